Source: an optimization exercise on an open RTL-to-GDS flow (aim: small area, a short achievable clock period and few clock cycles). Production flows keep margins and buffers that such runs may drop.
Where RTL was checked, it was by simulation tests only, not by an equivalence proof against the original.
Runs are listed by start time; runs that overlapped did not see each other's results, and the first one shown may already differ from the original design.
Not every run is shown, and edits may drop behaviour that the tests do not exercise.
Only the layout flow was run in runs 1, 3 to 10, 12, 19, 20, 24 and 30; the RTL was not checked for function there.
Power is estimated from default activity; no workload was simulated.

### flow/design.v
module apb_ram (
  input presetn,
  input pclk,
  input psel,
  input penable,
  input pwrite,
  input [31:0] paddr, pwdata,
  output reg [31:0] prdata,
  output reg pready, pslverr
);
  reg [31:0] mem [32];
  typedef enum {idle = 0, setup = 1, access = 2, transfer = 3} state_type;
  state_type state;
  always@(posedge pclk)
    begin
      if(presetn == 1'b0)  
        begin
        state <= idle;
        prdata <= 32'h00000000;
        pready <= 1'b0;
        pslverr <= 1'b0;
        for(int i = 0; i < 32; i++) 
        begin
          mem[i] <= 0;
        end
       end 
      else 
        begin
      case(state)
      idle : 
      begin
        prdata <= 32'h00000000;
        pready <= 1'b0;
        pslverr <= 1'b0;
        state   <= setup;
      end
      setup:  
      begin
           if(psel == 1'b1)
             state <= access;
           else
             state <= setup;
      end
      access: 
      begin 
        if(pwrite && penable) 
          begin
            if(paddr < 32) 
            begin
            mem[paddr] <= pwdata;
            state <= transfer;
            pslverr <= 1'b0;
            pready  <= 1'b1;
            end
            else 
            begin
            state <= transfer;
            pready <= 1'b1;
            pslverr <= 1'b1;
            end
          end
        else if (!pwrite && penable)
            begin
            if(paddr < 32) 
            begin
            prdata <= mem[paddr];
            state <= transfer;
            pready <= 1'b1;
            pslverr <= 1'b0;
            end
            else 
            begin
            state <= transfer;
            pready <= 1'b1;
            pslverr <= 1'b1;
            prdata <= 32'h00000000;
            end
          end
        else
           state <= setup;
       end  
        transfer: begin
          state <= setup;
          pready <= 1'b0;
          pslverr <= 1'b0;
        end
      default : state <= idle;
      endcase      
    end
  end
endmodule
### flow/run.sh
#!/bin/bash
# synth_recipe.tcl (not shown) runs the flow's synth.tcl, then flattens the netlist and writes it again
# the make line also repeats each setting of config.mk as NAME=value (left out here)
make -C /OpenROAD-flow-scripts/flow DESIGN_CONFIG=/design/flow/config.mk WORK_HOME=/design/flow/orfs CLKGATE_MAP_FILE= SYNTH_SCRIPT=/design/flow/synth_recipe.tcl finish
### flow/config.mk
export PLATFORM = sky130hd
export DESIGN_NAME = apb_ram
export DESIGN_NICKNAME = apb_ram
export VERILOG_FILES = /design/flow/design.v
export SDC_FILE = /design/flow/constraint.sdc
export NUM_CORES = 4
export LEC_CHECK = 0
export CAP_MARGIN = 20
export CORE_MARGIN = 2
export CORE_UTILIZATION = 40
export SLEW_MARGIN = 20
### flow/constraint.sdc
create_clock -name core_clock -period 2.6 [get_ports {pclk}]
set_input_delay 0.5200 -clock core_clock [delete_from_list [all_inputs] [get_ports {pclk}]]
set_output_delay 0.5200 -clock core_clock [all_outputs]
set_load 0.01 [all_outputs]
==> results of run 1 <==
[cell families after synthesis]
family	after synthesis
and+or+nand+nor	1240
DFF	1060
AOI/OAI and AO/OA	228
adders and majority gates	3
buffers and inverters	316
muxes	385
[worst max-delay path, delay by kind of cell, from the launching register on]
family / cells / cell delay (ns)
buf+inv: 3 / 0.49
fa+ha+maj: 1 / 0.25
flops: 1 / 0.31
simple gates: 4 / 1.06
[power by group through the flow]
| stage | sequential, mW | clock, mW | combinational (mW) |
|---|---|---|---|
| after floorplan | 19.5 | 0 | 1.28 |
| after global placement | 19.5 | 0 | 2.67 |
| after detailed placement | 19.5 | 0 | 2.68 |
| after CTS | 19.2 | 16.0 | 2.69 |
| after global routing | 19.2 | 16.7 | 2.82 |
| final | 19.2 | 15.8 | 2.68 |
[worst paths after layout]
check        slack [ns]            startpoint                  endpoint  cells past startpoint
min reg2reg        0.47  pslverr$_SDFFE_PN0P_      pslverr$_SDFFE_PN0P_                      2
max reg2reg        0.19   state[0]$_SDFF_PN0_  mem[30][5]$_SDFFCE_PN0P_                      8
min                0.15               presetn      pslverr$_SDFFE_PN0P_                      2
max                0.19   state[0]$_SDFF_PN0_  mem[30][5]$_SDFFCE_PN0P_                      8
[placed cells by master (no fill, tap or decap), drive strengths merged, types with 47 or more instances in the layout]
master,synthesis,layout
buf,83,331
edfxtp,1024,1024
mux2i,257,257
clkbuf,229,141
o22ai,63,63
mux4,128,128
clkinv,0,47
clkdlybuf4s50,0,99
a22oi,128,128
and2,1025,1025
[layout make-up]
cell class	count	area share [%]
antenna	3	0.0131
clock buffer	141	5.04
clock inverter	63	1.19
inverter	4	0.0261
multi-input combinational	1856	27.2
sequential	1060	54.7
tap	1612	3.51
timing repair buffer	430	8.35
[metrics by stage]
| stage | area (um2) | TNS (ns) | instances | setup slack [ns] | power, mW |
|---|---|---|---|---|---|
| final | 57500 | 0 | 5169 | 0.187 | 37.7 |
| after global routing | 57500 | 0 | 5166 | 0.0698 | 38.7 |
| after CTS | 57500 | 0 | 5166 | 0.190 | 37.9 |
| after detailed placement | 53900 | -708.47 | 4962 | -0.447 | 22.2 |
| after global placement | 53900 | -698.09 | 4962 | -0.442 | 22.2 |
| after floorplan | 48400 | 0 | 3232 | 0.00261 | 20.8 |
[state kept, by name, summed over array words and instances, names as in the netlist]
signal   cells
prdata      32
state        2
pslverr      1
pready       1
mem       1024
[per-layer routing]
| layer | wire length [um] | share of wire, % | vias to the layer above |
|---|---|---|---|
| li1 | - | - | 12400 |
| met1 | 58800 | 43 | 14500 |
| met2 | 64800 | 47 | 1047 |
| met3 | 11500 | 8.4 | 181 |
| met4 | 2950 | 2.1 | 2 |
| met5 | 8 | 0.0058 | - |
==> qor.yml, run 1 <==
clock_network:
  clk_pin_slew_worst_paths_ns: 0.07
  numCtsBuffers: 110
  clock_path_buffers: 3
  ctsResizeCount: 0
  clock_sinks: 1060
  cts_tree: "yes"
  cts_setup_buffers: 0
  clock_latency_ns: 0.73
  ctsHoldBuffers: 0
  cts_root_buf: "clkbuf_16"
  htree_num_levels: 3
synth:
  async_flop_share_pct: 0
  synth-warning-count: 1
  ys_seq_elements: 1060
  synth-edff-count: 1024
  synth_fa_ha_area_share_pct: 0.0777
  ys.flop_type: "edfxtp_1"
  synth_fp_nets: 3304
  synthesis.area_um2: 48300
  synth_top_area_share_pct: 63.7
  synth_compound_area_share_pct: 3.69
  synth_common_cells: "1025 x and2_1, 1024 x edfxtp_1, 257 x mux2i_1"
  synthTopCellsByArea: "edfxtp_1 64%, and2_1 13%, mux4_2 6.0%"
  syn_inst: 3232
  synth_top_family_by_area: "simple AND/OR/NAND/NOR gates"
  synth_xor_area_share_pct: 0
  yosysMostFrequentCell: "and2_1"
  ys_seq_area_share_pct: 65.1
  avgSynthCellArea_um2: 14.9
  synthDistinctLibCells: 46
  muxShareOfSynthArea_pct: 11.3
  synth_top_cell_by_area: "edfxtp_1"
  synth-simple-area-share_pct: 17.0
pwr:
  power_frac_seq_pct: 50.9
  p_per_area_nw_per_um2: 655
  vdd_drop_max_mv: 0.539
  p_leak_nw: 22.2
  p_sw_mw: 8.55
  pwr-share-comb_pct: 7.1
  switching_share_pct: 22.7
  p_clk_share_pct: 41.9
  p_int_mw: 29.1
timing:
  min_period_ns: 2.41
  grt_setup_unrepaired: "false"
  timing.slew.headroom_pct: 27.3
  post-route-period-util_pct: 92.8
  fmax_ghz: 0.414
  finalHoldViolations: 0
  worstMarginPinSlew_ns: 1.09
  setup_viol_count_final: 0
  whs_ns: 0.146
  drv_slew: 0
  fin_skew_ns: 0.0388
layout:
  fillers: 10100
  multi_input_area_um2: 15600
  syn_to_final_growth_pct: 19.1
  nNetsFinal: 3534
  regArea_um2: 31500
  post-route-util_pct: 48.0
  drive_gt1_share_pct: 21.4
routing:
  drt_pre_antenna_iters: 5
  wl_per_cell_um: 26.7
  ant_nets: 0
  routed_wl_mm: 138
  drt-vias-per-instance: 5.44
  routed-via-count: 28100
  drc: 0
  drtIter0Drc: 2622
global_routing:
  grt_pass1_wl_mm: 199
  met3_usage_pct: 4.46
  grt_pass1_vias: 27800
  grt_use_total_pct: 22.5
  use_met1_pct: 31.8
  grt_overflow_total: 0
  busiest_layer: "met2"
  grt_use_met2_pct: 35.6
  grt_max_degree: 47
  antenna_found_initial: 7
min_path:
  min_path_type: "primary input to flip-flop"
critical_path:
  crit_top_cell: "buf_12"
  slowest_stage: "and4_1"
  end_kind: "flip-flop"
  slowest_delay_ns: 0.41
  worstPathArrival_ns: 2.82
  critPathLaunchType: "flip-flop"
  critPathKind: "flip-flop to flip-flop"
  cp.required_ns: 3.01
  path_max_fanout: 20
  crit_chain: "inv_1 -> ha_1 -> and4_1 -> nand2_1 -> buf_12 -> nor4_4 -> nand2b_2 -> buf_12"
die:
  rows: 127
  dieHeight_um: 352
  die_x_um: 352
  ioPinCount: 103
  die_area_um2: 124000
  initial_utilization_pct: 40.3
  core_um2: 120000
job:
  cap_violations: 0
outcome:
  status: "no timing/DRC/antenna violations"
place:
  gp_congestion: 0.820
  dp_hpwl_mm: 90.0
  io_buffers: 102
==> run 2: changes to the inputs <==
==> flow/design.v (replaced) <==
module apb_ram (
  input presetn,
  input pclk,
  input psel,
  input penable,
  input pwrite,
  input [31:0] paddr, pwdata,
  output reg [31:0] prdata,
  output pready,
  output reg pslverr
);
  wire [31:0] mem [0:31];
  wire [4:0]  a   = paddr[4:0];
  wire        wr  = psel & penable & pwrite & ~pslverr;
  wire [31:0] wd  = pwdata & {32{presetn}};
  assign pready = penable;
  always @(posedge pclk) begin
    prdata  <= mem[a];
    pslverr <= |paddr[31:5];
  end
  genvar i;
  generate
    for (i = 0; i < 32; i = i + 1) begin : g_word
      reg [31:0] q;
      always @(posedge pclk)
        if (!presetn || (wr && a == i))
          q <= wd;
      assign mem[i] = q;
    end
  endgenerate
endmodule
--- a/flow/config.mk
+++ b/flow/config.mk
@@ -5,6 +5,7 @@
 export SDC_FILE = /design/flow/constraint.sdc
 export NUM_CORES = 4
 export LEC_CHECK = 0
+export ABC_AREA = 1
 export CAP_MARGIN = 20
 export CORE_MARGIN = 2
 export CORE_UTILIZATION = 40
==> qor.yml, run 2 <==
critical_path:
  end_kind: "output port"  # was flip-flop
  regToRegEndpoint: "g_word[1].q[24]$_DFFE_PP_"  # was mem[30][5]$_SDFFCE_PN0P_
  path_max_fanout: 1  # was 20
  slowest_delay_ns: 0.62  # was 0.41 ns
  reg2regPathDepth: 5  # was 8
  cp_top_family: "buffers and inverters"  # was simple AND/OR/NAND/NOR gates
  r2r_start: "pslverr$_DFF_P_"  # was state[0]$_SDFF_PN0_
  crit_chain: "clkdlybuf4s50_1"  # was inv_1 -> ha_1 -> and4_1 -> nand2_1 -> buf_12 -> nor4_4 -> nand2b_2 -> buf_12
  critPathKind: "flip-flop to output port"  # was flip-flop to flip-flop
  slowest_stage: "clkdlybuf4s50_1"  # was and4_1
  r2r_setup_slack_ns: 0.86  # was 0.19 ns
  cp_num_buf_inv: 1  # was 3
  worstPathArrival_ns: 1.82  # was 2.82 ns
  cp.required_ns: 2.08  # was 3.01 ns
  critPathLaunchType: "flip-flop"  # unchanged
routing:
  drt_pre_antenna_iters: 5  # unchanged
  ant_nets: 0  # unchanged
  wl_per_cell_um: 24.3  # was 26.7 um
  drtIter0Drc: 3245  # was 2622
  drc: 0  # unchanged
  routed_wl_mm: 128  # was 138 mm
  drt-vias-per-instance: 5.59  # was 5.44
  routed-via-count: 29500  # was 28100
synth:
  synth_top_cell_by_area: "edfxtp_1"  # unchanged
  synthesis.area_um2: 42600  # was 48300 um2
  synth_common_cells: "1024 x edfxtp_1, 666 x nand2_1, 589 x nand3_1"  # was 1025 x and2_1, 1024 x edfxtp_1, 257 x mux2i_1
  ys.flop_type: "edfxtp_1"  # unchanged
  yosysMostFrequentCell: "edfxtp_1"  # was and2_1
  synth_top_area_share_pct: 72.1  # was 63.7%
  avgSynthCellArea_um2: 12.1  # was 14.9 um2
  async_flop_share_pct: 0  # unchanged
  syn_inst: 3513  # was 3232
  ys_seq_elements: 1057  # was 1060
  synthDistinctLibCells: 18  # was 46
  ys_seq_area_share_pct: 73.7  # was 65.1%
  synth-edff-count: 1024  # unchanged
  synth_fp_nets: 3582  # was 3304
  synth-warning-count: 1  # unchanged
  synthTopCellsByArea: "edfxtp_1 72%, nand3_1 6.9%, nand2_1 5.9%"  # was edfxtp_1 64%, and2_1 13%, mux4_2 6.0%
clock_network:
  clock_sinks: 1057  # was 1060
  clock_latency_ns: 0.69  # was 0.73 ns
  cts_tree: "yes"  # unchanged
  ctsResizeCount: 0  # unchanged
  cts_setup_buffers: 0  # unchanged
  ctsHoldBuffers: 0  # unchanged
  clock_path_buffers: 3  # unchanged
  numCtsBuffers: 109  # was 110
  htree_num_levels: 3  # unchanged
  cts_root_buf: "clkbuf_16"  # unchanged
  clk_pin_slew_worst_paths_ns: 0.05  # was 0.07 ns
layout:
  final_common_cell: "edfxtp_1"  # was and2_1
  layout_common_cells: "1024 x edfxtp_1, 665 x nand2_1, 589 x nand3_1"  # was 1025 x and2_1, 1024 x edfxtp_1, 257 x mux2i_1
  drive_gt1_share_pct: 14.2  # was 21.4%
  syn_to_final_growth_pct: 22.3  # was 19.1%
  nNetsFinal: 3863  # was 3534
  reg_top3: "g_word.q (1024), prdata (32), pslverr (1)"  # was mem (1024), prdata (32), state (2)
  layout.cells.non_filler: 5278  # was 5169
  regMostFlops: "g_word.q"  # was mem
  fillers: 9119  # was 10100
  post-route-util_pct: 49.5  # was 48.0%
  largest_reg_flops: 1024  # unchanged
  fin_area_um2: 52100  # was 57500 um2
pwr:
  vdd_drop_max_mv: 0.653  # was 0.539 mV
  p_per_area_nw_per_um2: 754  # was 655 nW/um2
  p_leak_nw: 20.4  # was 22.2 nW
  switching_share_pct: 22.7  # about the same
  p_clk_share_pct: 39.7  # was 41.9%
  p_int_mw: 30.4  # was 29.1 mW
  p_sw_mw: 8.91  # was 8.55 mW
  pwr-share-comb_pct: 7.8  # was 7.1%
  power_frac_seq_pct: 52.5  # was 50.9%
global_routing:
  grt_max_degree: 103  # was 47
  grt_overflow_total: 0  # unchanged
  grt_pass1_wl_mm: 189  # was 199 mm
  grt_pass1_vias: 28300  # was 27800
  grt_use_total_pct: 23.6  # was 22.5%
  antenna_found_initial: 1  # was 7
min_path:
  hold_depth: 3  # was 2
  min_path_type: "primary input to flip-flop"  # unchanged
  hp-start: "paddr[27]"  # was presetn
  worstHoldEndpoint: "pslverr$_DFF_P_"  # was pslverr$_SDFFE_PN0P_
place:
  gp_congestion: 0.820  # about the same
  pre_cts_ws_ns: -0.180  # was -0.447 ns
  dp_hpwl_mm: 81.1  # was 90.0 mm
  dpl.cell_count: 5074  # was 4962
  io_buffers: 102  # unchanged
  post_dp_cell_area_um2: 48600  # was 53900 um2
die:
  initial_utilization_pct: 40.4  # was 40.3%
  die_area_um2: 109000  # was 124000 um2
  dieHeight_um: 330  # was 352 um
  core_um2: 105000  # was 120000 um2
  rows: 119  # was 127
  ioPinCount: 103  # unchanged
  die_x_um: 330  # was 352 um
timing:
  drv_slew: 0  # unchanged
  setup_viol_count_final: 0  # unchanged
  post-route-period-util_pct: 89.9  # was 92.8%
  worstMarginPinSlew_ns: 0.916  # was 1.09 ns
  grt_setup_unrepaired: "false"  # unchanged
  setup_ws_ns: 0.263  # was 0.187 ns
  timing.slew.headroom_pct: 39.0  # was 27.3%
  min_period_ns: 2.34  # was 2.41 ns
  whs_ns: 0.436  # was 0.146 ns
  fin_skew_ns: 0.0199  # was 0.0388 ns
  fmax_ghz: 0.428  # was 0.414 GHz
  finalHoldViolations: 0  # unchanged
outcome:
  status: "no timing/DRC/antenna violations"  # unchanged
job:
  cap_violations: 0  # unchanged
[run 2: changes by cell type after synthesis, moves of 128 or more]
cell | previous run | this run
mux4_2 | 128 | 0
and2_1 | 1025 | 0
clkbuf_1 | 226 | 88
nand3_1 | 3 | 589
mux2i_1 | 257 | 0
a22oi_1 | 128 | 0
nand2_1 | 36 | 666
nor2_1 | 3 | 366
nand4_1 | 34 | 386
[run 2: stage by stage]
stage	TNS [ns]	total power, mW
3_3_place_gp	-36.03	24.0
2_1_floorplan	-72.19	22.1
5_1_grt	0	40.5
4_1_cts	0	39.5
6_report	0	39.3
3_5_place_dp	-46.57	24.1
[run 2: area by class of cell]
class | instances | area, um2 | area share (%)
clock buffers | 161 | 3130 | 5.99
multi-input cells | 2081 | 10100 | 19.4
well taps | 1391 | 1740 | 3.34
diodes | 1 | 2.50 | 0.00480
flip-flops and latches | 1057 | 31400 | 60.2
repair buffers | 440 | 4910 | 9.42
inverters | 105 | 402 | 0.770
clock inverters | 42 | 462 | 0.885
[run 2: cells by family after synthesis]
logic type | Yosys count | share of synthesized area, %
AND/OR/NAND/NOR | 2017 | 21.8
flip-flops | 1057 | 73.7
AO/OA/AOI/OAI | 64 | 0.751
buffers and inverters | 375 | 3.73
[run 2: power by group through the flow]
stage | Clock [mW] | Combinational [mW] | Sequential (mW)
finish | 15.6 | 3.06 | 20.7
detailed placement | 0 | 3.04 | 21.0
CTS | 15.8 | 3.05 | 20.7
global route | 16.5 | 3.25 | 20.8
global placement | 0 | 3.02 | 21.0
floorplan | 0 | 1.23 | 20.9
[run 2: worst max-delay path by stage]
stage / cells past startpoint / start / end / slack (ns)
floorplan: 6 / paddr[4] / g_word[28].q[0]$_DFFE_PP_ / -0.55
global placement: 10 / paddr[1] / g_word[9].q[19]$_DFFE_PP_ / -0.18
detailed placement: 10 / paddr[1] / g_word[9].q[19]$_DFFE_PP_ / -0.18
CTS: 1 / prdata[9]$_DFF_P_ / prdata[9] / 0.19
global route: 1 / prdata[11]$_DFF_P_ / prdata[11] / 0.23
finish: 1 / prdata[2]$_DFF_P_ / prdata[2] / 0.26
[run 2: layer usage]
layer / track usage, % / part of all wire (%)
met5: 0 / 0
met4: 7.31 / 2.9
met2: 38.2 / 47
met3: 3.54 / 7.9
met1: 33.0 / 42
==> run 3: changes to the inputs <==
--- a/flow/design.v
+++ b/flow/design.v
@@ -15,10 +15,23 @@
   wire [31:0] wd  = pwdata & {32{presetn}};
   assign pready = penable;
   always @(posedge pclk) begin
-    prdata  <= mem[a];
+    prdata  <= rd;
     pslverr <= |paddr[31:5];
   end
+  wire [31:0] l1 [0:7];
+  wire [31:0] l2 [0:1];
+  wire [31:0] rd = a[4] ? l2[1] : l2[0];
   genvar i;
+  generate
+    for (i = 0; i < 8; i = i + 1) begin : g_l1
+      assign l1[i] = a[1] ? (a[0] ? mem[4*i+3] : mem[4*i+2])
+                          : (a[0] ? mem[4*i+1] : mem[4*i]);
+    end
+    for (i = 0; i < 2; i = i + 1) begin : g_l2
+      assign l2[i] = a[3] ? (a[2] ? l1[4*i+3] : l1[4*i+2])
+                          : (a[2] ? l1[4*i+1] : l1[4*i]);
+    end
+  endgenerate
   generate
     for (i = 0; i < 32; i = i + 1) begin : g_word
       reg [31:0] q;
--- a/flow/config.mk
+++ b/flow/config.mk
@@ -5,7 +5,6 @@
 export SDC_FILE = /design/flow/constraint.sdc
 export NUM_CORES = 4
 export LEC_CHECK = 0
-export ABC_AREA = 1
 export CAP_MARGIN = 20
 export CORE_MARGIN = 2
 export CORE_UTILIZATION = 40
==> qor.yml, run 3 <==
outcome:
  status: "no timing/DRC/antenna violations"  # unchanged
pwr:
  finalPower_mw: 37.6  # was 39.3 mW
  pwr-share-comb_pct: 8.1  # was 7.8%
  p_per_area_nw_per_um2: 776  # was 754 nW/um2
  power_frac_seq_pct: 53.3  # was 52.5%
  p_sw_mw: 8.22  # was 8.91 mW
  p_leak_nw: 17.3  # was 20.4 nW
  p_clk_share_pct: 38.6  # was 39.7%
  p_int_mw: 29.4  # was 30.4 mW
  switching_share_pct: 21.9  # was 22.7%
  vdd_drop_max_mv: 0.463  # was 0.653 mV
timing:
  fin_skew_ns: 0.0264  # was 0.0199 ns
  worstMarginPinSlew_ns: 0.820  # was 0.916 ns
  whs_ns: 0.459  # was 0.436 ns
  grt_setup_unrepaired: "false"  # unchanged
  min_period_ns: 2.18  # was 2.34 ns
  drv_slew: 0  # unchanged
  setup_tns_ns: 0  # unchanged
  setup_viol_count_final: 0  # unchanged
  fmax_ghz: 0.460  # was 0.428 GHz
  post-route-period-util_pct: 83.7  # was 89.9%
  finalHoldViolations: 0  # unchanged
  timing.slew.headroom_pct: 45.3  # was 39.0%
layout:
  fin_area_um2: 48400  # was 52100 um2
  largest_reg_flops: 1024  # unchanged
  regMostFlops: "g_word.q"  # unchanged
  layout.cells.non_filler: 3653  # was 5278
  reg_top3: "g_word.q (1024), prdata (32), pslverr (1)"  # unchanged
  layout_common_cells: "1024 x edfxtp_1, 248 x mux2i_1, 132 x mux4_2"  # was 1024 x edfxtp_1, 665 x nand2_1, 589 x nand3_1
  regArea_um2: 31400  # unchanged
  syn_to_final_growth_pct: 20.7  # was 22.3%
  antennaDiodeCount: 0  # was 1
  multi_input_area_um2: 8460  # was 10100 um2
  fillers: 7950  # was 9119
  final_common_cell: "edfxtp_1"  # unchanged
  drive_gt1_share_pct: 23.1  # was 14.2%
  nNetsFinal: 2339  # was 3863
clock_network:
  cts_root_buf: "clkbuf_16"  # unchanged
  clock_sinks: 1057  # unchanged
  ctsHoldBuffers: 0  # unchanged
  cts_tree: "yes"  # unchanged
  numCtsBuffers: 100  # was 109
  clk_pin_slew_worst_paths_ns: 0.07  # was 0.05 ns
  clock_latency_ns: 0.67  # was 0.69 ns
  clock_path_buffers: 3  # unchanged
  cts_setup_buffers: 0  # unchanged
  ctsResizeCount: 0  # unchanged
  htree_num_levels: 3  # unchanged
critical_path:
  r2r_setup_slack_ns: 0.56  # was 0.86 ns
  path_max_fanout: 1  # unchanged
  slowest_stage: "clkdlybuf4s50_1"  # unchanged
  cp_num_buf_inv: 1  # unchanged
  end_kind: "output port"  # unchanged
  cp.required_ns: 2.08  # about the same
  critPathLaunchType: "flip-flop"  # unchanged
  critPathKind: "flip-flop to output port"  # unchanged
  crit_chain: "clkdlybuf4s50_1"  # unchanged
  worstPathArrival_ns: 1.66  # was 1.82 ns
  slowest_delay_ns: 0.58  # was 0.62 ns
  cp_top_family: "buffers and inverters"  # unchanged
routing:
  wl_per_cell_um: 26.5  # was 24.3 um
  routed.top_layer: "met5"  # was met4
  met3_length_mm: 7.37  # was 10.1 mm
  drt-vias-per-instance: 5.53  # was 5.59
  ant_nets: 0  # unchanged
  drc: 0  # unchanged
  drtIter0Drc: 2304  # was 3245
  met1_length_mm: 42.8  # was 54.0 mm
  wl_met2_mm: 44.7  # was 60.2 mm
  drt_pre_antenna_iters: 6  # was 5
  routed-via-count: 20200  # was 29500
  routed_wl_mm: 96.7  # was 128 mm
global_routing:
  grt_max_degree: 52  # was 103
  grt_pass1_vias: 20700  # was 28300
  grt_pass1_wl_mm: 141  # was 189 mm
  grt_overflow_total: 0  # unchanged
  antenna_found_initial: 2  # was 1
  grt_use_total_pct: 18.9  # was 23.6%
synth:
  ys_seq_elements: 1057  # unchanged
  ys_seq_area_share_pct: 78.3  # was 73.7%
  synth_common_cells: "1024 x edfxtp_1, 248 x mux2i_1, 132 x mux4_2"  # was 1024 x edfxtp_1, 666 x nand2_1, 589 x nand3_1
  avgSynthCellArea_um2: 20.3  # was 12.1 um2
  synthesis.area_um2: 40100  # was 42600 um2
  syn_inst: 1977  # was 3513
  ys.flop_type: "edfxtp_1"  # unchanged
  synth-edff-count: 1024  # unchanged
  yosysMostFrequentCell: "edfxtp_1"  # unchanged
  async_flop_share_pct: 0  # unchanged
  synth_top_area_share_pct: 76.6  # was 72.1%
  synth_fp_nets: 2046  # was 3582
  synth_top_cell_by_area: "edfxtp_1"  # unchanged
  synthDistinctLibCells: 37  # was 18
  synthTopCellsByArea: "edfxtp_1 77%, mux4_2 7.4%, mux2i_1 6.2%"  # was edfxtp_1 72%, nand3_1 6.9%, nand2_1 5.9%
  synth-warning-count: 1  # unchanged
place:
  dpl.cell_count: 3466  # was 5074
  gp_congestion: 0.829  # was 0.820
  post_dp_cell_area_um2: 45100  # was 48600 um2
  dp_hpwl_mm: 62.3  # was 81.1 mm
  io_buffers: 102  # unchanged
die:
  dieHeight_um: 321  # was 330 um
  ioPinCount: 103  # unchanged
  die_x_um: 321  # was 330 um
  initial_utilization_pct: 40.2  # was 40.4%
  rows: 116  # was 119
  die_area_um2: 103000  # was 109000 um2
  core_um2: 99700  # was 105000 um2
min_path:
  min_path_type: "primary input to flip-flop"  # unchanged
job:
  cap_violations: 0  # unchanged
## run 3: cell count changes after synthesis, moves of 62 or more
cell	before	now
nand2_1	666	37
nand3_1	589	31
nand4_1	386	1
nor2_1	366	19
mux2i_1	0	248
mux4_2	0	132
buf_2	141	38
inv_1	103	1
o22ai_1	0	62
## run 3: final timing paths
check / start / endpoint / depth (start not counted)
min reg2reg: g_word[21].q[10]$_DFFE_PP_ / prdata[10]$_DFF_P_ / 4
max: prdata[19]$_DFF_P_ / prdata[19] / 1
min: paddr[19] / pslverr$_DFF_P_ / 3
max reg2reg: pslverr$_DFF_P_ / g_word[11].q[18]$_DFFE_PP_ / 8
## run 3: worst register-to-register path, stage by stage (launching register included)
cell and delay (ns):
dfxtp_1 0.31, nand4b_1 0.17, buf_4 0.19, nor2_1 0.21, buf_4 0.15, nand2_1 0.10, buf_4 0.18, o21ai_4 0.15
buf_12 0.23
## run 3: cell families (layout without fill, tap and decap cells)
family                 after synthesis  count (layout)  synth area share [%]
AOI/OAI and AO/OA                  256             256                  4.47
buffers and inverters              124             502                  1.62
DFF                               1057            1057                  78.3
and+or+nand+nor                    160             160                  2.03
muxes                              380             380                  13.6
## run 3: layout make-up
type	count	area share [%]
sequential	1057	64.9
multi-input combinational	796	17.5
timing repair buffer	313	7.54
clock buffer	123	5.50
tap	1298	3.35
clock inverter	64	1.26
inverter	2	0.0155
## run 3: power by group through the flow
stage | clock network (mW) | registers [mW] | logic [mW]
final | 14.5 | 20.0 | 3.06
after global routing | 15.4 | 20.1 | 3.25
after CTS | 14.8 | 20.0 | 3.09
after detailed placement | 0 | 20.4 | 3.08
after global placement | 0 | 20.3 | 3.04
after floorplan | 0 | 20.3 | 1.53
## run 3: per-layer routing
| metal | global-route usage [%] | vias up |
|---|---|---|
| li1 | - | 8801 |
| met1 | 27.4 | 10600 |
| met2 | 28.9 | 731 |
| met3 | 4.00 | 106 |
| met4 | 5.20 | 2 |
| met5 | 0 | - |
## run 3: per-stage QoR
stage          setup WS [ns]  utilization [%]
6_report               0.425             48.6
5_1_grt                0.377             48.6
4_1_cts                0.364             48.6
3_5_place_dp         -0.0382             45.3
3_3_place_gp         -0.0643             45.3
2_1_floorplan         -0.255                -
==> run 4: changes to the inputs <==
--- a/flow/config.mk
+++ b/flow/config.mk
@@ -8,4 +8,5 @@
 export CAP_MARGIN = 20
 export CORE_MARGIN = 2
 export CORE_UTILIZATION = 40
+export SETUP_SLACK_MARGIN = 0.5
 export SLEW_MARGIN = 20
==> qor.yml, run 4 <==
global_routing:
  grt_max_degree: 49  # was 52
  antenna_found_initial: 3  # was 2
  grt_overflow_total: 0  # unchanged
  grt_use_total_pct: 19.3  # was 18.9%
  grt_pass1_vias: 20500  # was 20700
  grt_pass1_wl_mm: 144  # was 141 mm
clock_network:
  clock_path_buffers: 3  # unchanged
  cts_root_buf: "clkbuf_16"  # unchanged
  numCtsBuffers: 99  # was 100
  htree_num_levels: 3  # unchanged
  ctsHoldBuffers: 0  # unchanged
  clk_pin_slew_worst_paths_ns: 0.06  # was 0.07 ns
  clock_sinks: 1057  # unchanged
  clock_latency_ns: 0.67  # about the same
  cts_tree: "yes"  # unchanged
routing:
  ant_nets: 0  # unchanged
  routed-via-count: 20900  # was 20200
  wl_per_cell_um: 27.8  # was 26.5 um
  drt_pre_antenna_iters: 6  # unchanged
  drt-vias-per-instance: 5.62  # was 5.53
  routed_wl_mm: 104  # was 96.7 mm
  drtIter0Drc: 2544  # was 2304
  drc: 0  # unchanged
outcome:
  status: "no timing/DRC/antenna violations"  # unchanged
critical_path:
  cp.required_ns: 2.99  # was 2.08 ns
  critPathLaunchType: "flip-flop"  # unchanged
  critPathKind: "flip-flop to flip-flop"  # was flip-flop to output port
  cp_num_buf_inv: 4  # was 1
  slowest_delay_ns: 0.40  # was 0.58 ns
  path_max_fanout: 7  # was 1
  cp_top_family: "simple AND/OR/NAND/NOR gates"  # was buffers and inverters
  end_kind: "flip-flop"  # was output port
  crit_chain: "nand4b_1 -> buf_4 -> buf_6 -> or3_4 -> o21ai_4 -> buf_12 -> clkbuf_16"  # was clkdlybuf4s50_1
  slowest_stage: "or3_4"  # was clkdlybuf4s50_1
  worstPathArrival_ns: 2.61  # was 1.66 ns
layout:
  largest_reg_flops: 1024  # unchanged
  reg_top3: "g_word.q (1024), prdata (32), pslverr (1)"  # unchanged
  layout_common_cells: "1024 x edfxtp_1, 248 x mux2i_1, 139 x clkbuf_16"  # was 1024 x edfxtp_1, 248 x mux2i_1, 132 x mux4_2
  syn_to_final_growth_pct: 25.5  # was 20.7%
  post-route-util_pct: 50.5  # was 48.6%
  fillers: 7696  # was 7950
  regMostFlops: "g_word.q"  # unchanged
  nNetsFinal: 2413  # was 2339
  multi_input_area_um2: 8540  # was 8460 um2
  drive_gt1_share_pct: 26.3  # was 23.1%
  regArea_um2: 31400  # about the same
  final_common_cell: "edfxtp_1"  # unchanged
timing:
  finalHoldViolations: 0  # unchanged
  worstMarginPinSlew_ns: 0.556  # was 0.820 ns
  post-route-period-util_pct: 85.4  # was 83.7%
  min_period_ns: 2.22  # was 2.18 ns
  drv_slew: 0  # unchanged
  timing.slew.headroom_pct: 62.6  # was 45.3%
  grt_setup_unrepaired: "true"  # was false
  setup_viol_count_final: 0  # unchanged
  fin_skew_ns: 0.0260  # was 0.0264 ns
  fmax_ghz: 0.451  # was 0.460 GHz
place:
  dp_hpwl_mm: 61.7  # was 62.3 mm
  gp_congestion: 0.809  # was 0.829
  io_buffers: 102  # unchanged
pwr:
  vdd_drop_max_mv: 0.434  # was 0.463 mV
  power_frac_seq_pct: 53.0  # was 53.3%
  p_clk_share_pct: 37.9  # was 38.6%
  switching_share_pct: 22.0  # was 21.9%
  p_int_mw: 29.5  # was 29.4 mW
  p_sw_mw: 8.33  # was 8.22 mW
  finalPower_mw: 37.8  # was 37.6 mW
  pwr-share-comb_pct: 9.1  # was 8.1%
  p_per_area_nw_per_um2: 751  # was 776 nW/um2
  p_leak_nw: 18.3  # was 17.3 nW
die:
  die_area_um2: 103000  # unchanged
  initial_utilization_pct: 40.2  # unchanged
  rows: 116  # unchanged
  dieHeight_um: 321  # unchanged
  ioPinCount: 103  # unchanged
  core_um2: 99700  # unchanged
  die_x_um: 321  # unchanged
synth:
  ys_seq_area_share_pct: 78.3  # unchanged
  ys_seq_elements: 1057  # unchanged
  syn_inst: 1977  # unchanged
  ys.flop_type: "edfxtp_1"  # unchanged
  yosysMostFrequentCell: "edfxtp_1"  # unchanged
  async_flop_share_pct: 0  # unchanged
  synth_top_cell_by_area: "edfxtp_1"  # unchanged
  synth_fp_nets: 2046  # unchanged
  synthTopCellsByArea: "edfxtp_1 77%, mux4_2 7.4%, mux2i_1 6.2%"  # unchanged
  avgSynthCellArea_um2: 20.3  # unchanged
  synthDistinctLibCells: 37  # unchanged
  synth-warning-count: 1  # unchanged
  synthesis.area_um2: 40100  # unchanged
  synth_common_cells: "1024 x edfxtp_1, 248 x mux2i_1, 132 x mux4_2"  # unchanged
  synth_top_area_share_pct: 76.6  # unchanged
  synth-edff-count: 1024  # unchanged
job:
  cap_violations: 0  # unchanged
min_path:
  min_path_type: "primary input to flip-flop"  # unchanged
[run 4: what timing repair did]
action,4_1_cts,5_1_grt
setup buffers,20,17
pin swaps,7,10
cloned,8,40
gates resized for setup,35,22
endpoints found under the setup margin,646,730
[run 4: metrics by stage]
stage / setup slack [ns] / instances / instance area (um2) / hold slack, ns / setup TNS [ns]
after CTS: 0.413 / 3671 / 49000 / 0.382 / 0
after global placement: -0.240 / 3456 / 45300 / 0.740 / -148.92
after global routing: 0.303 / 3728 / 50300 / 0.432 / 0
after floorplan: 0.0144 / 1977 / 40600 / 0.637 / 0
final: 0.380 / 3729 / 50300 / 0.445 / 0
after detailed placement: -0.228 / 3456 / 45300 / 0.763 / -156.08
[run 4: kinds of logic (layout without fill, tap and decap cells)]
family,after synthesis,in the layout,share of synthesized area (%)
AO/OA/AOI/OAI,256,256,4.47
buffers and inverters,124,577,1.62
flip-flops,1057,1057,78.3
multiplexers,380,380,13.6
other,0,1,0
AND/OR/NAND/NOR,160,160,2.03
[run 4: final cells by class]
cell class / count / share of cell area, %
Antenna cell: 1 / 0.00497
Clock buffer: 133 / 5.46
Clock inverter: 54 / 0.999
Inverter: 2 / 0.0174
Multi-Input combinational cell: 796 / 17.0
Sequential cell: 1057 / 62.4
Tap cell: 1298 / 3.23
Timing Repair Buffer: 388 / 10.9
[run 4: worst paths after layout]
check	start	cells past startpoint	end	slack, ns
setup / recovery	pslverr$_DFF_P_	7	g_word[16].q[0]$_DFFE_PP_	0.38
hold / removal	paddr[22]	3	pslverr$_DFF_P_	0.45
setup reg to reg	pslverr$_DFF_P_	7	g_word[16].q[0]$_DFFE_PP_	0.38
hold reg to reg	g_word[21].q[10]$_DFFE_PP_	4	prdata[10]$_DFF_P_	0.75
[run 4: power by group through the flow]
| stage | Sequential, mW | Clock [mW] | Combinational (mW) |
|---|---|---|---|
| detailed placement | 20.4 | 0 | 3.12 |
| finish | 20.0 | 14.3 | 3.44 |
| CTS | 20.0 | 14.6 | 3.21 |
| global placement | 20.4 | 0 | 3.08 |
| floorplan | 20.3 | 0 | 1.56 |
| global route | 20.1 | 15.2 | 3.61 |
[run 4: tightest hold or removal path: cells and delay by family]
kind,cells,cell delay (ns)
simple gates,2,0.11
buf+inv,1,0.45
[run 4: metal layers]
| metal | GRT usage (%) | routed length (um) |
|---|---|---|
| met1 | 28.6 | 44100 |
| met2 | 29.6 | 49100 |
| met3 | 3.86 | 8770 |
| met4 | 4.47 | 1780 |
| met5 | 0 | 0 |
==> run 5: changes to the inputs <==
--- a/flow/config.mk
+++ b/flow/config.mk
@@ -8,5 +8,6 @@
 export CAP_MARGIN = 20
 export CORE_MARGIN = 2
 export CORE_UTILIZATION = 40
-export SETUP_SLACK_MARGIN = 0.5
+export CTS_BUF_LIST = sky130_fd_sc_hd__clkbuf_8
+export CTS_CLUSTER_SIZE = 30
 export SLEW_MARGIN = 20
==> qor.yml, run 5 <==
outcome:
  status: "no timing/DRC/antenna violations"  # unchanged
pwr:
  p_leak_nw: 17.4  # was 18.3 nW
  vdd_drop_max_mv: 0.408  # was 0.434 mV
  p_per_area_nw_per_um2: 745  # was 751 nW/um2
synth:
  synth-warning-count: 1  # unchanged
  syn_inst: 1977  # unchanged
  ys_seq_elements: 1057  # unchanged
  yosysMostFrequentCell: "edfxtp_1"  # unchanged
  synth_top_area_share_pct: 76.6  # unchanged
  ys.flop_type: "edfxtp_1"  # unchanged
  async_flop_share_pct: 0  # unchanged
  synth-edff-count: 1024  # unchanged
  synthDistinctLibCells: 37  # unchanged
  synthesis.area_um2: 40100  # unchanged
  avgSynthCellArea_um2: 20.3  # unchanged
  ys_seq_area_share_pct: 78.3  # unchanged
  synthTopCellsByArea: "edfxtp_1 77%, mux4_2 7.4%, mux2i_1 6.2%"  # unchanged
  synth_common_cells: "1024 x edfxtp_1, 248 x mux2i_1, 132 x mux4_2"  # unchanged
  synth_top_cell_by_area: "edfxtp_1"  # unchanged
  synth_fp_nets: 2046  # unchanged
critical_path:
  cp_num_buf_inv: 1  # was 4
  r2r_start: "pslverr$_DFF_P_"  # unchanged
  crit_start: "prdata[19]$_DFF_P_"  # was pslverr$_DFF_P_
  worstPathArrival_ns: 1.80  # was 2.61 ns
  cp.required_ns: 2.08  # was 2.99 ns
  end_kind: "output port"  # was flip-flop
  critPathKind: "flip-flop to output port"  # was flip-flop to flip-flop
  cp_top_family: "buffers and inverters"  # was simple AND/OR/NAND/NOR gates
  critPathLaunchType: "flip-flop"  # unchanged
  slowest_stage: "clkdlybuf4s50_1"  # was or3_4
  crit_chain: "clkdlybuf4s50_1"  # was nand4b_1 -> buf_4 -> buf_6 -> or3_4 -> o21ai_4 -> buf_12 -> clkbuf_16
  path_max_fanout: 1  # was 7
  slowest_delay_ns: 0.58  # was 0.40 ns
layout:
  reg_top3: "g_word.q (1024), prdata (32), pslverr (1)"  # unchanged
  layout_common_cells: "1024 x edfxtp_1, 248 x mux2i_1, 175 x clkbuf_8"  # was 1024 x edfxtp_1, 248 x mux2i_1, 139 x clkbuf_16
  final_common_cell: "edfxtp_1"  # unchanged
  largest_reg_flops: 1024  # unchanged
  syn_to_final_growth_pct: 20.0  # was 25.5%
  post-route-util_pct: 48.3  # was 50.5%
  regMostFlops: "g_word.q"  # unchanged
  drive_gt1_share_pct: 24.6  # was 26.3%
  nNetsFinal: 2400  # was 2413
job:
  cap_violations: 0  # unchanged
clock_network:
  ctsResizeCount: 0  # was 35
  clock_latency_ns: 0.80  # was 0.67 ns
  numCtsBuffers: 161  # was 99
  clock_path_buffers: 3  # unchanged
  clock_sinks: 1057  # unchanged
  cts_root_buf: "clkbuf_8"  # was clkbuf_16
  ctsHoldBuffers: 0  # unchanged
  clk_pin_slew_worst_paths_ns: 0.06  # about the same
  cts_setup_buffers: 0  # was 20
  cts_tree: "yes"  # unchanged
  htree_num_levels: 4  # was 3
global_routing:
  grt_overflow_total: 0  # unchanged
  use_met1_pct: 27.7  # was 28.6%
  grt_max_degree: 52  # was 49
  grt_use_total_pct: 19.1  # was 19.3%
  met3_usage_pct: 4.02  # was 3.86%
  busiest_layer: "met2"  # unchanged
  grt_pass1_wl_mm: 142  # was 144 mm
  antenna_found_initial: 4  # was 3
  grt_pass1_vias: 21100  # was 20500
  grt_use_met2_pct: 29.2  # was 29.6%
die:
  die_x_um: 321  # unchanged
  core_um2: 99700  # unchanged
  ioPinCount: 103  # unchanged
  dieHeight_um: 321  # unchanged
  initial_utilization_pct: 40.2  # unchanged
  rows: 116  # unchanged
  die_area_um2: 103000  # unchanged
timing:
  drv_slew: 0  # unchanged
  setup_viol_count_final: 0  # unchanged
  finalHoldViolations: 0  # unchanged
  min_period_ns: 2.32  # was 2.22 ns
  timing.slew.headroom_pct: 52.1  # was 62.6%
  worstMarginPinSlew_ns: 0.718  # was 0.556 ns
  fmax_ghz: 0.431  # was 0.451 GHz
  fin_skew_ns: 0.0228  # was 0.0260 ns
  setup_tns_ns: 0  # unchanged
  post-route-period-util_pct: 89.3  # was 85.4%
  grt_setup_unrepaired: "false"  # was true
routing:
  ant_nets: 0  # unchanged
  drtIter0Drc: 2094  # was 2544
  routed-via-count: 20600  # was 20900
  wl_per_cell_um: 25.9  # was 27.8 um
  drt_pre_antenna_iters: 6  # unchanged
  routed_wl_mm: 97.3  # was 104 mm
  drc: 0  # unchanged
  drt-vias-per-instance: 5.49  # was 5.62
min_path:
  hp-start: "paddr[19]"  # was paddr[22]
  min_path_type: "primary input to flip-flop"  # unchanged
place:
  dp_hpwl_mm: 62.3  # was 61.7 mm
  io_buffers: 102  # unchanged
  gp_congestion: 0.829  # was 0.809
-- run 5: path summary, 6_finish.rpt --
check                                            endpoint  slack (ns)  cells after the start
worst min register to register         prdata[10]$_DFF_P_        0.77                      4
worst max register to register  g_word[11].q[7]$_DFFE_PP_        0.55                      8
worst max-delay path                           prdata[19]        0.28                      1
worst min-delay path                      pslverr$_DFF_P_        0.31                      3
-- run 5: power by group --
group	switching (mW)	internal, mW	total, mW
clock	6.20	6.60	12.8
combinational	1.77	1.29	3.06
sequential	0.253	19.8	20.0
total	8.23	27.7	35.9
-- run 5: kinds of logic (layout without fill, tap and decap cells) --
kind of cell           Yosys count  count (layout)  synth area share, %
buffers and inverters          124             600                 1.62
flip-flops                    1057            1057                 78.3
other                            0               1                    0
AO/OA/AOI/OAI                  256             256                 4.47
multiplexers                   380             380                 13.6
AND/OR/NAND/NOR                160             160                 2.03
-- run 5: cell type report --
cell class	count	area (um2)
multi-input combinational	796	8460
clock buffer	175	2410
sequential	1057	31400
antenna	1	2.50
fill	8020	51500
tap	1298	1620
clock inverter	110	601
timing repair buffer	313	3650
inverter	2	7.51
-- run 5: stage by stage --
step,std cells,hold WS (ns),area (um2),setup slack (ns),total power [mW]
final,3752,0.314,48200,0.278,35.9
after global routing,3752,0.278,48200,0.215,37.2
after CTS,3751,0.240,48200,0.206,36.3
after detailed placement,3466,0.747,45100,-0.0382,23.5
after global placement,3466,0.749,45100,-0.0643,23.4
after floorplan,1977,0.637,40400,-0.255,21.9
-- run 5: metal layers --
| metal | wire, um | part of all wire, % | vias to the layer above |
|---|---|---|---|
| met5 | 0 | 0 | - |
| met4 | 1660 | 1.7 | 0 |
| met3 | 7260 | 7.5 | 114 |
| met2 | 45100 | 46 | 829 |
| met1 | 43400 | 45 | 10700 |
| li1 | - | - | 8938 |
==> run 6: changes to the inputs <==
==> flow/flow/run.sh (new file) <==
#!/bin/bash
# Standard ORFS layout (standard synthesis unchanged); only the port buffers
# differ: buf_2 instead of the default pick (a slow delay buffer).
set -euo pipefail
bash standard.sh "BUFFER_PORTS_ARGS=-buffer_cell sky130_fd_sc_hd__buf_2" finish > orfs_make.log 2>&1
==> flow/standard.sh (new file) <==
#!/bin/bash
# synth_recipe.tcl (not shown) runs the flow's synth.tcl, then flattens the netlist and writes it again
# the make line also repeats each setting of config.mk as NAME=value (left out here)
make -C /OpenROAD-flow-scripts/flow DESIGN_CONFIG=/design/flow/config.mk WORK_HOME=/design/flow/orfs CLKGATE_MAP_FILE= SYNTH_SCRIPT=/design/flow/synth_recipe.tcl "${@:-finish}"
--- a/flow/config.mk
+++ b/flow/config.mk
@@ -8,6 +8,4 @@
 export CAP_MARGIN = 20
 export CORE_MARGIN = 2
 export CORE_UTILIZATION = 40
-export CTS_BUF_LIST = sky130_fd_sc_hd__clkbuf_8
-export CTS_CLUSTER_SIZE = 30
 export SLEW_MARGIN = 20
removed: flow/run.sh
==> qor.yml, run 6 <==
pwr:
  p_per_area_nw_per_um2: 787  # was 745 nW/um2
  finalPower_mw: 37.1  # was 35.9 mW
  vdd_drop_max_mv: 0.620  # was 0.408 mV
  p_leak_nw: 16.9  # was 17.4 nW
critical_path:
  reg2regPathDepth: 6  # was 8
  critPathKind: "flip-flop to flip-flop"  # was flip-flop to output port
  critPathLaunchType: "flip-flop"  # unchanged
  worstPathArrival_ns: 2.53  # was 1.80 ns
  end_kind: "flip-flop"  # was output port
  path_max_fanout: 25  # was 1
  cp.required_ns: 2.95  # was 2.08 ns
synth:
  muxShareOfSynthArea_pct: 13.6  # unchanged
  synth_top_family_by_area: "multiplexers"  # unchanged
  synthesis.area_um2: 40100  # unchanged
  syn_inst: 1977  # unchanged
  ys_seq_elements: 1057  # unchanged
  synth_compound_area_share_pct: 4.47  # unchanged
  synth-edff-count: 1024  # unchanged
  synth_top_area_share_pct: 76.6  # unchanged
  synth-warning-count: 1  # unchanged
  avgSynthCellArea_um2: 20.3  # unchanged
  ys.flop_type: "edfxtp_1"  # unchanged
  yosysMostFrequentCell: "edfxtp_1"  # unchanged
  synth_fa_ha_area_share_pct: 0  # unchanged
  ys_seq_area_share_pct: 78.3  # unchanged
  synthTopCellsByArea: "edfxtp_1 77%, mux4_2 7.4%, mux2i_1 6.2%"  # unchanged
  synth_fp_nets: 2046  # unchanged
  synth-simple-area-share_pct: 2.03  # unchanged
  synth_top_cell_by_area: "edfxtp_1"  # unchanged
  async_flop_share_pct: 0  # unchanged
  synthDistinctLibCells: 37  # unchanged
  synth_xor_area_share_pct: 0  # unchanged
  synth_common_cells: "1024 x edfxtp_1, 248 x mux2i_1, 132 x mux4_2"  # unchanged
layout:
  layout_common_cells: "1024 x edfxtp_1, 248 x mux2i_1, 132 x mux4_2"  # was 1024 x edfxtp_1, 248 x mux2i_1, 175 x clkbuf_8
  layout.cells.non_filler: 3592  # was 3752
  regMostFlops: "g_word.q"  # unchanged
  syn_to_final_growth_pct: 17.6  # was 20.0%
  nNetsFinal: 2281  # was 2400
  drive_gt1_share_pct: 25.3  # was 24.6%
  reg_top3: "g_word.q (1024), prdata (32), pslverr (1)"  # unchanged
  final_common_cell: "edfxtp_1"  # unchanged
  largest_reg_flops: 1024  # unchanged
global_routing:
  grt_use_total_pct: 19.3  # was 19.1%
  grt_overflow_total: 0  # unchanged
  grt_pass1_wl_mm: 143  # was 142 mm
  antenna_found_initial: 0  # was 4
  grt_pass1_vias: 20700  # was 21100
  grt_max_degree: 59  # was 52
clock_network:
  cts_setup_buffers: 0  # unchanged
  clk_pin_slew_worst_paths_ns: 0.06  # about the same
  htree_num_levels: 3  # was 4
  clock_path_buffers: 3  # unchanged
  clock_sinks: 1057  # unchanged
  cts_tree: "yes"  # unchanged
  cts_root_buf: "clkbuf_16"  # was clkbuf_8
  ctsHoldBuffers: 0  # unchanged
  clock_latency_ns: 0.67  # was 0.80 ns
  numCtsBuffers: 98  # was 161
  ctsResizeCount: 0  # unchanged
die:
  rows: 116  # unchanged
  die_area_um2: 103000  # unchanged
  dieHeight_um: 321  # unchanged
  die_x_um: 321  # unchanged
  initial_utilization_pct: 40.2  # unchanged
  ioPinCount: 103  # unchanged
  core_um2: 99700  # unchanged
timing:
  min_period_ns: 2.18  # was 2.32 ns
  setup_viol_count_final: 0  # unchanged
  timing.slew.headroom_pct: 61.8  # was 52.1%
  fin_skew_ns: 0.0267  # was 0.0228 ns
  fmax_ghz: 0.460  # was 0.431 GHz
  drv_slew: 0  # unchanged
  finalHoldViolations: 0  # unchanged
  post-route-period-util_pct: 83.7  # was 89.3%
  worstMarginPinSlew_ns: 0.569  # was 0.718 ns
  setup_tns_ns: 0  # unchanged
  grt_setup_unrepaired: "false"  # unchanged
  setup_ws_ns: 0.424  # was 0.278 ns
min_path:
  min_path_type: "primary input to flip-flop"  # unchanged
  hold_depth: 3  # unchanged
place:
  gp_congestion: 0.804  # was 0.829
  pre_cts_ws_ns: 0.142  # was -0.0382 ns
  dp_hpwl_mm: 60.3  # was 62.3 mm
  dpl.cell_count: 3410  # was 3466
  io_buffers: 102  # unchanged
routing:
  routed-via-count: 20200  # was 20600
  ant_nets: 0  # unchanged
  wl_per_cell_um: 27.5  # was 25.9 um
  routed_wl_mm: 98.7  # was 97.3 mm
  drt-vias-per-instance: 5.61  # was 5.49
  drc: 0  # unchanged
  drt_pre_antenna_iters: 7  # was 6
  drtIter0Drc: 1987  # was 2094
outcome:
  status: "no timing/DRC/antenna violations"  # unchanged
job:
  cap_violations: 0  # unchanged
-- run 6: cell types whose count changed in the layout (fill, tap and decap cells not counted), sizes merged --
cell / previous run / this run
buf: 217 / 257
bufinv: 4 / 9
clkbuf: 175 / 134
clkdlybuf4s50: 96 / 0
clkinv: 52 / 33
clkinvlp: 6 / 4
inv: 50 / 3
-- run 6: cell type report --
class / count / area (um2)
Clock buffer: 134 / 2690
Antenna cell: 1 / 2.50
Tap cell: 1298 / 1620
Clock inverter: 47 / 529
Fill cell: 8097 / 52500
Sequential cell: 1057 / 31400
Inverter: 2 / 7.51
Multi-Input combinational cell: 796 / 8460
Timing Repair Buffer: 257 / 2470
-- run 6: worst max-delay path, cell delays in order (launching register included) --
cell and delay [ns]:
dfxtp_1 0.31, nand4b_1 0.18, buf_4 0.20, nor2_1 0.18, nand3_1 0.36, o21ai_4 0.35, buf_12 0.25
-- run 6: worst paths after layout --
check,from,endpoint,slack [ns]
setup / recovery,pslverr$_DFF_P_,g_word[6].q[31]$_DFFE_PP_,0.42
hold reg to reg,g_word[5].q[0]$_DFFE_PP_,prdata[0]$_DFF_P_,0.75
setup reg to reg,pslverr$_DFF_P_,g_word[6].q[31]$_DFFE_PP_,0.42
hold / removal,paddr[22],pslverr$_DFF_P_,0.06
-- run 6: cell families (layout without fill, tap and decap cells) --
logic type	after synthesis	count (layout)
buf+inv	124	440
flops	1057	1057
other cells	0	1
simple gates	160	160
compound gates	256	256
mux	380	380
-- run 6: per-stage QoR --
step	hold WS [ns]	utilization [%]	cell area [um2]
6_report	0.0575	47.3	47200
5_1_grt	0.0590	47.3	47200
4_1_cts	0.0260	47.3	47200
3_5_place_dp	0.708	44.1	44000
3_3_place_gp	0.678	44.1	44000
2_1_floorplan	0.637	-	40400
-- run 6: where the power goes --
| group | total (mW) | internal [mW] | leakage [nW] | switching (mW) |
|---|---|---|---|---|
| Clock | 14.3 | 8.17 | 1.57 | 6.10 |
| Sequential | 20.0 | 19.8 | 10.8 | 0.268 |
| Combinational | 2.81 | 1.07 | 4.53 | 1.74 |
| Total | 37.1 | 29.0 | 16.9 | 8.11 |
-- run 6: per-layer routing --
metal	GRT usage (%)	vias to the layer above	part of all wire [%]
li1	-	8683	-
met1	27.3	10600	43
met2	31.3	739	49
met3	3.35	110	6.8
met4	4.43	0	1.7
met5	0	-	0
==> run 7: changes to the inputs <==
==> flow/run.sh (new file) <==
#!/bin/bash
# synth_recipe.tcl (not shown) runs the flow's synth.tcl, then flattens the netlist and writes it again
# the make line also repeats each setting of config.mk as NAME=value (left out here)
make -C /OpenROAD-flow-scripts/flow DESIGN_CONFIG=/design/flow/config.mk WORK_HOME=/design/flow/orfs CLKGATE_MAP_FILE= SYNTH_SCRIPT=/design/flow/synth_recipe.tcl finish
--- a/flow/config.mk
+++ b/flow/config.mk
@@ -8,4 +8,6 @@
 export CAP_MARGIN = 20
 export CORE_MARGIN = 2
 export CORE_UTILIZATION = 40
+export CTS_CLUSTER_DIAMETER = 100
+export CTS_CLUSTER_SIZE = 32
 export SLEW_MARGIN = 20
removed: flow/flow/run.sh
removed: flow/standard.sh
==> qor.yml, run 7 <==
layout:
  layout.cells.non_filler: 3536  # was 3592
  fillers: 8123  # was 8097
  syn_to_final_growth_pct: 15.5  # was 17.6%
  fin_area_um2: 46300  # was 47200 um2
  antennaDiodeCount: 0  # was 1
  reg_top3: "g_word.q (1024), prdata (32), pslverr (1)"  # unchanged
  post-route-util_pct: 46.5  # was 47.3%
  nNetsFinal: 2278  # was 2281
  largest_reg_flops: 1024  # unchanged
  drive_gt1_share_pct: 19.5  # was 25.3%
  final_common_cell: "edfxtp_1"  # unchanged
  regMostFlops: "g_word.q"  # unchanged
  layout_common_cells: "1024 x edfxtp_1, 248 x mux2i_1, 132 x mux4_2"  # unchanged
routing:
  drtIter0Drc: 2545  # was 1987
  drc: 0  # unchanged
  drt-vias-per-instance: 5.63  # was 5.61
  ant_nets: 0  # unchanged
  wl_per_cell_um: 27.0  # was 27.5 um
  routed_wl_mm: 95.5  # was 98.7 mm
  drt_pre_antenna_iters: 5  # was 7
  routed-via-count: 19900  # was 20200
die:
  initial_utilization_pct: 40.2  # unchanged
  die_area_um2: 103000  # unchanged
  ioPinCount: 103  # unchanged
  core_um2: 99700  # unchanged
  dieHeight_um: 321  # unchanged
  die_x_um: 321  # unchanged
  rows: 116  # unchanged
timing:
  finalHoldViolations: 0  # unchanged
  drv_slew: 0  # unchanged
  post-route-period-util_pct: 82.9  # was 83.7%
  setup_tns_ns: 0  # unchanged
  grt_setup_unrepaired: "false"  # unchanged
  fin_skew_ns: 0.0203  # was 0.0267 ns
  fmax_ghz: 0.464  # was 0.460 GHz
  worstMarginPinSlew_ns: 0.677  # was 0.569 ns
  timing.slew.headroom_pct: 54.9  # was 61.8%
  min_period_ns: 2.16  # was 2.18 ns
  setup_viol_count_final: 0  # unchanged
  whs_ns: 0.511  # was 0.0575 ns
  setup_ws_ns: 0.444  # was 0.424 ns
clock_network:
  ctsResizeCount: 0  # unchanged
  cts_tree: "yes"  # unchanged
  cts_setup_buffers: 0  # unchanged
  clock_sinks: 1057  # unchanged
  clock_path_buffers: 3  # unchanged
  ctsHoldBuffers: 0  # unchanged
  numCtsBuffers: 39  # was 98
  htree_num_levels: 2  # was 3
  cts_root_buf: "clkbuf_16"  # unchanged
  clk_pin_slew_worst_paths_ns: 0.12  # was 0.06 ns
  clock_latency_ns: 0.60  # was 0.67 ns
critical_path:
  cp_top_family: "buffers and inverters"  # was simple AND/OR/NAND/NOR gates
  end_kind: "output port"  # was flip-flop
  path_max_fanout: 1  # was 25
  cp_num_buf_inv: 1  # was 2
  cp.required_ns: 2.08  # was 2.95 ns
  critPathLaunchType: "flip-flop"  # unchanged
  critPathKind: "flip-flop to output port"  # was flip-flop to flip-flop
  crit_start: "prdata[19]$_DFF_P_"  # was pslverr$_DFF_P_
  slowest_stage: "clkdlybuf4s50_1"  # was nand3_1
  worstPathArrival_ns: 1.64  # was 2.53 ns
  slowest_delay_ns: 0.59  # was 0.36 ns
  r2r_start: "pslverr$_DFF_P_"  # unchanged
  crit_chain: "clkdlybuf4s50_1"  # was nand4b_1 -> buf_4 -> nor2_1 -> nand3_1 -> o21ai_4 -> buf_12
synth:
  synth-warning-count: 1  # unchanged
  synthDistinctLibCells: 37  # unchanged
  avgSynthCellArea_um2: 20.3  # unchanged
  synth_common_cells: "1024 x edfxtp_1, 248 x mux2i_1, 132 x mux4_2"  # unchanged
  syn_inst: 1977  # unchanged
  ys.flop_type: "edfxtp_1"  # unchanged
  synth-edff-count: 1024  # unchanged
  synthTopCellsByArea: "edfxtp_1 77%, mux4_2 7.4%, mux2i_1 6.2%"  # unchanged
  synth_top_area_share_pct: 76.6  # unchanged
  synthesis.area_um2: 40100  # unchanged
  ys_seq_elements: 1057  # unchanged
  synth_top_cell_by_area: "edfxtp_1"  # unchanged
  async_flop_share_pct: 0  # unchanged
  synth_fp_nets: 2046  # unchanged
  yosysMostFrequentCell: "edfxtp_1"  # unchanged
  ys_seq_area_share_pct: 78.3  # unchanged
place:
  dp_hpwl_mm: 62.3  # was 60.3 mm
  gp_congestion: 0.829  # was 0.804
  post_dp_cell_area_um2: 45100  # was 44000 um2
  pre_cts_ws_ns: -0.0382  # was 0.142 ns
  io_buffers: 102  # unchanged
  dpl.cell_count: 3466  # was 3410
job:
  cap_violations: 0  # unchanged
pwr:
  finalPower_mw: 31.0  # was 37.1 mW
  p_per_area_nw_per_um2: 670  # was 787 nW/um2
  vdd_drop_max_mv: 0.433  # was 0.620 mV
  p_leak_nw: 16.3  # was 16.9 nW
outcome:
  status: "no timing/DRC/antenna violations"  # unchanged
global_routing:
  grt_pass1_wl_mm: 139  # was 143 mm
  grt_pass1_vias: 20000  # was 20700
  grt_overflow_total: 0  # unchanged
  antenna_found_initial: 1  # was 0
  grt_use_total_pct: 18.5  # was 19.3%
  grt_max_degree: 52  # was 59
min_path:
  min_path_type: "primary input to flip-flop"  # unchanged
  hp-start: "paddr[19]"  # was paddr[22]
-- run 7: worst paths after layout --
check	slack (ns)	cells past startpoint	endpoint
setup / recovery	0.44	1	prdata[19]
hold / removal	0.51	3	pslverr$_DFF_P_
setup reg to reg	0.56	8	g_word[11].q[20]$_DFFE_PP_
hold reg to reg	0.78	4	prdata[10]$_DFF_P_
-- run 7: power by group --
group	switching, mW	total (mW)	internal (mW)
combinational	1.77	3.06	1.29
sequential	0.254	20.0	19.7
clock	4.83	7.98	3.15
total	6.85	31.0	24.2
-- run 7: cell families after synthesis --
kind of cell,after synthesis,share of synthesized area (%)
AOI/OAI and AO/OA,256,4.47
buffers and inverters,124,1.62
DFF,1057,78.3
muxes,380,13.6
and+or+nand+nor,160,2.03
-- run 7: area by class of cell --
type | instances | area, um2 | share of cell area (%)
flip-flops and latches | 1057 | 31400 | 67.8
clock buffers | 67 | 1120 | 2.43
multi-input cells | 796 | 8460 | 18.3
well taps | 1298 | 1620 | 3.51
inverters | 2 | 7.51 | 0.0162
repair buffers | 313 | 3650 | 7.88
clock inverters | 3 | 58.8 | 0.127
-- run 7: per-layer routing --
metal / up-vias / part of all wire, % / track usage (%)
met1: 10500 / 45 / 28.2
met4: 0 / 1.4 / 3.08
met3: 70 / 6.6 / 2.25
met2: 734 / 47 / 28.9
li1: 8598 / - / -
met5: - / 0 / 0
==> run 8: changes to the inputs <==
==> flow/design.v (replaced) <==
module apb_ram (
  input presetn,
  input pclk,
  input psel,
  input penable,
  input pwrite,
  input [31:0] paddr, pwdata,
  output reg [31:0] prdata,
  output pready,
  output reg pslverr
);
  wire [31:0] mem [0:31];
  wire [4:0]  a   = paddr[4:0];
  wire        bad = |paddr[31:5];
  wire [31:0] wd  = pwdata & {32{presetn}};
  reg         wr_q;
  assign pready = penable;
  wire [31:0] oh;
  wire [31:0] rd;
  always @(posedge pclk) begin
    prdata  <= rd;
    pslverr <= bad;
    wr_q    <= psel & ~penable & pwrite & ~bad;
  end
  genvar i, j;
  generate
    for (i = 0; i < 32; i = i + 1) begin : g_word
      reg [31:0] q;
      assign oh[i] = (a == i);
      always @(posedge pclk)
        if (!presetn || (wr_q && oh[i]))
          q <= wd;
      assign mem[i] = q;
    end
    for (j = 0; j < 32; j = j + 1) begin : g_rd
      wire [31:0] col;
      wire [10:0] g;
      for (i = 0; i < 32; i = i + 1) begin : g_col
        assign col[i] = mem[i][j];
      end
      for (i = 0; i < 11; i = i + 1) begin : g_grp
        if (i < 10) begin : g3
          apb_ram_aoi3 u_aoi (.s(oh[3*i+2:3*i]), .d(col[3*i+2:3*i]), .y_n(g[i]));
        end else begin : g2
          apb_ram_aoi2 u_aoi (.s(oh[31:30]), .d(col[31:30]), .y_n(g[i]));
        end
      end
      apb_ram_nand11 u_or (.g_n(g), .y(rd[j]));
    end
  endgenerate
endmodule
module apb_ram_aoi3 (
  input  [2:0] s,
  input  [2:0] d,
  output       y_n
);
  assign y_n = ~|(s & d);
endmodule
module apb_ram_aoi2 (
  input  [1:0] s,
  input  [1:0] d,
  output       y_n
);
  assign y_n = ~|(s & d);
endmodule
module apb_ram_nand11 (
  input  [10:0] g_n,
  output        y
);
  assign y = ~&g_n;
endmodule
==> flow/flow/run.sh (new file) <==
#!/bin/bash
# Standard ORFS layout (standard synthesis unchanged); only the port buffers
# differ: buf_2 instead of the default pick (a slow delay buffer).
set -euo pipefail
bash standard.sh "BUFFER_PORTS_ARGS=-buffer_cell sky130_fd_sc_hd__buf_2" finish > orfs_make.log 2>&1
==> flow/standard.sh (new file) <==
#!/bin/bash
# synth_recipe.tcl (not shown) runs the flow's synth.tcl, then flattens the netlist and writes it again
# the make line also repeats each setting of config.mk as NAME=value (left out here)
make -C /OpenROAD-flow-scripts/flow DESIGN_CONFIG=/design/flow/config.mk WORK_HOME=/design/flow/orfs CLKGATE_MAP_FILE= SYNTH_SCRIPT=/design/flow/synth_recipe.tcl "${@:-finish}"
--- a/flow/config.mk
+++ b/flow/config.mk
@@ -9,5 +9,7 @@
 export CORE_MARGIN = 2
 export CORE_UTILIZATION = 40
 export CTS_CLUSTER_DIAMETER = 100
-export CTS_CLUSTER_SIZE = 32
+export CTS_CLUSTER_SIZE = 24
 export SLEW_MARGIN = 20
+export SYNTH_HIERARCHICAL = 1
+export SYNTH_MINIMUM_KEEP_SIZE = 0
removed: flow/run.sh
==> qor.yml, run 8 <==
synth:
  yosysMostFrequentCell: "edfxtp_1"  # unchanged
  ys_seq_area_share_pct: 85.8  # was 78.3%
  synth_top_cell_by_area: "edfxtp_1"  # unchanged
  avgSynthCellArea_um2: 21.7  # was 20.3 um2
  synthTopCellsByArea: "edfxtp_1 84%, a222oi_1 8.7%, dfxtp_1 1.9%"  # was edfxtp_1 77%, mux4_2 7.4%, mux2i_1 6.2%
  synth_top_area_share_pct: 84.0  # was 76.6%
  synth_fp_nets: 1760  # was 2046
  synthesis.area_um2: 36600  # was 40100 um2
  synth_common_cells: "1024 x edfxtp_1, 320 x a222oi_1, 66 x nand4_1"  # was 1024 x edfxtp_1, 248 x mux2i_1, 132 x mux4_2
  synthDistinctLibCells: 27  # was 37
  async_flop_share_pct: 0  # unchanged
  ys.flop_type: "edfxtp_1"  # unchanged
  synth-edff-count: 1024  # unchanged
  syn_inst: 1691  # was 1977
  synth-warning-count: 7  # was 1
  ys_seq_elements: 1058  # was 1057
pwr:
  pwr-share-comb_pct: 6.3  # was 9.9%
  power_frac_seq_pct: 65.7  # was 64.4%
  vdd_drop_max_mv: 0.566  # was 0.433 mV
  p_sw_mw: 6.89  # was 6.85 mW
  switching_share_pct: 21.9  # was 22.1%
  p_int_mw: 24.6  # was 24.2 mW
  p_leak_nw: 14.0  # was 16.3 nW
  p_per_area_nw_per_um2: 733  # was 670 nW/um2
  p_clk_share_pct: 28.0  # was 25.7%
die:
  die_area_um2: 94000  # was 103000 um2
  dieHeight_um: 307  # was 321 um
  die_x_um: 307  # was 321 um
  ioPinCount: 103  # unchanged
  core_um2: 90400  # was 99700 um2
  rows: 110  # was 116
  initial_utilization_pct: 40.5  # was 40.2%
timing:
  min_period_ns: 2.29  # was 2.16 ns
  post-route-period-util_pct: 88.2  # was 82.9%
  setup_ws_ns: 0.308  # was 0.444 ns
  finalHoldViolations: 0  # unchanged
  worstMarginPinSlew_ns: 1.24  # was 0.677 ns
  fmax_ghz: 0.436  # was 0.464 GHz
  timing.slew.headroom_pct: 16.9  # was 54.9%
  setup_tns_ns: 0  # unchanged
  fin_skew_ns: 0.0336  # was 0.0203 ns
  grt_setup_unrepaired: "false"  # unchanged
  drv_slew: 0  # unchanged
  setup_viol_count_final: 0  # unchanged
place:
  post_dp_cell_area_um2: 41500  # was 45100 um2
  pre_cts_ws_ns: -0.256  # was -0.0382 ns
  dp_hpwl_mm: 67.2  # was 62.3 mm
  io_buffers: 102  # unchanged
  gp_congestion: 0.857  # was 0.829
global_routing:
  grt_pass1_vias: 20300  # was 20000
  antenna_found_initial: 11  # was 1
  grt_pass1_wl_mm: 152  # was 139 mm
  grt_use_total_pct: 22.8  # was 18.5%
  grt_overflow_total: 0  # unchanged
  grt_max_degree: 42  # was 52
critical_path:
  end_kind: "flip-flop"  # was output port
  path_max_fanout: 19  # was 1
  cp.required_ns: 3.11  # was 2.08 ns
  critPathKind: "primary input to flip-flop"  # was flip-flop to output port
  worstPathArrival_ns: 2.80  # was 1.64 ns
  critPathLaunchType: "primary input"  # was flip-flop
layout:
  antennaDiodeCount: 0  # unchanged
  largest_reg_flops: 1024  # unchanged
  regMostFlops: "g_word.q"  # unchanged
  drive_gt1_share_pct: 22.0  # was 19.5%
  reg_top3: "g_word.q (1024), prdata (32)"  # was g_word.q (1024), prdata (32), pslverr (1)
  layout_common_cells: "1024 x edfxtp_1, 320 x a222oi_1, 144 x buf_4"  # was 1024 x edfxtp_1, 248 x mux2i_1, 132 x mux4_2
  syn_to_final_growth_pct: 17.4  # was 15.5%
  nNetsFinal: 2107  # was 2278
  final_common_cell: "edfxtp_1"  # unchanged
  fin_area_um2: 43000  # was 46300 um2
clock_network:
  cts_setup_buffers: 0  # unchanged
  clk_pin_slew_worst_paths_ns: 0.09  # was 0.12 ns
  cts_root_buf: "clkbuf_16"  # unchanged
  htree_num_levels: 2  # unchanged
  numCtsBuffers: 50  # was 39
  cts_tree: "yes"  # unchanged
  ctsResizeCount: 0  # unchanged
  clock_latency_ns: 0.65  # was 0.60 ns
  clock_path_buffers: 3  # unchanged
  ctsHoldBuffers: 0  # unchanged
  clock_sinks: 1058  # was 1057
job:
  cap_violations: 0  # unchanged
routing:
  wl_per_cell_um: 33.4  # was 27.0 um
  routed-via-count: 20700  # was 19900
  drc: 0  # unchanged
  routed_wl_mm: 109  # was 95.5 mm
  drt_pre_antenna_iters: 7  # was 5
  drt-vias-per-instance: 6.37  # was 5.63
  drtIter0Drc: 3922  # was 2545
  ant_nets: 0  # unchanged
outcome:
  status: "no timing/DRC/antenna violations"  # unchanged
min_path:
  min_path_type: "primary input to flip-flop"  # unchanged
## run 8: cell count changes after synthesis, moves of 32 or more
cell	previous run	this run
a22oi_2	0	32
a22oi_1	46	0
a222oi_1	0	320
mux4_2	132	0
a21oi_1	33	0
nand4_1	1	66
o221ai_1	32	0
clkbuf_1	52	9
buf_2	38	2
o22ai_1	62	0
mux2i_1	248	0
## run 8: path summary, 6_finish.rpt
| path | startpoint | to | slack, ns | cells after the start |
|---|---|---|---|---|
| setup / recovery | paddr[1] | prdata[19]$_DFF_P_ | 0.31 | 9 |
| hold / removal | psel | wr_q$_DFF_P_ | 0.13 | 3 |
| setup reg to reg | wr_q$_DFF_P_ | g_word[1].q[23]$_DFFE_PP_ | 0.56 | 5 |
| hold reg to reg | g_word[31].q[9]$_DFFE_PP_ | prdata[9]$_DFF_P_ | 0.56 | 3 |
## run 8: routing by layer
layer  up-vias  global-route usage (%)  routed length [um]
met5         -                       0                  51
met4        10                    6.62                3280
met3       178                    3.88               10300
met2      1227                    37.6               52700
met1     10800                    31.4               42400
li1       8476                       -                   -
## run 8: cell families (layout without fill, tap and decap cells)
group | Yosys count | count (layout) | synth area share (%)
AOI/OAI and AO/OA | 384 | 384 | 10.3
buffers and inverters | 15 | 402 | 0.191
DFF | 1058 | 1058 | 85.8
and+or+nand+nor | 234 | 234 | 3.68
## run 8: area by class of cell
type,count,area [um2]
clock buffer,89,1420
clock inverter,3,62.6
fill,7330,47400
inverter,1,3.75
multi-input combinational,618,5720
sequential,1058,31400
tap,1176,1470
timing repair buffer,309,2870
## run 8: per-stage QoR
stage               power [mW]  utilization, %  hold slack (ns)  std cells
floorplan                 21.7               -            0.516       1691
global placement          23.0            45.9            0.541       3162
detailed placement        23.1            45.9            0.546       3162
CTS                       31.6            47.5            0.107       3254
global route              32.4            47.5            0.125       3254
finish                    31.5            47.5            0.133       3254
## run 8: modules after synthesis, one instance, submodules excluded
module          times used  area (um2)  flops+latches
apb_ram                  1       32300           1058
apb_ram_aoi2            32        12.5              0
apb_ram_aoi3           320        10.0              0
apb_ram_nand11          32        23.8              0
## run 8: worst max-delay path: stages
cell	delay, ns
buf_2	0.18
and2b_1	0.23
nand2_1	0.18
buf_4	0.18
nor2_4	0.04
buf_4	0.26
a222oi_1	0.37
nand4_1	0.35
or3_1	0.47
## run 8: power by group through the flow
stage	registers (mW)	logic, mW	clock network [mW]
after floorplan	20.9	0.764	0
after global placement	21.0	1.97	0
after detailed placement	21.1	2.01	0
after CTS	20.7	2.01	8.94
after global routing	20.8	2.10	9.55
final	20.7	2.00	8.82
==> run 9: changes to the inputs <==
==> flow/run.sh (new file) <==
#!/bin/bash
# synth_recipe.tcl (not shown) runs the flow's synth.tcl, then flattens the netlist and writes it again
# the make line also repeats each setting of config.mk as NAME=value (left out here)
make -C /OpenROAD-flow-scripts/flow DESIGN_CONFIG=/design/flow/config.mk WORK_HOME=/design/flow/orfs CLKGATE_MAP_FILE= SYNTH_SCRIPT=/design/flow/synth_recipe.tcl finish
removed: flow/flow/run.sh
removed: flow/standard.sh
==> qor.yml, run 9 <==
outcome:
  status: "finished with violations"  # was no timing/DRC/antenna violations
  so.violations: "setup timing"
synth:
  yosysMostFrequentCell: "edfxtp_1"  # unchanged
  synth-warning-count: 7  # unchanged
  synthTopCellsByArea: "edfxtp_1 84%, a222oi_1 8.7%, dfxtp_1 1.9%"  # unchanged
  synthesis.area_um2: 36600  # unchanged
  avgSynthCellArea_um2: 21.7  # unchanged
  synth_fp_nets: 1760  # unchanged
  synthDistinctLibCells: 27  # unchanged
  synth-edff-count: 1024  # unchanged
  ys.flop_type: "edfxtp_1"  # unchanged
  synth_top_cell_by_area: "edfxtp_1"  # unchanged
  syn_inst: 1691  # unchanged
  synth_top_area_share_pct: 84.0  # unchanged
  synth_common_cells: "1024 x edfxtp_1, 320 x a222oi_1, 66 x nand4_1"  # unchanged
  async_flop_share_pct: 0  # unchanged
  ys_seq_elements: 1058  # unchanged
  ys_seq_area_share_pct: 85.8  # unchanged
routing:
  drtIter0Drc: 3667  # was 3922
  routed_wl_mm: 103  # was 109 mm
  routed-via-count: 20600  # was 20700
  drt_pre_antenna_iters: 9  # was 7
  drc: 0  # unchanged
  drt-vias-per-instance: 6.16  # was 6.37
  ant_nets: 0  # unchanged
  wl_per_cell_um: 30.9  # was 33.4 um
timing:
  setup_viol_count_final: 11  # was 0
  drv_slew: 0  # unchanged
  worstMarginPinSlew_ns: 1.22  # was 1.24 ns
  fin_skew_ns: 0.0437  # was 0.0336 ns
  grt_setup_unrepaired: "true"  # was false
  finalHoldViolations: 0  # unchanged
  fmax_ghz: 0.379  # was 0.436 GHz
  post-route-period-util_pct: 102  # was 88.2%
  timing.slew.headroom_pct: 18.3  # was 16.9%
  setup_ws_ns: -0.0412  # was 0.308 ns
  min_period_ns: 2.64  # was 2.29 ns
  whs_ns: 0.471  # was 0.133 ns
clock_network:
  cts_root_buf: "clkbuf_16"  # unchanged
  numCtsBuffers: 50  # unchanged
  clock_sinks: 1058  # unchanged
  clock_path_buffers: 3  # unchanged
  clk_pin_slew_worst_paths_ns: 0.09  # about the same
  clock_latency_ns: 0.65  # about the same
  ctsHoldBuffers: 0  # unchanged
  htree_num_levels: 2  # unchanged
  cts_tree: "yes"  # unchanged
  cts_setup_buffers: 0  # unchanged
layout:
  final_common_cell: "edfxtp_1"  # unchanged
  reg_top3: "g_word.q (1024), prdata (32)"  # unchanged
  largest_reg_flops: 1024  # unchanged
  post-route-util_pct: 49.3  # was 47.5%
  layout.cells.non_filler: 3334  # was 3254
  nNetsFinal: 2188  # was 2107
  drive_gt1_share_pct: 20.4  # was 22.0%
  fin_area_um2: 44600  # was 43000 um2
  layout_common_cells: "1024 x edfxtp_1, 320 x a222oi_1, 188 x buf_4"  # was 1024 x edfxtp_1, 320 x a222oi_1, 144 x buf_4
  regMostFlops: "g_word.q"  # unchanged
  syn_to_final_growth_pct: 21.7  # was 17.4%
job:
  cap_violations: 0  # unchanged
pwr:
  p_leak_nw: 14.6  # was 14.0 nW
  p_sw_mw: 6.90  # was 6.89 mW
  p_clk_share_pct: 27.8  # was 28.0%
  p_int_mw: 24.9  # was 24.6 mW
  vdd_drop_max_mv: 0.534  # was 0.566 mV
  p_per_area_nw_per_um2: 714  # was 733 nW/um2
  power_frac_seq_pct: 65.1  # was 65.7%
  pwr-share-comb_pct: 7.1  # was 6.3%
  switching_share_pct: 21.7  # was 21.9%
die:
  dieHeight_um: 307  # unchanged
  initial_utilization_pct: 40.5  # unchanged
  ioPinCount: 103  # unchanged
  die_x_um: 307  # unchanged
  rows: 110  # unchanged
  core_um2: 90400  # unchanged
  die_area_um2: 94000  # unchanged
critical_path:
  critPathKind: "primary input to flip-flop"  # unchanged
  path_max_fanout: 15  # was 19
  crit_start: "paddr[1]"  # unchanged
  cp.required_ns: 3.19  # was 3.11 ns
  end_kind: "flip-flop"  # unchanged
  r2r_start: "wr_q$_DFF_P_"  # unchanged
  worstPathArrival_ns: 3.23  # was 2.80 ns
  critPathLaunchType: "primary input"  # unchanged
place:
  io_buffers: 102  # unchanged
  gp_congestion: 0.814  # was 0.857
  pre_cts_ws_ns: -0.639  # was -0.256 ns
  post_dp_cell_area_um2: 43000  # was 41500 um2
  dp_hpwl_mm: 64.2  # was 67.2 mm
  dpl.cell_count: 3238  # was 3162
global_routing:
  grt_use_total_pct: 21.4  # was 22.8%
  grt_pass1_wl_mm: 145  # was 152 mm
  grt_pass1_vias: 20500  # was 20300
  grt_max_degree: 44  # was 42
  antenna_found_initial: 5  # was 11
  grt_overflow_total: 0  # unchanged
min_path:
  min_path_type: "primary input to flip-flop"  # unchanged
  hp-start: "psel"  # unchanged
## run 9: power groups by stage
stage | clock [mW] | sequential (mW) | combinational [mW]
after floorplan | 0 | 20.9 | 0.764
after global placement | 0 | 21.0 | 2.23
after detailed placement | 0 | 21.1 | 2.27
after CTS | 8.97 | 20.7 | 2.28
after global routing | 9.53 | 20.8 | 2.38
final | 8.84 | 20.7 | 2.27
## run 9: cells by family (layout without fill, tap and decap cells)
family,count (synthesis),in the layout,share of synthesized area (%)
flops,1058,1058,85.8
simple gates,234,236,3.68
compound gates,384,384,10.3
other cells,0,1,0
buf+inv,15,479,0.191
## run 9: what timing repair did
action	CTS	global route
hold endpoints to repair	0	0
setup endpoints to repair	0	22
gates resized for setup	0	2
## run 9: final cells by class
cell class | count | area (um2)
Tap cell | 1176 | 1470
Clock buffer | 87 | 1430
Clock inverter | 3 | 55.1
Fill cell | 7194 | 45900
Timing Repair Buffer | 388 | 4430
Antenna cell | 1 | 2.50
Inverter | 1 | 3.75
Multi-Input combinational cell | 620 | 5740
Sequential cell | 1058 | 31400
## run 9: path summary, 6_finish.rpt
kind | depth (start not counted) | slack, ns | end
worst max-delay path | 8 | -0.04 | prdata[26]$_DFF_P_
worst min-delay path | 3 | 0.47 | wr_q$_DFF_P_
worst max register to register | 5 | 0.69 | g_word[9].q[11]$_DFFE_PP_
worst min register to register | 3 | 0.57 | prdata[29]$_DFF_P_
## run 9: stage by stage
stage	total power, mW	setup TNS [ns]
final	31.8	-0.193
after global routing	32.7	-0.0699
after detailed placement	23.4	-21.01
after global placement	23.3	-20.22
after CTS	32.0	0
after floorplan	21.7	-35.94
## run 9: critical path, stage by stage
cell	delay (ns)
clkdlybuf4s50_1	0.57
buf_4	0.16
nand3_2	0.19
nor2_2	0.98
a222oi_1	0.32
nand4_1	0.22
buf_4	0.15
or3_1	0.09
## run 9: per-layer routing
metal  vias to the layer above  wire length [um]  global-route usage [%]
met4                         4              3910                    8.01
met3                       137              9440                    3.44
met5                         -                24                       0
met1                     10700             39900                    28.7
li1                       8643                 -                       -
met2                      1037             49700                    35.3
## run 9: per-module statistics from Yosys (local to each module, per instance)
module	cell area [um2]	cells inside	copies in the design
apb_ram	32300	1211	1
apb_ram_aoi2	12.5	1	32
apb_ram_aoi3	10.0	1	320
apb_ram_nand11	23.8	4	32
==> run 10: changes to the inputs <==
==> flow/design.v (replaced) <==
module apb_ram (
  input presetn,
  input pclk,
  input psel,
  input penable,
  input pwrite,
  input [31:0] paddr, pwdata,
  output reg [31:0] prdata,
  output pready,
  output reg pslverr
);
  wire [31:0] mem [0:31];
  wire [4:0]  a   = paddr[4:0];
  wire        bad = |paddr[31:5];
  wire [31:0] wd  = pwdata & {32{presetn}};
  reg         wr_q;
  assign pready = penable;
  wire [31:0] oh;
  wire [31:0] l1 [0:7];
  wire [31:0] l2 [0:1];
  wire [31:0] rd = a[4] ? l2[1] : l2[0];
  always @(posedge pclk) begin
    prdata  <= rd;
    pslverr <= bad;
    wr_q    <= psel & ~penable & pwrite & ~bad;
  end
  genvar i;
  generate
    for (i = 0; i < 32; i = i + 1) begin : g_word
      reg [31:0] q;
      assign oh[i] = (a == i);
      always @(posedge pclk)
        if (!presetn || (wr_q && oh[i]))
          q <= wd;
      assign mem[i] = q;
    end
    for (i = 0; i < 8; i = i + 1) begin : g_l1
      assign l1[i] = a[1] ? (a[0] ? mem[4*i+3] : mem[4*i+2])
                          : (a[0] ? mem[4*i+1] : mem[4*i]);
    end
    for (i = 0; i < 2; i = i + 1) begin : g_l2
      assign l2[i] = a[3] ? (a[2] ? l1[4*i+3] : l1[4*i+2])
                          : (a[2] ? l1[4*i+1] : l1[4*i]);
    end
  endgenerate
endmodule
==> flow/flow/run.sh (new file) <==
#!/bin/bash
# Standard ORFS layout (standard synthesis unchanged); only the port buffers
# differ: buf_2 instead of the default pick (a slow delay buffer).
set -euo pipefail
bash standard.sh "BUFFER_PORTS_ARGS=-buffer_cell sky130_fd_sc_hd__buf_2" finish > orfs_make.log 2>&1
==> flow/standard.sh (new file) <==
#!/bin/bash
# synth_recipe.tcl (not shown) runs the flow's synth.tcl, then flattens the netlist and writes it again
# the make line also repeats each setting of config.mk as NAME=value (left out here)
make -C /OpenROAD-flow-scripts/flow DESIGN_CONFIG=/design/flow/config.mk WORK_HOME=/design/flow/orfs CLKGATE_MAP_FILE= SYNTH_SCRIPT=/design/flow/synth_recipe.tcl "${@:-finish}"
--- a/flow/config.mk
+++ b/flow/config.mk
@@ -11,5 +11,3 @@
 export CTS_CLUSTER_DIAMETER = 100
 export CTS_CLUSTER_SIZE = 24
 export SLEW_MARGIN = 20
-export SYNTH_HIERARCHICAL = 1
-export SYNTH_MINIMUM_KEEP_SIZE = 0
removed: flow/run.sh
==> qor.yml, run 10 <==
critical_path:
  cp.required_ns: 3.11  # was 3.19 ns
  critPathKind: "flip-flop to flip-flop"  # was primary input to flip-flop
  slowest_delay_ns: 0.79  # was 0.98 ns
  cp_top_family: "compound AO/OA/AOI/OAI gates"  # was simple AND/OR/NAND/NOR gates
  slowest_stage: "a2111oi_0"  # was nor2_2
  cp_num_buf_inv: 1  # was 3
  path_max_fanout: 1  # was 15
  crit_chain: "mux4_2 -> mux2_2 -> a2111oi_0 -> buf_4 -> a21oi_1"  # was clkdlybuf4s50_1 -> buf_4 -> nand3_2 -> nor2_2 -> a222oi_1 -> nand4_1 -> buf_4 -> or3_1
  end_kind: "flip-flop"  # unchanged
  critPathLaunchType: "flip-flop"  # was primary input
  worstPathArrival_ns: 2.84  # was 3.23 ns
layout:
  syn_to_final_growth_pct: 14.3  # was 21.7%
  reg_top3: "g_word.q (1024), prdata (32)"  # unchanged
  regMostFlops: "g_word.q"  # unchanged
  nNetsFinal: 2262  # was 2188
  largest_reg_flops: 1024  # unchanged
  drive_gt1_share_pct: 26.1  # was 20.4%
  final_common_cell: "edfxtp_1"  # unchanged
  fin_area_um2: 46100  # was 44600 um2
  layout.cells.non_filler: 3534  # was 3334
  layout_common_cells: "1024 x edfxtp_1, 194 x mux2i_1, 132 x buf_4"  # was 1024 x edfxtp_1, 320 x a222oi_1, 188 x buf_4
routing:
  drt_pre_antenna_iters: 5  # was 9
  routed_wl_mm: 100  # was 103 mm
  drtIter0Drc: 2277  # was 3667
  routed-via-count: 20200  # was 20600
  drt-vias-per-instance: 5.71  # was 6.16
  ant_nets: 0  # unchanged
  drc: 0  # unchanged
  wl_per_cell_um: 28.3  # was 30.9 um
pwr:
  p_per_area_nw_per_um2: 709  # was 714 nW/um2
  p_int_mw: 25.4  # was 24.9 mW
  p_sw_mw: 7.33  # was 6.90 mW
  power_frac_seq_pct: 62.8  # was 65.1%
  vdd_drop_max_mv: 0.491  # was 0.534 mV
  switching_share_pct: 22.4  # was 21.7%
  pwr-share-comb_pct: 9.5  # was 7.1%
  p_clk_share_pct: 27.6  # was 27.8%
  p_leak_nw: 15.6  # was 14.6 nW
die:
  ioPinCount: 103  # unchanged
  initial_utilization_pct: 40.3  # was 40.5%
  core_um2: 100000  # was 90400 um2
  die_area_um2: 103000  # was 94000 um2
  rows: 116  # was 110
  dieHeight_um: 322  # was 307 um
  die_x_um: 322  # was 307 um
synth:
  synthTopCellsByArea: "edfxtp_1 76%, mux4_2 7.3%, mux2i_1 4.8%"  # was edfxtp_1 84%, a222oi_1 8.7%, dfxtp_1 1.9%
  async_flop_share_pct: 0  # unchanged
  synth_top_area_share_pct: 76.2  # was 84.0%
  synth_fp_nets: 2032  # was 1760
  synthDistinctLibCells: 42  # was 27
  syn_inst: 1963  # was 1691
  ys.flop_type: "edfxtp_1"  # unchanged
  ys_seq_area_share_pct: 77.9  # was 85.8%
  synth_common_cells: "1024 x edfxtp_1, 194 x mux2i_1, 130 x mux4_2"  # was 1024 x edfxtp_1, 320 x a222oi_1, 66 x nand4_1
  ys_seq_elements: 1058  # unchanged
  synth-warning-count: 1  # was 7
  synth-edff-count: 1024  # unchanged
  avgSynthCellArea_um2: 20.5  # was 21.7 um2
  synthesis.area_um2: 40300  # was 36600 um2
  synth_top_cell_by_area: "edfxtp_1"  # unchanged
  yosysMostFrequentCell: "edfxtp_1"  # unchanged
global_routing:
  grt_max_degree: 41  # was 44
  antenna_found_initial: 0  # was 5
  grt_pass1_wl_mm: 144  # was 145 mm
  grt_overflow_total: 0  # unchanged
  grt_use_total_pct: 19.3  # was 21.4%
  grt_pass1_vias: 20400  # was 20500
clock_network:
  clock_sinks: 1058  # unchanged
  cts_tree: "yes"  # unchanged
  ctsHoldBuffers: 0  # unchanged
  ctsResizeCount: 0  # unchanged
  clk_pin_slew_worst_paths_ns: 0.09  # about the same
  numCtsBuffers: 51  # was 50
  clock_latency_ns: 0.64  # was 0.65 ns
  cts_setup_buffers: 0  # unchanged
  htree_num_levels: 2  # unchanged
  clock_path_buffers: 3  # unchanged
  cts_root_buf: "clkbuf_16"  # unchanged
timing:
  timing.slew.headroom_pct: 24.0  # was 18.3%
  fmax_ghz: 0.430  # was 0.379 GHz
  post-route-period-util_pct: 89.4  # was 102%
  drv_slew: 0  # unchanged
  min_period_ns: 2.32  # was 2.64 ns
  fin_skew_ns: 0.0229  # was 0.0437 ns
  setup_viol_count_final: 0  # was 11
  whs_ns: 0.0843  # was 0.471 ns
  grt_setup_unrepaired: "false"  # was true
  worstMarginPinSlew_ns: 1.14  # was 1.22 ns
  finalHoldViolations: 0  # unchanged
job:
  cap_violations: 0  # unchanged
place:
  io_buffers: 102  # unchanged
  dpl.cell_count: 3438  # was 3238
  dp_hpwl_mm: 60.3  # was 64.2 mm
  post_dp_cell_area_um2: 44600  # was 43000 um2
  gp_congestion: 0.771  # was 0.814
outcome:
  status: "no timing/DRC/antenna violations"  # was finished with violations
min_path:
  min_path_type: "primary input to flip-flop"  # unchanged
==> run 10: per-stage QoR <==
stage               TNS, ns  total power [mW]  util [%]  worst slack (ns)
floorplan            -73.21              22.6         -            -0.307
global placement     -0.568              24.0      44.6            -0.290
detailed placement   -0.592              24.1      44.6            -0.276
CTS                       0              33.0      46.1             0.313
global route              0              33.8      46.1             0.249
finish                    0              32.7      46.1             0.275
==> run 10: cell type report <==
| class | instances | area [um2] |
|---|---|---|
| clock inverters | 5 | 76.3 |
| fillers | 8241 | 53900 |
| repair buffers | 298 | 2870 |
| diodes | 1 | 2.50 |
| well taps | 1298 | 1620 |
| clock buffers | 90 | 1450 |
| multi-input cells | 783 | 8650 |
| flip-flops and latches | 1058 | 31400 |
| inverters | 1 | 3.75 |
==> run 10: worst paths after layout <==
path,cells past startpoint,endpoint,slack [ns],startpoint
max,5,prdata[28]$_DFF_P_,0.28,g_word[14].q[28]$_DFFE_PP_
min,2,wr_q$_DFF_P_,0.08,penable
max reg2reg,5,prdata[28]$_DFF_P_,0.28,g_word[14].q[28]$_DFFE_PP_
min reg2reg,4,prdata[4]$_DFF_P_,0.67,g_word[17].q[4]$_DFFE_PP_
==> run 10: cell families after synthesis <==
group	after synthesis	share of synthesized area [%]
compound gates	240	4.25
buf+inv	122	1.60
flops	1058	77.9
mux	384	14.3
simple gates	159	1.95
==> run 10: layer usage <==
layer | GRT usage [%] | vias to the layer above | wire length (um) | share of wire [%]
met4 | 4.28 | 0 | 2140 | 2.1
met3 | 2.90 | 110 | 6410 | 6.4
met1 | 27.4 | 10800 | 43100 | 43
met2 | 31.7 | 663 | 48500 | 48
li1 | - | 8580 | - | -
met5 | 0 | - | 0 | 0
==> run 10: worst reg2reg max path, delay by kind of cell, from the launching register on <==
kind,cells,cell delay (ns)
compound gates,2,0.83
mux,2,0.77
flops,1,0.37
buf+inv,1,0.23
==> run 10: power by group through the flow <==
| stage | Sequential, mW | Clock, mW | Combinational, mW |
|---|---|---|---|
| finish | 20.5 | 9.04 | 3.12 |
| global route | 20.7 | 9.82 | 3.32 |
| CTS | 20.6 | 9.24 | 3.15 |
| detailed placement | 21.0 | 0 | 3.14 |
| global placement | 20.9 | 0 | 3.10 |
| floorplan | 20.8 | 0 | 1.74 |
==> run 11: changes to the inputs <==
==> flow/design.v (replaced) <==
module apb_ram (
  input presetn,
  input pclk,
  input psel,
  input penable,
  input pwrite,
  input [31:0] paddr, pwdata,
  output reg [31:0] prdata,
  output pready,
  output reg pslverr
);
  wire [31:0] mem [0:31];
  wire [4:0]  a   = paddr[4:0];
  wire        bad = |paddr[31:5];
  wire [31:0] wd  = pwdata & {32{presetn}};
  reg         wr_q;
  assign pready = penable;
  wire [31:0] oh;
  wire [7:0]  oh8;
  wire [31:0] rd;
  always @(posedge pclk) begin
    prdata  <= rd;
    pslverr <= bad;
    wr_q    <= psel & ~penable & pwrite & ~bad;
  end
  genvar i, j;
  generate
    for (i = 0; i < 32; i = i + 1) begin : g_word
      reg [31:0] q;
      assign oh[i] = (a == i);
      always @(posedge pclk)
        if (!presetn || (wr_q && oh[i]))
          q <= wd;
      assign mem[i] = q;
    end
    for (i = 0; i < 8; i = i + 1) begin : g_oh8
      assign oh8[i] = (a[4:2] == i);
    end
    for (j = 0; j < 32; j = j + 1) begin : g_rd
      wire [7:0] m;
      wire [2:0] g;
      for (i = 0; i < 8; i = i + 1) begin : g_l1
        apb_ram_mux4 u_mux (.s(a[1:0]),
                            .d({mem[4*i+3][j], mem[4*i+2][j], mem[4*i+1][j], mem[4*i][j]}),
                            .y(m[i]));
      end
      apb_ram_aoi3 u_aoi0 (.s(oh8[2:0]), .d(m[2:0]), .y_n(g[0]));
      apb_ram_aoi3 u_aoi1 (.s(oh8[5:3]), .d(m[5:3]), .y_n(g[1]));
      apb_ram_aoi2 u_aoi2 (.s(oh8[7:6]), .d(m[7:6]), .y_n(g[2]));
      assign rd[j] = ~&g;
    end
  endgenerate
endmodule
module apb_ram_mux4 (
  input  [1:0] s,
  input  [3:0] d,
  output       y
);
  assign y = d[s];
endmodule
module apb_ram_aoi3 (
  input  [2:0] s,
  input  [2:0] d,
  output       y_n
);
  assign y_n = ~|(s & d);
endmodule
module apb_ram_aoi2 (
  input  [1:0] s,
  input  [1:0] d,
  output       y_n
);
  assign y_n = ~|(s & d);
endmodule
--- a/flow/config.mk
+++ b/flow/config.mk
@@ -11,3 +11,5 @@
 export CTS_CLUSTER_DIAMETER = 100
 export CTS_CLUSTER_SIZE = 24
 export SLEW_MARGIN = 20
+export SYNTH_HIERARCHICAL = 1
+export SYNTH_MINIMUM_KEEP_SIZE = 0
==> qor.yml, run 11 <==
synth:
  synth-warning-count: 7  # was 1
  synth-edff-count: 1024  # unchanged
  syn_inst: 1553  # was 1963
  avgSynthCellArea_um2: 25.1  # was 20.5 um2
  synth_top_family_by_area: "multiplexers"  # unchanged
  synthDistinctLibCells: 24  # was 42
  synth_common_cells: "1024 x edfxtp_1, 256 x mux4_2, 64 x a222oi_1"  # was 1024 x edfxtp_1, 194 x mux2i_1, 130 x mux4_2
  synthesis.area_um2: 39000  # was 40300 um2
  synth-simple-area-share_pct: 1.47  # was 1.95%
  synth_fa_ha_area_share_pct: 0  # unchanged
  ys.flop_type: "edfxtp_1"  # unchanged
  ys_seq_elements: 1058  # unchanged
  async_flop_share_pct: 0  # unchanged
  synth_top_cell_by_area: "edfxtp_1"  # unchanged
  ys_seq_area_share_pct: 80.6  # was 77.9%
  yosysMostFrequentCell: "edfxtp_1"  # unchanged
  synthTopCellsByArea: "edfxtp_1 79%, mux4_2 15%, dfxtp_1 1.7%"  # was edfxtp_1 76%, mux4_2 7.3%, mux2i_1 4.8%
  synth_fp_nets: 1622  # was 2032
  muxShareOfSynthArea_pct: 14.8  # was 14.3%
  synth_top_area_share_pct: 78.8  # was 76.2%
  synth_xor_area_share_pct: 0  # unchanged
  synth_compound_area_share_pct: 3.08  # was 4.25%
global_routing:
  antenna_found_initial: 3  # was 0
  grt_use_total_pct: 20.0  # was 19.3%
  grt_pass1_wl_mm: 141  # was 144 mm
  grt_overflow_total: 0  # unchanged
  grt_max_degree: 44  # was 41
  grt_pass1_vias: 19100  # was 20400
place:
  dpl.cell_count: 3087  # was 3438
  dp_hpwl_mm: 58.0  # was 60.3 mm
  gp_congestion: 0.777  # was 0.771
  pre_cts_ws_ns: -0.0162  # was -0.276 ns
  post_dp_cell_area_um2: 43500  # was 44600 um2
  io_buffers: 102  # unchanged
routing:
  ant_nets: 0  # unchanged
  routed_wl_mm: 99.3  # was 100 mm
  drt-vias-per-instance: 5.86  # was 5.71
  routed-via-count: 18600  # was 20200
  drt_pre_antenna_iters: 5  # unchanged
  drc: 0  # unchanged
  wl_per_cell_um: 31.3  # was 28.3 um
  drtIter0Drc: 2651  # was 2277
layout:
  nNetsFinal: 1932  # was 2262
  largest_reg_flops: 1024  # unchanged
  layout_common_cells: "1024 x edfxtp_1, 256 x mux4_2, 103 x buf_4"  # was 1024 x edfxtp_1, 194 x mux2i_1, 132 x buf_4
  layout.cells.non_filler: 3179  # was 3534
  antennaDiodeCount: 0  # was 1
  reg_top3: "g_word.q (1024), prdata (32)"  # unchanged
  drive_gt1_share_pct: 34.4  # was 26.1%
  regMostFlops: "g_word.q"  # unchanged
  final_common_cell: "edfxtp_1"  # unchanged
  fin_area_um2: 45000  # was 46100 um2
  post-route-util_pct: 46.5  # was 46.1%
  syn_to_final_growth_pct: 15.4  # was 14.3%
min_path:
  hold_depth: 3  # was 2
  min_path_type: "primary input to flip-flop"  # unchanged
  worstHoldEndpoint: "wr_q$_DFF_P_"  # unchanged
  hp-start: "psel"  # was penable
die:
  core_um2: 96700  # was 100000 um2
  rows: 114  # was 116
  die_area_um2: 100000  # was 103000 um2
  ioPinCount: 103  # unchanged
  dieHeight_um: 316  # was 322 um
  die_x_um: 316  # was 322 um
  initial_utilization_pct: 40.3  # about the same
clock_network:
  cts_root_buf: "clkbuf_16"  # unchanged
  clock_path_buffers: 3  # unchanged
  cts_setup_buffers: 0  # unchanged
  clock_latency_ns: 0.65  # was 0.64 ns
  clk_pin_slew_worst_paths_ns: 0.09  # about the same
  numCtsBuffers: 50  # was 51
  cts_tree: "yes"  # unchanged
  ctsResizeCount: 0  # unchanged
  htree_num_levels: 2  # unchanged
  clock_sinks: 1058  # unchanged
  ctsHoldBuffers: 0  # unchanged
timing:
  setup_ws_ns: 0.509  # was 0.275 ns
  min_period_ns: 2.09  # was 2.32 ns
  whs_ns: 0.161  # was 0.0843 ns
  finalHoldViolations: 0  # unchanged
  timing.slew.headroom_pct: 41.8  # was 24.0%
  fin_skew_ns: 0.0420  # was 0.0229 ns
  drv_slew: 0  # unchanged
  worstMarginPinSlew_ns: 0.874  # was 1.14 ns
  post-route-period-util_pct: 80.4  # was 89.4%
  fmax_ghz: 0.478  # was 0.430 GHz
  setup_viol_count_final: 0  # unchanged
  setup_tns_ns: 0  # unchanged
  grt_setup_unrepaired: "false"  # unchanged
critical_path:
  path_max_fanout: 24  # was 1
  critPathLaunchType: "flip-flop"  # unchanged
  cp.required_ns: 2.91  # was 3.11 ns
  end_kind: "flip-flop"  # unchanged
  r2r_setup_slack_ns: 0.51  # was 0.28 ns
  worstPathArrival_ns: 2.40  # was 2.84 ns
  critPathKind: "flip-flop to flip-flop"  # unchanged
  reg2regPathDepth: 4  # was 5
  regToRegEndpoint: "g_word[24].q[0]$_DFFE_PP_"  # was prdata[28]$_DFF_P_
  r2r_start: "wr_q$_DFF_P_"  # was g_word[14].q[28]$_DFFE_PP_
job:
  cap_violations: 0  # unchanged
pwr:
  p_per_area_nw_per_um2: 721  # was 709 nW/um2
  vdd_drop_max_mv: 0.528  # was 0.491 mV
  p_leak_nw: 14.5  # was 15.6 nW
  finalPower_mw: 32.5  # was 32.7 mW
outcome:
  status: "no timing/DRC/antenna violations"  # unchanged
-- run 11: changes by cell type after synthesis, sizes merged, moves of 47 or more --
| cell | change |
|---|---|
| a222oi | +64 |
| buf | -69 |
| mux2i | -194 |
| mux4 | +112 |
| nand2 | -47 |
| o22ai | -50 |
-- run 11: worst max path at each step --
stage / cells past startpoint / slack [ns] / end / from
global placement: 6 / 0.05 / prdata[5]$_DFF_P_ / paddr[0]
global route: 4 / 0.46 / g_word[24].q[0]$_DFFE_PP_ / wr_q$_DFF_P_
finish: 4 / 0.51 / g_word[24].q[0]$_DFFE_PP_ / wr_q$_DFF_P_
floorplan: 3 / -0.32 / g_word[0].q[0]$_DFFE_PP_ / paddr[0]
CTS: 4 / 0.56 / g_word[24].q[0]$_DFFE_PP_ / wr_q$_DFF_P_
detailed placement: 6 / -0.02 / prdata[16]$_DFF_P_ / paddr[0]
-- run 11: cell families (layout without fill, tap and decap cells) --
kind of cell,after synthesis,count (layout)
DFF,1058,1058
muxes,256,256
AOI/OAI and AO/OA,128,128
and+or+nand+nor,101,101
buffers and inverters,10,360
-- run 11: power by group --
| group | switching (mW) | internal (mW) | total (mW) |
|---|---|---|---|
| sequential | 0.394 | 20.2 | 20.6 |
| clock | 5.10 | 3.76 | 8.87 |
| combinational | 1.68 | 1.32 | 3.00 |
| total | 7.18 | 25.3 | 32.5 |
-- run 11: cell type report --
class | instances | area [um2]
well taps | 1276 | 1600
multi-input cells | 485 | 7940
fillers | 7907 | 51700
flip-flops and latches | 1058 | 31400
clock inverters | 5 | 56.3
repair buffers | 268 | 2580
clock buffers | 87 | 1410
-- run 11: per-layer routing --
layer,share of wire (%),routed length (um),track usage [%],vias up
li1,-,-,-,7562
met1,41,40600,28.4,10200
met2,50,49300,32.9,748
met3,7.1,7010,3.01,125
met4,2.5,2440,4.93,4
met5,0.030,30,0,-
-- run 11: modules after synthesis (local to each module, per instance) --
module,cells inside,flip-flops and latches,area (um2)
apb_ram_aoi2,1,0,12.5
apb_ram,1201,1058,32200
apb_ram_mux4,1,0,22.5
apb_ram_aoi3,1,0,10.0
-- run 11: critical path: stages, from the launching register on --
cell,delay (ns)
dfxtp_1,0.48
nor2b_1,0.32
nand3_1,0.38
o21ai_4,0.32
buf_12,0.27
Testbench counts for the RTL of run 11, summed over its fixed seeds: cycles 32,000.
==> run 12: changes to the inputs <==
==> flow/design.v (replaced) <==
module apb_ram (
  input presetn,
  input pclk,
  input psel,
  input penable,
  input pwrite,
  input [31:0] paddr, pwdata,
  output reg [31:0] prdata,
  output pready,
  output reg pslverr
);
  wire [31:0] mem [0:31];
  wire [4:0]  a   = paddr[4:0];
  wire        bad = |paddr[31:5];
  wire [31:0] wd  = pwdata & {32{presetn}};
  reg         wr_q;
  assign pready = penable;
  wire [31:0] oh;
  wire [31:0] rd;
  always @(posedge pclk) begin
    prdata  <= rd;
    pslverr <= bad;
    wr_q    <= psel & ~penable & pwrite & ~bad;
  end
  genvar i, j;
  generate
    for (i = 0; i < 32; i = i + 1) begin : g_word
      reg [31:0] q;
      assign oh[i] = (a == i);
      always @(posedge pclk)
        if (!presetn || (wr_q && oh[i]))
          q <= wd;
      assign mem[i] = q;
    end
    for (j = 0; j < 32; j = j + 1) begin : g_rd
      wire [31:0] col;
      wire [10:0] g;
      for (i = 0; i < 32; i = i + 1) begin : g_col
        assign col[i] = mem[i][j];
      end
      for (i = 0; i < 11; i = i + 1) begin : g_grp
        if (i < 10) begin : g3
          apb_ram_aoi3 u_aoi (.s(oh[3*i+2:3*i]), .d(col[3*i+2:3*i]), .y_n(g[i]));
        end else begin : g2
          apb_ram_aoi2 u_aoi (.s(oh[31:30]), .d(col[31:30]), .y_n(g[i]));
        end
      end
      apb_ram_nand11 u_or (.g_n(g), .y(rd[j]));
    end
  endgenerate
endmodule
module apb_ram_aoi3 (
  input  [2:0] s,
  input  [2:0] d,
  output       y_n
);
  assign y_n = ~|(s & d);
endmodule
module apb_ram_aoi2 (
  input  [1:0] s,
  input  [1:0] d,
  output       y_n
);
  assign y_n = ~|(s & d);
endmodule
module apb_ram_nand11 (
  input  [10:0] g_n,
  output        y
);
  assign y = ~&g_n;
endmodule
--- a/flow/config.mk
+++ b/flow/config.mk
@@ -10,6 +10,7 @@
 export CORE_UTILIZATION = 40
 export CTS_CLUSTER_DIAMETER = 100
 export CTS_CLUSTER_SIZE = 24
+export SETUP_SLACK_MARGIN = 1.0
 export SLEW_MARGIN = 20
 export SYNTH_HIERARCHICAL = 1
 export SYNTH_MINIMUM_KEEP_SIZE = 0
==> qor.yml, run 12 <==
synth:
  ys.flop_type: "edfxtp_1"  # unchanged
  yosysMostFrequentCell: "edfxtp_1"  # unchanged
  syn_inst: 1691  # was 1553
  synth_top_cell_by_area: "edfxtp_1"  # unchanged
  synthDistinctLibCells: 27  # was 24
  synth-warning-count: 7  # unchanged
  synthesis.area_um2: 36600  # was 39000 um2
  ys_seq_area_share_pct: 85.8  # was 80.6%
  avgSynthCellArea_um2: 21.7  # was 25.1 um2
  synthTopCellsByArea: "edfxtp_1 84%, a222oi_1 8.7%, dfxtp_1 1.9%"  # was edfxtp_1 79%, mux4_2 15%, dfxtp_1 1.7%
  synth_top_area_share_pct: 84.0  # was 78.8%
  synth-edff-count: 1024  # unchanged
  async_flop_share_pct: 0  # unchanged
  synth_fp_nets: 1760  # was 1622
  ys_seq_elements: 1058  # unchanged
  synth_common_cells: "1024 x edfxtp_1, 320 x a222oi_1, 66 x nand4_1"  # was 1024 x edfxtp_1, 256 x mux4_2, 64 x a222oi_1
timing:
  finalHoldViolations: 0  # unchanged
  fin_skew_ns: 0.0193  # was 0.0420 ns
  worstMarginPinSlew_ns: 1.01  # was 0.874 ns
  setup_viol_count_final: 0  # unchanged
  drv_slew: 0  # unchanged
  timing.slew.headroom_pct: 32.1  # was 41.8%
  min_period_ns: 2.09  # about the same
  grt_setup_unrepaired: "true"  # was false
  post-route-period-util_pct: 80.3  # was 80.4%
  fmax_ghz: 0.479  # was 0.478 GHz
clock_network:
  cts_tree: "yes"  # unchanged
  cts_root_buf: "clkbuf_16"  # unchanged
  clk_pin_slew_worst_paths_ns: 0.10  # was 0.09 ns
  clock_sinks: 1058  # unchanged
  clock_latency_ns: 0.63  # was 0.65 ns
  htree_num_levels: 2  # unchanged
  clock_path_buffers: 3  # unchanged
  numCtsBuffers: 50  # unchanged
global_routing:
  grt_pass1_wl_mm: 163  # was 141 mm
  antenna_found_initial: 0  # was 3
  grt_max_degree: 41  # was 44
  grt_overflow_total: 0  # unchanged
  grt_use_total_pct: 24.7  # was 20.0%
  grt_pass1_vias: 21200  # was 19100
critical_path:
  r2r_setup_slack_ns: 0.61  # was 0.51 ns
  worstPathArrival_ns: 2.67  # was 2.40 ns
  cp.required_ns: 3.18  # was 2.91 ns
  path_max_fanout: 8  # was 24
  end_kind: "flip-flop"  # unchanged
  critPathKind: "primary input to flip-flop"  # was flip-flop to flip-flop
  critPathLaunchType: "primary input"  # was flip-flop
die:
  initial_utilization_pct: 40.5  # was 40.3%
  rows: 110  # was 114
  dieHeight_um: 307  # was 316 um
  die_area_um2: 94000  # was 100000 um2
  core_um2: 90400  # was 96700 um2
  die_x_um: 307  # was 316 um
  ioPinCount: 103  # unchanged
routing:
  wl_per_cell_um: 37.2  # was 31.3 um
  routed-via-count: 23300  # was 18600
  ant_nets: 0  # unchanged
  drt-vias-per-instance: 6.63  # was 5.86
  routed_wl_mm: 130  # was 99.3 mm
  drt_pre_antenna_iters: 9  # was 5
  drtIter0Drc: 5337  # was 2651
  drc: 0  # unchanged
place:
  post_dp_cell_area_um2: 41400  # was 43500 um2
  io_buffers: 102  # unchanged
  dp_hpwl_mm: 56.6  # was 58.0 mm
  gp_congestion: 0.795  # was 0.777
pwr:
  switching_share_pct: 22.7  # was 22.1%
  vdd_drop_max_mv: 0.523  # was 0.528 mV
  p_per_area_nw_per_um2: 679  # was 721 nW/um2
  p_leak_nw: 16.4  # was 14.5 nW
  pwr-share-comb_pct: 9.3  # was 9.2%
  finalPower_mw: 32.7  # was 32.5 mW
  p_sw_mw: 7.42  # was 7.18 mW
  power_frac_seq_pct: 63.5  # was 63.4%
  p_int_mw: 25.3  # about the same
  p_clk_share_pct: 27.2  # was 27.3%
outcome:
  status: "no timing/DRC/antenna violations"  # unchanged
layout:
  drive_gt1_share_pct: 33.4  # was 34.4%
  layout_common_cells: "1024 x edfxtp_1, 320 x a222oi_1, 159 x buf_4"  # was 1024 x edfxtp_1, 256 x mux4_2, 103 x buf_4
  regArea_um2: 31500  # was 31400 um2
  fin_area_um2: 48200  # was 45000 um2
  fillers: 6645  # was 7907
  multi_input_area_um2: 6230  # was 7940 um2
  final_common_cell: "edfxtp_1"  # unchanged
  syn_to_final_growth_pct: 31.5  # was 15.4%
  regMostFlops: "g_word.q"  # unchanged
  largest_reg_flops: 1024  # unchanged
  reg_top3: "g_word.q (1024), prdata (32)"  # unchanged
  nNetsFinal: 2364  # was 1932
min_path:
  min_path_type: "primary input to flip-flop"  # unchanged
job:
  cap_violations: 0  # unchanged
run 12: cell families after synthesis:
family                 share of synthesized area (%)
buffers and inverters                          0.191
flip-flops                                      85.8
AO/OA/AOI/OAI                                   10.3
AND/OR/NAND/NOR                                 3.68
run 12: stage by stage:
step                instances  worst slack [ns]  hold WS (ns)  util [%]  TNS (ns)
floorplan                1691            0.0284         0.520         -         0
global placement         3135            -0.333         0.540      45.8     -7.06
detailed placement       3137            -0.295         0.550      45.8     -7.38
CTS                      3403             0.655         0.102      50.9         0
global route             3510             0.576         0.129      53.3         0
finish                   3511             0.514         0.116      53.3         0
run 12: layout make-up:
class / instances / share of cell area, %
clock buffers: 88 / 2.94
clock inverters: 3 / 0.0701
flip-flops and latches: 1058 / 65.4
well taps: 1176 / 3.05
diodes: 1 / 0.00519
repair buffers: 542 / 15.6
multi-input cells: 642 / 12.9
inverters: 1 / 0.00779
run 12: critical path: stages:
cell       delay (ns)
buf_12           0.10
buf_8            0.12
nand2_8          0.08
nor4b_4          0.90
bufbuf_16        0.43
a222oi_1         0.12
nand4_1          0.24
or3_1            0.14
run 12: final timing paths:
kind | from | end | cells past startpoint
worst max register to register | wr_q$_DFF_P_ | g_word[13].q[19]$_DFFE_PP_ | 10
worst min-delay path | pwrite | wr_q$_DFF_P_ | 3
worst min register to register | g_word[16].q[8]$_DFFE_PP_ | prdata[8]$_DFF_P_ | 3
worst max-delay path | paddr[3] | prdata[24]$_DFF_P_ | 8
run 12: power groups by stage:
| stage | combinational, mW | sequential [mW] | clock [mW] |
|---|---|---|---|
| 2_1_floorplan | 0.809 | 20.9 | 0 |
| 3_3_place_gp | 1.92 | 21.0 | 0 |
| 3_5_place_dp | 1.96 | 21.1 | 0 |
| 4_1_cts | 2.56 | 20.8 | 8.90 |
| 5_1_grt | 3.10 | 20.9 | 9.48 |
| 6_report | 3.04 | 20.8 | 8.88 |
run 12: what timing repair did:
item,4_1_cts,5_1_grt
gates resized for setup,220,80
setup buffers,117,48
gates cloned,58,59
pin swaps,122,104
hold buffers,0,0
endpoints found under the setup margin,444,893
run 12: per-layer routing:
layer / vias up / GRT usage [%] / share of wire [%]
met5: - / 0 / 0
met4: 0 / 8.89 / 4.2
met3: 272 / 5.78 / 15
met2: 2060 / 38.7 / 45
met1: 11900 / 33.9 / 35
li1: 9082 / - / -
run 12: modules after synthesis (local to each module, per instance):
module          area (um2)  flip-flops and latches  cells  times used
apb_ram_aoi3          10.0                       0      1         320
apb_ram_nand11        23.8                       0      4          32
apb_ram_aoi2          12.5                       0      1          32
apb_ram              32300                    1058   1211           1
==> run 13: changes to the inputs <==
--- a/flow/design.v
+++ b/flow/design.v
@@ -16,6 +16,7 @@
   reg         wr_q;
   assign pready = penable;
   wire [31:0] oh;
+  wire [7:0]  oh8;
   wire [31:0] rd;
   always @(posedge pclk) begin
     prdata  <= rd;
@@ -32,22 +33,30 @@
           q <= wd;
       assign mem[i] = q;
     end
+    for (i = 0; i < 8; i = i + 1) begin : g_oh8
+      assign oh8[i] = (a[4:2] == i);
+    end
     for (j = 0; j < 32; j = j + 1) begin : g_rd
-      wire [31:0] col;
-      wire [10:0] g;
-      for (i = 0; i < 32; i = i + 1) begin : g_col
-        assign col[i] = mem[i][j];
+      wire [7:0] m;
+      wire [2:0] g;
+      for (i = 0; i < 8; i = i + 1) begin : g_l1
+        apb_ram_mux4 u_mux (.s(a[1:0]),
+                            .d({mem[4*i+3][j], mem[4*i+2][j], mem[4*i+1][j], mem[4*i][j]}),
+                            .y(m[i]));
       end
-      for (i = 0; i < 11; i = i + 1) begin : g_grp
-        if (i < 10) begin : g3
-          apb_ram_aoi3 u_aoi (.s(oh[3*i+2:3*i]), .d(col[3*i+2:3*i]), .y_n(g[i]));
-        end else begin : g2
-          apb_ram_aoi2 u_aoi (.s(oh[31:30]), .d(col[31:30]), .y_n(g[i]));
-        end
-      end
-      apb_ram_nand11 u_or (.g_n(g), .y(rd[j]));
+      apb_ram_aoi3 u_aoi0 (.s(oh8[2:0]), .d(m[2:0]), .y_n(g[0]));
+      apb_ram_aoi3 u_aoi1 (.s(oh8[5:3]), .d(m[5:3]), .y_n(g[1]));
+      apb_ram_aoi2 u_aoi2 (.s(oh8[7:6]), .d(m[7:6]), .y_n(g[2]));
+      assign rd[j] = ~&g;
     end
   endgenerate
+endmodule
+module apb_ram_mux4 (
+  input  [1:0] s,
+  input  [3:0] d,
+  output       y
+);
+  assign y = d[s];
 endmodule
 module apb_ram_aoi3 (
   input  [2:0] s,
@@ -63,9 +72,3 @@
 );
   assign y_n = ~|(s & d);
 endmodule
-module apb_ram_nand11 (
-  input  [10:0] g_n,
-  output        y
-);
-  assign y = ~&g_n;
-endmodule
--- a/flow/config.mk
+++ b/flow/config.mk
@@ -10,7 +10,7 @@
 export CORE_UTILIZATION = 40
 export CTS_CLUSTER_DIAMETER = 100
 export CTS_CLUSTER_SIZE = 24
-export SETUP_SLACK_MARGIN = 1.0
+export SETUP_SLACK_MARGIN = 0.7
 export SLEW_MARGIN = 20
 export SYNTH_HIERARCHICAL = 1
 export SYNTH_MINIMUM_KEEP_SIZE = 0
==> qor.yml, run 13 <==
layout:
  nNetsFinal: 1945  # was 2364
  fillers: 7968  # was 6645
  layout_common_cells: "1024 x edfxtp_1, 256 x mux4_2, 111 x buf_4"  # was 1024 x edfxtp_1, 320 x a222oi_1, 159 x buf_4
  fin_area_um2: 45300  # was 48200 um2
  drive_gt1_share_pct: 35.8  # was 33.4%
  regMostFlops: "g_word.q"  # unchanged
  post-route-util_pct: 46.8  # was 53.3%
  syn_to_final_growth_pct: 16.1  # was 31.5%
  final_common_cell: "edfxtp_1"  # unchanged
  multi_input_area_um2: 8040  # was 6230 um2
  largest_reg_flops: 1024  # unchanged
  layout.cells.non_filler: 3186  # was 3511
  reg_top3: "g_word.q (1024), prdata (32)"  # unchanged
  regArea_um2: 31400  # was 31500 um2
timing:
  post-route-period-util_pct: 71.8  # was 80.3%
  grt_setup_unrepaired: "false"  # was true
  min_period_ns: 1.87  # was 2.09 ns
  timing.slew.headroom_pct: 20.7  # was 32.1%
  setup_viol_count_final: 0  # unchanged
  worstMarginPinSlew_ns: 1.19  # was 1.01 ns
  fin_skew_ns: 0.0206  # was 0.0193 ns
  whs_ns: 0.149  # was 0.116 ns
  fmax_ghz: 0.535  # was 0.479 GHz
  setup_tns_ns: 0  # unchanged
  finalHoldViolations: 0  # unchanged
  drv_slew: 0  # unchanged
synth:
  async_flop_share_pct: 0  # unchanged
  synth-edff-count: 1024  # unchanged
  yosysMostFrequentCell: "edfxtp_1"  # unchanged
  ys_seq_area_share_pct: 80.6  # was 85.8%
  syn_inst: 1553  # was 1691
  synth_fp_nets: 1622  # was 1760
  synth_common_cells: "1024 x edfxtp_1, 256 x mux4_2, 64 x a222oi_1"  # was 1024 x edfxtp_1, 320 x a222oi_1, 66 x nand4_1
  synth_top_cell_by_area: "edfxtp_1"  # unchanged
  synth_top_area_share_pct: 78.8  # was 84.0%
  avgSynthCellArea_um2: 25.1  # was 21.7 um2
  synthesis.area_um2: 39000  # was 36600 um2
  synthDistinctLibCells: 24  # was 27
  ys_seq_elements: 1058  # unchanged
  ys.flop_type: "edfxtp_1"  # unchanged
  synthTopCellsByArea: "edfxtp_1 79%, mux4_2 15%, dfxtp_1 1.7%"  # was edfxtp_1 84%, a222oi_1 8.7%, dfxtp_1 1.9%
  synth-warning-count: 7  # unchanged
critical_path:
  slowest_stage: "nor2b_4"  # was nor4b_4
  critPathKind: "primary input to flip-flop"  # unchanged
  cp.required_ns: 3.17  # was 3.18 ns
  path_max_fanout: 21  # was 8
  critPathLaunchType: "primary input"  # unchanged
  cp_num_buf_inv: 2  # was 3
  crit_chain: "buf_2 -> and2b_2 -> nor2b_4 -> buf_4 -> a222oi_1 -> nand3_1"  # was buf_12 -> buf_8 -> nand2_8 -> nor4b_4 -> bufbuf_16 -> a222oi_1 -> nand4_1 -> or3_1
  end_kind: "flip-flop"  # unchanged
  cp_top_family: "simple AND/OR/NAND/NOR gates"  # unchanged
  worstPathArrival_ns: 2.44  # was 2.67 ns
  slowest_delay_ns: 0.94  # was 0.90 ns
place:
  dpl.cell_count: 3095  # was 3137
  io_buffers: 102  # unchanged
  post_dp_cell_area_um2: 43700  # was 41400 um2
  gp_congestion: 0.771  # was 0.795
  dp_hpwl_mm: 56.2  # was 56.6 mm
clock_network:
  clock_latency_ns: 0.64  # was 0.63 ns
  clk_pin_slew_worst_paths_ns: 0.09  # was 0.10 ns
  numCtsBuffers: 51  # was 50
  ctsHoldBuffers: 0  # unchanged
  clock_sinks: 1058  # unchanged
  clock_path_buffers: 3  # unchanged
  cts_tree: "yes"  # unchanged
  htree_num_levels: 2  # unchanged
  cts_root_buf: "clkbuf_16"  # unchanged
global_routing:
  grt_overflow_total: 0  # unchanged
  grt_use_total_pct: 20.3  # was 24.7%
  grt_max_degree: 41  # unchanged
  grt_pass1_wl_mm: 142  # was 163 mm
  antenna_found_initial: 4  # was 0
  grt_pass1_vias: 19200  # was 21200
outcome:
  status: "no timing/DRC/antenna violations"  # unchanged
routing:
  routed_wl_mm: 102  # was 130 mm
  drtIter0Drc: 2771  # was 5337
  wl_per_cell_um: 31.9  # was 37.2 um
  drc: 0  # unchanged
  routed-via-count: 18700  # was 23300
  ant_nets: 0  # unchanged
  drt_pre_antenna_iters: 5  # was 9
  drt-vias-per-instance: 5.86  # was 6.63
min_path:
  min_path_type: "primary input to flip-flop"  # unchanged
pwr:
  vdd_drop_max_mv: 0.447  # was 0.523 mV
  p_leak_nw: 14.7  # was 16.4 nW
  p_per_area_nw_per_um2: 720  # was 679 nW/um2
die:
  dieHeight_um: 316  # was 307 um
  core_um2: 96700  # was 90400 um2
  die_x_um: 316  # was 307 um
  ioPinCount: 103  # unchanged
  die_area_um2: 100000  # was 94000 um2
  initial_utilization_pct: 40.3  # was 40.5%
  rows: 114  # was 110
job:
  cap_violations: 0  # unchanged
==> run 13: routing by layer <==
metal / global-route usage, % / wire length (um)
met2: 35.2 / 52000
met4: 3.83 / 1940
met3: 2.62 / 7230
met1: 27.7 / 40400
met5: 0 / 0
==> run 13: final timing paths <==
kind	slack, ns	startpoint	to	cells past startpoint
worst max-delay path	0.73	paddr[4]	prdata[12]$_DFF_P_	6
worst min-delay path	0.15	psel	wr_q$_DFF_P_	3
worst max register to register	0.75	wr_q$_DFF_P_	g_word[10].q[28]$_DFFE_PP_	5
worst min register to register	0.69	g_word[7].q[24]$_DFFE_PP_	prdata[24]$_DFF_P_	3
==> run 13: final cells by class <==
cell class / instances / share of cell area, %
multi-input cells: 485 / 17.8
flip-flops and latches: 1058 / 69.4
diodes: 1 / 0.00553
clock buffers: 79 / 3.10
well taps: 1276 / 3.53
repair buffers: 280 / 6.02
clock inverters: 7 / 0.182
==> run 13: cells by family after synthesis <==
group	count (synthesis)	share of synthesized area [%]
and+or+nand+nor	101	1.47
AOI/OAI and AO/OA	128	3.08
muxes	256	14.8
buffers and inverters	10	0.109
DFF	1058	80.6
==> run 13: stage by stage <==
step / setup slack (ns) / total power [mW]
global route: 0.700 / 33.6
finish: 0.732 / 32.6
CTS: 0.695 / 32.8
detailed placement: -0.112 / 24.0
global placement: -0.141 / 23.9
floorplan: 0.612 / 22.4
==> run 13: per-module statistics from Yosys (local to each module, per instance) <==
module | copies in the design | cell area, um2 | cells inside
apb_ram | 1 | 32200 | 1201
apb_ram_aoi2 | 32 | 12.5 | 1
apb_ram_aoi3 | 64 | 10.0 | 1
apb_ram_mux4 | 256 | 22.5 | 1
==> run 13: report_power, final <==
group,leakage [nW],switching (mW),internal (mW),total [mW]
combinational,3.83,1.70,1.34,3.04
clock,0.707,5.20,3.80,9.00
sequential,10.2,0.367,20.2,20.6
total,14.7,7.27,25.3,32.6
==> run 13: worst reg2reg max path: cells and delay by family, from the launching register on <==
| family | cells | cell delay, ns |
|---|---|---|
| flip-flops | 1 | 0.45 |
| buffers and inverters | 2 | 0.45 |
| AND/OR/NAND/NOR | 2 | 0.36 |
| AO/OA/AOI/OAI | 1 | 0.29 |
==> run 13: what timing repair did <==
| item | 4_1_cts | 5_1_grt |
|---|---|---|
| gates resized for setup | 1 | 4 |
| cloned | 0 | 2 |
| pin swaps | 0 | 1 |
| buffers inserted | 2 | 0 |
| endpoints found under the setup margin | 97 | 103 |
Testbench counts for the RTL of run 13, summed over its fixed seeds: cycles 32,000.
==> run 14: changes to the inputs <==
--- a/flow/config.mk
+++ b/flow/config.mk
@@ -7,7 +7,7 @@
 export LEC_CHECK = 0
 export CAP_MARGIN = 20
 export CORE_MARGIN = 2
-export CORE_UTILIZATION = 40
+export CORE_UTILIZATION = 60
 export CTS_CLUSTER_DIAMETER = 100
 export CTS_CLUSTER_SIZE = 24
 export SETUP_SLACK_MARGIN = 0.7
==> qor.yml, run 14 <==
layout:
  antennaDiodeCount: 0  # was 1
  regMostFlops: "g_word.q"  # unchanged
  fillers: 3911  # was 7968
  final_common_cell: "edfxtp_1"  # unchanged
  reg_top3: "g_word.q (1024), prdata (32)"  # unchanged
  nNetsFinal: 1931  # was 1945
  drive_gt1_share_pct: 35.2  # was 35.8%
  layout_common_cells: "1024 x edfxtp_1, 256 x mux4_2, 99 x buf_2"  # was 1024 x edfxtp_1, 256 x mux4_2, 111 x buf_4
  syn_to_final_growth_pct: 14.6  # was 16.1%
  largest_reg_flops: 1024  # unchanged
timing:
  worstMarginPinSlew_ns: 0.955  # was 1.19 ns
  fmax_ghz: 0.539  # was 0.535 GHz
  grt_setup_unrepaired: "false"  # unchanged
  setup_viol_count_final: 0  # unchanged
  timing.slew.headroom_pct: 36.2  # was 20.7%
  fin_skew_ns: 0.0291  # was 0.0206 ns
  drv_slew: 0  # unchanged
  setup_tns_ns: 0  # unchanged
  finalHoldViolations: 0  # unchanged
  min_period_ns: 1.86  # was 1.87 ns
  post-route-period-util_pct: 71.3  # was 71.8%
global_routing:
  grt_pass1_vias: 18800  # was 19200
  grt_max_degree: 60  # was 41
  grt_overflow_total: 0  # unchanged
  grt_pass1_wl_mm: 135  # was 142 mm
  antenna_found_initial: 0  # was 4
  grt_use_total_pct: 29.1  # was 20.3%
routing:
  routed.top_layer: "met4"  # unchanged
  routed-via-count: 18500  # was 18700
  drt_pre_antenna_iters: 9  # was 5
  drtIter0Drc: 2366  # was 2771
  routed_wl_mm: 95.2  # was 102 mm
  met3_length_mm: 8.03  # was 7.23 mm
  wl_per_cell_um: 34.7  # was 31.9 um
  drt-vias-per-instance: 6.73  # was 5.86
  drc: 0  # unchanged
  ant_nets: 0  # unchanged
  wl_met2_mm: 48.0  # was 52.0 mm
  met1_length_mm: 36.8  # was 40.4 mm
outcome:
  status: "no timing/DRC/antenna violations"  # unchanged
critical_path:
  critPathLaunchType: "flip-flop"  # was primary input
  crit_start: "wr_q$_DFF_P_"  # was paddr[4]
  cp.required_ns: 2.93  # was 3.17 ns
  end_kind: "flip-flop"  # unchanged
  critPathKind: "flip-flop to flip-flop"  # was primary input to flip-flop
  r2r_setup_slack_ns: 0.74  # was 0.75 ns
  reg2regPathDepth: 4  # was 5
  r2r_start: "wr_q$_DFF_P_"  # unchanged
  regToRegEndpoint: "g_word[17].q[3]$_DFFE_PP_"  # was g_word[10].q[28]$_DFFE_PP_
  path_max_fanout: 16  # was 21
  worstPathArrival_ns: 2.18  # was 2.44 ns
die:
  ioPinCount: 103  # unchanged
  core_um2: 64300  # was 96700 um2
  die_x_um: 259  # was 316 um
  dieHeight_um: 259  # was 316 um
  initial_utilization_pct: 60.6  # was 40.3%
  rows: 93  # was 114
  die_area_um2: 67100  # was 100000 um2
job:
  cap_violations: 0  # unchanged
clock_network:
  cts_root_buf: "clkbuf_16"  # unchanged
  ctsHoldBuffers: 0  # unchanged
  htree_num_levels: 2  # unchanged
  cts_tree: "yes"  # unchanged
  clk_pin_slew_worst_paths_ns: 0.10  # was 0.09 ns
  numCtsBuffers: 50  # was 51
  clock_path_buffers: 3  # unchanged
  clock_latency_ns: 0.65  # was 0.64 ns
  clock_sinks: 1058  # unchanged
synth:
  async_flop_share_pct: 0  # unchanged
  synthDistinctLibCells: 24  # unchanged
  ys.flop_type: "edfxtp_1"  # unchanged
  synth-warning-count: 7  # unchanged
  yosysMostFrequentCell: "edfxtp_1"  # unchanged
  synth_common_cells: "1024 x edfxtp_1, 256 x mux4_2, 64 x a222oi_1"  # unchanged
  synthTopCellsByArea: "edfxtp_1 79%, mux4_2 15%, dfxtp_1 1.7%"  # unchanged
  ys_seq_elements: 1058  # unchanged
  synth-edff-count: 1024  # unchanged
  synth_fp_nets: 1622  # unchanged
  synth_top_area_share_pct: 78.8  # unchanged
  avgSynthCellArea_um2: 25.1  # unchanged
  syn_inst: 1553  # unchanged
  ys_seq_area_share_pct: 80.6  # unchanged
  synthesis.area_um2: 39000  # unchanged
  synth_top_cell_by_area: "edfxtp_1"  # unchanged
pwr:
  p_leak_nw: 14.6  # was 14.7 nW
  p_clk_share_pct: 26.9  # was 27.6%
  p_per_area_nw_per_um2: 721  # was 720 nW/um2
  p_sw_mw: 7.00  # was 7.27 mW
  power_frac_seq_pct: 63.8  # was 63.1%
  finalPower_mw: 32.2  # was 32.6 mW
  p_int_mw: 25.2  # was 25.3 mW
  switching_share_pct: 21.7  # was 22.3%
  vdd_drop_max_mv: 0.790  # was 0.447 mV
  pwr-share-comb_pct: 9.3  # about the same
min_path:
  min_path_type: "primary input to flip-flop"  # unchanged
  hp-start: "pwrite"  # was psel
  hold_depth: 3  # unchanged
  worstHoldEndpoint: "wr_q$_DFF_P_"  # unchanged
place:
  gp_congestion: 0.766  # was 0.771
  io_buffers: 102  # unchanged
  dp_hpwl_mm: 51.0  # was 56.2 mm
-- run 14: area by class of cell --
| type | instances | area [um2] | share of cell area (%) |
|---|---|---|---|
| well taps | 855 | 1070 | 2.39 |
| clock buffers | 79 | 1380 | 3.09 |
| repair buffers | 267 | 2770 | 6.18 |
| clock inverters | 3 | 33.8 | 0.0755 |
| multi-input cells | 485 | 8040 | 18.0 |
| flip-flops and latches | 1058 | 31400 | 70.3 |
-- run 14: kinds of logic (layout without fill, tap and decap cells) --
family	Yosys count	in the layout	synth area share, %
flip-flops	1058	1058	80.6
multiplexers	256	256	14.8
AO/OA/AOI/OAI	128	128	3.08
AND/OR/NAND/NOR	101	101	1.47
buffers and inverters	10	349	0.109
-- run 14: worst max path at each step --
stage                                      to  depth (start not counted)
floorplan           g_word[28].q[0]$_DFFE_PP_                          2
global placement           prdata[16]$_DFF_P_                          5
detailed placement         prdata[16]$_DFF_P_                          5
CTS                 g_word[18].q[3]$_DFFE_PP_                          4
global route                prdata[1]$_DFF_P_                          6
finish              g_word[17].q[3]$_DFFE_PP_                          4
-- run 14: timing repair --
action / 4_1_cts / 5_1_grt
endpoints found under the setup margin: 0 / 30
resized for setup: 0 / 2
setup buffers: 0 / 3
-- run 14: metal layers --
layer  global-route usage [%]  up-vias
met1                     41.3     9937
met3                     5.06      135
met5                        0        -
met4                     7.47        0
li1                         -     7540
met2                     48.0      873
-- run 14: Yosys stat by module, one instance, submodules excluded --
| module | flops+latches | area, um2 | copies in the design |
|---|---|---|---|
| apb_ram | 1058 | 32200 | 1 |
| apb_ram_mux4 | 0 | 22.5 | 256 |
| apb_ram_aoi2 | 0 | 12.5 | 32 |
| apb_ram_aoi3 | 0 | 10.0 | 64 |
-- run 14: stage by stage --
step	hold WS (ns)	utilization, %	instance area (um2)	worst slack (ns)	std cells
global route	0.179	69.5	44700	0.710	2747
CTS	0.145	69.4	44600	0.715	2743
detailed placement	0.671	67.2	43200	0.0752	2661
floorplan	0.647	-	39500	0.612	1553
finish	0.179	69.5	44700	0.745	2747
global placement	0.669	67.2	43200	0.0516	2661
-- run 14: critical path, stage by stage (launching register included) --
cell and delay (ns):
dfxtp_2 0.44, nor2b_4 0.33, nand2_4 0.15, o21ai_4 0.37, buf_12 0.24
-- run 14: power by group through the flow --
stage	registers, mW	logic (mW)	clock network [mW]
after global routing	20.7	3.16	9.36
after detailed placement	21.0	3.01	0
after floorplan	20.8	1.52	0
final	20.6	3.00	8.68
after global placement	20.9	2.98	0
after CTS	20.6	3.01	8.81
==> run 15: changes to the inputs <==
--- a/flow/config.mk
+++ b/flow/config.mk
@@ -7,10 +7,10 @@
 export LEC_CHECK = 0
 export CAP_MARGIN = 20
 export CORE_MARGIN = 2
-export CORE_UTILIZATION = 60
+export CORE_UTILIZATION = 40
 export CTS_CLUSTER_DIAMETER = 100
 export CTS_CLUSTER_SIZE = 24
-export SETUP_SLACK_MARGIN = 0.7
+export SETUP_SLACK_MARGIN = 0.8
 export SLEW_MARGIN = 20
 export SYNTH_HIERARCHICAL = 1
 export SYNTH_MINIMUM_KEEP_SIZE = 0
==> qor.yml, run 15 <==
outcome:
  status: "no timing/DRC/antenna violations"  # unchanged
layout:
  regMostFlops: "g_word.q"  # unchanged
  final_common_cell: "edfxtp_1"  # unchanged
  reg_top3: "g_word.q (1024), prdata (32)"  # unchanged
  fin_area_um2: 45600  # was 44700 um2
  antennaDiodeCount: 0  # unchanged
  syn_to_final_growth_pct: 16.8  # was 14.6%
  layout_common_cells: "1024 x edfxtp_1, 256 x mux4_2, 103 x buf_4"  # was 1024 x edfxtp_1, 256 x mux4_2, 99 x buf_2
  drive_gt1_share_pct: 35.8  # was 35.2%
  largest_reg_flops: 1024  # unchanged
  post-route-util_pct: 47.1  # was 69.5%
  nNetsFinal: 1947  # was 1931
timing:
  min_period_ns: 1.87  # was 1.86 ns
  grt_setup_unrepaired: "true"  # was false
  finalHoldViolations: 0  # unchanged
  drv_slew: 0  # unchanged
  timing.slew.headroom_pct: 49.5  # was 36.2%
  fin_skew_ns: 0.0240  # was 0.0291 ns
  worstMarginPinSlew_ns: 0.756  # was 0.955 ns
  setup_viol_count_final: 0  # unchanged
  post-route-period-util_pct: 71.9  # was 71.3%
  setup_tns_ns: 0  # unchanged
  fmax_ghz: 0.535  # was 0.539 GHz
die:
  dieHeight_um: 316  # was 259 um
  initial_utilization_pct: 40.3  # was 60.6%
  ioPinCount: 103  # unchanged
  core_um2: 96700  # was 64300 um2
  die_area_um2: 100000  # was 67100 um2
  die_x_um: 316  # was 259 um
  rows: 114  # was 93
synth:
  async_flop_share_pct: 0  # unchanged
  synth_fp_nets: 1622  # unchanged
  synth_common_cells: "1024 x edfxtp_1, 256 x mux4_2, 64 x a222oi_1"  # unchanged
  avgSynthCellArea_um2: 25.1  # unchanged
  synth-edff-count: 1024  # unchanged
  ys.flop_type: "edfxtp_1"  # unchanged
  synth-warning-count: 7  # unchanged
  synthesis.area_um2: 39000  # unchanged
  synth_compound_area_share_pct: 3.08  # unchanged
  synth_fa_ha_area_share_pct: 0  # unchanged
  synthTopCellsByArea: "edfxtp_1 79%, mux4_2 15%, dfxtp_1 1.7%"  # unchanged
  synth_top_cell_by_area: "edfxtp_1"  # unchanged
  synth_top_area_share_pct: 78.8  # unchanged
  muxShareOfSynthArea_pct: 14.8  # unchanged
  synth_top_family_by_area: "multiplexers"  # unchanged
  syn_inst: 1553  # unchanged
  synth-simple-area-share_pct: 1.47  # unchanged
  ys_seq_area_share_pct: 80.6  # unchanged
  yosysMostFrequentCell: "edfxtp_1"  # unchanged
  ys_seq_elements: 1058  # unchanged
  synth_xor_area_share_pct: 0  # unchanged
  synthDistinctLibCells: 24  # unchanged
min_path:
  worstHoldEndpoint: "wr_q$_DFF_P_"  # unchanged
  hold_depth: 3  # unchanged
  hp-start: "pwrite"  # unchanged
  min_path_type: "primary input to flip-flop"  # unchanged
critical_path:
  regToRegEndpoint: "prdata[15]$_DFF_P_"  # was g_word[17].q[3]$_DFFE_PP_
  cp_top_family: "compound AO/OA/AOI/OAI gates"  # was simple AND/OR/NAND/NOR gates
  crit_chain: "buf_2 -> buf_4 -> nor2b_2 -> and2_4 -> buf_4 -> a222oi_1 -> nand3_1"  # was nor2b_4 -> nand2_4 -> o21ai_4 -> buf_12
  end_kind: "flip-flop"  # unchanged
  critPathKind: "primary input to flip-flop"  # was flip-flop to flip-flop
  crit_top_cell: "buf_4"
  critPathLaunchType: "primary input"  # was flip-flop
  slowest_stage: "a222oi_1"  # was dfxtp_2
  cp_num_buf_inv: 3  # was 1
  r2r_start: "g_word[15].q[15]$_DFFE_PP_"  # was wr_q$_DFF_P_
  r2r_setup_slack_ns: 0.77  # was 0.74 ns
  reg2regPathDepth: 3  # was 4
  slowest_delay_ns: 0.69  # was 0.44 ns
  path_depth: 7  # was 4
  path_max_fanout: 14  # was 16
  worstPathArrival_ns: 2.35  # was 2.18 ns
  cp.required_ns: 3.08  # was 2.93 ns
routing:
  wl_per_cell_um: 30.5  # was 34.7 um
  drtIter0Drc: 2420  # was 2366
  drc: 0  # unchanged
  ant_nets: 0  # unchanged
  routed-via-count: 18600  # was 18500
  drt-vias-per-instance: 5.84  # was 6.73
  drt_pre_antenna_iters: 6  # was 9
  routed_wl_mm: 97.4  # was 95.2 mm
place:
  dp_hpwl_mm: 54.5  # was 51.0 mm
  post_dp_cell_area_um2: 43700  # was 43200 um2
  gp_congestion: 0.729  # was 0.766
  io_buffers: 102  # unchanged
clock_network:
  clock_sinks: 1058  # unchanged
  clock_path_buffers: 3  # unchanged
  htree_num_levels: 2  # unchanged
  numCtsBuffers: 51  # was 50
  clk_pin_slew_worst_paths_ns: 0.09  # was 0.10 ns
  clock_latency_ns: 0.64  # was 0.65 ns
  cts_root_buf: "clkbuf_16"  # unchanged
  cts_tree: "yes"  # unchanged
job:
  cap_violations: 0  # unchanged
global_routing:
  grt_pass1_wl_mm: 137  # was 135 mm
  grt_overflow_total: 0  # unchanged
  grt_pass1_vias: 19200  # was 18800
  grt_max_degree: 40  # was 60
  antenna_found_initial: 0  # unchanged
  grt_use_total_pct: 19.4  # was 29.1%
pwr:
  vdd_drop_max_mv: 0.640  # was 0.790 mV
  p_per_area_nw_per_um2: 718  # was 721 nW/um2
  p_leak_nw: 14.8  # was 14.6 nW
run 15: cell count changes in the layout (fill, tap and decap cells not counted), moves of 2 or more:
cell / previous run / this run
clkbuf_16: 52 / 57
clkbuf_1: 28 / 33
buf_12: 77 / 70
buf_4: 88 / 103
buf_16: 1 / 5
inv_6: 2 / 0
clkinv_8: 0 / 2
run 15: cells by family (layout without fill, tap and decap cells):
logic type / after synthesis / in the layout
compound gates: 128 / 128
buf+inv: 10 / 374
flops: 1058 / 1058
mux: 256 / 256
simple gates: 101 / 101
run 15: layer usage:
metal / global-route usage, % / up-vias / wire (um)
met4: 4.00 / 0 / 1920
met3: 3.09 / 107 / 7230
li1: - / 7608 / -
met5: 0 / - / 0
met2: 31.6 / 753 / 47200
met1: 28.0 / 10200 / 41000
run 15: power breakdown:
group	internal, mW	leakage (nW)	switching (mW)	total [mW]
combinational	1.37	3.91	1.68	3.05
sequential	20.2	10.2	0.370	20.6
clock	3.90	0.731	5.19	9.08
run 15: what timing repair did:
| item | 4_1_cts | 5_1_grt |
|---|---|---|
| buffers inserted | 3 | 7 |
| endpoints found under the hold margin | 0 | 0 |
| pin swaps | 4 | 7 |
| hold buffers | 0 | 0 |
| setup endpoints to repair | 134 | 285 |
| gates resized for setup | 8 | 4 |
| gates cloned | 2 | 4 |
run 15: worst max path at each step:
stage                                          start                        end  slack (ns)
after floorplan                             paddr[2]  g_word[28].q[0]$_DFFE_PP_        0.60
after global placement                      paddr[0]         prdata[15]$_DFF_P_       -0.16
after detailed placement                    paddr[0]         prdata[15]$_DFF_P_       -0.08
after CTS                 g_word[15].q[15]$_DFFE_PP_         prdata[15]$_DFF_P_        0.73
after global routing      g_word[15].q[15]$_DFFE_PP_         prdata[15]$_DFF_P_        0.76
final                                       paddr[3]         prdata[15]$_DFF_P_        0.73
run 15: through the flow:
stage	setup WS [ns]	total power, mW	std cells	hold slack (ns)
final	0.732	32.7	3193	0.144
after floorplan	0.602	22.4	1553	0.647
after global placement	-0.163	23.9	3085	0.675
after global routing	0.758	33.7	3193	0.152
after CTS	0.734	32.9	3182	0.118
after detailed placement	-0.0770	24.0	3085	0.679
run 15: worst register-to-register path: cells and delay by family, from the launching register on:
family           cells  cell delay, ns
AO/OA/AOI/OAI        1            0.68
multiplexers         1            0.48
flip-flops           1            0.36
AND/OR/NAND/NOR      1            0.17
run 15: modules after synthesis, one instance, submodules excluded:
module	flops+latches	area [um2]	cells inside	copies in the design
apb_ram_aoi2	0	12.5	1	32
apb_ram_mux4	0	22.5	1	256
apb_ram	1058	32200	1201	1
apb_ram_aoi3	0	10.0	1	64
run 15: layout make-up:
class	count	area, um2
Clock buffer	86	1450
Clock inverter	6	82.6
Fill cell	7865	51200
Multi-Input combinational cell	485	8040
Sequential cell	1058	31400
Tap cell	1276	1600
Timing Repair Buffer	282	2950
==> run 16: changes to the inputs <==
--- a/flow/config.mk
+++ b/flow/config.mk
@@ -7,10 +7,10 @@
 export LEC_CHECK = 0
 export CAP_MARGIN = 20
 export CORE_MARGIN = 2
-export CORE_UTILIZATION = 40
+export CORE_UTILIZATION = 75
 export CTS_CLUSTER_DIAMETER = 100
 export CTS_CLUSTER_SIZE = 24
-export SETUP_SLACK_MARGIN = 0.8
+export SETUP_SLACK_MARGIN = 0.7
 export SLEW_MARGIN = 20
 export SYNTH_HIERARCHICAL = 1
 export SYNTH_MINIMUM_KEEP_SIZE = 0
==> qor.yml, run 16 <==
synth:
  synth-edff-count: 1024  # unchanged
  yosysMostFrequentCell: "edfxtp_1"  # unchanged
  ys_seq_area_share_pct: 80.6  # unchanged
  synth-warning-count: 7  # unchanged
  synthTopCellsByArea: "edfxtp_1 79%, mux4_2 15%, dfxtp_1 1.7%"  # unchanged
  ys_seq_elements: 1058  # unchanged
  async_flop_share_pct: 0  # unchanged
  synthDistinctLibCells: 24  # unchanged
  ys.flop_type: "edfxtp_1"  # unchanged
  synth_common_cells: "1024 x edfxtp_1, 256 x mux4_2, 64 x a222oi_1"  # unchanged
  synthesis.area_um2: 39000  # unchanged
  avgSynthCellArea_um2: 25.1  # unchanged
  synth_fp_nets: 1622  # unchanged
  synth_top_area_share_pct: 78.8  # unchanged
  syn_inst: 1553  # unchanged
  synth_top_cell_by_area: "edfxtp_1"  # unchanged
die:
  rows: 83  # was 114
  initial_utilization_pct: 75.9  # was 40.3%
  die_x_um: 232  # was 316 um
  dieHeight_um: 232  # was 316 um
  ioPinCount: 103  # unchanged
clock_network:
  htree_num_levels: 2  # unchanged
  clock_sinks: 1058  # unchanged
  clock_path_buffers: 3  # unchanged
  cts_setup_buffers: 2  # was 3
  ctsResizeCount: 3  # was 8
  numCtsBuffers: 50  # was 51
  cts_root_buf: "clkbuf_16"  # unchanged
  ctsHoldBuffers: 0  # unchanged
outcome:
  status: "stopped before the end"  # was no timing/DRC/antenna violations
  stop_error: "[ERROR DPL-0033] detailed placement checks failed during check placement."
  flow.stopped_at: "clock tree synthesis (4_1_cts)"
place:
  gp_congestion: 0.772  # was 0.729
  io_buffers: 102  # unchanged
  dp_hpwl_mm: 54.8  # was 54.5 mm
run 16: cell counts after synthesis:
No cell type changed its count.
run 16: cell families after synthesis:
group | Yosys count | share of synthesized area (%)
AO/OA/AOI/OAI | 128 | 3.08
buffers and inverters | 10 | 0.109
flip-flops | 1058 | 80.6
multiplexers | 256 | 14.8
AND/OR/NAND/NOR | 101 | 1.47
run 16: modules after synthesis, one instance, submodules excluded:
module | area (um2) | cells inside | flops+latches
apb_ram_aoi3 | 10.0 | 1 | 0
apb_ram_aoi2 | 12.5 | 1 | 0
apb_ram | 32200 | 1201 | 1058
apb_ram_mux4 | 22.5 | 1 | 0
run 16: power groups by stage:
stage / sequential, mW / combinational (mW) / clock, mW
after floorplan: 20.8 / 1.52 / 0
after global placement: 20.9 / 2.84 / 0
after detailed placement: 21.0 / 2.95 / 0
run 16: stage by stage:
step	total power, mW	setup WS [ns]	util [%]	std cells	instance area (um2)
after floorplan	22.4	0.612	-	1553	39500
after global placement	23.7	0.0490	83.3	2480	42800
after detailed placement	24.0	0.00675	83.4	2481	42900
run 16: worst min path at each step:
stage | from | endpoint | cells after the start
floorplan | g_word[18].q[0]$_DFFE_PP_ | prdata[0]$_DFF_P_ | 3
global placement | g_word[18].q[2]$_DFFE_PP_ | prdata[2]$_DFF_P_ | 3
detailed placement | g_word[19].q[2]$_DFFE_PP_ | prdata[2]$_DFF_P_ | 3
==> run 17: changes to the inputs <==
--- a/flow/config.mk
+++ b/flow/config.mk
@@ -7,10 +7,10 @@
 export LEC_CHECK = 0
 export CAP_MARGIN = 20
 export CORE_MARGIN = 2
-export CORE_UTILIZATION = 75
+export CORE_UTILIZATION = 60
 export CTS_CLUSTER_DIAMETER = 100
 export CTS_CLUSTER_SIZE = 24
-export SETUP_SLACK_MARGIN = 0.7
+export SETUP_SLACK_MARGIN = 0.6
 export SLEW_MARGIN = 20
 export SYNTH_HIERARCHICAL = 1
 export SYNTH_MINIMUM_KEEP_SIZE = 0
==> qor.yml, run 17 <==
outcome:
  status: "no timing/DRC/antenna violations"  # was stopped before the end
die:
  die_area_um2: 67100
  core_um2: 64300
  ioPinCount: 103  # unchanged
  rows: 93  # was 83
  die_x_um: 259  # was 232 um
  dieHeight_um: 259  # was 232 um
  initial_utilization_pct: 60.6  # was 75.9%
clock_network:
  clock_latency_ns: 0.63
  cts_root_buf: "clkbuf_16"  # unchanged
  clock_path_buffers: 3  # unchanged
  htree_num_levels: 2  # unchanged
  clk_pin_slew_worst_paths_ns: 0.09
  ctsHoldBuffers: 0  # unchanged
  cts_tree: "yes"
  clock_sinks: 1058  # unchanged
  numCtsBuffers: 50  # unchanged
routing:
  drc: 0
  routed-via-count: 18700
  routed_wl_mm: 94.8
  drt-vias-per-instance: 6.75
  wl_per_cell_um: 34.2
  drtIter0Drc: 2678
  drt_pre_antenna_iters: 6
  ant_nets: 0
timing:
  finalHoldViolations: 0
  fin_skew_ns: 0.0342
  setup_viol_count_final: 0
  worstMarginPinSlew_ns: 0.999
  fmax_ghz: 0.503
  post-route-period-util_pct: 76.4
  timing.slew.headroom_pct: 33.2
  min_period_ns: 1.99
  drv_slew: 0
  setup_tns_ns: 0
  grt_setup_unrepaired: "true"
synth:
  synthesis.area_um2: 39000  # unchanged
  synthTopCellsByArea: "edfxtp_1 79%, mux4_2 15%, dfxtp_1 1.7%"  # unchanged
  ys.flop_type: "edfxtp_1"  # unchanged
  ys_seq_area_share_pct: 80.6  # unchanged
  synth_fp_nets: 1622  # unchanged
  yosysMostFrequentCell: "edfxtp_1"  # unchanged
  synthDistinctLibCells: 24  # unchanged
  avgSynthCellArea_um2: 25.1  # unchanged
  synth_top_cell_by_area: "edfxtp_1"  # unchanged
  synth_top_area_share_pct: 78.8  # unchanged
  synth-edff-count: 1024  # unchanged
  async_flop_share_pct: 0  # unchanged
  synth-warning-count: 7  # unchanged
  ys_seq_elements: 1058  # unchanged
  synth_common_cells: "1024 x edfxtp_1, 256 x mux4_2, 64 x a222oi_1"  # unchanged
  syn_inst: 1553  # unchanged
layout:
  reg_top3: "g_word.q (1024), prdata (32)"
  layout_common_cells: "1024 x edfxtp_1, 256 x mux4_2, 112 x buf_4"
  antennaDiodeCount: 0
  largest_reg_flops: 1024
  final_common_cell: "edfxtp_1"
  syn_to_final_growth_pct: 14.5
  nNetsFinal: 1946
  fin_area_um2: 44700
  fillers: 3907
  regMostFlops: "g_word.q"
  drive_gt1_share_pct: 35.0
pwr:
  p_per_area_nw_per_um2: 726
  vdd_drop_max_mv: 0.684
  finalPower_mw: 32.4
  p_leak_nw: 14.6
place:
  post_dp_cell_area_um2: 43200  # was 42900 um2
  dp_hpwl_mm: 54.1  # was 54.8 mm
  io_buffers: 102  # unchanged
  gp_congestion: 0.776  # was 0.772
min_path:
  hp-start: "psel"
  min_path_type: "primary input to flip-flop"
  worstHoldEndpoint: "wr_q$_DFF_P_"
  hold_depth: 3
global_routing:
  grt_pass1_wl_mm: 136
  grt_overflow_total: 0
  grt_pass1_vias: 19000
  grt_use_total_pct: 29.1
  grt_max_degree: 42
  antenna_found_initial: 0
critical_path:
  critPathKind: "flip-flop to flip-flop"
  critPathLaunchType: "flip-flop"
  r2r_start: "wr_q$_DFF_P_"
  regToRegEndpoint: "g_word[17].q[0]$_DFFE_PP_"
  cp.required_ns: 2.91
  worstPathArrival_ns: 2.30
  path_max_fanout: 13
  reg2regPathDepth: 4
  end_kind: "flip-flop"
  r2r_setup_slack_ns: 0.61
job:
  cap_violations: 0
run 17: cell counts after synthesis:
Identical to the previous run, type by type.
run 17: worst max-delay path, stage by stage (launching register included):
cell and delay [ns]:
dfxtp_1 0.47, nor2b_2 0.31, nand2_1 0.30, o21ai_4 0.30, buf_6 0.27
run 17: layout make-up:
type / instances / area [um2] / share of cell area [%]
Clock buffer: 91 / 1470 / 3.29
Clock inverter: 2 / 25.0 / 0.0560
Multi-Input combinational cell: 485 / 7960 / 17.8
Sequential cell: 1058 / 31400 / 70.4
Tap cell: 855 / 1070 / 2.39
Timing Repair Buffer: 282 / 2720 / 6.09
run 17: per-module statistics from Yosys, one instance, submodules excluded:
| module | copies in the design | flops+latches |
|---|---|---|
| apb_ram | 1 | 1058 |
| apb_ram_aoi2 | 32 | 0 |
| apb_ram_aoi3 | 64 | 0 |
| apb_ram_mux4 | 256 | 0 |
run 17: what timing repair did:
| action | in CTS | in global routing |
|---|---|---|
| endpoints found under the setup margin | 25 | 57 |
| buffers inserted | 0 | 0 |
| resized for setup | 2 | 3 |
| gates cloned | 0 | 0 |
run 17: how the worst max path moves through the flow:
stage	cells past startpoint	to	startpoint	slack, ns
after floorplan	3	g_word[21].q[0]$_DFFE_PP_	paddr[4]	0.33
after global placement	5	prdata[12]$_DFF_P_	paddr[0]	0.07
after detailed placement	6	prdata[26]$_DFF_P_	paddr[4]	0.07
after CTS	4	g_word[17].q[14]$_DFFE_PP_	wr_q$_DFF_P_	0.58
after global routing	4	g_word[17].q[0]$_DFFE_PP_	wr_q$_DFF_P_	0.57
final	4	g_word[17].q[0]$_DFFE_PP_	wr_q$_DFF_P_	0.61
run 17: kinds of logic (layout without fill, tap and decap cells):
group / count (synthesis) / after routing / synth area share, %
simple gates: 101 / 101 / 1.47
flops: 1058 / 1058 / 80.6
buf+inv: 10 / 375 / 0.109
mux: 256 / 256 / 14.8
compound gates: 128 / 128 / 3.08
run 17: routing by layer:
metal  GRT usage (%)  up-vias  part of all wire [%]
met4            7.84        0                   2.7
met2            48.1      899                    51
met3            3.42      139                   7.6
li1                -     7600                     -
met5               0        -                     0
met1            42.2    10100                    39
run 17: metrics by stage:
| step | setup WS, ns | util (%) | std cells | hold slack (ns) |
|---|---|---|---|---|
| after floorplan | 0.330 | - | 1553 | 0.647 |
| after global placement | 0.0749 | 67.1 | 2680 | 0.669 |
| after global routing | 0.570 | 69.4 | 2773 | 0.151 |
| after detailed placement | 0.0682 | 67.1 | 2680 | 0.676 |
| after CTS | 0.584 | 69.4 | 2773 | 0.123 |
| final | 0.613 | 69.4 | 2773 | 0.144 |
run 17: where the power goes:
part           leakage, nW  switching [mW]  internal [mW]  total (mW)
clock                0.712            5.01           3.88        8.89
combinational         3.77            1.65           1.33        2.98
sequential            10.2           0.364           20.2        20.6
total                 14.6            7.03           25.4        32.4
==> run 18: changes to the inputs <==
--- a/flow/config.mk
+++ b/flow/config.mk
@@ -7,10 +7,10 @@
 export LEC_CHECK = 0
 export CAP_MARGIN = 20
 export CORE_MARGIN = 2
-export CORE_UTILIZATION = 60
+export CORE_UTILIZATION = 65
 export CTS_CLUSTER_DIAMETER = 100
 export CTS_CLUSTER_SIZE = 24
-export SETUP_SLACK_MARGIN = 0.6
+export SETUP_SLACK_MARGIN = 0.7
 export SLEW_MARGIN = 20
 export SYNTH_HIERARCHICAL = 1
 export SYNTH_MINIMUM_KEEP_SIZE = 0
==> qor.yml, run 18 <==
synth:
  synth_top_area_share_pct: 78.8  # unchanged
  ys.flop_type: "edfxtp_1"  # unchanged
  synthesis.area_um2: 39000  # unchanged
  syn_inst: 1553  # unchanged
  ys_seq_elements: 1058  # unchanged
  ys_seq_area_share_pct: 80.6  # unchanged
  synth-warning-count: 7  # unchanged
  async_flop_share_pct: 0  # unchanged
  synth-edff-count: 1024  # unchanged
  synthDistinctLibCells: 24  # unchanged
  avgSynthCellArea_um2: 25.1  # unchanged
  synthTopCellsByArea: "edfxtp_1 79%, mux4_2 15%, dfxtp_1 1.7%"  # unchanged
  synth_top_cell_by_area: "edfxtp_1"  # unchanged
  synth_fp_nets: 1622  # unchanged
  yosysMostFrequentCell: "edfxtp_1"  # unchanged
  synth_common_cells: "1024 x edfxtp_1, 256 x mux4_2, 64 x a222oi_1"  # unchanged
routing:
  wl_per_cell_um: 34.6  # was 34.2 um
  drt_pre_antenna_iters: 8  # was 6
  ant_nets: 0  # unchanged
  drtIter0Drc: 2700  # was 2678
  drt-vias-per-instance: 6.96  # was 6.75
  routed_wl_mm: 92.0  # was 94.8 mm
  routed-via-count: 18500  # was 18700
  drc: 0  # unchanged
timing:
  min_period_ns: 1.92  # was 1.99 ns
  setup_ws_ns: 0.679  # was 0.613 ns
  post-route-period-util_pct: 73.9  # was 76.4%
  timing.slew.headroom_pct: 20.0  # was 33.2%
  setup_tns_ns: 0  # unchanged
  fin_skew_ns: 0.0281  # was 0.0342 ns
  worstMarginPinSlew_ns: 1.20  # was 0.999 ns
  setup_viol_count_final: 0  # unchanged
  drv_slew: 0  # unchanged
  grt_setup_unrepaired: "false"  # was true
  fmax_ghz: 0.521  # was 0.503 GHz
  finalHoldViolations: 0  # unchanged
layout:
  largest_reg_flops: 1024  # unchanged
  antennaDiodeCount: 0  # unchanged
  nNetsFinal: 1916  # was 1946
  regMostFlops: "g_word.q"  # unchanged
  drive_gt1_share_pct: 34.5  # was 35.0%
  fillers: 3186  # was 3907
  final_common_cell: "edfxtp_1"  # unchanged
  reg_top3: "g_word.q (1024), prdata (32)"  # unchanged
  syn_to_final_growth_pct: 13.6  # was 14.5%
  post-route-util_pct: 75.0  # was 69.4%
  layout.cells.non_filler: 2659  # was 2773
  layout_common_cells: "1024 x edfxtp_1, 256 x mux4_2, 99 x buf_2"  # was 1024 x edfxtp_1, 256 x mux4_2, 112 x buf_4
  fin_area_um2: 44300  # was 44700 um2
clock_network:
  clock_latency_ns: 0.64  # was 0.63 ns
  clock_sinks: 1058  # unchanged
  cts_root_buf: "clkbuf_16"  # unchanged
  htree_num_levels: 2  # unchanged
  cts_tree: "yes"  # unchanged
  clk_pin_slew_worst_paths_ns: 0.10  # was 0.09 ns
  clock_path_buffers: 3  # unchanged
  numCtsBuffers: 50  # unchanged
pwr:
  vdd_drop_max_mv: 0.857  # was 0.684 mV
  p_leak_nw: 14.5  # was 14.6 nW
  p_per_area_nw_per_um2: 728  # was 726 nW/um2
outcome:
  status: "no timing/DRC/antenna violations"  # unchanged
global_routing:
  grt_pass1_vias: 18800  # was 19000
  grt_pass1_wl_mm: 132  # was 136 mm
  grt_max_degree: 47  # was 42
  antenna_found_initial: 1  # was 0
  grt_use_total_pct: 30.4  # was 29.1%
  grt_overflow_total: 0  # unchanged
die:
  core_um2: 59100  # was 64300 um2
  rows: 89  # was 93
  die_x_um: 249  # was 259 um
  initial_utilization_pct: 66.0  # was 60.6%
  ioPinCount: 103  # unchanged
  die_area_um2: 62000  # was 67100 um2
  dieHeight_um: 249  # was 259 um
critical_path:
  path_max_fanout: 25  # was 13
  regToRegEndpoint: "g_word[10].q[17]$_DFFE_PP_"  # was g_word[17].q[0]$_DFFE_PP_
  r2r_setup_slack_ns: 0.77  # was 0.61 ns
  reg2regPathDepth: 4  # unchanged
  crit_start: "paddr[4]"  # was wr_q$_DFF_P_
  endpoint: "prdata[19]$_DFF_P_"  # was g_word[17].q[0]$_DFFE_PP_
  critPathKind: "primary input to flip-flop"  # was flip-flop to flip-flop
  end_kind: "flip-flop"  # unchanged
  r2r_start: "wr_q$_DFF_P_"  # unchanged
  cp.required_ns: 3.17  # was 2.91 ns
  critPathLaunchType: "primary input"  # was flip-flop
  worstPathArrival_ns: 2.49  # was 2.30 ns
place:
  io_buffers: 102  # unchanged
  gp_congestion: 0.764  # was 0.776
  dp_hpwl_mm: 50.4  # was 54.1 mm
  pre_cts_ws_ns: 0.0830  # was 0.0682 ns
  dpl.cell_count: 2567  # was 2680
  post_dp_cell_area_um2: 42800  # was 43200 um2
job:
  cap_violations: 0  # unchanged
min_path:
  min_path_type: "primary input to flip-flop"  # unchanged
## run 18: cell count changes in the layout (fill, tap and decap cells not counted), moves of 2 or more
cell and change:
buf_4 -24, buf_12 -7, nand2_4 +3, nand3_4 +3, nand2_1 -2, nand2b_1 -2
nand2b_4 +2, nand3_1 -2, nor2b_4 +2
## run 18: metrics by stage
step | power (mW) | hold slack (ns)
3_5_place_dp | 23.9 | 0.676
5_1_grt | 33.2 | 0.155
2_1_floorplan | 22.4 | 0.647
3_3_place_gp | 23.7 | 0.667
6_report | 32.3 | 0.121
4_1_cts | 32.4 | 0.0967
## run 18: kinds of logic (layout without fill, tap and decap cells)
logic type	count (synthesis)	count (layout)	share of synthesized area (%)
muxes	256	256	14.8
DFF	1058	1058	80.6
buffers and inverters	10	343	0.109
AOI/OAI and AO/OA	128	128	3.08
and+or+nand+nor	101	101	1.47
## run 18: power by group
| part | switching, mW | leakage [nW] | internal, mW |
|---|---|---|---|
| Sequential | 0.373 | 10.2 | 20.2 |
| Clock | 5.02 | 0.688 | 3.75 |
| Combinational | 1.63 | 3.66 | 1.30 |
| Total | 7.02 | 14.5 | 25.2 |
## run 18: per-module statistics from Yosys, one instance, submodules excluded
module	cell area (um2)	cells inside	flops+latches	times used
apb_ram_mux4	22.5	1	0	256
apb_ram_aoi3	10.0	1	0	64
apb_ram_aoi2	12.5	1	0	32
apb_ram	32200	1201	1058	1
## run 18: layer usage
metal / global-route usage [%] / share of wire (%)
met1: 45.2 / 38
met2: 48.5 / 49
met3: 5.26 / 10
met4: 7.91 / 2.4
met5: 0 / 0.014
## run 18: worst min-delay path by stage
stage	from	slack, ns	cells after the start	to
detailed placement	g_word[16].q[18]$_DFFE_PP_	0.68	3	prdata[18]$_DFF_P_
finish	psel	0.12	3	wr_q$_DFF_P_
floorplan	g_word[18].q[0]$_DFFE_PP_	0.65	3	prdata[0]$_DFF_P_
CTS	psel	0.1	3	wr_q$_DFF_P_
global route	psel	0.15	3	wr_q$_DFF_P_
global placement	g_word[19].q[20]$_DFFE_PP_	0.67	3	prdata[20]$_DFF_P_
## run 18: worst max-delay path, cell delays in order
cell,delay (ns)
buf_2,0.10
and2b_2,0.21
nor2b_4,0.95
buf_4,0.41
a222oi_1,0.15
nand3_1,0.13
## run 18: layout make-up
class	count	area, um2	share of cell area (%)
flip-flops and latches	1058	31400	70.9
clock buffers	88	1420	3.19
well taps	773	967	2.18
clock inverters	3	32.5	0.0734
multi-input cells	485	8040	18.1
repair buffers	252	2440	5.51
## run 18: repair_timing
action	CTS	global route
gates resized for setup	1	2
buffers inserted	0	0
gates cloned	0	1
hold buffers	0	0
pin swaps	0	2
endpoints found under the hold margin	0	0
setup endpoints to repair	6	17
==> run 19: changes to the inputs <==
--- a/flow/design.v
+++ b/flow/design.v
@@ -17,6 +17,7 @@
   assign pready = penable;
   wire [31:0] oh;
   wire [7:0]  oh8;
+  wire [3:0]  oh4;
   wire [31:0] rd;
   always @(posedge pclk) begin
     prdata  <= rd;
@@ -36,11 +37,14 @@
     for (i = 0; i < 8; i = i + 1) begin : g_oh8
       assign oh8[i] = (a[4:2] == i);
     end
+    for (i = 0; i < 4; i = i + 1) begin : g_oh4
+      assign oh4[i] = (a[1:0] == i);
+    end
     for (j = 0; j < 32; j = j + 1) begin : g_rd
       wire [7:0] m;
       wire [2:0] g;
       for (i = 0; i < 8; i = i + 1) begin : g_l1
-        apb_ram_mux4 u_mux (.s(a[1:0]),
+        apb_ram_aor4 u_mux (.s(oh4),
                             .d({mem[4*i+3][j], mem[4*i+2][j], mem[4*i+1][j], mem[4*i][j]}),
                             .y(m[i]));
       end
@@ -51,12 +55,12 @@
     end
   endgenerate
 endmodule
-module apb_ram_mux4 (
-  input  [1:0] s,
+module apb_ram_aor4 (
+  input  [3:0] s,
   input  [3:0] d,
   output       y
 );
-  assign y = d[s];
+  assign y = |(s & d);
 endmodule
 module apb_ram_aoi3 (
   input  [2:0] s,
--- a/flow/config.mk
+++ b/flow/config.mk
@@ -7,7 +7,7 @@
 export LEC_CHECK = 0
 export CAP_MARGIN = 20
 export CORE_MARGIN = 2
-export CORE_UTILIZATION = 65
+export CORE_UTILIZATION = 60
 export CTS_CLUSTER_DIAMETER = 100
 export CTS_CLUSTER_SIZE = 24
 export SETUP_SLACK_MARGIN = 0.7
==> qor.yml, run 19 <==
global_routing:
  antenna_found_initial: 0  # was 1
  grt_pass1_vias: 21400  # was 18800
  grt_overflow_total: 0  # unchanged
  grt_use_total_pct: 31.0  # was 30.4%
  grt_max_degree: 76  # was 47
  grt_pass1_wl_mm: 147  # was 132 mm
layout:
  post-route-util_pct: 70.2  # was 75.0%
  fillers: 4125  # was 3186
  syn_to_final_growth_pct: 15.9  # was 13.6%
  fin_area_um2: 44100  # was 44300 um2
  final_common_cell: "edfxtp_1"  # unchanged
  layout_common_cells: "1024 x edfxtp_1, 500 x a22oi_1, 262 x nand2_1"  # was 1024 x edfxtp_1, 256 x mux4_2, 99 x buf_2
  nNetsFinal: 2483  # was 1916
  reg_top3: "g_word.q (1024), prdata (32)"  # unchanged
  largest_reg_flops: 1024  # unchanged
  layout.cells.non_filler: 3298  # was 2659
  multi_input_area_um2: 7050  # was 8040 um2
  antennaDiodeCount: 0  # unchanged
  regMostFlops: "g_word.q"  # unchanged
  regArea_um2: 31400  # about the same
  drive_gt1_share_pct: 18.4  # was 34.5%
synth:
  synth-edff-count: 1024  # unchanged
  synth_top_area_share_pct: 80.8  # was 78.8%
  synth_top_family_by_area: "compound AO/OA/AOI/OAI gates"  # was multiplexers
  synthDistinctLibCells: 25  # was 24
  syn_inst: 2069  # was 1553
  avgSynthCellArea_um2: 18.4  # was 25.1 um2
  synthesis.area_um2: 38100  # was 39000 um2
  synth-simple-area-share_pct: 4.03  # was 1.47%
  yosysMostFrequentCell: "edfxtp_1"  # unchanged
  synth_xor_area_share_pct: 0  # unchanged
  ys_seq_elements: 1058  # unchanged
  synth-warning-count: 7  # unchanged
  synth_fp_nets: 2138  # was 1622
  synthTopCellsByArea: "edfxtp_1 81%, a22oi_1 10%, nand2_1 2.6%"  # was edfxtp_1 79%, mux4_2 15%, dfxtp_1 1.7%
  synth_common_cells: "1024 x edfxtp_1, 512 x a22oi_1, 262 x nand2_1"  # was 1024 x edfxtp_1, 256 x mux4_2, 64 x a222oi_1
  ys_seq_area_share_pct: 82.6  # was 80.6%
  synth_fa_ha_area_share_pct: 0  # unchanged
  synth_top_cell_by_area: "edfxtp_1"  # unchanged
  muxShareOfSynthArea_pct: 0  # was 14.8%
  synth_compound_area_share_pct: 13.3  # was 3.08%
  async_flop_share_pct: 0  # unchanged
  ys.flop_type: "edfxtp_1"  # unchanged
critical_path:
  cp.required_ns: 3.10  # was 3.17 ns
  reg2regPathDepth: 4  # unchanged
  endpoint: "prdata[27]$_DFF_P_"  # was prdata[19]$_DFF_P_
  critPathLaunchType: "primary input"  # unchanged
  worstPathArrival_ns: 2.40  # was 2.49 ns
  r2r_setup_slack_ns: 0.71  # was 0.77 ns
  critPathKind: "primary input to flip-flop"  # unchanged
  r2r_start: "wr_q$_DFF_P_"  # unchanged
  path_max_fanout: 13  # was 25
  end_kind: "flip-flop"  # unchanged
  crit_start: "paddr[1]"  # was paddr[4]
  regToRegEndpoint: "g_word[1].q[16]$_DFFE_PP_"  # was g_word[10].q[17]$_DFFE_PP_
clock_network:
  numCtsBuffers: 50  # unchanged
  clock_latency_ns: 0.63  # was 0.64 ns
  cts_root_buf: "clkbuf_16"  # unchanged
  clock_path_buffers: 3  # unchanged
  clock_sinks: 1058  # unchanged
  clk_pin_slew_worst_paths_ns: 0.10  # about the same
  htree_num_levels: 2  # unchanged
  cts_tree: "yes"  # unchanged
timing:
  fin_skew_ns: 0.0266  # was 0.0281 ns
  timing.slew.headroom_pct: 52.5  # was 20.0%
  grt_setup_unrepaired: "true"  # was false
  drv_slew: 0  # unchanged
  finalHoldViolations: 0  # unchanged
  setup_tns_ns: 0  # unchanged
  setup_ws_ns: 0.703  # was 0.679 ns
  min_period_ns: 1.90  # was 1.92 ns
  setup_viol_count_final: 0  # unchanged
  post-route-period-util_pct: 73.0  # was 73.9%
  fmax_ghz: 0.527  # was 0.521 GHz
  worstMarginPinSlew_ns: 0.709  # was 1.20 ns
  whs_ns: 0.146  # was 0.121 ns
outcome:
  status: "no timing/DRC/antenna violations"  # unchanged
routing:
  drt_pre_antenna_iters: 8  # unchanged
  drt-vias-per-instance: 6.76  # was 6.96
  routed_wl_mm: 107  # was 92.0 mm
  wl_per_cell_um: 32.4  # was 34.6 um
  ant_nets: 0  # unchanged
  drtIter0Drc: 3437  # was 2700
  routed-via-count: 22300  # was 18500
  drc: 0  # unchanged
pwr:
  finalPower_mw: 32.2  # was 32.3 mW
  p_per_area_nw_per_um2: 731  # was 728 nW/um2
  vdd_drop_max_mv: 0.610  # was 0.857 mV
  p_leak_nw: 15.2  # was 14.5 nW
place:
  post_dp_cell_area_um2: 42000  # was 42800 um2
  io_buffers: 102  # unchanged
  dp_hpwl_mm: 55.1  # was 50.4 mm
  pre_cts_ws_ns: -0.0994  # was 0.0830 ns
  gp_congestion: 0.811  # was 0.764
  dpl.cell_count: 3170  # was 2567
min_path:
  min_path_type: "primary input to flip-flop"  # unchanged
die:
  initial_utilization_pct: 60.6  # was 66.0%
  die_area_um2: 65500  # was 62000 um2
  rows: 92  # was 89
  core_um2: 62900  # was 59100 um2
  dieHeight_um: 256  # was 249 um
  ioPinCount: 103  # unchanged
  die_x_um: 256  # was 249 um
job:
  cap_violations: 0  # unchanged
-- run 19: cell count changes after synthesis --
cell     delta
a22oi_1   +512
nand2_1   +256
mux4_2    -256
inv_1       +4
-- run 19: timing repair --
action	4_1_cts	5_1_grt
pin swaps	3	12
resized for setup	3	30
setup buffers	4	19
hold buffers	0	0
gates cloned	1	14
endpoints found under the setup margin	178	147
-- run 19: cells by family (layout without fill, tap and decap cells) --
group,count (synthesis),after routing
buffers and inverters,14,397
and+or+nand+nor,357,357
DFF,1058,1058
AOI/OAI and AO/OA,640,640
-- run 19: per-layer routing --
layer | GRT usage (%) | share of wire (%)
met2 | 51.3 | 50
met5 | 0 | 0
met1 | 44.8 | 39
met3 | 3.39 | 9.0
met4 | 8.15 | 2.5
-- run 19: cell type report --
| cell class | instances | share of cell area (%) |
|---|---|---|
| Inverter | 4 | 0.0681 |
| Clock inverter | 3 | 0.0936 |
| Timing Repair Buffer | 303 | 7.05 |
| Clock buffer | 87 | 3.15 |
| Sequential cell | 1058 | 71.2 |
| Tap cell | 846 | 2.40 |
| Multi-Input combinational cell | 997 | 16.0 |
-- run 19: worst min path at each step --
stage | from | end | slack (ns) | cells after the start
finish | pwrite | wr_q$_DFF_P_ | 0.15 | 3
global placement | g_word[19].q[23]$_DFFE_PP_ | prdata[23]$_DFF_P_ | 0.56 | 4
CTS | pwrite | wr_q$_DFF_P_ | 0.12 | 3
detailed placement | g_word[19].q[23]$_DFFE_PP_ | prdata[23]$_DFF_P_ | 0.56 | 4
global route | pwrite | wr_q$_DFF_P_ | 0.13 | 3
floorplan | g_word[19].q[0]$_DFFE_PP_ | prdata[0]$_DFF_P_ | 0.54 | 4
-- run 19: modules after synthesis (local to each module, per instance) --
module | cell area [um2] | cells inside | flip-flops and latches
apb_ram | 32200 | 1205 | 1058
apb_ram_aor4 | 18.8 | 3 | 0
apb_ram_aoi3 | 10.0 | 1 | 0
apb_ram_aoi2 | 12.5 | 1 | 0
-- run 19: critical path, stage by stage --
cell and delay [ns]:
buf_4 0.11, or2_4 0.13, clkinvlp_4 0.15, buf_6 0.17, buf_16 0.15, a22oi_2 0.19
nand2_1 0.06, a222oi_1 0.58, buf_4 0.23, nand3_2 0.08
-- run 19: report_power, final --
| group | switching, mW | internal, mW |
|---|---|---|
| combinational | 1.96 | 1.01 |
| sequential | 0.410 | 20.2 |
| clock | 4.97 | 3.69 |
==> run 20: changes to the inputs <==
--- a/flow/config.mk
+++ b/flow/config.mk
@@ -10,7 +10,7 @@
 export CORE_UTILIZATION = 60
 export CTS_CLUSTER_DIAMETER = 100
 export CTS_CLUSTER_SIZE = 24
-export SETUP_SLACK_MARGIN = 0.7
+export SETUP_SLACK_MARGIN = 0.8
 export SLEW_MARGIN = 20
 export SYNTH_HIERARCHICAL = 1
 export SYNTH_MINIMUM_KEEP_SIZE = 0
==> qor.yml, run 20 <==
layout:
  layout_common_cells: "1024 x edfxtp_1, 495 x a22oi_1, 258 x nand2_1"  # was 1024 x edfxtp_1, 500 x a22oi_1, 262 x nand2_1
  final_common_cell: "edfxtp_1"  # unchanged
  antennaDiodeCount: 0  # unchanged
  multi_input_area_um2: 7090  # was 7050 um2
  reg_top3: "g_word.q (1024), prdata (32)"  # unchanged
  fillers: 4084  # was 4125
  regArea_um2: 31400  # about the same
  syn_to_final_growth_pct: 15.8  # was 15.9%
  drive_gt1_share_pct: 18.3  # was 18.4%
  largest_reg_flops: 1024  # unchanged
  fin_area_um2: 44100  # about the same
  nNetsFinal: 2469  # was 2483
  regMostFlops: "g_word.q"  # unchanged
clock_network:
  clk_pin_slew_worst_paths_ns: 0.10  # about the same
  clock_latency_ns: 0.64  # was 0.63 ns
  cts_tree: "yes"  # unchanged
  htree_num_levels: 2  # unchanged
  numCtsBuffers: 50  # unchanged
  clock_sinks: 1058  # unchanged
  cts_root_buf: "clkbuf_16"  # unchanged
  clock_path_buffers: 3  # unchanged
routing:
  drc: 0  # unchanged
  routed_wl_mm: 109  # was 107 mm
  drtIter0Drc: 3115  # was 3437
  drt_pre_antenna_iters: 8  # unchanged
  routed-via-count: 22500  # was 22300
  ant_nets: 0  # unchanged
  drt-vias-per-instance: 6.84  # was 6.76
  wl_per_cell_um: 33.1  # was 32.4 um
timing:
  whs_ns: 0.155  # was 0.146 ns
  drv_slew: 0  # unchanged
  finalHoldViolations: 0  # unchanged
  post-route-period-util_pct: 70.3  # was 73.0%
  setup_viol_count_final: 0  # unchanged
  timing.slew.headroom_pct: 28.4  # was 52.5%
  fin_skew_ns: 0.0213  # was 0.0266 ns
  grt_setup_unrepaired: "true"  # unchanged
  fmax_ghz: 0.547  # was 0.527 GHz
  worstMarginPinSlew_ns: 1.07  # was 0.709 ns
  min_period_ns: 1.83  # was 1.90 ns
critical_path:
  cp_top_family: "compound AO/OA/AOI/OAI gates"  # was buffers and inverters
  cp.required_ns: 3.09  # was 3.10 ns
  critPathLaunchType: "primary input"  # unchanged
  path_max_fanout: 11  # was 13
  cp_num_buf_inv: 4  # was 5
  slowest_stage: "a222oi_1"  # unchanged
  r2r_start: "wr_q$_DFF_P_"  # unchanged
  worstPathArrival_ns: 2.31  # was 2.40 ns
  crit_top_cell: "buf_4"  # unchanged
  endpoint: "prdata[16]$_DFF_P_"  # was prdata[27]$_DFF_P_
  crit_chain: "buf_4 -> nand2b_4 -> clkinvlp_4 -> buf_16 -> buf_4 -> a22oi_1 -> nand2_1 -> a222oi_1 -> nand3_1"  # was buf_4 -> or2_4 -> clkinvlp_4 -> buf_6 -> buf_16 -> a22oi_2 -> nand2_1 -> a222oi_1 -> buf_4 -> nand3_2
  end_kind: "flip-flop"  # unchanged
  slowest_delay_ns: 0.53  # was 0.58 ns
  r2r_setup_slack_ns: 0.87  # was 0.71 ns
  path_depth: 9  # was 10
  reg2regPathDepth: 5  # was 4
  critPathKind: "primary input to flip-flop"  # unchanged
  crit_start: "paddr[0]"  # was paddr[1]
  regToRegEndpoint: "g_word[6].q[6]$_DFFE_PP_"  # was g_word[1].q[16]$_DFFE_PP_
place:
  gp_congestion: 0.795  # was 0.811
  io_buffers: 102  # unchanged
  post_dp_cell_area_um2: 41800  # was 42000 um2
  dp_hpwl_mm: 54.2  # was 55.1 mm
synth:
  yosysMostFrequentCell: "edfxtp_1"  # unchanged
  synth-edff-count: 1024  # unchanged
  avgSynthCellArea_um2: 18.4  # unchanged
  synth_common_cells: "1024 x edfxtp_1, 512 x a22oi_1, 262 x nand2_1"  # unchanged
  synthDistinctLibCells: 25  # unchanged
  synth-warning-count: 7  # unchanged
  synth_top_cell_by_area: "edfxtp_1"  # unchanged
  ys_seq_elements: 1058  # unchanged
  synthTopCellsByArea: "edfxtp_1 81%, a22oi_1 10%, nand2_1 2.6%"  # unchanged
  synthesis.area_um2: 38100  # unchanged
  ys_seq_area_share_pct: 82.6  # unchanged
  syn_inst: 2069  # unchanged
  async_flop_share_pct: 0  # unchanged
  ys.flop_type: "edfxtp_1"  # unchanged
  synth_fp_nets: 2138  # unchanged
  synth_top_area_share_pct: 80.8  # unchanged
min_path:
  min_path_type: "primary input to flip-flop"  # unchanged
  hold_depth: 3  # unchanged
global_routing:
  grt_pass1_wl_mm: 152  # was 147 mm
  grt_max_degree: 94  # was 76
  grt_use_total_pct: 32.4  # was 31.0%
  grt_overflow_total: 0  # unchanged
  antenna_found_initial: 0  # unchanged
  grt_pass1_vias: 21700  # was 21400
die:
  dieHeight_um: 256  # unchanged
  die_x_um: 256  # unchanged
  die_area_um2: 65500  # unchanged
  initial_utilization_pct: 60.6  # unchanged
  rows: 92  # unchanged
  core_um2: 62900  # unchanged
  ioPinCount: 103  # unchanged
outcome:
  status: "no timing/DRC/antenna violations"  # unchanged
pwr:
  finalPower_mw: 32.4  # was 32.2 mW
  p_leak_nw: 15.2  # about the same
  p_per_area_nw_per_um2: 735  # was 731 nW/um2
  vdd_drop_max_mv: 0.710  # was 0.610 mV
job:
  cap_violations: 0  # unchanged
==> run 20: cell counts after synthesis <==
No cell type changed its count.
==> run 20: cell type report <==
cell class              count  share of cell area, %
flip-flops and latches   1058                   71.3
multi-input cells         997                   16.1
repair buffers            289                   6.77
clock buffers              89                   3.22
well taps                 846                   2.40
clock inverters             3                  0.133
inverters                   4                 0.0681
==> run 20: worst reg2reg max path: cells and delay by family (launching register included) <==
kind	cells	cell delay, ns
compound gates	1	0.26
flops	1	0.39
buf+inv	2	0.37
simple gates	2	0.40
==> run 20: metrics by stage <==
stage / setup slack [ns] / utilization (%) / std cells / TNS [ns]
2_1_floorplan: -1.52 / - / 2069 / -1092.55
5_1_grt: 0.762 / 70.1 / 3286 / 0
4_1_cts: 0.769 / 69.4 / 3266 / 0
3_5_place_dp: -0.0478 / 66.6 / 3160 / -0.0478
6_report: 0.773 / 70.1 / 3286 / 0
3_3_place_gp: -0.0384 / 66.6 / 3160 / -0.0384
==> run 20: per-layer routing <==
layer / track usage (%) / wire [um] / vias up
met4: 9.73 / 3320 / 0
met1: 47.7 / 43100 / 11600
met2: 51.3 / 52000 / 1276
met3: 5.01 / 10500 / 175
met5: 0 / 0 / -
li1: - / - / 9420
==> run 20: how the worst min path moves through the flow <==
stage	slack, ns	end	startpoint
3_5_place_dp	0.57	prdata[18]$_DFF_P_	g_word[19].q[18]$_DFFE_PP_
5_1_grt	0.15	wr_q$_DFF_P_	paddr[27]
3_3_place_gp	0.56	prdata[26]$_DFF_P_	g_word[19].q[26]$_DFFE_PP_
2_1_floorplan	0.54	prdata[0]$_DFF_P_	g_word[19].q[0]$_DFFE_PP_
4_1_cts	0.14	wr_q$_DFF_P_	paddr[27]
6_report	0.16	wr_q$_DFF_P_	psel
==> run 20: kinds of logic (layout without fill, tap and decap cells) <==
logic type | after synthesis | count (layout) | synth area share [%]
DFF | 1058 | 1058 | 82.6
and+or+nand+nor | 357 | 357 | 4.03
AOI/OAI and AO/OA | 640 | 640 | 13.3
buffers and inverters | 14 | 385 | 0.151
==> run 20: power breakdown <==
group,internal [mW],switching (mW)
logic,0.997,2.00
registers,20.2,0.396
clock network,3.77,5.04
==> run 20: per-module statistics from Yosys, one instance, submodules excluded <==
module,flip-flops and latches,area (um2)
apb_ram,1058,32200
apb_ram_aor4,0,18.8
apb_ram_aoi2,0,12.5
apb_ram_aoi3,0,10.0
==> run 20: repair_timing <==
item,in CTS,in global routing
endpoints found under the setup margin,487,66
cloned,6,6
pin swaps,5,20
buffers inserted,8,14
hold buffers,0,0
resized for setup,14,44
==> run 21: changes to the inputs <==
--- a/flow/design.v
+++ b/flow/design.v
@@ -42,16 +42,12 @@
     end
     for (j = 0; j < 32; j = j + 1) begin : g_rd
       wire [7:0] m;
-      wire [2:0] g;
       for (i = 0; i < 8; i = i + 1) begin : g_l1
         apb_ram_aor4 u_mux (.s(oh4),
                             .d({mem[4*i+3][j], mem[4*i+2][j], mem[4*i+1][j], mem[4*i][j]}),
                             .y(m[i]));
       end
-      apb_ram_aoi3 u_aoi0 (.s(oh8[2:0]), .d(m[2:0]), .y_n(g[0]));
-      apb_ram_aoi3 u_aoi1 (.s(oh8[5:3]), .d(m[5:3]), .y_n(g[1]));
-      apb_ram_aoi2 u_aoi2 (.s(oh8[7:6]), .d(m[7:6]), .y_n(g[2]));
-      assign rd[j] = ~&g;
+      apb_ram_aor8 u_aor (.s(oh8), .d(m), .y(rd[j]));
     end
   endgenerate
 endmodule
@@ -62,17 +58,10 @@
 );
   assign y = |(s & d);
 endmodule
-module apb_ram_aoi3 (
-  input  [2:0] s,
-  input  [2:0] d,
-  output       y_n
+module apb_ram_aor8 (
+  input  [7:0] s,
+  input  [7:0] d,
+  output       y
 );
-  assign y_n = ~|(s & d);
+  assign y = |(s & d);
 endmodule
-module apb_ram_aoi2 (
-  input  [1:0] s,
-  input  [1:0] d,
-  output       y_n
-);
-  assign y_n = ~|(s & d);
-endmodule
==> qor.yml, run 21 <==
layout:
  reg_top3: "g_word.q (1024), prdata (32)"  # unchanged
  fillers: 4140  # was 4084
  syn_to_final_growth_pct: 14.6  # was 15.8%
  layout_common_cells: "1024 x edfxtp_1, 638 x a22oi_1, 259 x nand2_1"  # was 1024 x edfxtp_1, 495 x a22oi_1, 258 x nand2_1
  largest_reg_flops: 1024  # unchanged
  final_common_cell: "edfxtp_1"  # unchanged
  post-route-util_pct: 69.3  # was 70.1%
  multi_input_area_um2: 6970  # was 7090 um2
  nNetsFinal: 2476  # was 2469
  antennaDiodeCount: 0  # unchanged
  regArea_um2: 31400  # about the same
  regMostFlops: "g_word.q"  # unchanged
  drive_gt1_share_pct: 15.3  # was 18.3%
clock_network:
  cts_root_buf: "clkbuf_16"  # unchanged
  clock_path_buffers: 3  # unchanged
  clock_latency_ns: 0.62  # was 0.64 ns
  clk_pin_slew_worst_paths_ns: 0.09  # was 0.10 ns
  htree_num_levels: 2  # unchanged
  numCtsBuffers: 50  # unchanged
  cts_tree: "yes"  # unchanged
  ctsHoldBuffers: 0  # unchanged
  clock_sinks: 1058  # unchanged
routing:
  drtIter0Drc: 2638  # was 3115
  routed.top_layer: "met4"  # unchanged
  met1_length_mm: 40.8  # was 43.1 mm
  drt-vias-per-instance: 6.67  # was 6.84
  met3_length_mm: 7.65  # was 10.5 mm
  drc: 0  # unchanged
  routed-via-count: 22000  # was 22500
  wl_met2_mm: 49.1  # was 52.0 mm
  routed_wl_mm: 99.9  # was 109 mm
  drt_pre_antenna_iters: 5  # was 8
  ant_nets: 0  # unchanged
  wl_per_cell_um: 30.4  # was 33.1 um
global_routing:
  grt_use_total_pct: 29.9  # was 32.4%
  grt_max_degree: 137  # was 94
  antenna_found_initial: 0  # unchanged
  grt_pass1_wl_mm: 143  # was 152 mm
  grt_pass1_vias: 21400  # was 21700
  grt_overflow_total: 0  # unchanged
die:
  rows: 92  # unchanged
  dieHeight_um: 256  # about the same
  ioPinCount: 103  # unchanged
  initial_utilization_pct: 60.5  # was 60.6%
  die_x_um: 256  # about the same
  die_area_um2: 65400  # was 65500 um2
  core_um2: 62900  # unchanged
synth:
  synth_top_family_by_area: "compound AO/OA/AOI/OAI gates"  # unchanged
  ys_seq_elements: 1058  # unchanged
  synthDistinctLibCells: 23  # was 25
  synth_top_area_share_pct: 80.9  # was 80.8%
  synth_fp_nets: 2170  # was 2138
  synth_compound_area_share_pct: 13.1  # was 13.3%
  ys_seq_area_share_pct: 82.7  # was 82.6%
  synthesis.area_um2: 38000  # was 38100 um2
  synth-warning-count: 7  # unchanged
  synth-simple-area-share_pct: 4.14  # was 4.03%
  synth_xor_area_share_pct: 0  # unchanged
  synth_common_cells: "1024 x edfxtp_1, 640 x a22oi_1, 262 x nand2_1"  # was 1024 x edfxtp_1, 512 x a22oi_1, 262 x nand2_1
  async_flop_share_pct: 0  # unchanged
  synth_top_cell_by_area: "edfxtp_1"  # unchanged
  synth-edff-count: 1024  # unchanged
  ys.flop_type: "edfxtp_1"  # unchanged
  syn_inst: 2101  # was 2069
  synth_fa_ha_area_share_pct: 0  # unchanged
  avgSynthCellArea_um2: 18.1  # was 18.4 um2
  synthTopCellsByArea: "edfxtp_1 81%, a22oi_1 13%, nand2_1 2.6%"  # was edfxtp_1 81%, a22oi_1 10%, nand2_1 2.6%
  yosysMostFrequentCell: "edfxtp_1"  # unchanged
  muxShareOfSynthArea_pct: 0  # unchanged
critical_path:
  critPathKind: "flip-flop to flip-flop"  # was primary input to flip-flop
  worstPathArrival_ns: 2.18  # was 2.31 ns
  path_max_fanout: 16  # was 11
  cp_num_buf_inv: 1  # was 4
  slowest_delay_ns: 0.43  # was 0.53 ns
  slowest_stage: "dfxtp_2"  # was a222oi_1
  path_depth: 4  # was 9
  cp.required_ns: 2.93  # was 3.09 ns
  crit_chain: "nor2b_4 -> nand2_2 -> o21ai_4 -> bufbuf_16"  # was buf_4 -> nand2b_4 -> clkinvlp_4 -> buf_16 -> buf_4 -> a22oi_1 -> nand2_1 -> a222oi_1 -> nand3_1
  end_kind: "flip-flop"  # unchanged
  cp_top_family: "simple AND/OR/NAND/NOR gates"  # was compound AO/OA/AOI/OAI gates
  critPathLaunchType: "flip-flop"  # was primary input
  reg2regPathDepth: 4  # was 5
pwr:
  vdd_drop_max_mv: 0.632  # was 0.710 mV
  p_per_area_nw_per_um2: 736  # was 735 nW/um2
  p_leak_nw: 14.9  # was 15.2 nW
  finalPower_mw: 32.1  # was 32.4 mW
timing:
  fmax_ghz: 0.539  # was 0.547 GHz
  min_period_ns: 1.86  # was 1.83 ns
  setup_ws_ns: 0.745  # was 0.773 ns
  finalHoldViolations: 0  # unchanged
  timing.slew.headroom_pct: 39.9  # was 28.4%
  worstMarginPinSlew_ns: 0.902  # was 1.07 ns
  setup_viol_count_final: 0  # unchanged
  post-route-period-util_pct: 71.4  # was 70.3%
  drv_slew: 0  # unchanged
  grt_setup_unrepaired: "true"  # unchanged
  fin_skew_ns: 0.0209  # was 0.0213 ns
outcome:
  status: "no timing/DRC/antenna violations"  # unchanged
place:
  pre_cts_ws_ns: 0.197  # was -0.0478 ns
  gp_congestion: 0.755  # was 0.795
  io_buffers: 102  # unchanged
  dp_hpwl_mm: 52.3  # was 54.2 mm
min_path:
  hold_depth: 3  # unchanged
  min_path_type: "primary input to flip-flop"  # unchanged
job:
  cap_violations: 0  # unchanged
==> run 21: per-stage QoR <==
step	setup TNS, ns	instances	cell area [um2]	hold WS, ns
finish	0	3290	43600	0.156
global route	0	3290	43600	0.159
CTS	0	3282	43400	0.132
detailed placement	0	3187	41900	0.569
global placement	0	3187	41900	0.566
floorplan	-1091.43	2101	38100	0.541
==> run 21: power breakdown <==
| part | switching, mW | internal, mW | total [mW] |
|---|---|---|---|
| Combinational | 1.84 | 0.921 | 2.76 |
| Clock | 4.97 | 3.74 | 8.71 |
| Sequential | 0.388 | 20.2 | 20.6 |
==> run 21: worst reg2reg max path: cells and delay by family, from the launching register on <==
| kind | cells | cell delay, ns |
|---|---|---|
| buffers and inverters | 1 | 0.39 |
| AO/OA/AOI/OAI | 1 | 0.26 |
| AND/OR/NAND/NOR | 2 | 0.47 |
| flip-flops | 1 | 0.43 |
==> run 21: area by class of cell <==
class                           count  area share [%]
Clock buffer                       86            3.23
Clock inverter                      3          0.0775
Inverter                            4          0.0689
Multi-Input combinational cell   1029            16.0
Sequential cell                  1058            72.1
Tap cell                          846            2.43
Timing Repair Buffer              264            6.09
==> run 21: logic make-up after synthesis <==
kind of cell	after synthesis
simple gates	357
buf+inv	14
flops	1058
compound gates	672
==> run 21: path summary, 6_finish.rpt <==
check             slack, ns                  startpoint                    endpoint
hold / removal         0.16                   paddr[27]                wr_q$_DFF_P_
hold reg to reg        0.60  g_word[27].q[23]$_DFFE_PP_          prdata[23]$_DFF_P_
setup reg to reg       0.74                wr_q$_DFF_P_  g_word[17].q[11]$_DFFE_PP_
setup / recovery       0.74                wr_q$_DFF_P_  g_word[17].q[11]$_DFFE_PP_
==> run 21: per-layer routing <==
| layer | up-vias | track usage, % |
|---|---|---|
| li1 | 9423 | - |
| met4 | 0 | 7.55 |
| met3 | 138 | 3.48 |
| met1 | 11400 | 44.1 |
| met2 | 1031 | 48.7 |
| met5 | - | 0 |
==> run 21: Yosys stat by module, one instance, submodules excluded <==
module	copies in the design	area, um2	cells
apb_ram	1	32100	1173
apb_ram_aor8	32	36.3	5
apb_ram_aor4	256	18.8	3
==> run 21: timing repair <==
| action | CTS | global route |
|---|---|---|
| pin swaps | 5 | 2 |
| setup endpoints to repair | 512 | 130 |
| resized for setup | 9 | 8 |
| buffers inserted | 5 | 4 |
| gates cloned | 1 | 4 |
| hold endpoints to repair | 0 | 0 |
Testbench counts for the RTL of run 21, summed over its fixed seeds: cycles 32,000.
==> run 22: changes to the inputs <==
--- a/flow/config.mk
+++ b/flow/config.mk
@@ -8,8 +8,9 @@
 export CAP_MARGIN = 20
 export CORE_MARGIN = 2
 export CORE_UTILIZATION = 60
+export CTS_BUF_LIST = sky130_fd_sc_hd__clkbuf_8
 export CTS_CLUSTER_DIAMETER = 100
-export CTS_CLUSTER_SIZE = 24
+export CTS_CLUSTER_SIZE = 16
 export SETUP_SLACK_MARGIN = 0.8
 export SLEW_MARGIN = 20
 export SYNTH_HIERARCHICAL = 1
==> qor.yml, run 22 <==
clock_network:
  ctsHoldBuffers: 0  # unchanged
  clk_pin_slew_worst_paths_ns: 0.10  # was 0.09 ns
  cts_root_buf: "clkbuf_8"  # was clkbuf_16
  clock_latency_ns: 0.69  # was 0.62 ns
  clock_path_buffers: 3  # unchanged
  htree_num_levels: 3  # was 2
  cts_tree: "yes"  # unchanged
  numCtsBuffers: 76  # was 50
  clock_sinks: 1058  # unchanged
synth:
  avgSynthCellArea_um2: 18.1  # unchanged
  synth-warning-count: 7  # unchanged
  synthesis.area_um2: 38000  # unchanged
  synth_top_area_share_pct: 80.9  # unchanged
  ys_seq_area_share_pct: 82.7  # unchanged
  ys_seq_elements: 1058  # unchanged
  async_flop_share_pct: 0  # unchanged
  yosysMostFrequentCell: "edfxtp_1"  # unchanged
  synth_fp_nets: 2170  # unchanged
  synth-edff-count: 1024  # unchanged
  syn_inst: 2101  # unchanged
  synthDistinctLibCells: 23  # unchanged
  synth_common_cells: "1024 x edfxtp_1, 640 x a22oi_1, 262 x nand2_1"  # unchanged
  synthTopCellsByArea: "edfxtp_1 81%, a22oi_1 13%, nand2_1 2.6%"  # unchanged
  synth_top_cell_by_area: "edfxtp_1"  # unchanged
  ys.flop_type: "edfxtp_1"  # unchanged
critical_path:
  cp_top_family: "simple AND/OR/NAND/NOR gates"  # unchanged
  crit_start: "wr_q$_DFF_P_"  # unchanged
  worstPathArrival_ns: 2.17  # was 2.18 ns
  slowest_stage: "dfxtp_4"  # was dfxtp_2
  r2r_setup_slack_ns: 0.82  # was 0.74 ns
  cp.required_ns: 3.00  # was 2.93 ns
  regToRegEndpoint: "g_word[26].q[17]$_DFFE_PP_"  # was g_word[17].q[11]$_DFFE_PP_
  endpoint: "g_word[26].q[17]$_DFFE_PP_"  # was g_word[17].q[11]$_DFFE_PP_
  critPathKind: "flip-flop to flip-flop"  # unchanged
  slowest_delay_ns: 0.40  # was 0.43 ns
  cp_num_buf_inv: 2  # was 1
  path_max_fanout: 14  # was 16
  reg2regPathDepth: 5  # was 4
  crit_chain: "nor2b_4 -> nand3_2 -> o21ai_4 -> buf_12 -> clkbuf_16"  # was nor2b_4 -> nand2_2 -> o21ai_4 -> bufbuf_16
  path_depth: 5  # was 4
  critPathLaunchType: "flip-flop"  # unchanged
  r2r_start: "wr_q$_DFF_P_"  # unchanged
  end_kind: "flip-flop"  # unchanged
die:
  initial_utilization_pct: 60.5  # unchanged
  die_x_um: 256  # unchanged
  die_area_um2: 65400  # unchanged
  ioPinCount: 103  # unchanged
  rows: 92  # unchanged
  dieHeight_um: 256  # unchanged
  core_um2: 62900  # unchanged
layout:
  fin_area_um2: 43300  # was 43600 um2
  drive_gt1_share_pct: 15.9  # was 15.3%
  regMostFlops: "g_word.q"  # unchanged
  nNetsFinal: 2496  # was 2476
  post-route-util_pct: 68.9  # was 69.3%
  layout_common_cells: "1024 x edfxtp_1, 639 x a22oi_1, 259 x nand2_1"  # was 1024 x edfxtp_1, 638 x a22oi_1, 259 x nand2_1
  syn_to_final_growth_pct: 13.9  # was 14.6%
  reg_top3: "g_word.q (1024), prdata (32)"  # unchanged
  final_common_cell: "edfxtp_1"  # unchanged
  largest_reg_flops: 1024  # unchanged
timing:
  min_period_ns: 1.78  # was 1.86 ns
  post-route-period-util_pct: 68.4  # was 71.4%
  drv_slew: 0  # unchanged
  fmax_ghz: 0.562  # was 0.539 GHz
  fin_skew_ns: 0.0234  # was 0.0209 ns
  grt_setup_unrepaired: "true"  # unchanged
  setup_viol_count_final: 0  # unchanged
  finalHoldViolations: 0  # unchanged
  worstMarginPinSlew_ns: 0.840  # was 0.902 ns
  timing.slew.headroom_pct: 44.0  # was 39.9%
routing:
  drtIter0Drc: 2431  # was 2638
  drt_pre_antenna_iters: 8  # was 5
  drt-vias-per-instance: 6.56  # was 6.67
  ant_nets: 0  # unchanged
  drc: 0  # unchanged
  routed_wl_mm: 99.4  # was 99.9 mm
  routed-via-count: 21800  # was 22000
  wl_per_cell_um: 29.8  # was 30.4 um
place:
  gp_congestion: 0.755  # unchanged
  post_dp_cell_area_um2: 41900  # unchanged
  dp_hpwl_mm: 52.3  # unchanged
  io_buffers: 102  # unchanged
global_routing:
  use_met1_pct: 43.8  # was 44.1%
  grt_use_total_pct: 30.3  # was 29.9%
  grt_pass1_wl_mm: 143  # about the same
  grt_use_met2_pct: 47.7  # was 48.7%
  busiest_layer: "met2"  # unchanged
  grt_max_degree: 137  # unchanged
  met3_usage_pct: 4.91  # was 3.48%
  antenna_found_initial: 1  # was 0
  grt_overflow_total: 0  # unchanged
  grt_pass1_vias: 21500  # was 21400
pwr:
  p_per_area_nw_per_um2: 720  # was 736 nW/um2
  finalPower_mw: 31.2  # was 32.1 mW
  p_leak_nw: 15.0  # was 14.9 nW
  vdd_drop_max_mv: 0.607  # was 0.632 mV
job:
  cap_violations: 0  # unchanged
outcome:
  status: "no timing/DRC/antenna violations"  # unchanged
min_path:
  min_path_type: "primary input to flip-flop"  # unchanged
## run 22: layer usage
metal / share of wire (%) / vias up
met3: 8.2 / 193
li1: - / 9459
met1: 41 / 11100
met5: 0 / -
met4: 3.2 / 0
met2: 48 / 1044
## run 22: area by class of cell
class                   count  area [um2]
diodes                      1        2.50
clock buffers              78        1070
clock inverters            56         228
fillers                  4148       19500
inverters                   4        30.0
multi-input cells        1029        6970
flip-flops and latches   1058       31400
well taps                 846        1060
repair buffers            258        2530
## run 22: stage by stage
stage          setup TNS (ns)  setup WS [ns]  instances  hold WS (ns)
6_report                    0          0.821       3330         0.105
5_1_grt                     0          0.785       3330         0.102
4_1_cts                     0          0.774       3327        0.0627
3_5_place_dp                0          0.197       3187         0.569
3_3_place_gp                0          0.252       3187         0.566
2_1_floorplan        -1091.43          -1.43       2101         0.541
## run 22: timing repair
action / in CTS / in global routing
cloned: 1 / 1
hold endpoints to repair: 0 / 0
endpoints found under the setup margin: 516 / 95
pin swaps: 5 / 2
buffers inserted: 5 / 1
gates resized for setup: 13 / 6
## run 22: worst register-to-register path, delay by kind of cell, from the launching register on
family,cells,cell delay (ns)
flops,1,0.40
simple gates,2,0.52
compound gates,1,0.22
buf+inv,2,0.36
## run 22: worst min-delay path by stage
stage                     depth (start not counted)                       start  slack [ns]            endpoint
after global placement                            4  g_word[27].q[23]$_DFFE_PP_        0.57  prdata[23]$_DFF_P_
after CTS                                         3                   paddr[27]        0.06        wr_q$_DFF_P_
after detailed placement                          4  g_word[27].q[23]$_DFFE_PP_        0.57  prdata[23]$_DFF_P_
final                                             3                   paddr[27]        0.11        wr_q$_DFF_P_
after floorplan                                   4   g_word[27].q[0]$_DFFE_PP_        0.54   prdata[0]$_DFF_P_
after global routing                              3                   paddr[27]        0.10        wr_q$_DFF_P_
## run 22: logic make-up after synthesis
family	share of synthesized area (%)
compound gates	13.1
buf+inv	0.151
flops	82.7
simple gates	4.14
## run 22: Yosys stat by module (local to each module, per instance)
module	times used	flip-flops and latches	cell area (um2)
apb_ram_aor4	256	0	18.8
apb_ram_aor8	32	0	36.3
apb_ram	1	1058	32100
## run 22: power breakdown
| group | switching, mW | internal, mW | leakage [nW] |
|---|---|---|---|
| registers | 0.389 | 20.2 | 10.2 |
| logic | 1.82 | 0.902 | 4.03 |
| clock network | 5.07 | 2.83 | 0.860 |
| total | 7.29 | 23.9 | 15.0 |
==> run 23: changes to the inputs <==
--- a/flow/config.mk
+++ b/flow/config.mk
@@ -10,7 +10,7 @@
 export CORE_UTILIZATION = 60
 export CTS_BUF_LIST = sky130_fd_sc_hd__clkbuf_8
 export CTS_CLUSTER_DIAMETER = 100
-export CTS_CLUSTER_SIZE = 16
+export CTS_CLUSTER_SIZE = 12
 export SETUP_SLACK_MARGIN = 0.8
 export SLEW_MARGIN = 20
 export SYNTH_HIERARCHICAL = 1
==> qor.yml, run 23 <==
clock_network:
  clock_path_buffers: 3  # unchanged
  clock_sinks: 1058  # unchanged
  cts_root_buf: "clkbuf_8"  # unchanged
  cts_tree: "yes"  # unchanged
  clk_pin_slew_worst_paths_ns: 0.08  # was 0.10 ns
  numCtsBuffers: 98  # was 76
  ctsHoldBuffers: 0  # unchanged
  htree_num_levels: 3  # unchanged
  clock_latency_ns: 0.71  # was 0.69 ns
synth:
  synth_common_cells: "1024 x edfxtp_1, 640 x a22oi_1, 262 x nand2_1"  # unchanged
  synthTopCellsByArea: "edfxtp_1 81%, a22oi_1 13%, nand2_1 2.6%"  # unchanged
  synthDistinctLibCells: 23  # unchanged
  synth-edff-count: 1024  # unchanged
  synth_xor_area_share_pct: 0  # unchanged
  yosysMostFrequentCell: "edfxtp_1"  # unchanged
  synth-simple-area-share_pct: 4.14  # unchanged
  ys_seq_area_share_pct: 82.7  # unchanged
  syn_inst: 2101  # unchanged
  muxShareOfSynthArea_pct: 0  # unchanged
  async_flop_share_pct: 0  # unchanged
  synthesis.area_um2: 38000  # unchanged
  synth_fp_nets: 2170  # unchanged
  synth_top_cell_by_area: "edfxtp_1"  # unchanged
  synth_top_area_share_pct: 80.9  # unchanged
  synth-warning-count: 7  # unchanged
  synth_compound_area_share_pct: 13.1  # unchanged
  synth_fa_ha_area_share_pct: 0  # unchanged
  ys_seq_elements: 1058  # unchanged
  avgSynthCellArea_um2: 18.1  # unchanged
  ys.flop_type: "edfxtp_1"  # unchanged
  synth_top_family_by_area: "compound AO/OA/AOI/OAI gates"  # unchanged
timing:
  setup_viol_count_final: 0  # unchanged
  grt_setup_unrepaired: "true"  # unchanged
  fmax_ghz: 0.553  # was 0.562 GHz
  setup_tns_ns: 0  # unchanged
  whs_ns: 0.0879  # was 0.105 ns
  finalHoldViolations: 0  # unchanged
  drv_slew: 0  # unchanged
  fin_skew_ns: 0.0211  # was 0.0234 ns
  worstMarginPinSlew_ns: 0.820  # was 0.840 ns
  min_period_ns: 1.81  # was 1.78 ns
  setup_ws_ns: 0.791  # was 0.821 ns
  post-route-period-util_pct: 69.6  # was 68.4%
  timing.slew.headroom_pct: 45.3  # was 44.0%
die:
  initial_utilization_pct: 60.5  # unchanged
  die_x_um: 256  # unchanged
  core_um2: 62900  # unchanged
  die_area_um2: 65400  # unchanged
  rows: 92  # unchanged
  ioPinCount: 103  # unchanged
  dieHeight_um: 256  # unchanged
critical_path:
  worstPathArrival_ns: 2.21  # was 2.17 ns
  regToRegEndpoint: "g_word[17].q[12]$_DFFE_PP_"  # was g_word[26].q[17]$_DFFE_PP_
  end_kind: "flip-flop"  # unchanged
  cp.required_ns: 3.01  # was 3.00 ns
  critPathLaunchType: "flip-flop"  # unchanged
  r2r_start: "wr_q$_DFF_P_"  # unchanged
  path_max_fanout: 16  # was 14
  critPathKind: "flip-flop to flip-flop"  # unchanged
  r2r_setup_slack_ns: 0.79  # was 0.82 ns
  reg2regPathDepth: 4  # was 5
global_routing:
  antenna_found_initial: 1  # unchanged
  busiest_layer: "met2"  # unchanged
  grt_max_degree: 137  # unchanged
  grt_use_total_pct: 30.4  # was 30.3%
  grt_pass1_vias: 21800  # was 21500
  use_met1_pct: 43.4  # was 43.8%
  grt_overflow_total: 0  # unchanged
  grt_pass1_wl_mm: 144  # was 143 mm
  grt_use_met2_pct: 47.9  # was 47.7%
  met3_usage_pct: 5.50  # was 4.91%
pwr:
  p_per_area_nw_per_um2: 737  # was 720 nW/um2
  p_leak_nw: 15.2  # was 15.0 nW
  finalPower_mw: 32.2  # was 31.2 mW
  vdd_drop_max_mv: 0.528  # was 0.607 mV
layout:
  drive_gt1_share_pct: 16.6  # was 15.9%
  reg_top3: "g_word.q (1024), prdata (32)"  # unchanged
  regMostFlops: "g_word.q"  # unchanged
  syn_to_final_growth_pct: 14.7  # was 13.9%
  layout.cells.non_filler: 3361  # was 3330
  final_common_cell: "edfxtp_1"  # unchanged
  largest_reg_flops: 1024  # unchanged
  fillers: 4169  # was 4148
  layout_common_cells: "1024 x edfxtp_1, 639 x a22oi_1, 259 x nand2_1"  # unchanged
  nNetsFinal: 2516  # was 2496
routing:
  drc: 0  # unchanged
  routed_wl_mm: 99.7  # was 99.4 mm
  routed-via-count: 22000  # was 21800
  drt-vias-per-instance: 6.56  # about the same
  drtIter0Drc: 2428  # was 2431
  ant_nets: 0  # unchanged
  wl_per_cell_um: 29.7  # was 29.8 um
  drt_pre_antenna_iters: 5  # was 8
min_path:
  worstHoldEndpoint: "wr_q$_DFF_P_"  # unchanged
  min_path_type: "primary input to flip-flop"  # unchanged
  hp-start: "paddr[27]"  # unchanged
  hold_depth: 3  # unchanged
place:
  pre_cts_ws_ns: 0.197  # unchanged
  gp_congestion: 0.755  # unchanged
  io_buffers: 102  # unchanged
  dpl.cell_count: 3187  # unchanged
  dp_hpwl_mm: 52.3  # unchanged
outcome:
  status: "no timing/DRC/antenna violations"  # unchanged
job:
  cap_violations: 0  # unchanged
[run 23: cell counts after synthesis]
No cell type changed its count.
[run 23: power by group]
part           total, mW  internal [mW]  switching [mW]
Clock               8.86           3.56            5.30
Sequential          20.6           20.2           0.389
Combinational       2.72          0.895            1.82
Total               32.2           24.7            7.51
[run 23: per-stage QoR]
step                      utilization [%]  area [um2]
final                                69.4       43600
after global routing                 69.4       43600
after CTS                            69.4       43600
after detailed placement             66.6       41900
after global placement               66.6       41900
after floorplan                         -       38100
[run 23: timing repair]
action / CTS / global route
pin swaps: 4 / 1
cloned: 1 / 0
endpoints found under the hold margin: 0 / 0
gates resized for setup: 14 / 3
buffers inserted: 4 / 1
endpoints found under the setup margin: 517 / 45
[run 23: layout make-up]
type / instances / area (um2) / area share [%]
Sequential cell: 1058 / 31400 / 72.1
Multi-Input combinational cell: 1029 / 6960 / 16.0
Timing Repair Buffer: 256 / 2480 / 5.69
Clock buffer: 100 / 1380 / 3.16
Tap cell: 846 / 1060 / 2.43
Clock inverter: 67 / 272 / 0.622
Inverter: 4 / 30.0 / 0.0688
Antenna cell: 1 / 2.50 / 0.00574
[run 23: how the worst max path moves through the flow]
stage | slack (ns) | depth (start not counted) | from | endpoint
global route | 0.78 | 4 | wr_q$_DFF_P_ | g_word[26].q[21]$_DFFE_PP_
finish | 0.79 | 4 | wr_q$_DFF_P_ | g_word[17].q[12]$_DFFE_PP_
floorplan | -1.43 | 7 | paddr[1] | prdata[0]$_DFF_P_
CTS | 0.80 | 1 | prdata[13]$_DFF_P_ | prdata[13]
global placement | 0.25 | 9 | paddr[1] | prdata[11]$_DFF_P_
detailed placement | 0.20 | 9 | paddr[1] | prdata[11]$_DFF_P_
[run 23: modules after synthesis (local to each module, per instance)]
module / flip-flops and latches / cells / times used / cell area, um2
apb_ram_aor8: 0 / 5 / 32 / 36.3
apb_ram_aor4: 0 / 3 / 256 / 18.8
apb_ram: 1058 / 1173 / 1 / 32100
[run 23: logic make-up after synthesis]
| family | count (synthesis) |
|---|---|
| flip-flops | 1058 |
| AO/OA/AOI/OAI | 672 |
| buffers and inverters | 14 |
| AND/OR/NAND/NOR | 357 |
[run 23: critical path, stage by stage (launching register included)]
cell,delay [ns]
dfxtp_2,0.41
nor2b_4,0.27
nand2_2,0.19
o21ai_4,0.26
bufbuf_16,0.38
[run 23: layer usage]
metal | vias up | part of all wire, %
met5 | - | 0
met4 | 0 | 3.2
met3 | 204 | 9.0
met2 | 1120 | 48
met1 | 11200 | 40
li1 | 9519 | -
==> run 24: changes to the inputs <==
==> flow/design.v (replaced) <==
module apb_ram (
  input presetn,
  input pclk,
  input psel,
  input penable,
  input pwrite,
  input [31:0] paddr, pwdata,
  output reg [31:0] prdata,
  output pready,
  output reg pslverr
);
  wire [31:0] mem [0:31];
  wire [4:0]  a   = paddr[4:0];
  wire        bad = |paddr[31:5];
  wire [31:0] wd  = pwdata & {32{presetn}};
  reg         wr_q;
  assign pready = penable;
  wire [31:0] oh;
  wire [31:0] rd;
  always @(posedge pclk) begin
    prdata  <= rd;
    pslverr <= bad;
    wr_q    <= psel & ~penable & pwrite & ~bad;
  end
  genvar i, j;
  generate
    for (i = 0; i < 32; i = i + 1) begin : g_word
      reg [31:0] q;
      assign oh[i] = (a == i);
      always @(posedge pclk)
        if (!presetn || (wr_q && oh[i]))
          q <= wd;
      assign mem[i] = q;
    end
    for (j = 0; j < 32; j = j + 1) begin : g_rd
      wire [31:0] col;
      for (i = 0; i < 32; i = i + 1) begin : g_col
        assign col[i] = mem[i][j];
      end
      apb_ram_aor32 u_aor (.s(oh), .d(col), .y(rd[j]));
    end
  endgenerate
endmodule
module apb_ram_aor32 (
  input  [31:0] s,
  input  [31:0] d,
  output        y
);
  assign y = |(s & d);
endmodule
--- a/flow/config.mk
+++ b/flow/config.mk
@@ -8,9 +8,8 @@
 export CAP_MARGIN = 20
 export CORE_MARGIN = 2
 export CORE_UTILIZATION = 60
-export CTS_BUF_LIST = sky130_fd_sc_hd__clkbuf_8
 export CTS_CLUSTER_DIAMETER = 100
-export CTS_CLUSTER_SIZE = 12
+export CTS_CLUSTER_SIZE = 24
 export SETUP_SLACK_MARGIN = 0.8
 export SLEW_MARGIN = 20
 export SYNTH_HIERARCHICAL = 1
==> qor.yml, run 24 <==
routing:
  ant_nets: 0  # unchanged
  drt-vias-per-instance: 6.90  # was 6.56
  drc: 0  # unchanged
  drt_pre_antenna_iters: 5  # unchanged
  routed-via-count: 21800  # was 22000
  wl_per_cell_um: 35.2  # was 29.7 um
  drtIter0Drc: 2601  # was 2428
  routed_wl_mm: 112  # was 99.7 mm
layout:
  layout_common_cells: "1024 x edfxtp_1, 419 x a22oi_1, 147 x buf_4"  # was 1024 x edfxtp_1, 639 x a22oi_1, 259 x nand2_1
  drive_gt1_share_pct: 26.1  # was 16.6%
  nNetsFinal: 2356  # was 2516
  final_common_cell: "edfxtp_1"  # unchanged
  regMostFlops: "g_word.q"  # unchanged
  fin_area_um2: 44700  # was 43600 um2
  largest_reg_flops: 1024  # unchanged
  fillers: 3681  # was 4169
  syn_to_final_growth_pct: 19.8  # was 14.7%
  reg_top3: "g_word.q (1024), prdata (32)"  # unchanged
place:
  post_dp_cell_area_um2: 41800  # was 41900 um2
  dp_hpwl_mm: 60.8  # was 52.3 mm
  io_buffers: 102  # unchanged
  gp_congestion: 0.846  # was 0.755
timing:
  min_period_ns: 1.95  # was 1.81 ns
  whs_ns: 0.151  # was 0.0879 ns
  timing.slew.headroom_pct: 42.9  # was 45.3%
  fin_skew_ns: 0.0233  # was 0.0211 ns
  grt_setup_unrepaired: "true"  # unchanged
  finalHoldViolations: 0  # unchanged
  post-route-period-util_pct: 75.0  # was 69.6%
  drv_slew: 0  # unchanged
  fmax_ghz: 0.513  # was 0.553 GHz
  worstMarginPinSlew_ns: 0.854  # was 0.820 ns
  setup_viol_count_final: 0  # unchanged
synth:
  syn_inst: 1883  # was 2101
  synth_top_cell_by_area: "edfxtp_1"  # unchanged
  ys_seq_elements: 1058  # unchanged
  synthDistinctLibCells: 28  # was 23
  ys.flop_type: "edfxtp_1"  # unchanged
  synth_common_cells: "1024 x edfxtp_1, 480 x a22oi_1, 130 x nand4_1"  # was 1024 x edfxtp_1, 640 x a22oi_1, 262 x nand2_1
  synthTopCellsByArea: "edfxtp_1 82%, a22oi_1 9.7%, nand4_1 2.2%"  # was edfxtp_1 81%, a22oi_1 13%, nand2_1 2.6%
  synth_top_area_share_pct: 82.4  # was 80.9%
  synthesis.area_um2: 37300  # was 38000 um2
  yosysMostFrequentCell: "edfxtp_1"  # unchanged
  async_flop_share_pct: 0  # unchanged
  synth-edff-count: 1024  # unchanged
  avgSynthCellArea_um2: 19.8  # was 18.1 um2
  synth-warning-count: 7  # unchanged
  ys_seq_area_share_pct: 84.3  # was 82.7%
  synth_fp_nets: 1952  # was 2170
clock_network:
  clock_sinks: 1058  # unchanged
  numCtsBuffers: 50  # was 98
  htree_num_levels: 2  # was 3
  cts_root_buf: "clkbuf_16"  # was clkbuf_8
  clock_path_buffers: 3  # unchanged
  clock_latency_ns: 0.65  # was 0.71 ns
  clk_pin_slew_worst_paths_ns: 0.09  # was 0.08 ns
  cts_tree: "yes"  # unchanged
global_routing:
  grt_use_total_pct: 34.7  # was 30.4%
  grt_pass1_wl_mm: 153  # was 144 mm
  grt_max_degree: 43  # was 137
  antenna_found_initial: 3  # was 1
  grt_overflow_total: 0  # unchanged
  grt_pass1_vias: 20900  # was 21800
critical_path:
  end_kind: "flip-flop"  # unchanged
  reg2regPathDepth: 4  # unchanged
  worstPathArrival_ns: 2.45  # was 2.21 ns
  critPathKind: "primary input to flip-flop"  # was flip-flop to flip-flop
  slowest_stage: "or4_1"  # was dfxtp_2
  slowest_delay_ns: 0.55  # was 0.41 ns
  path_depth: 11  # was 4
  crit_chain: "buf_6 -> buf_12 -> and2b_2 -> buf_6 -> buf_4 -> nand2_4 -> nor2_4 -> buf_12 -> a22oi_1 -> nand4_1 -> or4_1"  # was nor2b_4 -> nand2_2 -> o21ai_4 -> bufbuf_16
  path_max_fanout: 8  # was 16
  cp_top_family: "simple AND/OR/NAND/NOR gates"  # unchanged
  r2r_setup_slack_ns: 0.85  # was 0.79 ns
  cp.required_ns: 3.10  # was 3.01 ns
  cp_num_buf_inv: 5  # was 1
  critPathLaunchType: "primary input"  # was flip-flop
pwr:
  finalPower_mw: 31.6  # was 32.2 mW
  p_leak_nw: 14.6  # was 15.2 nW
  vdd_drop_max_mv: 0.708  # was 0.528 mV
  p_per_area_nw_per_um2: 708  # was 737 nW/um2
outcome:
  status: "no timing/DRC/antenna violations"  # unchanged
die:
  rows: 91  # was 92
  die_x_um: 253  # was 256 um
  core_um2: 61600  # was 62900 um2
  die_area_um2: 64200  # was 65400 um2
  ioPinCount: 103  # unchanged
  initial_utilization_pct: 60.6  # was 60.5%
  dieHeight_um: 253  # was 256 um
min_path:
  hold_depth: 3  # unchanged
  min_path_type: "primary input to flip-flop"  # unchanged
job:
  cap_violations: 0  # unchanged
[run 24: metrics by stage]
step	util, %	setup TNS, ns	cells	setup slack [ns]
after global routing	72.6	0	3165	0.636
after detailed placement	67.9	-2.65	2993	-0.191
after CTS	71.8	0	3141	0.699
after global placement	67.7	-3.89	2988	-0.164
after floorplan	-	0	1883	0.0440
final	72.6	0	3166	0.649
[run 24: path summary, 6_finish.rpt]
check,endpoint,startpoint
worst max-delay path,prdata[18]$_DFF_P_,paddr[1]
worst min-delay path,wr_q$_DFF_P_,psel
worst max register to register,g_word[12].q[13]$_DFFE_PP_,wr_q$_DFF_P_
worst min register to register,prdata[29]$_DFF_P_,g_word[25].q[29]$_DFFE_PP_
[run 24: worst register-to-register path, cell delays in order (launching register included)]
cell and delay [ns]:
dfxtp_2 0.45, nor2b_4 0.25, nand3_4 0.16, o31ai_4 0.34, buf_8 0.24
[run 24: cell families (layout without fill, tap and decap cells)]
| logic type | count (synthesis) | count (layout) | share of synthesized area, % |
|---|---|---|---|
| AO/OA/AOI/OAI | 544 | 544 | 11.2 |
| AND/OR/NAND/NOR | 266 | 270 | 4.36 |
| buffers and inverters | 15 | 456 | 0.188 |
| other | 0 | 1 | 0 |
| flip-flops | 1058 | 1058 | 84.3 |
[run 24: per-layer routing]
layer  global-route usage [%]  wire length (um)
met1                     49.7             41800
met3                     6.76             13300
met4                     9.23              3180
met5                    0.849               110
met2                     55.3             53200
[run 24: timing repair]
item,CTS,global route
pin swaps,71,48
gates cloned,7,6
setup buffers,48,18
hold endpoints to repair,0,0
gates resized for setup,70,43
endpoints found under the setup margin,203,105
hold buffers,0,0
[run 24: modules after synthesis (local to each module, per instance)]
module | area (um2) | copies in the design | flops+latches
apb_ram_aor32 | 158 | 32 | 0
apb_ram | 32300 | 1 | 1058
[run 24: layout make-up]
type,instances,area (um2),area share [%]
sequential,1058,31400,70.3
antenna,1,2.50,0.00560
timing repair buffer,362,3820,8.56
clock inverter,2,38.8,0.0868
tap,837,1050,2.34
inverter,1,3.75,0.00840
multi-input combinational,814,6910,15.5
clock buffer,91,1430,3.19
[run 24: power breakdown]
group / switching (mW) / internal (mW)
clock network: 5.03 / 3.77
logic: 1.42 / 0.682
registers: 0.509 / 20.2
==> run 25: changes to the inputs <==
--- a/flow/design.v
+++ b/flow/design.v
@@ -16,6 +16,8 @@
   reg         wr_q;
   assign pready = penable;
   wire [31:0] oh;
+  wire [7:0]  oh8;
+  wire [3:0]  oh4;
   wire [31:0] rd;
   always @(posedge pclk) begin
     prdata  <= rd;
@@ -32,19 +34,35 @@
           q <= wd;
       assign mem[i] = q;
     end
+    for (i = 0; i < 8; i = i + 1) begin : g_oh8
+      assign oh8[i] = (a[2:0] == i);
+    end
+    for (i = 0; i < 4; i = i + 1) begin : g_oh4
+      assign oh4[i] = (a[4:3] == i);
+    end
     for (j = 0; j < 32; j = j + 1) begin : g_rd
-      wire [31:0] col;
-      for (i = 0; i < 32; i = i + 1) begin : g_col
-        assign col[i] = mem[i][j];
+      wire [3:0] m;
+      for (i = 0; i < 4; i = i + 1) begin : g_l1
+        apb_ram_aor8 u_aor (.s(oh8),
+                            .d({mem[8*i+7][j], mem[8*i+6][j], mem[8*i+5][j], mem[8*i+4][j],
+                                mem[8*i+3][j], mem[8*i+2][j], mem[8*i+1][j], mem[8*i][j]}),
+                            .y(m[i]));
       end
-      apb_ram_aor32 u_aor (.s(oh), .d(col), .y(rd[j]));
+      apb_ram_aor4 u_aor (.s(oh4), .d(m), .y(rd[j]));
     end
   endgenerate
 endmodule
-module apb_ram_aor32 (
-  input  [31:0] s,
-  input  [31:0] d,
-  output        y
+module apb_ram_aor4 (
+  input  [3:0] s,
+  input  [3:0] d,
+  output       y
 );
   assign y = |(s & d);
 endmodule
+module apb_ram_aor8 (
+  input  [7:0] s,
+  input  [7:0] d,
+  output       y
+);
+  assign y = |(s & d);
+endmodule
--- a/flow/config.mk
+++ b/flow/config.mk
@@ -8,9 +8,10 @@
 export CAP_MARGIN = 20
 export CORE_MARGIN = 2
 export CORE_UTILIZATION = 60
+export CTS_BUF_LIST = sky130_fd_sc_hd__clkbuf_8
 export CTS_CLUSTER_DIAMETER = 100
-export CTS_CLUSTER_SIZE = 24
-export SETUP_SLACK_MARGIN = 0.8
+export CTS_CLUSTER_SIZE = 12
+export SETUP_SLACK_MARGIN = 0.7
 export SLEW_MARGIN = 20
 export SYNTH_HIERARCHICAL = 1
 export SYNTH_MINIMUM_KEEP_SIZE = 0
==> qor.yml, run 25 <==
timing:
  fin_skew_ns: 0.0405  # was 0.0233 ns
  timing.slew.headroom_pct: 53.5  # was 42.9%
  setup_viol_count_final: 0  # unchanged
  post-route-period-util_pct: 70.8  # was 75.0%
  drv_slew: 0  # unchanged
  grt_setup_unrepaired: "false"  # was true
  worstMarginPinSlew_ns: 0.697  # was 0.854 ns
  whs_ns: 0.0676  # was 0.151 ns
  fmax_ghz: 0.543  # was 0.513 GHz
  finalHoldViolations: 0  # unchanged
  setup_ws_ns: 0.759  # was 0.649 ns
  min_period_ns: 1.84  # was 1.95 ns
global_routing:
  grt_overflow_total: 0  # unchanged
  grt_use_total_pct: 32.6  # was 34.7%
  grt_max_degree: 93  # was 43
  grt_pass1_vias: 21300  # was 20900
  grt_pass1_wl_mm: 146  # was 153 mm
  antenna_found_initial: 1  # was 3
layout:
  layout.cells.non_filler: 3182  # was 3166
  reg_top3: "g_word.q (1024), prdata (32)"  # unchanged
  fillers: 4025  # was 3681
  largest_reg_flops: 1024  # unchanged
  final_common_cell: "edfxtp_1"  # unchanged
  multi_input_area_um2: 6200  # was 6910 um2
  regArea_um2: 31400  # about the same
  layout_common_cells: "1024 x edfxtp_1, 576 x a22oi_1, 129 x nand4_1"  # was 1024 x edfxtp_1, 419 x a22oi_1, 147 x buf_4
  drive_gt1_share_pct: 18.3  # was 26.1%
  nNetsFinal: 2336  # was 2356
  regMostFlops: "g_word.q"  # unchanged
  post-route-util_pct: 69.9  # was 72.6%
  syn_to_final_growth_pct: 15.5  # was 19.8%
synth:
  async_flop_share_pct: 0  # unchanged
  synth_fp_nets: 1973  # was 1952
  ys_seq_area_share_pct: 84.3  # about the same
  synthTopCellsByArea: "edfxtp_1 82%, a22oi_1 12%, nand4_1 2.2%"  # was edfxtp_1 82%, a22oi_1 9.7%, nand4_1 2.2%
  synthDistinctLibCells: 20  # was 28
  synth-edff-count: 1024  # unchanged
  synthesis.area_um2: 37300  # about the same
  synth_common_cells: "1024 x edfxtp_1, 576 x a22oi_1, 129 x nand4_1"  # was 1024 x edfxtp_1, 480 x a22oi_1, 130 x nand4_1
  yosysMostFrequentCell: "edfxtp_1"  # unchanged
  synth_top_cell_by_area: "edfxtp_1"  # unchanged
  synth-warning-count: 7  # unchanged
  synth_top_area_share_pct: 82.5  # was 82.4%
  ys.flop_type: "edfxtp_1"  # unchanged
  avgSynthCellArea_um2: 19.6  # was 19.8 um2
  syn_inst: 1904  # was 1883
  ys_seq_elements: 1058  # unchanged
critical_path:
  cp.required_ns: 3.00  # was 3.10 ns
  r2r_setup_slack_ns: 0.76  # was 0.85 ns
  path_max_fanout: 23  # was 8
  end_kind: "flip-flop"  # unchanged
  regToRegEndpoint: "g_word[2].q[12]$_DFFE_PP_"  # was g_word[12].q[13]$_DFFE_PP_
  worstPathArrival_ns: 2.24  # was 2.45 ns
  reg2regPathDepth: 4  # unchanged
  critPathKind: "flip-flop to flip-flop"  # was primary input to flip-flop
  r2r_start: "wr_q$_DFF_P_"  # unchanged
  critPathLaunchType: "flip-flop"  # was primary input
place:
  pre_cts_ws_ns: 0.244  # was -0.191 ns
  dp_hpwl_mm: 53.2  # was 60.8 mm
  dpl.cell_count: 2989  # was 2993
  io_buffers: 102  # unchanged
  gp_congestion: 0.768  # was 0.846
pwr:
  p_clk_share_pct: 28.0  # was 27.8%
  p_per_area_nw_per_um2: 744  # was 708 nW/um2
  power_frac_seq_pct: 64.3  # was 65.6%
  p_int_mw: 24.6  # was 24.7 mW
  p_sw_mw: 7.43  # was 6.95 mW
  vdd_drop_max_mv: 0.615  # was 0.708 mV
  p_leak_nw: 14.3  # was 14.6 nW
  switching_share_pct: 23.2  # was 22.0%
  pwr-share-comb_pct: 7.7  # was 6.6%
clock_network:
  numCtsBuffers: 98  # was 50
  clk_pin_slew_worst_paths_ns: 0.09  # about the same
  clock_latency_ns: 0.73  # was 0.65 ns
  cts_tree: "yes"  # unchanged
  ctsHoldBuffers: 0  # unchanged
  clock_sinks: 1058  # unchanged
  htree_num_levels: 3  # was 2
  cts_root_buf: "clkbuf_8"  # was clkbuf_16
  clock_path_buffers: 3  # unchanged
outcome:
  status: "no timing/DRC/antenna violations"  # unchanged
job:
  cap_violations: 0  # unchanged
die:
  ioPinCount: 103  # unchanged
  core_um2: 61600  # unchanged
  initial_utilization_pct: 60.5  # was 60.6%
  dieHeight_um: 253  # about the same
  rows: 91  # unchanged
  die_x_um: 253  # about the same
  die_area_um2: 64200  # about the same
routing:
  routed_wl_mm: 104  # was 112 mm
  drt_pre_antenna_iters: 5  # unchanged
  wl_per_cell_um: 32.7  # was 35.2 um
  ant_nets: 0  # unchanged
  drt-vias-per-instance: 6.77  # was 6.90
  routed-via-count: 21500  # was 21800
  drc: 0  # unchanged
  drtIter0Drc: 2529  # was 2601
min_path:
  min_path_type: "primary input to flip-flop"  # unchanged
  hold_depth: 3  # unchanged
  hp-start: "psel"  # unchanged
  worstHoldEndpoint: "wr_q$_DFF_P_"  # unchanged
==> run 25: cell count changes after synthesis, moves of 7 or more <==
cell,delta
inv_1,+7
or4_1,-32
a22oi_2,-32
nand2_1,+22
o21ai_1,+14
a22oi_1,+96
nor2_1,-22
o21ai_0,-11
==> run 25: per-layer routing <==
layer	share of wire [%]	wire length (um)	track usage, %
met5	0	0	0
met4	3.4	3530	12.0
met3	9.5	9840	6.05
met2	48	50300	52.4
met1	39	40300	45.1
==> run 25: power by group through the flow <==
stage	Combinational, mW	Clock [mW]	Sequential, mW
floorplan	1.09	0	20.9
global placement	2.38	0	20.9
detailed placement	2.42	0	21.0
CTS	2.44	9.13	20.6
global route	2.61	9.73	20.7
finish	2.48	8.97	20.6
==> run 25: timing repair <==
item,in CTS,in global routing
gates cloned,1,3
endpoints found under the setup margin,28,93
pin swaps,2,2
resized for setup,0,3
buffers inserted,5,6
==> run 25: critical path, stage by stage (launching register included) <==
cell and delay (ns):
dfxtp_2 0.38, or3b_1 0.35, buf_4 0.21, o21ai_4 0.27, buf_12 0.29
==> run 25: layout make-up <==
cell class	instances	share of cell area (%)
Timing Repair Buffer	272	6.06
Multi-Input combinational cell	829	14.4
Antenna cell	1	0.00581
Clock inverter	76	0.732
Inverter	8	0.139
Tap cell	837	2.43
Sequential cell	1058	73.0
Clock buffer	101	3.23
==> run 25: how the worst max path moves through the flow <==
stage,to,cells after the start,slack [ns],startpoint
after global routing,g_word[0].q[1]$_DFFE_PP_,5,0.72,wr_q$_DFF_P_
after CTS,g_word[5].q[13]$_DFFE_PP_,4,0.71,wr_q$_DFF_P_
after floorplan,g_word[19].q[0]$_DFFE_PP_,2,-0.29,paddr[3]
after detailed placement,prdata[7]$_DFF_P_,8,0.24,paddr[1]
final,g_word[2].q[12]$_DFFE_PP_,4,0.76,wr_q$_DFF_P_
after global placement,prdata[7]$_DFF_P_,8,0.25,paddr[1]
==> run 25: per-stage QoR <==
stage	TNS (ns)	area, um2	total power, mW
finish	0	43100	32.0
floorplan	-64.22	37500	22.0
global placement	0	41100	23.3
CTS	0	42900	32.2
global route	0	43100	33.1
detailed placement	0	41100	23.4
==> run 25: cell families (layout without fill, tap and decap cells) <==
logic type,after synthesis,count (layout),share of synthesized area [%]
AOI/OAI and AO/OA,608,608,12.0
and+or+nand+nor,221,221,3.52
DFF,1058,1058,84.3
other,0,1,0
buffers and inverters,17,457,0.185
==> run 25: modules after synthesis (local to each module, per instance) <==
module	area, um2	copies in the design	cells
apb_ram	32000	1	1168
apb_ram_aor4	18.8	32	3
apb_ram_aor8	36.3	128	5
Testbench counts for the RTL of run 25, summed over its fixed seeds: cycles 32,000.
==> run 26: changes to the inputs <==
--- a/flow/config.mk
+++ b/flow/config.mk
@@ -11,7 +11,7 @@
 export CTS_BUF_LIST = sky130_fd_sc_hd__clkbuf_8
 export CTS_CLUSTER_DIAMETER = 100
 export CTS_CLUSTER_SIZE = 12
-export SETUP_SLACK_MARGIN = 0.7
+export SETUP_SLACK_MARGIN = 0.8
 export SLEW_MARGIN = 20
 export SYNTH_HIERARCHICAL = 1
 export SYNTH_MINIMUM_KEEP_SIZE = 0
==> qor.yml, run 26 <==
place:
  dp_hpwl_mm: 52.5  # was 53.2 mm
  pre_cts_ws_ns: 0.0427  # was 0.244 ns
  io_buffers: 102  # unchanged
  gp_congestion: 0.773  # was 0.768
synth:
  ys_seq_area_share_pct: 84.3  # unchanged
  syn_inst: 1904  # unchanged
  synthTopCellsByArea: "edfxtp_1 82%, a22oi_1 12%, nand4_1 2.2%"  # unchanged
  synthesis.area_um2: 37300  # unchanged
  synth-warning-count: 7  # unchanged
  synth_top_area_share_pct: 82.5  # unchanged
  synth_fp_nets: 1973  # unchanged
  avgSynthCellArea_um2: 19.6  # unchanged
  synth-edff-count: 1024  # unchanged
  yosysMostFrequentCell: "edfxtp_1"  # unchanged
  synth_common_cells: "1024 x edfxtp_1, 576 x a22oi_1, 129 x nand4_1"  # unchanged
  synthDistinctLibCells: 20  # unchanged
  synth_top_cell_by_area: "edfxtp_1"  # unchanged
  ys.flop_type: "edfxtp_1"  # unchanged
  ys_seq_elements: 1058  # unchanged
  async_flop_share_pct: 0  # unchanged
pwr:
  vdd_drop_max_mv: 0.595  # was 0.615 mV
  p_leak_nw: 14.2  # was 14.3 nW
  p_sw_mw: 7.48  # was 7.43 mW
  p_int_mw: 24.6  # about the same
  p_per_area_nw_per_um2: 747  # was 744 nW/um2
  switching_share_pct: 23.3  # was 23.2%
  p_clk_share_pct: 28.0  # about the same
  power_frac_seq_pct: 64.3  # about the same
  pwr-share-comb_pct: 7.7  # about the same
  finalPower_mw: 32.1  # was 32.0 mW
routing:
  wl_per_cell_um: 32.5  # was 32.7 um
  routed-via-count: 21300  # was 21500
  drtIter0Drc: 2442  # was 2529
  drt-vias-per-instance: 6.71  # was 6.77
  drc: 0  # unchanged
  met1_length_mm: 39.3  # was 40.3 mm
  routed.top_layer: "met5"  # was met4
  routed_wl_mm: 103  # was 104 mm
  met3_length_mm: 8.48  # was 9.84 mm
  ant_nets: 0  # unchanged
  drt_pre_antenna_iters: 5  # unchanged
  wl_met2_mm: 51.8  # was 50.3 mm
outcome:
  status: "no timing/DRC/antenna violations"  # unchanged
layout:
  multi_input_area_um2: 6220  # was 6200 um2
  regArea_um2: 31500  # was 31400 um2
  fillers: 3990  # was 4025
  largest_reg_flops: 1024  # unchanged
  final_common_cell: "edfxtp_1"  # unchanged
  syn_to_final_growth_pct: 15.0  # was 15.5%
  nNetsFinal: 2324  # was 2336
  drive_gt1_share_pct: 18.5  # was 18.3%
  regMostFlops: "g_word.q"  # unchanged
  reg_top3: "g_word.q (1024), prdata (32)"  # unchanged
  layout_common_cells: "1024 x edfxtp_1, 573 x a22oi_1, 129 x nand4_1"  # was 1024 x edfxtp_1, 576 x a22oi_1, 129 x nand4_1
timing:
  min_period_ns: 1.75  # was 1.84 ns
  setup_viol_count_final: 0  # unchanged
  whs_ns: 0.0488  # was 0.0676 ns
  fmax_ghz: 0.571  # was 0.543 GHz
  fin_skew_ns: 0.0464  # was 0.0405 ns
  setup_ws_ns: 0.847  # was 0.759 ns
  post-route-period-util_pct: 67.4  # was 70.8%
  timing.slew.headroom_pct: 48.3  # was 53.5%
  drv_slew: 0  # unchanged
  grt_setup_unrepaired: "false"  # unchanged
  worstMarginPinSlew_ns: 0.776  # was 0.697 ns
  finalHoldViolations: 0  # unchanged
clock_network:
  clk_pin_slew_worst_paths_ns: 0.08  # was 0.09 ns
  clock_path_buffers: 3  # unchanged
  numCtsBuffers: 98  # unchanged
  cts_tree: "yes"  # unchanged
  cts_root_buf: "clkbuf_8"  # unchanged
  ctsHoldBuffers: 0  # unchanged
  htree_num_levels: 3  # unchanged
  clock_sinks: 1058  # unchanged
  clock_latency_ns: 0.75  # was 0.73 ns
critical_path:
  end_kind: "output port"  # was flip-flop
  crit_chain: "buf_2"  # was or3b_1 -> buf_4 -> o21ai_4 -> buf_12
  slowest_delay_ns: 0.39  # was 0.38 ns
  cp_top_family: "flip-flops"  # was buffers and inverters
  worstPathArrival_ns: 1.23  # was 2.24 ns
  cp.required_ns: 2.08  # was 3.00 ns
  path_max_fanout: 2  # was 23
  slowest_stage: "dfxtp_4"  # was dfxtp_2
  critPathLaunchType: "flip-flop"  # unchanged
  critPathKind: "flip-flop to output port"  # was flip-flop to flip-flop
  cp_num_buf_inv: 1  # was 2
die:
  ioPinCount: 103  # unchanged
  die_area_um2: 64200  # unchanged
  die_x_um: 253  # unchanged
  initial_utilization_pct: 60.5  # unchanged
  dieHeight_um: 253  # unchanged
  rows: 91  # unchanged
  core_um2: 61600  # unchanged
global_routing:
  grt_overflow_total: 0  # unchanged
  grt_pass1_vias: 21300  # about the same
  grt_max_degree: 79  # was 93
  antenna_found_initial: 2  # was 1
  grt_pass1_wl_mm: 146  # about the same
  grt_use_total_pct: 32.5  # was 32.6%
job:
  cap_violations: 0  # unchanged
min_path:
  min_path_type: "primary input to flip-flop"  # unchanged
run 26: cell counts after synthesis:
No cell type changed its count.
run 26: metal layers:
layer,vias up,global-route usage [%]
li1,9005,-
met1,11000,43.3
met2,1122,54.9
met3,196,5.34
met4,2,11.5
met5,-,0
run 26: layout make-up:
| type | count | share of cell area (%) |
|---|---|---|
| flip-flops and latches | 1058 | 73.3 |
| inverters | 8 | 0.140 |
| diodes | 2 | 0.0117 |
| repair buffers | 260 | 5.59 |
| multi-input cells | 829 | 14.5 |
| clock inverters | 79 | 0.773 |
| clock buffers | 100 | 3.21 |
| well taps | 837 | 2.44 |
run 26: kinds of logic (layout without fill, tap and decap cells):
group / count (synthesis) / in the layout / share of synthesized area [%]
AOI/OAI and AO/OA: 608 / 608 / 12.0
buffers and inverters: 17 / 447 / 0.185
DFF: 1058 / 1058 / 84.3
other: 0 / 2 / 0
and+or+nand+nor: 221 / 221 / 3.52
run 26: what timing repair did:
| item | 4_1_cts | 5_1_grt |
|---|---|---|
| setup buffers | 5 | 0 |
| pin swaps | 2 | 0 |
| endpoints found under the setup margin | 101 | 316 |
| gates cloned | 0 | 1 |
| gates resized for setup | 26 | 6 |
run 26: modules after synthesis, one instance, submodules excluded:
module	flip-flops and latches	copies in the design	area, um2
apb_ram_aor4	0	32	18.8
apb_ram	1058	1	32000
apb_ram_aor8	0	128	36.3
run 26: worst register-to-register path, cell delays in order (launching register included):
cell	delay (ns)
dfxtp_2	0.39
or3b_1	0.35
buf_4	0.22
o21ai_4	0.24
buf_12	0.24
run 26: final timing paths:
| kind | end | slack (ns) | from | cells past startpoint |
|---|---|---|---|---|
| hold reg to reg | prdata[0]$_DFF_P_ | 0.60 | g_word[30].q[0]$_DFFE_PP_ | 4 |
| setup / recovery | prdata[6] | 0.85 | prdata[6]$_DFF_P_ | 1 |
| hold / removal | wr_q$_DFF_P_ | 0.05 | psel | 3 |
| setup reg to reg | g_word[2].q[11]$_DFFE_PP_ | 0.85 | wr_q$_DFF_P_ | 4 |
run 26: stage by stage:
stage	setup TNS [ns]	utilization, %	instances	area (um2)
detailed placement	0	66.6	2986	41000
floorplan	-64.22	-	1904	37500
finish	0	69.6	3173	42900
CTS	0	69.6	3170	42800
global route	0	69.6	3172	42900
global placement	0	66.6	2986	41000
run 26: power by group through the flow:
stage	Combinational (mW)	Clock, mW	Sequential (mW)
3_3_place_gp	2.38	0	20.9
4_1_cts	2.45	9.09	20.6
3_5_place_dp	2.41	0	21.0
5_1_grt	2.60	9.68	20.7
2_1_floorplan	1.09	0	20.9
6_report	2.46	8.98	20.6
==> run 27: changes to the inputs <==
--- a/flow/config.mk
+++ b/flow/config.mk
@@ -11,7 +11,7 @@
 export CTS_BUF_LIST = sky130_fd_sc_hd__clkbuf_8
 export CTS_CLUSTER_DIAMETER = 100
 export CTS_CLUSTER_SIZE = 12
-export SETUP_SLACK_MARGIN = 0.8
+export SETUP_SLACK_MARGIN = 0.9
 export SLEW_MARGIN = 20
 export SYNTH_HIERARCHICAL = 1
 export SYNTH_MINIMUM_KEEP_SIZE = 0
==> qor.yml, run 27 <==
place:
  io_buffers: 102  # unchanged
  dpl.cell_count: 2988  # was 2986
  post_dp_cell_area_um2: 41100  # was 41000 um2
  gp_congestion: 0.797  # was 0.773
  dp_hpwl_mm: 54.4  # was 52.5 mm
  pre_cts_ws_ns: 0.134  # was 0.0427 ns
synth:
  ys_seq_elements: 1058  # unchanged
  synth_top_cell_by_area: "edfxtp_1"  # unchanged
  ys_seq_area_share_pct: 84.3  # unchanged
  synthDistinctLibCells: 20  # unchanged
  synthTopCellsByArea: "edfxtp_1 82%, a22oi_1 12%, nand4_1 2.2%"  # unchanged
  async_flop_share_pct: 0  # unchanged
  syn_inst: 1904  # unchanged
  synth_top_area_share_pct: 82.5  # unchanged
  synth_common_cells: "1024 x edfxtp_1, 576 x a22oi_1, 129 x nand4_1"  # unchanged
  ys.flop_type: "edfxtp_1"  # unchanged
  synthesis.area_um2: 37300  # unchanged
  synth-edff-count: 1024  # unchanged
  avgSynthCellArea_um2: 19.6  # unchanged
  yosysMostFrequentCell: "edfxtp_1"  # unchanged
  synth_fp_nets: 1973  # unchanged
  synth-warning-count: 7  # unchanged
timing:
  worstMarginPinSlew_ns: 0.875  # was 0.776 ns
  drv_slew: 0  # unchanged
  timing.slew.headroom_pct: 41.7  # was 48.3%
  fmax_ghz: 0.558  # was 0.571 GHz
  post-route-period-util_pct: 69.0  # was 67.4%
  setup_viol_count_final: 0  # unchanged
  finalHoldViolations: 0  # unchanged
  setup_ws_ns: 0.806  # was 0.847 ns
  fin_skew_ns: 0.0371  # was 0.0464 ns
  min_period_ns: 1.79  # was 1.75 ns
  setup_tns_ns: 0  # unchanged
  grt_setup_unrepaired: "true"  # was false
critical_path:
  path_max_fanout: 8  # was 2
  r2r_setup_slack_ns: 0.81  # was 0.85 ns
  crit_start: "wr_q$_DFF_P_"  # was prdata[6]$_DFF_P_
  critPathKind: "flip-flop to flip-flop"  # was flip-flop to output port
  reg2regPathDepth: 5  # was 4
  r2r_start: "wr_q$_DFF_P_"  # unchanged
  cp.required_ns: 3.03  # was 2.08 ns
  end_kind: "flip-flop"  # was output port
  critPathLaunchType: "flip-flop"  # unchanged
  regToRegEndpoint: "g_word[2].q[21]$_DFFE_PP_"  # was g_word[2].q[11]$_DFFE_PP_
  worstPathArrival_ns: 2.23  # was 1.23 ns
routing:
  drt-vias-per-instance: 6.79  # was 6.71
  ant_nets: 0  # unchanged
  routed-via-count: 21700  # was 21300
  drc: 0  # unchanged
  drt_pre_antenna_iters: 6  # was 5
  wl_per_cell_um: 33.5  # was 32.5 um
  routed_wl_mm: 107  # was 103 mm
  drtIter0Drc: 2995  # was 2442
die:
  initial_utilization_pct: 60.5  # unchanged
  die_x_um: 253  # unchanged
  core_um2: 61600  # unchanged
  dieHeight_um: 253  # unchanged
  ioPinCount: 103  # unchanged
  die_area_um2: 64200  # unchanged
  rows: 91  # unchanged
layout:
  final_common_cell: "edfxtp_1"  # unchanged
  reg_top3: "g_word.q (1024), prdata (32)"  # unchanged
  regMostFlops: "g_word.q"  # unchanged
  syn_to_final_growth_pct: 17.6  # was 15.0%
  largest_reg_flops: 1024  # unchanged
  regArea_um2: 31500  # about the same
  multi_input_area_um2: 6240  # was 6220 um2
  nNetsFinal: 2356  # was 2324
  fillers: 3916  # was 3990
  layout.cells.non_filler: 3201  # was 3173
  layout_common_cells: "1024 x edfxtp_1, 572 x a22oi_1, 129 x nand4_1"  # was 1024 x edfxtp_1, 573 x a22oi_1, 129 x nand4_1
  drive_gt1_share_pct: 20.3  # was 18.5%
  fin_area_um2: 43900  # was 42900 um2
clock_network:
  clock_sinks: 1058  # unchanged
  cts_root_buf: "clkbuf_8"  # unchanged
  cts_tree: "yes"  # unchanged
  clk_pin_slew_worst_paths_ns: 0.08  # about the same
  clock_path_buffers: 3  # unchanged
  htree_num_levels: 3  # unchanged
  numCtsBuffers: 98  # unchanged
  clock_latency_ns: 0.72  # was 0.75 ns
job:
  cap_violations: 0  # unchanged
global_routing:
  grt_pass1_wl_mm: 144  # was 146 mm
  grt_pass1_vias: 21300  # about the same
  grt_overflow_total: 0  # unchanged
  grt_use_total_pct: 32.2  # was 32.5%
  antenna_found_initial: 1  # was 2
  grt_max_degree: 77  # was 79
pwr:
  p_per_area_nw_per_um2: 737  # was 747 nW/um2
  finalPower_mw: 32.3  # was 32.1 mW
  vdd_drop_max_mv: 0.484  # was 0.595 mV
  p_leak_nw: 14.6  # was 14.2 nW
min_path:
  min_path_type: "primary input to flip-flop"  # unchanged
  hp-start: "psel"  # unchanged
  hold_depth: 3  # unchanged
  worstHoldEndpoint: "wr_q$_DFF_P_"  # unchanged
outcome:
  status: "no timing/DRC/antenna violations"  # unchanged
-- run 27: cell counts after synthesis --
No cell type changed its count.
-- run 27: per-layer routing --
metal  vias to the layer above  global-route usage (%)  wire length [um]
li1                       9071                       -                 -
met1                     11300                    43.4             41100
met2                      1163                    54.2             53100
met3                       188                    4.53              9290
met4                         0                    11.8              3590
met5                         -                       0                 0
-- run 27: timing repair --
item,4_1_cts,5_1_grt
gates cloned,1,19
pin swaps,1,1
endpoints found under the setup margin,555,259
hold buffers,0,0
gates resized for setup,71,46
buffers inserted,2,14
-- run 27: cell type report --
| cell class | instances | share of cell area, % |
|---|---|---|
| Tap cell | 837 | 2.39 |
| Clock buffer | 101 | 3.17 |
| Sequential cell | 1058 | 71.8 |
| Clock inverter | 75 | 0.716 |
| Inverter | 8 | 0.137 |
| Multi-Input combinational cell | 829 | 14.2 |
| Timing Repair Buffer | 292 | 7.58 |
| Antenna cell | 1 | 0.00571 |
-- run 27: logic make-up after synthesis --
kind of cell / count (synthesis) / share of synthesized area (%)
AOI/OAI and AO/OA: 608 / 12.0
and+or+nand+nor: 221 / 3.52
buffers and inverters: 17 / 0.185
DFF: 1058 / 84.3
-- run 27: where the power goes --
group	switching, mW	leakage, nW	internal, mW
combinational	1.76	3.36	0.935
sequential	0.408	10.2	20.2
clock	5.38	1.12	3.62
total	7.55	14.6	24.8
-- run 27: how the worst max path moves through the flow --
stage	end	slack, ns	cells past startpoint
finish	g_word[2].q[21]$_DFFE_PP_	0.81	5
global route	g_word[1].q[3]$_DFFE_PP_	0.80	5
CTS	prdata[16]	0.80	1
detailed placement	prdata[30]$_DFF_P_	0.13	9
global placement	prdata[30]$_DFF_P_	0.15	9
floorplan	g_word[19].q[0]$_DFFE_PP_	-0.29	2
-- run 27: modules after synthesis, one instance, submodules excluded --
module	flops+latches	cells inside	times used	area (um2)
apb_ram	1058	1168	1	32000
apb_ram_aor4	0	3	32	18.8
apb_ram_aor8	0	5	128	36.3
-- run 27: stage by stage --
step	util [%]	hold slack (ns)
after floorplan	-	0.544
after global placement	66.7	0.580
after detailed placement	66.7	0.575
after CTS	70.0	0.000195
after global routing	71.2	0.0478
final	71.2	0.0649
-- run 27: critical path: stages, from the launching register on --
cell and delay [ns]:
dfxtp_4 0.38, or3b_4 0.39, buf_12 0.17, o21ai_4 0.16, buf_6 0.19, clkbuf_16 0.20
==> run 28: changes to the inputs <==
--- a/flow/config.mk
+++ b/flow/config.mk
@@ -10,8 +10,8 @@
 export CORE_UTILIZATION = 60
 export CTS_BUF_LIST = sky130_fd_sc_hd__clkbuf_8
 export CTS_CLUSTER_DIAMETER = 100
-export CTS_CLUSTER_SIZE = 12
-export SETUP_SLACK_MARGIN = 0.9
+export CTS_CLUSTER_SIZE = 14
+export SETUP_SLACK_MARGIN = 0.8
 export SLEW_MARGIN = 20
 export SYNTH_HIERARCHICAL = 1
 export SYNTH_MINIMUM_KEEP_SIZE = 0
==> qor.yml, run 28 <==
pwr:
  p_leak_nw: 14.0  # was 14.6 nW
  p_per_area_nw_per_um2: 734  # was 737 nW/um2
  vdd_drop_max_mv: 0.633  # was 0.484 mV
routing:
  wl_per_cell_um: 32.7  # was 33.5 um
  drt-vias-per-instance: 6.77  # was 6.79
  ant_nets: 0  # unchanged
  drt_pre_antenna_iters: 5  # was 6
  drtIter0Drc: 2457  # was 2995
  routed_wl_mm: 103  # was 107 mm
  routed-via-count: 21300  # was 21700
  drc: 0  # unchanged
layout:
  multi_input_area_um2: 6220  # was 6240 um2
  fillers: 4013  # was 3916
  regMostFlops: "g_word.q"  # unchanged
  regArea_um2: 31500  # about the same
  post-route-util_pct: 69.2  # was 71.2%
  syn_to_final_growth_pct: 14.3  # was 17.6%
  reg_top3: "g_word.q (1024), prdata (32)"  # unchanged
  drive_gt1_share_pct: 17.9  # was 20.3%
  layout_common_cells: "1024 x edfxtp_1, 573 x a22oi_1, 129 x nand4_1"  # was 1024 x edfxtp_1, 572 x a22oi_1, 129 x nand4_1
  fin_area_um2: 42600  # was 43900 um2
  largest_reg_flops: 1024  # unchanged
  final_common_cell: "edfxtp_1"  # unchanged
  nNetsFinal: 2312  # was 2356
timing:
  min_period_ns: 1.78  # was 1.79 ns
  timing.slew.headroom_pct: 46.1  # was 41.7%
  drv_slew: 0  # unchanged
  finalHoldViolations: 0  # unchanged
  fin_skew_ns: 0.0322  # was 0.0371 ns
  setup_viol_count_final: 0  # unchanged
  fmax_ghz: 0.561  # was 0.558 GHz
  grt_setup_unrepaired: "true"  # unchanged
  setup_ws_ns: 0.818  # was 0.806 ns
  worstMarginPinSlew_ns: 0.808  # was 0.875 ns
  post-route-period-util_pct: 68.5  # was 69.0%
clock_network:
  ctsHoldBuffers: 0  # unchanged
  htree_num_levels: 3  # unchanged
  clk_pin_slew_worst_paths_ns: 0.09  # was 0.08 ns
  cts_root_buf: "clkbuf_8"  # unchanged
  clock_sinks: 1058  # unchanged
  clock_latency_ns: 0.70  # was 0.72 ns
  cts_tree: "yes"  # unchanged
  numCtsBuffers: 85  # was 98
  clock_path_buffers: 3  # unchanged
synth:
  synth_top_cell_by_area: "edfxtp_1"  # unchanged
  synth_fp_nets: 1973  # unchanged
  synth_top_area_share_pct: 82.5  # unchanged
  synthesis.area_um2: 37300  # unchanged
  ys_seq_elements: 1058  # unchanged
  synthTopCellsByArea: "edfxtp_1 82%, a22oi_1 12%, nand4_1 2.2%"  # unchanged
  ys.flop_type: "edfxtp_1"  # unchanged
  synth_common_cells: "1024 x edfxtp_1, 576 x a22oi_1, 129 x nand4_1"  # unchanged
  async_flop_share_pct: 0  # unchanged
  syn_inst: 1904  # unchanged
  avgSynthCellArea_um2: 19.6  # unchanged
  yosysMostFrequentCell: "edfxtp_1"  # unchanged
  synth-warning-count: 7  # unchanged
  synthDistinctLibCells: 20  # unchanged
  ys_seq_area_share_pct: 84.3  # unchanged
  synth-edff-count: 1024  # unchanged
place:
  io_buffers: 102  # unchanged
  pre_cts_ws_ns: 0.0427  # was 0.134 ns
  gp_congestion: 0.773  # was 0.797
  dp_hpwl_mm: 52.5  # was 54.4 mm
  post_dp_cell_area_um2: 41000  # was 41100 um2
die:
  dieHeight_um: 253  # unchanged
  die_x_um: 253  # unchanged
  core_um2: 61600  # unchanged
  initial_utilization_pct: 60.5  # unchanged
  ioPinCount: 103  # unchanged
  rows: 91  # unchanged
  die_area_um2: 64200  # unchanged
global_routing:
  grt_pass1_vias: 21200  # was 21300
  grt_pass1_wl_mm: 146  # was 144 mm
  antenna_found_initial: 2  # was 1
  grt_overflow_total: 0  # unchanged
  grt_use_total_pct: 32.4  # was 32.2%
  grt_max_degree: 79  # was 77
critical_path:
  r2r_setup_slack_ns: 0.84  # was 0.81 ns
  critPathKind: "primary input to flip-flop"  # was flip-flop to flip-flop
  critPathLaunchType: "primary input"  # was flip-flop
  cp.required_ns: 3.16  # was 3.03 ns
  worstPathArrival_ns: 2.34  # was 2.23 ns
  end_kind: "flip-flop"  # unchanged
  path_max_fanout: 58  # was 8
outcome:
  status: "no timing/DRC/antenna violations"  # unchanged
job:
  cap_violations: 0  # unchanged
min_path:
  min_path_type: "primary input to flip-flop"  # unchanged
==> run 28: cell counts after synthesis <==
Identical to the previous run, type by type.
==> run 28: layer usage <==
layer  track usage, %  part of all wire (%)  up-vias  wire (um)
li1                 -                     -     8962          -
met1             43.8                    38    10900      39400
met2             54.2                    50     1146      51100
met3             4.74                   8.4      207       8670
met4             12.3                   3.7        2       3760
met5                0                0.0068        -          7
==> run 28: power by group <==
part           switching [mW]  internal, mW
Sequential              0.402          20.2
Clock                    5.13          3.12
Combinational            1.69         0.764
Total                    7.22          24.1
==> run 28: area by class of cell <==
class	instances	area share, %
sequential	1058	73.8
multi-input combinational	829	14.6
timing repair buffer	261	5.65
clock buffer	87	2.81
tap	837	2.46
clock inverter	61	0.558
inverter	8	0.141
antenna	1	0.00587
==> run 28: timing repair <==
| item | in CTS | in global routing |
|---|---|---|
| pin swaps | 2 | 1 |
| setup endpoints to repair | 153 | 16 |
| resized for setup | 17 | 4 |
| buffers inserted | 4 | 1 |
| cloned | 1 | 1 |
==> run 28: modules after synthesis, one instance, submodules excluded <==
module | cells | copies in the design | cell area [um2]
apb_ram_aor4 | 3 | 32 | 18.8
apb_ram | 1168 | 1 | 32000
apb_ram_aor8 | 5 | 128 | 36.3
==> run 28: worst paths after layout <==
| check | from | end | cells past startpoint |
|---|---|---|---|
| worst max-delay path | paddr[1] | prdata[28]$_DFF_P_ | 9 |
| worst min-delay path | psel | wr_q$_DFF_P_ | 3 |
| worst max register to register | wr_q$_DFF_P_ | g_word[2].q[15]$_DFFE_PP_ | 5 |
| worst min register to register | g_word[28].q[29]$_DFFE_PP_ | prdata[29]$_DFF_P_ | 4 |
==> run 28: logic make-up after synthesis <==
group | share of synthesized area [%]
AO/OA/AOI/OAI | 12.0
buffers and inverters | 0.185
flip-flops | 84.3
AND/OR/NAND/NOR | 3.52
==> run 28: worst max-delay path, stage by stage <==
cell and delay, ns:
buf_2 0.15, nand3b_1 0.19, clkinvlp_4 0.16, buf_12 0.22, buf_4 0.26, a22oi_1 0.23
nand4_1 0.14, a22oi_2 0.30, nand2_1 0.09
==> run 28: per-stage QoR <==
step,setup TNS [ns],cells,total power [mW],hold WS [ns]
after global placement,0,2986,23.3,0.571
after detailed placement,0,2986,23.4,0.578
after floorplan,-64.22,1904,22.0,0.544
after global routing,0,3142,32.3,0.0704
final,0,3142,31.3,0.0799
after CTS,0,3139,31.4,0.0217
==> run 29: changes to the inputs <==
--- a/flow/config.mk
+++ b/flow/config.mk
@@ -8,9 +8,9 @@
 export CAP_MARGIN = 20
 export CORE_MARGIN = 2
 export CORE_UTILIZATION = 60
-export CTS_BUF_LIST = sky130_fd_sc_hd__clkbuf_8
+export CTS_BUF_LIST = sky130_fd_sc_hd__clkbuf_4 sky130_fd_sc_hd__clkbuf_8
 export CTS_CLUSTER_DIAMETER = 100
-export CTS_CLUSTER_SIZE = 14
+export CTS_CLUSTER_SIZE = 8
 export SETUP_SLACK_MARGIN = 0.8
 export SLEW_MARGIN = 20
 export SYNTH_HIERARCHICAL = 1
==> qor.yml, run 29 <==
synth:
  yosysMostFrequentCell: "edfxtp_1"  # unchanged
  synth_top_area_share_pct: 82.5  # unchanged
  ys_seq_area_share_pct: 84.3  # unchanged
  synthDistinctLibCells: 20  # unchanged
  ys_seq_elements: 1058  # unchanged
  synth-warning-count: 7  # unchanged
  synthesis.area_um2: 37300  # unchanged
  synth-edff-count: 1024  # unchanged
  avgSynthCellArea_um2: 19.6  # unchanged
  synthTopCellsByArea: "edfxtp_1 82%, a22oi_1 12%, nand4_1 2.2%"  # unchanged
  ys.flop_type: "edfxtp_1"  # unchanged
  syn_inst: 1904  # unchanged
  async_flop_share_pct: 0  # unchanged
  synth_common_cells: "1024 x edfxtp_1, 576 x a22oi_1, 129 x nand4_1"  # unchanged
  synth_top_cell_by_area: "edfxtp_1"  # unchanged
  synth_fp_nets: 1973  # unchanged
die:
  initial_utilization_pct: 60.5  # unchanged
  core_um2: 61600  # unchanged
  dieHeight_um: 253  # unchanged
  die_x_um: 253  # unchanged
  ioPinCount: 103  # unchanged
  die_area_um2: 64200  # unchanged
  rows: 91  # unchanged
layout:
  largest_reg_flops: 1024  # unchanged
  drive_gt1_share_pct: 24.7  # was 17.9%
  fillers: 3820  # was 4013
  nNetsFinal: 2389  # was 2312
  reg_top3: "g_word.q (1024), prdata (32)"  # unchanged
  final_common_cell: "edfxtp_1"  # unchanged
  regMostFlops: "g_word.q"  # unchanged
  fin_area_um2: 44400  # was 42600 um2
  layout_common_cells: "1024 x edfxtp_1, 575 x a22oi_1, 150 x clkbuf_8"  # was 1024 x edfxtp_1, 573 x a22oi_1, 129 x nand4_1
  syn_to_final_growth_pct: 19.1  # was 14.3%
global_routing:
  grt_max_degree: 79  # unchanged
  antenna_found_initial: 1  # was 2
  grt_pass1_vias: 22000  # was 21200
  grt_use_total_pct: 33.3  # was 32.4%
  grt_pass1_wl_mm: 150  # was 146 mm
  grt_overflow_total: 0  # unchanged
timing:
  fin_skew_ns: 0.0275  # was 0.0322 ns
  setup_viol_count_final: 0  # unchanged
  setup_ws_ns: 0.723  # was 0.818 ns
  post-route-period-util_pct: 72.2  # was 68.5%
  fmax_ghz: 0.533  # was 0.561 GHz
  worstMarginPinSlew_ns: 0.811  # was 0.808 ns
  min_period_ns: 1.88  # was 1.78 ns
  grt_setup_unrepaired: "true"  # unchanged
  drv_slew: 0  # unchanged
  timing.slew.headroom_pct: 45.9  # was 46.1%
  finalHoldViolations: 0  # unchanged
  setup_tns_ns: 0  # unchanged
routing:
  ant_nets: 0  # unchanged
  wl_per_cell_um: 32.1  # was 32.7 um
  drt_pre_antenna_iters: 6  # was 5
  routed_wl_mm: 105  # was 103 mm
  routed-via-count: 21800  # was 21300
  drc: 0  # unchanged
  drtIter0Drc: 2509  # was 2457
  drt-vias-per-instance: 6.67  # was 6.77
place:
  dp_hpwl_mm: 52.5  # unchanged
  io_buffers: 102  # unchanged
  pre_cts_ws_ns: 0.0427  # unchanged
  post_dp_cell_area_um2: 41000  # unchanged
  gp_congestion: 0.773  # unchanged
critical_path:
  critPathLaunchType: "primary input"  # unchanged
  path_max_fanout: 1  # was 58
  worstPathArrival_ns: 2.63  # was 2.34 ns
  critPathKind: "primary input to flip-flop"  # unchanged
  cp.required_ns: 3.35  # was 3.16 ns
  end_kind: "flip-flop"  # unchanged
clock_network:
  cts_root_buf: "clkbuf_8"  # unchanged
  clk_pin_slew_worst_paths_ns: 0.07  # was 0.09 ns
  clock_path_buffers: 3  # unchanged
  htree_num_levels: 4  # was 3
  numCtsBuffers: 150  # was 85
  cts_tree: "yes"  # unchanged
  clock_latency_ns: 0.82  # was 0.70 ns
  clock_sinks: 1058  # unchanged
pwr:
  pwr-share-comb_pct: 7.0  # was 7.8%
  p_leak_nw: 14.8  # was 14.0 nW
  power_frac_seq_pct: 57.2  # was 65.8%
  vdd_drop_max_mv: 0.604  # was 0.633 mV
  p_per_area_nw_per_um2: 813  # was 734 nW/um2
  p_int_mw: 27.9  # was 24.1 mW
  switching_share_pct: 22.8  # was 23.1%
  finalPower_mw: 36.1  # was 31.3 mW
  p_sw_mw: 8.23  # was 7.22 mW
  p_clk_share_pct: 35.8  # was 26.3%
outcome:
  status: "no timing/DRC/antenna violations"  # unchanged
min_path:
  min_path_type: "primary input to flip-flop"  # unchanged
job:
  cap_violations: 0  # unchanged
## run 29: repair_timing
| item | CTS | global route |
|---|---|---|
| setup buffers | 7 | 1 |
| endpoints found under the setup margin | 287 | 37 |
| hold endpoints to repair | 2 | 0 |
| pin swaps | 3 | 2 |
| gates cloned | 2 | 0 |
| gates resized for setup | 58 | 9 |
| hold buffers | 9 | 0 |
## run 29: final timing paths
check,from,endpoint,slack (ns),depth (start not counted)
worst max-delay path,psel,wr_q$_DFF_P_,0.72,6
worst min-delay path,paddr[4],prdata[2]$_DFF_P_,0.27,4
worst max register to register,wr_q$_DFF_P_,g_word[2].q[28]$_DFFE_PP_,0.84,5
worst min register to register,g_word[31].q[29]$_DFFE_PP_,prdata[29]$_DFF_P_,0.59,4
## run 29: worst max-delay path: stages
cell and delay (ns):
dlygate4sd3_1 0.55, buf_2 0.11, nand3b_1 0.08, dlygate4sd3_1 0.61, nor4_2 0.18, dlygate4sd3_1 0.58
## run 29: logic make-up (layout without fill, tap and decap cells)
| group | after synthesis | count (layout) | share of synthesized area (%) |
|---|---|---|---|
| DFF | 1058 | 1058 | 84.3 |
| AOI/OAI and AO/OA | 608 | 608 | 12.0 |
| buffers and inverters | 17 | 541 | 0.185 |
| and+or+nand+nor | 221 | 221 | 3.52 |
| other | 0 | 1 | 0 |
## run 29: stage by stage
step                      hold slack, ns  util [%]  std cells
final                              0.268      72.1       3266
after global routing               0.292      72.1       3266
after CTS                          0.223      72.0       3264
after detailed placement           0.578      66.6       2986
after global placement             0.571      66.6       2986
after floorplan                    0.544         -       1904
## run 29: metal layers
metal,part of all wire [%],global-route usage [%],wire length (um),vias up
li1,-,-,-,9171
met2,50,56.0,52900,1208
met3,8.0,5.29,8340,206
met1,38,44.0,39900,11200
met5,0,0,0,-
met4,3.4,13.7,3610,0
## run 29: final cells by class
| class | instances | area (um2) | area share (%) |
|---|---|---|---|
| clock buffers | 244 | 2770 | 6.24 |
| inverters | 8 | 60.1 | 0.135 |
| well taps | 837 | 1050 | 2.36 |
| multi-input cells | 829 | 6220 | 14.0 |
| clock inverters | 16 | 181 | 0.408 |
| repair buffers | 273 | 2650 | 5.96 |
| diodes | 1 | 2.50 | 0.00563 |
| flip-flops and latches | 1058 | 31500 | 70.9 |
## run 29: per-module statistics from Yosys, one instance, submodules excluded
module | cells inside | area, um2 | times used | flip-flops and latches
apb_ram_aor8 | 5 | 36.3 | 128 | 0
apb_ram | 1168 | 32000 | 1 | 1058
apb_ram_aor4 | 3 | 18.8 | 32 | 0
## run 29: power by group through the flow
stage	logic, mW	clock network (mW)	registers (mW)
final	2.53	12.9	20.7
after global routing	2.66	13.7	20.8
after CTS	2.51	13.1	20.7
after detailed placement	2.41	0	21.0
after global placement	2.38	0	20.9
after floorplan	1.09	0	20.9
==> run 30: changes to the inputs <==
--- a/flow/design.v
+++ b/flow/design.v
@@ -28,10 +28,16 @@
   generate
     for (i = 0; i < 32; i = i + 1) begin : g_word
       reg [31:0] q;
+      wire [1:0] en;
       assign oh[i] = (a == i);
+      apb_ram_wen u_en0 (.rst_n(presetn), .w(wr_q), .s(oh[i]), .en(en[0]));
+      apb_ram_wen u_en1 (.rst_n(presetn), .w(wr_q), .s(oh[i]), .en(en[1]));
       always @(posedge pclk)
-        if (!presetn || (wr_q && oh[i]))
-          q <= wd;
+        if (en[0])
+          q[15:0] <= wd[15:0];
+      always @(posedge pclk)
+        if (en[1])
+          q[31:16] <= wd[31:16];
       assign mem[i] = q;
     end
     for (i = 0; i < 8; i = i + 1) begin : g_oh8
@@ -66,3 +72,11 @@
 );
   assign y = |(s & d);
 endmodule
+module apb_ram_wen (
+  input  rst_n,
+  input  w,
+  input  s,
+  output en
+);
+  assign en = ~rst_n | (w & s);
+endmodule
--- a/flow/config.mk
+++ b/flow/config.mk
@@ -8,9 +8,9 @@
 export CAP_MARGIN = 20
 export CORE_MARGIN = 2
 export CORE_UTILIZATION = 60
-export CTS_BUF_LIST = sky130_fd_sc_hd__clkbuf_4 sky130_fd_sc_hd__clkbuf_8
+export CTS_BUF_LIST = sky130_fd_sc_hd__clkbuf_8
 export CTS_CLUSTER_DIAMETER = 100
-export CTS_CLUSTER_SIZE = 8
+export CTS_CLUSTER_SIZE = 12
 export SETUP_SLACK_MARGIN = 0.8
 export SLEW_MARGIN = 20
 export SYNTH_HIERARCHICAL = 1
==> qor.yml, run 30 <==
timing:
  setup_viol_count_final: 0  # unchanged
  worstMarginPinSlew_ns: 0.599  # was 0.811 ns
  min_period_ns: 1.85  # was 1.88 ns
  fmax_ghz: 0.541  # was 0.533 GHz
  finalHoldViolations: 0  # unchanged
  post-route-period-util_pct: 71.0  # was 72.2%
  whs_ns: 0.0519  # was 0.268 ns
  fin_skew_ns: 0.0298  # was 0.0275 ns
  drv_slew: 0  # unchanged
  setup_ws_ns: 0.753  # was 0.723 ns
  grt_setup_unrepaired: "true"  # unchanged
  setup_tns_ns: 0  # unchanged
  timing.slew.headroom_pct: 60.1  # was 45.9%
layout:
  post-route-util_pct: 69.4  # was 72.1%
  final_common_cell: "edfxtp_1"  # unchanged
  nNetsFinal: 2425  # was 2389
  multi_input_area_um2: 6500  # was 6220 um2
  syn_to_final_growth_pct: 15.0  # was 19.1%
  largest_reg_flops: 1024  # unchanged
  regArea_um2: 31400  # was 31500 um2
  reg_top3: "g_word.q (1024), prdata (32)"  # unchanged
  drive_gt1_share_pct: 19.2  # was 24.7%
  regMostFlops: "g_word.q"  # unchanged
  layout_common_cells: "1024 x edfxtp_1, 551 x a22oi_1, 141 x buf_4"  # was 1024 x edfxtp_1, 575 x a22oi_1, 150 x clkbuf_8
  fillers: 4107  # was 3820
job:
  cap_violations: 0  # unchanged
clock_network:
  clk_pin_slew_worst_paths_ns: 0.08  # was 0.07 ns
  clock_latency_ns: 0.73  # was 0.82 ns
  clock_sinks: 1058  # unchanged
  clock_path_buffers: 3  # unchanged
  cts_root_buf: "clkbuf_8"  # unchanged
  htree_num_levels: 3  # was 4
  numCtsBuffers: 98  # was 150
  cts_tree: "yes"  # unchanged
synth:
  synthTopCellsByArea: "edfxtp_1 81%, a22oi_1 11%, nand4_1 2.1%"  # was edfxtp_1 82%, a22oi_1 12%, nand4_1 2.2%
  synth-edff-count: 1024  # unchanged
  synth_top_family_by_area: "compound AO/OA/AOI/OAI gates"  # unchanged
  muxShareOfSynthArea_pct: 0  # unchanged
  synthDistinctLibCells: 19  # was 20
  synth_xor_area_share_pct: 0  # unchanged
  avgSynthCellArea_um2: 19.3  # was 19.6 um2
  synth_top_cell_by_area: "edfxtp_1"  # unchanged
  synth_fp_nets: 2035  # was 1973
  synthesis.area_um2: 37900  # was 37300 um2
  syn_inst: 1966  # was 1904
  synth_fa_ha_area_share_pct: 0  # unchanged
  synth-warning-count: 7  # unchanged
  yosysMostFrequentCell: "edfxtp_1"  # unchanged
  synth-simple-area-share_pct: 3.70  # was 3.52%
  ys_seq_area_share_pct: 83.0  # was 84.3%
  ys.flop_type: "edfxtp_1"  # unchanged
  synth_common_cells: "1024 x edfxtp_1, 576 x a22oi_1, 129 x nand4_1"  # unchanged
  ys_seq_elements: 1058  # unchanged
  synth_top_area_share_pct: 81.2  # was 82.5%
  async_flop_share_pct: 0  # unchanged
  synth_compound_area_share_pct: 13.1  # was 12.0%
routing:
  ant_nets: 0  # unchanged
  drt-vias-per-instance: 6.72  # was 6.67
  drt_pre_antenna_iters: 5  # was 6
  drtIter0Drc: 2745  # was 2509
  wl_per_cell_um: 31.0  # was 32.1 um
  drc: 0  # unchanged
  routed_wl_mm: 102  # was 105 mm
  routed-via-count: 22000  # was 21800
critical_path:
  crit_chain: "buf_2 -> or3b_4 -> clkinvlp_4 -> buf_4 -> buf_12 -> a22oi_1 -> nand4_1 -> a22oi_2 -> nand2_1"  # was dlygate4sd3_1 -> buf_2 -> nand3b_1 -> dlygate4sd3_1 -> nor4_2 -> dlygate4sd3_1
  end_kind: "flip-flop"  # unchanged
  crit_start: "paddr[0]"  # was psel
  regToRegEndpoint: "g_word[13].q[13]$_DFFE_PP_"  # was g_word[2].q[28]$_DFFE_PP_
  path_max_fanout: 59  # was 1
  r2r_start: "wr_q$_DFF_P_"  # unchanged
  endpoint: "prdata[3]$_DFF_P_"  # was wr_q$_DFF_P_
  r2r_setup_slack_ns: 0.98  # was 0.84 ns
  slowest_delay_ns: 0.42  # was 0.61 ns
  cp.required_ns: 3.18  # was 3.35 ns
  slowest_stage: "a22oi_2"  # was dlygate4sd3_1
  critPathLaunchType: "primary input"  # unchanged
  worstPathArrival_ns: 2.42  # was 2.63 ns
  critPathKind: "primary input to flip-flop"  # unchanged
  reg2regPathDepth: 3  # was 5
global_routing:
  grt_use_total_pct: 30.1  # was 33.3%
  grt_pass1_wl_mm: 139  # was 150 mm
  antenna_found_initial: 2  # was 1
  grt_overflow_total: 0  # unchanged
  grt_pass1_vias: 20900  # was 22000
  grt_max_degree: 75  # was 79
die:
  rows: 92  # was 91
  core_um2: 62700  # was 61600 um2
  die_x_um: 255  # was 253 um
  ioPinCount: 103  # unchanged
  dieHeight_um: 255  # was 253 um
  die_area_um2: 65100  # was 64200 um2
  initial_utilization_pct: 60.4  # was 60.5%
place:
  gp_congestion: 0.813  # was 0.773
  io_buffers: 102  # unchanged
  pre_cts_ws_ns: -0.247  # was 0.0427 ns
  dp_hpwl_mm: 53.2  # was 52.5 mm
min_path:
  min_path_type: "primary input to flip-flop"  # unchanged
pwr:
  vdd_drop_max_mv: 0.530  # was 0.604 mV
  p_leak_nw: 14.9  # was 14.8 nW
  p_per_area_nw_per_um2: 737  # was 813 nW/um2
outcome:
  status: "no timing/DRC/antenna violations"  # unchanged
run 30: cell types whose count changed after synthesis, moves of 4 or more:
| cell | previous run | this run |
|---|---|---|
| o21ai_1 | 14 | 0 |
| inv_1 | 8 | 12 |
| a21bo_1 | 0 | 64 |
| nor2_1 | 2 | 33 |
| o21ai_0 | 18 | 0 |
run 30: worst min path at each step:
| stage | from | to | slack, ns | depth (start not counted) |
|---|---|---|---|---|
| 2_1_floorplan | g_word[30].q[0]$_DFFE_PP_ | prdata[0]$_DFF_P_ | 0.54 | 4 |
| 3_3_place_gp | g_word[25].q[19]$_DFFE_PP_ | prdata[19]$_DFF_P_ | 0.57 | 4 |
| 3_5_place_dp | g_word[25].q[8]$_DFFE_PP_ | prdata[8]$_DFF_P_ | 0.58 | 4 |
| 4_1_cts | pwrite | wr_q$_DFF_P_ | 0.00007 | 3 |
| 5_1_grt | pwrite | wr_q$_DFF_P_ | 0.02 | 3 |
| 6_report | pwrite | wr_q$_DFF_P_ | 0.05 | 3 |
run 30: final cells by class:
type / instances / share of cell area, %
Inverter: 12 / 0.172
Timing Repair Buffer: 297 / 6.35
Tap cell: 846 / 2.43
Clock inverter: 75 / 0.681
Antenna cell: 1 / 0.00575
Sequential cell: 1058 / 72.2
Multi-Input combinational cell: 889 / 14.9
Clock buffer: 101 / 3.19
run 30: power breakdown:
| part | switching (mW) | internal [mW] | total, mW |
|---|---|---|---|
| clock network | 5.31 | 3.61 | 8.92 |
| registers | 0.390 | 20.2 | 20.6 |
| logic | 1.74 | 0.847 | 2.58 |
run 30: what timing repair did:
item / in CTS / in global routing
hold buffers: 1 / 0
setup endpoints to repair: 21 / 31
gates cloned: 1 / 12
pin swaps: 1 / 15
setup buffers: 1 / 22
resized for setup: 24 / 26
endpoints found under the hold margin: 1 / 0
run 30: stage by stage:
stage          total power [mW]  instance area [um2]  std cells
6_report                   32.1                43500       3279
3_3_place_gp               23.3                41100       3064
4_1_cts                    32.0                42900       3243
5_1_grt                    33.1                43500       3279
2_1_floorplan              22.0                37900       1966
3_5_place_dp               23.4                41100       3064
run 30: kinds of logic after synthesis:
group                  count (synthesis)
DFF                                 1058
buffers and inverters                 19
and+or+nand+nor                      249
AOI/OAI and AO/OA                    640
run 30: Yosys stat by module (local to each module, per instance):
| module | cell area (um2) | cells | flops+latches | times used |
|---|---|---|---|---|
| apb_ram_aor4 | 18.8 | 3 | 0 | 32 |
| apb_ram_wen | 10.0 | 1 | 0 | 64 |
| apb_ram_aor8 | 36.3 | 5 | 0 | 128 |
| apb_ram | 32000 | 1166 | 1058 | 1 |
run 30: critical path, delay by kind of cell:
family | cells | cell delay, ns
compound gates | 2 | 0.66
buf+inv | 4 | 0.60
simple gates | 3 | 0.58
run 30: metal layers:
metal | part of all wire [%] | global-route usage [%] | up-vias
met5 | 0 | 0 | -
met4 | 1.7 | 6.37 | 0
met3 | 11 | 6.51 | 120
met2 | 45 | 44.2 | 1220
met1 | 43 | 47.0 | 11400
li1 | - | - | 9292
==> run 31: changes to the inputs <==
--- a/flow/design.v
+++ b/flow/design.v
@@ -28,16 +28,10 @@
   generate
     for (i = 0; i < 32; i = i + 1) begin : g_word
       reg [31:0] q;
-      wire [1:0] en;
       assign oh[i] = (a == i);
-      apb_ram_wen u_en0 (.rst_n(presetn), .w(wr_q), .s(oh[i]), .en(en[0]));
-      apb_ram_wen u_en1 (.rst_n(presetn), .w(wr_q), .s(oh[i]), .en(en[1]));
       always @(posedge pclk)
-        if (en[0])
-          q[15:0] <= wd[15:0];
-      always @(posedge pclk)
-        if (en[1])
-          q[31:16] <= wd[31:16];
+        if (!presetn || (wr_q && oh[i]))
+          q <= wd;
       assign mem[i] = q;
     end
     for (i = 0; i < 8; i = i + 1) begin : g_oh8
@@ -72,11 +66,3 @@
 );
   assign y = |(s & d);
 endmodule
-module apb_ram_wen (
-  input  rst_n,
-  input  w,
-  input  s,
-  output en
-);
-  assign en = ~rst_n | (w & s);
-endmodule
--- a/flow/config.mk
+++ b/flow/config.mk
@@ -7,7 +7,7 @@
 export LEC_CHECK = 0
 export CAP_MARGIN = 20
 export CORE_MARGIN = 2
-export CORE_UTILIZATION = 60
+export CORE_UTILIZATION = 55
 export CTS_BUF_LIST = sky130_fd_sc_hd__clkbuf_8
 export CTS_CLUSTER_DIAMETER = 100
 export CTS_CLUSTER_SIZE = 12
==> qor.yml, run 31 <==
outcome:
  status: "no timing/DRC/antenna violations"  # unchanged
global_routing:
  grt_max_degree: 73  # was 75
  antenna_found_initial: 1  # was 2
  grt_overflow_total: 0  # unchanged
  grt_pass1_vias: 21400  # was 20900
  grt_pass1_wl_mm: 149  # was 139 mm
  grt_use_total_pct: 30.1  # about the same
critical_path:
  critPathKind: "flip-flop to flip-flop"  # was primary input to flip-flop
  r2r_start: "wr_q$_DFF_P_"  # unchanged
  slowest_delay_ns: 0.41  # was 0.42 ns
  r2r_setup_slack_ns: 0.77  # was 0.98 ns
  path_depth: 4  # was 9
  path_max_fanout: 32  # was 59
  critPathLaunchType: "flip-flop"  # was primary input
  end_kind: "flip-flop"  # unchanged
  cp.required_ns: 2.97  # was 3.18 ns
  cp_num_buf_inv: 2  # was 4
  crit_chain: "or3b_4 -> buf_4 -> o21ai_4 -> buf_12"  # was buf_2 -> or3b_4 -> clkinvlp_4 -> buf_4 -> buf_12 -> a22oi_1 -> nand4_1 -> a22oi_2 -> nand2_1
  regToRegEndpoint: "g_word[1].q[8]$_DFFE_PP_"  # was g_word[13].q[13]$_DFFE_PP_
  reg2regPathDepth: 4  # was 3
  slowest_stage: "or3b_4"  # was a22oi_2
  worstPathArrival_ns: 2.20  # was 2.42 ns
  cp_top_family: "buffers and inverters"  # was compound AO/OA/AOI/OAI gates
synth:
  synth-edff-count: 1024  # unchanged
  synth_compound_area_share_pct: 12.0  # was 13.1%
  synth-warning-count: 7  # unchanged
  async_flop_share_pct: 0  # unchanged
  synth_xor_area_share_pct: 0  # unchanged
  synthDistinctLibCells: 20  # was 19
  synthTopCellsByArea: "edfxtp_1 82%, a22oi_1 12%, nand4_1 2.2%"  # was edfxtp_1 81%, a22oi_1 11%, nand4_1 2.1%
  yosysMostFrequentCell: "edfxtp_1"  # unchanged
  synth_common_cells: "1024 x edfxtp_1, 576 x a22oi_1, 129 x nand4_1"  # unchanged
  synth_top_family_by_area: "compound AO/OA/AOI/OAI gates"  # unchanged
  synth_top_area_share_pct: 82.5  # was 81.2%
  synth_top_cell_by_area: "edfxtp_1"  # unchanged
  ys_seq_area_share_pct: 84.3  # was 83.0%
  synthesis.area_um2: 37300  # was 37900 um2
  ys_seq_elements: 1058  # unchanged
  synth_fa_ha_area_share_pct: 0  # unchanged
  syn_inst: 1904  # was 1966
  synth-simple-area-share_pct: 3.52  # was 3.70%
  ys.flop_type: "edfxtp_1"  # unchanged
  muxShareOfSynthArea_pct: 0  # unchanged
  avgSynthCellArea_um2: 19.6  # was 19.3 um2
  synth_fp_nets: 1973  # was 2035
die:
  ioPinCount: 103  # unchanged
  core_um2: 67200  # was 62700 um2
  die_x_um: 264  # was 255 um
  die_area_um2: 69900  # was 65100 um2
  dieHeight_um: 264  # was 255 um
  initial_utilization_pct: 55.5  # was 60.4%
  rows: 95  # was 92
timing:
  post-route-period-util_pct: 70.3  # was 71.0%
  setup_viol_count_final: 0  # unchanged
  grt_setup_unrepaired: "true"  # unchanged
  finalHoldViolations: 0  # unchanged
  worstMarginPinSlew_ns: 1.22  # was 0.599 ns
  timing.slew.headroom_pct: 18.5  # was 60.1%
  fmax_ghz: 0.547  # was 0.541 GHz
  min_period_ns: 1.83  # was 1.85 ns
  setup_ws_ns: 0.771  # was 0.753 ns
  setup_tns_ns: 0  # unchanged
  fin_skew_ns: 0.0323  # was 0.0298 ns
  drv_slew: 0  # unchanged
routing:
  ant_nets: 0  # unchanged
  drt-vias-per-instance: 6.68  # was 6.72
  routed_wl_mm: 105  # was 102 mm
  drtIter0Drc: 2879  # was 2745
  routed-via-count: 21500  # was 22000
  wl_per_cell_um: 32.7  # was 31.0 um
  drt_pre_antenna_iters: 6  # was 5
  drc: 0  # unchanged
clock_network:
  clock_sinks: 1058  # unchanged
  ctsHoldBuffers: 0  # was 1
  htree_num_levels: 3  # unchanged
  numCtsBuffers: 98  # unchanged
  clk_pin_slew_worst_paths_ns: 0.08  # about the same
  clock_path_buffers: 3  # unchanged
  clock_latency_ns: 0.73  # about the same
  cts_tree: "yes"  # unchanged
  cts_root_buf: "clkbuf_8"  # unchanged
place:
  pre_cts_ws_ns: 0.0704  # was -0.247 ns
  io_buffers: 102  # unchanged
  gp_congestion: 0.775  # was 0.813
  dpl.cell_count: 3030  # was 3064
  dp_hpwl_mm: 55.0  # was 53.2 mm
job:
  cap_violations: 0  # unchanged
layout:
  regMostFlops: "g_word.q"  # unchanged
  syn_to_final_growth_pct: 15.6  # was 15.0%
  reg_top3: "g_word.q (1024), prdata (32)"  # unchanged
  post-route-util_pct: 64.2  # was 69.4%
  final_common_cell: "edfxtp_1"  # unchanged
  layout_common_cells: "1024 x edfxtp_1, 574 x a22oi_1, 129 x nand4_1"  # was 1024 x edfxtp_1, 551 x a22oi_1, 141 x buf_4
  layout.cells.non_filler: 3213  # was 3279
  largest_reg_flops: 1024  # unchanged
  drive_gt1_share_pct: 18.6  # was 19.2%
  nNetsFinal: 2336  # was 2425
min_path:
  hold_depth: 3  # unchanged
  min_path_type: "primary input to flip-flop"  # unchanged
  hp-start: "psel"  # was pwrite
  worstHoldEndpoint: "wr_q$_DFF_P_"  # unchanged
pwr:
  p_per_area_nw_per_um2: 743  # was 737 nW/um2
  p_leak_nw: 14.3  # was 14.9 nW
  vdd_drop_max_mv: 0.585  # was 0.530 mV
## run 31: cell types whose count changed in the layout (fill, tap and decap cells not counted), sizes merged, moves of 2 or more
cell      before  now
nand2b         2    0
inv           77   70
o21ai          0   32
a21bo         64    0
clkinvlp      10    8
clkbuf       114  102
nor2          33    2
nand3b         4    6
buf          283  270
nor2b          0    2
## run 31: stage by stage
| stage | cell area [um2] | total power, mW | hold WS, ns |
|---|---|---|---|
| global route | 43100 | 33.0 | 0.0369 |
| floorplan | 37500 | 22.0 | 0.544 |
| finish | 43100 | 32.0 | 0.0677 |
| CTS | 43000 | 32.1 | 0.0110 |
| global placement | 41200 | 23.3 | 0.578 |
| detailed placement | 41200 | 23.4 | 0.582 |
## run 31: power breakdown
| group | switching, mW | leakage, nW | internal (mW) |
|---|---|---|---|
| combinational | 1.71 | 3.05 | 0.789 |
| clock | 5.34 | 1.10 | 3.57 |
| sequential | 0.386 | 10.2 | 20.2 |
## run 31: layer usage
layer | vias to the layer above | wire [um] | GRT usage (%)
met5 | - | 0 | 0
met4 | 0 | 3370 | 10.1
met3 | 208 | 9200 | 4.99
met2 | 1183 | 50200 | 48.6
met1 | 11000 | 42200 | 42.4
li1 | 9015 | - | -
## run 31: per-module statistics from Yosys (local to each module, per instance)
module	copies in the design	flip-flops and latches
apb_ram	1	1058
apb_ram_aor4	32	0
apb_ram_aor8	128	0
## run 31: tightest hold or removal path, delay by kind of cell
| kind | cells | cell delay [ns] |
|---|---|---|
| AND/OR/NAND/NOR | 2 | 0.13 |
| buffers and inverters | 1 | 0.10 |
## run 31: layout make-up
type | count | area (um2)
flip-flops and latches | 1058 | 31400
fillers | 4609 | 24100
multi-input cells | 829 | 6220
repair buffers | 272 | 2620
clock buffers | 100 | 1380
well taps | 873 | 1090
clock inverters | 71 | 287
inverters | 8 | 60.1
diodes | 2 | 5.00
## run 31: how the worst max path moves through the flow
stage,to,from
floorplan,g_word[19].q[0]$_DFFE_PP_,paddr[3]
global placement,prdata[3]$_DFF_P_,paddr[2]
detailed placement,prdata[3]$_DFF_P_,paddr[2]
CTS,g_word[7].q[22]$_DFFE_PP_,wr_q$_DFF_P_
global route,g_word[7].q[22]$_DFFE_PP_,wr_q$_DFF_P_
finish,g_word[1].q[8]$_DFFE_PP_,wr_q$_DFF_P_
## run 31: cells by family after synthesis
group | count (synthesis)
AO/OA/AOI/OAI | 608
buffers and inverters | 17
flip-flops | 1058
AND/OR/NAND/NOR | 221
## run 31: timing repair
action,CTS,global route
hold endpoints to repair,0,0
gates cloned,1,2
pin swaps,4,2
endpoints found under the setup margin,791,93
buffers inserted,4,3
gates resized for setup,17,5
Testbench counts for the RTL of run 31, summed over its fixed seeds: cycles 32,000.
==> run 32: changes to the inputs <==
--- a/flow/config.mk
+++ b/flow/config.mk
@@ -7,7 +7,7 @@
 export LEC_CHECK = 0
 export CAP_MARGIN = 20
 export CORE_MARGIN = 2
-export CORE_UTILIZATION = 55
+export CORE_UTILIZATION = 65
 export CTS_BUF_LIST = sky130_fd_sc_hd__clkbuf_8
 export CTS_CLUSTER_DIAMETER = 100
 export CTS_CLUSTER_SIZE = 12
==> qor.yml, run 32 <==
outcome:
  status: "no timing/DRC/antenna violations"  # unchanged
die:
  die_area_um2: 59300  # was 69900 um2
  dieHeight_um: 244  # was 264 um
  die_x_um: 244  # was 264 um
  ioPinCount: 103  # unchanged
  initial_utilization_pct: 65.9  # was 55.5%
  rows: 87  # was 95
  core_um2: 56600  # was 67200 um2
timing:
  setup_viol_count_final: 0  # unchanged
  fin_skew_ns: 0.0318  # was 0.0323 ns
  worstMarginPinSlew_ns: 0.628  # was 1.22 ns
  fmax_ghz: 0.554  # was 0.547 GHz
  timing.slew.headroom_pct: 58.2  # was 18.5%
  grt_setup_unrepaired: "true"  # unchanged
  finalHoldViolations: 0  # unchanged
  min_period_ns: 1.81  # was 1.83 ns
  post-route-period-util_pct: 69.5  # was 70.3%
  drv_slew: 0  # unchanged
synth:
  ys.flop_type: "edfxtp_1"  # unchanged
  synth_top_cell_by_area: "edfxtp_1"  # unchanged
  synth_common_cells: "1024 x edfxtp_1, 576 x a22oi_1, 129 x nand4_1"  # unchanged
  async_flop_share_pct: 0  # unchanged
  synth-warning-count: 7  # unchanged
  synthDistinctLibCells: 20  # unchanged
  synth_fp_nets: 1973  # unchanged
  ys_seq_area_share_pct: 84.3  # unchanged
  syn_inst: 1904  # unchanged
  synth_top_area_share_pct: 82.5  # unchanged
  synthesis.area_um2: 37300  # unchanged
  yosysMostFrequentCell: "edfxtp_1"  # unchanged
  avgSynthCellArea_um2: 19.6  # unchanged
  synth-edff-count: 1024  # unchanged
  ys_seq_elements: 1058  # unchanged
  synthTopCellsByArea: "edfxtp_1 82%, a22oi_1 12%, nand4_1 2.2%"  # unchanged
min_path:
  hold_depth: 3  # unchanged
  worstHoldEndpoint: "wr_q$_DFF_P_"  # unchanged
  min_path_type: "primary input to flip-flop"  # unchanged
  hp-start: "pwrite"  # was psel
layout:
  nNetsFinal: 2321  # was 2336
  syn_to_final_growth_pct: 14.9  # was 15.6%
  reg_top3: "g_word.q (1024), prdata (32)"  # unchanged
  layout.cells.non_filler: 3082  # was 3213
  drive_gt1_share_pct: 18.3  # was 18.6%
  layout_common_cells: "1024 x edfxtp_1, 575 x a22oi_1, 129 x nand4_1"  # was 1024 x edfxtp_1, 574 x a22oi_1, 129 x nand4_1
  fin_area_um2: 42900  # was 43100 um2
  fillers: 3293  # was 4609
  final_common_cell: "edfxtp_1"  # unchanged
  largest_reg_flops: 1024  # unchanged
  regMostFlops: "g_word.q"  # unchanged
place:
  post_dp_cell_area_um2: 41000  # was 41200 um2
  dp_hpwl_mm: 53.8  # was 55.0 mm
  gp_congestion: 0.801  # was 0.775
  dpl.cell_count: 2904  # was 3030
  io_buffers: 102  # unchanged
clock_network:
  cts_tree: "yes"  # unchanged
  htree_num_levels: 3  # unchanged
  clk_pin_slew_worst_paths_ns: 0.09  # was 0.08 ns
  numCtsBuffers: 98  # unchanged
  clock_path_buffers: 3  # unchanged
  cts_root_buf: "clkbuf_8"  # unchanged
  clock_latency_ns: 0.73  # about the same
  clock_sinks: 1058  # unchanged
pwr:
  p_leak_nw: 14.2  # was 14.3 nW
  p_per_area_nw_per_um2: 747  # was 743 nW/um2
  vdd_drop_max_mv: 0.738  # was 0.585 mV
  finalPower_mw: 32.0  # about the same
routing:
  drt_pre_antenna_iters: 5  # was 6
  drt-vias-per-instance: 7.07  # was 6.68
  routed_wl_mm: 102  # was 105 mm
  drc: 0  # unchanged
  drtIter0Drc: 2913  # was 2879
  routed-via-count: 21800  # was 21500
  ant_nets: 0  # unchanged
  wl_per_cell_um: 32.9  # was 32.7 um
critical_path:
  cp_top_family: "simple AND/OR/NAND/NOR gates"  # was buffers and inverters
  r2r_setup_slack_ns: 0.82  # was 0.77 ns
  reg2regPathDepth: 4  # unchanged
  crit_chain: "buf_2 -> or3b_4 -> clkinvlp_4 -> buf_12 -> a22oi_1 -> nand4_1 -> a22oi_1 -> nand2_1"  # was or3b_4 -> buf_4 -> o21ai_4 -> buf_12
  path_max_fanout: 52  # was 32
  cp.required_ns: 3.21  # was 2.97 ns
  critPathKind: "primary input to flip-flop"  # was flip-flop to flip-flop
  crit_top_cell: "a22oi_1"
  r2r_start: "wr_q$_DFF_P_"  # unchanged
  slowest_delay_ns: 0.41  # about the same
  cp_num_buf_inv: 3  # was 2
  end_kind: "flip-flop"  # unchanged
  critPathLaunchType: "primary input"  # was flip-flop
  slowest_stage: "a22oi_1"  # was or3b_4
  regToRegEndpoint: "g_word[1].q[11]$_DFFE_PP_"  # was g_word[1].q[8]$_DFFE_PP_
  worstPathArrival_ns: 2.42  # was 2.20 ns
global_routing:
  use_met1_pct: 50.3  # was 42.4%
  met3_usage_pct: 6.71  # was 4.99%
  grt_use_met2_pct: 54.1  # was 48.6%
  grt_max_degree: 83  # was 73
  busiest_layer: "met2"  # unchanged
  antenna_found_initial: 3  # was 1
  grt_overflow_total: 0  # unchanged
  grt_pass1_wl_mm: 147  # was 149 mm
  grt_use_total_pct: 34.7  # was 30.1%
  grt_pass1_vias: 21700  # was 21400
job:
  cap_violations: 0  # unchanged
run 32: changes by cell type in the layout (fill, tap and decap cells not counted), sizes merged:
cell / delta
diode: +2
bufbuf: +1
buf: -14
clkinvlp: +4
clkbuf: -2
inv: -5
run 32: metal layers:
layer  vias to the layer above  share of wire, %
li1                       9006                 -
met1                     11000                38
met2                      1523                47
met3                       251                11
met4                         0               3.6
met5                         -                 0
run 32: how the worst max path moves through the flow:
stage	end	slack [ns]	startpoint	depth (start not counted)
after global routing	prdata[31]	0.76	prdata[31]$_DFF_P_	1
after detailed placement	prdata[10]$_DFF_P_	0.12	paddr[2]	8
final	prdata[18]$_DFF_P_	0.79	paddr[2]	8
after floorplan	g_word[19].q[0]$_DFFE_PP_	-0.29	paddr[3]	2
after CTS	prdata[31]	0.75	prdata[31]$_DFF_P_	1
after global placement	prdata[10]$_DFF_P_	0.14	paddr[2]	8
run 32: Yosys stat by module, one instance, submodules excluded:
| module | cell area, um2 | copies in the design |
|---|---|---|
| apb_ram_aor8 | 36.3 | 128 |
| apb_ram_aor4 | 18.8 | 32 |
| apb_ram | 32000 | 1 |
run 32: cell families after synthesis:
kind of cell           share of synthesized area, %
DFF                                            84.3
buffers and inverters                         0.185
and+or+nand+nor                                3.52
AOI/OAI and AO/OA                              12.0
run 32: layout make-up:
type                            instances  area (um2)  area share, %
Inverter                                8        60.1          0.140
Sequential cell                      1058       31500           73.4
Multi-Input combinational cell        829        6210           14.5
Clock buffer                          100        1380           3.21
Antenna cell                            4        10.0         0.0234
Timing Repair Buffer                  257        2500           5.83
Tap cell                              756         946           2.21
Clock inverter                         70         298          0.695
run 32: power breakdown:
group	internal (mW)	switching [mW]
Clock	3.58	5.32
Combinational	0.789	1.69
Sequential	20.2	0.413
Total	24.6	7.43
run 32: repair_timing:
item,in CTS,in global routing
resized for setup,23,2
buffers inserted,1,2
setup endpoints to repair,108,45
pin swaps,1,1
cloned,1,0
hold buffers,0,0
run 32: through the flow:
| stage | setup slack, ns | TNS (ns) | util [%] | hold WS, ns |
|---|---|---|---|---|
| 3_3_place_gp | 0.139 | 0 | 72.5 | 0.576 |
| 2_1_floorplan | -0.287 | -64.22 | - | 0.544 |
| 4_1_cts | 0.752 | 0 | 75.7 | 0.0247 |
| 6_report | 0.794 | 0 | 75.7 | 0.0810 |
| 3_5_place_dp | 0.123 | 0 | 72.5 | 0.588 |
| 5_1_grt | 0.757 | 0 | 75.7 | 0.0472 |
run 32: worst register-to-register path, stage by stage, from the launching register on:
cell and delay [ns]:
dfxtp_4 0.38, or3b_1 0.34, buf_4 0.21, o21ai_4 0.22, bufbuf_16 0.35

==> what the ideal ports hide <==
How much do the figures lean on ideal ports? The routed layouts below were timed once more, with nothing changed but the port constraints.
Step 1: set_driving_cell puts a clkbuf_16 on pclk and a buf_2 on each other input, an assumption about the parent block.
Step 2 also shifts input and output timing later by t, the mid clock arrival at the registers, as if the neighbouring blocks saw the same clock.
Three values: no drivers, after step 1, after step 2; two values: the first two.
| run | t (ns) | setup slack, ns | hold slack, ns | worst slew at a driven data input, ns | cell pins on the clock port's net |
|---|---|---|---|---|---|
| run 1 | 0.782 | 0.187 / 0.187 / -0.509 | 0.146 / 0.108 / 0.475 | 0.07 | 1 |
| run 2 | 0.754 | 0.263 / 0.193 / -0.301 | 0.436 / 0.389 / 0.457 | 0.10 | 1 |
| run 3 | 0.724 | 0.425 / 0.358 / -0.095 | 0.459 / 0.415 / 0.764 | 0.11 | 1 |
| run 4 | 0.722 | 0.380 / 0.380 / -0.263 | 0.445 / 0.412 / 0.749 | 0.06 | 1 |
| run 5 | 0.856 | 0.278 / 0.219 / -0.099 | 0.314 / 0.278 / 0.769 | 0.10 | 1 |
| run 6 | 0.722 | 0.424 / 0.424 / 0.067 | 0.057 / 0.019 / 0.742 | 0.08 | 1 |
| run 7 | 0.663 | 0.444 / 0.378 / -0.073 | 0.511 / 0.468 / 0.780 | 0.10 | 1 |
| run 8 | 0.703 | 0.308 / 0.344 / -0.359 | 0.133 / 0.081 / 0.555 | 0.11 | 1 |
| run 9 | 0.695 | -0.041 / -0.040 / -0.735 | 0.471 / 0.422 / 0.568 | 0.09 | 1 |
| run 10 | 0.685 | 0.275 / 0.275 / -0.334 | 0.084 / 0.045 / 0.674 | 0.05 | 1 |
| run 11 | 0.696 | 0.509 / 0.509 / -0.135 | 0.161 / 0.114 / 0.683 | 0.07 | 1 |
| run 12 | 0.696 | 0.513 / 0.507 / -0.189 | 0.116 / 0.073 / 0.567 | 0.07 | 1 |
| run 13 | 0.691 | 0.732 / 0.608 / -0.083 | 0.149 / 0.106 / 0.695 | 0.30 | 1 |
| run 14 | 0.695 | 0.745 / 0.745 / 0.098 | 0.179 / 0.130 / 0.679 | 0.07 | 1 |
| run 15 | 0.693 | 0.732 / 0.697 / 0.004 | 0.144 / 0.098 / 0.698 | 0.21 | 1 |
| run 17 | 0.684 | 0.613 / 0.613 / 0.035 | 0.144 / 0.101 / 0.686 | 0.05 | 1 |
| run 18 | 0.693 | 0.679 / 0.721 / 0.028 | 0.121 / 0.077 / 0.690 | 0.05 | 1 |
| run 19 | 0.688 | 0.703 / 0.709 / 0.039 | 0.146 / 0.103 / 0.591 | 0.04 | 1 |
| run 20 | 0.694 | 0.773 / 0.806 / 0.115 | 0.155 / 0.110 / 0.592 | 0.06 | 1 |
| run 21 | 0.683 | 0.745 / 0.745 / 0.142 | 0.156 / 0.108 / 0.596 | 0.04 | 1 |
| run 22 | 0.734 | 0.821 / 0.806 / 0.135 | 0.105 / 0.066 / 0.597 | 0.05 | 1 |
| run 23 | 0.762 | 0.791 / 0.785 / 0.184 | 0.088 / 0.045 / 0.589 | 0.05 | 1 |
| run 24 | 0.694 | 0.649 / 0.668 / -0.026 | 0.151 / 0.103 / 0.564 | 0.05 | 1 |
| run 25 | 0.768 | 0.759 / 0.713 / 0.240 | 0.068 / 0.026 / 0.589 | 0.05 | 1 |
| run 26 | 0.787 | 0.847 / 0.784 / 0.132 | 0.049 / 0.014 / 0.599 | 0.05 | 1 |
| run 27 | 0.776 | 0.806 / 0.786 / 0.172 | 0.065 / 0.023 / 0.554 | 0.04 | 1 |
| run 28 | 0.742 | 0.818 / 0.756 / 0.111 | 0.080 / 0.039 / 0.597 | 0.05 | 1 |
| run 29 | 0.872 | 0.723 / 0.701 / -0.108 | 0.268 / 0.251 / 0.587 | 0.06 | 1 |
| run 30 | 0.770 | 0.753 / 0.792 / 0.024 | 0.052 / 0.006 / 0.600 | 0.06 | 1 |
| run 31 | 0.774 | 0.771 / 0.771 / 0.135 | 0.068 / 0.027 / 0.604 | 0.04 | 1 |
| run 32 | 0.776 | 0.794 / 0.737 / 0.035 | 0.081 / 0.042 / 0.596 | 0.08 | 1 |
With both steps, setup timing fails in 13 of these runs, where it was met with ideal ports. For run 29, which loses most, drivers alone change the setup slack by -0.022 ns; drivers and shift together by -0.831 ns.
